Context: an optimization exercise on an open-source flow, tuned for small area, a short achievable clock period and few clock cycles. The choices shown serve that exercise and are no tape-out recipe. RTL that was checked went through simulation tests only; none was proved equivalent to the original. Order is by start time. A run may have started before the one above it ended, and the first run may already hold edits. Some runs may be left out. An edit can pass the tests and still lose a function that they never use. No functional check of the RTL was part of runs 3 to 5, 7, 8, 10, 14, 15, 23, 31 and 32. Power is estimated from default activity; no workload was simulated.

### run.sh
#!/bin/bash
# synth_recipe.tcl (not shown) runs the flow's synth.tcl, then flattens the netlist and writes it again
# the make line also repeats each setting of config.mk as NAME=value (left out here)
make -C /OpenROAD-flow-scripts/flow DESIGN_CONFIG=/design/flow/config.mk WORK_HOME=/design/flow/orfs CLKGATE_MAP_FILE= SYNTH_SCRIPT=/design/flow/synth_recipe.tcl finish
### constraint.sdc
create_clock -name core_clock -period 12.0 [get_ports {clk}]
set_input_delay 2.4000 -clock core_clock [delete_from_list [all_inputs] [get_ports {clk}]]
set_output_delay 2.4000 -clock core_clock [all_outputs]
set_load 0.01 [all_outputs]
### config.mk
export PLATFORM = sky130hd
export DESIGN_NAME = task3
export DESIGN_NICKNAME = task3
export VERILOG_FILES = /design/flow/design.v
export SDC_FILE = /design/flow/constraint.sdc
export NUM_CORES = 4
export LEC_CHECK = 0
export CAP_MARGIN = 20
export CORE_MARGIN = 2
export CORE_UTILIZATION = 40
export SLEW_MARGIN = 20
### design.v
module new_top ( clk, rst, en, in0, in1, in2, done, out );
  input [3:0] in0;
  input [3:0] in1;
  input [3:0] in2;
  output reg [18:0] out;
  input clk, rst, en;
  output reg done;
  reg signed [18:0] result;
  reg [2:0] step;
    always @(posedge clk) begin
        if (!rst) begin
           out <= 0;
           done <= 0;
           result <= 0;
           step <= 0;
        end else begin
            case (step)
                0: begin
                    result <= 13;
                    step <= step + 1;
                    out <= result;
                end
                1: begin
                    result <= result + 5 * in0 * in0 + 8 * in0;
                    step <= step + 1;
                    out <= result;
                 end
                2: begin
                    result <= result - 4 * in1 * in1 + 3 * in1;
                    step <= step + 1;
                    out <= result;
                end
                3: begin
                    result <= result + 6 * in2 * in2 - 2 * in2;
                    step <= step + 1;
                    out <= result;
                end
                4: begin
                    done <= 1;
                    step <= 0;
                    out <= result;
                end
            endcase
         end
        end
endmodule
`timescale 1ns / 1ps
module task3(
    input [2:0] opcode,            
    output reg done,               
    output reg [23:0] out,         
    input [7:0] in2,               
    input [7:0] in1,               
    input [7:0] in0,               
    input clk,
    input rst
    );
    wire [3:0] in0_4bit;
    wire [3:0] in1_4bit;
    wire [3:0] in2_4bit;
    assign in0_4bit = in0[3:0];
    assign in1_4bit = in1[3:0];
    assign in2_4bit = in2[3:0];
    reg f_en;
    wire f_done;
    wire [18:0] f_out;
    new_top f_function (
        .clk(clk),
        .rst(rst),
        .en(f_en),
        .in0(in0_4bit),
        .in1(in1_4bit),
        .in2(in2_4bit),
        .done(f_done),
        .out(f_out)
    );
    always @(posedge clk) begin
        if (!rst) begin
            out <= 0;
            done <= 0;
            f_en <= 0;
        end
        else begin
            if (!done) begin
                case (opcode)
                    3'b000: begin  
                            out <= in0 + in1;
                            done <= 1;
                            end             
                    3'b001: begin  
                            out <= in0 - in1;              
                            done <= 1;
                            end
                    3'b010: begin  
                            out <= in0 * in1;
                            done <= 1;
                            end
                    3'b011: begin  
                            out <= in0 >> 1;
                            done <= 1;
                            end           
                    3'b100: begin  
                            out <= in0 * in0;
                            done <= 1;
                            end
                    3'b101: begin  
                            out <= in0 * in0 * in0;
                            done <= 1;
                            end      
                    3'b110: begin  
                            out <= in0 + in1 + in2;   
                            done <= 1;
                            end     
                    3'b111: begin
                            f_en <= 1;
                            if (!f_done) begin
                                f_en <= 1;
                                done <= 0;
                            end else begin
                                out <= {5'b0, f_out};
                                done <= 1;
                                f_en <= 0;
                            end
                            end
                endcase
           end
        end
     end
endmodule
==> results of run 1 <==
-- cells in the mapped netlist, types with 14 or more instances --
cell,count
a21o_1,29
a21oi_1,140
a221oi_1,14
a31oi_1,18
and2_1,99
clkbuf_1,53
dfxtp_1,67
fa_1,180
ha_1,246
inv_1,310
nand2_1,202
nand2b_1,18
nand3_1,29
nor2_1,126
nor3_1,28
o21a_1,15
o21ai_0,67
o21ai_1,23
xnor2_1,66
xor2_1,32
-- worst max-delay path: cells and delay by family --
kind,cells,cell delay (ns)
adders and majority gates,10,4.77
and+or+nand+nor,5,0.87
buffers and inverters,9,1.24
AOI/OAI and AO/OA,8,1.16
xor gates and xnor gates,2,0.86
-- cells by family (layout without fill, tap and decap cells) --
logic type	count (synthesis)	count (layout)
DFF	67	67
adders and majority gates	426	426
AOI/OAI and AO/OA	425	425
other	1	1
buffers and inverters	379	423
xor gates and xnor gates	99	99
muxes	9	9
and+or+nand+nor	549	549
-- registers in the layout, summed over array words and instances, names as in the netlist --
register	flops
out	24
f_function.out	19
f_function.result	19
f_function.step	3
done	1
f_function.done	1
-- area by class of cell --
cell class,count,share of cell area (%)
repair buffers,90,4.66
flip-flops and latches,67,7.73
clock inverters,1,0.173
clock buffers,15,1.60
multi-input cells,1509,75.2
inverters,317,6.86
well taps,518,3.74
-- layer usage --
metal / up-vias / share of wire [%]
met2: 396 / 47
met4: 0 / 2.3
met1: 6758 / 45
met5: - / 0
li1: 6561 / -
met3: 66 / 6.0
-- through the flow --
stage | hold WS, ns | worst slack (ns) | cells | util, % | area [um2]
final | 0.456 | 0.875 | 2517 | 44.7 | 17300
after floorplan | 0.428 | 1.72 | 1955 | - | 15800
after CTS | 0.457 | 0.898 | 2517 | 44.7 | 17300
after global placement | 0.443 | 0.799 | 2501 | 43.9 | 17000
after detailed placement | 0.449 | 0.578 | 2501 | 43.9 | 17000
after global routing | 0.472 | 0.247 | 2517 | 44.7 | 17300
-- path summary, 6_finish.rpt --
check | start | end | slack [ns]
worst max-delay path | in0[3] | out[20] | 0.88
worst min-delay path | f_function.out[10] | f_function.out[10] | 0.46
worst max register to register | f_function.result[4] | f_function.result[14] | 7.67
worst min register to register | f_function.out[10] | f_function.out[10] | 0.46
==> run summary, run 1 <==
I/O pins = 54
largest net degree at the start of global routing = 48
die width = 203 um
Clock Skews = 0.00784 ns
Reg clk slew, reported paths = 0.06 ns
Crit path required time = 12.21 ns
met2 Track Usage GR = 40.0%
vias in the first global route = 14356
yosys warns = 2
Final Cycle Share = 92.7%
Worst Path Arrival = 11.33 ns
1st-iter DRT viols = 1071
most common cell after layout, fill and taps aside = inv_1
Final Max Slew Viols = 0
DP HPWL = 38000 um
first-pass GRT wire length = 77200 um
simple-gate share of the synthesized area = 16.2%
Antenna Cells = 0
Die Y = 203 um
most used flip-flop cell after synthesis = dfxtp_1
Slowest-stage cell, CP = xnor2_1
Most Crowded Layer GR = met2
Bufs on Longest Clock Path = 2
proportion of layout cells with a drive suffix above 1 = 4.10%
final net count = 2449
vias per inst = 5.48
post-route ant nets = 0
GR Util met3 = 2.47%
sum of negative setup slack = 0 ns
Startpoint Class = input port
Clock H-tree levels = 3
Seq cells post-synth = 67
DRC errors left = 0
Area contributors post-synth = fa_1 23%, ha_1 19%, dfxtp_1 8.5%, inv_1 7.4%, nand2_1 4.8%
die area = 0.0411 mm2
final routed wire length divided by cell count = 18.7 um
worst hold path depth = 2
Post-synth EDFFs = 0
Setup Crit Path Kind = input port to flop
clock root buffer = clkbuf_16
endpoints failing setup = 0
Synth cell types = 83
fraction of synthesized area in multiplexers = 0.823%
core area = 0.0388 mm2
post-synthesis adder-cell area fraction = 42.3%
Synth Instances = 1955
Slew Limit Headroom = 37.1%
Yosys top cell by area = fa_1
final hold vios = 0
fill count = 3918
MaxCap Viol Count = 0
met1 Resource Use GR = 32.4%
hold_buf cts = 0
min Tclk post-route = 11.12 ns
CTS tree = built
Synth top area share = 22.8%
post-CTS resize count = 0
GPL Wtd Cong = 0.903
First-pass DRT Iterations = 5
status = finished clean
total grt overflow = 0
postcts setup bufs = 0
Core Rows = 72
Max Clk Rate = 89.9 MHz
worst reg-to-reg path cell count = 15
worst slew pin tran = 0.937 ns
main combinational cell family by area after synthesis = adder cells
antenna violations before repair = 0
Register Area = 0.00134 mm2
FFs w/ async S/R, synth = 0%
Area Growth Syn to Fin = 9.70%
worst-path maximum fanout = 10
CP peak stage delay = 0.70 ns
most frequent cells in the layout = 310 x inv_1, 246 x ha_1, 202 x nand2_1
HP Class = flop to flop
Clock Sinks = 67
area of the multi-input gates = 0.0130 mm2
Compound-Gate Fraction of Synth Area = 17.6%
xor/xnor share of the synthesized area = 5.53%
syn_area_per_cell = 8.09 um2
TritonCTS Buffers = 9
crit end category = flop
overall routing resource usage = 23.7%
routed vias = 13781
Cell Area, Synth = 0.0158 mm2
Worst-Skew Late Latency = 0.35 ns
initial core utilization = 40.7%
Critical Path Most Common Cell = fa_1
sequential fraction of the synthesis area = 8.48%
I/O Buffers = 53
DRT Wirelength = 47000 um
unrepaired setup endpoints after global routing = no
Testbench counts, summed over its fixed seeds: cycles 20,800.
Power of run 1 is left out: the tool's default activity adds up to more than one toggle a clock period on the data nets, which glitch-free logic cannot reach.
==> inputs of run 2 (changes only) <==
==> design.v (replaced) <==
`timescale 1ns / 1ps
module task3(
    input [2:0] opcode,
    output reg done,
    output reg [23:0] out,
    input [7:0] in2,
    input [7:0] in1,
    input [7:0] in0,
    input clk,
    input rst
    );
    reg [1:0] ph;    
    function [10:0] fx; input [3:0] v;
        case (v)
            4'd0: fx = 11'd0;
            4'd1: fx = 11'd13;
            4'd2: fx = 11'd36;
            4'd3: fx = 11'd69;
            4'd4: fx = 11'd112;
            4'd5: fx = 11'd165;
            4'd6: fx = 11'd228;
            4'd7: fx = 11'd301;
            4'd8: fx = 11'd384;
            4'd9: fx = 11'd477;
            4'd10: fx = 11'd580;
            4'd11: fx = 11'd693;
            4'd12: fx = 11'd816;
            4'd13: fx = 11'd949;
            4'd14: fx = 11'd1092;
            4'd15: fx = 11'd1245;
        endcase
    endfunction
    function [9:0] gy; input [3:0] v;
        case (v)
            4'd0: gy = 10'd0;
            4'd1: gy = 10'd1;
            4'd2: gy = 10'd10;
            4'd3: gy = 10'd27;
            4'd4: gy = 10'd52;
            4'd5: gy = 10'd85;
            4'd6: gy = 10'd126;
            4'd7: gy = 10'd175;
            4'd8: gy = 10'd232;
            4'd9: gy = 10'd297;
            4'd10: gy = 10'd370;
            4'd11: gy = 10'd451;
            4'd12: gy = 10'd540;
            4'd13: gy = 10'd637;
            4'd14: gy = 10'd742;
            4'd15: gy = 10'd855;
        endcase
    endfunction
    function [10:0] fz; input [3:0] v;
        case (v)
            4'd0: fz = 11'd13;
            4'd1: fz = 11'd17;
            4'd2: fz = 11'd33;
            4'd3: fz = 11'd61;
            4'd4: fz = 11'd101;
            4'd5: fz = 11'd153;
            4'd6: fz = 11'd217;
            4'd7: fz = 11'd293;
            4'd8: fz = 11'd381;
            4'd9: fz = 11'd481;
            4'd10: fz = 11'd593;
            4'd11: fz = 11'd717;
            4'd12: fz = 11'd853;
            4'd13: fz = 11'd1001;
            4'd14: fz = 11'd1161;
            4'd15: fz = 11'd1333;
        endcase
    endfunction
    wire sub = (opcode == 3'd1);
    reg [7:0] mx;
    always @*
        case (ph)
            2'd1:    mx = out[7:0];
            2'd2:    mx = out[23:16];
            default: mx = (opcode == 3'd2) ? in1 : in0;
        endcase
    wire [7:0] mz = (ph == 2'd2) ? out[15:8] : 8'd0;
    wire [15:0] prod = mx * in0 + mz;
    wire [9:0] sum = {2'b0, in0} + (sub ? {2'b11, ~in1} : {2'b0, in1})
                   + ((opcode == 3'd6) ? {2'b0, in2} : 10'd0) + {9'd0, sub};
    wire [12:0] f = {2'b0, fx(in0[3:0])} + {2'b0, fz(in2[3:0])} - {3'b0, gy(in1[3:0])};
    reg [23:0] res;
    always @* begin
        case (opcode)
            3'd0, 3'd6: res = {14'd0, sum};
            3'd1:       res = {{14{sum[9]}}, sum};
            3'd3:       res = {17'd0, in0[7:1]};
            3'd7:       res = {5'd0, {6{f[12]}}, f};
            3'd5:       res = (ph == 2'd1) ? {out[15:8], prod}
                            : (ph == 2'd2) ? {prod, out[7:0]} : {8'd0, prod};
            default:    res = {8'd0, prod};
        endcase
    end
    always @(posedge clk) begin
        if (!rst) begin
            done <= 1'b0;
            ph <= 2'd0;
        end else if (!done) begin
            out <= res;
            if (opcode == 3'd5 && ph != 2'd2)
                ph <= ph + 2'd1;
            else
                done <= 1'b1;
        end
    end
endmodule
==> run summary, run 2 <==
final net count = 901 (was 2449)
worst hold path depth = 1 (was 2)
most frequent cells in the layout = 88 x inv_1, 87 x nand2_1, 79 x ha_1 (was 310 x inv_1, 246 x ha_1, 202 x nand2_1)
DP HPWL = 14400 um (was 38000 um)
worst reg-to-reg path cell count = 19 (was 15)
clock root buffer = clkbuf_16 (unchanged)
postcts setup bufs = 0 (unchanged)
Clock Skews = 0.00493 ns (was 0.00784 ns)
Core Rows = 44 (was 72)
Clock Sinks = 27 (was 67)
Post-synth EDFFs = 24 (was 0)
Final WS setup = 3.60 ns (was 0.875 ns)
post-route ant nets = 0 (unchanged)
Slew Limit Headroom = 28.9% (was 37.1%)
I/O Buffers = 53 (unchanged)
antenna violations before repair = 0 (unchanged)
worst ir drop on vdd = 0.0856 mV
most used flip-flop cell after synthesis = edfxtp_1 (was dfxtp_1)
critical-path cell list = clkdlybuf4s50_1, nand2b_1, or2_2, nand2_1, a31oi_1, nand2_1, fa_1, inv_1, fa_1, inv_1, fa_1, fa_1, inv_1, ha_1, a21o_1, a21oi_1, a21oi_1, o41ai_1, xor2_1, o22ai_1
worst slew pin tran = 1.06 ns (was 0.937 ns)
Yosys top cell by area = fa_1 (unchanged)
unrepaired setup endpoints after global routing = no (unchanged)
Crit. path cell count = 20 (was 34)
Critical Path Most Common Cell = fa_1 (unchanged)
final routed wire length divided by cell count = 19.2 um (was 18.7 um)
Final Max Slew Viols = 0 (unchanged)
Startpoint Class = input port (unchanged)
r2r startpoint = ph[0] (was f_function.result[4])
r2r setup slk = 5.64 ns (was 7.67 ns)
final hold vios = 0 (unchanged)
CP peak stage delay = 0.82 ns (was 0.70 ns)
Clock H-tree levels = 1 (was 3)
Antenna Cells = 0 (unchanged)
DRC errors left = 0 (unchanged)
proportion of layout cells with a drive suffix above 1 = 3.29% (was 4.10%)
GPL Wtd Cong = 0.944 (was 0.903)
vias in the first global route = 5101 (was 14356)
die width = 126 um (was 203 um)
initial core utilization = 40.8% (was 40.7%)
Cell Area, Synth = 0.00593 mm2 (was 0.0158 mm2)
cell with the most instances after synthesis = inv_1 (unchanged)
Slowest-stage cell, CP = a31oi_1 (was xnor2_1)
HP Class = flop to flop (unchanged)
sum of negative setup slack = 0 ns (unchanged)
sequential fraction of the synthesis area = 13.2% (was 8.48%)
Seq cells post-synth = 27 (was 67)
most common cell after layout, fill and taps aside = inv_1 (unchanged)
Area contributors post-synth = fa_1 21%, ha_1 17%, edfxtp_1 12%, inv_1 5.6%, nand2_1 5.5% (was fa_1 23%, ha_1 19%, dfxtp_1 8.5%, inv_1 7.4%, nand2_1 4.8%)
vias per inst = 5.53 (was 5.48)
worst-path maximum fanout = 12 (was 10)
Worst-Skew Late Latency = 0.27 ns (was 0.35 ns)
syn_area_per_cell = 8.53 um2 (was 8.09 um2)
P_leak = 3.05 nW
1st-iter DRT viols = 457 (was 1071)
Worst Path Buf+Inv = 4 (was 9)
yosys warns = 1 (was 2)
overall routing resource usage = 22.4% (was 23.7%)
min Tclk post-route = 8.40 ns (was 11.12 ns)
I/O pins = 54 (unchanged)
Crit path required time = 11.97 ns (was 12.21 ns)
endpoints failing setup = 0 (unchanged)
Top reg by flops = out (unchanged)
Reg clk slew, reported paths = 0.07 ns (was 0.06 ns)
die area = 0.0158 mm2 (was 0.0411 mm2)
biggest regs = out: 24 flops, ph: 2 flops, done: 1 flops (was out: 24 flops, f_function.out: 19 flops, f_function.result: 19 flops)
Synth cell types = 62 (was 83)
First-pass DRT Iterations = 6 (was 5)
final core occ = 46.1% (was 44.7%)
MaxCap Viol Count = 0 (unchanged)
Final Cycle Share = 70.0% (was 92.7%)
Crit. Startpoint = opcode[0] (was in0[3])
post-CTS resize count = 0 (unchanged)
core area = 0.0145 mm2 (was 0.0388 mm2)
PwrDens = 159 mW/mm2
hold_buf cts = 0 (unchanged)
routed vias = 5056 (was 13781)
Area Growth Syn to Fin = 13.1% (was 9.70%)
hold_sp = ph[1] (was f_function.out[10])
largest net degree at the start of global routing = 24 (was 48)
Die Y = 126 um (was 203 um)
total power = 0.00107 W
crit end category = flop (unchanged)
Worst Path Arrival = 8.37 ns (was 11.33 ns)
Max Clk Rate = 119 MHz (was 89.9 MHz)
Synth Instances = 695 (was 1955)
Setup Crit Path Kind = input port to flop (unchanged)
Top delay family on crit path = adder cells (unchanged)
Synth top area share = 20.9% (was 22.8%)
status = finished clean (unchanged)
first-pass GRT wire length = 28100 um (was 77200 um)
max FFs per register = 24 (unchanged)
top cells by count, synth = 88 x inv_1, 87 x nand2_1, 79 x ha_1, 62 x fa_1, 45 x and2_1 (was 310 x inv_1, 246 x ha_1, 202 x nand2_1, 180 x fa_1, 140 x a21oi_1)
CTS tree = built (unchanged)
total grt overflow = 0 (unchanged)
pre-CTS setup slack = 3.42 ns (was 0.578 ns)
FFs w/ async S/R, synth = 0% (unchanged)
DRT Wirelength = 17600 um (was 47000 um)
Bufs on Longest Clock Path = 2 (unchanged)
TritonCTS Buffers = 3 (was 9)
==> run 2: changes by cell type after synthesis, moves of 40 or more <==
cell | previous run | this run
o21ai_0 | 67 | 23
clkbuf_1 | 53 | 13
fa_1 | 180 | 62
a21oi_1 | 140 | 42
inv_1 | 310 | 88
and2_1 | 99 | 45
dfxtp_1 | 67 | 3
nor2_1 | 126 | 26
ha_1 | 246 | 79
nand2_1 | 202 | 87
xnor2_1 | 66 | 17
==> run 2: final cells by class <==
class                   count  area (um2)
clock buffers               3        75.1
flip-flops and latches     27         781
repair buffers             59         576
inverters                  90         338
fillers                  1461        7830
multi-input cells         550        4700
well taps                 184         230
clock inverters             1        5.00
==> run 2: path summary, 6_finish.rpt <==
path                  end
setup / recovery  out[14]
hold / removal      ph[1]
setup reg to reg  out[14]
hold reg to reg     ph[1]
==> run 2: through the flow <==
stage                     area [um2]  std cells  hold WS (ns)
after floorplan                 5930        695         0.497
after global placement          6620        910         0.516
after detailed placement        6620        910         0.528
after CTS                       6700        914         0.544
after global routing            6700        914         0.577
final                           6700        914         0.539
==> run 2: metal layers <==
| layer | vias up | track usage, % | wire [um] |
|---|---|---|---|
| met5 | - | 0 | 0 |
| met4 | 0 | 4.01 | 227 |
| li1 | 2449 | - | - |
| met2 | 154 | 40.6 | 8870 |
| met1 | 2432 | 30.1 | 7550 |
| met3 | 21 | 0.935 | 913 |
==> run 2: cells by family (layout without fill, tap and decap cells) <==
logic type,count (synthesis),count (layout),share of synthesized area [%]
flip-flops,27,27,13.2
AND/OR/NAND/NOR,207,207,16.8
multiplexers,8,8,1.58
buffers and inverters,118,153,7.64
XOR/XNOR,35,35,5.17
AO/OA/AOI/OAI,159,159,18.0
adder cells (fa/ha/maj),141,141,37.6
==> run 2: report_power, final <==
group          total [W]  internal [W]  switching, W
Combinational   0.000848      0.000347      0.000501
Clock          0.0000779     0.0000451     0.0000328
Sequential      0.000142      0.000128     0.0000134
Total            0.00107      0.000521      0.000547
Testbench counts for the RTL of run 2, summed over its fixed seeds: cycles 18,034.
==> inputs of run 3 (changes only) <==
--- a/design.v
+++ b/design.v
@@ -10,5 +10,5 @@
     input rst
     );
-    reg [1:0] ph;    
+    reg [2:0] st;    
     function [10:0] fx; input [3:0] v;
         case (v)
@@ -72,13 +72,10 @@
     endfunction
     wire sub = (opcode == 3'd1);
-    reg [7:0] mx;
-    always @*
-        case (ph)
-            2'd1:    mx = out[7:0];
-            2'd2:    mx = out[23:16];
-            default: mx = (opcode == 3'd2) ? in1 : in0;
-        endcase
-    wire [7:0] mz = (ph == 2'd2) ? out[15:8] : 8'd0;
-    wire [15:0] prod = mx * in0 + mz;
+    wire [7:0] mb = (opcode == 3'd2) ? in1 : in0;
+    wire lo = (st == 3'd0);
+    wire sq = (st[2:1] == 2'd0);         
+    wire [3:0] d = sq ? (lo ? mb[3:0] : mb[7:4]) : out[3:0];
+    wire [7:0] z = lo ? 8'd0 : (sq ? out[11:4] : out[23:16]);
+    wire [11:0] t = in0 * d + z;
     wire [9:0] sum = {2'b0, in0} + (sub ? {2'b11, ~in1} : {2'b0, in1})
                    + ((opcode == 3'd6) ? {2'b0, in2} : 10'd0) + {9'd0, sub};
@@ -91,18 +88,17 @@
             3'd3:       res = {17'd0, in0[7:1]};
             3'd7:       res = {5'd0, {6{f[12]}}, f};
-            3'd5:       res = (ph == 2'd1) ? {out[15:8], prod}
-                            : (ph == 2'd2) ? {prod, out[7:0]} : {8'd0, prod};
-            default:    res = {8'd0, prod};
+            default:    res = lo ? {12'd0, t} : sq ? {8'd0, t, out[3:0]} : {t, out[15:4]};
         endcase
     end
+    wire last = (opcode == 3'd5) ? (st == 3'd5)
+              : (opcode == 3'd2 || opcode == 3'd4) ? (st == 3'd1) : 1'b1;
     always @(posedge clk) begin
         if (!rst) begin
             done <= 1'b0;
-            ph <= 2'd0;
+            st <= 3'd0;
         end else if (!done) begin
             out <= res;
-            if (opcode == 3'd5 && ph != 2'd2)
-                ph <= ph + 2'd1;
-            else
+            st <= st + 3'd1;
+            if (last)
                 done <= 1'b1;
         end
--- a/config.mk
+++ b/config.mk
@@ -6,6 +6,8 @@
 export NUM_CORES = 4
 export LEC_CHECK = 0
+export ABC_CLOCK_PERIOD_IN_PS = 3000
 export CAP_MARGIN = 20
 export CORE_MARGIN = 2
 export CORE_UTILIZATION = 40
+export SETUP_SLACK_MARGIN = 5
 export SLEW_MARGIN = 20
==> run summary, run 3 <==
worst-path maximum fanout = 19 (was 12)
Final Max Slew Viols = 0 (unchanged)
1st-iter DRT viols = 356 (was 457)
TritonCTS Buffers = 3 (unchanged)
most used flip-flop cell after synthesis = edfxtp_1 (unchanged)
Worst Path Arrival = 6.90 ns (was 8.37 ns)
MaxCap Viol Count = 0 (unchanged)
vias per inst = 5.60 (was 5.53)
FFs w/ async S/R, synth = 0% (unchanged)
Reg clk slew, reported paths = 0.07 ns (about the same)
Setup Crit Path Kind = input port to flop (unchanged)
Post-synth EDFFs = 24 (unchanged)
I/O Buffers = 53 (unchanged)
final hold vios = 0 (unchanged)
Max Clk Rate = 145 MHz (was 119 MHz)
area of the multi-input gates = 0.00405 mm2 (was 0.00470 mm2)
DRC errors left = 0 (unchanged)
PwrDens = 173 mW/mm2 (was 159 mW/mm2)
Crit path required time = 12.00 ns (was 11.97 ns)
cell with the most instances after synthesis = ha_1 (was inv_1)
First-pass DRT Iterations = 5 (was 6)
final core occ = 48.9% (was 46.1%)
die width = 116 um (was 126 um)
most common cell after layout, fill and taps aside = ha_1 (was inv_1)
top cells by count, synth = 63 x ha_1, 54 x inv_1, 50 x nand2_1, 39 x nor2_1, 38 x o21ai_0 (was 88 x inv_1, 87 x nand2_1, 79 x ha_1, 62 x fa_1, 45 x and2_1)
DP HPWL = 12100 um (was 14400 um)
Startpoint Class = input port (unchanged)
routed vias = 4383 (was 5056)
Antenna Cells = 0 (unchanged)
fill count = 1158 (was 1461)
Yosys top cell by area = ha_1 (was fa_1)
worst hold path depth = 2 (was 1)
Clock Sinks = 28 (was 27)
crit end category = flop (unchanged)
Area contributors post-synth = ha_1 16%, fa_1 15%, edfxtp_1 14%, inv_1 4.0%, xnor2_1 4.0% (was fa_1 21%, ha_1 17%, edfxtp_1 12%, inv_1 5.6%, nand2_1 5.5%)
GPL Wtd Cong = 0.942 (was 0.944)
status = finished clean (unchanged)
Synth top area share = 15.7% (was 20.9%)
Synth cell types = 65 (was 62)
max FFs per register = 24 (unchanged)
endpoints failing setup = 0 (unchanged)
hold_sp = st[0] (was ph[1])
Hold Crit Endpoint = st[0] (was ph[1])
first-pass GRT wire length = 23100 um (was 28100 um)
total grt overflow = 0 (unchanged)
Cells after DPL = 773 (was 910)
final net count = 744 (was 901)
Core Rows = 40 (was 44)
Clock H-tree levels = 1 (unchanged)
r2r setup slk = 6.49 ns (was 5.64 ns)
most frequent cells in the layout = 59 x ha_1, 54 x inv_1, 50 x nand2_1 (was 88 x inv_1, 87 x nand2_1, 79 x ha_1)
hold slack = 0.616 ns (was 0.539 ns)
filler-free cell count of the finished design = 782 (was 914)
die area = 0.0135 mm2 (was 0.0158 mm2)
Seq cells post-synth = 28 (was 27)
Top reg by flops = out (unchanged)
DRT Wirelength = 14800 um (was 17600 um)
CTS tree = built (unchanged)
HP Class = flop to flop (unchanged)
Synth Instances = 566 (was 695)
Register Area = 801 um2 (was 781 um2)
Area Growth Syn to Fin = 18.3% (was 13.1%)
RR Endpoint = out[15] (was out[14])
Clock Skews = 0.00251 ns (was 0.00493 ns)
worst reg-to-reg path cell count = 18 (was 19)
antenna violations before repair = 0 (unchanged)
I/O pins = 54 (unchanged)
Die Y = 116 um (was 126 um)
hold_buf cts = 0 (unchanged)
Worst-Skew Late Latency = 0.27 ns (about the same)
proportion of layout cells with a drive suffix above 1 = 11.2% (was 3.29%)
clock root buffer = clkbuf_16 (unchanged)
post-route ant nets = 0 (unchanged)
sequential fraction of the synthesis area = 15.9% (was 13.2%)
core area = 0.0122 mm2 (was 0.0145 mm2)
sum of negative setup slack = 0 ns (unchanged)
r2r startpoint = st[1] (was ph[0])
largest net degree at the start of global routing = 23 (was 24)
worst slew pin tran = 0.651 ns (was 1.06 ns)
yosys warns = 1 (unchanged)
Final Cycle Share = 57.5% (was 70.0%)
overall routing resource usage = 22.2% (was 22.4%)
P_leak = 2.55 nW (was 3.05 nW)
vias in the first global route = 4393 (was 5101)
Bufs on Longest Clock Path = 2 (unchanged)
unrepaired setup endpoints after global routing = yes (was no)
biggest regs = out: 24 flops, st: 3 flops, done: 1 flops (was out: 24 flops, ph: 2 flops, done: 1 flops)
syn_area_per_cell = 8.88 um2 (was 8.53 um2)
Slew Limit Headroom = 56.6% (was 28.9%)
worst ir drop on vdd = 0.104 mV (was 0.0856 mV)
min Tclk post-route = 6.90 ns (was 8.40 ns)
Cell Area, Synth = 0.00503 mm2 (was 0.00593 mm2)
initial core utilization = 41.3% (was 40.8%)
final routed wire length divided by cell count = 19.0 um (was 19.2 um)
==> run 3: worst max-delay path, stage by stage <==
cell      delay [ns]
buf_6           0.14
nand2b_4        0.16
nor2_4          0.14
mux4_2          0.53
mux2i_4         0.28
nand2b_4        0.20
fa_1            0.45
fa_1            0.53
fa_1            0.55
inv_1           0.07
ha_4            0.24
a211oi_4        0.26
o21bai_2        0.09
a221o_1         0.31
a21oi_2         0.18
xor2_2          0.25
o211ai_1        0.12
==> run 3: kinds of logic after synthesis <==
group / synth area share [%]
XOR/XNOR: 6.77
multiplexers: 5.70
AO/OA/AOI/OAI: 18.7
flip-flops: 15.9
adder cells (fa/ha/maj): 30.4
buffers and inverters: 5.92
AND/OR/NAND/NOR: 16.5
==> run 3: per-stage QoR <==
step	instance area, um2	power [W]	setup WS [ns]
final	5950	0.00103	5.10
after global routing	5950	0.00111	4.96
after CTS	5870	0.000983	5.01
after detailed placement	5760	0.000880	3.86
after global placement	5760	0.000868	3.99
after floorplan	5070	0.000671	5.00
==> run 3: power by group <==
part	leakage, nW	internal [W]	switching, W
clock	0.0511	0.0000665	0.0000335
combinational	2.24	0.000335	0.000453
sequential	0.265	0.000127	0.0000150
==> run 3: worst max-delay path by stage <==
stage / from / to / slack (ns) / depth (start not counted)
final: opcode[2] / out[15] / 5.10 / 17
after global routing: opcode[2] / out[8] / 4.96 / 18
after CTS: in1[3] / out[15] / 5.01 / 17
after detailed placement: opcode[2] / out[15] / 3.86 / 17
after global placement: opcode[2] / out[15] / 3.99 / 17
after floorplan: opcode[2] / out[11] / 5.00 / 18
==> run 3: area by class of cell <==
type / count / area share [%]
clock buffers: 3 / 1.26
repair buffers: 63 / 9.76
flip-flops and latches: 28 / 13.5
inverters: 54 / 3.41
clock inverters: 1 / 0.505
multi-input cells: 465 / 68.1
well taps: 168 / 3.53
==> run 3: repair_timing <==
action | CTS | global route
gates cloned | 0 | 0
pin swaps | 2 | 10
gates resized for setup | 30 | 25
endpoints found under the setup margin | 21 | 12
buffers inserted | 2 | 3
==> run 3: routing by layer <==
metal  GRT usage, %  vias up  wire, um
met4           4.44        0       253
met5              0        -         0
met1           29.6     2150      6270
met2           39.5      130      7590
li1               -     2084         -
met3           2.23       19       713
==> inputs of run 4 (changes only) <==
--- a/config.mk
+++ b/config.mk
@@ -6,8 +6,6 @@
 export NUM_CORES = 4
 export LEC_CHECK = 0
-export ABC_CLOCK_PERIOD_IN_PS = 3000
 export CAP_MARGIN = 20
 export CORE_MARGIN = 2
 export CORE_UTILIZATION = 40
-export SETUP_SLACK_MARGIN = 5
 export SLEW_MARGIN = 20
==> run summary, run 4 <==
die area = 0.0135 mm2 (unchanged)
Top reg by flops = out (unchanged)
Reg clk slew, reported paths = 0.07 ns (about the same)
I/O pins = 54 (unchanged)
MaxCap Viol Count = 0 (unchanged)
most common cell after layout, fill and taps aside = ha_1 (unchanged)
Reg power frac = 15.2% (was 13.8%)
first-pass GRT wire length = 22800 um (was 23100 um)
status = finished clean (unchanged)
First-pass DRT Iterations = 5 (unchanged)
1st-iter DRT viols = 342 (was 356)
Bufs on Longest Clock Path = 2 (unchanged)
Startpoint Class = input port (unchanged)
crit end category = flop (unchanged)
GPL Wtd Cong = 0.944 (was 0.942)
Max Clk Rate = 124 MHz (was 145 MHz)
most frequent cells in the layout = 63 x ha_1, 54 x inv_1, 53 x clkdlybuf4s50_1 (was 59 x ha_1, 54 x inv_1, 50 x nand2_1)
sum of negative setup slack = 0 ns (unchanged)
hold slack = 0.625 ns (was 0.616 ns)
Synth Instances = 566 (unchanged)
TritonCTS Buffers = 3 (unchanged)
r2r setup slk = 6.22 ns (was 6.49 ns)
Clock Skews = 0.00616 ns (was 0.00251 ns)
DP HPWL = 11800 um (was 12100 um)
vias in the first global route = 4299 (was 4393)
Cells after DPL = 772 (was 773)
Final Cycle Share = 67.0% (was 57.5%)
antenna violations before repair = 0 (unchanged)
hold_buf cts = 0 (unchanged)
proportion of layout cells with a drive suffix above 1 = 6.41% (was 11.2%)
Area contributors post-synth = ha_1 16%, fa_1 15%, edfxtp_1 14%, inv_1 4.0%, xnor2_1 4.0% (unchanged)
sw frac = 49.6% (was 48.6%)
Logic pwr share = 75.9% (was 76.5%)
final net count = 738 (was 744)
Crit path required time = 12.00 ns (about the same)
Antenna Cells = 0 (unchanged)
final hold vios = 0 (unchanged)
HP Class = flop to flop (unchanged)
clock root buffer = clkbuf_16 (unchanged)
unrepaired setup endpoints after global routing = no (was yes)
worst slew pin tran = 1.03 ns (was 0.651 ns)
P_int = 0.000472 W (was 0.000529 W)
Synth cell types = 65 (unchanged)
postcts setup bufs = 0 (was 2)
RR Endpoint = out[11] (was out[15])
core area = 0.0122 mm2 (unchanged)
filler-free cell count of the finished design = 776 (was 782)
CTS tree = built (unchanged)
I/O Buffers = 53 (unchanged)
initial core utilization = 41.3% (unchanged)
Clock Sinks = 28 (unchanged)
Worst Path Arrival = 8.04 ns (was 6.90 ns)
Die Y = 116 um (unchanged)
worst hold path depth = 2 (unchanged)
largest net degree at the start of global routing = 23 (unchanged)
P_leak = 2.46 nW (was 2.55 nW)
top cells by count, synth = 63 x ha_1, 54 x inv_1, 50 x nand2_1, 39 x nor2_1, 38 x o21ai_0 (unchanged)
syn_area_per_cell = 8.88 um2 (unchanged)
Seq cells post-synth = 28 (unchanged)
Crit. Startpoint = opcode[2] (unchanged)
Worst Setup EP = out[11] (was out[15])
DRT Wirelength = 14300 um (was 14800 um)
Clock H-tree levels = 1 (unchanged)
Synth top area share = 15.7% (unchanged)
min Tclk post-route = 8.05 ns (was 6.90 ns)
final core occ = 47.7% (was 48.9%)
overall routing resource usage = 21.8% (was 22.2%)
Yosys top cell by area = ha_1 (unchanged)
yosys warns = 1 (unchanged)
die width = 116 um (unchanged)
post-CTS resize count = 0 (was 30)
Setup Crit Path Kind = input port to flop (unchanged)
final routed wire length divided by cell count = 18.5 um (was 19.0 um)
Switch Pwr = 0.000465 W (was 0.000501 W)
routed vias = 4363 (was 4383)
Worst-Skew Late Latency = 0.27 ns (about the same)
fill count = 1176 (was 1158)
post-route ant nets = 0 (unchanged)
Post-synth EDFFs = 24 (unchanged)
endpoints failing setup = 0 (unchanged)
Slew Limit Headroom = 30.7% (was 56.6%)
Area Growth Syn to Fin = 15.4% (was 18.3%)
total grt overflow = 0 (unchanged)
cell with the most instances after synthesis = ha_1 (unchanged)
worst ir drop on vdd = 0.0958 mV (was 0.104 mV)
Final Max Slew Viols = 0 (unchanged)
most used flip-flop cell after synthesis = edfxtp_1 (unchanged)
worst-path maximum fanout = 19 (unchanged)
Core Rows = 40 (unchanged)
r2r startpoint = st[1] (unchanged)
worst reg-to-reg path cell count = 18 (unchanged)
FFs w/ async S/R, synth = 0% (unchanged)
max FFs per register = 24 (unchanged)
Cell Area, Synth = 0.00503 mm2 (unchanged)
sequential fraction of the synthesis area = 15.9% (unchanged)
biggest regs = out: 24 flops, st: 3 flops, done: 1 flops (unchanged)
Clk network pwr share = 9.0% (was 9.7%)
vias per inst = 5.62 (was 5.60)
DRC errors left = 0 (unchanged)
PwrDens = 162 mW/mm2 (was 173 mW/mm2)
## run 4: stage by stage
step	cell area [um2]	worst slack, ns	total power, W
4_1_cts	5800	3.99	0.000936
6_report	5800	3.95	0.000938
5_1_grt	5800	3.65	0.00102
3_5_place_dp	5710	3.71	0.000846
2_1_floorplan	5030	4.89	0.000649
3_3_place_gp	5710	3.88	0.000839
## run 4: worst max-delay path, cell delays in order
cell             delay [ns]
clkdlybuf4s50_1        0.73
nand2b_2               0.38
nor2_4                 0.21
mux4_2                 0.56
mux2i_4                0.26
nand2b_1               0.18
fa_1                   0.46
fa_1                   0.53
fa_1                   0.56
inv_1                  0.05
ha_1                   0.35
a211oi_1               0.30
o21bai_1               0.15
a221o_1                0.35
a21oi_2                0.18
xor2_2                 0.25
o221ai_2               0.15
## run 4: cell families (layout without fill, tap and decap cells)
kind of cell    Yosys count  in the layout  share of synthesized area, %
xor+xnor                 38             38                          6.77
buf+inv                  73            115                          5.92
simple gates            166            166                          16.5
fa+ha+maj               100            100                          30.4
flops                    28             28                          15.9
mux                      17             17                          5.70
compound gates          144            144                          18.7
## run 4: layout make-up
class	instances	area (um2)	area share, %
clock buffer	4	88.8	1.53
inverter	54	203	3.50
multi-input combinational	465	3940	67.9
sequential	28	801	13.8
tap	168	210	3.63
timing repair buffer	57	561	9.67
## run 4: layer usage
| metal | vias to the layer above | routed length (um) | GRT usage [%] |
|---|---|---|---|
| li1 | 2077 | - | - |
| met1 | 2119 | 6110 | 29.9 |
| met2 | 140 | 7010 | 36.8 |
| met3 | 27 | 882 | 2.59 |
| met4 | 0 | 327 | 5.56 |
| met5 | - | 0 | 0 |
## run 4: worst min-delay path by stage
stage,slack [ns],to,startpoint
floorplan,0.57,st[0],st[0]
global placement,0.60,st[0],st[0]
detailed placement,0.61,st[0],st[0]
CTS,0.63,st[0],st[0]
global route,0.67,st[0],st[0]
finish,0.63,st[0],st[0]
## run 4: power groups by stage
| stage | sequential [W] | clock, W | combinational, W |
|---|---|---|---|
| final | 0.000142 | 0.0000840 | 0.000711 |
| after floorplan | 0.000143 | 0 | 0.000507 |
| after global placement | 0.000144 | 0 | 0.000695 |
| after global routing | 0.000144 | 0.0000879 | 0.000790 |
| after CTS | 0.000142 | 0.0000853 | 0.000708 |
| after detailed placement | 0.000144 | 0 | 0.000702 |
==> inputs of run 5 (changes only) <==
==> flow/run.sh (new file) <==
#!/bin/bash
set -euo pipefail
cd "$(dirname "$0")/.."
bash standard.sh finish \
  SETUP_SLACK_MARGIN=7 \
  "BUFFER_PORTS_ARGS=-buffer_cell sky130_fd_sc_hd__buf_1" \
  > run_standard.log 2>&1
==> standard.sh (new file) <==
#!/bin/bash
# synth_recipe.tcl (not shown) runs the flow's synth.tcl, then flattens the netlist and writes it again
# the make line also repeats each setting of config.mk as NAME=value (left out here)
make -C /OpenROAD-flow-scripts/flow DESIGN_CONFIG=/design/flow/config.mk WORK_HOME=/design/flow/orfs CLKGATE_MAP_FILE= SYNTH_SCRIPT=/design/flow/synth_recipe.tcl "${@:-finish}"
--- a/config.mk
+++ b/config.mk
@@ -6,4 +6,5 @@
 export NUM_CORES = 4
 export LEC_CHECK = 0
+export ABC_CLOCK_PERIOD_IN_PS = 3000
 export CAP_MARGIN = 20
 export CORE_MARGIN = 2
removed: run.sh
==> run summary, run 5 <==
biggest regs = out: 24 flops, st: 3 flops, done: 1 flops (unchanged)
unrepaired setup endpoints after global routing = yes (was no)
Synth cell types = 65 (unchanged)
Worst Path Arrival = 6.67 ns (was 8.04 ns)
DRC errors left = 0 (unchanged)
CP peak stage delay = 0.56 ns (was 0.73 ns)
most used flip-flop cell after synthesis = edfxtp_1 (unchanged)
Area Growth Syn to Fin = 23.5% (was 15.4%)
worst ir drop on vdd = 0.111 mV (was 0.0958 mV)
worst reg-to-reg path cell count = 18 (unchanged)
min Tclk post-route = 6.68 ns (was 8.05 ns)
proportion of layout cells with a drive suffix above 1 = 22.9% (was 6.41%)
Max Clk Rate = 150 MHz (was 124 MHz)
hold_sp = done (was st[0])
First-pass DRT Iterations = 5 (unchanged)
Yosys top cell by area = ha_1 (unchanged)
die area = 0.0135 mm2 (unchanged)
sum of negative setup slack = 0 ns (unchanged)
Slowest-stage cell, CP = fa_1 (was clkdlybuf4s50_1)
Clock H-tree levels = 1 (unchanged)
overall routing resource usage = 22.4% (was 21.8%)
worst hold path depth = 2 (unchanged)
Reg clk slew, reported paths = 0.07 ns (about the same)
Logic pwr share = 81.1% (was 75.9%)
Cell Area, Synth = 0.00503 mm2 (unchanged)
I/O pins = 54 (unchanged)
Final Max Slew Viols = 0 (unchanged)
Setup Crit Path Kind = input port to flop (unchanged)
max FFs per register = 24 (unchanged)
Top reg by flops = out (unchanged)
Clock Sinks = 28 (unchanged)
FFs w/ async S/R, synth = 0% (unchanged)
Switch Pwr = 0.000619 W (was 0.000465 W)
HP Class = flop to flop (unchanged)
routed vias = 4604 (was 4363)
MaxCap Viol Count = 0 (unchanged)
Crit. Startpoint = opcode[2] (unchanged)
post-route ant nets = 0 (unchanged)
CTS tree = built (unchanged)
Area contributors post-synth = ha_1 16%, fa_1 15%, edfxtp_1 14%, inv_1 4.0%, xnor2_1 4.0% (unchanged)
Register Area = 801 um2 (unchanged)
DP HPWL = 11900 um (was 11800 um)
Critical Path Most Common Cell = fa_1 (unchanged)
worst slew pin tran = 0.734 ns (was 1.03 ns)
core area = 0.0122 mm2 (unchanged)
Slew Limit Headroom = 51.0% (was 30.7%)
Worst-Skew Late Latency = 0.26 ns (was 0.27 ns)
status = finished clean (unchanged)
vias in the first global route = 4503 (was 4299)
Crit. path cell count = 18 (was 17)
1st-iter DRT viols = 348 (was 342)
top cells by count, synth = 63 x ha_1, 54 x inv_1, 50 x nand2_1, 39 x nor2_1, 38 x o21ai_0 (unchanged)
sw frac = 48.5% (was 49.6%)
Reg power frac = 11.1% (was 15.2%)
P_int = 0.000659 W (was 0.000472 W)
worst-path maximum fanout = 7 (was 19)
Die Y = 116 um (unchanged)
Startpoint Class = input port (unchanged)
endpoints failing setup = 0 (unchanged)
Crit path required time = 11.99 ns (was 12.00 ns)
I/O Buffers = 53 (unchanged)
Core Rows = 40 (unchanged)
DRT Wirelength = 15500 um (was 14300 um)
final net count = 763 (was 738)
crit end category = flop (unchanged)
Clock Skews = 0.00278 ns (was 0.00616 ns)
yosys warns = 1 (unchanged)
sequential fraction of the synthesis area = 15.9% (unchanged)
Synth top area share = 15.7% (unchanged)
Clk network pwr share = 7.8% (was 9.0%)
syn_area_per_cell = 8.88 um2 (unchanged)
Final Cycle Share = 55.7% (was 67.0%)
fill count = 1151 (was 1176)
total power = 0.00128 W (was 0.000938 W)
most frequent cells in the layout = 52 x ha_1, 50 x nand2_1, 44 x inv_1 (was 63 x ha_1, 54 x inv_1, 53 x clkdlybuf4s50_1)
clock root buffer = clkbuf_16 (unchanged)
r2r startpoint = st[1] (unchanged)
Seq cells post-synth = 28 (unchanged)
Worst Path Buf+Inv = 3 (was 2)
P_leak = 2.59 nW (was 2.46 nW)
antenna violations before repair = 1 (was 0)
initial core utilization = 41.3% (unchanged)
die width = 116 um (unchanged)
area of the multi-input gates = 0.00438 mm2 (was 0.00394 mm2)
vias per inst = 5.74 (was 5.62)
critical-path cell list = buf_12, nand2b_4, nor2_4, buf_6, mux4_2, mux2i_4, nand2b_4, fa_1, fa_1, fa_1, inv_2, ha_4, a211oi_4, o21bai_2, a221o_1, a21oi_2, xor2_2, o211ai_1 (was clkdlybuf4s50_1, nand2b_2, nor2_4, mux4_2, mux2i_4, nand2b_1, fa_1, fa_1, fa_1, inv_1, ha_1, a211oi_1, o21bai_1, a221o_1, a21oi_2, xor2_2, o221ai_2)
Top delay family on crit path = adder cells (unchanged)
Bufs on Longest Clock Path = 2 (unchanged)
TritonCTS Buffers = 3 (unchanged)
PwrDens = 206 mW/mm2 (was 162 mW/mm2)
final routed wire length divided by cell count = 19.3 um (was 18.5 um)
cell with the most instances after synthesis = ha_1 (unchanged)
most common cell after layout, fill and taps aside = ha_1 (unchanged)
largest net degree at the start of global routing = 19 (was 23)
first-pass GRT wire length = 23300 um (was 22800 um)
GPL Wtd Cong = 0.937 (was 0.944)
total grt overflow = 0 (unchanged)
final hold vios = 0 (unchanged)
Synth Instances = 566 (unchanged)
Post-synth EDFFs = 24 (unchanged)
[run 5: cell counts after synthesis]
No cell type changed its count.
[run 5: worst paths after layout]
kind / slack [ns] / end
setup / recovery: 5.32 / out[15]
hold / removal: 0.62 / done
setup reg to reg: 6.52 / out[15]
hold reg to reg: 0.62 / done
[run 5: layer usage]
layer / share of wire (%) / up-vias / GRT usage [%]
met1: 40 / 2252 / 28.6
li1: - / 2123 / -
met5: 0 / - / 0
met2: 50 / 185 / 38.7
met4: 3.1 / 0 / 6.59
met3: 6.9 / 44 / 4.41
[run 5: cells by family after synthesis]
kind of cell / after synthesis / synth area share (%)
buf+inv: 73 / 5.92
xor+xnor: 38 / 6.77
flops: 28 / 15.9
compound gates: 144 / 18.7
fa+ha+maj: 100 / 30.4
simple gates: 166 / 16.5
mux: 17 / 5.70
[run 5: stage by stage]
| step | hold slack (ns) | instance area, um2 | instances | utilization, % | setup WS [ns] |
|---|---|---|---|---|---|
| after floorplan | 0.568 | 5170 | 566 | - | 5.22 |
| after global placement | 0.593 | 5530 | 774 | 45.4 | 4.61 |
| after detailed placement | 0.599 | 5530 | 774 | 45.4 | 4.48 |
| after CTS | 0.625 | 5890 | 792 | 48.4 | 5.30 |
| after global routing | 0.670 | 6210 | 801 | 51.0 | 5.19 |
| final | 0.623 | 6210 | 802 | 51.0 | 5.32 |
[run 5: area by class of cell]
type / count / area share, %
clock inverter: 1 / 0.484
multi-input combinational: 465 / 70.6
inverter: 54 / 3.31
clock buffer: 3 / 1.21
sequential: 28 / 12.9
timing repair buffer: 82 / 8.08
antenna: 1 / 0.0403
tap: 168 / 3.39
[run 5: worst min-delay path: stages (launching register included)]
cell and delay, ns:
dfxtp_1 0.37, a21oi_1 0.12, a21boi_0 0.08
[run 5: repair_timing]
item / CTS / global route
buffers inserted: 13 / 9
gates cloned: 1 / 0
pin swaps: 29 / 31
endpoints found under the setup margin: 23 / 23
hold buffers: 0 / 0
resized for setup: 46 / 48
[run 5: power groups by stage]
stage	Sequential, W	Clock, W	Combinational, W
global placement	0.000143	0	0.000761
floorplan	0.000143	0	0.000586
detailed placement	0.000143	0	0.000778
global route	0.000143	0.000105	0.00111
CTS	0.000141	0.000101	0.000868
finish	0.000142	0.000100	0.00104
==> inputs of run 6 (changes only) <==
--- a/design.v
+++ b/design.v
@@ -10,5 +10,5 @@
     input rst
     );
-    reg [2:0] st;    
+    reg [1:0] ph;    
     function [10:0] fx; input [3:0] v;
         case (v)
@@ -72,10 +72,13 @@
     endfunction
     wire sub = (opcode == 3'd1);
-    wire [7:0] mb = (opcode == 3'd2) ? in1 : in0;
-    wire lo = (st == 3'd0);
-    wire sq = (st[2:1] == 2'd0);         
-    wire [3:0] d = sq ? (lo ? mb[3:0] : mb[7:4]) : out[3:0];
-    wire [7:0] z = lo ? 8'd0 : (sq ? out[11:4] : out[23:16]);
-    wire [11:0] t = in0 * d + z;
+    reg [7:0] mx;
+    always @*
+        case (ph)
+            2'd1:    mx = out[7:0];
+            2'd2:    mx = out[23:16];
+            default: mx = (opcode == 3'd2) ? in1 : in0;
+        endcase
+    wire [7:0] mz = (ph == 2'd2) ? out[15:8] : 8'd0;
+    wire [15:0] prod = mx * in0 + mz;
     wire [9:0] sum = {2'b0, in0} + (sub ? {2'b11, ~in1} : {2'b0, in1})
                    + ((opcode == 3'd6) ? {2'b0, in2} : 10'd0) + {9'd0, sub};
@@ -88,17 +91,18 @@
             3'd3:       res = {17'd0, in0[7:1]};
             3'd7:       res = {5'd0, {6{f[12]}}, f};
-            default:    res = lo ? {12'd0, t} : sq ? {8'd0, t, out[3:0]} : {t, out[15:4]};
+            3'd5:       res = (ph == 2'd1) ? {out[15:8], prod}
+                            : (ph == 2'd2) ? {prod, out[7:0]} : {8'd0, prod};
+            default:    res = {8'd0, prod};
         endcase
     end
-    wire last = (opcode == 3'd5) ? (st == 3'd5)
-              : (opcode == 3'd2 || opcode == 3'd4) ? (st == 3'd1) : 1'b1;
     always @(posedge clk) begin
         if (!rst) begin
             done <= 1'b0;
-            st <= 3'd0;
+            ph <= 2'd0;
         end else if (!done) begin
             out <= res;
-            st <= st + 3'd1;
-            if (last)
+            if (opcode == 3'd5 && ph != 2'd2)
+                ph <= ph + 2'd1;
+            else
                 done <= 1'b1;
         end
==> run summary, run 6 <==
status = finished clean (unchanged)
P_leak = 3.20 nW (was 2.59 nW)
final hold vios = 0 (unchanged)
Die Y = 126 um (was 116 um)
TritonCTS Buffers = 3 (unchanged)
Critical Path Most Common Cell = fa_1 (unchanged)
HP Class = flop to flop (unchanged)
clock root buffer = clkbuf_16 (unchanged)
Final Cycle Share = 58.4% (was 55.7%)
sequential fraction of the synthesis area = 13.2% (was 15.9%)
PwrDens = 176 mW/mm2 (was 206 mW/mm2)
min Tclk post-route = 7.01 ns (was 6.68 ns)
Synth cell types = 62 (was 65)
Area Growth Syn to Fin = 22.9% (was 23.5%)
DRT Wirelength = 17600 um (was 15500 um)
syn_area_per_cell = 8.53 um2 (was 8.88 um2)
max FFs per register = 24 (unchanged)
unrepaired setup endpoints after global routing = yes (unchanged)
1st-iter DRT viols = 385 (was 348)
Reg clk slew, reported paths = 0.07 ns (about the same)
worst slew pin tran = 0.979 ns (was 0.734 ns)
GPL Wtd Cong = 0.903 (was 0.937)
Worst-Skew Late Latency = 0.26 ns (about the same)
core area = 0.0145 mm2 (was 0.0122 mm2)
Setup Crit Path Kind = input port to flop (unchanged)
crit end category = flop (unchanged)
Area contributors post-synth = fa_1 21%, ha_1 17%, edfxtp_1 12%, inv_1 5.6%, nand2_1 5.5% (was ha_1 16%, fa_1 15%, edfxtp_1 14%, inv_1 4.0%, xnor2_1 4.0%)
Seq cells post-synth = 27 (was 28)
Yosys top cell by area = fa_1 (was ha_1)
Clock H-tree levels = 1 (unchanged)
Post-synth EDFFs = 24 (unchanged)
CP peak stage delay = 0.55 ns (was 0.56 ns)
FFs w/ async S/R, synth = 0% (unchanged)
top cells by count, synth = 88 x inv_1, 87 x nand2_1, 79 x ha_1, 62 x fa_1, 45 x and2_1 (was 63 x ha_1, 54 x inv_1, 50 x nand2_1, 39 x nor2_1, 38 x o21ai_0)
proportion of layout cells with a drive suffix above 1 = 20.9% (was 22.9%)
Antenna Cells = 0 (was 1)
Worst Path Arrival = 6.98 ns (was 6.67 ns)
most frequent cells in the layout = 78 x inv_1, 67 x ha_1, 66 x nand2_1 (was 52 x ha_1, 50 x nand2_1, 44 x inv_1)
post-route ant nets = 0 (unchanged)
DRC errors left = 0 (unchanged)
hold_buf cts = 0 (unchanged)
fill count = 1371 (was 1151)
initial core utilization = 40.8% (was 41.3%)
Synth Instances = 695 (was 566)
final net count = 935 (was 763)
die width = 126 um (was 116 um)
final routed wire length divided by cell count = 18.6 um (was 19.3 um)
total power = 0.00128 W (about the same)
First-pass DRT Iterations = 5 (unchanged)
yosys warns = 1 (unchanged)
endpoints failing setup = 0 (unchanged)
biggest regs = out: 24 flops, ph: 2 flops, done: 1 flops (was out: 24 flops, st: 3 flops, done: 1 flops)
vias in the first global route = 5481 (was 4503)
worst ir drop on vdd = 0.108 mV (was 0.111 mV)
antenna violations before repair = 0 (was 1)
total grt overflow = 0 (unchanged)
I/O pins = 54 (unchanged)
Clock Sinks = 27 (was 28)
Cell Area, Synth = 0.00593 mm2 (was 0.00503 mm2)
CTS tree = built (unchanged)
MaxCap Viol Count = 0 (unchanged)
vias per inst = 5.59 (was 5.74)
Final Max Slew Viols = 0 (unchanged)
Startpoint Class = input port (unchanged)
Max Clk Rate = 143 MHz (was 150 MHz)
DP HPWL = 13700 um (was 11900 um)
Synth top area share = 20.9% (was 15.7%)
largest net degree at the start of global routing = 24 (was 19)
routed vias = 5297 (was 4604)
critical-path cell list = buf_12, nand2b_4, or2_4, nand2_2, a31oi_4, buf_12, buf_4, and2_4, fa_2, fa_1, fa_1, inv_1, fa_1, inv_2, ha_4, or4_4, o21ai_4, o21ai_2, xnor2_2, o22ai_2 (was buf_12, nand2b_4, nor2_4, buf_6, mux4_2, mux2i_4, nand2b_4, fa_1, fa_1, fa_1, inv_2, ha_4, a211oi_4, o21bai_2, a221o_1, a21oi_2, xor2_2, o211ai_1)
sum of negative setup slack = 0 ns (unchanged)
Slowest-stage cell, CP = fa_1 (unchanged)
Crit path required time = 11.97 ns (was 11.99 ns)
Bufs on Longest Clock Path = 2 (unchanged)
cell with the most instances after synthesis = inv_1 (was ha_1)
worst-path maximum fanout = 7 (unchanged)
most used flip-flop cell after synthesis = edfxtp_1 (unchanged)
Slew Limit Headroom = 34.5% (was 51.0%)
die area = 0.0158 mm2 (was 0.0135 mm2)
I/O Buffers = 53 (unchanged)
first-pass GRT wire length = 28100 um (was 23300 um)
Core Rows = 44 (was 40)
filler-free cell count of the finished design = 948 (was 802)
hold slack = 0.564 ns (was 0.623 ns)
Cells after DPL = 910 (was 774)
worst reg-to-reg path cell count = 18 (unchanged)
Clock Skews = 0.00409 ns (was 0.00278 ns)
Top reg by flops = out (unchanged)
overall routing resource usage = 22.0% (was 22.4%)
worst hold path depth = 1 (was 2)
most common cell after layout, fill and taps aside = inv_1 (was ha_1)
## run 6: changes by cell type after synthesis, sizes merged, moves of 8 or more
cell    change
nand2b     -15
nor2       -15
a31oi       +8
and2       +34
o21ai      -10
inv        +35
nor2b      -13
o22ai       +9
nand2      +37
fa         +25
ha         +16
## run 6: logic make-up (layout without fill, tap and decap cells)
family,after synthesis,after routing,synth area share [%]
muxes,8,8,1.58
and+or+nand+nor,207,209,16.8
buffers and inverters,118,185,7.64
DFF,27,27,13.2
adders and majority gates,141,141,37.6
AOI/OAI and AO/OA,159,159,18.0
xor gates and xnor gates,35,35,5.17
## run 6: stage by stage
| stage | setup slack (ns) | util (%) | area [um2] |
|---|---|---|---|
| detailed placement | 4.01 | 45.0 | 6540 |
| global route | 4.86 | 50.1 | 7280 |
| CTS | 5.04 | 48.1 | 6990 |
| global placement | 4.13 | 45.0 | 6540 |
| finish | 4.99 | 50.1 | 7280 |
| floorplan | 5.18 | - | 6230 |
## run 6: worst paths after layout
check                               end  slack, ns       from
worst max register to register  out[23]       6.14      ph[0]
worst min register to register    ph[1]       0.56      ph[1]
worst min-delay path              ph[1]       0.56      ph[1]
worst max-delay path            out[23]       4.99  opcode[0]
## run 6: worst max-delay path: cells and delay by family
kind | cells | cell delay, ns
adder cells (fa/ha/maj) | 5 | 2.04
buffers and inverters | 5 | 0.52
AND/OR/NAND/NOR | 5 | 1.24
AO/OA/AOI/OAI | 4 | 0.55
XOR/XNOR | 1 | 0.22
## run 6: repair_timing
| item | 4_1_cts | 5_1_grt |
|---|---|---|
| cloned | 2 | 0 |
| resized for setup | 49 | 49 |
| pin swaps | 42 | 35 |
| setup buffers | 22 | 10 |
| setup endpoints to repair | 24 | 23 |
## run 6: per-layer routing
metal | GRT usage (%) | up-vias | part of all wire [%]
met5 | 0 | - | 0
met4 | 5.30 | 0 | 2.5
met3 | 1.57 | 33 | 4.3
met2 | 39.6 | 157 | 51
met1 | 29.0 | 2588 | 43
li1 | - | 2519 | -
## run 6: final cells by class
class / count / area (um2) / area share, %
clock buffer: 4 / 78.8 / 1.08
inverter: 90 / 350 / 4.81
multi-input combinational: 552 / 5280 / 72.4
sequential: 27 / 781 / 10.7
tap: 184 / 230 / 3.16
timing repair buffer: 91 / 567 / 7.78
## run 6: power breakdown
| part | internal, W | switching [W] |
|---|---|---|
| registers | 0.000128 | 0.0000138 |
| clock network | 0.0000455 | 0.0000313 |
| logic | 0.000475 | 0.000590 |
| total | 0.000649 | 0.000635 |
Testbench counts for the RTL of run 6, summed over its fixed seeds: cycles 18,034.
==> inputs of run 7 (changes only) <==
--- a/design.v
+++ b/design.v
@@ -10,5 +10,4 @@
     input rst
     );
-    reg [1:0] ph;    
     function [10:0] fx; input [3:0] v;
         case (v)
@@ -71,4 +70,6 @@
         endcase
     endfunction
+    reg [1:0] ph;    
+    wire op7 = (opcode == 3'd7);
     wire sub = (opcode == 3'd1);
     reg [7:0] mx;
@@ -81,14 +82,15 @@
     wire [7:0] mz = (ph == 2'd2) ? out[15:8] : 8'd0;
     wire [15:0] prod = mx * in0 + mz;
-    wire [9:0] sum = {2'b0, in0} + (sub ? {2'b11, ~in1} : {2'b0, in1})
-                   + ((opcode == 3'd6) ? {2'b0, in2} : 10'd0) + {9'd0, sub};
-    wire [12:0] f = {2'b0, fx(in0[3:0])} + {2'b0, fz(in2[3:0])} - {3'b0, gy(in1[3:0])};
+    wire [12:0] s0 = op7 ? {2'b0, fx(in0[3:0])} : {5'd0, in0};
+    wire [12:0] s1 = op7 ? ~{3'b0, gy(in1[3:0])} : sub ? {5'h1f, ~in1} : {5'd0, in1};
+    wire [12:0] s2 = op7 ? {2'b0, fz(in2[3:0])} : (opcode == 3'd6) ? {5'd0, in2} : 13'd0;
+    wire [12:0] sum = s0 + s1 + s2 + {12'd0, sub | op7};
     reg [23:0] res;
     always @* begin
         case (opcode)
-            3'd0, 3'd6: res = {14'd0, sum};
-            3'd1:       res = {{14{sum[9]}}, sum};
+            3'd0, 3'd6: res = {14'd0, sum[9:0]};
+            3'd1:       res = {{14{sum[9]}}, sum[9:0]};
             3'd3:       res = {17'd0, in0[7:1]};
-            3'd7:       res = {5'd0, {6{f[12]}}, f};
+            3'd7:       res = {5'd0, {6{sum[12]}}, sum};
             3'd5:       res = (ph == 2'd1) ? {out[15:8], prod}
                             : (ph == 2'd2) ? {prod, out[7:0]} : {8'd0, prod};
==> run.sh (new file) <==
#!/bin/bash
# synth_recipe.tcl (not shown) runs the flow's synth.tcl, then flattens the netlist and writes it again
# the make line also repeats each setting of config.mk as NAME=value (left out here)
make -C /OpenROAD-flow-scripts/flow DESIGN_CONFIG=/design/flow/config.mk WORK_HOME=/design/flow/orfs CLKGATE_MAP_FILE= SYNTH_SCRIPT=/design/flow/synth_recipe.tcl finish
--- a/config.mk
+++ b/config.mk
@@ -10,3 +10,4 @@
 export CORE_MARGIN = 2
 export CORE_UTILIZATION = 40
+export SETUP_SLACK_MARGIN = 5
 export SLEW_MARGIN = 20
removed: flow/run.sh
removed: standard.sh
==> run summary, run 7 <==
Cell Area, Synth = 0.00556 mm2 (was 0.00593 mm2)
placed instance area = 0.00635 mm2 (was 0.00654 mm2)
min Tclk post-route = 7.34 ns (was 7.01 ns)
Startpoint Class = input port (unchanged)
largest net degree at the start of global routing = 20 (was 24)
Final Cycle Share = 61.2% (was 58.4%)
Post-synth EDFFs = 24 (unchanged)
Core Rows = 43 (was 44)
I/O pins = 54 (unchanged)
Worst-Skew Late Latency = 0.26 ns (about the same)
post-route ant nets = 0 (unchanged)
Clock Sinks = 27 (unchanged)
HP Class = flop to flop (unchanged)
final hold vios = 0 (unchanged)
crit end category = flop (unchanged)
Clock H-tree levels = 1 (unchanged)
GPL Wtd Cong = 0.935 (was 0.903)
die area = 0.0149 mm2 (was 0.0158 mm2)
Crit path required time = 12.02 ns (was 11.97 ns)
1st-iter DRT viols = 405 (was 385)
P_leak = 3.22 nW (was 3.20 nW)
r2r setup slk = 5.71 ns (was 6.14 ns)
die width = 122 um (was 126 um)
first-pass GRT wire length = 27300 um (was 28100 um)
unrepaired setup endpoints after global routing = yes (unchanged)
most used flip-flop cell after synthesis = edfxtp_1 (unchanged)
final core occ = 52.4% (was 50.1%)
worst-path maximum fanout = 6 (was 7)
overall routing resource usage = 23.6% (was 22.0%)
DP HPWL = 13200 um (was 13700 um)
Synth Instances = 658 (was 695)
endpoints failing setup = 0 (unchanged)
DRC errors left = 0 (unchanged)
worst slew pin tran = 1.11 ns (was 0.979 ns)
Top reg by flops = out (unchanged)
clock root buffer = clkbuf_16 (unchanged)
yosys warns = 1 (unchanged)
Slew Limit Headroom = 26.3% (was 34.5%)
Yosys top cell by area = fa_1 (unchanged)
CTS tree = built (unchanged)
vias per inst = 5.63 (was 5.59)
proportion of layout cells with a drive suffix above 1 = 18.6% (was 20.9%)
TritonCTS Buffers = 3 (unchanged)
Synth top area share = 19.8% (was 20.9%)
antenna violations before repair = 0 (unchanged)
most common cell after layout, fill and taps aside = inv_1 (unchanged)
hold slack = 0.554 ns (was 0.564 ns)
hold_buf cts = 0 (unchanged)
Seq cells post-synth = 27 (unchanged)
biggest regs = out: 24 flops, ph: 2 flops, done: 1 flops (unchanged)
Clock Skews = 0.00257 ns (was 0.00409 ns)
PwrDens = 189 mW/mm2 (was 176 mW/mm2)
final instance area = 0.00718 mm2 (was 0.00728 mm2)
Bufs on Longest Clock Path = 2 (unchanged)
sequential fraction of the synthesis area = 14.0% (was 13.2%)
top cells by count, synth = 87 x inv_1, 87 x nand2_1, 71 x ha_1, 55 x fa_1, 45 x and2_1 (was 88 x inv_1, 87 x nand2_1, 79 x ha_1, 62 x fa_1, 45 x and2_1)
core area = 0.0137 mm2 (was 0.0145 mm2)
vias in the first global route = 5213 (was 5481)
initial core utilization = 40.5% (was 40.8%)
Area contributors post-synth = fa_1 20%, ha_1 16%, edfxtp_1 13%, inv_1 5.9%, nand2_1 5.9% (was fa_1 21%, ha_1 17%, edfxtp_1 12%, inv_1 5.6%, nand2_1 5.5%)
status = finished clean (unchanged)
Area Growth Syn to Fin = 29.2% (was 22.9%)
I/O Buffers = 53 (unchanged)
sum of negative setup slack = 0 ns (unchanged)
final routed wire length divided by cell count = 19.1 um (was 18.6 um)
Setup Crit Path Kind = input port to flop (unchanged)
Die Y = 122 um (was 126 um)
total grt overflow = 0 (unchanged)
MaxCap Viol Count = 0 (unchanged)
most frequent cells in the layout = 81 x inv_1, 68 x nand2_1, 65 x ha_1 (was 78 x inv_1, 67 x ha_1, 66 x nand2_1)
Reg clk slew, reported paths = 0.07 ns (about the same)
Synth cell types = 56 (was 62)
Worst Path Arrival = 7.36 ns (was 6.98 ns)
Antenna Cells = 0 (unchanged)
Max Clk Rate = 136 MHz (was 143 MHz)
syn_area_per_cell = 8.45 um2 (was 8.53 um2)
worst ir drop on vdd = 0.163 mV (was 0.108 mV)
DRT Wirelength = 17200 um (was 17600 um)
FFs w/ async S/R, synth = 0% (unchanged)
max FFs per register = 24 (unchanged)
First-pass DRT Iterations = 5 (unchanged)
Final Max Slew Viols = 0 (unchanged)
fill count = 1272 (was 1371)
routed vias = 5087 (was 5297)
final net count = 880 (was 935)
-- run 7: power by group --
part           internal (W)  switching, W
combinational      0.000532      0.000607
sequential         0.000130     0.0000125
clock             0.0000454     0.0000331
-- run 7: critical path: stages --
cell      delay (ns)
buf_8           0.10
buf_12          0.12
nor3b_4         0.21
buf_6           0.15
nand2_1         0.09
a31oi_4         0.40
nand2_2         0.11
fa_1            0.50
fa_1            0.50
inv_1           0.05
fa_1            0.47
inv_1           0.05
fa_1            0.49
inv_2           0.05
ha_4            0.23
a21o_1          0.21
a221oi_4        0.39
buf_4           0.18
o211ai_1        0.12
xnor2_2         0.20
a221o_2         0.34
-- run 7: path summary, 6_finish.rpt --
path | from | end | depth (start not counted)
setup / recovery | opcode[0] | out[23] | 21
hold / removal | ph[1] | ph[1] | 1
setup reg to reg | ph[0] | out[23] | 19
hold reg to reg | ph[1] | ph[1] | 1
-- run 7: repair_timing --
item,4_1_cts,5_1_grt
gates cloned,3,0
resized for setup,98,34
buffers inserted,30,5
setup endpoints to repair,20,17
pin swaps,51,19
-- run 7: layout make-up --
cell class | instances | area (um2) | share of cell area (%)
tap | 180 | 225 | 3.14
clock buffer | 3 | 75.1 | 1.05
timing repair buffer | 95 | 1030 | 14.3
sequential | 27 | 781 | 10.9
multi-input combinational | 511 | 4740 | 66.0
inverter | 87 | 327 | 4.55
clock inverter | 1 | 7.51 | 0.105
-- run 7: layer usage --
metal / global-route usage [%] / up-vias / wire length, um
met4: 6.47 / 0 / 465
met2: 40.7 / 219 / 8440
li1: - / 2380 / -
met3: 1.26 / 32 / 1160
met1: 32.2 / 2456 / 7180
met5: 0 / - / 0
-- run 7: kinds of logic (layout without fill, tap and decap cells) --
logic type,Yosys count,count (layout),synth area share (%)
compound gates,148,148,18.3
flops,27,27,14.0
buf+inv,120,186,8.24
mux,8,8,1.78
xor+xnor,25,25,3.94
simple gates,204,204,17.9
fa+ha+maj,126,126,35.8
-- run 7: through the flow --
step	power, W	std cells	worst slack [ns]
floorplan	0.000709	658	4.96
global placement	0.000933	862	3.70
detailed placement	0.000942	862	3.43
CTS	0.00122	899	4.78
global route	0.00145	904	4.52
finish	0.00136	904	4.66
==> inputs of run 8 (changes only) <==
--- a/design.v
+++ b/design.v
@@ -73,13 +73,205 @@
     wire op7 = (opcode == 3'd7);
     wire sub = (opcode == 3'd1);
-    reg [7:0] mx;
-    always @*
-        case (ph)
-            2'd1:    mx = out[7:0];
-            2'd2:    mx = out[23:16];
-            default: mx = (opcode == 3'd2) ? in1 : in0;
-        endcase
-    wire [7:0] mz = (ph == 2'd2) ? out[15:8] : 8'd0;
-    wire [15:0] prod = mx * in0 + mz;
+    wire [7:0] mx = (ph == 2'd0) ? (opcode[2] ? in0 : in1) : (ph[0] ? out[7:0] : out[23:16]);
+    wire [7:0] mz = ph[1] ? out[15:8] : 8'd0;
+    wire m_1;
+    wire m_2;
+    wire m_3;
+    wire m_4;
+    wire m_5;
+    wire m_6;
+    wire m_7;
+    wire m_8;
+    wire m_9;
+    wire m_10;
+    wire m_11;
+    wire m_12;
+    wire m_13;
+    wire m_14;
+    wire m_15;
+    wire m_16;
+    wire m_17;
+    wire m_18;
+    wire m_19;
+    wire m_20;
+    wire m_21;
+    wire m_22;
+    wire m_23;
+    wire m_24;
+    wire m_25;
+    wire m_26;
+    wire m_27;
+    wire m_28;
+    wire m_29;
+    wire m_30;
+    wire m_31;
+    wire m_32;
+    wire m_33;
+    wire m_34;
+    wire m_35;
+    wire m_36;
+    wire m_37;
+    wire m_38;
+    wire m_39;
+    wire m_40;
+    wire m_41;
+    wire m_42;
+    wire m_43;
+    wire m_44;
+    wire m_45;
+    wire m_46;
+    wire m_47;
+    wire m_48;
+    wire m_49;
+    wire m_50;
+    wire m_51;
+    wire m_52;
+    wire m_53;
+    wire m_54;
+    wire m_55;
+    wire m_56;
+    wire m_57;
+    wire m_58;
+    wire m_59;
+    wire m_60;
+    wire m_61;
+    wire m_62;
+    wire m_63;
+    wire m_64;
+    wire m_65;
+    wire m_66;
+    wire m_67;
+    wire m_68;
+    wire m_69;
+    wire m_70;
+    wire m_71;
+    wire m_72;
+    wire m_73;
+    wire m_74;
+    wire m_75;
+    wire m_76;
+    wire m_77;
+    wire m_78;
+    wire m_79;
+    wire m_80;
+    wire m_81;
+    wire m_82;
+    wire m_83;
+    wire m_84;
+    wire m_85;
+    wire m_86;
+    wire m_87;
+    wire m_88;
+    wire m_89;
+    wire m_90;
+    wire m_91;
+    wire m_92;
+    wire m_93;
+    wire m_94;
+    wire m_95;
+    wire m_96;
+    wire m_97;
+    wire m_98;
+    assign m_1 = (mx[0] & in0[5]) ^ (mx[1] & in0[4]);
+    assign m_2 = (mx[0] & in0[5]) & (mx[1] & in0[4]);
+    assign m_3 = (mx[0] & in0[6]) ^ (mx[1] & in0[5]) ^ (mx[2] & in0[4]);
+    assign m_4 = ((mx[0] & in0[6]) & (mx[1] & in0[5])) | ((mx[0] & in0[6]) & (mx[2] & in0[4])) | ((mx[1] & in0[5]) & (mx[2] & in0[4]));
+    assign m_5 = (mx[3] & in0[3]) ^ (mx[4] & in0[2]);
+    assign m_6 = (mx[3] & in0[3]) & (mx[4] & in0[2]);
+    assign m_7 = (mx[0] & in0[7]) ^ (mx[1] & in0[6]) ^ (mx[2] & in0[5]);
+    assign m_8 = ((mx[0] & in0[7]) & (mx[1] & in0[6])) | ((mx[0] & in0[7]) & (mx[2] & in0[5])) | ((mx[1] & in0[6]) & (mx[2] & in0[5]));
+    assign m_9 = (mx[3] & in0[4]) ^ (mx[4] & in0[3]) ^ (mx[5] & in0[2]);
+    assign m_10 = ((mx[3] & in0[4]) & (mx[4] & in0[3])) | ((mx[3] & in0[4]) & (mx[5] & in0[2])) | ((mx[4] & in0[3]) & (mx[5] & in0[2]));
+    assign m_11 = (mx[6] & in0[1]) ^ (mx[7] & in0[0]);
+    assign m_12 = (mx[6] & in0[1]) & (mx[7] & in0[0]);
+    assign m_13 = (mx[1] & in0[7]) ^ (mx[2] & in0[6]) ^ (mx[3] & in0[5]);
+    assign m_14 = ((mx[1] & in0[7]) & (mx[2] & in0[6])) | ((mx[1] & in0[7]) & (mx[3] & in0[5])) | ((mx[2] & in0[6]) & (mx[3] & in0[5]));
+    assign m_15 = (mx[4] & in0[4]) ^ (mx[5] & in0[3]) ^ (mx[6] & in0[2]);
+    assign m_16 = ((mx[4] & in0[4]) & (mx[5] & in0[3])) | ((mx[4] & in0[4]) & (mx[6] & in0[2])) | ((mx[5] & in0[3]) & (mx[6] & in0[2]));
+    assign m_17 = (mx[2] & in0[7]) ^ (mx[3] & in0[6]) ^ (mx[4] & in0[5]);
+    assign m_18 = ((mx[2] & in0[7]) & (mx[3] & in0[6])) | ((mx[2] & in0[7]) & (mx[4] & in0[5])) | ((mx[3] & in0[6]) & (mx[4] & in0[5]));
+    assign m_19 = (mx[0] & in0[3]) ^ (mx[1] & in0[2]);
+    assign m_20 = (mx[0] & in0[3]) & (mx[1] & in0[2]);
+    assign m_21 = (mx[0] & in0[4]) ^ (mx[1] & in0[3]) ^ (mx[2] & in0[2]);
+    assign m_22 = ((mx[0] & in0[4]) & (mx[1] & in0[3])) | ((mx[0] & in0[4]) & (mx[2] & in0[2])) | ((mx[1] & in0[3]) & (mx[2] & in0[2]));
+    assign m_23 = (mx[3] & in0[1]) ^ (mx[4] & in0[0]);
+    assign m_24 = (mx[3] & in0[1]) & (mx[4] & in0[0]);
+    assign m_25 = (mx[2] & in0[3]) ^ (mx[3] & in0[2]) ^ (mx[4] & in0[1]);
+    assign m_26 = ((mx[2] & in0[3]) & (mx[3] & in0[2])) | ((mx[2] & in0[3]) & (mx[4] & in0[1])) | ((mx[3] & in0[2]) & (mx[4] & in0[1]));
+    assign m_27 = (mx[5] & in0[0]) ^ mz[5] ^ m_1;
+    assign m_28 = ((mx[5] & in0[0]) & mz[5]) | ((mx[5] & in0[0]) & m_1) | (mz[5] & m_1);
+    assign m_29 = (mx[5] & in0[1]) ^ (mx[6] & in0[0]) ^ mz[6];
+    assign m_30 = ((mx[5] & in0[1]) & (mx[6] & in0[0])) | ((mx[5] & in0[1]) & mz[6]) | ((mx[6] & in0[0]) & mz[6]);
+    assign m_31 = m_2 ^ m_3 ^ m_5;
+    assign m_32 = (m_2 & m_3) | (m_2 & m_5) | (m_3 & m_5);
+    assign m_33 = mz[7] ^ m_4 ^ m_6;
+    assign m_34 = (mz[7] & m_4) | (mz[7] & m_6) | (m_4 & m_6);
+    assign m_35 = m_7 ^ m_9 ^ m_11;
+    assign m_36 = (m_7 & m_9) | (m_7 & m_11) | (m_9 & m_11);
+    assign m_37 = (mx[7] & in0[1]) ^ m_8 ^ m_10;
+    assign m_38 = ((mx[7] & in0[1]) & m_8) | ((mx[7] & in0[1]) & m_10) | (m_8 & m_10);
+    assign m_39 = m_12 ^ m_13 ^ m_15;
+    assign m_40 = (m_12 & m_13) | (m_12 & m_15) | (m_13 & m_15);
+    assign m_41 = (mx[5] & in0[4]) ^ (mx[6] & in0[3]) ^ (mx[7] & in0[2]);
+    assign m_42 = ((mx[5] & in0[4]) & (mx[6] & in0[3])) | ((mx[5] & in0[4]) & (mx[7] & in0[2])) | ((mx[6] & in0[3]) & (mx[7] & in0[2]));
+    assign m_43 = m_14 ^ m_16 ^ m_17;
+    assign m_44 = (m_14 & m_16) | (m_14 & m_17) | (m_16 & m_17);
+    assign m_45 = (mx[3] & in0[7]) ^ (mx[4] & in0[6]) ^ (mx[5] & in0[5]);
+    assign m_46 = ((mx[3] & in0[7]) & (mx[4] & in0[6])) | ((mx[3] & in0[7]) & (mx[5] & in0[5])) | ((mx[4] & in0[6]) & (mx[5] & in0[5]));
+    assign m_47 = (mx[6] & in0[4]) ^ (mx[7] & in0[3]) ^ m_18;
+    assign m_48 = ((mx[6] & in0[4]) & (mx[7] & in0[3])) | ((mx[6] & in0[4]) & m_18) | ((mx[7] & in0[3]) & m_18);
+    assign m_49 = (mx[4] & in0[7]) ^ (mx[5] & in0[6]) ^ (mx[6] & in0[5]);
+    assign m_50 = ((mx[4] & in0[7]) & (mx[5] & in0[6])) | ((mx[4] & in0[7]) & (mx[6] & in0[5])) | ((mx[5] & in0[6]) & (mx[6] & in0[5]));
+    assign m_51 = (mx[0] & in0[2]) ^ (mx[1] & in0[1]);
+    assign m_52 = (mx[0] & in0[2]) & (mx[1] & in0[1]);
+    assign m_53 = (mx[2] & in0[1]) ^ (mx[3] & in0[0]) ^ mz[3];
+    assign m_54 = ((mx[2] & in0[1]) & (mx[3] & in0[0])) | ((mx[2] & in0[1]) & mz[3]) | ((mx[3] & in0[0]) & mz[3]);
+    assign m_55 = mz[4] ^ m_20 ^ m_21;
+    assign m_56 = (mz[4] & m_20) | (mz[4] & m_21) | (m_20 & m_21);
+    assign m_57 = m_22 ^ m_24 ^ m_25;
+    assign m_58 = (m_22 & m_24) | (m_22 & m_25) | (m_24 & m_25);
+    assign m_59 = m_26 ^ m_28 ^ m_29;
+    assign m_60 = (m_26 & m_28) | (m_26 & m_29) | (m_28 & m_29);
+    assign m_61 = m_30 ^ m_32 ^ m_33;
+    assign m_62 = (m_30 & m_32) | (m_30 & m_33) | (m_32 & m_33);
+    assign m_63 = m_34 ^ m_36 ^ m_37;
+    assign m_64 = (m_34 & m_36) | (m_34 & m_37) | (m_36 & m_37);
+    assign m_65 = m_38 ^ m_40 ^ m_41;
+    assign m_66 = (m_38 & m_40) | (m_38 & m_41) | (m_40 & m_41);
+    assign m_67 = m_42 ^ m_44 ^ m_45;
+    assign m_68 = (m_42 & m_44) | (m_42 & m_45) | (m_44 & m_45);
+    assign m_69 = (mx[7] & in0[4]) ^ m_46 ^ m_48;
+    assign m_70 = ((mx[7] & in0[4]) & m_46) | ((mx[7] & in0[4]) & m_48) | (m_46 & m_48);
+    assign m_71 = (mx[5] & in0[7]) ^ (mx[6] & in0[6]) ^ (mx[7] & in0[5]);
+    assign m_72 = ((mx[5] & in0[7]) & (mx[6] & in0[6])) | ((mx[5] & in0[7]) & (mx[7] & in0[5])) | ((mx[6] & in0[6]) & (mx[7] & in0[5]));
+    assign m_73 = (mx[0] & in0[1]) ^ (mx[1] & in0[0]);
+    assign m_74 = (mx[0] & in0[1]) & (mx[1] & in0[0]);
+    assign m_75 = (mx[2] & in0[0]) ^ mz[2] ^ m_51;
+    assign m_76 = ((mx[2] & in0[0]) & mz[2]) | ((mx[2] & in0[0]) & m_51) | (mz[2] & m_51);
+    assign m_77 = m_19 ^ m_52 ^ m_53;
+    assign m_78 = (m_19 & m_52) | (m_19 & m_53) | (m_52 & m_53);
+    assign m_79 = m_23 ^ m_54 ^ m_55;
+    assign m_80 = (m_23 & m_54) | (m_23 & m_55) | (m_54 & m_55);
+    assign m_81 = m_27 ^ m_56 ^ m_57;
+    assign m_82 = (m_27 & m_56) | (m_27 & m_57) | (m_56 & m_57);
+    assign m_83 = m_31 ^ m_58 ^ m_59;
+    assign m_84 = (m_31 & m_58) | (m_31 & m_59) | (m_58 & m_59);
+    assign m_85 = m_35 ^ m_60 ^ m_61;
+    assign m_86 = (m_35 & m_60) | (m_35 & m_61) | (m_60 & m_61);
+    assign m_87 = m_39 ^ m_62 ^ m_63;
+    assign m_88 = (m_39 & m_62) | (m_39 & m_63) | (m_62 & m_63);
+    assign m_89 = m_43 ^ m_64 ^ m_65;
+    assign m_90 = (m_43 & m_64) | (m_43 & m_65) | (m_64 & m_65);
+    assign m_91 = m_47 ^ m_66 ^ m_67;
+    assign m_92 = (m_47 & m_66) | (m_47 & m_67) | (m_66 & m_67);
+    assign m_93 = m_49 ^ m_68 ^ m_69;
+    assign m_94 = (m_49 & m_68) | (m_49 & m_69) | (m_68 & m_69);
+    assign m_95 = m_50 ^ m_70 ^ m_71;
+    assign m_96 = (m_50 & m_70) | (m_50 & m_71) | (m_70 & m_71);
+    assign m_97 = (mx[6] & in0[7]) ^ (mx[7] & in0[6]) ^ m_72;
+    assign m_98 = ((mx[6] & in0[7]) & (mx[7] & in0[6])) | ((mx[6] & in0[7]) & m_72) | ((mx[7] & in0[6]) & m_72);
+    wire [15:0] pa = {1'b0, (mx[7] & in0[7]), m_96, m_94, m_92, m_90, m_88, m_86, m_84, m_82, m_80, m_78, m_76, m_74, mz[1], (mx[0] & in0[0])};
+    wire [15:0] pb = {1'b0, m_98, m_97, m_95, m_93, m_91, m_89, m_87, m_85, m_83, m_81, m_79, m_77, m_75, m_73, mz[0]};
+    wire [15:0] prod = pa + pb;
     wire [12:0] s0 = op7 ? {2'b0, fx(in0[3:0])} : {5'd0, in0};
     wire [12:0] s1 = op7 ? ~{3'b0, gy(in1[3:0])} : sub ? {5'h1f, ~in1} : {5'd0, in1};
==> run summary, run 8 <==
TritonCTS Buffers = 3 (unchanged)
Slowest-stage cell, CP = fa_1 (unchanged)
die width = 123 um (was 122 um)
worst reg-to-reg path cell count = 18 (was 19)
vias in the first global route = 5082 (was 5213)
r2r setup slk = 5.54 ns (was 5.71 ns)
Clock Skews = 0.00598 ns (was 0.00257 ns)
final routed wire length divided by cell count = 19.0 um (was 19.1 um)
Reg clk slew, reported paths = 0.07 ns (about the same)
unrepaired setup endpoints after global routing = no (was yes)
1st-iter DRT viols = 454 (was 405)
r2r startpoint = ph[0] (unchanged)
Yosys top cell by area = fa_1 (unchanged)
Final Max Slew Viols = 0 (unchanged)
Synth cell types = 63 (was 56)
I/O Buffers = 53 (unchanged)
most common cell after layout, fill and taps aside = nand2_1 (was inv_1)
Cell Area, Synth = 0.00569 mm2 (was 0.00556 mm2)
FFs w/ async S/R, synth = 0% (unchanged)
Register Area = 781 um2 (unchanged)
Worst Path Arrival = 6.97 ns (was 7.36 ns)
area of the multi-input gates = 0.00465 mm2 (was 0.00474 mm2)
Final Cycle Share = 57.2% (was 61.2%)
overall routing resource usage = 22.6% (was 23.6%)
Bufs on Longest Clock Path = 2 (unchanged)
PwrDens = 152 mW/mm2 (was 189 mW/mm2)
post-route ant nets = 0 (unchanged)
DRC errors left = 0 (unchanged)
GPL Wtd Cong = 0.892 (was 0.935)
I/O pins = 54 (unchanged)
worst ir drop on vdd = 0.0889 mV (was 0.163 mV)
min Tclk post-route = 6.87 ns (was 7.34 ns)
yosys warns = 1 (unchanged)
Worst-Skew Late Latency = 0.26 ns (about the same)
most used flip-flop cell after synthesis = edfxtp_1 (unchanged)
P_leak = 3.01 nW (was 3.22 nW)
Crit path required time = 12.11 ns (was 12.02 ns)
hold_buf cts = 0 (unchanged)
cell with the most instances after synthesis = nand2_1
die area = 0.0152 mm2 (was 0.0149 mm2)
most frequent cells in the layout = 81 x nand2_1, 77 x inv_1, 55 x ha_1 (was 81 x inv_1, 68 x nand2_1, 65 x ha_1)
crit end category = flop (unchanged)
Synth top area share = 18.6% (was 19.8%)
CP peak stage delay = 0.55 ns (was 0.50 ns)
endpoints failing setup = 0 (unchanged)
Clock Sinks = 27 (unchanged)
biggest regs = out: 24 flops, ph: 2 flops, done: 1 flops (unchanged)
Worst Setup EP = out[21] (was out[23])
Clock H-tree levels = 1 (unchanged)
Slew Limit Headroom = 34.5% (was 26.3%)
Startpoint Class = input port (unchanged)
hold slack = 0.654 ns (was 0.554 ns)
status = finished clean (unchanged)
Area contributors post-synth = fa_1 19%, ha_1 13%, edfxtp_1 13%, nand2_1 5.5%, inv_1 5.1% (was fa_1 20%, ha_1 16%, edfxtp_1 13%, inv_1 5.9%, nand2_1 5.9%)
RR Endpoint = out[21] (was out[23])
Post-synth EDFFs = 24 (unchanged)
final hold vios = 0 (unchanged)
total grt overflow = 0 (unchanged)
initial core utilization = 41.0% (was 40.5%)
worst slew pin tran = 0.983 ns (was 1.11 ns)
Area Growth Syn to Fin = 18.0% (was 29.2%)
proportion of layout cells with a drive suffix above 1 = 11.9% (was 18.6%)
largest net degree at the start of global routing = 24 (was 20)
fill count = 1347 (was 1272)
Max Clk Rate = 146 MHz (was 136 MHz)
Setup Crit Path Kind = input port to flop (unchanged)
worst hold path depth = 2 (was 1)
Top reg by flops = out (unchanged)
Critical Path Most Common Cell = fa_1 (unchanged)
max FFs per register = 24 (unchanged)
DRT Wirelength = 17100 um (was 17200 um)
top cells by count, synth = 84 x nand2_1, 78 x inv_1, 59 x ha_1, 53 x fa_1, 43 x and2_1 (was 87 x inv_1, 87 x nand2_1, 71 x ha_1, 55 x fa_1, 45 x and2_1)
syn_area_per_cell = 8.42 um2 (was 8.45 um2)
worst-path maximum fanout = 6 (unchanged)
antenna violations before repair = 0 (unchanged)
Core Rows = 43 (unchanged)
Crit. Startpoint = in1[6] (was opcode[0])
routed vias = 5159 (was 5087)
Synth Instances = 676 (was 658)
CTS tree = built (unchanged)
sequential fraction of the synthesis area = 13.7% (was 14.0%)
Seq cells post-synth = 27 (unchanged)
Die Y = 123 um (was 122 um)
clock root buffer = clkbuf_16 (unchanged)
core area = 0.0139 mm2 (was 0.0137 mm2)
first-pass GRT wire length = 26300 um (was 27300 um)
Antenna Cells = 0 (unchanged)
final net count = 862 (was 880)
DP HPWL = 13500 um (was 13200 um)
vias per inst = 5.73 (was 5.63)
critical-path cell list = dlygate4sd2_1, mux2i_2, a21oi_4, and2_4, fa_1, inv_1, fa_1, fa_1, fa_1, inv_1, ha_4, and4_1, and2_1, o21a_2, a211oi_4, mux2_4, o211ai_1 (was buf_8, buf_12, nor3b_4, buf_6, nand2_1, a31oi_4, nand2_2, fa_1, fa_1, inv_1, fa_1, inv_1, fa_1, inv_2, ha_4, a21o_1, a221oi_4, buf_4, o211ai_1, xnor2_2, a221o_2)
First-pass DRT Iterations = 5 (unchanged)
sum of negative setup slack = 0 ns (unchanged)
HP Class = flop to flop (unchanged)
MaxCap Viol Count = 0 (unchanged)
run 8: changes by cell type after synthesis, sizes merged, moves of 6 or more:
cell	change
a221oi	-9
o211ai	+12
o21ai	-10
a31oi	-10
nor2b	+13
o221ai	+6
mux2i	+14
a21oi	+15
nand3	-7
ha	-12
inv	-9
a211oi	+7
run 8: worst min-delay path by stage:
stage	start	to
finish	out[15]	out[23]
CTS	out[11]	out[19]
global route	out[11]	out[19]
detailed placement	out[12]	out[20]
global placement	out[12]	out[20]
floorplan	out[10]	out[18]
run 8: cell families (layout without fill, tap and decap cells):
family / count (synthesis) / in the layout / synth area share, %
adder cells (fa/ha/maj): 112 / 112 / 31.6
AO/OA/AOI/OAI: 160 / 160 / 19.8
XOR/XNOR: 28 / 28 / 4.44
flip-flops: 27 / 27 / 13.7
multiplexers: 22 / 22 / 3.93
buffers and inverters: 110 / 154 / 7.45
AND/OR/NAND/NOR: 217 / 217 / 19.1
run 8: layout make-up:
class	instances	share of cell area (%)
clock inverters	1	0.112
flip-flops and latches	27	11.6
repair buffers	72	10.3
inverters	78	4.36
clock buffers	3	1.12
multi-input cells	539	69.2
well taps	180	3.35
run 8: critical path: cells and delay by family:
| kind | cells | cell delay, ns |
|---|---|---|
| multiplexers | 2 | 0.56 |
| adder cells (fa/ha/maj) | 5 | 2.23 |
| buffers and inverters | 3 | 0.42 |
| AO/OA/AOI/OAI | 4 | 0.79 |
| AND/OR/NAND/NOR | 3 | 0.58 |
run 8: report_power, final:
| group | switching (W) | internal, W | total [W] | leakage (nW) |
|---|---|---|---|---|
| logic | 0.000456 | 0.000346 | 0.000802 | 2.72 |
| clock network | 0.0000326 | 0.0000453 | 0.0000779 | 0.0371 |
| registers | 0.0000131 | 0.000130 | 0.000144 | 0.254 |
run 8: what timing repair did:
item	in CTS	in global routing
resized for setup	67	39
setup endpoints to repair	19	16
endpoints found under the hold margin	0	0
cloned	1	0
pin swaps	10	19
buffers inserted	8	7
run 8: stage by stage:
step	worst slack [ns]	util [%]	total power, W	area [um2]	std cells
after floorplan	5.04	-	0.000646	5730	676
after CTS	5.00	47.4	0.000944	6590	893
after global placement	3.84	45.9	0.000848	6370	880
final	5.13	48.4	0.00102	6720	900
after global routing	4.96	48.4	0.00110	6720	900
after detailed placement	3.75	45.9	0.000853	6370	880
run 8: routing by layer:
| metal | routed length, um | part of all wire (%) | GRT usage, % | vias to the layer above |
|---|---|---|---|---|
| met1 | 7160 | 42 | 29.0 | 2590 |
| met3 | 669 | 3.9 | 1.38 | 28 |
| met2 | 8850 | 52 | 41.9 | 143 |
| met4 | 370 | 2.2 | 4.33 | 0 |
| met5 | 0 | 0 | 0 | - |
| li1 | - | - | - | 2398 |
==> inputs of run 9 (changes only) <==
==> design.v (replaced) <==
`timescale 1ns / 1ps
module task3(
    input [2:0] opcode,
    output reg done,
    output reg [23:0] out,
    input [7:0] in2,
    input [7:0] in1,
    input [7:0] in0,
    input clk,
    input rst
    );
    function [10:0] fx; input [3:0] v;
        case (v)
            4'd0: fx = 11'd0;
            4'd1: fx = 11'd13;
            4'd2: fx = 11'd36;
            4'd3: fx = 11'd69;
            4'd4: fx = 11'd112;
            4'd5: fx = 11'd165;
            4'd6: fx = 11'd228;
            4'd7: fx = 11'd301;
            4'd8: fx = 11'd384;
            4'd9: fx = 11'd477;
            4'd10: fx = 11'd580;
            4'd11: fx = 11'd693;
            4'd12: fx = 11'd816;
            4'd13: fx = 11'd949;
            4'd14: fx = 11'd1092;
            4'd15: fx = 11'd1245;
        endcase
    endfunction
    function [9:0] gy; input [3:0] v;
        case (v)
            4'd0: gy = 10'd0;
            4'd1: gy = 10'd1;
            4'd2: gy = 10'd10;
            4'd3: gy = 10'd27;
            4'd4: gy = 10'd52;
            4'd5: gy = 10'd85;
            4'd6: gy = 10'd126;
            4'd7: gy = 10'd175;
            4'd8: gy = 10'd232;
            4'd9: gy = 10'd297;
            4'd10: gy = 10'd370;
            4'd11: gy = 10'd451;
            4'd12: gy = 10'd540;
            4'd13: gy = 10'd637;
            4'd14: gy = 10'd742;
            4'd15: gy = 10'd855;
        endcase
    endfunction
    function [10:0] fz; input [3:0] v;
        case (v)
            4'd0: fz = 11'd13;
            4'd1: fz = 11'd17;
            4'd2: fz = 11'd33;
            4'd3: fz = 11'd61;
            4'd4: fz = 11'd101;
            4'd5: fz = 11'd153;
            4'd6: fz = 11'd217;
            4'd7: fz = 11'd293;
            4'd8: fz = 11'd381;
            4'd9: fz = 11'd481;
            4'd10: fz = 11'd593;
            4'd11: fz = 11'd717;
            4'd12: fz = 11'd853;
            4'd13: fz = 11'd1001;
            4'd14: fz = 11'd1161;
            4'd15: fz = 11'd1333;
        endcase
    endfunction
    reg [1:0] st;        
    reg [7:0] areg;      
    reg [7:0] breg;      
    wire op7 = (opcode == 3'd7);
    wire sub = (opcode == 3'd1);
    wire [7:0] mx = (st == 2'd1) ? breg : (st == 2'd2) ? out[7:0] : out[23:16];
    wire [7:0] mz = (st == 2'd3) ? out[15:8] : 8'd0;
    wire m_1;
    wire m_2;
    wire m_3;
    wire m_4;
    wire m_5;
    wire m_6;
    wire m_7;
    wire m_8;
    wire m_9;
    wire m_10;
    wire m_11;
    wire m_12;
    wire m_13;
    wire m_14;
    wire m_15;
    wire m_16;
    wire m_17;
    wire m_18;
    wire m_19;
    wire m_20;
    wire m_21;
    wire m_22;
    wire m_23;
    wire m_24;
    wire m_25;
    wire m_26;
    wire m_27;
    wire m_28;
    wire m_29;
    wire m_30;
    wire m_31;
    wire m_32;
    wire m_33;
    wire m_34;
    wire m_35;
    wire m_36;
    wire m_37;
    wire m_38;
    wire m_39;
    wire m_40;
    wire m_41;
    wire m_42;
    wire m_43;
    wire m_44;
    wire m_45;
    wire m_46;
    wire m_47;
    wire m_48;
    wire m_49;
    wire m_50;
    wire m_51;
    wire m_52;
    wire m_53;
    wire m_54;
    wire m_55;
    wire m_56;
    wire m_57;
    wire m_58;
    wire m_59;
    wire m_60;
    wire m_61;
    wire m_62;
    wire m_63;
    wire m_64;
    wire m_65;
    wire m_66;
    wire m_67;
    wire m_68;
    wire m_69;
    wire m_70;
    wire m_71;
    wire m_72;
    wire m_73;
    wire m_74;
    wire m_75;
    wire m_76;
    wire m_77;
    wire m_78;
    wire m_79;
    wire m_80;
    wire m_81;
    wire m_82;
    wire m_83;
    wire m_84;
    wire m_85;
    wire m_86;
    wire m_87;
    wire m_88;
    wire m_89;
    wire m_90;
    wire m_91;
    wire m_92;
    wire m_93;
    wire m_94;
    wire m_95;
    wire m_96;
    wire m_97;
    wire m_98;
    assign m_1 = (mx[0] & areg[5]) ^ (mx[1] & areg[4]);
    assign m_2 = (mx[0] & areg[5]) & (mx[1] & areg[4]);
    assign m_3 = (mx[0] & areg[6]) ^ (mx[1] & areg[5]) ^ (mx[2] & areg[4]);
    assign m_4 = ((mx[0] & areg[6]) & (mx[1] & areg[5])) | ((mx[0] & areg[6]) & (mx[2] & areg[4])) | ((mx[1] & areg[5]) & (mx[2] & areg[4]));
    assign m_5 = (mx[3] & areg[3]) ^ (mx[4] & areg[2]);
    assign m_6 = (mx[3] & areg[3]) & (mx[4] & areg[2]);
    assign m_7 = (mx[0] & areg[7]) ^ (mx[1] & areg[6]) ^ (mx[2] & areg[5]);
    assign m_8 = ((mx[0] & areg[7]) & (mx[1] & areg[6])) | ((mx[0] & areg[7]) & (mx[2] & areg[5])) | ((mx[1] & areg[6]) & (mx[2] & areg[5]));
    assign m_9 = (mx[3] & areg[4]) ^ (mx[4] & areg[3]) ^ (mx[5] & areg[2]);
    assign m_10 = ((mx[3] & areg[4]) & (mx[4] & areg[3])) | ((mx[3] & areg[4]) & (mx[5] & areg[2])) | ((mx[4] & areg[3]) & (mx[5] & areg[2]));
    assign m_11 = (mx[6] & areg[1]) ^ (mx[7] & areg[0]);
    assign m_12 = (mx[6] & areg[1]) & (mx[7] & areg[0]);
    assign m_13 = (mx[1] & areg[7]) ^ (mx[2] & areg[6]) ^ (mx[3] & areg[5]);
    assign m_14 = ((mx[1] & areg[7]) & (mx[2] & areg[6])) | ((mx[1] & areg[7]) & (mx[3] & areg[5])) | ((mx[2] & areg[6]) & (mx[3] & areg[5]));
    assign m_15 = (mx[4] & areg[4]) ^ (mx[5] & areg[3]) ^ (mx[6] & areg[2]);
    assign m_16 = ((mx[4] & areg[4]) & (mx[5] & areg[3])) | ((mx[4] & areg[4]) & (mx[6] & areg[2])) | ((mx[5] & areg[3]) & (mx[6] & areg[2]));
    assign m_17 = (mx[2] & areg[7]) ^ (mx[3] & areg[6]) ^ (mx[4] & areg[5]);
    assign m_18 = ((mx[2] & areg[7]) & (mx[3] & areg[6])) | ((mx[2] & areg[7]) & (mx[4] & areg[5])) | ((mx[3] & areg[6]) & (mx[4] & areg[5]));
    assign m_19 = (mx[0] & areg[3]) ^ (mx[1] & areg[2]);
    assign m_20 = (mx[0] & areg[3]) & (mx[1] & areg[2]);
    assign m_21 = (mx[0] & areg[4]) ^ (mx[1] & areg[3]) ^ (mx[2] & areg[2]);
    assign m_22 = ((mx[0] & areg[4]) & (mx[1] & areg[3])) | ((mx[0] & areg[4]) & (mx[2] & areg[2])) | ((mx[1] & areg[3]) & (mx[2] & areg[2]));
    assign m_23 = (mx[3] & areg[1]) ^ (mx[4] & areg[0]);
    assign m_24 = (mx[3] & areg[1]) & (mx[4] & areg[0]);
    assign m_25 = (mx[2] & areg[3]) ^ (mx[3] & areg[2]) ^ (mx[4] & areg[1]);
    assign m_26 = ((mx[2] & areg[3]) & (mx[3] & areg[2])) | ((mx[2] & areg[3]) & (mx[4] & areg[1])) | ((mx[3] & areg[2]) & (mx[4] & areg[1]));
    assign m_27 = (mx[5] & areg[0]) ^ mz[5] ^ m_1;
    assign m_28 = ((mx[5] & areg[0]) & mz[5]) | ((mx[5] & areg[0]) & m_1) | (mz[5] & m_1);
    assign m_29 = (mx[5] & areg[1]) ^ (mx[6] & areg[0]) ^ mz[6];
    assign m_30 = ((mx[5] & areg[1]) & (mx[6] & areg[0])) | ((mx[5] & areg[1]) & mz[6]) | ((mx[6] & areg[0]) & mz[6]);
    assign m_31 = m_2 ^ m_3 ^ m_5;
    assign m_32 = (m_2 & m_3) | (m_2 & m_5) | (m_3 & m_5);
    assign m_33 = mz[7] ^ m_4 ^ m_6;
    assign m_34 = (mz[7] & m_4) | (mz[7] & m_6) | (m_4 & m_6);
    assign m_35 = m_7 ^ m_9 ^ m_11;
    assign m_36 = (m_7 & m_9) | (m_7 & m_11) | (m_9 & m_11);
    assign m_37 = (mx[7] & areg[1]) ^ m_8 ^ m_10;
    assign m_38 = ((mx[7] & areg[1]) & m_8) | ((mx[7] & areg[1]) & m_10) | (m_8 & m_10);
    assign m_39 = m_12 ^ m_13 ^ m_15;
    assign m_40 = (m_12 & m_13) | (m_12 & m_15) | (m_13 & m_15);
    assign m_41 = (mx[5] & areg[4]) ^ (mx[6] & areg[3]) ^ (mx[7] & areg[2]);
    assign m_42 = ((mx[5] & areg[4]) & (mx[6] & areg[3])) | ((mx[5] & areg[4]) & (mx[7] & areg[2])) | ((mx[6] & areg[3]) & (mx[7] & areg[2]));
    assign m_43 = m_14 ^ m_16 ^ m_17;
    assign m_44 = (m_14 & m_16) | (m_14 & m_17) | (m_16 & m_17);
    assign m_45 = (mx[3] & areg[7]) ^ (mx[4] & areg[6]) ^ (mx[5] & areg[5]);
    assign m_46 = ((mx[3] & areg[7]) & (mx[4] & areg[6])) | ((mx[3] & areg[7]) & (mx[5] & areg[5])) | ((mx[4] & areg[6]) & (mx[5] & areg[5]));
    assign m_47 = (mx[6] & areg[4]) ^ (mx[7] & areg[3]) ^ m_18;
    assign m_48 = ((mx[6] & areg[4]) & (mx[7] & areg[3])) | ((mx[6] & areg[4]) & m_18) | ((mx[7] & areg[3]) & m_18);
    assign m_49 = (mx[4] & areg[7]) ^ (mx[5] & areg[6]) ^ (mx[6] & areg[5]);
    assign m_50 = ((mx[4] & areg[7]) & (mx[5] & areg[6])) | ((mx[4] & areg[7]) & (mx[6] & areg[5])) | ((mx[5] & areg[6]) & (mx[6] & areg[5]));
    assign m_51 = (mx[0] & areg[2]) ^ (mx[1] & areg[1]);
    assign m_52 = (mx[0] & areg[2]) & (mx[1] & areg[1]);
    assign m_53 = (mx[2] & areg[1]) ^ (mx[3] & areg[0]) ^ mz[3];
    assign m_54 = ((mx[2] & areg[1]) & (mx[3] & areg[0])) | ((mx[2] & areg[1]) & mz[3]) | ((mx[3] & areg[0]) & mz[3]);
    assign m_55 = mz[4] ^ m_20 ^ m_21;
    assign m_56 = (mz[4] & m_20) | (mz[4] & m_21) | (m_20 & m_21);
    assign m_57 = m_22 ^ m_24 ^ m_25;
    assign m_58 = (m_22 & m_24) | (m_22 & m_25) | (m_24 & m_25);
    assign m_59 = m_26 ^ m_28 ^ m_29;
    assign m_60 = (m_26 & m_28) | (m_26 & m_29) | (m_28 & m_29);
    assign m_61 = m_30 ^ m_32 ^ m_33;
    assign m_62 = (m_30 & m_32) | (m_30 & m_33) | (m_32 & m_33);
    assign m_63 = m_34 ^ m_36 ^ m_37;
    assign m_64 = (m_34 & m_36) | (m_34 & m_37) | (m_36 & m_37);
    assign m_65 = m_38 ^ m_40 ^ m_41;
    assign m_66 = (m_38 & m_40) | (m_38 & m_41) | (m_40 & m_41);
    assign m_67 = m_42 ^ m_44 ^ m_45;
    assign m_68 = (m_42 & m_44) | (m_42 & m_45) | (m_44 & m_45);
    assign m_69 = (mx[7] & areg[4]) ^ m_46 ^ m_48;
    assign m_70 = ((mx[7] & areg[4]) & m_46) | ((mx[7] & areg[4]) & m_48) | (m_46 & m_48);
    assign m_71 = (mx[5] & areg[7]) ^ (mx[6] & areg[6]) ^ (mx[7] & areg[5]);
    assign m_72 = ((mx[5] & areg[7]) & (mx[6] & areg[6])) | ((mx[5] & areg[7]) & (mx[7] & areg[5])) | ((mx[6] & areg[6]) & (mx[7] & areg[5]));
    assign m_73 = (mx[0] & areg[1]) ^ (mx[1] & areg[0]);
    assign m_74 = (mx[0] & areg[1]) & (mx[1] & areg[0]);
    assign m_75 = (mx[2] & areg[0]) ^ mz[2] ^ m_51;
    assign m_76 = ((mx[2] & areg[0]) & mz[2]) | ((mx[2] & areg[0]) & m_51) | (mz[2] & m_51);
    assign m_77 = m_19 ^ m_52 ^ m_53;
    assign m_78 = (m_19 & m_52) | (m_19 & m_53) | (m_52 & m_53);
    assign m_79 = m_23 ^ m_54 ^ m_55;
    assign m_80 = (m_23 & m_54) | (m_23 & m_55) | (m_54 & m_55);
    assign m_81 = m_27 ^ m_56 ^ m_57;
    assign m_82 = (m_27 & m_56) | (m_27 & m_57) | (m_56 & m_57);
    assign m_83 = m_31 ^ m_58 ^ m_59;
    assign m_84 = (m_31 & m_58) | (m_31 & m_59) | (m_58 & m_59);
    assign m_85 = m_35 ^ m_60 ^ m_61;
    assign m_86 = (m_35 & m_60) | (m_35 & m_61) | (m_60 & m_61);
    assign m_87 = m_39 ^ m_62 ^ m_63;
    assign m_88 = (m_39 & m_62) | (m_39 & m_63) | (m_62 & m_63);
    assign m_89 = m_43 ^ m_64 ^ m_65;
    assign m_90 = (m_43 & m_64) | (m_43 & m_65) | (m_64 & m_65);
    assign m_91 = m_47 ^ m_66 ^ m_67;
    assign m_92 = (m_47 & m_66) | (m_47 & m_67) | (m_66 & m_67);
    assign m_93 = m_49 ^ m_68 ^ m_69;
    assign m_94 = (m_49 & m_68) | (m_49 & m_69) | (m_68 & m_69);
    assign m_95 = m_50 ^ m_70 ^ m_71;
    assign m_96 = (m_50 & m_70) | (m_50 & m_71) | (m_70 & m_71);
    assign m_97 = (mx[6] & areg[7]) ^ (mx[7] & areg[6]) ^ m_72;
    assign m_98 = ((mx[6] & areg[7]) & (mx[7] & areg[6])) | ((mx[6] & areg[7]) & m_72) | ((mx[7] & areg[6]) & m_72);
    wire [15:0] pa = {1'b0, (mx[7] & areg[7]), m_96, m_94, m_92, m_90, m_88, m_86, m_84, m_82, m_80, m_78, m_76, m_74, mz[1], (mx[0] & areg[0])};
    wire [15:0] pb = {1'b0, m_98, m_97, m_95, m_93, m_91, m_89, m_87, m_85, m_83, m_81, m_79, m_77, m_75, m_73, mz[0]};
    wire [15:0] prod = pa + pb;
    wire [12:0] s0 = op7 ? {2'b0, fx(in0[3:0])} : {5'd0, in0};
    wire [12:0] s1 = op7 ? ~{3'b0, gy(in1[3:0])} : sub ? {5'h1f, ~in1} : {5'd0, in1};
    wire [12:0] s2 = op7 ? {2'b0, fz(in2[3:0])} : (opcode == 3'd6) ? {5'd0, in2} : 13'd0;
    wire [12:0] sum = s0 + s1 + s2 + {12'd0, sub | op7};
    reg [23:0] res;
    always @* begin
        case (opcode)
            3'd0, 3'd6: res = {14'd0, sum[9:0]};
            3'd1:       res = {{14{sum[9]}}, sum[9:0]};
            3'd3:       res = {17'd0, in0[7:1]};
            3'd7:       res = {5'd0, {6{sum[12]}}, sum};
            default:    res = (st == 2'd2) ? {out[15:8], prod}
                            : (st == 2'd3) ? {prod, out[7:0]} : {8'd0, prod};
        endcase
    end
    wire mul = (opcode == 3'd2) | (opcode == 3'd4) | (opcode == 3'd5);
    wire last = !mul | ((opcode == 3'd5) ? (st == 2'd3) : (st == 2'd1));
    always @(posedge clk) begin
        areg <= in0;
        breg <= opcode[2] ? in0 : in1;
        if (!rst) begin
            done <= 1'b0;
            st <= 2'd0;
        end else if (!done) begin
            out <= res;
            st <= st + 2'd1;
            if (last)
                done <= 1'b1;
        end
    end
endmodule
==> run summary, run 9 <==
status = finished clean (unchanged)
DRT Wirelength = 16400 um (was 17100 um)
sum of negative setup slack = 0 ns (unchanged)
proportion of layout cells with a drive suffix above 1 = 5.03% (was 11.9%)
Post-synth EDFFs = 24 (unchanged)
Worst Path Arrival = 6.59 ns (was 6.97 ns)
die area = 0.0156 mm2 (was 0.0152 mm2)
vias in the first global route = 5056 (was 5082)
Synth Instances = 672 (was 676)
Bufs on Longest Clock Path = 2 (unchanged)
Final Max Slew Viols = 0 (unchanged)
hold_sp = done (was out[15])
Worst-Skew Late Latency = 0.28 ns (was 0.26 ns)
antenna violations before repair = 0 (unchanged)
yosys warns = 1 (unchanged)
worst slew pin tran = 0.972 ns (was 0.983 ns)
min Tclk post-route = 6.57 ns (was 6.87 ns)
filler-free cell count of the finished design = 900 (unchanged)
final hold vios = 0 (unchanged)
Core Rows = 44 (was 43)
Max Clk Rate = 152 MHz (was 146 MHz)
Register Area = 0.00110 mm2 (was 781 um2)
final routed wire length divided by cell count = 18.2 um (was 19.0 um)
GPL Wtd Cong = 0.937 (was 0.892)
total grt overflow = 0 (unchanged)
Clock Skews = 0.00639 ns (was 0.00598 ns)
Crit. Startpoint = opcode[1] (was in1[6])
biggest regs = out: 24 flops, areg: 8 flops, breg: 8 flops (was out: 24 flops, ph: 2 flops, done: 1 flops)
I/O Buffers = 53 (unchanged)
top cells by count, synth = 82 x inv_1, 82 x nand2_1, 57 x ha_1, 53 x fa_1, 47 x and2_1 (was 84 x nand2_1, 78 x inv_1, 59 x ha_1, 53 x fa_1, 43 x and2_1)
most used flip-flop cell after synthesis = edfxtp_1 (unchanged)
Area contributors post-synth = fa_1 18%, edfxtp_1 12%, ha_1 12%, dfxtp_1 6.5%, inv_1 5.3% (was fa_1 19%, ha_1 13%, edfxtp_1 13%, nand2_1 5.5%, inv_1 5.1%)
I/O pins = 54 (unchanged)
r2r setup slk = 5.91 ns (was 5.54 ns)
Final Cycle Share = 54.7% (was 57.2%)
Synth top area share = 18.2% (was 18.6%)
Clock Sinks = 43 (was 27)
Synth cell types = 63 (unchanged)
1st-iter DRT viols = 355 (was 454)
postcts setup bufs = 0 (was 8)
Slew Limit Headroom = 34.8% (was 34.5%)
Seq cells post-synth = 43 (was 27)
hold slack = 0.602 ns (was 0.654 ns)
Crit path required time = 12.02 ns (was 12.11 ns)
MaxCap Viol Count = 0 (unchanged)
Area Growth Syn to Fin = 14.5% (was 18.0%)
Clock H-tree levels = 2 (was 1)
DP HPWL = 13500 um (about the same)
Yosys top cell by area = fa_1 (unchanged)
fill count = 1407 (was 1347)
core area = 0.0144 mm2 (was 0.0139 mm2)
Top reg by flops = out (unchanged)
largest net degree at the start of global routing = 22 (was 24)
met2 Track Usage GR = 35.0% (was 41.9%)
GR Util met3 = 2.28% (was 1.38%)
CTS tree = built (unchanged)
die width = 125 um (was 123 um)
first-pass GRT wire length = 26400 um (was 26300 um)
overall routing resource usage = 21.2% (was 22.6%)
area of the multi-input gates = 0.00432 mm2 (was 0.00465 mm2)
TritonCTS Buffers = 5 (was 3)
Cells after DPL = 892 (was 880)
r2r startpoint = st[1] (was ph[0])
initial core utilization = 40.6% (was 41.0%)
Reg clk slew, reported paths = 0.06 ns (was 0.07 ns)
HP Class = flop to flop (unchanged)
Startpoint Class = input port (unchanged)
Die Y = 125 um (was 123 um)
most frequent cells in the layout = 82 x inv_1, 82 x nand2_1, 57 x ha_1 (was 81 x nand2_1, 77 x inv_1, 55 x ha_1)
met1 Resource Use GR = 28.8% (was 29.0%)
post-route ant nets = 0 (unchanged)
DRC errors left = 0 (unchanged)
Cell Area, Synth = 0.00583 mm2 (was 0.00569 mm2)
First-pass DRT Iterations = 5 (unchanged)
clock root buffer = clkbuf_16 (unchanged)
routed vias = 5022 (was 5159)
Antenna Cells = 0 (unchanged)
PwrDens = 182 mW/mm2 (was 152 mW/mm2)
unrepaired setup endpoints after global routing = no (unchanged)
Setup Crit Path Kind = input port to flop (unchanged)
worst-path maximum fanout = 11 (was 6)
sequential fraction of the synthesis area = 18.9% (was 13.7%)
worst ir drop on vdd = 0.112 mV (was 0.0889 mV)
final net count = 854 (was 862)
crit end category = flop (unchanged)
P_leak = 2.99 nW (was 3.01 nW)
vias per inst = 5.58 (was 5.73)
syn_area_per_cell = 8.68 um2 (was 8.42 um2)
FFs w/ async S/R, synth = 0% (unchanged)
endpoints failing setup = 0 (unchanged)
Most Crowded Layer GR = met2 (unchanged)
max FFs per register = 24 (unchanged)
-- run 9: path summary, 6_finish.rpt --
kind | to | cells past startpoint
setup / recovery | out[14] | 16
hold / removal | done | 1
setup reg to reg | out[10] | 18
hold reg to reg | done | 1
-- run 9: cell type report --
cell class	count	share of cell area (%)
Clock buffer	7	2.14
Clock inverter	1	0.131
Inverter	83	4.67
Multi-Input combinational cell	526	64.8
Sequential cell	43	16.5
Tap cell	184	3.45
Timing Repair Buffer	56	8.36
-- run 9: power breakdown --
part | total, W | switching [W] | internal (W)
Clock | 0.000136 | 0.0000532 | 0.0000832
Sequential | 0.000211 | 0.0000210 | 0.000190
Combinational | 0.000870 | 0.000517 | 0.000353
-- run 9: logic make-up after synthesis --
| kind of cell | after synthesis | synth area share [%] |
|---|---|---|
| flip-flops | 43 | 18.9 |
| AND/OR/NAND/NOR | 199 | 16.3 |
| multiplexers | 25 | 4.53 |
| XOR/XNOR | 31 | 4.66 |
| AO/OA/AOI/OAI | 161 | 18.1 |
| buffers and inverters | 103 | 7.04 |
| adder cells (fa/ha/maj) | 110 | 30.4 |
-- run 9: metal layers --
layer	vias to the layer above	wire length, um
li1	2360	-
met1	2439	7310
met2	189	7720
met3	34	876
met4	0	522
met5	-	0
-- run 9: worst max-delay path, stage by stage --
cell and delay [ns]:
clkdlybuf4s50_1 0.73, nor2_1 0.16, and2_1 0.33, nor2_2 0.25, inv_1 0.15, xnor2_1 0.17, fa_1 0.52, inv_1 0.04
ha_1 0.37, o21ai_0 0.25, o21bai_1 0.11, a21oi_2 0.24, o21ai_1 0.13, a21oi_1 0.30, o31a_2 0.31, o211ai_1 0.12
-- run 9: per-stage QoR --
step	util [%]	area, um2	worst slack [ns]	power (W)
finish	46.4	6670	5.43	0.00122
global route	46.4	6670	5.12	0.00133
CTS	46.4	6670	5.13	0.00122
detailed placement	45.3	6520	4.87	0.00107
global placement	45.3	6520	5.02	0.00106
floorplan	-	5830	6.14	0.000834
-- run 9: timing repair --
action                     4_1_cts  5_1_grt
setup endpoints to repair        0       13
resized for setup                0        3
hold buffers                     0        0
Testbench counts for the RTL of run 9, summed over its fixed seeds: cycles 21,090.
==> inputs of run 10 (changes only) <==
==> design.v: back to that of run 8 <==
==> flow/run.sh (new file) <==
#!/bin/bash
set -euo pipefail
cd "$(dirname "$0")/.."
bash standard.sh finish \
  SETUP_SLACK_MARGIN=6.5 \
  "BUFFER_PORTS_ARGS=-buffer_cell sky130_fd_sc_hd__buf_1" \
  > run_standard.log 2>&1
==> standard.sh (new file) <==
#!/bin/bash
# synth_recipe.tcl (not shown) runs the flow's synth.tcl, then flattens the netlist and writes it again
# the make line also repeats each setting of config.mk as NAME=value (left out here)
make -C /OpenROAD-flow-scripts/flow DESIGN_CONFIG=/design/flow/config.mk WORK_HOME=/design/flow/orfs CLKGATE_MAP_FILE= SYNTH_SCRIPT=/design/flow/synth_recipe.tcl "${@:-finish}"
--- a/config.mk
+++ b/config.mk
@@ -10,4 +10,3 @@
 export CORE_MARGIN = 2
 export CORE_UTILIZATION = 40
-export SETUP_SLACK_MARGIN = 5
 export SLEW_MARGIN = 20
removed: run.sh
==> run summary, run 10 <==
status = finished clean (unchanged)
fill count = 1323 (was 1407)
hold slack = 0.627 ns (was 0.602 ns)
placed instance area = 0.00616 mm2 (was 0.00652 mm2)
die width = 123 um (was 125 um)
die area = 0.0152 mm2 (was 0.0156 mm2)
vias per inst = 5.67 (was 5.58)
Area Growth Syn to Fin = 25.5% (was 14.5%)
top cells by count, synth = 84 x nand2_1, 78 x inv_1, 59 x ha_1, 53 x fa_1, 43 x and2_1 (was 82 x inv_1, 82 x nand2_1, 57 x ha_1, 53 x fa_1, 47 x and2_1)
Final WS setup = 5.21 ns (was 5.43 ns)
critical-path cell list = buf_6, buf_12, buf_8, mux2i_4, a21oi_4, buf_6, nand2_4, fa_2, inv_2, fa_1, fa_1, inv_2, fa_1, inv_2, ha_4, a211oi_2, o21bai_2, o21a_4, a211oi_4, mux2_4, o211ai_1 (was clkdlybuf4s50_1, nor2_1, and2_1, nor2_2, inv_1, xnor2_1, fa_1, inv_1, ha_1, o21ai_0, o21bai_1, a21oi_2, o21ai_1, a21oi_1, o31a_2, o211ai_1)
final routed wire length divided by cell count = 19.2 um (was 18.2 um)
worst slew pin tran = 1.13 ns (was 0.972 ns)
routed vias = 5289 (was 5022)
most common cell after layout, fill and taps aside = nand2_1
HP Class = flop to flop (unchanged)
xor/xnor share of the synthesized area = 4.44% (was 4.66%)
Worst Path Arrival = 6.90 ns (was 6.59 ns)
most frequent cells in the layout = 75 x nand2_1, 69 x inv_1, 50 x ha_1 (was 82 x inv_1, 82 x nand2_1, 57 x ha_1)
Clock Skews = 0.0128 ns (was 0.00639 ns)
Worst-Skew Late Latency = 0.27 ns (was 0.28 ns)
fraction of synthesized area in multiplexers = 3.93% (was 4.53%)
Core Rows = 43 (was 44)
cell with the most instances after synthesis = nand2_1
first-pass GRT wire length = 28400 um (was 26400 um)
Yosys top cell by area = fa_1 (unchanged)
worst-path maximum fanout = 6 (was 11)
DRC errors left = 0 (unchanged)
Reg clk slew, reported paths = 0.06 ns (about the same)
pre-CTS setup slack = 4.42 ns (was 4.87 ns)
core area = 0.0139 mm2 (was 0.0144 mm2)
Final Cycle Share = 56.6% (was 54.7%)
Synth cell types = 63 (unchanged)
endpoints failing setup = 0 (unchanged)
TritonCTS Buffers = 3 (was 5)
Final Max Slew Viols = 0 (unchanged)
max FFs per register = 24 (unchanged)
I/O pins = 54 (unchanged)
I/O Buffers = 53 (unchanged)
Clock Sinks = 27 (was 43)
Post-synth EDFFs = 24 (unchanged)
total power = 0.00131 W (was 0.00122 W)
largest net degree at the start of global routing = 24 (was 22)
sequential fraction of the synthesis area = 13.7% (was 18.9%)
Compound-Gate Fraction of Synth Area = 19.8% (was 18.1%)
post-synthesis adder-cell area fraction = 31.6% (was 30.4%)
CP peak stage delay = 0.55 ns (was 0.73 ns)
1st-iter DRT viols = 349 (was 355)
biggest regs = out: 24 flops, ph: 2 flops, done: 1 flops (was out: 24 flops, areg: 8 flops, breg: 8 flops)
simple-gate share of the synthesized area = 19.1% (was 16.3%)
First-pass DRT Iterations = 4 (was 5)
overall routing resource usage = 24.3% (was 21.2%)
worst ir drop on vdd = 0.139 mV (was 0.112 mV)
Synth Instances = 676 (was 672)
min Tclk post-route = 6.79 ns (was 6.57 ns)
crit end category = flop (unchanged)
MaxCap Viol Count = 0 (unchanged)
CTS tree = built (unchanged)
Clock H-tree levels = 1 (was 2)
unrepaired setup endpoints after global routing = yes (was no)
Area contributors post-synth = fa_1 19%, ha_1 13%, edfxtp_1 13%, nand2_1 5.5%, inv_1 5.1% (was fa_1 18%, edfxtp_1 12%, ha_1 12%, dfxtp_1 6.5%, inv_1 5.3%)
DP HPWL = 13500 um (about the same)
Bufs on Longest Clock Path = 2 (unchanged)
Slew Limit Headroom = 24.5% (was 34.8%)
Slowest-stage cell, CP = fa_1 (was clkdlybuf4s50_1)
Antenna Cells = 0 (unchanged)
final net count = 894 (was 854)
Die Y = 123 um (was 125 um)
initial core utilization = 41.0% (was 40.6%)
P_leak = 3.07 nW (was 2.99 nW)
antenna violations before repair = 0 (unchanged)
Cell Area, Synth = 0.00569 mm2 (was 0.00583 mm2)
FFs w/ async S/R, synth = 0% (unchanged)
Setup Crit Path Kind = input port to flop (unchanged)
Max Clk Rate = 147 MHz (was 152 MHz)
vias in the first global route = 5417 (was 5056)
total grt overflow = 0 (unchanged)
most used flip-flop cell after synthesis = edfxtp_1 (unchanged)
Seq cells post-synth = 27 (was 43)
Startpoint Class = input port (unchanged)
post-route ant nets = 0 (unchanged)
main combinational cell family by area after synthesis = adder cells (unchanged)
DRT Wirelength = 17900 um (was 16400 um)
syn_area_per_cell = 8.42 um2 (was 8.68 um2)
yosys warns = 1 (unchanged)
Synth top area share = 18.6% (was 18.2%)
PwrDens = 183 mW/mm2 (was 182 mW/mm2)
sum of negative setup slack = 0 ns (unchanged)
clock root buffer = clkbuf_16 (unchanged)
Top reg by flops = out (unchanged)
final hold vios = 0 (unchanged)
proportion of layout cells with a drive suffix above 1 = 21.9% (was 5.03%)
final instance area = 0.00714 mm2 (was 0.00667 mm2)
GPL Wtd Cong = 0.910 (was 0.937)
Crit path required time = 12.11 ns (was 12.02 ns)
## run 10: cell count changes in the layout (fill, tap and decap cells not counted), sizes merged, moves of 5 or more
cell | previous run | this run
a211oi | 10 | 16
a21oi | 36 | 42
buf | 3 | 104
clkdlybuf4s50 | 51 | 0
dfxtp | 19 | 3
mux2 | 11 | 3
mux2i | 14 | 19
nor2 | 34 | 28
nor2b | 4 | 19
nor3 | 3 | 9
o211ai | 13 | 20
o21ai | 46 | 23
o221ai | 1 | 6
## run 10: final cells by class
cell class	count	area [um2]	area share (%)
Clock buffer	3	75.1	1.05
Clock inverter	1	8.76	0.123
Sequential cell	27	781	10.9
Multi-Input combinational cell	539	5090	71.3
Tap cell	180	225	3.15
Inverter	78	293	4.10
Timing Repair Buffer	104	669	9.37
## run 10: cell families after synthesis
group                      Yosys count
xor gates and xnor gates            28
DFF                                 27
adders and majority gates          112
muxes                               22
AOI/OAI and AO/OA                  160
buffers and inverters              110
and+or+nand+nor                    217
## run 10: through the flow
| stage | util (%) | cells |
|---|---|---|
| floorplan | - | 676 |
| global placement | 44.4 | 883 |
| detailed placement | 44.4 | 883 |
| CTS | 49.3 | 917 |
| global route | 51.5 | 932 |
| finish | 51.5 | 932 |
## run 10: where the power goes
part | internal, W | total, W | switching, W
combinational | 0.000503 | 0.00108 | 0.000579
sequential | 0.000131 | 0.000144 | 0.0000134
clock | 0.0000462 | 0.0000801 | 0.0000340
total | 0.000680 | 0.00131 | 0.000626
## run 10: worst paths after layout
path | start | end | slack (ns) | depth (start not counted)
worst max-delay path | opcode[2] | out[21] | 5.21 | 21
worst min-delay path | out[12] | out[20] | 0.63 | 2
worst max register to register | ph[0] | out[21] | 5.58 | 19
worst min register to register | out[12] | out[20] | 0.63 | 2
## run 10: what timing repair did
item / 4_1_cts / 5_1_grt
setup endpoints to repair: 23 / 21
hold buffers: 0 / 0
buffers inserted: 29 / 15
gates cloned: 1 / 0
resized for setup: 89 / 36
pin swaps: 51 / 34
## run 10: routing by layer
metal | vias up | wire length (um) | GRT usage (%)
met5 | - | 0 | 0
met4 | 0 | 738 | 9.16
met3 | 56 | 766 | 2.35
met2 | 170 | 9120 | 43.8
met1 | 2598 | 7280 | 29.8
li1 | 2465 | - | -
## run 10: critical path: cells and delay by family
family | cells | cell delay, ns
fa+ha+maj | 5 | 2.00
compound gates | 6 | 1.27
buf+inv | 7 | 0.66
mux | 2 | 0.52
simple gates | 1 | 0.05
==> inputs of run 11 (changes only) <==
==> design.v: back to that of run 9 <==
==> flow/run.sh (replaced) <==
#!/bin/bash
set -euo pipefail
cd "$(dirname "$0")/.."
bash standard.sh finish \
  SETUP_SLACK_MARGIN=7 \
  "BUFFER_PORTS_ARGS=-buffer_cell sky130_fd_sc_hd__buf_1" \
  > run_standard.log 2>&1
==> run summary, run 11 <==
PwrDens = 189 mW/mm2 (was 183 mW/mm2)
Top delay family on crit path = compound AO/OA/AOI/OAI gates (was adder cells)
Core Rows = 44 (was 43)
critical-path cell list = buf_6, buf_8, buf_6, or3_4, fa_1, inv_2, fa_2, a211oi_2, o21bai_2, o31a_1, a41oi_2, xnor2_1, a211o_1 (was buf_6, buf_12, buf_8, mux2i_4, a21oi_4, buf_6, nand2_4, fa_2, inv_2, fa_1, fa_1, inv_2, fa_1, inv_2, ha_4, a211oi_2, o21bai_2, o21a_4, a211oi_4, mux2_4, o211ai_1)
max FFs per register = 24 (unchanged)
Seq cells post-synth = 43 (was 27)
overall routing resource usage = 22.5% (was 24.3%)
Cell Area, Synth = 0.00583 mm2 (was 0.00569 mm2)
1st-iter DRT viols = 286 (was 349)
sum of negative setup slack = 0 ns (unchanged)
RR Endpoint = out[10] (was out[21])
clock root buffer = clkbuf_16 (unchanged)
most common cell after layout, fill and taps aside = nand2_1 (unchanged)
Cells after DPL = 892 (was 883)
DP HPWL = 13600 um (was 13500 um)
Synth cell types = 63 (unchanged)
Setup Crit Path Kind = input port to flop (unchanged)
initial core utilization = 40.6% (was 41.0%)
vias per inst = 5.51 (was 5.67)
Slowest-stage cell, CP = fa_1 (unchanged)
final routed wire length divided by cell count = 18.6 um (was 19.2 um)
HP Class = flop to flop (unchanged)
die width = 125 um (was 123 um)
MaxCap Viol Count = 0 (unchanged)
proportion of layout cells with a drive suffix above 1 = 25.7% (was 21.9%)
CP peak stage delay = 0.54 ns (was 0.55 ns)
Top reg by flops = out (unchanged)
final net count = 904 (was 894)
P_leak = 3.28 nW (was 3.07 nW)
Clock H-tree levels = 2 (was 1)
total grt overflow = 0 (unchanged)
Reg clk slew, reported paths = 0.06 ns (about the same)
top cells by count, synth = 82 x inv_1, 82 x nand2_1, 57 x ha_1, 53 x fa_1, 47 x and2_1 (was 84 x nand2_1, 78 x inv_1, 59 x ha_1, 53 x fa_1, 43 x and2_1)
most used flip-flop cell after synthesis = edfxtp_1 (unchanged)
min Tclk post-route = 5.31 ns (was 6.79 ns)
Final Cycle Share = 44.3% (was 56.6%)
Area Growth Syn to Fin = 30.3% (was 25.5%)
Max Clk Rate = 188 MHz (was 147 MHz)
DRC errors left = 0 (unchanged)
DRT Wirelength = 17700 um (was 17900 um)
Worst Path Buf+Inv = 4 (was 7)
Bufs on Longest Clock Path = 2 (unchanged)
core area = 0.0144 mm2 (was 0.0139 mm2)
Clock Skews = 0.00587 ns (was 0.0128 ns)
biggest regs = out: 24 flops, areg: 8 flops, breg: 8 flops (was out: 24 flops, ph: 2 flops, done: 1 flops)
worst slew pin tran = 0.594 ns (was 1.13 ns)
Critical Path Most Common Cell = buf_6
Antenna Cells = 0 (unchanged)
final core occ = 52.9% (was 51.5%)
worst hold path depth = 1 (was 2)
hold_buf cts = 0 (unchanged)
die area = 0.0156 mm2 (was 0.0152 mm2)
Synth Instances = 672 (was 676)
Slew Limit Headroom = 60.3% (was 24.5%)
worst reg-to-reg path cell count = 18 (was 19)
Crit path required time = 12.04 ns (was 12.11 ns)
Yosys top cell by area = fa_1 (unchanged)
syn_area_per_cell = 8.68 um2 (was 8.42 um2)
r2r setup slk = 6.83 ns (was 5.58 ns)
crit end category = flop (unchanged)
final hold vios = 0 (unchanged)
FFs w/ async S/R, synth = 0% (unchanged)
yosys warns = 1 (unchanged)
Die Y = 125 um (was 123 um)
filler-free cell count of the finished design = 950 (was 932)
Post-synth EDFFs = 24 (unchanged)
antenna violations before repair = 0 (unchanged)
worst-path maximum fanout = 6 (unchanged)
Clock Sinks = 43 (was 27)
hold_sp = done (was out[12])
vias in the first global route = 5333 (was 5417)
sequential fraction of the synthesis area = 18.9% (was 13.7%)
Synth top area share = 18.2% (was 18.6%)
First-pass DRT Iterations = 4 (unchanged)
most frequent cells in the layout = 74 x nand2_1, 71 x inv_1, 50 x fa_1 (was 75 x nand2_1, 69 x inv_1, 50 x ha_1)
status = finished clean (unchanged)
Worst-Skew Late Latency = 0.29 ns (was 0.27 ns)
I/O Buffers = 53 (unchanged)
Worst Path Arrival = 5.35 ns (was 6.90 ns)
worst ir drop on vdd = 0.108 mV (was 0.139 mV)
first-pass GRT wire length = 28100 um (was 28400 um)
Final Max Slew Viols = 0 (unchanged)
routed vias = 5234 (was 5289)
largest net degree at the start of global routing = 18 (was 24)
GPL Wtd Cong = 0.916 (was 0.910)
CTS tree = built (unchanged)
r2r startpoint = st[0] (was ph[0])
TritonCTS Buffers = 5 (was 3)
post-route ant nets = 0 (unchanged)
Area contributors post-synth = fa_1 18%, edfxtp_1 12%, ha_1 12%, dfxtp_1 6.5%, inv_1 5.3% (was fa_1 19%, ha_1 13%, edfxtp_1 13%, nand2_1 5.5%, inv_1 5.1%)
I/O pins = 54 (unchanged)
Hold Crit Endpoint = done (was out[20])
unrepaired setup endpoints after global routing = yes (unchanged)
endpoints failing setup = 0 (unchanged)
Startpoint Class = input port (unchanged)
## run 11: metal layers
| layer | share of wire [%] | vias up | global-route usage (%) |
|---|---|---|---|
| met4 | 3.6 | 0 | 7.87 |
| met1 | 44 | 2560 | 30.1 |
| li1 | - | 2470 | - |
| met3 | 4.2 | 44 | 2.15 |
| met5 | 0 | - | 0 |
| met2 | 48 | 160 | 38.0 |
## run 11: what timing repair did
item | in CTS | in global routing
gates cloned | 1 | 0
setup endpoints to repair | 23 | 20
buffers inserted | 35 | 14
resized for setup | 123 | 55
pin swaps | 42 | 38
## run 11: kinds of logic after synthesis
family | share of synthesized area [%]
AOI/OAI and AO/OA | 18.1
xor gates and xnor gates | 4.66
adders and majority gates | 30.4
buffers and inverters | 7.04
DFF | 18.9
muxes | 4.53
and+or+nand+nor | 16.3
## run 11: layout make-up
class,instances,area [um2]
Inverter,83,334
Tap cell,184,230
Clock buffer,8,179
Sequential cell,43,1110
Timing Repair Buffer,105,731
Multi-Input combinational cell,527,5020
Fill cell,1301,6770
## run 11: stage by stage
step                      power (W)  hold WS [ns]  worst slack [ns]  area, um2
after floorplan            0.000850         0.584              6.68       6030
after detailed placement    0.00106         0.590              5.49       6310
after CTS                   0.00135         0.602              6.72       7250
after global routing        0.00156         0.620              6.60       7600
after global placement      0.00106         0.567              5.62       6310
final                       0.00144         0.599              6.69       7600
## run 11: report_power, final
group | internal [W] | switching [W] | leakage, nW
sequential | 0.000190 | 0.0000236 | 0.393
clock | 0.000102 | 0.0000539 | 0.0874
combinational | 0.000466 | 0.000602 | 2.79
total | 0.000758 | 0.000679 | 3.28
## run 11: worst max-delay path by stage
stage | start | to | slack, ns | depth (start not counted)
CTS | opcode[0] | out[15] | 6.72 | 14
global route | st[0] | out[10] | 6.60 | 20
floorplan | opcode[2] | out[10] | 6.68 | 16
finish | opcode[0] | out[10] | 6.69 | 13
global placement | opcode[2] | out[15] | 5.62 | 15
detailed placement | opcode[2] | out[19] | 5.49 | 15
Testbench counts for the RTL of run 11, summed over its fixed seeds: cycles 21,090.
==> inputs of run 12 (changes only) <==
==> flow/run.sh (replaced) <==
#!/bin/bash
set -euo pipefail
cd "$(dirname "$0")/.."
bash standard.sh finish \
  SETUP_SLACK_MARGIN=6.5 \
  "BUFFER_PORTS_ARGS=-buffer_cell sky130_fd_sc_hd__buf_1" \
  > run_standard.log 2>&1
==> run summary, run 12 <==
die area = 0.0156 mm2 (unchanged)
Top reg by flops = out (unchanged)
die width = 125 um (unchanged)
Post-synth EDFFs = 24 (unchanged)
Register Area = 0.00110 mm2 (was 0.00111 mm2)
DRT Wirelength = 17100 um (was 17700 um)
Synth Instances = 672 (unchanged)
routed vias = 5092 (was 5234)
Crit. Startpoint = opcode[1] (was opcode[0])
GPL Wtd Cong = 0.912 (was 0.916)
worst-path maximum fanout = 11 (was 6)
Cell Area, Synth = 0.00583 mm2 (unchanged)
First-pass DRT Iterations = 5 (was 4)
I/O Buffers = 53 (unchanged)
biggest regs = out: 24 flops, areg: 8 flops, breg: 8 flops (unchanged)
hold slack = 0.584 ns (was 0.599 ns)
xor/xnor share of the synthesized area = 4.66% (unchanged)
initial core utilization = 40.6% (unchanged)
top cells by count, synth = 82 x inv_1, 82 x nand2_1, 57 x ha_1, 53 x fa_1, 47 x and2_1 (unchanged)
Synth top area share = 18.2% (unchanged)
Final WS setup = 6.60 ns (was 6.69 ns)
simple-gate share of the synthesized area = 16.3% (unchanged)
Final Cycle Share = 45.0% (was 44.3%)
vias in the first global route = 5106 (was 5333)
sum of negative setup slack = 0 ns (unchanged)
Yosys top cell by area = fa_1 (unchanged)
1st-iter DRT viols = 351 (was 286)
Area contributors post-synth = fa_1 18%, edfxtp_1 12%, ha_1 12%, dfxtp_1 6.5%, inv_1 5.3% (unchanged)
r2r startpoint = st[0] (unchanged)
metal2 WL = 8610 um (was 8440 um)
first-pass GRT wire length = 26700 um (was 28100 um)
Clock Sinks = 43 (unchanged)
placed instance area = 0.00623 mm2 (was 0.00631 mm2)
post-route ant nets = 0 (unchanged)
core area = 0.0144 mm2 (unchanged)
CTS tree = built (unchanged)
critical-path cell list = buf_4, nor2_4, and2_4, nor2_4, xnor2_1, fa_1, inv_1, fa_2, a211oi_2, o21bai_1, o31a_1, a41oi_2, xnor2_1, a211o_1 (was buf_6, buf_8, buf_6, or3_4, fa_1, inv_2, fa_2, a211oi_2, o21bai_2, o31a_1, a41oi_2, xnor2_1, a211o_1)
worst slew pin tran = 0.548 ns (was 0.594 ns)
main combinational cell family by area after synthesis = adder cells (unchanged)
worst hold path depth = 1 (unchanged)
most used flip-flop cell after synthesis = edfxtp_1 (unchanged)
Die Y = 125 um (unchanged)
endpoints failing setup = 0 (unchanged)
proportion of layout cells with a drive suffix above 1 = 15.8% (was 25.7%)
most common cell after layout, fill and taps aside = nand2_1 (unchanged)
pre-CTS setup slack = 5.26 ns (was 5.49 ns)
MaxCap Viol Count = 0 (unchanged)
DP HPWL = 13800 um (was 13600 um)
min Tclk post-route = 5.40 ns (was 5.31 ns)
total grt overflow = 0 (unchanged)
Reg clk slew, reported paths = 0.06 ns (about the same)
final core occ = 47.7% (was 52.9%)
Area Growth Syn to Fin = 17.6% (was 30.3%)
Clock Skews = 0.0109 ns (was 0.00587 ns)
final hold vios = 0 (unchanged)
vias per inst = 5.55 (was 5.51)
Compound-Gate Fraction of Synth Area = 18.1% (unchanged)
Seq cells post-synth = 43 (unchanged)
Worst-Skew Late Latency = 0.29 ns (about the same)
most frequent cells in the layout = 80 x nand2_1, 79 x inv_1, 52 x fa_1 (was 74 x nand2_1, 71 x inv_1, 50 x fa_1)
RR Endpoint = out[10] (unchanged)
DR top layer = met4 (unchanged)
Core Rows = 44 (unchanged)
Clock H-tree levels = 2 (unchanged)
overall routing resource usage = 21.8% (was 22.5%)
WL met1 = 7100 um (was 7840 um)
syn_area_per_cell = 8.68 um2 (unchanged)
Antenna Cells = 0 (unchanged)
Final Max Slew Viols = 0 (unchanged)
Slowest-stage cell, CP = fa_1 (unchanged)
Synth cell types = 63 (unchanged)
final instance area = 0.00686 mm2 (was 0.00760 mm2)
TritonCTS Buffers = 5 (unchanged)
I/O pins = 54 (unchanged)
Max Clk Rate = 185 MHz (was 188 MHz)
Slew Limit Headroom = 63.3% (was 60.3%)
status = finished clean (unchanged)
Crit path required time = 12.04 ns (about the same)
fill count = 1387 (was 1301)
area of the multi-input gates = 0.00467 mm2 (was 0.00502 mm2)
max FFs per register = 24 (unchanged)
Setup Crit Path Kind = input port to flop (unchanged)
wire length on met3 = 740 um (was 736 um)
yosys warns = 1 (unchanged)
Worst Setup EP = out[10] (unchanged)
HP Class = flop to flop (unchanged)
P_leak = 3.02 nW (was 3.28 nW)
post-synthesis adder-cell area fraction = 30.4% (unchanged)
DRC errors left = 0 (unchanged)
largest net degree at the start of global routing = 20 (was 18)
r2r setup slk = 6.63 ns (was 6.83 ns)
antenna violations before repair = 0 (unchanged)
final net count = 871 (was 904)
final routed wire length divided by cell count = 18.6 um (about the same)
worst ir drop on vdd = 0.115 mV (was 0.108 mV)
CP peak stage delay = 0.51 ns (was 0.54 ns)
crit end category = flop (unchanged)
worst reg-to-reg path cell count = 19 (was 18)
clock root buffer = clkbuf_16 (unchanged)
Worst Path Arrival = 5.44 ns (was 5.35 ns)
Bufs on Longest Clock Path = 2 (unchanged)
fraction of synthesized area in multiplexers = 4.53% (unchanged)
FFs w/ async S/R, synth = 0% (unchanged)
unrepaired setup endpoints after global routing = no (was yes)
Startpoint Class = input port (unchanged)
sequential fraction of the synthesis area = 18.9% (unchanged)
PwrDens = 190 mW/mm2 (was 189 mW/mm2)
## run 12: worst min path at each step
stage	endpoint	start	slack, ns
finish	done	done	0.58
global route	done	done	0.61
CTS	done	done	0.59
detailed placement	done	done	0.57
global placement	done	done	0.56
floorplan	st[0]	st[0]	0.58
## run 12: logic make-up after synthesis
family,Yosys count
AND/OR/NAND/NOR,199
AO/OA/AOI/OAI,161
adder cells (fa/ha/maj),110
buffers and inverters,103
flip-flops,43
XOR/XNOR,31
multiplexers,25
## run 12: power breakdown
group / internal, W / total (W) / switching [W] / leakage, nW
Clock: 0.0000981 / 0.000153 / 0.0000548 / 0.0818
Combinational: 0.000376 / 0.000936 / 0.000560 / 2.54
Sequential: 0.000190 / 0.000213 / 0.0000234 / 0.393
Total: 0.000664 / 0.00130 / 0.000638 / 3.02
## run 12: layout make-up
cell class	count	area share [%]
Multi-Input combinational cell	527	68.0
Clock buffer	5	1.82
Inverter	83	4.54
Clock inverter	3	0.620
Sequential cell	43	16.1
Tap cell	184	3.36
Timing Repair Buffer	72	5.56
## run 12: what timing repair did
| action | 4_1_cts | 5_1_grt |
|---|---|---|
| buffers inserted | 6 | 11 |
| pin swaps | 6 | 11 |
| setup endpoints to repair | 23 | 17 |
| gates resized for setup | 42 | 43 |
| cloned | 1 | 0 |
| hold buffers | 0 | 0 |
## run 12: routing by layer
layer,global-route usage [%],vias up
met5,0,-
met4,10.3,0
met3,1.37,38
met2,38.1,179
met1,27.4,2472
li1,-,2403
## run 12: worst max-delay path: cells and delay by family
kind / cells / cell delay, ns
compound gates: 5 / 1.22
xor+xnor: 2 / 0.25
buf+inv: 2 / 0.24
simple gates: 3 / 0.42
fa+ha+maj: 2 / 0.90
## run 12: stage by stage
stage	total power (W)	cells
floorplan	0.000839	672
global placement	0.00106	891
detailed placement	0.00107	891
CTS	0.00125	906
global route	0.00141	917
finish	0.00130	917
==> inputs of run 13 (changes only) <==
==> flow/run.sh (replaced) <==
#!/bin/bash
set -euo pipefail
cd "$(dirname "$0")/.."
bash standard.sh finish \
  SETUP_SLACK_MARGIN=6 \
  "BUFFER_PORTS_ARGS=-buffer_cell sky130_fd_sc_hd__buf_1" \
  > run_standard.log 2>&1
==> run summary, run 13 <==
status = finished clean (unchanged)
first-pass GRT wire length = 26100 um (was 26700 um)
crit end category = flop (unchanged)
Startpoint Class = input port (unchanged)
Crit path required time = 12.04 ns (about the same)
final net count = 855 (was 871)
RR Endpoint = out[10] (unchanged)
Antenna Cells = 0 (unchanged)
overall routing resource usage = 20.7% (was 21.8%)
Clock Skews = 0.00391 ns (was 0.0109 ns)
die area = 0.0156 mm2 (unchanged)
r2r setup slk = 6.26 ns (was 6.63 ns)
endpoints failing setup = 0 (unchanged)
Core Rows = 44 (unchanged)
I/O pins = 54 (unchanged)
unrepaired setup endpoints after global routing = yes (was no)
Hold Crit Endpoint = done (unchanged)
most common cell after layout, fill and taps aside = inv_1 (was nand2_1)
Max Clk Rate = 173 MHz (was 185 MHz)
final routed wire length divided by cell count = 18.1 um (was 18.6 um)
initial core utilization = 40.6% (unchanged)
Final Max Slew Viols = 0 (unchanged)
I/O Buffers = 53 (unchanged)
antenna violations before repair = 0 (unchanged)
sum of negative setup slack = 0 ns (unchanged)
largest net degree at the start of global routing = 22 (was 20)
Clock Sinks = 43 (unchanged)
post-route ant nets = 0 (unchanged)
filler-free cell count of the finished design = 901 (was 917)
vias per inst = 5.55 (about the same)
most used flip-flop cell after synthesis = edfxtp_1 (unchanged)
Synth top area share = 18.2% (unchanged)
die width = 125 um (unchanged)
FFs w/ async S/R, synth = 0% (unchanged)
TritonCTS Buffers = 5 (unchanged)
Top reg by flops = out (unchanged)
Setup Crit Path Kind = input port to flop (unchanged)
HP Class = flop to flop (unchanged)
Die Y = 125 um (unchanged)
min Tclk post-route = 5.78 ns (was 5.40 ns)
Cells after DPL = 892 (was 891)
max FFs per register = 24 (unchanged)
total grt overflow = 0 (unchanged)
proportion of layout cells with a drive suffix above 1 = 7.81% (was 15.8%)
vias in the first global route = 4932 (was 5106)
Worst Path Arrival = 5.82 ns (was 5.44 ns)
core area = 0.0144 mm2 (unchanged)
Synth cell types = 63 (unchanged)
worst ir drop on vdd = 0.110 mV (was 0.115 mV)
CTS tree = built (unchanged)
Final Cycle Share = 48.2% (was 45.0%)
Synth Instances = 672 (unchanged)
biggest regs = out: 24 flops, areg: 8 flops, breg: 8 flops (unchanged)
hold slack = 0.601 ns (was 0.584 ns)
most frequent cells in the layout = 82 x inv_1, 81 x nand2_1, 57 x ha_1 (was 80 x nand2_1, 79 x inv_1, 52 x fa_1)
total power = 0.00119 W (was 0.00130 W)
Post-synth EDFFs = 24 (unchanged)
sequential fraction of the synthesis area = 18.9% (unchanged)
Bufs on Longest Clock Path = 2 (unchanged)
Area Growth Syn to Fin = 9.91% (was 17.6%)
PwrDens = 186 mW/mm2 (was 190 mW/mm2)
routed vias = 5000 (was 5092)
final hold vios = 0 (unchanged)
worst slew pin tran = 0.791 ns (was 0.548 ns)
hold_sp = done (unchanged)
DP HPWL = 13400 um (was 13800 um)
Reg clk slew, reported paths = 0.06 ns (about the same)
DRT Wirelength = 16300 um (was 17100 um)
Worst-Skew Late Latency = 0.28 ns (was 0.29 ns)
Slew Limit Headroom = 47.2% (was 63.3%)
MaxCap Viol Count = 0 (unchanged)
Cell Area, Synth = 0.00583 mm2 (unchanged)
yosys warns = 1 (unchanged)
top cells by count, synth = 82 x inv_1, 82 x nand2_1, 57 x ha_1, 53 x fa_1, 47 x and2_1 (unchanged)
P_leak = 2.87 nW (was 3.02 nW)
DRC errors left = 0 (unchanged)
Area contributors post-synth = fa_1 18%, edfxtp_1 12%, ha_1 12%, dfxtp_1 6.5%, inv_1 5.3% (unchanged)
Yosys top cell by area = fa_1 (unchanged)
Seq cells post-synth = 43 (unchanged)
clock root buffer = clkbuf_16 (unchanged)
hold_buf cts = 0 (unchanged)
First-pass DRT Iterations = 5 (unchanged)
worst hold path depth = 1 (unchanged)
1st-iter DRT viols = 303 (was 351)
worst-path maximum fanout = 7 (was 11)
Clock H-tree levels = 2 (unchanged)
r2r startpoint = st[1] (was st[0])
GPL Wtd Cong = 0.986 (was 0.912)
syn_area_per_cell = 8.68 um2 (unchanged)
worst reg-to-reg path cell count = 18 (was 19)
==> run 13: area by class of cell <==
type	count	area, um2
clock buffers	6	129
repair buffers	57	248
flip-flops and latches	43	1100
multi-input cells	526	4380
clock inverters	2	12.5
inverters	83	312
fillers	1467	7960
well taps	184	230
==> run 13: worst max path at each step <==
stage / startpoint / endpoint / slack (ns) / depth (start not counted)
after floorplan: opcode[1] / out[10] / 6.14 / 14
after detailed placement: opcode[2] / out[14] / 5.02 / 16
after global placement: opcode[2] / out[15] / 5.34 / 16
after CTS: in0[0] / out[14] / 6.00 / 16
final: in2[1] / out[10] / 6.22 / 16
after global routing: st[1] / out[21] / 5.97 / 16
==> run 13: kinds of logic after synthesis <==
family	Yosys count	synth area share, %
and+or+nand+nor	199	16.3
AOI/OAI and AO/OA	161	18.1
adders and majority gates	110	30.4
buffers and inverters	103	7.04
DFF	43	18.9
xor gates and xnor gates	31	4.66
muxes	25	4.53
==> run 13: where the power goes <==
part	total [W]	internal [W]	switching, W
Sequential	0.000213	0.000190	0.0000230
Clock	0.000130	0.0000767	0.0000533
Combinational	0.000849	0.000332	0.000517
Total	0.00119	0.000598	0.000593
==> run 13: metrics by stage <==
| stage | worst slack [ns] | area, um2 | util, % |
|---|---|---|---|
| 3_3_place_gp | 5.34 | 6180 | 43.0 |
| 3_5_place_dp | 5.02 | 6180 | 43.0 |
| 2_1_floorplan | 6.14 | 5830 | - |
| 5_1_grt | 5.97 | 6410 | 44.6 |
| 4_1_cts | 6.00 | 6340 | 44.1 |
| 6_report | 6.22 | 6410 | 44.6 |
==> run 13: metal layers <==
metal	wire length [um]	share of wire (%)	track usage, %	vias up
met2	7540	46	33.7	174
met4	390	2.4	6.35	0
met1	7490	46	29.3	2416
met5	0	0	0	-
li1	-	-	-	2384
met3	846	5.2	1.93	26
==> run 13: what timing repair did <==
item	4_1_cts	5_1_grt
endpoints found under the setup margin	18	17
gates resized for setup	7	20
setup buffers	0	1
pin swaps	0	1
==> run 13: worst max-delay path, stage by stage <==
cell	delay [ns]
buf_1	0.24
inv_1	0.11
ha_1	0.37
nand2_1	0.11
o311ai_0	0.14
o21ai_0	0.12
mux2i_1	0.11
nor2_1	0.20
fa_1	0.47
ha_1	0.35
o21ai_0	0.13
o21bai_1	0.12
o31a_1	0.29
a41oi_1	0.27
xnor2_1	0.10
a211o_1	0.29
==> inputs of run 14 (changes only) <==
--- a/design.v
+++ b/design.v
@@ -72,8 +72,7 @@
     reg [1:0] st;        
     reg [7:0] areg;      
-    reg [7:0] breg;      
     wire op7 = (opcode == 3'd7);
     wire sub = (opcode == 3'd1);
-    wire [7:0] mx = (st == 2'd1) ? breg : (st == 2'd2) ? out[7:0] : out[23:16];
+    wire [7:0] mx = (st == 2'd3) ? out[23:16] : out[7:0];
     wire [7:0] mz = (st == 2'd3) ? out[15:8] : 8'd0;
     wire m_1;
@@ -287,5 +286,6 @@
             3'd3:       res = {17'd0, in0[7:1]};
             3'd7:       res = {5'd0, {6{sum[12]}}, sum};
-            default:    res = (st == 2'd2) ? {out[15:8], prod}
+            default:    res = (st == 2'd0) ? {16'd0, opcode[2] ? in0 : in1}
+                            : (st == 2'd2) ? {out[15:8], prod}
                             : (st == 2'd3) ? {prod, out[7:0]} : {8'd0, prod};
         endcase
@@ -295,5 +295,4 @@
     always @(posedge clk) begin
         areg <= in0;
-        breg <= opcode[2] ? in0 : in1;
         if (!rst) begin
             done <= 1'b0;
==> run summary, run 14 <==
status = finished clean (unchanged)
sum of negative setup slack = 0 ns (unchanged)
Post-synth EDFFs = 24 (unchanged)
Slowest-stage cell, CP = fa_1 (unchanged)
crit end category = flop (unchanged)
most used flip-flop cell after synthesis = edfxtp_1 (unchanged)
core area = 0.0146 mm2 (was 0.0144 mm2)
Max Clk Rate = 172 MHz (was 173 MHz)
unrepaired setup endpoints after global routing = no (was yes)
syn_area_per_cell = 8.51 um2 (was 8.68 um2)
area of the multi-input gates = 0.00472 mm2 (was 0.00438 mm2)
Synth cell types = 67 (was 63)
PwrDens = 173 mW/mm2 (was 186 mW/mm2)
I/O pins = 54 (unchanged)
First-pass DRT Iterations = 5 (unchanged)
fill count = 1442 (was 1467)
proportion of layout cells with a drive suffix above 1 = 10.3% (was 7.81%)
endpoints failing setup = 0 (unchanged)
min Tclk post-route = 5.82 ns (was 5.78 ns)
DRC errors left = 0 (unchanged)
most common cell after layout, fill and taps aside = inv_1 (unchanged)
Clock Skews = 0.00607 ns (was 0.00391 ns)
I/O Buffers = 53 (unchanged)
1st-iter DRT viols = 492 (was 303)
Top delay family on crit path = compound AO/OA/AOI/OAI gates (unchanged)
first-pass GRT wire length = 28200 um (was 26100 um)
Area Growth Syn to Fin = 11.4% (was 9.91%)
Setup Crit Path Kind = input port to flop (unchanged)
Die Y = 127 um (was 125 um)
cell with the most instances after synthesis = inv_1
CTS tree = built (unchanged)
Final Cycle Share = 48.5% (was 48.2%)
clock root buffer = clkbuf_16 (unchanged)
Crit path required time = 12.02 ns (was 12.04 ns)
final hold vios = 0 (unchanged)
Slew Limit Headroom = 33.5% (was 47.2%)
die area = 0.0161 mm2 (was 0.0156 mm2)
worst ir drop on vdd = 0.0909 mV (was 0.110 mV)
most frequent cells in the layout = 90 x inv_1, 78 x nand2_1, 54 x ha_1 (was 82 x inv_1, 81 x nand2_1, 57 x ha_1)
Startpoint Class = input port (unchanged)
Reg clk slew, reported paths = 0.05 ns (was 0.06 ns)
Worst-Skew Late Latency = 0.28 ns (about the same)
HP Class = flop to flop (unchanged)
Clock Sinks = 35 (was 43)
Synth top area share = 17.6% (was 18.2%)
P_leak = 3.07 nW (was 2.87 nW)
post-route ant nets = 0 (unchanged)
CP peak stage delay = 0.45 ns (was 0.47 ns)
Synth Instances = 710 (was 672)
top cells by count, synth = 92 x inv_1, 79 x nand2_1, 59 x ha_1, 53 x fa_1, 43 x a21oi_1 (was 82 x inv_1, 82 x nand2_1, 57 x ha_1, 53 x fa_1, 47 x and2_1)
max FFs per register = 24 (unchanged)
hold slack = 0.568 ns (was 0.601 ns)
final net count = 896 (was 855)
Final Max Slew Viols = 0 (unchanged)
Register Area = 941 um2 (was 0.00110 mm2)
Worst Path Buf+Inv = 2 (unchanged)
Area contributors post-synth = fa_1 18%, ha_1 12%, edfxtp_1 12%, inv_1 5.7%, nand2_1 4.9% (was fa_1 18%, edfxtp_1 12%, ha_1 12%, dfxtp_1 6.5%, inv_1 5.3%)
die width = 127 um (was 125 um)
Worst Path Arrival = 5.84 ns (was 5.82 ns)
DRT Wirelength = 17500 um (was 16300 um)
Yosys top cell by area = fa_1 (unchanged)
FFs w/ async S/R, synth = 0% (unchanged)
largest net degree at the start of global routing = 37 (was 22)
initial core utilization = 41.3% (was 40.6%)
vias per inst = 5.77 (was 5.55)
worst-path maximum fanout = 7 (unchanged)
critical-path cell list = buf_2, inv_1, ha_1, nand2b_1, a31oi_1, o22ai_1, a21oi_2, fa_1, ha_2, and3_1, a221o_1, o22ai_2, xor2_1, nor2_1, a2111o_1 (was buf_1, inv_1, ha_1, nand2_1, o311ai_0, o21ai_0, mux2i_1, nor2_1, fa_1, ha_1, o21ai_0, o21bai_1, o31a_1, a41oi_1, xnor2_1, a211o_1)
Antenna Cells = 0 (unchanged)
final routed wire length divided by cell count = 18.6 um (was 18.1 um)
GPL Wtd Cong = 0.938 (was 0.986)
overall routing resource usage = 22.2% (was 20.7%)
biggest regs = out: 24 flops, areg: 8 flops, st: 2 flops (was out: 24 flops, areg: 8 flops, breg: 8 flops)
Cell Area, Synth = 0.00604 mm2 (was 0.00583 mm2)
total grt overflow = 0 (unchanged)
antenna violations before repair = 1 (was 0)
Seq cells post-synth = 35 (was 43)
yosys warns = 1 (unchanged)
vias in the first global route = 5221 (was 4932)
routed vias = 5421 (was 5000)
MaxCap Viol Count = 0 (unchanged)
Top reg by flops = out (unchanged)
worst slew pin tran = 0.996 ns (was 0.791 ns)
Core Rows = 44 (unchanged)
Clock H-tree levels = 2 (unchanged)
sequential fraction of the synthesis area = 15.6% (was 18.9%)
Bufs on Longest Clock Path = 2 (unchanged)
DP HPWL = 14200 um (was 13400 um)
TritonCTS Buffers = 5 (unchanged)
-- run 14: logic make-up (layout without fill, tap and decap cells) --
kind of cell             count (synthesis)  after routing  share of synthesized area, %
adder cells (fa/ha/maj)                112            112                          29.8
AO/OA/AOI/OAI                          179            179                          21.1
flip-flops                              35             35                          15.6
multiplexers                            26             26                          4.55
XOR/XNOR                                26             26                          3.77
AND/OR/NAND/NOR                        207            207                          17.0
buffers and inverters                  125            171                          8.22
-- run 14: worst reg2reg max path, stage by stage, from the launching register on --
cell      delay (ns)
dfxtp_1         0.39
ha_1            0.17
buf_4           0.26
mux2_2          0.48
and2_1          0.21
fa_1            0.54
inv_1           0.06
fa_1            0.42
inv_1           0.09
fa_1            0.42
inv_1           0.09
fa_1            0.38
inv_1           0.06
ha_1            0.32
and3_1          0.22
nand3_1         0.09
o211ai_1        0.09
a21oi_1         0.38
o21ai_0         0.26
a221o_1         0.39
-- run 14: where the power goes --
part / switching (W) / total [W] / internal (W)
Sequential: 0.0000161 / 0.000167 / 0.000151
Combinational: 0.000538 / 0.000875 / 0.000337
Clock: 0.0000469 / 0.000123 / 0.0000765
-- run 14: repair_timing --
item / in CTS / in global routing
gates resized for setup: 15 / 25
pin swaps: 3 / 4
hold buffers: 0 / 0
setup endpoints to repair: 16 / 17
buffers inserted: 1 / 8
-- run 14: worst paths after layout --
check	start	to	slack [ns]	cells after the start
max	in1[0]	out[10]	6.18	15
min	st[1]	st[1]	0.57	2
min reg2reg	st[1]	st[1]	0.57	2
max reg2reg	st[0]	out[23]	6.43	19
-- run 14: final cells by class --
cell class              count  share of cell area (%)
clock inverters             2                   0.186
repair buffers             69                    5.07
multi-input cells         550                    70.1
clock buffers               6                    1.91
well taps                 184                    3.42
flip-flops and latches     35                    14.0
inverters                  94                    5.33
-- run 14: metal layers --
| metal | track usage (%) | routed length, um |
|---|---|---|
| met5 | 0 | 0 |
| met4 | 3.49 | 221 |
| met3 | 2.61 | 1100 |
| met2 | 36.1 | 8200 |
| met1 | 32.4 | 7970 |
-- run 14: stage by stage --
stage / total power, W / std cells / setup WS (ns) / utilization [%] / area, um2
floorplan: 0.000809 / 710 / 6.05 / - / 6040
global placement: 0.00100 / 923 / 5.38 / 43.6 / 6380
detailed placement: 0.00102 / 923 / 5.42 / 43.6 / 6380
CTS: 0.00115 / 932 / 6.01 / 45.0 / 6590
global route: 0.00128 / 940 / 6.00 / 46.0 / 6730
finish: 0.00117 / 940 / 6.18 / 46.0 / 6730
==> inputs of run 15 (changes only) <==
--- a/design.v
+++ b/design.v
@@ -70,10 +70,10 @@
         endcase
     endfunction
-    reg [1:0] st;        
+    reg k1, k2, k3;      
     reg [7:0] areg;      
     wire op7 = (opcode == 3'd7);
     wire sub = (opcode == 3'd1);
-    wire [7:0] mx = (st == 2'd3) ? out[23:16] : out[7:0];
-    wire [7:0] mz = (st == 2'd3) ? out[15:8] : 8'd0;
+    wire [7:0] mx = k3 ? out[23:16] : out[7:0];
+    wire [7:0] mz = out[15:8] & {8{k3}};
     wire m_1;
     wire m_2;
@@ -286,19 +286,22 @@
             3'd3:       res = {17'd0, in0[7:1]};
             3'd7:       res = {5'd0, {6{sum[12]}}, sum};
-            default:    res = (st == 2'd0) ? {16'd0, opcode[2] ? in0 : in1}
-                            : (st == 2'd2) ? {out[15:8], prod}
-                            : (st == 2'd3) ? {prod, out[7:0]} : {8'd0, prod};
+            default:    res = k1 ? {8'd0, prod} : k2 ? {out[15:8], prod}
+                            : k3 ? {prod, out[7:0]} : {16'd0, opcode[2] ? in0 : in1};
         endcase
     end
     wire mul = (opcode == 3'd2) | (opcode == 3'd4) | (opcode == 3'd5);
-    wire last = !mul | ((opcode == 3'd5) ? (st == 2'd3) : (st == 2'd1));
+    wire last = !mul | ((opcode == 3'd5) ? k3 : k1);
     always @(posedge clk) begin
         areg <= in0;
         if (!rst) begin
             done <= 1'b0;
-            st <= 2'd0;
+            k1 <= 1'b0;
+            k2 <= 1'b0;
+            k3 <= 1'b0;
         end else if (!done) begin
             out <= res;
-            st <= st + 2'd1;
+            k1 <= !(k1 | k2 | k3);
+            k2 <= k1;
+            k3 <= k2;
             if (last)
                 done <= 1'b1;
==> run summary, run 15 <==
status = finished clean (unchanged)
most common cell after layout, fill and taps aside = inv_1 (unchanged)
unrepaired setup endpoints after global routing = yes (was no)
worst slew pin tran = 0.891 ns (was 0.996 ns)
HP Class = flop to flop (unchanged)
Final Cycle Share = 48.8% (was 48.5%)
DRT Wirelength = 16000 um (was 17500 um)
Final Max Slew Viols = 0 (unchanged)
Cell Area, Synth = 0.00575 mm2 (was 0.00604 mm2)
DP HPWL = 13200 um (was 14200 um)
Crit path required time = 12.02 ns (about the same)
first-pass GRT wire length = 25500 um (was 28200 um)
critical-path cell list = buf_1, inv_2, ha_1, o311ai_1, o21ai_1, mux2_2, nand2_1, fa_1, inv_1, ha_4, a21o_1, a31o_1, nor3b_2, o31ai_2, xor2_2, a22o_4, or3_1 (was buf_2, inv_1, ha_1, nand2b_1, a31oi_1, o22ai_1, a21oi_2, fa_1, ha_2, and3_1, a221o_1, o22ai_2, xor2_1, nor2_1, a2111o_1)
total grt overflow = 0 (unchanged)
DRC errors left = 0 (unchanged)
Slew Limit Headroom = 38.9% (was 33.5%)
vias per inst = 5.55 (was 5.77)
largest net degree at the start of global routing = 24 (was 37)
final hold vios = 0 (unchanged)
Antenna Cells = 0 (unchanged)
sw frac = 49.4% (was 51.6%)
vias in the first global route = 4972 (was 5221)
core area = 0.0140 mm2 (was 0.0146 mm2)
Clock H-tree levels = 2 (unchanged)
worst ir drop on vdd = 0.0940 mV (was 0.0909 mV)
final core occ = 45.8% (was 46.0%)
final instance area = 0.00640 mm2 (was 0.00673 mm2)
Core Rows = 43 (was 44)
P_leak = 2.86 nW (was 3.07 nW)
biggest regs = out: 24 flops, areg: 8 flops (was out: 24 flops, areg: 8 flops, st: 2 flops)
Final WS setup = 6.15 ns (was 6.18 ns)
Clock Skews = 0.00650 ns (was 0.00607 ns)
Slowest-stage cell, CP = fa_1 (unchanged)
Worst Path Arrival = 5.88 ns (was 5.84 ns)
Synth top area share = 18.4% (was 17.6%)
GR Util met3 = 1.19% (was 2.61%)
Clk network pwr share = 12.7% (was 10.6%)
max FFs per register = 24 (unchanged)
Clock Sinks = 36 (was 35)
Area contributors post-synth = fa_1 18%, edfxtp_1 13%, ha_1 12%, inv_1 5.9%, nand2_1 4.5% (was fa_1 18%, ha_1 12%, edfxtp_1 12%, inv_1 5.7%, nand2_1 4.9%)
Area Growth Syn to Fin = 11.3% (was 11.4%)
Reg power frac = 16.6% (was 14.3%)
Reg clk slew, reported paths = 0.05 ns (about the same)
Die Y = 124 um (was 127 um)
I/O Buffers = 53 (unchanged)
Synth Instances = 679 (was 710)
worst reg-to-reg path cell count = 15 (was 19)
Seq cells post-synth = 36 (was 35)
Most Crowded Layer GR = met2 (unchanged)
most used flip-flop cell after synthesis = edfxtp_1 (unchanged)
Worst Path Buf+Inv = 3 (was 2)
Worst-Skew Late Latency = 0.28 ns (about the same)
Max Clk Rate = 171 MHz (was 172 MHz)
Synth cell types = 52 (was 67)
Startpoint Class = input port (unchanged)
yosys warns = 1 (unchanged)
routed vias = 5019 (was 5421)
initial core utilization = 41.1% (was 41.3%)
most frequent cells in the layout = 88 x inv_1, 68 x nand2_1, 53 x fa_1 (was 90 x inv_1, 78 x nand2_1, 54 x ha_1)
sequential fraction of the synthesis area = 16.7% (was 15.6%)
CP peak stage delay = 0.39 ns (was 0.45 ns)
FFs w/ async S/R, synth = 0% (unchanged)
Top reg by flops = out (unchanged)
Bufs on Longest Clock Path = 2 (unchanged)
crit end category = flop (unchanged)
die area = 0.0154 mm2 (was 0.0161 mm2)
P_int = 0.000512 W (was 0.000565 W)
antenna violations before repair = 0 (was 1)
pre-CTS setup slack = 4.85 ns (was 5.42 ns)
Switch Pwr = 0.000501 W (was 0.000601 W)
sum of negative setup slack = 0 ns (unchanged)
Yosys top cell by area = fa_1 (unchanged)
post-route ant nets = 0 (unchanged)
I/O pins = 54 (unchanged)
die width = 124 um (was 127 um)
PwrDens = 158 mW/mm2 (was 173 mW/mm2)
placed instance area = 0.00612 mm2 (was 0.00638 mm2)
clock root buffer = clkbuf_16 (unchanged)
met2 Track Usage GR = 38.0% (was 36.1%)
1st-iter DRT viols = 328 (was 492)
worst hold path depth = 2 (unchanged)
worst-path maximum fanout = 7 (unchanged)
cell with the most instances after synthesis = inv_1 (unchanged)
MaxCap Viol Count = 0 (unchanged)
Setup Crit Path Kind = input port to flop (unchanged)
Top delay family on crit path = compound AO/OA/AOI/OAI gates (unchanged)
First-pass DRT Iterations = 5 (unchanged)
overall routing resource usage = 21.5% (was 22.2%)
Logic pwr share = 70.7% (was 75.1%)
final routed wire length divided by cell count = 17.7 um (was 18.6 um)
proportion of layout cells with a drive suffix above 1 = 7.87% (was 10.3%)
TritonCTS Buffers = 5 (unchanged)
final net count = 860 (was 896)
endpoints failing setup = 0 (unchanged)
GPL Wtd Cong = 0.936 (was 0.938)
hold_buf cts = 0 (unchanged)
fill count = 1405 (was 1442)
Post-synth EDFFs = 24 (unchanged)
min Tclk post-route = 5.85 ns (was 5.82 ns)
top cells by count, synth = 91 x inv_1, 69 x nand2_1, 55 x ha_1, 53 x fa_1, 46 x o21ai_0 (was 92 x inv_1, 79 x nand2_1, 59 x ha_1, 53 x fa_1, 43 x a21oi_1)
syn_area_per_cell = 8.47 um2 (was 8.51 um2)
Crit. path cell count = 17 (was 15)
CTS tree = built (unchanged)
met1 Resource Use GR = 27.7% (was 32.4%)
run 15: changes by cell type after synthesis, sizes merged, moves of 6 or more:
cell   before  now
buf        10    2
nor2b       9   41
mux2i      14   22
nand2      79   69
and2       37   25
a31oi      10    4
o21ai      31   46
run 15: power by group through the flow:
| stage | combinational [W] | clock (W) | sequential, W |
|---|---|---|---|
| after floorplan | 0.000516 | 0 | 0.000167 |
| after global placement | 0.000691 | 0 | 0.000170 |
| after detailed placement | 0.000695 | 0 | 0.000171 |
| after CTS | 0.000703 | 0.000129 | 0.000168 |
| after global routing | 0.000804 | 0.000134 | 0.000170 |
| final | 0.000717 | 0.000129 | 0.000168 |
run 15: final timing paths:
kind / startpoint / to / slack, ns
setup / recovery: in2[0] / out[15] / 6.15
hold / removal: k2 / k3 / 0.59
setup reg to reg: k3 / out[21] / 6.49
hold reg to reg: k2 / k3 / 0.59
run 15: layout make-up:
type	count	area, um2	area share, %
Multi-Input combinational cell	530	4450	69.5
Tap cell	180	225	3.52
Sequential cell	36	962	15.0
Clock inverter	2	10.0	0.156
Clock buffer	6	139	2.17
Inverter	92	350	5.47
Timing Repair Buffer	58	264	4.13
run 15: logic make-up (layout without fill, tap and decap cells):
logic type | Yosys count | count (layout) | synth area share (%)
AO/OA/AOI/OAI | 157 | 157 | 17.7
AND/OR/NAND/NOR | 208 | 208 | 18.1
multiplexers | 30 | 30 | 5.59
buffers and inverters | 113 | 158 | 7.40
XOR/XNOR | 27 | 27 | 4.11
flip-flops | 36 | 36 | 16.7
adder cells (fa/ha/maj) | 108 | 108 | 30.4
run 15: repair_timing:
action                     4_1_cts  5_1_grt
buffers inserted                 1        2
gates cloned                     0        0
resized for setup               23       23
setup endpoints to repair       19       18
pin swaps                        0        3
run 15: per-stage QoR:
| stage | instances | total power (W) | hold slack, ns |
|---|---|---|---|
| final | 904 | 0.00101 | 0.592 |
| after detailed placement | 893 | 0.000866 | 0.590 |
| after global routing | 904 | 0.00111 | 0.633 |
| after floorplan | 679 | 0.000683 | 0.531 |
| after global placement | 893 | 0.000861 | 0.570 |
| after CTS | 902 | 0.00100 | 0.603 |
run 15: worst min-delay path, stage by stage (launching register included):
cell     delay, ns
dfxtp_1       0.35
mux2i_1       0.14
nor2b_1       0.06
run 15: metal layers:
layer  wire length (um)  vias up
met5                  0        -
met4                474        0
met3                576       31
met2               7920      164
met1               7070     2434
li1                   -     2390
==> inputs of run 16 (changes only) <==
--- a/design.v
+++ b/design.v
@@ -72,6 +72,4 @@
     reg k1, k2, k3;      
     reg [7:0] areg;      
-    wire op7 = (opcode == 3'd7);
-    wire sub = (opcode == 3'd1);
     wire [7:0] mx = k3 ? out[23:16] : out[7:0];
     wire [7:0] mz = out[15:8] & {8{k3}};
@@ -275,18 +273,19 @@
     wire [15:0] pb = {1'b0, m_98, m_97, m_95, m_93, m_91, m_89, m_87, m_85, m_83, m_81, m_79, m_77, m_75, m_73, mz[0]};
     wire [15:0] prod = pa + pb;
-    wire [12:0] s0 = op7 ? {2'b0, fx(in0[3:0])} : {5'd0, in0};
-    wire [12:0] s1 = op7 ? ~{3'b0, gy(in1[3:0])} : sub ? {5'h1f, ~in1} : {5'd0, in1};
-    wire [12:0] s2 = op7 ? {2'b0, fz(in2[3:0])} : (opcode == 3'd6) ? {5'd0, in2} : 13'd0;
-    wire [12:0] sum = s0 + s1 + s2 + {12'd0, sub | op7};
+    wire t7 = opcode[2] & opcode[0];         
+    wire [12:0] s0 = t7 ? {2'b0, fx(in0[3:0])} : {5'd0, in0};
+    wire [12:0] s1 = (t7 ? {3'b0, gy(in1[3:0])} : {5'd0, in1}) ^ {13{opcode[0]}};
+    wire [12:0] s2 = opcode[2] ? (opcode[0] ? {2'b0, fz(in2[3:0])} : {5'd0, in2}) : 13'd0;
+    wire [12:0] sum = s0 + s1 + s2 + {12'd0, opcode[0]};
+    wire [23:0] sres = {{5{sum[12] & ~opcode[2]}}, {6{sum[12]}}, sum};
     reg [23:0] res;
     always @* begin
-        case (opcode)
-            3'd0, 3'd6: res = {14'd0, sum[9:0]};
-            3'd1:       res = {{14{sum[9]}}, sum[9:0]};
-            3'd3:       res = {17'd0, in0[7:1]};
-            3'd7:       res = {5'd0, {6{sum[12]}}, sum};
-            default:    res = k1 ? {8'd0, prod} : k2 ? {out[15:8], prod}
-                            : k3 ? {prod, out[7:0]} : {16'd0, opcode[2] ? in0 : in1};
-        endcase
+        if (opcode[2] == opcode[1])          
+            res = sres;
+        else if (opcode == 3'd3)
+            res = {17'd0, in0[7:1]};
+        else                                 
+            res = k1 ? {8'd0, prod} : k2 ? {out[15:8], prod}
+                : k3 ? {prod, out[7:0]} : {16'd0, opcode[2] ? in0 : in1};
     end
     wire mul = (opcode == 3'd2) | (opcode == 3'd4) | (opcode == 3'd5);
==> run summary, run 16 <==
FFs w/ async S/R, synth = 0% (unchanged)
HP Class = flop to flop (unchanged)
clock root buffer = clkbuf_16 (unchanged)
Final WS setup = 6.13 ns (was 6.15 ns)
vias per inst = 5.57 (was 5.55)
die width = 125 um (was 124 um)
vias in the first global route = 4878 (was 4972)
crit end category = flop (unchanged)
most common cell after layout, fill and taps aside = nand2_1 (was inv_1)
PwrDens = 181 mW/mm2 (was 158 mW/mm2)
Antenna Cells = 0 (unchanged)
hold_buf cts = 0 (unchanged)
worst slew pin tran = 0.979 ns (was 0.891 ns)
Cell Area, Synth = 0.00581 mm2 (was 0.00575 mm2)
worst hold path depth = 2 (unchanged)
Synth top area share = 19.0% (was 18.4%)
fill count = 1422 (was 1405)
DRT Wirelength = 16100 um (was 16000 um)
endpoints failing setup = 0 (unchanged)
total grt overflow = 0 (unchanged)
overall routing resource usage = 20.4% (was 21.5%)
Setup Crit Path Kind = input port to flop (unchanged)
Core Rows = 44 (was 43)
Yosys top cell by area = fa_1 (unchanged)
largest net degree at the start of global routing = 34 (was 24)
final routed wire length divided by cell count = 17.9 um (was 17.7 um)
Synth Instances = 677 (was 679)
post-route ant nets = 0 (unchanged)
I/O Buffers = 53 (unchanged)
most frequent cells in the layout = 91 x nand2_1, 88 x inv_1, 55 x fa_1 (was 88 x inv_1, 68 x nand2_1, 53 x fa_1)
Max Clk Rate = 170 MHz (was 171 MHz)
final core occ = 44.0% (was 45.8%)
first-pass GRT wire length = 25700 um (was 25500 um)
First-pass DRT Iterations = 4 (was 5)
cell with the most instances after synthesis = nand2_1 (was inv_1)
Bufs on Longest Clock Path = 2 (unchanged)
Startpoint Class = input port (unchanged)
Area contributors post-synth = fa_1 19%, edfxtp_1 12%, ha_1 12%, nand2_1 5.9%, inv_1 5.7% (was fa_1 18%, edfxtp_1 13%, ha_1 12%, inv_1 5.9%, nand2_1 4.5%)
worst ir drop on vdd = 0.102 mV (was 0.0940 mV)
fraction of synthesized area in multiplexers = 6.27% (was 5.59%)
proportion of layout cells with a drive suffix above 1 = 6.46% (was 7.87%)
top cells by count, synth = 92 x nand2_1, 88 x inv_1, 55 x fa_1, 54 x ha_1, 40 x and2_1 (was 91 x inv_1, 69 x nand2_1, 55 x ha_1, 53 x fa_1, 46 x o21ai_0)
post-synthesis adder-cell area fraction = 30.6% (was 30.4%)
Clock Skews = 0.0104 ns (was 0.00650 ns)
Slew Limit Headroom = 34.6% (was 38.9%)
Top reg by flops = out (unchanged)
Final Cycle Share = 48.9% (was 48.8%)
P_leak = 2.86 nW (about the same)
pre-CTS setup slack = 5.77 ns (was 4.85 ns)
postcts setup bufs = 0 (was 1)
Compound-Gate Fraction of Synth Area = 18.0% (was 17.7%)
Clock H-tree levels = 2 (unchanged)
Area Growth Syn to Fin = 8.88% (was 11.3%)
die area = 0.0155 mm2 (was 0.0154 mm2)
r2r setup slk = 6.45 ns (was 6.49 ns)
Seq cells post-synth = 36 (unchanged)
RR Endpoint = out[20] (was out[21])
core area = 0.0144 mm2 (was 0.0140 mm2)
status = finished clean (unchanged)
Final Max Slew Viols = 0 (unchanged)
most used flip-flop cell after synthesis = edfxtp_1 (unchanged)
simple-gate share of the synthesized area = 16.3% (was 18.1%)
Crit path required time = 12.03 ns (was 12.02 ns)
routed vias = 4991 (was 5019)
initial core utilization = 40.4% (was 41.1%)
syn_area_per_cell = 8.58 um2 (was 8.47 um2)
1st-iter DRT viols = 465 (was 328)
CTS tree = built (unchanged)
unrepaired setup endpoints after global routing = no (was yes)
yosys warns = 1 (unchanged)
Post-synth EDFFs = 24 (unchanged)
worst-path maximum fanout = 11 (was 7)
final net count = 849 (was 860)
worst reg-to-reg path cell count = 15 (unchanged)
r2r startpoint = k3 (unchanged)
I/O pins = 54 (unchanged)
xor/xnor share of the synthesized area = 4.52% (was 4.11%)
Synth cell types = 58 (was 52)
Worst Path Arrival = 5.89 ns (was 5.88 ns)
hold slack = 0.603 ns (was 0.592 ns)
min Tclk post-route = 5.87 ns (was 5.85 ns)
MaxCap Viol Count = 0 (unchanged)
TritonCTS Buffers = 5 (unchanged)
DP HPWL = 13100 um (was 13200 um)
main combinational cell family by area after synthesis = adder cells (unchanged)
GPL Wtd Cong = 0.906 (was 0.936)
max FFs per register = 24 (unchanged)
Hold Crit Endpoint = k3 (unchanged)
Die Y = 125 um (was 124 um)
DRC errors left = 0 (unchanged)
final hold vios = 0 (unchanged)
sequential fraction of the synthesis area = 16.5% (was 16.7%)
antenna violations before repair = 0 (unchanged)
Clock Sinks = 36 (unchanged)
hold_sp = k2 (unchanged)
sum of negative setup slack = 0 ns (unchanged)
biggest regs = out: 24 flops, areg: 8 flops (unchanged)
Worst-Skew Late Latency = 0.28 ns (about the same)
Reg clk slew, reported paths = 0.06 ns (was 0.05 ns)
==> run 16: changes by cell type after synthesis, sizes merged, moves of 4 or more <==
cell / previous run / this run
o211ai: 10 / 15
o211a: 0 / 6
nor2: 37 / 20
xor2: 12 / 16
mux2i: 22 / 18
nand2: 69 / 92
and2: 25 / 40
o21ai: 46 / 42
nor2b: 41 / 7
buf: 2 / 7
mux2: 7 / 16
a21o: 10 / 4
nor3b: 5 / 1
==> run 16: cells by family after synthesis <==
kind of cell	Yosys count
multiplexers	34
flip-flops	36
AND/OR/NAND/NOR	199
AO/OA/AOI/OAI	151
adder cells (fa/ha/maj)	109
XOR/XNOR	30
buffers and inverters	118
==> run 16: layer usage <==
metal	track usage, %	wire [um]	vias up
met5	0	0	-
met4	3.77	142	0
met3	1.93	664	11
met2	34.3	7620	156
met1	28.7	7630	2458
li1	-	-	2366
==> run 16: worst max-delay path, cell delays in order <==
cell,delay [ns]
buf_1,0.43
mux2_2,0.40
nand2_1,0.06
o21ai_0,0.08
a221o_1,0.39
fa_1,0.46
ha_1,0.35
o21a_1,0.13
o31a_1,0.16
o211ai_2,0.19
o211a_4,0.23
mux2_4,0.33
a221o_1,0.27
==> run 16: what timing repair did <==
item                                   in CTS  in global routing
endpoints found under the hold margin       0                  0
setup endpoints to repair                   0                 15
resized for setup                           0                 10
==> run 16: area by class of cell <==
type	count	area, um2	area share [%]
tap	184	230	3.64
clock buffer	8	156	2.47
inverter	89	334	5.28
timing repair buffer	56	230	3.64
multi-input combinational	523	4410	69.8
sequential	36	961	15.2
==> run 16: per-stage QoR <==
stage,cell area [um2],total power (W),std cells
floorplan,5810,0.000787,677
global placement,6140,0.000989,888
detailed placement,6140,0.00100,888
CTS,6300,0.00114,896
global route,6320,0.00125,896
finish,6320,0.00114,896
==> run 16: worst max path at each step <==
stage / startpoint / end / slack, ns / cells after the start
4_1_cts: in0[1] / out[19] / 6.05 / 13
5_1_grt: in1[3] / out[11] / 6.02 / 13
3_3_place_gp: in2[1] / out[21] / 5.85 / 15
3_5_place_dp: in0[1] / out[23] / 5.77 / 13
6_report: in1[3] / out[19] / 6.13 / 13
2_1_floorplan: opcode[2] / out[19] / 6.04 / 14
==> run 16: power breakdown <==
group          switching (W)  internal, W  leakage [nW]
clock              0.0000480    0.0000883        0.0772
combinational       0.000517     0.000317          2.45
sequential         0.0000180     0.000155         0.332
Testbench counts for the RTL of run 16, summed over its fixed seeds: cycles 21,090.
==> inputs of run 17 (changes only) <==
--- a/config.mk
+++ b/config.mk
@@ -9,4 +9,5 @@
 export CAP_MARGIN = 20
 export CORE_MARGIN = 2
-export CORE_UTILIZATION = 40
+export CORE_UTILIZATION = 70
+export CTS_BUF_LIST = sky130_fd_sc_hd__clkbuf_4 sky130_fd_sc_hd__clkbuf_8
 export SLEW_MARGIN = 20
==> run summary, run 17 <==
Clk network pwr share = 7.9% (was 11.9%)
proportion of layout cells with a drive suffix above 1 = 6.32% (was 6.46%)
sequential fraction of the synthesis area = 16.5% (unchanged)
HP Class = flop to flop (unchanged)
Switch Pwr = 0.000597 W (was 0.000583 W)
final hold vios = 0 (unchanged)
Crit path required time = 12.04 ns (was 12.03 ns)
filler-free cell count of the finished design = 817 (was 896)
worst ir drop on vdd = 0.101 mV (was 0.102 mV)
P_leak = 2.83 nW (was 2.86 nW)
First-pass DRT Iterations = 5 (was 4)
Yosys top cell by area = fa_1 (unchanged)
Final Cycle Share = 48.6% (was 48.9%)
clock root buffer = clkbuf_8 (was clkbuf_16)
Bufs on Longest Clock Path = 2 (unchanged)
sum of negative setup slack = 0 ns (unchanged)
Post-synth EDFFs = 24 (unchanged)
Top reg by flops = out (unchanged)
Die Y = 95.1 um (was 125 um)
CTS tree = built (unchanged)
vias in the first global route = 4959 (was 4878)
worst slew pin tran = 1.01 ns (was 0.979 ns)
min Tclk post-route = 5.83 ns (was 5.87 ns)
Clock Sinks = 36 (unchanged)
PwrDens = 182 mW/mm2 (was 181 mW/mm2)
Reg power frac = 15.3% (was 15.1%)
Compound-Gate Fraction of Synth Area = 18.0% (unchanged)
first-pass GRT wire length = 24700 um (was 25700 um)
Synth top area share = 19.0% (unchanged)
xor/xnor share of the synthesized area = 4.52% (unchanged)
crit end category = flop (unchanged)
Area Growth Syn to Fin = 5.88% (was 8.88%)
unrepaired setup endpoints after global routing = no (unchanged)
sw frac = 53.4% (was 51.0%)
Synth Instances = 677 (unchanged)
r2r setup slk = 6.51 ns (was 6.45 ns)
DRC errors left = 0 (unchanged)
fraction of synthesized area in multiplexers = 6.27% (unchanged)
max FFs per register = 24 (unchanged)
Clock Skews = 0.00618 ns (was 0.0104 ns)
largest net degree at the start of global routing = 34 (unchanged)
Setup Crit Path Kind = input port to flop (unchanged)
vias per inst = 6.34 (was 5.57)
post-synthesis adder-cell area fraction = 30.6% (unchanged)
endpoints failing setup = 0 (unchanged)
MaxCap Viol Count = 0 (unchanged)
worst reg-to-reg path cell count = 15 (unchanged)
main combinational cell family by area after synthesis = adder cells (unchanged)
Worst-Skew Late Latency = 0.29 ns (was 0.28 ns)
top cells by count, synth = 92 x nand2_1, 88 x inv_1, 55 x fa_1, 54 x ha_1, 40 x and2_1 (unchanged)
Area contributors post-synth = fa_1 19%, edfxtp_1 12%, ha_1 12%, nand2_1 5.9%, inv_1 5.7% (unchanged)
biggest regs = out: 24 flops, areg: 8 flops (unchanged)
I/O Buffers = 53 (unchanged)
initial core utilization = 71.4% (was 40.4%)
Cell Area, Synth = 0.00581 mm2 (unchanged)
I/O pins = 54 (unchanged)
post-route ant nets = 0 (unchanged)
die width = 95.1 um (was 125 um)
most used flip-flop cell after synthesis = edfxtp_1 (unchanged)
hold_sp = k2 (unchanged)
postcts setup bufs = 0 (unchanged)
die area = 0.00904 mm2 (was 0.0155 mm2)
Reg clk slew, reported paths = 0.07 ns (was 0.06 ns)
Cells after DPL = 809 (was 888)
worst-path maximum fanout = 11 (unchanged)
routed vias = 5177 (was 4991)
1st-iter DRT viols = 425 (was 465)
Hold Crit Endpoint = k3 (unchanged)
overall routing resource usage = 36.0% (was 20.4%)
r2r startpoint = k3 (unchanged)
Core Rows = 33 (was 44)
most frequent cells in the layout = 92 x nand2_1, 88 x inv_1, 55 x fa_1 (was 91 x nand2_1, 88 x inv_1, 55 x fa_1)
TritonCTS Buffers = 5 (unchanged)
Worst Path Arrival = 5.87 ns (was 5.89 ns)
antenna violations before repair = 0 (unchanged)
Final Max Slew Viols = 0 (unchanged)
Logic pwr share = 76.8% (was 73.0%)
P_int = 0.000521 W (was 0.000561 W)
RR Endpoint = out[20] (unchanged)
Slew Limit Headroom = 32.7% (was 34.6%)
hold_buf cts = 0 (unchanged)
cell with the most instances after synthesis = nand2_1 (unchanged)
Clock H-tree levels = 2 (unchanged)
GPL Wtd Cong = 0.958 (was 0.906)
worst hold path depth = 2 (unchanged)
yosys warns = 1 (unchanged)
DRT Wirelength = 15800 um (was 16100 um)
Startpoint Class = input port (unchanged)
syn_area_per_cell = 8.58 um2 (unchanged)
final routed wire length divided by cell count = 19.4 um (was 17.9 um)
final net count = 849 (unchanged)
DP HPWL = 12800 um (was 13100 um)
Antenna Cells = 0 (unchanged)
Seq cells post-synth = 36 (unchanged)
Synth cell types = 58 (unchanged)
FFs w/ async S/R, synth = 0% (unchanged)
most common cell after layout, fill and taps aside = nand2_1 (unchanged)
Max Clk Rate = 172 MHz (was 170 MHz)
simple-gate share of the synthesized area = 16.3% (unchanged)
status = finished clean (unchanged)
total grt overflow = 0 (unchanged)
core area = 0.00813 mm2 (was 0.0144 mm2)
==> run 17: cell counts after synthesis <==
No cell type changed its count.
==> run 17: how the worst max path moves through the flow <==
stage	from	to	slack [ns]	cells past startpoint
3_3_place_gp	in1[1]	out[9]	5.76	16
2_1_floorplan	opcode[2]	out[19]	6.04	14
3_5_place_dp	in0[1]	out[9]	5.71	14
6_report	in1[3]	out[9]	6.17	13
5_1_grt	in1[3]	out[9]	6.00	13
4_1_cts	in0[1]	out[9]	6.01	14
==> run 17: layout make-up <==
type	instances	area (um2)
well taps	105	131
repair buffers	56	230
clock buffers	7	83.8
inverters	89	334
clock inverters	1	8.76
flip-flops and latches	36	961
fillers	598	1980
multi-input cells	523	4400
==> run 17: layer usage <==
metal / global-route usage [%] / vias up / part of all wire (%)
met4: 17.8 / 0 / 4.9
met3: 4.03 / 61 / 6.9
met2: 64.3 / 269 / 51
met5: 0 / - / 0
met1: 42.9 / 2486 / 38
li1: - / 2361 / -
==> run 17: logic make-up after synthesis <==
group	after synthesis
AO/OA/AOI/OAI	151
XOR/XNOR	30
adder cells (fa/ha/maj)	109
buffers and inverters	118
flip-flops	36
multiplexers	34
AND/OR/NAND/NOR	199
==> run 17: what timing repair did <==
| action | 4_1_cts | 5_1_grt |
|---|---|---|
| resized for setup | 0 | 8 |
| endpoints found under the hold margin | 0 | 0 |
| setup endpoints to repair | 0 | 15 |
==> run 17: critical path, stage by stage <==
cell       delay [ns]
buf_1            0.43
mux2_2           0.40
nand2_1          0.06
o21ai_0          0.10
a221o_1          0.38
fa_1             0.46
ha_1             0.27
a2111oi_2        0.39
o21ai_2          0.15
a31o_1           0.26
a21oi_2          0.14
xnor2_1          0.12
a221o_1          0.31
==> run 17: through the flow <==
step | setup slack (ns) | instance area [um2] | hold slack, ns | power [W] | utilization [%]
after floorplan | 6.04 | 5810 | 0.536 | 0.000787 | -
after detailed placement | 5.71 | 6050 | 0.585 | 0.00100 | 74.3
after global routing | 6.00 | 6150 | 0.635 | 0.00120 | 75.6
after CTS | 6.01 | 6140 | 0.596 | 0.00109 | 75.5
after global placement | 5.76 | 6050 | 0.572 | 0.000978 | 74.3
final | 6.17 | 6150 | 0.598 | 0.00112 | 75.6
==> run 17: power by group through the flow <==
stage          combinational, W  sequential, W  clock [W]
3_3_place_gp           0.000806       0.000172          0
5_1_grt                0.000941       0.000172  0.0000918
3_5_place_dp           0.000828       0.000173          0
4_1_cts                0.000835       0.000170  0.0000880
2_1_floorplan          0.000616       0.000171          0
6_report               0.000859       0.000171  0.0000880
==> inputs of run 18 (changes only) <==
==> flow/run.sh (replaced) <==
#!/bin/bash
set -euo pipefail
cd "$(dirname "$0")/.."
bash standard.sh finish \
  SETUP_SLACK_MARGIN=6.5 \
  "BUFFER_PORTS_ARGS=-buffer_cell sky130_fd_sc_hd__buf_1" \
  > run_standard.log 2>&1
==> run summary, run 18 <==
Clock Sinks = 36 (unchanged)
antenna violations before repair = 0 (unchanged)
worst reg-to-reg path cell count = 15 (unchanged)
filler-free cell count of the finished design = 829 (was 817)
FFs w/ async S/R, synth = 0% (unchanged)
Die Y = 95.1 um (unchanged)
CTS tree = built (unchanged)
yosys warns = 1 (unchanged)
Seq cells post-synth = 36 (unchanged)
crit end category = flop (unchanged)
PwrDens = 184 mW/mm2 (was 182 mW/mm2)
vias in the first global route = 5112 (was 4959)
syn_area_per_cell = 8.58 um2 (unchanged)
Worst Path Arrival = 5.62 ns (was 5.87 ns)
Clock H-tree levels = 2 (unchanged)
final net count = 861 (was 849)
final instance area = 0.00654 mm2 (was 0.00615 mm2)
r2r startpoint = k3 (unchanged)
Worst-Skew Late Latency = 0.30 ns (was 0.29 ns)
Cell Area, Synth = 0.00581 mm2 (unchanged)
die area = 0.00904 mm2 (unchanged)
cell with the most instances after synthesis = nand2_1 (unchanged)
Startpoint Class = input port (unchanged)
biggest regs = out: 24 flops, areg: 8 flops (unchanged)
worst ir drop on vdd = 0.130 mV (was 0.101 mV)
die width = 95.1 um (unchanged)
worst-path maximum fanout = 5 (was 11)
Clk network pwr share = 9.0% (was 7.9%)
Clock Skews = 0.0105 ns (was 0.00618 ns)
Final Max Slew Viols = 0 (unchanged)
RR Endpoint = out[20] (unchanged)
TritonCTS Buffers = 5 (unchanged)
Setup Crit Path Kind = input port to flop (unchanged)
I/O Buffers = 53 (unchanged)
endpoints failing setup = 0 (unchanged)
GPL Wtd Cong = 0.992 (was 0.958)
status = finished clean (unchanged)
unrepaired setup endpoints after global routing = yes (was no)
worst hold path depth = 2 (unchanged)
Top reg by flops = out (unchanged)
sum of negative setup slack = 0 ns (unchanged)
fill count = 575 (was 598)
final hold vios = 0 (unchanged)
MaxCap Viol Count = 0 (unchanged)
hold_buf cts = 0 (unchanged)
r2r setup slk = 6.85 ns (was 6.51 ns)
sequential fraction of the synthesis area = 16.5% (unchanged)
Logic pwr share = 76.7% (was 76.8%)
most common cell after layout, fill and taps aside = nand2_1 (unchanged)
Area Growth Syn to Fin = 12.6% (was 5.88%)
Yosys top cell by area = fa_1 (unchanged)
largest net degree at the start of global routing = 34 (unchanged)
Slew Limit Headroom = 30.9% (was 32.7%)
Post-synth EDFFs = 24 (unchanged)
proportion of layout cells with a drive suffix above 1 = 12.4% (was 6.32%)
Final Cycle Share = 46.4% (was 48.6%)
Area contributors post-synth = fa_1 19%, edfxtp_1 12%, ha_1 12%, nand2_1 5.9%, inv_1 5.7% (unchanged)
most frequent cells in the layout = 91 x nand2_1, 83 x inv_1, 53 x fa_1 (was 92 x nand2_1, 88 x inv_1, 55 x fa_1)
hold slack = 0.577 ns (was 0.598 ns)
Max Clk Rate = 180 MHz (was 172 MHz)
Synth top area share = 19.0% (unchanged)
clock root buffer = clkbuf_8 (unchanged)
P_leak = 2.96 nW (was 2.83 nW)
total power = 0.00120 W (was 0.00112 W)
HP Class = flop to flop (unchanged)
core area = 0.00813 mm2 (unchanged)
total grt overflow = 0 (unchanged)
P_int = 0.000570 W (was 0.000521 W)
sw frac = 52.6% (was 53.4%)
Bufs on Longest Clock Path = 2 (unchanged)
Cells after DPL = 809 (unchanged)
DRT Wirelength = 16200 um (was 15800 um)
Reg clk slew, reported paths = 0.08 ns (was 0.07 ns)
initial core utilization = 71.4% (unchanged)
overall routing resource usage = 36.1% (was 36.0%)
max FFs per register = 24 (unchanged)
most used flip-flop cell after synthesis = edfxtp_1 (unchanged)
top cells by count, synth = 92 x nand2_1, 88 x inv_1, 55 x fa_1, 54 x ha_1, 40 x and2_1 (unchanged)
vias per inst = 6.40 (was 6.34)
Synth cell types = 58 (unchanged)
Switch Pwr = 0.000634 W (was 0.000597 W)
Crit. Startpoint = in1[0] (was in1[3])
final routed wire length divided by cell count = 19.5 um (was 19.4 um)
Core Rows = 33 (unchanged)
min Tclk post-route = 5.57 ns (was 5.83 ns)
routed vias = 5309 (was 5177)
post-route ant nets = 0 (unchanged)
I/O pins = 54 (unchanged)
DRC errors left = 0 (unchanged)
Crit path required time = 12.06 ns (was 12.04 ns)
1st-iter DRT viols = 379 (was 425)
Reg power frac = 14.3% (was 15.3%)
worst slew pin tran = 1.03 ns (was 1.01 ns)
DP HPWL = 12400 um (was 12800 um)
first-pass GRT wire length = 25100 um (was 24700 um)
placed instance area = 0.00613 mm2 (was 0.00605 mm2)
Worst Setup EP = out[23] (was out[9])
Synth Instances = 677 (unchanged)
First-pass DRT Iterations = 5 (unchanged)
Antenna Cells = 0 (unchanged)
==> run 18: cell counts after synthesis <==
No cell type changed its count.
==> run 18: worst min path at each step <==
stage | end | startpoint | slack, ns
3_3_place_gp | k3 | k2 | 0.56
2_1_floorplan | k3 | k2 | 0.54
6_report | k3 | k2 | 0.58
4_1_cts | k3 | k2 | 0.59
5_1_grt | k3 | k2 | 0.63
3_5_place_dp | k3 | k2 | 0.58
==> run 18: cell type report <==
| type | count | area (um2) | share of cell area (%) |
|---|---|---|---|
| clock buffer | 5 | 68.8 | 1.05 |
| clock inverter | 3 | 42.5 | 0.650 |
| inverter | 89 | 344 | 5.26 |
| multi-input combinational | 523 | 4600 | 70.3 |
| sequential | 36 | 962 | 14.7 |
| tap | 105 | 131 | 2.01 |
| timing repair buffer | 68 | 393 | 6.00 |
==> run 18: what timing repair did <==
item,in CTS,in global routing
hold endpoints to repair,0,0
gates resized for setup,29,37
cloned,0,0
endpoints found under the setup margin,17,17
buffers inserted,6,6
pin swaps,10,13
==> run 18: critical path, stage by stage <==
cell,delay (ns)
buf_12,0.09
inv_6,0.04
ha_4,0.26
o211ai_1,0.08
o21ai_1,0.15
mux2i_1,0.12
mux2_4,0.28
fa_1,0.54
ha_4,0.33
buf_6,0.12
a21oi_4,0.07
o211a_1,0.26
o211a_4,0.28
mux2_4,0.33
a221o_1,0.27
==> run 18: through the flow <==
step	worst slack [ns]	util (%)
final	6.43	80.4
after global routing	6.34	80.4
after CTS	6.51	78.3
after detailed placement	5.84	75.4
after global placement	5.95	75.4
after floorplan	6.50	-
==> run 18: power groups by stage <==
stage	clock, W	combinational, W	sequential [W]
after detailed placement	0	0.000855	0.000174
after global placement	0	0.000834	0.000173
final	0.000108	0.000924	0.000172
after CTS	0.000106	0.000880	0.000171
after global routing	0.000114	0.00101	0.000172
after floorplan	0	0.000631	0.000171
==> run 18: kinds of logic (layout without fill, tap and decap cells) <==
kind of cell	Yosys count	after routing	share of synthesized area (%)
mux	34	34	6.27
buf+inv	118	165	7.73
simple gates	199	199	16.3
xor+xnor	30	30	4.52
compound gates	151	151	18.0
fa+ha+maj	109	109	30.6
flops	36	36	16.5
==> run 18: layer usage <==
metal | track usage, % | part of all wire [%] | vias to the layer above
met5 | 0 | 0 | -
met4 | 17.4 | 5.5 | 0
met3 | 4.11 | 7.2 | 79
met2 | 62.9 | 49 | 297
met1 | 44.5 | 38 | 2545
li1 | - | - | 2388
==> inputs of run 19 (changes only) <==
==> flow/run.sh (replaced) <==
#!/bin/bash
set -euo pipefail
cd "$(dirname "$0")/.."
bash standard.sh finish \
  SETUP_SLACK_MARGIN=6 \
  "BUFFER_PORTS_ARGS=-buffer_cell sky130_fd_sc_hd__buf_1" \
  > run_standard.log 2>&1
--- a/config.mk
+++ b/config.mk
@@ -6,5 +6,5 @@
 export NUM_CORES = 4
 export LEC_CHECK = 0
-export ABC_CLOCK_PERIOD_IN_PS = 3000
+export ABC_AREA = 1
 export CAP_MARGIN = 20
 export CORE_MARGIN = 2
==> run summary, run 19 <==
status = finished clean (unchanged)
crit end category = flop (unchanged)
largest net degree at the start of global routing = 21 (was 34)
final core occ = 77.6% (was 80.4%)
Slew Limit Headroom = 51.6% (was 30.9%)
MaxCap Viol Count = 0 (unchanged)
endpoints failing setup = 0 (unchanged)
final hold vios = 0 (unchanged)
routed vias = 6214 (was 5309)
unrepaired setup endpoints after global routing = no (was yes)
Clock Skews = 0.00995 ns (was 0.0105 ns)
RR Endpoint = out[13] (was out[20])
Worst-Skew Late Latency = 0.29 ns (was 0.30 ns)
clock root buffer = clkbuf_8 (unchanged)
Hold Crit Endpoint = k3 (unchanged)
worst slew pin tran = 0.726 ns (was 1.03 ns)
Top reg by flops = out (unchanged)
Seq cells post-synth = 36 (unchanged)
hold slack = 0.527 ns (was 0.577 ns)
Synth cell types = 44 (was 58)
die area = 0.00941 mm2 (was 0.00904 mm2)
Area contributors post-synth = fa_1 18%, nand2_1 17%, edfxtp_1 12%, ha_1 11%, inv_1 10% (was fa_1 19%, edfxtp_1 12%, ha_1 12%, nand2_1 5.9%, inv_1 5.7%)
most used flip-flop cell after synthesis = edfxtp_1 (unchanged)
most common cell after layout, fill and taps aside = nand2_1 (unchanged)
First-pass DRT Iterations = 5 (unchanged)
sum of negative setup slack = 0 ns (unchanged)
overall routing resource usage = 39.1% (was 36.1%)
DRC errors left = 0 (unchanged)
area of the multi-input gates = 0.00433 mm2 (was 0.00460 mm2)
DRT Wirelength = 18200 um (was 16200 um)
initial core utilization = 73.0% (was 71.4%)
Die Y = 97 um (was 95.1 um)
worst reg-to-reg path cell count = 24 (was 15)
post-route ant nets = 0 (unchanged)
Synth top area share = 18.2% (was 19.0%)
Clock H-tree levels = 2 (unchanged)
max FFs per register = 24 (unchanged)
core area = 0.00830 mm2 (was 0.00813 mm2)
top cells by count, synth = 269 x nand2_1, 167 x inv_1, 62 x nor2_1, 56 x nand3_1, 55 x fa_1 (was 92 x nand2_1, 88 x inv_1, 55 x fa_1, 54 x ha_1, 40 x and2_1)
Yosys top cell by area = fa_1 (unchanged)
final routed wire length divided by cell count = 17.3 um (was 19.5 um)
Reg clk slew, reported paths = 0.07 ns (was 0.08 ns)
Post-synth EDFFs = 24 (unchanged)
Final Max Slew Viols = 0 (unchanged)
Synth Instances = 898 (was 677)
hold_sp = done (was k2)
HP Class = flop to flop (unchanged)
total grt overflow = 0 (unchanged)
cell with the most instances after synthesis = nand2_1 (unchanged)
worst ir drop on vdd = 0.148 mV (was 0.130 mV)
r2r setup slk = 6.98 ns (was 6.85 ns)
vias in the first global route = 6133 (was 5112)
I/O pins = 54 (unchanged)
syn_area_per_cell = 6.74 um2 (was 8.58 um2)
placed instance area = 0.00634 mm2 (was 0.00613 mm2)
Startpoint Class = input port (unchanged)
Bufs on Longest Clock Path = 2 (unchanged)
I/O Buffers = 53 (unchanged)
Worst Path Arrival = 5.71 ns (was 5.62 ns)
Core Rows = 33 (unchanged)
total power = 0.00137 W (was 0.00120 W)
fill count = 616 (was 575)
Clock Sinks = 36 (unchanged)
CTS tree = built (unchanged)
Cell Area, Synth = 0.00605 mm2 (was 0.00581 mm2)
worst-path maximum fanout = 20 (was 5)
Final Cycle Share = 47.3% (was 46.4%)
worst hold path depth = 1 (was 2)
r2r startpoint = k3 (unchanged)
Antenna Cells = 0 (unchanged)
final net count = 1084 (was 861)
PwrDens = 213 mW/mm2 (was 184 mW/mm2)
min Tclk post-route = 5.67 ns (was 5.57 ns)
most frequent cells in the layout = 269 x nand2_1, 167 x inv_1, 62 x nor2_1 (was 91 x nand2_1, 83 x inv_1, 53 x fa_1)
P_leak = 3.43 nW (was 2.96 nW)
Max Clk Rate = 176 MHz (was 180 MHz)
Area Growth Syn to Fin = 6.30% (was 12.6%)
biggest regs = out: 24 flops, areg: 8 flops (unchanged)
antenna violations before repair = 0 (unchanged)
TritonCTS Buffers = 5 (unchanged)
proportion of layout cells with a drive suffix above 1 = 4.75% (was 12.4%)
GPL Wtd Cong = 1.18 (was 0.992)
die width = 97 um (was 95.1 um)
DP HPWL = 15100 um (was 12400 um)
Crit path required time = 12.04 ns (was 12.06 ns)
hold_buf cts = 0 (unchanged)
vias per inst = 5.91 (was 6.40)
sequential fraction of the synthesis area = 15.9% (was 16.5%)
final instance area = 0.00644 mm2 (was 0.00654 mm2)
yosys warns = 1 (unchanged)
FFs w/ async S/R, synth = 0% (unchanged)
Register Area = 961 um2 (was 962 um2)
first-pass GRT wire length = 29200 um (was 25100 um)
1st-iter DRT viols = 549 (was 379)
Setup Crit Path Kind = input port to flop (unchanged)
## run 19: routing by layer
| layer | GRT usage, % | up-vias | part of all wire (%) | routed length [um] |
|---|---|---|---|---|
| met2 | 68.0 | 402 | 48 | 8790 |
| met3 | 4.05 | 99 | 7.6 | 1370 |
| met5 | 0 | - | 0 | 0 |
| li1 | - | 2897 | - | - |
| met1 | 44.7 | 2816 | 36 | 6500 |
| met4 | 27.8 | 0 | 8.2 | 1490 |
## run 19: metrics by stage
step	worst slack (ns)	cells
final	6.33	1052
after global routing	6.02	1052
after CTS	6.24	1052
after detailed placement	5.93	1044
after global placement	6.04	1044
after floorplan	6.89	898
## run 19: worst max path at each step
stage                          from       to  slack, ns  cells after the start
after floorplan           opcode[0]  out[12]       6.89                     14
after global placement    opcode[2]  out[18]       6.04                     15
after detailed placement  opcode[2]  out[15]       5.93                     15
after CTS                 opcode[2]  out[15]       6.24                     15
after global routing      opcode[0]  out[12]       6.02                     16
final                     opcode[0]  out[15]       6.33                     16
## run 19: cells by family (layout without fill, tap and decap cells)
family,Yosys count,in the layout,share of synthesized area (%)
AOI/OAI and AO/OA,125,125,11.9
xor gates and xnor gates,8,8,1.16
adders and majority gates,109,109,29.3
buffers and inverters,200,249,12.6
DFF,36,36,15.9
and+or+nand+nor,420,420,29.1
## run 19: layout make-up
cell class                      count  area share [%]
Clock buffer                        5            1.07
Clock inverter                      3           0.292
Inverter                          184            10.8
Multi-Input combinational cell    662            67.3
Sequential cell                    36            14.9
Tap cell                          105            2.04
Timing Repair Buffer               57            3.58
## run 19: timing repair
| action | in CTS | in global routing |
|---|---|---|
| hold endpoints to repair | 0 | 0 |
| setup buffers | 0 | 0 |
| gates resized for setup | 0 | 2 |
| endpoints found under the setup margin | 0 | 12 |
## run 19: worst max-delay path, cell delays in order
cell	delay, ns
buf_1	0.07
buf_4	0.22
nand2_1	0.31
clkinvlp_4	0.40
nand2_1	0.18
o21ai_0	0.12
fa_1	0.53
inv_1	0.04
ha_1	0.38
inv_1	0.11
o21ai_0	0.27
a31oi_1	0.16
nand3_1	0.09
nand2_1	0.07
nand3_1	0.21
nand2_1	0.12
## run 19: where the power goes
part | switching [W] | leakage, nW | internal, W
logic | 0.000745 | 3.05 | 0.000368
clock network | 0.0000429 | 0.0479 | 0.0000404
registers | 0.0000173 | 0.332 | 0.000159
==> inputs of run 20 (changes only) <==
==> flow/run.sh (replaced) <==
#!/bin/bash
set -euo pipefail
cd "$(dirname "$0")/.."
bash standard.sh finish \
  SETUP_SLACK_MARGIN=6.5 \
  "BUFFER_PORTS_ARGS=-buffer_cell sky130_fd_sc_hd__buf_1" \
  > run_standard.log 2>&1
==> run summary, run 20 <==
overall routing resource usage = 39.1% (unchanged)
TritonCTS Buffers = 5 (unchanged)
Top delay family on crit path = compound AO/OA/AOI/OAI gates (was simple AND/OR/NAND/NOR gates)
CTS tree = built (unchanged)
vias in the first global route = 6132 (was 6133)
Die Y = 97 um (unchanged)
Worst Path Arrival = 5.37 ns (was 5.71 ns)
P_leak = 3.47 nW (was 3.43 nW)
die width = 97 um (unchanged)
total grt overflow = 0 (unchanged)
worst reg-to-reg path cell count = 24 (unchanged)
Seq cells post-synth = 36 (unchanged)
Synth cell types = 44 (unchanged)
antenna violations before repair = 0 (unchanged)
r2r setup slk = 7.01 ns (was 6.98 ns)
routed vias = 6215 (was 6214)
min Tclk post-route = 5.32 ns (was 5.67 ns)
most used flip-flop cell after synthesis = edfxtp_1 (unchanged)
Slew Limit Headroom = 61.3% (was 51.6%)
Clock H-tree levels = 2 (unchanged)
r2r startpoint = k3 (unchanged)
final routed wire length divided by cell count = 17.2 um (was 17.3 um)
1st-iter DRT viols = 491 (was 549)
sum of negative setup slack = 0 ns (unchanged)
Core Rows = 33 (unchanged)
Cell Area, Synth = 0.00605 mm2 (unchanged)
Area contributors post-synth = fa_1 18%, nand2_1 17%, edfxtp_1 12%, ha_1 11%, inv_1 10% (unchanged)
fill count = 612 (was 616)
Worst Path Buf+Inv = 2 (was 5)
HP Class = flop to flop (unchanged)
Post-synth EDFFs = 24 (unchanged)
proportion of layout cells with a drive suffix above 1 = 6.53% (was 4.75%)
clock root buffer = clkbuf_8 (unchanged)
GPL Wtd Cong = 1.18 (unchanged)
worst-path maximum fanout = 8 (was 20)
biggest regs = out: 24 flops, areg: 8 flops (unchanged)
Crit. path cell count = 13 (was 16)
Crit. Startpoint = in0[3] (was opcode[0])
MaxCap Viol Count = 0 (unchanged)
Crit path required time = 12.05 ns (was 12.04 ns)
Register Area = 961 um2 (unchanged)
Max Clk Rate = 188 MHz (was 176 MHz)
die area = 0.00941 mm2 (unchanged)
DP HPWL = 15100 um (unchanged)
Top reg by flops = out (unchanged)
Antenna Cells = 0 (unchanged)
placed instance area = 0.00634 mm2 (unchanged)
Final WS setup = 6.68 ns (was 6.33 ns)
area of the multi-input gates = 0.00436 mm2 (was 0.00433 mm2)
Yosys top cell by area = fa_1 (unchanged)
Clock Skews = 0.00977 ns (was 0.00995 ns)
Synth Instances = 898 (unchanged)
max FFs per register = 24 (unchanged)
vias per inst = 5.89 (was 5.91)
most frequent cells in the layout = 268 x nand2_1, 166 x inv_1, 62 x nor2_1 (was 269 x nand2_1, 167 x inv_1, 62 x nor2_1)
core area = 0.00830 mm2 (unchanged)
Synth top area share = 18.2% (unchanged)
largest net degree at the start of global routing = 21 (unchanged)
sequential fraction of the synthesis area = 15.9% (unchanged)
total power = 0.00138 W (was 0.00137 W)
worst slew pin tran = 0.579 ns (was 0.726 ns)
pre-CTS setup slack = 5.93 ns (unchanged)
I/O pins = 54 (unchanged)
RR Endpoint = out[13] (unchanged)
most common cell after layout, fill and taps aside = nand2_1 (unchanged)
Reg clk slew, reported paths = 0.07 ns (about the same)
FFs w/ async S/R, synth = 0% (unchanged)
PwrDens = 211 mW/mm2 (was 213 mW/mm2)
endpoints failing setup = 0 (unchanged)
initial core utilization = 73.0% (unchanged)
DRC errors left = 0 (unchanged)
Final Cycle Share = 44.3% (was 47.3%)
yosys warns = 1 (unchanged)
first-pass GRT wire length = 29200 um (unchanged)
top cells by count, synth = 269 x nand2_1, 167 x inv_1, 62 x nor2_1, 56 x nand3_1, 55 x fa_1 (unchanged)
First-pass DRT Iterations = 5 (unchanged)
DRT Wirelength = 18200 um (about the same)
Final Max Slew Viols = 0 (unchanged)
Clock Sinks = 36 (unchanged)
worst ir drop on vdd = 0.148 mV (about the same)
critical-path cell list = buf_1, inv_1, a21oi_1, o21ai_0, a31oi_1, fa_1, ha_1, a21oi_1, o21ai_0, a21o_1, or2_1, nand3_1, nand2_1 (was buf_1, buf_4, nand2_1, clkinvlp_4, nand2_1, o21ai_0, fa_1, inv_1, ha_1, inv_1, o21ai_0, a31oi_1, nand3_1, nand2_1, nand3_1, nand2_1)
Slowest-stage cell, CP = fa_1 (unchanged)
hold_buf cts = 0 (unchanged)
crit end category = flop (unchanged)
status = finished clean (unchanged)
final net count = 1087 (was 1084)
Worst-Skew Late Latency = 0.30 ns (was 0.29 ns)
unrepaired setup endpoints after global routing = no (unchanged)
post-route ant nets = 0 (unchanged)
Setup Crit Path Kind = input port to flop (unchanged)
Worst Setup EP = out[6] (was out[15])
I/O Buffers = 53 (unchanged)
final hold vios = 0 (unchanged)
Bufs on Longest Clock Path = 2 (unchanged)
cell with the most instances after synthesis = nand2_1 (unchanged)
final instance area = 0.00651 mm2 (was 0.00644 mm2)
Startpoint Class = input port (unchanged)
CP peak stage delay = 0.45 ns (was 0.53 ns)
syn_area_per_cell = 6.74 um2 (unchanged)
Area Growth Syn to Fin = 7.46% (was 6.30%)
==> run 20: cell counts after synthesis <==
Identical to the previous run, type by type.
==> run 20: layout make-up <==
type,count,share of cell area [%]
Tap cell,105,2.02
Clock buffer,5,1.06
Inverter,184,10.8
Clock inverter,3,0.288
Timing Repair Buffer,60,4.08
Sequential cell,36,14.8
Multi-Input combinational cell,662,67.0
==> run 20: stage by stage <==
step	instances	util (%)	hold slack, ns
6_report	1055	78.4	0.530
5_1_grt	1055	78.4	0.542
3_3_place_gp	1044	76.4	0.473
3_5_place_dp	1044	76.4	0.508
2_1_floorplan	898	-	0.504
4_1_cts	1052	77.6	0.526
==> run 20: worst min path at each step <==
stage | slack [ns] | to | start | cells past startpoint
2_1_floorplan | 0.50 | k3 | done | 1
3_3_place_gp | 0.47 | k3 | done | 1
3_5_place_dp | 0.51 | k3 | done | 1
4_1_cts | 0.53 | k3 | done | 1
5_1_grt | 0.54 | k3 | done | 1
6_report | 0.53 | k3 | done | 1
==> run 20: kinds of logic after synthesis <==
family / share of synthesized area, %
AOI/OAI and AO/OA: 11.9
and+or+nand+nor: 29.1
buffers and inverters: 12.6
DFF: 15.9
adders and majority gates: 29.3
xor gates and xnor gates: 1.16
==> run 20: where the power goes <==
part | switching, W | leakage (nW) | internal (W)
registers | 0.0000172 | 0.332 | 0.000159
logic | 0.000743 | 3.09 | 0.000373
clock network | 0.0000436 | 0.0479 | 0.0000404
==> run 20: per-layer routing <==
metal	part of all wire [%]	routed length, um	track usage (%)
met5	0	0	0
met4	8.4	1520	27.8
met3	7.7	1390	4.05
met2	49	8910	68.0
met1	35	6360	44.7
==> run 20: timing repair <==
item | in CTS | in global routing
buffers inserted | 0 | 3
hold endpoints to repair | 0 | 0
endpoints found under the setup margin | 18 | 19
resized for setup | 5 | 14
pin swaps | 0 | 1
==> inputs of run 21 (changes only) <==
==> flow/run.sh (replaced) <==
#!/bin/bash
set -euo pipefail
cd "$(dirname "$0")/.."
bash standard.sh finish \
  SETUP_SLACK_MARGIN=7 \
  "BUFFER_PORTS_ARGS=-buffer_cell sky130_fd_sc_hd__buf_1" \
  > run_standard.log 2>&1
==> run summary, run 21 <==
Reg clk slew, reported paths = 0.08 ns (was 0.07 ns)
Startpoint Class = input port (unchanged)
total grt overflow = 0 (unchanged)
initial core utilization = 73.0% (unchanged)
1st-iter DRT viols = 673 (was 491)
sequential fraction of the synthesis area = 15.9% (unchanged)
CP peak stage delay = 0.60 ns (was 0.45 ns)
yosys warns = 1 (unchanged)
Setup Crit Path Kind = input port to flop (unchanged)
P_leak = 3.68 nW (was 3.47 nW)
TritonCTS Buffers = 5 (unchanged)
most used flip-flop cell after synthesis = edfxtp_1 (unchanged)
Crit path required time = 12.03 ns (was 12.05 ns)
most common cell after layout, fill and taps aside = nand2_1 (unchanged)
die width = 97 um (unchanged)
status = finished clean (unchanged)
Worst-Skew Late Latency = 0.29 ns (was 0.30 ns)
unrepaired setup endpoints after global routing = yes (was no)
DRT Wirelength = 21100 um (was 18200 um)
Slowest-stage cell, CP = o21ai_0 (was fa_1)
Max Clk Rate = 188 MHz (about the same)
most frequent cells in the layout = 257 x nand2_1, 156 x inv_1, 59 x nor2_1 (was 268 x nand2_1, 166 x inv_1, 62 x nor2_1)
Core Rows = 33 (unchanged)
antenna violations before repair = 0 (unchanged)
worst-path maximum fanout = 10 (was 8)
proportion of layout cells with a drive suffix above 1 = 16.3% (was 6.53%)
FFs w/ async S/R, synth = 0% (unchanged)
Seq cells post-synth = 36 (unchanged)
routed vias = 6670 (was 6215)
biggest regs = out: 24 flops, areg: 8 flops (unchanged)
Worst Path Arrival = 5.35 ns (was 5.37 ns)
Yosys top cell by area = fa_1 (unchanged)
Final Cycle Share = 44.3% (about the same)
vias per inst = 6.16 (was 5.89)
post-route ant nets = 0 (unchanged)
Synth top area share = 18.2% (unchanged)
PwrDens = 204 mW/mm2 (was 211 mW/mm2)
Cells after DPL = 1042 (was 1044)
Synth cell types = 44 (unchanged)
Top delay family on crit path = compound AO/OA/AOI/OAI gates (unchanged)
final instance area = 0.00717 mm2 (was 0.00651 mm2)
vias in the first global route = 6187 (was 6132)
filler-free cell count of the finished design = 1083 (was 1055)
total power = 0.00147 W (was 0.00138 W)
clock root buffer = clkbuf_8 (unchanged)
min Tclk post-route = 5.32 ns (about the same)
GPL Wtd Cong = 1.09 (was 1.18)
syn_area_per_cell = 6.74 um2 (unchanged)
DRC errors left = 0 (unchanged)
core area = 0.00830 mm2 (unchanged)
First-pass DRT Iterations = 8 (was 5)
first-pass GRT wire length = 29700 um (was 29200 um)
cell with the most instances after synthesis = nand2_1 (unchanged)
Clock Sinks = 36 (unchanged)
Critical Path Most Common Cell = nand2_2
Clock H-tree levels = 2 (unchanged)
MaxCap Viol Count = 0 (unchanged)
Area Growth Syn to Fin = 18.5% (was 7.46%)
final net count = 1115 (was 1087)
worst slew pin tran = 0.705 ns (was 0.579 ns)
hold_buf cts = 0 (unchanged)
crit end category = flop (unchanged)
worst ir drop on vdd = 0.146 mV (was 0.148 mV)
overall routing resource usage = 39.4% (was 39.1%)
Cell Area, Synth = 0.00605 mm2 (unchanged)
placed instance area = 0.00635 mm2 (was 0.00634 mm2)
largest net degree at the start of global routing = 21 (unchanged)
HP Class = flop to flop (unchanged)
Top reg by flops = out (unchanged)
I/O pins = 54 (unchanged)
Worst Path Buf+Inv = 2 (unchanged)
Synth Instances = 898 (unchanged)
final routed wire length divided by cell count = 19.4 um (was 17.2 um)
Final Max Slew Viols = 0 (unchanged)
Post-synth EDFFs = 24 (unchanged)
I/O Buffers = 53 (unchanged)
Antenna Cells = 0 (unchanged)
sum of negative setup slack = 0 ns (unchanged)
critical-path cell list = clkbuf_2, inv_1, o21ai_0, a32o_1, fa_1, ha_4, nand2_2, o21bai_4, nand2_2, nand3_2, nand2_2, nand3b_1, nand2_1 (was buf_1, inv_1, a21oi_1, o21ai_0, a31oi_1, fa_1, ha_1, a21oi_1, o21ai_0, a21o_1, or2_1, nand3_1, nand2_1)
die area = 0.00941 mm2 (unchanged)
Area contributors post-synth = fa_1 18%, nand2_1 17%, edfxtp_1 12%, ha_1 11%, inv_1 10% (unchanged)
CTS tree = built (unchanged)
Clock Skews = 0.00510 ns (was 0.00977 ns)
final hold vios = 0 (unchanged)
DP HPWL = 15100 um (about the same)
Die Y = 97 um (unchanged)
endpoints failing setup = 0 (unchanged)
Bufs on Longest Clock Path = 2 (unchanged)
top cells by count, synth = 269 x nand2_1, 167 x inv_1, 62 x nor2_1, 56 x nand3_1, 55 x fa_1 (unchanged)
Slew Limit Headroom = 52.5% (was 61.3%)
max FFs per register = 24 (unchanged)
## run 21: repair_timing
item	4_1_cts	5_1_grt
endpoints found under the setup margin	22	19
hold endpoints to repair	0	0
resized for setup	50	100
pin swaps	10	33
setup buffers	6	27
## run 21: through the flow
step | worst slack (ns) | utilization [%] | hold WS [ns]
final | 6.68 | 86.4 | 0.512
after global routing | 6.61 | 86.4 | 0.547
after CTS | 7.00 | 80.0 | 0.512
after detailed placement | 5.89 | 76.6 | 0.501
after global placement | 6.02 | 76.6 | 0.478
after floorplan | 7.01 | - | 0.504
## run 21: per-layer routing
layer	routed length [um]	share of wire [%]	vias to the layer above	GRT usage, %
li1	-	-	2971	-
met1	7000	33	3011	44.2
met2	9990	47	522	68.1
met3	2130	10	166	5.35
met4	1950	9.3	0	28.7
met5	0	0	-	0
## run 21: cell type report
class / count / area (um2)
multi-input cells: 662 / 4690
well taps: 105 / 131
clock inverters: 3 / 18.8
repair buffers: 88 / 562
clock buffers: 5 / 68.8
fillers: 470 / 1120
inverters: 184 / 742
flip-flops and latches: 36 / 965
## run 21: cells by family (layout without fill, tap and decap cells)
kind of cell	after synthesis	count (layout)	synth area share (%)
adders and majority gates	109	109	29.3
DFF	36	36	15.9
xor gates and xnor gates	8	8	1.16
and+or+nand+nor	420	420	29.1
buffers and inverters	200	280	12.6
AOI/OAI and AO/OA	125	125	11.9
## run 21: final timing paths
path | from | end | slack (ns) | depth (start not counted)
hold / removal | done | k3 | 0.51 | 1
setup reg to reg | k3 | out[22] | 7.19 | 21
hold reg to reg | done | k3 | 0.51 | 1
setup / recovery | in2[2] | out[23] | 6.68 | 13
## run 21: power by group
group / total (W) / internal, W / switching [W]
clock: 0.0000858 / 0.0000404 / 0.0000453
sequential: 0.000179 / 0.000159 / 0.0000198
combinational: 0.00120 / 0.000421 / 0.000782
==> inputs of run 22 (changes only) <==
==> flow/run.sh (replaced) <==
#!/bin/bash
set -euo pipefail
cd "$(dirname "$0")/.."
bash standard.sh finish \
  SETUP_SLACK_MARGIN=6.8 \
  "BUFFER_PORTS_ARGS=-buffer_cell sky130_fd_sc_hd__buf_1" \
  > run_standard.log 2>&1
==> run summary, run 22 <==
endpoints failing setup = 0 (unchanged)
hold_buf cts = 0 (unchanged)
Slew Limit Headroom = 60.8% (was 52.5%)
die area = 0.00941 mm2 (unchanged)
core area = 0.00830 mm2 (unchanged)
final instance area = 0.00668 mm2 (was 0.00717 mm2)
Area contributors post-synth = fa_1 18%, nand2_1 17%, edfxtp_1 12%, ha_1 11%, inv_1 10% (unchanged)
largest net degree at the start of global routing = 21 (unchanged)
final routed wire length divided by cell count = 17.5 um (was 19.4 um)
main combinational cell family by area after synthesis = adder cells (unchanged)
Bufs on Longest Clock Path = 2 (unchanged)
hold slack = 0.531 ns (was 0.512 ns)
DRT Wirelength = 18500 um (was 21100 um)
Clock Sinks = 36 (unchanged)
routed vias = 6303 (was 6670)
Post-synth EDFFs = 24 (unchanged)
Core Rows = 33 (unchanged)
final net count = 1091 (was 1115)
biggest regs = out: 24 flops, areg: 8 flops (unchanged)
r2r startpoint = k3 (unchanged)
first-pass GRT wire length = 29200 um (was 29700 um)
Area Growth Syn to Fin = 10.4% (was 18.5%)
Final Cycle Share = 42.7% (was 44.3%)
Startpoint Class = input port (unchanged)
sequential fraction of the synthesis area = 15.9% (unchanged)
worst reg-to-reg path cell count = 24 (was 21)
crit end category = flop (unchanged)
total grt overflow = 0 (unchanged)
Crit path required time = 12.04 ns (was 12.03 ns)
r2r setup slk = 7.08 ns (was 7.19 ns)
Synth cell types = 44 (unchanged)
total power = 0.00140 W (was 0.00147 W)
Yosys top cell by area = fa_1 (unchanged)
die width = 97 um (unchanged)
vias per inst = 5.95 (was 6.16)
Hold Crit Endpoint = k3 (unchanged)
Synth Instances = 898 (unchanged)
worst ir drop on vdd = 0.147 mV (was 0.146 mV)
Final Max Slew Viols = 0 (unchanged)
fraction of synthesized area in multiplexers = 0% (unchanged)
critical-path cell list = clkbuf_4, inv_2, ha_4, nand2_1, inv_2, nor2_1, o21ai_0, o211ai_1, fa_1, inv_1, ha_4, a21oi_4, o21ai_0, a21o_1, or2_1, nand3_1, nand2_1 (was clkbuf_2, inv_1, o21ai_0, a32o_1, fa_1, ha_4, nand2_2, o21bai_4, nand2_2, nand3_2, nand2_2, nand3b_1, nand2_1)
DRC errors left = 0 (unchanged)
post-route ant nets = 0 (unchanged)
1st-iter DRT viols = 555 (was 673)
Worst-Skew Late Latency = 0.29 ns (about the same)
area of the multi-input gates = 0.00448 mm2 (was 0.00469 mm2)
Compound-Gate Fraction of Synth Area = 11.9% (unchanged)
final hold vios = 0 (unchanged)
hold_sp = done (unchanged)
max FFs per register = 24 (unchanged)
Synth top area share = 18.2% (unchanged)
RR Endpoint = out[13] (was out[22])
Cell Area, Synth = 0.00605 mm2 (unchanged)
Die Y = 97 um (unchanged)
clock root buffer = clkbuf_8 (unchanged)
Cells after DPL = 1044 (was 1042)
Reg clk slew, reported paths = 0.07 ns (was 0.08 ns)
top cells by count, synth = 269 x nand2_1, 167 x inv_1, 62 x nor2_1, 56 x nand3_1, 55 x fa_1 (unchanged)
overall routing resource usage = 38.9% (was 39.4%)
vias in the first global route = 6131 (was 6187)
initial core utilization = 73.0% (unchanged)
CTS tree = built (unchanged)
status = finished clean (unchanged)
I/O pins = 54 (unchanged)
cell with the most instances after synthesis = nand2_1 (unchanged)
FFs w/ async S/R, synth = 0% (unchanged)
HP Class = flop to flop (unchanged)
GPL Wtd Cong = 1.18 (was 1.09)
placed instance area = 0.00634 mm2 (was 0.00635 mm2)
most frequent cells in the layout = 267 x nand2_1, 161 x inv_1, 60 x nor2_1 (was 257 x nand2_1, 156 x inv_1, 59 x nor2_1)
Clock H-tree levels = 2 (unchanged)
simple-gate share of the synthesized area = 29.1% (unchanged)
P_leak = 3.51 nW (was 3.68 nW)
Worst Path Buf+Inv = 4 (was 2)
worst hold path depth = 1 (unchanged)
Top reg by flops = out (unchanged)
MaxCap Viol Count = 0 (unchanged)
Clock Skews = 0.00810 ns (was 0.00510 ns)
yosys warns = 1 (unchanged)
sum of negative setup slack = 0 ns (unchanged)
CP peak stage delay = 0.57 ns (was 0.60 ns)
worst-path maximum fanout = 7 (was 10)
Register Area = 961 um2 (was 965 um2)
Setup Crit Path Kind = input port to flop (unchanged)
min Tclk post-route = 5.13 ns (was 5.32 ns)
Antenna Cells = 0 (unchanged)
First-pass DRT Iterations = 6 (was 8)
syn_area_per_cell = 6.74 um2 (unchanged)
worst slew pin tran = 0.588 ns (was 0.705 ns)
unrepaired setup endpoints after global routing = yes (unchanged)
Worst Path Arrival = 5.17 ns (was 5.35 ns)
xor/xnor share of the synthesized area = 1.16% (unchanged)
PwrDens = 210 mW/mm2 (was 204 mW/mm2)
DP HPWL = 15100 um (about the same)
Max Clk Rate = 195 MHz (was 188 MHz)
I/O Buffers = 53 (unchanged)
Seq cells post-synth = 36 (unchanged)
proportion of layout cells with a drive suffix above 1 = 9.12% (was 16.3%)
filler-free cell count of the finished design = 1059 (was 1083)
post-synthesis adder-cell area fraction = 29.3% (unchanged)
fill count = 591 (was 470)
antenna violations before repair = 0 (unchanged)
most common cell after layout, fill and taps aside = nand2_1 (unchanged)
Top delay family on crit path = adder cells (was compound AO/OA/AOI/OAI gates)
Slowest-stage cell, CP = fa_1 (was o21ai_0)
most used flip-flop cell after synthesis = edfxtp_1 (unchanged)
TritonCTS Buffers = 5 (unchanged)
run 22: repair_timing:
item | CTS | global route
gates cloned | 0 | 0
endpoints found under the hold margin | 0 | 0
resized for setup | 17 | 47
setup buffers | 3 | 4
setup endpoints to repair | 20 | 19
pin swaps | 1 | 7
run 22: cell type report:
class	instances	area share, %
clock inverters	3	0.281
flip-flops and latches	36	14.4
well taps	105	1.97
inverters	184	10.6
multi-input cells	662	67.1
repair buffers	64	4.68
clock buffers	5	1.03
run 22: power breakdown:
group,internal [W],leakage (nW),switching (W)
combinational,0.000389,3.13,0.000755
clock,0.0000404,0.0479,0.0000430
sequential,0.000159,0.332,0.0000174
run 22: layer usage:
layer  track usage, %  vias to the layer above  wire length [um]
met5                0                        -                 0
met4             27.1                        0              1540
met3             2.31                      108              1400
met2             68.6                      404              9060
met1             45.1                     2877              6540
li1                 -                     2914                 -
run 22: cells by family (layout without fill, tap and decap cells):
group | count (synthesis) | count (layout)
compound gates | 125 | 125
simple gates | 420 | 420
flops | 36 | 36
xor+xnor | 8 | 8
fa+ha+maj | 109 | 109
buf+inv | 200 | 256
run 22: how the worst max path moves through the flow:
stage | slack, ns | cells after the start | end | start
3_5_place_dp | 5.93 | 15 | out[15] | opcode[2]
5_1_grt | 6.70 | 16 | out[22] | in0[0]
4_1_cts | 6.80 | 18 | out[22] | in2[0]
6_report | 6.87 | 17 | out[6] | in2[1]
3_3_place_gp | 6.04 | 15 | out[18] | opcode[2]
2_1_floorplan | 6.89 | 14 | out[12] | opcode[0]
run 22: worst reg2reg max path: cells and delay by family, from the launching register on:
family | cells | cell delay, ns
AND/OR/NAND/NOR | 10 | 0.90
buffers and inverters | 7 | 0.77
adder cells (fa/ha/maj) | 5 | 2.36
AO/OA/AOI/OAI | 2 | 0.33
flip-flops | 1 | 0.30
run 22: per-stage QoR:
stage          utilization (%)  setup slack (ns)
5_1_grt                   80.5              6.70
4_1_cts                   78.2              6.80
3_5_place_dp              76.4              5.93
2_1_floorplan                -              6.89
6_report                  80.5              6.87
3_3_place_gp              76.4              6.04
==> inputs of run 23 (changes only) <==
--- a/design.v
+++ b/design.v
@@ -72,4 +72,6 @@
     reg k1, k2, k3;      
     reg [7:0] areg;      
+    wire op7 = (opcode == 3'd7);
+    wire sub = (opcode == 3'd1);
     wire [7:0] mx = k3 ? out[23:16] : out[7:0];
     wire [7:0] mz = out[15:8] & {8{k3}};
@@ -273,19 +275,18 @@
     wire [15:0] pb = {1'b0, m_98, m_97, m_95, m_93, m_91, m_89, m_87, m_85, m_83, m_81, m_79, m_77, m_75, m_73, mz[0]};
     wire [15:0] prod = pa + pb;
-    wire t7 = opcode[2] & opcode[0];         
-    wire [12:0] s0 = t7 ? {2'b0, fx(in0[3:0])} : {5'd0, in0};
-    wire [12:0] s1 = (t7 ? {3'b0, gy(in1[3:0])} : {5'd0, in1}) ^ {13{opcode[0]}};
-    wire [12:0] s2 = opcode[2] ? (opcode[0] ? {2'b0, fz(in2[3:0])} : {5'd0, in2}) : 13'd0;
-    wire [12:0] sum = s0 + s1 + s2 + {12'd0, opcode[0]};
-    wire [23:0] sres = {{5{sum[12] & ~opcode[2]}}, {6{sum[12]}}, sum};
+    wire [12:0] s0 = op7 ? {2'b0, fx(in0[3:0])} : {5'd0, in0};
+    wire [12:0] s1 = op7 ? ~{3'b0, gy(in1[3:0])} : sub ? {5'h1f, ~in1} : {5'd0, in1};
+    wire [12:0] s2 = op7 ? {2'b0, fz(in2[3:0])} : (opcode == 3'd6) ? {5'd0, in2} : 13'd0;
+    wire [12:0] sum = s0 + s1 + s2 + {12'd0, sub | op7};
     reg [23:0] res;
     always @* begin
-        if (opcode[2] == opcode[1])          
-            res = sres;
-        else if (opcode == 3'd3)
-            res = {17'd0, in0[7:1]};
-        else                                 
-            res = k1 ? {8'd0, prod} : k2 ? {out[15:8], prod}
-                : k3 ? {prod, out[7:0]} : {16'd0, opcode[2] ? in0 : in1};
+        case (opcode)
+            3'd0, 3'd6: res = {14'd0, sum[9:0]};
+            3'd1:       res = {{14{sum[9]}}, sum[9:0]};
+            3'd3:       res = {17'd0, in0[7:1]};
+            3'd7:       res = {5'd0, {6{sum[12]}}, sum};
+            default:    res = k1 ? {8'd0, prod} : k2 ? {out[15:8], prod}
+                            : k3 ? {prod, out[7:0]} : {16'd0, opcode[2] ? in0 : in1};
+        endcase
     end
     wire mul = (opcode == 3'd2) | (opcode == 3'd4) | (opcode == 3'd5);
==> run summary, run 23 <==
yosys warns = 1 (unchanged)
Core Rows = 33 (unchanged)
Synth cell types = 46 (was 44)
Top reg by flops = out (unchanged)
DRC errors left = 0 (unchanged)
First-pass DRT Iterations = 6 (unchanged)
Worst-Skew Late Latency = 0.29 ns (about the same)
Final Max Slew Viols = 0 (unchanged)
die width = 96.9 um (was 97 um)
sum of negative setup slack = 0 ns (unchanged)
P_int = 0.000626 W (was 0.000588 W)
proportion of layout cells with a drive suffix above 1 = 12.8% (was 9.12%)
DRT Wirelength = 19800 um (was 18500 um)
total power = 0.00149 W (was 0.00140 W)
Seq cells post-synth = 36 (unchanged)
final hold vios = 0 (unchanged)
endpoints failing setup = 0 (unchanged)
DP HPWL = 15200 um (was 15100 um)
critical-path cell list = buf_2, inv_1, ha_1, nor3_2, a211oi_2, fa_1, ha_4, a21o_1, nor2_1, nand4_1, nand3_4, buf_4, nand3_1 (was clkbuf_4, inv_2, ha_4, nand2_1, inv_2, nor2_1, o21ai_0, o211ai_1, fa_1, inv_1, ha_4, a21oi_4, o21ai_0, a21o_1, or2_1, nand3_1, nand2_1)
Die Y = 96.9 um (was 97 um)
most frequent cells in the layout = 231 x nand2_1, 170 x inv_1, 75 x nor2_1 (was 267 x nand2_1, 161 x inv_1, 60 x nor2_1)
Cell Area, Synth = 0.00605 mm2 (about the same)
most used flip-flop cell after synthesis = edfxtp_1 (unchanged)
Slew Limit Headroom = 52.3% (was 60.8%)
Crit. path cell count = 13 (was 17)
worst ir drop on vdd = 0.127 mV (was 0.147 mV)
Slowest-stage cell, CP = fa_1 (unchanged)
min Tclk post-route = 5.23 ns (was 5.13 ns)
antenna violations before repair = 0 (unchanged)
routed vias = 6536 (was 6303)
1st-iter DRT viols = 703 (was 555)
Clk network pwr share = 7.2% (was 5.9%)
status = finished clean (unchanged)
clock root buffer = clkbuf_8 (unchanged)
worst-path maximum fanout = 14 (was 7)
Yosys top cell by area = fa_1 (unchanged)
top cells by count, synth = 237 x nand2_1, 178 x inv_1, 76 x nor2_1, 59 x nand3_1, 55 x ha_1 (was 269 x nand2_1, 167 x inv_1, 62 x nor2_1, 56 x nand3_1, 55 x fa_1)
Final Cycle Share = 43.6% (was 42.7%)
most common cell after layout, fill and taps aside = nand2_1 (unchanged)
Reg clk slew, reported paths = 0.08 ns (was 0.07 ns)
Area Growth Syn to Fin = 13.7% (was 10.4%)
r2r setup slk = 7.14 ns (was 7.08 ns)
final routed wire length divided by cell count = 18.7 um (was 17.5 um)
CTS tree = built (unchanged)
Setup Crit Path Kind = input port to flop (unchanged)
Top delay family on crit path = adder cells (unchanged)
die area = 0.00940 mm2 (was 0.00941 mm2)
Worst Path Arrival = 5.25 ns (was 5.17 ns)
max FFs per register = 24 (unchanged)
overall routing resource usage = 41.0% (was 38.9%)
worst hold path depth = 1 (unchanged)
I/O pins = 54 (unchanged)
CP peak stage delay = 0.68 ns (was 0.57 ns)
cell with the most instances after synthesis = nand2_1 (unchanged)
Max Clk Rate = 191 MHz (was 195 MHz)
Area contributors post-synth = fa_1 18%, nand2_1 15%, edfxtp_1 12%, ha_1 11%, inv_1 11% (was fa_1 18%, nand2_1 17%, edfxtp_1 12%, ha_1 11%, inv_1 10%)
TritonCTS Buffers = 5 (unchanged)
crit end category = flop (unchanged)
FFs w/ async S/R, synth = 0% (unchanged)
PwrDens = 217 mW/mm2 (was 210 mW/mm2)
Switch Pwr = 0.000865 W (was 0.000815 W)
worst reg-to-reg path cell count = 21 (was 24)
MaxCap Viol Count = 0 (unchanged)
Logic pwr share = 80.8% (was 81.5%)
vias per inst = 6.17 (was 5.95)
initial core utilization = 72.9% (was 73.0%)
GPL Wtd Cong = 1.02 (was 1.18)
Bufs on Longest Clock Path = 2 (unchanged)
Synth top area share = 17.5% (was 18.2%)
core area = 0.00830 mm2 (unchanged)
syn_area_per_cell = 6.81 um2 (was 6.74 um2)
Clock H-tree levels = 2 (unchanged)
Clock Sinks = 36 (unchanged)
first-pass GRT wire length = 31100 um (was 29200 um)
Reg power frac = 12.0% (was 12.6%)
Synth Instances = 888 (was 898)
final net count = 1091 (unchanged)
sw frac = 58.0% (was 58.1%)
Clock Skews = 0.00267 ns (was 0.00810 ns)
HP Class = flop to flop (unchanged)
total grt overflow = 0 (unchanged)
unrepaired setup endpoints after global routing = no (was yes)
Startpoint Class = input port (unchanged)
P_leak = 3.62 nW (was 3.51 nW)
Post-synth EDFFs = 24 (unchanged)
biggest regs = out: 24 flops, areg: 8 flops (unchanged)
sequential fraction of the synthesis area = 15.9% (about the same)
Antenna Cells = 0 (unchanged)
largest net degree at the start of global routing = 19 (was 21)
Worst Path Buf+Inv = 3 (was 4)
vias in the first global route = 6505 (was 6131)
I/O Buffers = 53 (unchanged)
post-route ant nets = 0 (unchanged)
Crit path required time = 12.02 ns (was 12.04 ns)
worst slew pin tran = 0.702 ns (was 0.588 ns)
[run 23: changes by cell type in the layout (fill, tap and decap cells not counted), moves of 6 or more]
cell     before  now
or2_1         9    0
or2_2         2    9
inv_2        18   12
inv_1       161  170
o21ai_0      37   30
nor2_1       60   75
nand2_2       2    8
o21ai_1      16   10
buf_4        11   22
nand2_1     267  231
[run 23: cell families after synthesis]
logic type      count (synthesis)  synth area share [%]
fa+ha+maj                     108                  28.9
compound gates                123                  11.8
simple gates                  407                  28.8
buf+inv                       200                  12.5
xor+xnor                       11                  1.59
flops                          36                  15.9
mux                             3                 0.497
[run 23: worst paths after layout]
path / end / startpoint
worst max register to register: out[11] / k3
worst min-delay path: k3 / done
worst max-delay path: out[10] / in0[2]
worst min register to register: k3 / done
[run 23: layer usage]
layer	GRT usage, %	wire length (um)	up-vias
met4	25.4	1770	0
li1	-	-	2923
met2	73.6	9610	494
met1	46.1	6640	2951
met5	0	0	-
met3	4.77	1810	168
[run 23: repair_timing]
| item | 4_1_cts | 5_1_grt |
|---|---|---|
| cloned | 1 | 0 |
| pin swaps | 8 | 15 |
| setup endpoints to repair | 22 | 20 |
| buffers inserted | 5 | 12 |
| hold buffers | 0 | 0 |
| gates resized for setup | 32 | 60 |
[run 23: power by group through the flow]
stage	clock network, W	logic (W)	registers [W]
after detailed placement	0	0.00109	0.000180
final	0.000107	0.00120	0.000180
after global placement	0	0.00107	0.000179
after CTS	0.000105	0.00112	0.000177
after floorplan	0	0.000814	0.000178
after global routing	0.000112	0.00133	0.000180
[run 23: through the flow]
step / util, % / hold WS (ns) / setup slack, ns / std cells / cell area (um2)
6_report: 82.9 / 0.546 / 6.77 / 1060 / 6880
5_1_grt: 82.9 / 0.561 / 6.69 / 1060 / 6880
3_3_place_gp: 76.3 / 0.514 / 5.97 / 1034 / 6330
4_1_cts: 79.3 / 0.548 / 6.78 / 1048 / 6580
3_5_place_dp: 76.3 / 0.537 / 5.81 / 1034 / 6330
2_1_floorplan: - / 0.521 / 6.86 / 888 / 6050
[run 23: cell type report]
cell class              count  area, um2
clock buffers               5       68.8
clock inverters             3       42.5
fillers                   526       1420
inverters                 187        716
multi-input cells         653       4590
flip-flops and latches     36        965
well taps                 105        131
repair buffers             71        368
==> inputs of run 24 (changes only) <==
--- a/design.v
+++ b/design.v
@@ -3,5 +3,5 @@
     input [2:0] opcode,
     output reg done,
-    output reg [23:0] out,
+    output [23:0] out,
     input [7:0] in2,
     input [7:0] in1,
@@ -72,8 +72,11 @@
     reg k1, k2, k3;      
     reg [7:0] areg;      
-    wire op7 = (opcode == 3'd7);
-    wire sub = (opcode == 3'd1);
-    wire [7:0] mx = k3 ? out[23:16] : out[7:0];
-    wire [7:0] mz = out[15:8] & {8{k3}};
+    reg [23:0] oreg;     
+    reg [12:0] creg;     
+    reg e6, e5;          
+    wire [12:0] pre = oreg[12:0] + creg;
+    assign out = {oreg[23:19] | {5{pre[12] & e5}}, oreg[18:13] | {6{pre[12] & e6}}, pre};
+    wire [7:0] mx = oreg[7:0];
+    wire [7:0] mz = oreg[15:8] & {8{k3}};
     wire m_1;
     wire m_2;
@@ -275,18 +278,21 @@
     wire [15:0] pb = {1'b0, m_98, m_97, m_95, m_93, m_91, m_89, m_87, m_85, m_83, m_81, m_79, m_77, m_75, m_73, mz[0]};
     wire [15:0] prod = pa + pb;
-    wire [12:0] s0 = op7 ? {2'b0, fx(in0[3:0])} : {5'd0, in0};
-    wire [12:0] s1 = op7 ? ~{3'b0, gy(in1[3:0])} : sub ? {5'h1f, ~in1} : {5'd0, in1};
-    wire [12:0] s2 = op7 ? {2'b0, fz(in2[3:0])} : (opcode == 3'd6) ? {5'd0, in2} : 13'd0;
-    wire [12:0] sum = s0 + s1 + s2 + {12'd0, sub | op7};
+    wire t7 = opcode[2] & opcode[0];         
+    wire [12:0] s0 = t7 ? {2'b0, fx(in0[3:0])} : {5'd0, in0};
+    wire [12:0] s1 = (t7 ? {3'b0, gy(in1[3:0])} : {5'd0, in1}) ^ {13{opcode[0]}};
+    wire [12:0] s2 = opcode[2] ? (opcode[0] ? {2'b0, fz(in2[3:0])} : {5'd0, in2}) : 13'd0;
+    wire [12:0] cs_s = s0 ^ s1 ^ s2;
+    wire [12:0] cs_m = (s0 & s1) | (s0 & s2) | (s1 & s2);
+    wire [12:0] cs_c = {cs_m[11:0], opcode[0]};
+    wire sc = (opcode[2] == opcode[1]);      
     reg [23:0] res;
     always @* begin
-        case (opcode)
-            3'd0, 3'd6: res = {14'd0, sum[9:0]};
-            3'd1:       res = {{14{sum[9]}}, sum[9:0]};
-            3'd3:       res = {17'd0, in0[7:1]};
-            3'd7:       res = {5'd0, {6{sum[12]}}, sum};
-            default:    res = k1 ? {8'd0, prod} : k2 ? {out[15:8], prod}
-                            : k3 ? {prod, out[7:0]} : {16'd0, opcode[2] ? in0 : in1};
-        endcase
+        if (sc)
+            res = {11'd0, cs_s};
+        else if (opcode == 3'd3)
+            res = {17'd0, in0[7:1]};
+        else                                 
+            res = k1 ? {8'd0, prod} : k2 ? {prod[7:0], prod[15:8], oreg[15:8]}
+                : k3 ? {prod, oreg[23:16]} : {16'd0, opcode[2] ? in0 : in1};
     end
     wire mul = (opcode == 3'd2) | (opcode == 3'd4) | (opcode == 3'd5);
@@ -300,5 +306,8 @@
             k3 <= 1'b0;
         end else if (!done) begin
-            out <= res;
+            oreg <= res;
+            creg <= sc ? cs_c : 13'd0;
+            e6 <= sc;
+            e5 <= sc & ~opcode[2];
             k1 <= !(k1 | k2 | k3);
             k2 <= k1;
==> flow/run.sh (replaced) <==
#!/bin/bash
set -euo pipefail
cd "$(dirname "$0")/.."
bash standard.sh finish \
  SETUP_SLACK_MARGIN=7.4 \
  "BUFFER_PORTS_ARGS=-buffer_cell sky130_fd_sc_hd__buf_1" \
  > run_standard.log 2>&1
==> run summary, run 24 <==
Setup Crit Path Kind = flop to output port (was input port to flop)
Hold Crit Endpoint = k3 (unchanged)
Worst Path Arrival = 2.33 ns (was 5.25 ns)
cell with the most instances after synthesis = nand2_1 (unchanged)
r2r setup slk = 7.60 ns (was 7.14 ns)
PwrDens = 168 mW/mm2 (was 217 mW/mm2)
FFs w/ async S/R, synth = 0% (unchanged)
Seq cells post-synth = 50 (was 36)
total power = 0.00123 W (was 0.00149 W)
Bufs on Longest Clock Path = 2 (unchanged)
MaxCap Viol Count = 0 (unchanged)
unrepaired setup endpoints after global routing = yes (was no)
sequential fraction of the synthesis area = 20.7% (was 15.9%)
Clock Skews = 0.00936 ns (was 0.00267 ns)
DR top layer = met4 (unchanged)
worst reg-to-reg path cell count = 20 (was 21)
CTS tree = built (unchanged)
Area Growth Syn to Fin = 9.96% (was 13.7%)
initial core utilization = 72.1% (was 72.9%)
final hold vios = 0 (unchanged)
Slew Limit Headroom = 29.0% (was 52.3%)
die area = 0.0103 mm2 (was 0.00940 mm2)
Synth top area share = 17.1% (was 17.5%)
most common cell after layout, fill and taps aside = nand2_1 (unchanged)
routed vias = 6466 (was 6536)
crit end category = output port (was flop)
I/O pins = 54 (unchanged)
P_int = 0.000582 W (was 0.000626 W)
Antenna Cells = 0 (unchanged)
first-pass GRT wire length = 29100 um (was 31100 um)
Switch Pwr = 0.000650 W (was 0.000865 W)
post-route ant nets = 0 (unchanged)
biggest regs = oreg: 24 flops, creg: 12 flops, areg: 8 flops (was out: 24 flops, areg: 8 flops)
wire length on met3 = 2090 um (was 1810 um)
Crit path required time = 9.60 ns (was 12.02 ns)
Area contributors post-synth = edfxtp_1 17%, fa_1 17%, nand2_1 14%, ha_1 10%, inv_1 10% (was fa_1 18%, nand2_1 15%, edfxtp_1 12%, ha_1 11%, inv_1 11%)
min Tclk post-route = 4.73 ns (was 5.23 ns)
antenna violations before repair = 0 (unchanged)
Clk network pwr share = 9.3% (was 7.2%)
fill count = 672 (was 526)
DRT Wirelength = 18700 um (was 19800 um)
P_leak = 3.78 nW (was 3.62 nW)
worst-path maximum fanout = 5 (was 14)
DRC errors left = 0 (unchanged)
TritonCTS Buffers = 5 (unchanged)
r2r startpoint = oreg[2] (was k3)
proportion of layout cells with a drive suffix above 1 = 11.0% (was 12.8%)
1st-iter DRT viols = 809 (was 703)
sw frac = 52.8% (was 58.0%)
clock root buffer = clkbuf_8 (unchanged)
Synth cell types = 46 (unchanged)
Post-synth EDFFs = 38 (was 24)
Die Y = 102 um (was 96.9 um)
Core Rows = 35 (was 33)
metal2 WL = 8600 um (was 9610 um)
sum of negative setup slack = 0 ns (unchanged)
worst slew pin tran = 1.06 ns (was 0.702 ns)
Synth Instances = 934 (was 888)
Startpoint Class = flop (was input port)
Logic pwr share = 71.7% (was 80.8%)
Max Clk Rate = 211 MHz (was 191 MHz)
Final Cycle Share = 39.4% (was 43.6%)
top cells by count, synth = 257 x nand2_1, 183 x inv_1, 55 x fa_1, 55 x ha_1, 52 x nand3_1 (was 237 x nand2_1, 178 x inv_1, 76 x nor2_1, 59 x nand3_1, 55 x ha_1)
final routed wire length divided by cell count = 16.9 um (was 18.7 um)
Reg clk slew, reported paths = 0.12 ns (was 0.08 ns)
total grt overflow = 0 (unchanged)
I/O Buffers = 53 (unchanged)
final net count = 1119 (was 1091)
Cell Area, Synth = 0.00666 mm2 (was 0.00605 mm2)
vias per inst = 5.83 (was 6.17)
overall routing resource usage = 36.2% (was 41.0%)
DP HPWL = 14400 um (was 15200 um)
most used flip-flop cell after synthesis = edfxtp_1 (unchanged)
filler-free cell count of the finished design = 1110 (was 1060)
RR Endpoint = oreg[11] (was out[11])
most frequent cells in the layout = 253 x nand2_1, 180 x inv_1, 52 x fa_1 (was 231 x nand2_1, 170 x inv_1, 75 x nor2_1)
vias in the first global route = 5889 (was 6505)
syn_area_per_cell = 7.13 um2 (was 6.81 um2)
yosys warns = 1 (unchanged)
status = finished clean (unchanged)
Clock Sinks = 50 (was 36)
First-pass DRT Iterations = 7 (was 6)
core area = 0.00924 mm2 (was 0.00830 mm2)
Yosys top cell by area = edfxtp_1 (was fa_1)
Final Max Slew Viols = 0 (unchanged)
die width = 102 um (was 96.9 um)
Reg power frac = 18.9% (was 12.0%)
Top reg by flops = oreg (was out)
WL met1 = 7530 um (was 6640 um)
endpoints failing setup = 0 (unchanged)
Cells after DPL = 1081 (was 1034)
worst ir drop on vdd = 0.117 mV (was 0.127 mV)
hold_sp = done (unchanged)
Clock H-tree levels = 2 (unchanged)
max FFs per register = 24 (unchanged)
GPL Wtd Cong = 1.04 (was 1.02)
Worst-Skew Late Latency = 0.32 ns (was 0.29 ns)
largest net degree at the start of global routing = 39 (was 19)
worst hold path depth = 1 (unchanged)
HP Class = flop to flop (unchanged)
-- run 24: changes by cell type after synthesis, sizes merged, moves of 4 or more --
| cell | previous run | this run |
|---|---|---|
| nor2 | 83 | 53 |
| nand2 | 240 | 265 |
| edfxtp | 24 | 38 |
| clkbuf | 9 | 21 |
| buf | 4 | 15 |
| o21ai | 45 | 54 |
| a21oi | 43 | 51 |
| or2 | 10 | 3 |
| o211ai | 7 | 13 |
| nand3 | 60 | 55 |
| xnor2 | 4 | 9 |
| and2 | 0 | 4 |
| inv | 186 | 190 |
-- run 24: how the worst max path moves through the flow --
stage | startpoint | to | slack (ns)
after floorplan | rst | creg[0] | 7.50
after global placement | opcode[2] | oreg[7] | 7.04
after detailed placement | opcode[2] | oreg[7] | 6.86
after CTS | oreg[0] | out[10] | 7.40
after global routing | oreg[9] | out[13] | 7.20
final | oreg[9] | out[19] | 7.27
-- run 24: per-stage QoR --
stage	worst slack [ns]	utilization (%)	hold slack [ns]	cell area, um2
floorplan	7.50	-	0.548	6660
global placement	7.04	74.3	0.561	6870
detailed placement	6.86	74.3	0.576	6870
CTS	7.40	77.1	0.595	7120
global route	7.20	79.2	0.633	7320
finish	7.27	79.2	0.614	7320
-- run 24: layout make-up --
cell class / count / area (um2) / area share (%)
Clock buffer: 5 / 68.8 / 0.940
Inverter: 191 / 717 / 9.79
Timing Repair Buffer: 75 / 405 / 5.54
Tap cell: 129 / 161 / 2.20
Clock inverter: 3 / 28.8 / 0.393
Multi-Input combinational cell: 657 / 4560 / 62.3
Sequential cell: 50 / 1380 / 18.9
-- run 24: power groups by stage --
| stage | Clock [W] | Sequential [W] | Combinational, W |
|---|---|---|---|
| 6_report | 0.000115 | 0.000233 | 0.000884 |
| 5_1_grt | 0.000117 | 0.000234 | 0.000987 |
| 3_3_place_gp | 0 | 0.000243 | 0.000745 |
| 3_5_place_dp | 0 | 0.000243 | 0.000770 |
| 4_1_cts | 0.000110 | 0.000232 | 0.000798 |
| 2_1_floorplan | 0 | 0.000221 | 0.000591 |
-- run 24: cells by family (layout without fill, tap and decap cells) --
group	after synthesis	in the layout	synth area share, %
adder cells (fa/ha/maj)	110	110	26.9
AO/OA/AOI/OAI	137	137	11.6
AND/OR/NAND/NOR	393	393	25.3
flip-flops	50	50	20.7
XOR/XNOR	17	17	2.24
buffers and inverters	227	274	13.2
-- run 24: critical path, stage by stage (launching register included) --
cell and delay [ns]:
edfxtp_1 0.46, ha_1 0.42, nand2_1 0.14, nor2_1 0.24
nand2_1 0.13, nand3_2 0.08, nand2_1 0.05, and2_4 0.20
nand2_4 0.10, nand2_1 0.06, buf_2 0.13
-- run 24: metal layers --
layer / global-route usage (%) / vias to the layer above
met3: 4.49 / 56
met4: 8.73 / 0
li1: - / 3004
met5: 0 / -
met2: 58.0 / 460
met1: 52.5 / 2946
-- run 24: what timing repair did --
| action | CTS | global route |
|---|---|---|
| hold buffers | 0 | 0 |
| pin swaps | 5 | 11 |
| endpoints found under the setup margin | 33 | 28 |
| buffers inserted | 14 | 7 |
| gates resized for setup | 23 | 35 |
Testbench counts for the RTL of run 24, summed over its fixed seeds: cycles 21,090.
==> inputs of run 25 (changes only) <==
==> flow/run.sh (replaced) <==
#!/bin/bash
set -euo pipefail
cd "$(dirname "$0")/.."
bash standard.sh finish \
  SETUP_SLACK_MARGIN=7.2 \
  "BUFFER_PORTS_ARGS=-buffer_cell sky130_fd_sc_hd__buf_1" \
  > run_standard.log 2>&1
==> run summary, run 25 <==
Switch Pwr = 0.000624 W (was 0.000650 W)
antenna violations before repair = 0 (unchanged)
core area = 0.00924 mm2 (unchanged)
overall routing resource usage = 35.6% (was 36.2%)
sw frac = 53.9% (was 52.8%)
CP peak stage delay = 0.58 ns (was 0.46 ns)
DRT Wirelength = 18200 um (was 18700 um)
worst ir drop on vdd = 0.108 mV (was 0.117 mV)
Worst-Skew Late Latency = 0.32 ns (about the same)
pre-CTS setup slack = 6.86 ns (unchanged)
first-pass GRT wire length = 28600 um (was 29100 um)
proportion of layout cells with a drive suffix above 1 = 6.48% (was 11.0%)
final net count = 1110 (was 1119)
MaxCap Viol Count = 0 (unchanged)
Setup Crit Path Kind = flop to output port (unchanged)
Worst Path Arrival = 2.36 ns (was 2.33 ns)
yosys warns = 1 (unchanged)
P_leak = 3.69 nW (was 3.78 nW)
most common cell after layout, fill and taps aside = nand2_1 (unchanged)
final instance area = 0.00709 mm2 (was 0.00732 mm2)
Seq cells post-synth = 50 (unchanged)
status = finished clean (unchanged)
sequential fraction of the synthesis area = 20.7% (unchanged)
die area = 0.0103 mm2 (unchanged)
Synth top area share = 17.1% (unchanged)
Cell Area, Synth = 0.00666 mm2 (unchanged)
hold_buf cts = 0 (unchanged)
top cells by count, synth = 257 x nand2_1, 183 x inv_1, 55 x fa_1, 55 x ha_1, 52 x nand3_1 (unchanged)
Most Crowded Layer GR = met2 (unchanged)
Core Rows = 35 (unchanged)
total grt overflow = 0 (unchanged)
Clock Skews = 0.0103 ns (was 0.00936 ns)
Crit path required time = 9.60 ns (about the same)
TritonCTS Buffers = 5 (unchanged)
PwrDens = 163 mW/mm2 (was 168 mW/mm2)
cell with the most instances after synthesis = nand2_1 (unchanged)
final routed wire length divided by cell count = 16.5 um (was 16.9 um)
final hold vios = 0 (unchanged)
worst-path maximum fanout = 8 (was 5)
Bufs on Longest Clock Path = 2 (unchanged)
I/O pins = 54 (unchanged)
min Tclk post-route = 4.76 ns (was 4.73 ns)
Synth cell types = 46 (unchanged)
most used flip-flop cell after synthesis = edfxtp_1 (unchanged)
1st-iter DRT viols = 697 (was 809)
Die Y = 102 um (unchanged)
Area contributors post-synth = edfxtp_1 17%, fa_1 17%, nand2_1 14%, ha_1 10%, inv_1 10% (unchanged)
sum of negative setup slack = 0 ns (unchanged)
final core occ = 76.8% (was 79.2%)
I/O Buffers = 53 (unchanged)
P_int = 0.000535 W (was 0.000582 W)
Top delay family on crit path = flip-flops (was simple AND/OR/NAND/NOR gates)
HP Class = flop to flop (unchanged)
initial core utilization = 72.1% (unchanged)
Reg clk slew, reported paths = 0.11 ns (was 0.12 ns)
First-pass DRT Iterations = 6 (was 7)
crit end category = output port (unchanged)
most frequent cells in the layout = 256 x nand2_1, 182 x inv_1, 54 x fa_1 (was 253 x nand2_1, 180 x inv_1, 52 x fa_1)
Clock H-tree levels = 2 (unchanged)
Logic pwr share = 70.2% (was 71.7%)
Clock Sinks = 50 (unchanged)
Final WS setup = 7.24 ns (was 7.27 ns)
Top reg by flops = oreg (unchanged)
hold slack = 0.606 ns (was 0.614 ns)
Reg power frac = 20.1% (was 18.9%)
Area Growth Syn to Fin = 6.56% (was 9.96%)
Slowest-stage cell, CP = edfxtp_1 (unchanged)
vias in the first global route = 5841 (was 5889)
Startpoint Class = flop (unchanged)
die width = 102 um (unchanged)
met1 Resource Use GR = 51.5% (was 52.5%)
clock root buffer = clkbuf_8 (unchanged)
vias per inst = 5.82 (was 5.83)
GPL Wtd Cong = 1.04 (unchanged)
Antenna Cells = 0 (unchanged)
CTS tree = built (unchanged)
Yosys top cell by area = edfxtp_1 (unchanged)
Synth Instances = 934 (unchanged)
Final Cycle Share = 39.6% (was 39.4%)
max FFs per register = 24 (unchanged)
Slew Limit Headroom = 27.7% (was 29.0%)
post-route ant nets = 0 (unchanged)
worst slew pin tran = 1.08 ns (was 1.06 ns)
FFs w/ async S/R, synth = 0% (unchanged)
unrepaired setup endpoints after global routing = yes (unchanged)
DRC errors left = 0 (unchanged)
syn_area_per_cell = 7.13 um2 (unchanged)
critical-path cell list = ha_1, a21oi_1, o21ai_2, a21oi_1, nor2_1, nor2_1, xnor2_1, buf_1 (was ha_1, nand2_1, nor2_1, nand2_1, nand3_2, nand2_1, and2_4, nand2_4, nand2_1, buf_2)
biggest regs = oreg: 24 flops, creg: 12 flops, areg: 8 flops (unchanged)
DP HPWL = 14400 um (unchanged)
met2 Track Usage GR = 57.0% (was 58.0%)
Final Max Slew Viols = 0 (unchanged)
routed vias = 6410 (was 6466)
Post-synth EDFFs = 38 (unchanged)
endpoints failing setup = 0 (unchanged)
Worst Path Buf+Inv = 1 (unchanged)
Max Clk Rate = 210 MHz (was 211 MHz)
placed instance area = 0.00687 mm2 (unchanged)
Clk network pwr share = 9.7% (was 9.3%)
GR Util met3 = 4.28% (was 4.49%)
largest net degree at the start of global routing = 39 (unchanged)
-- run 25: cell count changes in the layout (fill, tap and decap cells not counted), moves of 3 or more --
cell	before	now
buf_1	38	52
ha_1	46	52
ha_4	6	1
buf_6	4	0
buf_2	10	0
nand2_1	253	256
a21oi_1	45	49
buf_4	21	13
a21oi_2	6	2
nand2_2	10	7
-- run 25: layout make-up --
cell class / count / area [um2]
clock buffers: 5 / 68.8
clock inverters: 3 / 28.8
fillers: 746 / 2150
inverters: 191 / 717
multi-input cells: 657 / 4440
flip-flops and latches: 50 / 1380
well taps: 129 / 161
repair buffers: 66 / 298
-- run 25: final timing paths --
kind | start | end | slack [ns] | depth (start not counted)
worst max-delay path | oreg[2] | out[9] | 7.24 | 8
worst min-delay path | done | k3 | 0.61 | 1
worst max register to register | oreg[2] | oreg[12] | 7.47 | 19
worst min register to register | done | k3 | 0.61 | 1
-- run 25: repair_timing --
action	CTS	global route
setup buffers	4	8
setup endpoints to repair	16	24
resized for setup	1	9
pin swaps	0	3
-- run 25: power by group through the flow --
stage / clock network (W) / logic [W] / registers (W)
finish: 0.000112 / 0.000815 / 0.000233
global route: 0.000117 / 0.000915 / 0.000234
CTS: 0.000110 / 0.000784 / 0.000235
detailed placement: 0 / 0.000770 / 0.000243
global placement: 0 / 0.000745 / 0.000243
floorplan: 0 / 0.000591 / 0.000221
-- run 25: per-stage QoR --
step	total power (W)	std cells
after floorplan	0.000813	934
after global placement	0.000988	1081
after detailed placement	0.00101	1081
after CTS	0.00113	1093
after global routing	0.00127	1101
final	0.00116	1101
-- run 25: worst reg2reg max path, delay by kind of cell, from the launching register on --
kind	cells	cell delay, ns
fa+ha+maj	5	2.49
buf+inv	3	0.30
flops	1	0.60
simple gates	11	0.89
-- run 25: cell families after synthesis --
logic type               share of synthesized area, %
flip-flops                                       20.7
AO/OA/AOI/OAI                                    11.6
AND/OR/NAND/NOR                                  25.3
adder cells (fa/ha/maj)                          26.9
XOR/XNOR                                         2.24
buffers and inverters                            13.2
-- run 25: metal layers --
metal | wire, um | share of wire, %
met5 | 0 | 0
met4 | 524 | 2.9
met3 | 1830 | 10
met2 | 8350 | 46
met1 | 7500 | 41
==> inputs of run 26 (changes only) <==
--- a/config.mk
+++ b/config.mk
@@ -6,5 +6,4 @@
 export NUM_CORES = 4
 export LEC_CHECK = 0
-export ABC_AREA = 1
 export CAP_MARGIN = 20
 export CORE_MARGIN = 2
==> run summary, run 26 <==
status = finished clean (unchanged)
GPL Wtd Cong = 0.987 (was 1.04)
CP peak stage delay = 0.52 ns (was 0.58 ns)
core area = 0.00881 mm2 (was 0.00924 mm2)
Crit path required time = 9.60 ns (about the same)
I/O Buffers = 53 (unchanged)
Reg clk slew, reported paths = 0.10 ns (was 0.11 ns)
total grt overflow = 0 (unchanged)
Bufs on Longest Clock Path = 2 (unchanged)
Startpoint Class = flop (unchanged)
biggest regs = oreg: 24 flops, creg: 12 flops, areg: 8 flops (unchanged)
1st-iter DRT viols = 570 (was 697)
critical-path cell list = ha_4, nand2_1, o21ai_1, o211ai_2, o21a_4, mux2i_4, or2_1, buf_2 (was ha_1, a21oi_1, o21ai_2, a21oi_1, nor2_1, nor2_1, xnor2_1, buf_1)
first-pass GRT wire length = 28400 um (was 28600 um)
CTS tree = built (unchanged)
most common cell after layout, fill and taps aside = nand2_1 (unchanged)
Cell Area, Synth = 0.00641 mm2 (was 0.00666 mm2)
largest net degree at the start of global routing = 39 (unchanged)
most used flip-flop cell after synthesis = edfxtp_1 (unchanged)
die width = 99.7 um (was 102 um)
filler-free cell count of the finished design = 897 (was 1101)
routed vias = 5727 (was 6410)
Top delay family on crit path = compound AO/OA/AOI/OAI gates (was flip-flops)
Synth top area share = 17.8% (was 17.1%)
Top reg by flops = oreg (unchanged)
I/O pins = 54 (unchanged)
Setup Crit Path Kind = flop to output port (unchanged)
most frequent cells in the layout = 90 x nand2_1, 72 x inv_1, 54 x fa_1 (was 256 x nand2_1, 182 x inv_1, 54 x fa_1)
Area Growth Syn to Fin = 11.3% (was 6.56%)
Yosys top cell by area = edfxtp_1 (unchanged)
sum of negative setup slack = 0 ns (unchanged)
P_leak = 3.07 nW (was 3.69 nW)
Post-synth EDFFs = 38 (unchanged)
MaxCap Viol Count = 0 (unchanged)
HP Class = flop to flop (unchanged)
Seq cells post-synth = 50 (unchanged)
vias per inst = 6.38 (was 5.82)
Slowest-stage cell, CP = edfxtp_1 (unchanged)
top cells by count, synth = 90 x nand2_1, 73 x inv_1, 55 x fa_1, 55 x ha_1, 50 x o21ai_0 (was 257 x nand2_1, 183 x inv_1, 55 x fa_1, 55 x ha_1, 52 x nand3_1)
DRC errors left = 0 (unchanged)
post-route ant nets = 0 (unchanged)
yosys warns = 1 (unchanged)
Clock Skews = 0.0128 ns (was 0.0103 ns)
Max Clk Rate = 198 MHz (was 210 MHz)
Final Max Slew Viols = 0 (unchanged)
worst slew pin tran = 1.06 ns (was 1.08 ns)
cell with the most instances after synthesis = nand2_1 (unchanged)
Worst Path Arrival = 2.64 ns (was 2.36 ns)
clock root buffer = clkbuf_8 (unchanged)
Synth Instances = 740 (was 934)
PwrDens = 169 mW/mm2 (was 163 mW/mm2)
DRT Wirelength = 17600 um (was 18200 um)
antenna violations before repair = 0 (unchanged)
Cells after DPL = 870 (was 1081)
TritonCTS Buffers = 5 (unchanged)
DP HPWL = 13500 um (was 14400 um)
Slew Limit Headroom = 29.0% (was 27.7%)
hold slack = 0.660 ns (was 0.606 ns)
Antenna Cells = 0 (unchanged)
Clock Sinks = 50 (unchanged)
die area = 0.00994 mm2 (was 0.0103 mm2)
endpoints failing setup = 0 (unchanged)
proportion of layout cells with a drive suffix above 1 = 12.4% (was 6.48%)
Core Rows = 34 (was 35)
crit end category = output port (unchanged)
r2r startpoint = oreg[2] (unchanged)
max FFs per register = 24 (unchanged)
Area contributors post-synth = edfxtp_1 18%, fa_1 17%, ha_1 11%, nand2_1 5.3%, inv_1 4.3% (was edfxtp_1 17%, fa_1 17%, nand2_1 14%, ha_1 10%, inv_1 10%)
final routed wire length divided by cell count = 19.6 um (was 16.5 um)
Die Y = 99.7 um (was 102 um)
overall routing resource usage = 36.7% (was 35.6%)
FFs w/ async S/R, synth = 0% (unchanged)
sequential fraction of the synthesis area = 21.6% (was 20.7%)
vias in the first global route = 5540 (was 5841)
worst ir drop on vdd = 0.257 mV (was 0.108 mV)
Worst-Skew Late Latency = 0.30 ns (was 0.32 ns)
Worst Path Buf+Inv = 1 (unchanged)
syn_area_per_cell = 8.66 um2 (was 7.13 um2)
final hold vios = 0 (unchanged)
First-pass DRT Iterations = 8 (was 6)
final net count = 927 (was 1110)
min Tclk post-route = 5.04 ns (was 4.76 ns)
Final Cycle Share = 42.0% (was 39.6%)
Synth cell types = 64 (was 46)
initial core utilization = 72.8% (was 72.1%)
hold_sp = done (unchanged)
worst-path maximum fanout = 6 (was 8)
Clock H-tree levels = 2 (unchanged)
Crit. Startpoint = oreg[7] (was oreg[2])
unrepaired setup endpoints after global routing = yes (unchanged)
[run 26: power by group]
| part | internal (W) | leakage (nW) | total, W | switching, W |
|---|---|---|---|---|
| sequential | 0.000209 | 0.468 | 0.000231 | 0.0000227 |
| clock | 0.0000400 | 0.0416 | 0.0000954 | 0.0000553 |
| combinational | 0.000353 | 2.56 | 0.000877 | 0.000524 |
| total | 0.000601 | 3.07 | 0.00120 | 0.000602 |
[run 26: final timing paths]
kind / cells after the start / slack, ns / end
setup / recovery: 8 / 6.96 / out[16]
hold / removal: 1 / 0.66 / done
setup reg to reg: 16 / 7.34 / oreg[13]
hold reg to reg: 1 / 0.66 / done
[run 26: routing by layer]
| layer | GRT usage [%] | vias up | part of all wire (%) |
|---|---|---|---|
| met2 | 58.0 | 367 | 46 |
| li1 | - | 2603 | - |
| met4 | 9.80 | 0 | 2.2 |
| met5 | 0 | - | 0 |
| met3 | 5.69 | 45 | 10 |
| met1 | 53.2 | 2712 | 41 |
[run 26: per-stage QoR]
stage / util (%) / cell area [um2] / total power (W) / worst slack [ns]
6_report: 81.0 / 7140 / 0.00120 / 6.96
2_1_floorplan: - / 6410 / 0.000802 / 7.46
3_3_place_gp: 75.3 / 6630 / 0.000982 / 6.97
3_5_place_dp: 75.3 / 6630 / 0.00101 / 6.85
5_1_grt: 81.0 / 7140 / 0.00129 / 6.92
4_1_cts: 78.9 / 6950 / 0.00113 / 7.02
[run 26: repair_timing]
item / in CTS / in global routing
setup buffers: 14 / 5
setup endpoints to repair: 19 / 33
gates resized for setup: 33 / 33
hold buffers: 0 / 0
pin swaps: 13 / 17
[run 26: kinds of logic (layout without fill, tap and decap cells)]
group	Yosys count	after routing	share of synthesized area (%)
AOI/OAI and AO/OA	158	158	15.6
xor gates and xnor gates	25	25	3.53
adders and majority gates	110	110	27.9
buffers and inverters	109	158	6.66
DFF	50	50	21.6
muxes	29	29	4.67
and+or+nand+nor	259	259	20.0
[run 26: final cells by class]
| type | count | area, um2 |
|---|---|---|
| Clock buffer | 5 | 68.8 |
| Clock inverter | 3 | 16.3 |
| Fill cell | 601 | 1670 |
| Inverter | 75 | 282 |
| Multi-Input combinational cell | 581 | 4860 |
| Sequential cell | 50 | 1380 |
| Tap cell | 108 | 135 |
| Timing Repair Buffer | 75 | 389 |
==> inputs of run 27 (changes only) <==
--- a/design.v
+++ b/design.v
@@ -75,5 +75,77 @@
     reg [12:0] creg;     
     reg e6, e5;          
-    wire [12:0] pre = oreg[12:0] + creg;
+    wire [12:0] pre_gi = oreg[12:0] & creg;
+    wire [12:0] pre_pi = oreg[12:0] ^ creg;
+    wire pre_g0_0 = pre_gi[0];
+    wire pre_p0_0 = pre_pi[0];
+    wire pre_g0_1 = pre_gi[1];
+    wire pre_p0_1 = pre_pi[1];
+    wire pre_g0_2 = pre_gi[2];
+    wire pre_p0_2 = pre_pi[2];
+    wire pre_g0_3 = pre_gi[3];
+    wire pre_p0_3 = pre_pi[3];
+    wire pre_g0_4 = pre_gi[4];
+    wire pre_p0_4 = pre_pi[4];
+    wire pre_g0_5 = pre_gi[5];
+    wire pre_p0_5 = pre_pi[5];
+    wire pre_g0_6 = pre_gi[6];
+    wire pre_p0_6 = pre_pi[6];
+    wire pre_g0_7 = pre_gi[7];
+    wire pre_p0_7 = pre_pi[7];
+    wire pre_g0_8 = pre_gi[8];
+    wire pre_p0_8 = pre_pi[8];
+    wire pre_g0_9 = pre_gi[9];
+    wire pre_p0_9 = pre_pi[9];
+    wire pre_g0_10 = pre_gi[10];
+    wire pre_p0_10 = pre_pi[10];
+    wire pre_g0_11 = pre_gi[11];
+    wire pre_p0_11 = pre_pi[11];
+    wire pre_g0_12 = pre_gi[12];
+    wire pre_p0_12 = pre_pi[12];
+    wire pre_g1_1 = pre_g0_1 | (pre_p0_1 & pre_g0_0);
+    wire pre_p1_1 = pre_p0_1 & pre_p0_0;
+    wire pre_g1_3 = pre_g0_3 | (pre_p0_3 & pre_g0_2);
+    wire pre_p1_3 = pre_p0_3 & pre_p0_2;
+    wire pre_g1_5 = pre_g0_5 | (pre_p0_5 & pre_g0_4);
+    wire pre_p1_5 = pre_p0_5 & pre_p0_4;
+    wire pre_g1_7 = pre_g0_7 | (pre_p0_7 & pre_g0_6);
+    wire pre_p1_7 = pre_p0_7 & pre_p0_6;
+    wire pre_g1_9 = pre_g0_9 | (pre_p0_9 & pre_g0_8);
+    wire pre_p1_9 = pre_p0_9 & pre_p0_8;
+    wire pre_g1_11 = pre_g0_11 | (pre_p0_11 & pre_g0_10);
+    wire pre_p1_11 = pre_p0_11 & pre_p0_10;
+    wire pre_g2_2 = pre_g0_2 | (pre_p0_2 & pre_g1_1);
+    wire pre_p2_2 = pre_p0_2 & pre_p1_1;
+    wire pre_g2_3 = pre_g1_3 | (pre_p1_3 & pre_g1_1);
+    wire pre_p2_3 = pre_p1_3 & pre_p1_1;
+    wire pre_g2_6 = pre_g0_6 | (pre_p0_6 & pre_g1_5);
+    wire pre_p2_6 = pre_p0_6 & pre_p1_5;
+    wire pre_g2_7 = pre_g1_7 | (pre_p1_7 & pre_g1_5);
+    wire pre_p2_7 = pre_p1_7 & pre_p1_5;
+    wire pre_g2_10 = pre_g0_10 | (pre_p0_10 & pre_g1_9);
+    wire pre_p2_10 = pre_p0_10 & pre_p1_9;
+    wire pre_g2_11 = pre_g1_11 | (pre_p1_11 & pre_g1_9);
+    wire pre_p2_11 = pre_p1_11 & pre_p1_9;
+    wire pre_g3_4 = pre_g0_4 | (pre_p0_4 & pre_g2_3);
+    wire pre_p3_4 = pre_p0_4 & pre_p2_3;
+    wire pre_g3_5 = pre_g1_5 | (pre_p1_5 & pre_g2_3);
+    wire pre_p3_5 = pre_p1_5 & pre_p2_3;
+    wire pre_g3_6 = pre_g2_6 | (pre_p2_6 & pre_g2_3);
+    wire pre_p3_6 = pre_p2_6 & pre_p2_3;
+    wire pre_g3_7 = pre_g2_7 | (pre_p2_7 & pre_g2_3);
+    wire pre_p3_7 = pre_p2_7 & pre_p2_3;
+    wire pre_g3_12 = pre_g0_12 | (pre_p0_12 & pre_g2_11);
+    wire pre_p3_12 = pre_p0_12 & pre_p2_11;
+    wire pre_g4_8 = pre_g0_8 | (pre_p0_8 & pre_g3_7);
+    wire pre_p4_8 = pre_p0_8 & pre_p3_7;
+    wire pre_g4_9 = pre_g1_9 | (pre_p1_9 & pre_g3_7);
+    wire pre_p4_9 = pre_p1_9 & pre_p3_7;
+    wire pre_g4_10 = pre_g2_10 | (pre_p2_10 & pre_g3_7);
+    wire pre_p4_10 = pre_p2_10 & pre_p3_7;
+    wire pre_g4_11 = pre_g2_11 | (pre_p2_11 & pre_g3_7);
+    wire pre_p4_11 = pre_p2_11 & pre_p3_7;
+    wire pre_g4_12 = pre_g3_12 | (pre_p3_12 & pre_g3_7);
+    wire pre_p4_12 = pre_p3_12 & pre_p3_7;
+    wire [12:0] pre = {(pre_pi[12] ^ pre_g4_11), (pre_pi[11] ^ pre_g4_10), (pre_pi[10] ^ pre_g4_9), (pre_pi[9] ^ pre_g4_8), (pre_pi[8] ^ pre_g3_7), (pre_pi[7] ^ pre_g3_6), (pre_pi[6] ^ pre_g3_5), (pre_pi[5] ^ pre_g3_4), (pre_pi[4] ^ pre_g2_3), (pre_pi[3] ^ pre_g2_2), (pre_pi[2] ^ pre_g1_1), (pre_pi[1] ^ pre_g0_0), (pre_pi[0])};
     assign out = {oreg[23:19] | {5{pre[12] & e5}}, oreg[18:13] | {6{pre[12] & e6}}, pre};
     wire [7:0] mx = oreg[7:0];
@@ -277,5 +349,103 @@
     wire [15:0] pa = {1'b0, (mx[7] & areg[7]), m_96, m_94, m_92, m_90, m_88, m_86, m_84, m_82, m_80, m_78, m_76, m_74, mz[1], (mx[0] & areg[0])};
     wire [15:0] pb = {1'b0, m_98, m_97, m_95, m_93, m_91, m_89, m_87, m_85, m_83, m_81, m_79, m_77, m_75, m_73, mz[0]};
-    wire [15:0] prod = pa + pb;
+    wire [15:0] prod_gi = pa & pb;
+    wire [15:0] prod_pi = pa ^ pb;
+    wire prod_g0_0 = prod_gi[0];
+    wire prod_p0_0 = prod_pi[0];
+    wire prod_g0_1 = prod_gi[1];
+    wire prod_p0_1 = prod_pi[1];
+    wire prod_g0_2 = prod_gi[2];
+    wire prod_p0_2 = prod_pi[2];
+    wire prod_g0_3 = prod_gi[3];
+    wire prod_p0_3 = prod_pi[3];
+    wire prod_g0_4 = prod_gi[4];
+    wire prod_p0_4 = prod_pi[4];
+    wire prod_g0_5 = prod_gi[5];
+    wire prod_p0_5 = prod_pi[5];
+    wire prod_g0_6 = prod_gi[6];
+    wire prod_p0_6 = prod_pi[6];
+    wire prod_g0_7 = prod_gi[7];
+    wire prod_p0_7 = prod_pi[7];
+    wire prod_g0_8 = prod_gi[8];
+    wire prod_p0_8 = prod_pi[8];
+    wire prod_g0_9 = prod_gi[9];
+    wire prod_p0_9 = prod_pi[9];
+    wire prod_g0_10 = prod_gi[10];
+    wire prod_p0_10 = prod_pi[10];
+    wire prod_g0_11 = prod_gi[11];
+    wire prod_p0_11 = prod_pi[11];
+    wire prod_g0_12 = prod_gi[12];
+    wire prod_p0_12 = prod_pi[12];
+    wire prod_g0_13 = prod_gi[13];
+    wire prod_p0_13 = prod_pi[13];
+    wire prod_g0_14 = prod_gi[14];
+    wire prod_p0_14 = prod_pi[14];
+    wire prod_g0_15 = prod_gi[15];
+    wire prod_p0_15 = prod_pi[15];
+    wire prod_g1_1 = prod_g0_1 | (prod_p0_1 & prod_g0_0);
+    wire prod_p1_1 = prod_p0_1 & prod_p0_0;
+    wire prod_g1_3 = prod_g0_3 | (prod_p0_3 & prod_g0_2);
+    wire prod_p1_3 = prod_p0_3 & prod_p0_2;
+    wire prod_g1_5 = prod_g0_5 | (prod_p0_5 & prod_g0_4);
+    wire prod_p1_5 = prod_p0_5 & prod_p0_4;
+    wire prod_g1_7 = prod_g0_7 | (prod_p0_7 & prod_g0_6);
+    wire prod_p1_7 = prod_p0_7 & prod_p0_6;
+    wire prod_g1_9 = prod_g0_9 | (prod_p0_9 & prod_g0_8);
+    wire prod_p1_9 = prod_p0_9 & prod_p0_8;
+    wire prod_g1_11 = prod_g0_11 | (prod_p0_11 & prod_g0_10);
+    wire prod_p1_11 = prod_p0_11 & prod_p0_10;
+    wire prod_g1_13 = prod_g0_13 | (prod_p0_13 & prod_g0_12);
+    wire prod_p1_13 = prod_p0_13 & prod_p0_12;
+    wire prod_g1_15 = prod_g0_15 | (prod_p0_15 & prod_g0_14);
+    wire prod_p1_15 = prod_p0_15 & prod_p0_14;
+    wire prod_g2_2 = prod_g0_2 | (prod_p0_2 & prod_g1_1);
+    wire prod_p2_2 = prod_p0_2 & prod_p1_1;
+    wire prod_g2_3 = prod_g1_3 | (prod_p1_3 & prod_g1_1);
+    wire prod_p2_3 = prod_p1_3 & prod_p1_1;
+    wire prod_g2_6 = prod_g0_6 | (prod_p0_6 & prod_g1_5);
+    wire prod_p2_6 = prod_p0_6 & prod_p1_5;
+    wire prod_g2_7 = prod_g1_7 | (prod_p1_7 & prod_g1_5);
+    wire prod_p2_7 = prod_p1_7 & prod_p1_5;
+    wire prod_g2_10 = prod_g0_10 | (prod_p0_10 & prod_g1_9);
+    wire prod_p2_10 = prod_p0_10 & prod_p1_9;
+    wire prod_g2_11 = prod_g1_11 | (prod_p1_11 & prod_g1_9);
+    wire prod_p2_11 = prod_p1_11 & prod_p1_9;
+    wire prod_g2_14 = prod_g0_14 | (prod_p0_14 & prod_g1_13);
+    wire prod_p2_14 = prod_p0_14 & prod_p1_13;
+    wire prod_g2_15 = prod_g1_15 | (prod_p1_15 & prod_g1_13);
+    wire prod_p2_15 = prod_p1_15 & prod_p1_13;
+    wire prod_g3_4 = prod_g0_4 | (prod_p0_4 & prod_g2_3);
+    wire prod_p3_4 = prod_p0_4 & prod_p2_3;
+    wire prod_g3_5 = prod_g1_5 | (prod_p1_5 & prod_g2_3);
+    wire prod_p3_5 = prod_p1_5 & prod_p2_3;
+    wire prod_g3_6 = prod_g2_6 | (prod_p2_6 & prod_g2_3);
+    wire prod_p3_6 = prod_p2_6 & prod_p2_3;
+    wire prod_g3_7 = prod_g2_7 | (prod_p2_7 & prod_g2_3);
+    wire prod_p3_7 = prod_p2_7 & prod_p2_3;
+    wire prod_g3_12 = prod_g0_12 | (prod_p0_12 & prod_g2_11);
+    wire prod_p3_12 = prod_p0_12 & prod_p2_11;
+    wire prod_g3_13 = prod_g1_13 | (prod_p1_13 & prod_g2_11);
+    wire prod_p3_13 = prod_p1_13 & prod_p2_11;
+    wire prod_g3_14 = prod_g2_14 | (prod_p2_14 & prod_g2_11);
+    wire prod_p3_14 = prod_p2_14 & prod_p2_11;
+    wire prod_g3_15 = prod_g2_15 | (prod_p2_15 & prod_g2_11);
+    wire prod_p3_15 = prod_p2_15 & prod_p2_11;
+    wire prod_g4_8 = prod_g0_8 | (prod_p0_8 & prod_g3_7);
+    wire prod_p4_8 = prod_p0_8 & prod_p3_7;
+    wire prod_g4_9 = prod_g1_9 | (prod_p1_9 & prod_g3_7);
+    wire prod_p4_9 = prod_p1_9 & prod_p3_7;
+    wire prod_g4_10 = prod_g2_10 | (prod_p2_10 & prod_g3_7);
+    wire prod_p4_10 = prod_p2_10 & prod_p3_7;
+    wire prod_g4_11 = prod_g2_11 | (prod_p2_11 & prod_g3_7);
+    wire prod_p4_11 = prod_p2_11 & prod_p3_7;
+    wire prod_g4_12 = prod_g3_12 | (prod_p3_12 & prod_g3_7);
+    wire prod_p4_12 = prod_p3_12 & prod_p3_7;
+    wire prod_g4_13 = prod_g3_13 | (prod_p3_13 & prod_g3_7);
+    wire prod_p4_13 = prod_p3_13 & prod_p3_7;
+    wire prod_g4_14 = prod_g3_14 | (prod_p3_14 & prod_g3_7);
+    wire prod_p4_14 = prod_p3_14 & prod_p3_7;
+    wire prod_g4_15 = prod_g3_15 | (prod_p3_15 & prod_g3_7);
+    wire prod_p4_15 = prod_p3_15 & prod_p3_7;
+    wire [15:0] prod = {(prod_pi[15] ^ prod_g4_14), (prod_pi[14] ^ prod_g4_13), (prod_pi[13] ^ prod_g4_12), (prod_pi[12] ^ prod_g4_11), (prod_pi[11] ^ prod_g4_10), (prod_pi[10] ^ prod_g4_9), (prod_pi[9] ^ prod_g4_8), (prod_pi[8] ^ prod_g3_7), (prod_pi[7] ^ prod_g3_6), (prod_pi[6] ^ prod_g3_5), (prod_pi[5] ^ prod_g3_4), (prod_pi[4] ^ prod_g2_3), (prod_pi[3] ^ prod_g2_2), (prod_pi[2] ^ prod_g1_1), (prod_pi[1] ^ prod_g0_0), (prod_pi[0])};
     wire t7 = opcode[2] & opcode[0];         
     wire [12:0] s0 = t7 ? {2'b0, fx(in0[3:0])} : {5'd0, in0};
==> flow/run.sh (replaced) <==
#!/bin/bash
set -euo pipefail
cd "$(dirname "$0")/.."
bash standard.sh finish \
  SETUP_SLACK_MARGIN=7.0 \
  "BUFFER_PORTS_ARGS=-buffer_cell sky130_fd_sc_hd__buf_1" \
  > run_standard.log 2>&1
--- a/config.mk
+++ b/config.mk
@@ -6,4 +6,5 @@
 export NUM_CORES = 4
 export LEC_CHECK = 0
+export ABC_AREA = 1
 export CAP_MARGIN = 20
 export CORE_MARGIN = 2
==> run summary, run 27 <==
Seq cells post-synth = 50 (unchanged)
P_leak = 3.43 nW (was 3.07 nW)
Final Max Slew Viols = 0 (unchanged)
vias per inst = 5.88 (was 6.38)
Synth cell types = 43 (was 64)
Final Cycle Share = 40.8% (was 42.0%)
fill count = 641 (was 601)
Reg clk slew, reported paths = 0.10 ns (about the same)
worst hold path depth = 1 (unchanged)
hold_buf cts = 0 (unchanged)
most frequent cells in the layout = 208 x nand2_1, 165 x inv_1, 61 x fa_1 (was 90 x nand2_1, 72 x inv_1, 54 x fa_1)
Clock H-tree levels = 2 (unchanged)
final net count = 988 (was 927)
Area contributors post-synth = fa_1 20%, edfxtp_1 19%, nand2_1 13%, ha_1 11%, inv_1 10% (was edfxtp_1 18%, fa_1 17%, ha_1 11%, nand2_1 5.3%, inv_1 4.3%)
Crit path required time = 9.60 ns (about the same)
final routed wire length divided by cell count = 18.0 um (was 19.6 um)
sum of negative setup slack = 0 ns (unchanged)
vias in the first global route = 5721 (was 5540)
Top reg by flops = oreg (unchanged)
antenna violations before repair = 0 (unchanged)
syn_area_per_cell = 7.60 um2 (was 8.66 um2)
Max Clk Rate = 204 MHz (was 198 MHz)
Slew Limit Headroom = 27.9% (was 29.0%)
sequential fraction of the synthesis area = 22.4% (was 21.6%)
largest net degree at the start of global routing = 39 (unchanged)
Hold Crit Endpoint = k2 (was done)
Setup Crit Path Kind = flop to output port (unchanged)
Worst Path Arrival = 2.50 ns (was 2.64 ns)
Core Rows = 34 (unchanged)
Clock Skews = 0.0150 ns (was 0.0128 ns)
cell with the most instances after synthesis = nand2_1 (unchanged)
r2r setup slk = 7.27 ns (was 7.34 ns)
max FFs per register = 24 (unchanged)
GR Util met3 = 4.72% (was 5.69%)
Startpoint Class = flop (unchanged)
biggest regs = oreg: 24 flops, creg: 12 flops, areg: 8 flops (unchanged)
Most Crowded Layer GR = met2 (unchanged)
Cell Area, Synth = 0.00616 mm2 (was 0.00641 mm2)
HP Class = flop to flop (unchanged)
die area = 0.00956 mm2 (was 0.00994 mm2)
first-pass GRT wire length = 28100 um (was 28400 um)
RR Endpoint = oreg[9] (was oreg[13])
I/O pins = 54 (unchanged)
yosys warns = 1 (unchanged)
DRC errors left = 0 (unchanged)
met2 Track Usage GR = 63.3% (was 58.0%)
initial core utilization = 71.3% (was 72.8%)
CTS tree = built (unchanged)
worst slew pin tran = 1.08 ns (was 1.06 ns)
TritonCTS Buffers = 5 (unchanged)
endpoints failing setup = 0 (unchanged)
proportion of layout cells with a drive suffix above 1 = 4.84% (was 12.4%)
I/O Buffers = 53 (unchanged)
worst-path maximum fanout = 9 (was 6)
post-route ant nets = 0 (unchanged)
die width = 97.8 um (was 99.7 um)
Post-synth EDFFs = 38 (unchanged)
core area = 0.00864 mm2 (was 0.00881 mm2)
most used flip-flop cell after synthesis = edfxtp_1 (unchanged)
Antenna Cells = 0 (unchanged)
top cells by count, synth = 210 x nand2_1, 165 x inv_1, 61 x fa_1, 52 x ha_1, 45 x a21oi_1 (was 90 x nand2_1, 73 x inv_1, 55 x fa_1, 55 x ha_1, 50 x o21ai_0)
DRT Wirelength = 17200 um (was 17600 um)
clock root buffer = clkbuf_8 (unchanged)
worst ir drop on vdd = 0.0794 mV (was 0.257 mV)
met1 Resource Use GR = 47.3% (was 53.2%)
r2r startpoint = oreg[1] (was oreg[2])
hold_sp = done (unchanged)
Clock Sinks = 50 (unchanged)
crit end category = output port (unchanged)
overall routing resource usage = 37.3% (was 36.7%)
Synth top area share = 19.8% (was 17.8%)
1st-iter DRT viols = 471 (was 570)
MaxCap Viol Count = 0 (unchanged)
most common cell after layout, fill and taps aside = nand2_1 (unchanged)
Yosys top cell by area = fa_1 (was edfxtp_1)
routed vias = 5616 (was 5727)
Die Y = 97.8 um (was 99.7 um)
final hold vios = 0 (unchanged)
DP HPWL = 13800 um (was 13500 um)
FFs w/ async S/R, synth = 0% (unchanged)
Bufs on Longest Clock Path = 2 (unchanged)
total grt overflow = 0 (unchanged)
worst reg-to-reg path cell count = 18 (was 16)
GPL Wtd Cong = 1.01 (was 0.987)
PwrDens = 156 mW/mm2 (was 169 mW/mm2)
min Tclk post-route = 4.90 ns (was 5.04 ns)
First-pass DRT Iterations = 6 (was 8)
status = finished clean (unchanged)
Worst-Skew Late Latency = 0.31 ns (was 0.30 ns)
Synth Instances = 810 (was 740)
total power = 0.00103 W (was 0.00120 W)
Area Growth Syn to Fin = 6.89% (was 11.3%)
unrepaired setup endpoints after global routing = no (was yes)
[run 27: cell count changes after synthesis, sizes merged, moves of 8 or more]
cell | before | now
a211oi | 10 | 2
a21oi | 37 | 45
and2 | 44 | 2
inv | 73 | 169
mux2i | 22 | 0
nand2 | 90 | 212
nand2b | 9 | 0
nand3 | 8 | 42
nor2b | 21 | 0
o21a | 9 | 1
o21ai | 56 | 41
or2 | 12 | 0
xnor2 | 18 | 5
[run 27: power breakdown]
group / internal, W / leakage [nW] / total (W) / switching [W]
Combinational: 0.000238 / 2.90 / 0.000668 / 0.000430
Clock: 0.0000646 / 0.0548 / 0.000123 / 0.0000583
Sequential: 0.000210 / 0.470 / 0.000234 / 0.0000240
Total: 0.000513 / 3.43 / 0.00103 / 0.000512
[run 27: critical path: stages (launching register included)]
cell      delay (ns)
edfxtp_1        0.60
ha_1            0.41
a21oi_1         0.25
nand3_4         0.16
fa_1            0.41
xor2_1          0.18
buf_1           0.17
[run 27: cells by family after synthesis]
kind of cell	count (synthesis)	synth area share, %
fa+ha+maj	113	30.4
compound gates	126	12.0
buf+inv	203	12.8
xor+xnor	15	2.13
flops	50	22.4
simple gates	303	20.3
[run 27: per-layer routing]
metal	vias up	routed length [um]
met4	0	723
li1	2607	-
met5	-	0
met1	2625	6510
met3	59	1390
met2	325	8590
[run 27: final cells by class]
cell class                      count  area (um2)  share of cell area (%)
Clock buffer                        6        76.3                    1.16
Clock inverter                      2        37.5                   0.570
Inverter                          169         637                    9.67
Multi-Input combinational cell    557        4040                    61.3
Sequential cell                    50        1390                    21.0
Tap cell                          108         135                    2.05
Timing Repair Buffer               63         275                    4.18
[run 27: how the worst max path moves through the flow]
stage	slack, ns	start	end	cells past startpoint
after floorplan	7.51	rst	creg[0]	2
after global placement	6.65	opcode[2]	oreg[7]	9
after detailed placement	6.51	opcode[2]	oreg[7]	9
after CTS	7.01	oreg[6]	out[9]	8
after global routing	6.97	oreg[0]	out[14]	13
final	7.10	oreg[7]	out[9]	6
[run 27: through the flow]
step	instances	hold WS (ns)	setup slack (ns)	cell area (um2)	util, %
floorplan	810	0.528	7.51	6160	-
global placement	939	0.545	6.65	6370	73.7
detailed placement	939	0.569	6.51	6370	73.7
CTS	955	0.589	7.01	6550	75.8
global route	955	0.642	6.97	6580	76.2
finish	955	0.589	7.10	6580	76.2
[run 27: what timing repair did]
action	4_1_cts	5_1_grt
setup buffers	8	0
gates cloned	0	0
endpoints found under the setup margin	30	29
resized for setup	2	11
Testbench counts for the RTL of run 27, summed over its fixed seeds: cycles 21,090.
==> inputs of run 28 (changes only) <==
==> flow/run.sh (replaced) <==
#!/bin/bash
set -euo pipefail
cd "$(dirname "$0")/.."
bash standard.sh finish \
  SETUP_SLACK_MARGIN=7.4 \
  "BUFFER_PORTS_ARGS=-buffer_cell sky130_fd_sc_hd__buf_1" \
  > run_standard.log 2>&1
==> run summary, run 28 <==
Clock Skews = 0.0176 ns (was 0.0150 ns)
vias per inst = 6.09 (was 5.88)
initial core utilization = 71.3% (unchanged)
FFs w/ async S/R, synth = 0% (unchanged)
biggest regs = oreg: 24 flops, creg: 12 flops, areg: 8 flops (unchanged)
wire length on met3 = 1710 um (was 1390 um)
Clk network pwr share = 11.1% (was 12.0%)
clock root buffer = clkbuf_8 (unchanged)
Max Clk Rate = 209 MHz (was 204 MHz)
MaxCap Viol Count = 0 (unchanged)
vias in the first global route = 5827 (was 5721)
first-pass GRT wire length = 29000 um (was 28100 um)
post-synthesis adder-cell area fraction = 30.4% (unchanged)
WL met1 = 6540 um (was 6510 um)
hold slack = 0.597 ns (was 0.589 ns)
Area contributors post-synth = fa_1 20%, edfxtp_1 19%, nand2_1 13%, ha_1 11%, inv_1 10% (unchanged)
sum of negative setup slack = 0 ns (unchanged)
post-route ant nets = 0 (unchanged)
Reg power frac = 21.0% (was 22.9%)
yosys warns = 1 (unchanged)
total grt overflow = 0 (unchanged)
fraction of synthesized area in multiplexers = 0% (unchanged)
Logic pwr share = 67.9% (was 65.2%)
PwrDens = 161 mW/mm2 (was 156 mW/mm2)
worst slew pin tran = 1.08 ns (about the same)
GPL Wtd Cong = 1.01 (unchanged)
Worst-Skew Late Latency = 0.31 ns (about the same)
cell with the most instances after synthesis = nand2_1 (unchanged)
r2r setup slk = 7.50 ns (was 7.27 ns)
crit end category = output port (unchanged)
First-pass DRT Iterations = 5 (was 6)
overall routing resource usage = 38.6% (was 37.3%)
final hold vios = 0 (unchanged)
DR top layer = met4 (unchanged)
worst-path maximum fanout = 6 (was 9)
Core Rows = 34 (unchanged)
proportion of layout cells with a drive suffix above 1 = 12.0% (was 4.84%)
most frequent cells in the layout = 203 x nand2_1, 161 x inv_1, 54 x fa_1 (was 208 x nand2_1, 165 x inv_1, 61 x fa_1)
Bufs on Longest Clock Path = 2 (unchanged)
Compound-Gate Fraction of Synth Area = 12.0% (unchanged)
DP HPWL = 13800 um (unchanged)
die area = 0.00956 mm2 (unchanged)
Clock Sinks = 50 (unchanged)
HP Class = flop to flop (unchanged)
die width = 97.8 um (unchanged)
Synth cell types = 43 (unchanged)
Clock H-tree levels = 2 (unchanged)
worst reg-to-reg path cell count = 19 (was 18)
max FFs per register = 24 (unchanged)
unrepaired setup endpoints after global routing = yes (was no)
main combinational cell family by area after synthesis = adder cells (unchanged)
TritonCTS Buffers = 5 (unchanged)
syn_area_per_cell = 7.60 um2 (unchanged)
Worst Setup EP = out[16] (was out[9])
endpoints failing setup = 0 (unchanged)
core area = 0.00864 mm2 (unchanged)
Final Cycle Share = 39.9% (was 40.8%)
1st-iter DRT viols = 560 (was 471)
xor/xnor share of the synthesized area = 2.13% (unchanged)
metal2 WL = 9280 um (was 8590 um)
most used flip-flop cell after synthesis = edfxtp_1 (unchanged)
Antenna Cells = 0 (unchanged)
sequential fraction of the synthesis area = 22.4% (unchanged)
DRT Wirelength = 18600 um (was 17200 um)
Switch Pwr = 0.000550 W (was 0.000512 W)
Setup Crit Path Kind = flop to output port (unchanged)
antenna violations before repair = 0 (unchanged)
sw frac = 49.4% (was 49.9%)
P_int = 0.000564 W (was 0.000513 W)
final net count = 999 (was 988)
top cells by count, synth = 210 x nand2_1, 165 x inv_1, 61 x fa_1, 52 x ha_1, 45 x a21oi_1 (unchanged)
Die Y = 97.8 um (unchanged)
Startpoint Class = flop (unchanged)
Crit path required time = 9.60 ns (about the same)
r2r startpoint = oreg[1] (unchanged)
Yosys top cell by area = fa_1 (unchanged)
Area Growth Syn to Fin = 12.6% (was 6.89%)
CTS tree = built (unchanged)
Post-synth EDFFs = 38 (unchanged)
Final Max Slew Viols = 0 (unchanged)
Worst Path Arrival = 2.39 ns (was 2.50 ns)
Synth top area share = 19.8% (unchanged)
routed vias = 5879 (was 5616)
min Tclk post-route = 4.79 ns (was 4.90 ns)
largest net degree at the start of global routing = 39 (unchanged)
I/O pins = 54 (unchanged)
Top reg by flops = oreg (unchanged)
worst ir drop on vdd = 0.0886 mV (was 0.0794 mV)
Reg clk slew, reported paths = 0.10 ns (about the same)
DRC errors left = 0 (unchanged)
Synth Instances = 810 (unchanged)
Crit. Startpoint = oreg[9] (was oreg[7])
Slew Limit Headroom = 27.5% (was 27.9%)
simple-gate share of the synthesized area = 20.3% (unchanged)
final routed wire length divided by cell count = 19.2 um (was 18.0 um)
Cell Area, Synth = 0.00616 mm2 (unchanged)
I/O Buffers = 53 (unchanged)
Seq cells post-synth = 50 (unchanged)
RR Endpoint = oreg[9] (unchanged)
most common cell after layout, fill and taps aside = nand2_1 (unchanged)
status = finished clean (unchanged)
P_leak = 3.53 nW (was 3.43 nW)
-- run 28: worst max-delay path, cell delays in order, from the launching register on --
cell	delay, ns
edfxtp_1	0.46
ha_1	0.41
a21o_1	0.25
a31oi_1	0.39
nand2_2	0.14
nand2_4	0.11
nand3_4	0.10
nand2_1	0.07
buf_1	0.15
-- run 28: area by class of cell --
class	instances	area, um2
Timing Repair Buffer	74	399
Clock inverter	2	37.5
Tap cell	108	135
Clock buffer	6	76.3
Multi-Input combinational cell	557	4260
Sequential cell	50	1390
Fill cell	559	1700
Inverter	169	644
-- run 28: cells by family after synthesis --
family	count (synthesis)
and+or+nand+nor	303
buffers and inverters	203
AOI/OAI and AO/OA	126
adders and majority gates	113
DFF	50
xor gates and xnor gates	15
-- run 28: what timing repair did --
item / CTS / global route
hold buffers: 0 / 0
setup buffers: 13 / 6
endpoints found under the setup margin: 46 / 33
gates resized for setup: 32 / 54
pin swaps: 5 / 14
-- run 28: how the worst min path moves through the flow --
stage	from	endpoint	cells after the start
3_3_place_gp	done	k3	1
2_1_floorplan	done	k2	1
5_1_grt	done	k3	1
3_5_place_dp	done	k2	1
6_report	done	k2	1
4_1_cts	done	k2	1
-- run 28: through the flow --
step                cell area (um2)  cells  power [W]  utilization [%]  setup WS [ns]
CTS                            6730    960    0.00103             77.9           7.38
detailed placement             6370    939   0.000870             73.7           6.51
floorplan                      6160    810   0.000684                -           7.51
global route                   6940    966    0.00120             80.3           7.16
global placement               6370    939   0.000846             73.7           6.65
finish                         6940    966    0.00111             80.3           7.21
-- run 28: routing by layer --
layer | global-route usage, % | vias up
met5 | 0 | -
met4 | 17.3 | 0
met3 | 3.65 | 88
met2 | 68.1 | 391
met1 | 48.5 | 2767
li1 | - | 2633
-- run 28: power groups by stage --
| stage | Combinational, W | Sequential (W) | Clock (W) |
|---|---|---|---|
| 4_1_cts | 0.000680 | 0.000232 | 0.000123 |
| 3_5_place_dp | 0.000626 | 0.000243 | 0 |
| 5_1_grt | 0.000831 | 0.000235 | 0.000129 |
| 6_report | 0.000757 | 0.000234 | 0.000124 |
| 2_1_floorplan | 0.000463 | 0.000222 | 0 |
| 3_3_place_gp | 0.000602 | 0.000243 | 0 |
==> inputs of run 29 (changes only) <==
==> flow/run.sh (replaced) <==
#!/bin/bash
set -euo pipefail
cd "$(dirname "$0")/.."
bash standard.sh finish \
  SETUP_SLACK_MARGIN=7.6 \
  "BUFFER_PORTS_ARGS=-buffer_cell sky130_fd_sc_hd__buf_1" \
  > run_standard.log 2>&1
==> run summary, run 29 <==
sequential fraction of the synthesis area = 22.4% (unchanged)
vias in the first global route = 6018 (was 5827)
Synth top area share = 19.8% (unchanged)
worst reg-to-reg path cell count = 22 (was 19)
routed vias = 6280 (was 5879)
DP HPWL = 13900 um (was 13800 um)
die width = 97.8 um (unchanged)
Cell Area, Synth = 0.00616 mm2 (unchanged)
top cells by count, synth = 210 x nand2_1, 165 x inv_1, 61 x fa_1, 52 x ha_1, 45 x a21oi_1 (unchanged)
sw frac = 50.6% (was 49.4%)
sum of negative setup slack = 0 ns (unchanged)
Synth cell types = 43 (unchanged)
final hold vios = 0 (unchanged)
clock root buffer = clkbuf_8 (unchanged)
DRT Wirelength = 21000 um (was 18600 um)
worst-path maximum fanout = 4 (was 6)
worst hold path depth = 1 (unchanged)
Synth Instances = 810 (unchanged)
Area contributors post-synth = fa_1 20%, edfxtp_1 19%, nand2_1 13%, ha_1 11%, inv_1 10% (unchanged)
Area Growth Syn to Fin = 20.1% (was 12.6%)
Reg clk slew, reported paths = 0.10 ns (about the same)
Switch Pwr = 0.000644 W (was 0.000550 W)
Seq cells post-synth = 50 (unchanged)
PwrDens = 172 mW/mm2 (was 161 mW/mm2)
Clock Sinks = 50 (unchanged)
Post-synth EDFFs = 38 (unchanged)
die area = 0.00956 mm2 (unchanged)
proportion of layout cells with a drive suffix above 1 = 21.8% (was 12.0%)
Final Max Slew Viols = 0 (unchanged)
initial core utilization = 71.3% (unchanged)
Final Cycle Share = 39.1% (was 39.9%)
min Tclk post-route = 4.69 ns (was 4.79 ns)
Reg power frac = 18.6% (was 21.0%)
FFs w/ async S/R, synth = 0% (unchanged)
Worst-Skew Late Latency = 0.32 ns (was 0.31 ns)
RR Endpoint = oreg[9] (unchanged)
Worst Path Arrival = 2.29 ns (was 2.39 ns)
Clk network pwr share = 8.1% (was 11.1%)
unrepaired setup endpoints after global routing = yes (unchanged)
Core Rows = 34 (unchanged)
Startpoint Class = flop (unchanged)
status = finished clean (unchanged)
overall routing resource usage = 39.4% (was 38.6%)
Crit path required time = 9.60 ns (about the same)
Bufs on Longest Clock Path = 2 (unchanged)
post-route ant nets = 0 (unchanged)
endpoints failing setup = 0 (unchanged)
r2r setup slk = 7.41 ns (was 7.50 ns)
r2r startpoint = oreg[4] (was oreg[1])
HP Class = flop to flop (unchanged)
CTS tree = built (unchanged)
most frequent cells in the layout = 176 x nand2_1, 153 x inv_1, 47 x fa_1 (was 203 x nand2_1, 161 x inv_1, 54 x fa_1)
Slew Limit Headroom = 52.7% (was 27.5%)
final core occ = 85.7% (was 80.3%)
I/O Buffers = 53 (unchanged)
Clock H-tree levels = 2 (unchanged)
final routed wire length divided by cell count = 21.4 um (was 19.2 um)
max FFs per register = 24 (unchanged)
hold_sp = done (unchanged)
total grt overflow = 0 (unchanged)
cell with the most instances after synthesis = nand2_1 (unchanged)
biggest regs = oreg: 24 flops, creg: 12 flops, areg: 8 flops (unchanged)
TritonCTS Buffers = 5 (unchanged)
worst ir drop on vdd = 0.0890 mV (was 0.0886 mV)
first-pass GRT wire length = 29700 um (was 29000 um)
First-pass DRT Iterations = 8 (was 5)
DRC errors left = 0 (unchanged)
GPL Wtd Cong = 1.00 (was 1.01)
P_int = 0.000629 W (was 0.000564 W)
Setup Crit Path Kind = flop to output port (unchanged)
Clock Skews = 0.0176 ns (about the same)
P_leak = 3.71 nW (was 3.53 nW)
crit end category = output port (unchanged)
MaxCap Viol Count = 0 (unchanged)
most used flip-flop cell after synthesis = edfxtp_1 (unchanged)
antenna violations before repair = 0 (unchanged)
most common cell after layout, fill and taps aside = nand2_1 (unchanged)
worst slew pin tran = 0.710 ns (was 1.08 ns)
I/O pins = 54 (unchanged)
Yosys top cell by area = fa_1 (unchanged)
yosys warns = 1 (unchanged)
Die Y = 97.8 um (unchanged)
vias per inst = 6.39 (was 6.09)
final net count = 1016 (was 999)
core area = 0.00864 mm2 (unchanged)
1st-iter DRT viols = 707 (was 560)
Antenna Cells = 0 (unchanged)
syn_area_per_cell = 7.60 um2 (unchanged)
Hold Crit Endpoint = k2 (unchanged)
largest net degree at the start of global routing = 39 (unchanged)
Max Clk Rate = 213 MHz (was 209 MHz)
Top reg by flops = oreg (unchanged)
Logic pwr share = 73.4% (was 67.9%)
-- run 29: cell counts after synthesis --
Identical to the previous run, type by type.
-- run 29: logic make-up (layout without fill, tap and decap cells) --
group	after synthesis	count (layout)	share of synthesized area, %
AND/OR/NAND/NOR	303	303	20.3
flip-flops	50	50	22.4
buffers and inverters	203	268	12.8
adder cells (fa/ha/maj)	113	113	30.4
XOR/XNOR	15	15	2.13
AO/OA/AOI/OAI	126	126	12.0
-- run 29: stage by stage --
step / setup slack [ns] / cells / area, um2 / power [W] / hold slack, ns
6_report: 7.31 / 983 / 7400 / 0.00127 / 0.617
5_1_grt: 7.23 / 983 / 7400 / 0.00134 / 0.636
4_1_cts: 7.37 / 969 / 6880 / 0.00106 / 0.601
3_5_place_dp: 6.54 / 938 / 6360 / 0.000871 / 0.576
3_3_place_gp: 6.66 / 938 / 6360 / 0.000842 / 0.546
2_1_floorplan: 7.60 / 810 / 6160 / 0.000684 / 0.537
-- run 29: worst max-delay path: stages, from the launching register on --
cell	delay, ns
edfxtp_1	0.38
ha_2	0.18
inv_2	0.04
fa_2	0.33
inv_2	0.08
nand3_2	0.09
nand2_4	0.09
nand3_4	0.07
nand3_4	0.12
fa_2	0.47
buf_6	0.13
-- run 29: worst max path at each step --
stage / startpoint / endpoint / slack (ns) / cells after the start
final: oreg[0] / out[8] / 7.31 / 10
after global routing: oreg[0] / out[8] / 7.23 / 10
after CTS: oreg[0] / out[8] / 7.37 / 10
after detailed placement: opcode[2] / oreg[7] / 6.54 / 9
after global placement: opcode[2] / oreg[7] / 6.66 / 9
after floorplan: oreg[2] / oreg[17] / 7.60 / 17
-- run 29: cell type report --
class | instances | area (um2)
multi-input cells | 557 | 4520
flip-flops and latches | 50 | 1390
fillers | 456 | 1240
inverters | 169 | 647
repair buffers | 91 | 628
well taps | 108 | 135
clock buffers | 5 | 68.8
clock inverters | 3 | 16.3
-- run 29: repair_timing --
action                     in CTS  in global routing
hold buffers                    0                  0
pin swaps                       9                 49
gates resized for setup        64                118
cloned                          0                  0
buffers inserted               23                 13
setup endpoints to repair      53                 42
-- run 29: power by group through the flow --
stage / clock, W / sequential, W / combinational, W
2_1_floorplan: 0 / 0.000221 / 0.000463
3_3_place_gp: 0 / 0.000244 / 0.000599
3_5_place_dp: 0 / 0.000245 / 0.000627
4_1_cts: 0.0000989 / 0.000234 / 0.000722
5_1_grt: 0.000106 / 0.000237 / 0.000999
6_report: 0.000103 / 0.000236 / 0.000935
-- run 29: per-layer routing --
metal | GRT usage [%] | up-vias | part of all wire (%) | routed length, um
met5 | 0 | - | 0 | 0
met1 | 48.4 | 2897 | 33 | 6920
li1 | - | 2669 | - | -
met4 | 20.2 | 0 | 8.2 | 1730
met2 | 68.2 | 551 | 48 | 10000
met3 | 5.44 | 163 | 11 | 2350
==> inputs of run 30 (changes only) <==
==> flow/run.sh (replaced) <==
#!/bin/bash
set -euo pipefail
cd "$(dirname "$0")/.."
bash standard.sh finish \
  SETUP_SLACK_MARGIN=7.2 \
  "BUFFER_PORTS_ARGS=-buffer_cell sky130_fd_sc_hd__buf_1" \
  > run_standard.log 2>&1
==> run summary, run 30 <==
routed vias = 5671 (was 6280)
Antenna Cells = 0 (unchanged)
worst hold path depth = 1 (unchanged)
I/O pins = 54 (unchanged)
antenna violations before repair = 0 (unchanged)
P_leak = 3.45 nW (was 3.71 nW)
largest net degree at the start of global routing = 39 (unchanged)
die area = 0.00956 mm2 (unchanged)
Bufs on Longest Clock Path = 2 (unchanged)
clock root buffer = clkbuf_8 (unchanged)
total grt overflow = 0 (unchanged)
sequential fraction of the synthesis area = 22.4% (unchanged)
final net count = 991 (was 1016)
I/O Buffers = 53 (unchanged)
die width = 97.8 um (unchanged)
PwrDens = 157 mW/mm2 (was 172 mW/mm2)
RR Endpoint = oreg[9] (unchanged)
Area contributors post-synth = fa_1 20%, edfxtp_1 19%, nand2_1 13%, ha_1 11%, inv_1 10% (unchanged)
pre-CTS setup slack = 6.51 ns (was 6.54 ns)
Synth top area share = 19.8% (unchanged)
Startpoint Class = flop (unchanged)
final routed wire length divided by cell count = 18.0 um (was 21.4 um)
GPL Wtd Cong = 1.01 (was 1.00)
biggest regs = oreg: 24 flops, creg: 12 flops, areg: 8 flops (unchanged)
HP Class = flop to flop (unchanged)
worst reg-to-reg path cell count = 18 (was 22)
most frequent cells in the layout = 206 x nand2_1, 164 x inv_1, 60 x fa_1 (was 176 x nand2_1, 153 x inv_1, 47 x fa_1)
Final WS setup = 7.30 ns (was 7.31 ns)
r2r startpoint = oreg[1] (was oreg[4])
MaxCap Viol Count = 0 (unchanged)
Yosys top cell by area = fa_1 (unchanged)
final core occ = 77.3% (was 85.7%)
r2r setup slk = 7.40 ns (was 7.41 ns)
crit end category = output port (unchanged)
final instance area = 0.00668 mm2 (was 0.00740 mm2)
most used flip-flop cell after synthesis = edfxtp_1 (unchanged)
First-pass DRT Iterations = 5 (was 8)
final hold vios = 0 (unchanged)
vias per inst = 5.92 (was 6.39)
Synth Instances = 810 (unchanged)
Setup Crit Path Kind = flop to output port (unchanged)
TritonCTS Buffers = 5 (unchanged)
CTS tree = built (unchanged)
Die Y = 97.8 um (unchanged)
Worst-Skew Late Latency = 0.31 ns (was 0.32 ns)
sum of negative setup slack = 0 ns (unchanged)
FFs w/ async S/R, synth = 0% (unchanged)
most common cell after layout, fill and taps aside = nand2_1 (unchanged)
top cells by count, synth = 210 x nand2_1, 165 x inv_1, 61 x fa_1, 52 x ha_1, 45 x a21oi_1 (unchanged)
worst slew pin tran = 1.07 ns (was 0.710 ns)
max FFs per register = 24 (unchanged)
Max Clk Rate = 213 MHz (about the same)
first-pass GRT wire length = 28300 um (was 29700 um)
endpoints failing setup = 0 (unchanged)
worst ir drop on vdd = 0.0792 mV (was 0.0890 mV)
syn_area_per_cell = 7.60 um2 (unchanged)
DRC errors left = 0 (unchanged)
cell with the most instances after synthesis = nand2_1 (unchanged)
vias in the first global route = 5751 (was 6018)
Crit path required time = 9.60 ns (about the same)
proportion of layout cells with a drive suffix above 1 = 6.12% (was 21.8%)
unrepaired setup endpoints after global routing = yes (unchanged)
Cell Area, Synth = 0.00616 mm2 (unchanged)
yosys warns = 1 (unchanged)
1st-iter DRT viols = 512 (was 707)
total power = 0.00104 W (was 0.00127 W)
status = finished clean (unchanged)
placed instance area = 0.00637 mm2 (was 0.00636 mm2)
Area Growth Syn to Fin = 8.41% (was 20.1%)
Slew Limit Headroom = 28.3% (was 52.7%)
Clock Sinks = 50 (unchanged)
Hold Crit Endpoint = k2 (unchanged)
min Tclk post-route = 4.70 ns (was 4.69 ns)
Final Cycle Share = 39.2% (was 39.1%)
Clock H-tree levels = 2 (unchanged)
initial core utilization = 71.3% (unchanged)
hold_sp = done (unchanged)
Seq cells post-synth = 50 (unchanged)
DRT Wirelength = 17200 um (was 21000 um)
Top reg by flops = oreg (unchanged)
worst-path maximum fanout = 4 (unchanged)
Core Rows = 34 (unchanged)
core area = 0.00864 mm2 (unchanged)
Clock Skews = 0.0190 ns (was 0.0176 ns)
post-route ant nets = 0 (unchanged)
Final Max Slew Viols = 0 (unchanged)
Worst Path Arrival = 2.30 ns (was 2.29 ns)
overall routing resource usage = 37.7% (was 39.4%)
Synth cell types = 43 (unchanged)
DP HPWL = 13800 um (was 13900 um)
Reg clk slew, reported paths = 0.10 ns (about the same)
Post-synth EDFFs = 38 (unchanged)
## run 30: changes by cell type in the layout (fill, tap and decap cells not counted), sizes merged
cell and delta:
buf -17, clkbuf -8, clkinv -3, inv +2
bufinv +1, clkdlybuf4s15 +1, clkinvlp -1
## run 30: cell type report
class / count / area (um2)
clock buffers: 6 / 76.3
clock inverters: 2 / 37.5
fillers: 617 / 1960
inverters: 169 / 637
multi-input cells: 557 / 4100
flip-flops and latches: 50 / 1390
well taps: 108 / 135
repair buffers: 66 / 309
## run 30: repair_timing
item / CTS / global route
buffers inserted: 10 / 1
resized for setup: 9 / 18
hold buffers: 0 / 0
pin swaps: 0 / 3
endpoints found under the setup margin: 41 / 25
## run 30: where the power goes
part	total (W)	internal [W]	switching (W)
combinational	0.000688	0.000251	0.000437
sequential	0.000233	0.000210	0.0000224
clock	0.000124	0.0000646	0.0000594
total	0.00104	0.000526	0.000519
## run 30: cell families (layout without fill, tap and decap cells)
logic type               Yosys count  count (layout)  share of synthesized area [%]
adder cells (fa/ha/maj)          113             113                           30.4
AND/OR/NAND/NOR                  303             303                           20.3
flip-flops                        50              50                           22.4
buffers and inverters            203             243                           12.8
AO/OA/AOI/OAI                    126             126                           12.0
XOR/XNOR                          15              15                           2.13
## run 30: per-stage QoR
step	std cells	hold WS [ns]
after floorplan	810	0.528
after global placement	939	0.545
after detailed placement	939	0.569
after CTS	957	0.589
after global routing	958	0.642
final	958	0.593
## run 30: how the worst max path moves through the flow
stage	cells past startpoint	start	to
after floorplan	2	rst	creg[0]
after global placement	9	opcode[2]	oreg[7]
after detailed placement	9	opcode[2]	oreg[7]
after CTS	13	creg[0]	out[14]
after global routing	10	oreg[0]	out[8]
final	6	oreg[7]	out[9]
## run 30: per-layer routing
metal  wire length [um]  part of all wire [%]  track usage, %  vias up
li1                   -                     -               -     2618
met1               6420                    37            46.9     2666
met2               8360                    49            63.8      315
met3               1440                   8.4            5.44       72
met4                978                   5.7            20.3        0
met5                  0                     0               0        -
## run 30: worst max-delay path: stages (launching register included)
cell and delay (ns):
edfxtp_1 0.49, ha_1 0.37, a21oi_1 0.25, nand3_4 0.17, fa_2 0.37, xor2_1 0.18
clkbuf_2 0.16
==> inputs of run 31 (changes only) <==
--- a/design.v
+++ b/design.v
@@ -249,102 +249,53 @@
     wire m_97;
     wire m_98;
-    assign m_1 = (mx[0] & areg[5]) ^ (mx[1] & areg[4]);
-    assign m_2 = (mx[0] & areg[5]) & (mx[1] & areg[4]);
-    assign m_3 = (mx[0] & areg[6]) ^ (mx[1] & areg[5]) ^ (mx[2] & areg[4]);
-    assign m_4 = ((mx[0] & areg[6]) & (mx[1] & areg[5])) | ((mx[0] & areg[6]) & (mx[2] & areg[4])) | ((mx[1] & areg[5]) & (mx[2] & areg[4]));
-    assign m_5 = (mx[3] & areg[3]) ^ (mx[4] & areg[2]);
-    assign m_6 = (mx[3] & areg[3]) & (mx[4] & areg[2]);
-    assign m_7 = (mx[0] & areg[7]) ^ (mx[1] & areg[6]) ^ (mx[2] & areg[5]);
-    assign m_8 = ((mx[0] & areg[7]) & (mx[1] & areg[6])) | ((mx[0] & areg[7]) & (mx[2] & areg[5])) | ((mx[1] & areg[6]) & (mx[2] & areg[5]));
-    assign m_9 = (mx[3] & areg[4]) ^ (mx[4] & areg[3]) ^ (mx[5] & areg[2]);
-    assign m_10 = ((mx[3] & areg[4]) & (mx[4] & areg[3])) | ((mx[3] & areg[4]) & (mx[5] & areg[2])) | ((mx[4] & areg[3]) & (mx[5] & areg[2]));
-    assign m_11 = (mx[6] & areg[1]) ^ (mx[7] & areg[0]);
-    assign m_12 = (mx[6] & areg[1]) & (mx[7] & areg[0]);
-    assign m_13 = (mx[1] & areg[7]) ^ (mx[2] & areg[6]) ^ (mx[3] & areg[5]);
-    assign m_14 = ((mx[1] & areg[7]) & (mx[2] & areg[6])) | ((mx[1] & areg[7]) & (mx[3] & areg[5])) | ((mx[2] & areg[6]) & (mx[3] & areg[5]));
-    assign m_15 = (mx[4] & areg[4]) ^ (mx[5] & areg[3]) ^ (mx[6] & areg[2]);
-    assign m_16 = ((mx[4] & areg[4]) & (mx[5] & areg[3])) | ((mx[4] & areg[4]) & (mx[6] & areg[2])) | ((mx[5] & areg[3]) & (mx[6] & areg[2]));
-    assign m_17 = (mx[2] & areg[7]) ^ (mx[3] & areg[6]) ^ (mx[4] & areg[5]);
-    assign m_18 = ((mx[2] & areg[7]) & (mx[3] & areg[6])) | ((mx[2] & areg[7]) & (mx[4] & areg[5])) | ((mx[3] & areg[6]) & (mx[4] & areg[5]));
-    assign m_19 = (mx[0] & areg[3]) ^ (mx[1] & areg[2]);
-    assign m_20 = (mx[0] & areg[3]) & (mx[1] & areg[2]);
-    assign m_21 = (mx[0] & areg[4]) ^ (mx[1] & areg[3]) ^ (mx[2] & areg[2]);
-    assign m_22 = ((mx[0] & areg[4]) & (mx[1] & areg[3])) | ((mx[0] & areg[4]) & (mx[2] & areg[2])) | ((mx[1] & areg[3]) & (mx[2] & areg[2]));
-    assign m_23 = (mx[3] & areg[1]) ^ (mx[4] & areg[0]);
-    assign m_24 = (mx[3] & areg[1]) & (mx[4] & areg[0]);
-    assign m_25 = (mx[2] & areg[3]) ^ (mx[3] & areg[2]) ^ (mx[4] & areg[1]);
-    assign m_26 = ((mx[2] & areg[3]) & (mx[3] & areg[2])) | ((mx[2] & areg[3]) & (mx[4] & areg[1])) | ((mx[3] & areg[2]) & (mx[4] & areg[1]));
-    assign m_27 = (mx[5] & areg[0]) ^ mz[5] ^ m_1;
-    assign m_28 = ((mx[5] & areg[0]) & mz[5]) | ((mx[5] & areg[0]) & m_1) | (mz[5] & m_1);
-    assign m_29 = (mx[5] & areg[1]) ^ (mx[6] & areg[0]) ^ mz[6];
-    assign m_30 = ((mx[5] & areg[1]) & (mx[6] & areg[0])) | ((mx[5] & areg[1]) & mz[6]) | ((mx[6] & areg[0]) & mz[6]);
-    assign m_31 = m_2 ^ m_3 ^ m_5;
-    assign m_32 = (m_2 & m_3) | (m_2 & m_5) | (m_3 & m_5);
-    assign m_33 = mz[7] ^ m_4 ^ m_6;
-    assign m_34 = (mz[7] & m_4) | (mz[7] & m_6) | (m_4 & m_6);
-    assign m_35 = m_7 ^ m_9 ^ m_11;
-    assign m_36 = (m_7 & m_9) | (m_7 & m_11) | (m_9 & m_11);
-    assign m_37 = (mx[7] & areg[1]) ^ m_8 ^ m_10;
-    assign m_38 = ((mx[7] & areg[1]) & m_8) | ((mx[7] & areg[1]) & m_10) | (m_8 & m_10);
-    assign m_39 = m_12 ^ m_13 ^ m_15;
-    assign m_40 = (m_12 & m_13) | (m_12 & m_15) | (m_13 & m_15);
-    assign m_41 = (mx[5] & areg[4]) ^ (mx[6] & areg[3]) ^ (mx[7] & areg[2]);
-    assign m_42 = ((mx[5] & areg[4]) & (mx[6] & areg[3])) | ((mx[5] & areg[4]) & (mx[7] & areg[2])) | ((mx[6] & areg[3]) & (mx[7] & areg[2]));
-    assign m_43 = m_14 ^ m_16 ^ m_17;
-    assign m_44 = (m_14 & m_16) | (m_14 & m_17) | (m_16 & m_17);
-    assign m_45 = (mx[3] & areg[7]) ^ (mx[4] & areg[6]) ^ (mx[5] & areg[5]);
-    assign m_46 = ((mx[3] & areg[7]) & (mx[4] & areg[6])) | ((mx[3] & areg[7]) & (mx[5] & areg[5])) | ((mx[4] & areg[6]) & (mx[5] & areg[5]));
-    assign m_47 = (mx[6] & areg[4]) ^ (mx[7] & areg[3]) ^ m_18;
-    assign m_48 = ((mx[6] & areg[4]) & (mx[7] & areg[3])) | ((mx[6] & areg[4]) & m_18) | ((mx[7] & areg[3]) & m_18);
-    assign m_49 = (mx[4] & areg[7]) ^ (mx[5] & areg[6]) ^ (mx[6] & areg[5]);
-    assign m_50 = ((mx[4] & areg[7]) & (mx[5] & areg[6])) | ((mx[4] & areg[7]) & (mx[6] & areg[5])) | ((mx[5] & areg[6]) & (mx[6] & areg[5]));
-    assign m_51 = (mx[0] & areg[2]) ^ (mx[1] & areg[1]);
-    assign m_52 = (mx[0] & areg[2]) & (mx[1] & areg[1]);
-    assign m_53 = (mx[2] & areg[1]) ^ (mx[3] & areg[0]) ^ mz[3];
-    assign m_54 = ((mx[2] & areg[1]) & (mx[3] & areg[0])) | ((mx[2] & areg[1]) & mz[3]) | ((mx[3] & areg[0]) & mz[3]);
-    assign m_55 = mz[4] ^ m_20 ^ m_21;
-    assign m_56 = (mz[4] & m_20) | (mz[4] & m_21) | (m_20 & m_21);
-    assign m_57 = m_22 ^ m_24 ^ m_25;
-    assign m_58 = (m_22 & m_24) | (m_22 & m_25) | (m_24 & m_25);
-    assign m_59 = m_26 ^ m_28 ^ m_29;
-    assign m_60 = (m_26 & m_28) | (m_26 & m_29) | (m_28 & m_29);
-    assign m_61 = m_30 ^ m_32 ^ m_33;
-    assign m_62 = (m_30 & m_32) | (m_30 & m_33) | (m_32 & m_33);
-    assign m_63 = m_34 ^ m_36 ^ m_37;
-    assign m_64 = (m_34 & m_36) | (m_34 & m_37) | (m_36 & m_37);
-    assign m_65 = m_38 ^ m_40 ^ m_41;
-    assign m_66 = (m_38 & m_40) | (m_38 & m_41) | (m_40 & m_41);
-    assign m_67 = m_42 ^ m_44 ^ m_45;
-    assign m_68 = (m_42 & m_44) | (m_42 & m_45) | (m_44 & m_45);
-    assign m_69 = (mx[7] & areg[4]) ^ m_46 ^ m_48;
-    assign m_70 = ((mx[7] & areg[4]) & m_46) | ((mx[7] & areg[4]) & m_48) | (m_46 & m_48);
-    assign m_71 = (mx[5] & areg[7]) ^ (mx[6] & areg[6]) ^ (mx[7] & areg[5]);
-    assign m_72 = ((mx[5] & areg[7]) & (mx[6] & areg[6])) | ((mx[5] & areg[7]) & (mx[7] & areg[5])) | ((mx[6] & areg[6]) & (mx[7] & areg[5]));
-    assign m_73 = (mx[0] & areg[1]) ^ (mx[1] & areg[0]);
-    assign m_74 = (mx[0] & areg[1]) & (mx[1] & areg[0]);
-    assign m_75 = (mx[2] & areg[0]) ^ mz[2] ^ m_51;
-    assign m_76 = ((mx[2] & areg[0]) & mz[2]) | ((mx[2] & areg[0]) & m_51) | (mz[2] & m_51);
-    assign m_77 = m_19 ^ m_52 ^ m_53;
-    assign m_78 = (m_19 & m_52) | (m_19 & m_53) | (m_52 & m_53);
-    assign m_79 = m_23 ^ m_54 ^ m_55;
-    assign m_80 = (m_23 & m_54) | (m_23 & m_55) | (m_54 & m_55);
-    assign m_81 = m_27 ^ m_56 ^ m_57;
-    assign m_82 = (m_27 & m_56) | (m_27 & m_57) | (m_56 & m_57);
-    assign m_83 = m_31 ^ m_58 ^ m_59;
-    assign m_84 = (m_31 & m_58) | (m_31 & m_59) | (m_58 & m_59);
-    assign m_85 = m_35 ^ m_60 ^ m_61;
-    assign m_86 = (m_35 & m_60) | (m_35 & m_61) | (m_60 & m_61);
-    assign m_87 = m_39 ^ m_62 ^ m_63;
-    assign m_88 = (m_39 & m_62) | (m_39 & m_63) | (m_62 & m_63);
-    assign m_89 = m_43 ^ m_64 ^ m_65;
-    assign m_90 = (m_43 & m_64) | (m_43 & m_65) | (m_64 & m_65);
-    assign m_91 = m_47 ^ m_66 ^ m_67;
-    assign m_92 = (m_47 & m_66) | (m_47 & m_67) | (m_66 & m_67);
-    assign m_93 = m_49 ^ m_68 ^ m_69;
-    assign m_94 = (m_49 & m_68) | (m_49 & m_69) | (m_68 & m_69);
-    assign m_95 = m_50 ^ m_70 ^ m_71;
-    assign m_96 = (m_50 & m_70) | (m_50 & m_71) | (m_70 & m_71);
-    assign m_97 = (mx[6] & areg[7]) ^ (mx[7] & areg[6]) ^ m_72;
-    assign m_98 = ((mx[6] & areg[7]) & (mx[7] & areg[6])) | ((mx[6] & areg[7]) & m_72) | ((mx[7] & areg[6]) & m_72);
+    assign {m_2, m_1} = (mx[0] & areg[5]) + (mx[1] & areg[4]);
+    assign {m_4, m_3} = (mx[0] & areg[6]) + (mx[1] & areg[5]) + (mx[2] & areg[4]);
+    assign {m_6, m_5} = (mx[3] & areg[3]) + (mx[4] & areg[2]);
+    assign {m_8, m_7} = (mx[0] & areg[7]) + (mx[1] & areg[6]) + (mx[2] & areg[5]);
+    assign {m_10, m_9} = (mx[3] & areg[4]) + (mx[4] & areg[3]) + (mx[5] & areg[2]);
+    assign {m_12, m_11} = (mx[6] & areg[1]) + (mx[7] & areg[0]);
+    assign {m_14, m_13} = (mx[1] & areg[7]) + (mx[2] & areg[6]) + (mx[3] & areg[5]);
+    assign {m_16, m_15} = (mx[4] & areg[4]) + (mx[5] & areg[3]) + (mx[6] & areg[2]);
+    assign {m_18, m_17} = (mx[2] & areg[7]) + (mx[3] & areg[6]) + (mx[4] & areg[5]);
+    assign {m_20, m_19} = (mx[0] & areg[3]) + (mx[1] & areg[2]);
+    assign {m_22, m_21} = (mx[0] & areg[4]) + (mx[1] & areg[3]) + (mx[2] & areg[2]);
+    assign {m_24, m_23} = (mx[3] & areg[1]) + (mx[4] & areg[0]);
+    assign {m_26, m_25} = (mx[2] & areg[3]) + (mx[3] & areg[2]) + (mx[4] & areg[1]);
+    assign {m_28, m_27} = (mx[5] & areg[0]) + mz[5] + m_1;
+    assign {m_30, m_29} = (mx[5] & areg[1]) + (mx[6] & areg[0]) + mz[6];
+    assign {m_32, m_31} = m_2 + m_3 + m_5;
+    assign {m_34, m_33} = mz[7] + m_4 + m_6;
+    assign {m_36, m_35} = m_7 + m_9 + m_11;
+    assign {m_38, m_37} = (mx[7] & areg[1]) + m_8 + m_10;
+    assign {m_40, m_39} = m_12 + m_13 + m_15;
+    assign {m_42, m_41} = (mx[5] & areg[4]) + (mx[6] & areg[3]) + (mx[7] & areg[2]);
+    assign {m_44, m_43} = m_14 + m_16 + m_17;
+    assign {m_46, m_45} = (mx[3] & areg[7]) + (mx[4] & areg[6]) + (mx[5] & areg[5]);
+    assign {m_48, m_47} = (mx[6] & areg[4]) + (mx[7] & areg[3]) + m_18;
+    assign {m_50, m_49} = (mx[4] & areg[7]) + (mx[5] & areg[6]) + (mx[6] & areg[5]);
+    assign {m_52, m_51} = (mx[0] & areg[2]) + (mx[1] & areg[1]);
+    assign {m_54, m_53} = (mx[2] & areg[1]) + (mx[3] & areg[0]) + mz[3];
+    assign {m_56, m_55} = mz[4] + m_20 + m_21;
+    assign {m_58, m_57} = m_22 + m_24 + m_25;
+    assign {m_60, m_59} = m_26 + m_28 + m_29;
+    assign {m_62, m_61} = m_30 + m_32 + m_33;
+    assign {m_64, m_63} = m_34 + m_36 + m_37;
+    assign {m_66, m_65} = m_38 + m_40 + m_41;
+    assign {m_68, m_67} = m_42 + m_44 + m_45;
+    assign {m_70, m_69} = (mx[7] & areg[4]) + m_46 + m_48;
+    assign {m_72, m_71} = (mx[5] & areg[7]) + (mx[6] & areg[6]) + (mx[7] & areg[5]);
+    assign {m_74, m_73} = (mx[0] & areg[1]) + (mx[1] & areg[0]);
+    assign {m_76, m_75} = (mx[2] & areg[0]) + mz[2] + m_51;
+    assign {m_78, m_77} = m_19 + m_52 + m_53;
+    assign {m_80, m_79} = m_23 + m_54 + m_55;
+    assign {m_82, m_81} = m_27 + m_56 + m_57;
+    assign {m_84, m_83} = m_31 + m_58 + m_59;
+    assign {m_86, m_85} = m_35 + m_60 + m_61;
+    assign {m_88, m_87} = m_39 + m_62 + m_63;
+    assign {m_90, m_89} = m_43 + m_64 + m_65;
+    assign {m_92, m_91} = m_47 + m_66 + m_67;
+    assign {m_94, m_93} = m_49 + m_68 + m_69;
+    assign {m_96, m_95} = m_50 + m_70 + m_71;
+    assign {m_98, m_97} = (mx[6] & areg[7]) + (mx[7] & areg[6]) + m_72;
     wire [15:0] pa = {1'b0, (mx[7] & areg[7]), m_96, m_94, m_92, m_90, m_88, m_86, m_84, m_82, m_80, m_78, m_76, m_74, mz[1], (mx[0] & areg[0])};
     wire [15:0] pb = {1'b0, m_98, m_97, m_95, m_93, m_91, m_89, m_87, m_85, m_83, m_81, m_79, m_77, m_75, m_73, mz[0]};
@@ -452,6 +403,9 @@
     wire [12:0] s1 = (t7 ? {3'b0, gy(in1[3:0])} : {5'd0, in1}) ^ {13{opcode[0]}};
     wire [12:0] s2 = opcode[2] ? (opcode[0] ? {2'b0, fz(in2[3:0])} : {5'd0, in2}) : 13'd0;
-    wire [12:0] cs_s = s0 ^ s1 ^ s2;
-    wire [12:0] cs_m = (s0 & s1) | (s0 & s2) | (s1 & s2);
+    wire [12:0] cs_s, cs_m;
+    genvar gi;
+    generate for (gi = 0; gi < 13; gi = gi + 1) begin : csa
+        assign {cs_m[gi], cs_s[gi]} = s0[gi] + s1[gi] + s2[gi];
+    end endgenerate
     wire [12:0] cs_c = {cs_m[11:0], opcode[0]};
     wire sc = (opcode[2] == opcode[1]);      
==> run summary, run 31 <==
Slew Limit Headroom = 27.8% (was 28.3%)
most used flip-flop cell after synthesis = edfxtp_1 (unchanged)
total grt overflow = 0 (unchanged)
final hold vios = 0 (unchanged)
fill count = 660 (was 617)
Hold Crit Endpoint = k2 (unchanged)
most frequent cells in the layout = 208 x nand2_1, 170 x inv_1, 59 x fa_1 (was 206 x nand2_1, 164 x inv_1, 60 x fa_1)
Post-synth EDFFs = 38 (unchanged)
Reg power frac = 21.8% (was 22.3%)
status = finished clean (unchanged)
I/O pins = 54 (unchanged)
Final Max Slew Viols = 0 (unchanged)
routed vias = 5637 (was 5671)
Seq cells post-synth = 50 (unchanged)
crit end category = output port (unchanged)
Clock H-tree levels = 2 (unchanged)
Worst-Skew Late Latency = 0.30 ns (was 0.31 ns)
cell with the most instances after synthesis = nand2_1 (unchanged)
die area = 0.00962 mm2 (was 0.00956 mm2)
most common cell after layout, fill and taps aside = nand2_1 (unchanged)
1st-iter DRT viols = 511 (was 512)
Switch Pwr = 0.000565 W (was 0.000519 W)
Logic pwr share = 68.9% (was 65.8%)
worst reg-to-reg path cell count = 17 (was 18)
Area contributors post-synth = fa_1 20%, edfxtp_1 18%, nand2_1 13%, ha_1 11%, inv_1 10% (was fa_1 20%, edfxtp_1 19%, nand2_1 13%, ha_1 11%, inv_1 10%)
max FFs per register = 24 (unchanged)
Setup Crit Path Kind = flop to output port (unchanged)
RR Endpoint = oreg[17] (was oreg[9])
Die Y = 98.1 um (was 97.8 um)
Synth Instances = 819 (was 810)
Final Cycle Share = 39.7% (was 39.2%)
worst hold path depth = 2 (was 1)
vias in the first global route = 5595 (was 5751)
worst-path maximum fanout = 3 (was 4)
CTS tree = built (unchanged)
Synth cell types = 48 (was 43)
hold_buf cts = 0 (unchanged)
Top reg by flops = oreg (unchanged)
proportion of layout cells with a drive suffix above 1 = 8.27% (was 6.12%)
Startpoint Class = flop (unchanged)
Yosys top cell by area = fa_1 (unchanged)
vias per inst = 5.83 (was 5.92)
sw frac = 51.9% (was 49.7%)
r2r startpoint = oreg[0] (was oreg[1])
r2r setup slk = 7.28 ns (was 7.40 ns)
DRT Wirelength = 17100 um (was 17200 um)
sum of negative setup slack = 0 ns (unchanged)
yosys warns = 1 (unchanged)
hold_sp = done (unchanged)
sequential fraction of the synthesis area = 22.3% (was 22.4%)
worst slew pin tran = 1.08 ns (was 1.07 ns)
Max Clk Rate = 210 MHz (was 213 MHz)
P_leak = 3.42 nW (was 3.45 nW)
Area Growth Syn to Fin = 8.24% (was 8.41%)
biggest regs = oreg: 24 flops, creg: 12 flops, areg: 8 flops (unchanged)
endpoints failing setup = 0 (unchanged)
die width = 98.1 um (was 97.8 um)
Clock Skews = 0.00816 ns (was 0.0190 ns)
GPL Wtd Cong = 1.02 (was 1.01)
P_int = 0.000525 W (was 0.000526 W)
Clock Sinks = 50 (unchanged)
final net count = 1000 (was 991)
Reg clk slew, reported paths = 0.10 ns (about the same)
Crit path required time = 9.60 ns (about the same)
largest net degree at the start of global routing = 39 (unchanged)
core area = 0.00864 mm2 (unchanged)
FFs w/ async S/R, synth = 0% (unchanged)
antenna violations before repair = 0 (unchanged)
post-route ant nets = 0 (unchanged)
PwrDens = 163 mW/mm2 (was 157 mW/mm2)
initial core utilization = 71.7% (was 71.3%)
min Tclk post-route = 4.76 ns (was 4.70 ns)
worst ir drop on vdd = 0.0983 mV (was 0.0792 mV)
First-pass DRT Iterations = 5 (unchanged)
TritonCTS Buffers = 5 (unchanged)
Synth top area share = 19.7% (was 19.8%)
Bufs on Longest Clock Path = 2 (unchanged)
I/O Buffers = 53 (unchanged)
overall routing resource usage = 35.9% (was 37.7%)
clock root buffer = clkbuf_8 (unchanged)
Cell Area, Synth = 0.00620 mm2 (was 0.00616 mm2)
MaxCap Viol Count = 0 (unchanged)
first-pass GRT wire length = 27000 um (was 28300 um)
Core Rows = 34 (unchanged)
unrepaired setup endpoints after global routing = yes (unchanged)
DRC errors left = 0 (unchanged)
Antenna Cells = 0 (unchanged)
DP HPWL = 13500 um (was 13800 um)
top cells by count, synth = 214 x nand2_1, 172 x inv_1, 61 x fa_1, 52 x ha_1, 41 x a21oi_1 (was 210 x nand2_1, 165 x inv_1, 61 x fa_1, 52 x ha_1, 45 x a21oi_1)
Clk network pwr share = 9.4% (was 11.9%)
final routed wire length divided by cell count = 17.7 um (was 18.0 um)
syn_area_per_cell = 7.57 um2 (was 7.60 um2)
total power = 0.00109 W (was 0.00104 W)
Worst Path Arrival = 2.36 ns (was 2.30 ns)
HP Class = flop to flop (unchanged)
[run 31: cells by family after synthesis]
kind of cell / after synthesis / synth area share, %
AO/OA/AOI/OAI: 121 / 11.7
XOR/XNOR: 13 / 1.84
adder cells (fa/ha/maj): 113 / 30.2
buffers and inverters: 214 / 13.5
flip-flops: 50 / 22.3
AND/OR/NAND/NOR: 308 / 20.4
[run 31: worst max path at each step]
stage                     startpoint  endpoint  slack, ns  depth (start not counted)
after detailed placement   opcode[2]  oreg[19]       6.67                          9
after global routing         oreg[0]   oreg[9]       7.13                         18
after global placement     opcode[2]  oreg[21]       6.89                          9
final                        oreg[0]    out[9]       7.24                         12
after floorplan                  rst   creg[0]       7.50                          2
after CTS                    oreg[0]   out[17]       7.19                         13
[run 31: layer usage]
metal,global-route usage [%],wire length (um)
met5,0,0
met2,61.7,8460
met1,45.6,6460
met4,14.6,688
met3,5.30,1500
[run 31: critical path: stages (launching register included)]
cell	delay, ns
edfxtp_1	0.43
buf_6	0.15
ha_4	0.15
inv_2	0.05
fa_2	0.20
inv_2	0.04
nand3_2	0.05
nand2_2	0.06
nand2_2	0.08
nand3_4	0.10
fa_2	0.37
xor2_1	0.20
buf_2	0.17
[run 31: repair_timing]
action                     4_1_cts  5_1_grt
hold endpoints to repair         0        0
buffers inserted                 5       10
resized for setup                6       36
pin swaps                        1        9
setup endpoints to repair       27       27
[run 31: through the flow]
| stage | setup slack (ns) | hold slack (ns) | cells | instance area (um2) | utilization, % |
|---|---|---|---|---|---|
| finish | 7.24 | 0.646 | 967 | 6710 | 77.7 |
| global placement | 6.89 | 0.621 | 944 | 6370 | 73.8 |
| global route | 7.13 | 0.679 | 967 | 6710 | 77.7 |
| floorplan | 7.50 | 0.512 | 819 | 6200 | - |
| detailed placement | 6.67 | 0.643 | 944 | 6370 | 73.8 |
| CTS | 7.19 | 0.658 | 957 | 6530 | 75.6 |
[run 31: layout make-up]
| type | count | area (um2) | share of cell area (%) |
|---|---|---|---|
| clock buffer | 5 | 68.8 | 1.03 |
| clock inverter | 3 | 25.0 | 0.373 |
| inverter | 178 | 674 | 10.1 |
| timing repair buffer | 68 | 332 | 4.94 |
| multi-input combinational | 555 | 4090 | 60.9 |
| tap | 108 | 135 | 2.01 |
| sequential | 50 | 1390 | 20.7 |
[run 31: power by group through the flow]
stage	Clock (W)	Combinational [W]	Sequential [W]
after floorplan	0	0.000503	0.000224
after global placement	0	0.000656	0.000246
after detailed placement	0	0.000680	0.000247
after CTS	0.000101	0.000695	0.000237
after global routing	0.000108	0.000828	0.000239
final	0.000102	0.000751	0.000237
==> inputs of run 32 (changes only) <==
--- a/design.v
+++ b/design.v
@@ -155,152 +155,159 @@
     wire m_3;
     wire m_4;
-    wire m_5;
     wire m_6;
     wire m_7;
     wire m_8;
     wire m_9;
-    wire m_10;
     wire m_11;
     wire m_12;
-    wire m_13;
     wire m_14;
     wire m_15;
     wire m_16;
     wire m_17;
-    wire m_18;
     wire m_19;
     wire m_20;
-    wire m_21;
     wire m_22;
     wire m_23;
-    wire m_24;
     wire m_25;
     wire m_26;
     wire m_27;
     wire m_28;
-    wire m_29;
     wire m_30;
     wire m_31;
     wire m_32;
     wire m_33;
-    wire m_34;
     wire m_35;
     wire m_36;
-    wire m_37;
     wire m_38;
     wire m_39;
-    wire m_40;
     wire m_41;
     wire m_42;
-    wire m_43;
     wire m_44;
     wire m_45;
-    wire m_46;
     wire m_47;
     wire m_48;
-    wire m_49;
     wire m_50;
     wire m_51;
-    wire m_52;
     wire m_53;
     wire m_54;
-    wire m_55;
     wire m_56;
     wire m_57;
-    wire m_58;
     wire m_59;
     wire m_60;
-    wire m_61;
     wire m_62;
     wire m_63;
-    wire m_64;
     wire m_65;
     wire m_66;
-    wire m_67;
     wire m_68;
     wire m_69;
-    wire m_70;
     wire m_71;
     wire m_72;
     wire m_73;
     wire m_74;
-    wire m_75;
     wire m_76;
     wire m_77;
-    wire m_78;
     wire m_79;
     wire m_80;
-    wire m_81;
     wire m_82;
     wire m_83;
-    wire m_84;
     wire m_85;
     wire m_86;
-    wire m_87;
     wire m_88;
     wire m_89;
-    wire m_90;
     wire m_91;
     wire m_92;
-    wire m_93;
     wire m_94;
     wire m_95;
-    wire m_96;
     wire m_97;
     wire m_98;
-    assign {m_2, m_1} = (mx[0] & areg[5]) + (mx[1] & areg[4]);
-    assign {m_4, m_3} = (mx[0] & areg[6]) + (mx[1] & areg[5]) + (mx[2] & areg[4]);
-    assign {m_6, m_5} = (mx[3] & areg[3]) + (mx[4] & areg[2]);
-    assign {m_8, m_7} = (mx[0] & areg[7]) + (mx[1] & areg[6]) + (mx[2] & areg[5]);
-    assign {m_10, m_9} = (mx[3] & areg[4]) + (mx[4] & areg[3]) + (mx[5] & areg[2]);
-    assign {m_12, m_11} = (mx[6] & areg[1]) + (mx[7] & areg[0]);
-    assign {m_14, m_13} = (mx[1] & areg[7]) + (mx[2] & areg[6]) + (mx[3] & areg[5]);
-    assign {m_16, m_15} = (mx[4] & areg[4]) + (mx[5] & areg[3]) + (mx[6] & areg[2]);
-    assign {m_18, m_17} = (mx[2] & areg[7]) + (mx[3] & areg[6]) + (mx[4] & areg[5]);
-    assign {m_20, m_19} = (mx[0] & areg[3]) + (mx[1] & areg[2]);
-    assign {m_22, m_21} = (mx[0] & areg[4]) + (mx[1] & areg[3]) + (mx[2] & areg[2]);
-    assign {m_24, m_23} = (mx[3] & areg[1]) + (mx[4] & areg[0]);
-    assign {m_26, m_25} = (mx[2] & areg[3]) + (mx[3] & areg[2]) + (mx[4] & areg[1]);
-    assign {m_28, m_27} = (mx[5] & areg[0]) + mz[5] + m_1;
-    assign {m_30, m_29} = (mx[5] & areg[1]) + (mx[6] & areg[0]) + mz[6];
-    assign {m_32, m_31} = m_2 + m_3 + m_5;
-    assign {m_34, m_33} = mz[7] + m_4 + m_6;
-    assign {m_36, m_35} = m_7 + m_9 + m_11;
-    assign {m_38, m_37} = (mx[7] & areg[1]) + m_8 + m_10;
-    assign {m_40, m_39} = m_12 + m_13 + m_15;
-    assign {m_42, m_41} = (mx[5] & areg[4]) + (mx[6] & areg[3]) + (mx[7] & areg[2]);
-    assign {m_44, m_43} = m_14 + m_16 + m_17;
-    assign {m_46, m_45} = (mx[3] & areg[7]) + (mx[4] & areg[6]) + (mx[5] & areg[5]);
-    assign {m_48, m_47} = (mx[6] & areg[4]) + (mx[7] & areg[3]) + m_18;
-    assign {m_50, m_49} = (mx[4] & areg[7]) + (mx[5] & areg[6]) + (mx[6] & areg[5]);
-    assign {m_52, m_51} = (mx[0] & areg[2]) + (mx[1] & areg[1]);
-    assign {m_54, m_53} = (mx[2] & areg[1]) + (mx[3] & areg[0]) + mz[3];
-    assign {m_56, m_55} = mz[4] + m_20 + m_21;
-    assign {m_58, m_57} = m_22 + m_24 + m_25;
-    assign {m_60, m_59} = m_26 + m_28 + m_29;
-    assign {m_62, m_61} = m_30 + m_32 + m_33;
-    assign {m_64, m_63} = m_34 + m_36 + m_37;
-    assign {m_66, m_65} = m_38 + m_40 + m_41;
-    assign {m_68, m_67} = m_42 + m_44 + m_45;
-    assign {m_70, m_69} = (mx[7] & areg[4]) + m_46 + m_48;
-    assign {m_72, m_71} = (mx[5] & areg[7]) + (mx[6] & areg[6]) + (mx[7] & areg[5]);
-    assign {m_74, m_73} = (mx[0] & areg[1]) + (mx[1] & areg[0]);
-    assign {m_76, m_75} = (mx[2] & areg[0]) + mz[2] + m_51;
-    assign {m_78, m_77} = m_19 + m_52 + m_53;
-    assign {m_80, m_79} = m_23 + m_54 + m_55;
-    assign {m_82, m_81} = m_27 + m_56 + m_57;
-    assign {m_84, m_83} = m_31 + m_58 + m_59;
-    assign {m_86, m_85} = m_35 + m_60 + m_61;
-    assign {m_88, m_87} = m_39 + m_62 + m_63;
-    assign {m_90, m_89} = m_43 + m_64 + m_65;
-    assign {m_92, m_91} = m_47 + m_66 + m_67;
-    assign {m_94, m_93} = m_49 + m_68 + m_69;
-    assign {m_96, m_95} = m_50 + m_70 + m_71;
-    assign {m_98, m_97} = (mx[6] & areg[7]) + (mx[7] & areg[6]) + m_72;
-    wire [15:0] pa = {1'b0, (mx[7] & areg[7]), m_96, m_94, m_92, m_90, m_88, m_86, m_84, m_82, m_80, m_78, m_76, m_74, mz[1], (mx[0] & areg[0])};
-    wire [15:0] pb = {1'b0, m_98, m_97, m_95, m_93, m_91, m_89, m_87, m_85, m_83, m_81, m_79, m_77, m_75, m_73, mz[0]};
+    wire m_100;
+    wire m_101;
+    wire m_103;
+    wire m_104;
+    wire m_105;
+    wire m_106;
+    wire m_108;
+    wire m_109;
+    wire m_111;
+    wire m_112;
+    wire m_114;
+    wire m_115;
+    wire m_117;
+    wire m_118;
+    wire m_120;
+    wire m_121;
+    wire m_123;
+    wire m_124;
+    wire m_126;
+    wire m_127;
+    wire m_129;
+    wire m_130;
+    wire m_132;
+    wire m_133;
+    wire m_135;
+    wire m_136;
+    wire m_138;
+    wire m_139;
+    assign m_1 = ~(~(mx[0] & areg[5]) ^ ~(mx[1] & areg[4]));
+    assign m_2 = ~(mx[0] & areg[5]) | ~(mx[1] & areg[4]);
+    fa_cell m_i5 (.a(~(mx[0] & areg[6])), .b(~(mx[1] & areg[5])), .c(~(mx[2] & areg[4])), .s(m_3), .co(m_4));
+    assign m_6 = ~(~(mx[3] & areg[3]) ^ ~(mx[4] & areg[2]));
+    assign m_7 = ~(mx[3] & areg[3]) | ~(mx[4] & areg[2]);
+    fa_cell m_i10 (.a(~(mx[0] & areg[7])), .b(~(mx[1] & areg[6])), .c(~(mx[2] & areg[5])), .s(m_8), .co(m_9));
+    fa_cell m_i13 (.a(~(mx[3] & areg[4])), .b(~(mx[4] & areg[3])), .c(~(mx[5] & areg[2])), .s(m_11), .co(m_12));
+    assign m_14 = ~(~(mx[6] & areg[1]) ^ ~(mx[7] & areg[0]));
+    assign m_15 = ~(mx[6] & areg[1]) | ~(mx[7] & areg[0]);
+    fa_cell m_i18 (.a(~(mx[1] & areg[7])), .b(~(mx[2] & areg[6])), .c(~(mx[3] & areg[5])), .s(m_16), .co(m_17));
+    fa_cell m_i21 (.a(~(mx[4] & areg[4])), .b(~(mx[5] & areg[3])), .c(~(mx[6] & areg[2])), .s(m_19), .co(m_20));
+    fa_cell m_i24 (.a(~(mx[2] & areg[7])), .b(~(mx[3] & areg[6])), .c(~(mx[4] & areg[5])), .s(m_22), .co(m_23));
+    assign m_25 = ~(~(mx[0] & areg[3]) ^ ~(mx[1] & areg[2]));
+    assign m_26 = ~(mx[0] & areg[3]) | ~(mx[1] & areg[2]);
+    fa_cell m_i29 (.a(~(mx[0] & areg[4])), .b(~(mx[1] & areg[3])), .c(~(mx[2] & areg[2])), .s(m_27), .co(m_28));
+    assign m_30 = ~(~(mx[3] & areg[1]) ^ ~(mx[4] & areg[0]));
+    assign m_31 = ~(mx[3] & areg[1]) | ~(mx[4] & areg[0]);
+    fa_cell m_i34 (.a(~(mx[2] & areg[3])), .b(~(mx[3] & areg[2])), .c(~(mx[4] & areg[1])), .s(m_32), .co(m_33));
+    fa_cell m_i37 (.a(~(mx[5] & areg[0])), .b(~mz[5]), .c(m_1), .s(m_35), .co(m_36));
+    fa_cell m_i40 (.a(~(mx[5] & areg[1])), .b(~(mx[6] & areg[0])), .c(~mz[6]), .s(m_38), .co(m_39));
+    fa_cell m_i43 (.a(m_2), .b(m_3), .c(m_6), .s(m_41), .co(m_42));
+    fa_cell m_i46 (.a(~mz[7]), .b(m_4), .c(m_7), .s(m_44), .co(m_45));
+    fa_cell m_i49 (.a(m_8), .b(m_11), .c(m_14), .s(m_47), .co(m_48));
+    fa_cell m_i52 (.a(~(mx[7] & areg[1])), .b(m_9), .c(m_12), .s(m_50), .co(m_51));
+    fa_cell m_i55 (.a(m_15), .b(m_16), .c(m_19), .s(m_53), .co(m_54));
+    fa_cell m_i58 (.a(~(mx[5] & areg[4])), .b(~(mx[6] & areg[3])), .c(~(mx[7] & areg[2])), .s(m_56), .co(m_57));
+    fa_cell m_i61 (.a(m_17), .b(m_20), .c(m_22), .s(m_59), .co(m_60));
+    fa_cell m_i64 (.a(~(mx[3] & areg[7])), .b(~(mx[4] & areg[6])), .c(~(mx[5] & areg[5])), .s(m_62), .co(m_63));
+    fa_cell m_i67 (.a(~(mx[6] & areg[4])), .b(~(mx[7] & areg[3])), .c(m_23), .s(m_65), .co(m_66));
+    fa_cell m_i70 (.a(~(mx[4] & areg[7])), .b(~(mx[5] & areg[6])), .c(~(mx[6] & areg[5])), .s(m_68), .co(m_69));
+    assign m_71 = ~(~(mx[0] & areg[2]) ^ ~(mx[1] & areg[1]));
+    assign m_72 = ~(mx[0] & areg[2]) | ~(mx[1] & areg[1]);
+    fa_cell m_i75 (.a(~(mx[2] & areg[1])), .b(~(mx[3] & areg[0])), .c(~mz[3]), .s(m_73), .co(m_74));
+    fa_cell m_i78 (.a(~mz[4]), .b(m_26), .c(m_27), .s(m_76), .co(m_77));
+    fa_cell m_i81 (.a(m_28), .b(m_31), .c(m_32), .s(m_79), .co(m_80));
+    fa_cell m_i84 (.a(m_33), .b(m_36), .c(m_38), .s(m_82), .co(m_83));
+    fa_cell m_i87 (.a(m_39), .b(m_42), .c(m_44), .s(m_85), .co(m_86));
+    fa_cell m_i90 (.a(m_45), .b(m_48), .c(m_50), .s(m_88), .co(m_89));
+    fa_cell m_i93 (.a(m_51), .b(m_54), .c(m_56), .s(m_91), .co(m_92));
+    fa_cell m_i96 (.a(m_57), .b(m_60), .c(m_62), .s(m_94), .co(m_95));
+    fa_cell m_i99 (.a(~(mx[7] & areg[4])), .b(m_63), .c(m_66), .s(m_97), .co(m_98));
+    fa_cell m_i102 (.a(~(mx[5] & areg[7])), .b(~(mx[6] & areg[6])), .c(~(mx[7] & areg[5])), .s(m_100), .co(m_101));
+    assign m_103 = ~(~(mx[0] & areg[1]) ^ ~(mx[1] & areg[0]));
+    assign m_104 = ~(mx[0] & areg[1]) | ~(mx[1] & areg[0]);
+    fa_cell m_i107 (.a(~(mx[2] & areg[0])), .b(~mz[2]), .c(m_71), .s(m_105), .co(m_106));
+    fa_cell m_i110 (.a(m_25), .b(m_72), .c(m_73), .s(m_108), .co(m_109));
+    fa_cell m_i113 (.a(m_30), .b(m_74), .c(m_76), .s(m_111), .co(m_112));
+    fa_cell m_i116 (.a(m_35), .b(m_77), .c(m_79), .s(m_114), .co(m_115));
+    fa_cell m_i119 (.a(m_41), .b(m_80), .c(m_82), .s(m_117), .co(m_118));
+    fa_cell m_i122 (.a(m_47), .b(m_83), .c(m_85), .s(m_120), .co(m_121));
+    fa_cell m_i125 (.a(m_53), .b(m_86), .c(m_88), .s(m_123), .co(m_124));
+    fa_cell m_i128 (.a(m_59), .b(m_89), .c(m_91), .s(m_126), .co(m_127));
+    fa_cell m_i131 (.a(m_65), .b(m_92), .c(m_94), .s(m_129), .co(m_130));
+    fa_cell m_i134 (.a(m_68), .b(m_95), .c(m_97), .s(m_132), .co(m_133));
+    fa_cell m_i137 (.a(m_69), .b(m_98), .c(m_100), .s(m_135), .co(m_136));
+    fa_cell m_i140 (.a(~(mx[6] & areg[7])), .b(~(mx[7] & areg[6])), .c(m_101), .s(m_138), .co(m_139));
+    wire [15:0] pa = {1'b1, ~(mx[7] & areg[7]), m_136, m_133, m_130, m_127, m_124, m_121, m_118, m_115, m_112, m_109, m_106, m_104, ~mz[1], ~(mx[0] & areg[0])};
+    wire [15:0] pb = {1'b1, m_139, m_138, m_135, m_132, m_129, m_126, m_123, m_120, m_117, m_114, m_111, m_108, m_105, m_103, ~mz[0]};
     wire [15:0] prod_gi = pa & pb;
     wire [15:0] prod_pi = pa ^ pb;
-    wire prod_g0_0 = prod_gi[0];
+    wire prod_g0_0 = prod_gi[0] | prod_pi[0];
     wire prod_p0_0 = prod_pi[0];
     wire prod_g0_1 = prod_gi[1];
@@ -398,5 +405,5 @@
     wire prod_g4_15 = prod_g3_15 | (prod_p3_15 & prod_g3_7);
     wire prod_p4_15 = prod_p3_15 & prod_p3_7;
-    wire [15:0] prod = {(prod_pi[15] ^ prod_g4_14), (prod_pi[14] ^ prod_g4_13), (prod_pi[13] ^ prod_g4_12), (prod_pi[12] ^ prod_g4_11), (prod_pi[11] ^ prod_g4_10), (prod_pi[10] ^ prod_g4_9), (prod_pi[9] ^ prod_g4_8), (prod_pi[8] ^ prod_g3_7), (prod_pi[7] ^ prod_g3_6), (prod_pi[6] ^ prod_g3_5), (prod_pi[5] ^ prod_g3_4), (prod_pi[4] ^ prod_g2_3), (prod_pi[3] ^ prod_g2_2), (prod_pi[2] ^ prod_g1_1), (prod_pi[1] ^ prod_g0_0), (prod_pi[0])};
+    wire [15:0] prod = {(~(prod_pi[15] ^ prod_g4_14)), (~(prod_pi[14] ^ prod_g4_13)), (~(prod_pi[13] ^ prod_g4_12)), (~(prod_pi[12] ^ prod_g4_11)), (~(prod_pi[11] ^ prod_g4_10)), (~(prod_pi[10] ^ prod_g4_9)), (~(prod_pi[9] ^ prod_g4_8)), (~(prod_pi[8] ^ prod_g3_7)), (~(prod_pi[7] ^ prod_g3_6)), (~(prod_pi[6] ^ prod_g3_5)), (~(prod_pi[5] ^ prod_g3_4)), (~(prod_pi[4] ^ prod_g2_3)), (~(prod_pi[3] ^ prod_g2_2)), (~(prod_pi[2] ^ prod_g1_1)), (~(prod_pi[1] ^ prod_g0_0)), (prod_pi[0])};
     wire t7 = opcode[2] & opcode[0];         
     wire [12:0] s0 = t7 ? {2'b0, fx(in0[3:0])} : {5'd0, in0};
@@ -406,5 +413,5 @@
     genvar gi;
     generate for (gi = 0; gi < 13; gi = gi + 1) begin : csa
-        assign {cs_m[gi], cs_s[gi]} = s0[gi] + s1[gi] + s2[gi];
+        fa_cell f (.a(s0[gi]), .b(s1[gi]), .c(s2[gi]), .s(cs_s[gi]), .co(cs_m[gi]));
     end endgenerate
     wire [12:0] cs_c = {cs_m[11:0], opcode[0]};
@@ -442,2 +449,8 @@
     end
 endmodule
+module fa_cell(input a, input b, input c, output s, output co);
+    assign {co, s} = a + b + c;
+endmodule
+module ha_cell(input a, input b, output s, output co);
+    assign {co, s} = a + b;
+endmodule
--- a/config.mk
+++ b/config.mk
@@ -12,2 +12,3 @@
 export CTS_BUF_LIST = sky130_fd_sc_hd__clkbuf_4 sky130_fd_sc_hd__clkbuf_8
 export SLEW_MARGIN = 20
+export SYNTH_HIERARCHICAL = 1
==> run summary, run 32 <==
I/O Buffers = 53 (unchanged)
largest net degree at the start of global routing = 40 (was 39)
Setup Crit Path Kind = flop to output port (unchanged)
biggest regs = oreg: 24 flops, creg: 13 flops, areg: 8 flops (was oreg: 24 flops, creg: 12 flops, areg: 8 flops)
most common cell after layout, fill and taps aside = nand2_1 (unchanged)
First-pass DRT Iterations = 10 (was 5)
post-route ant nets = 0 (unchanged)
most used flip-flop cell after synthesis = edfxtp_1 (unchanged)
final routed wire length divided by cell count = 18.9 um (was 17.7 um)
r2r startpoint = oreg[0] (unchanged)
I/O pins = 54 (unchanged)
Crit. path cell count = 12 (unchanged)
Seq cells post-synth = 51 (was 50)
proportion of layout cells with a drive suffix above 1 = 9.47% (was 8.27%)
DRC errors left = 0 (unchanged)
GPL Wtd Cong = 0.981 (was 1.02)
Synth Instances = 772 (was 819)
sum of negative setup slack = 0 ns (unchanged)
CTS tree = built (unchanged)
Synth top area share = 20.3% (was 19.7%)
vias per inst = 6.07 (was 5.83)
Top reg by flops = oreg (unchanged)
PwrDens = 199 mW/mm2 (was 163 mW/mm2)
Clock Sinks = 51 (was 50)
Crit path required time = 9.60 ns (about the same)
hold_buf cts = 0 (unchanged)
Core Rows = 34 (unchanged)
Reg clk slew, reported paths = 0.09 ns (was 0.10 ns)
Slew Limit Headroom = 55.9% (was 27.8%)
Area Growth Syn to Fin = 8.05% (was 8.24%)
MaxCap Viol Count = 0 (unchanged)
DRT Wirelength = 17400 um (was 17100 um)
Top delay family on crit path = simple AND/OR/NAND/NOR gates (was adder cells)
endpoints failing setup = 0 (unchanged)
r2r setup slk = 7.41 ns (was 7.28 ns)
min Tclk post-route = 4.74 ns (was 4.76 ns)
sequential fraction of the synthesis area = 22.8% (was 22.3%)
routed vias = 5586 (was 5637)
Antenna Cells = 0 (unchanged)
overall routing resource usage = 36.7% (was 35.9%)
antenna violations before repair = 0 (unchanged)
Startpoint Class = flop (unchanged)
max FFs per register = 24 (unchanged)
most frequent cells in the layout = 212 x nand2_1, 104 x inv_1, 61 x fa_1 (was 208 x nand2_1, 170 x inv_1, 59 x fa_1)
CP peak stage delay = 0.44 ns (was 0.43 ns)
P_leak = 3.06 nW (was 3.42 nW)
worst slew pin tran = 0.661 ns (was 1.08 ns)
syn_area_per_cell = 8.03 um2 (was 7.57 um2)
final hold vios = 0 (unchanged)
first-pass GRT wire length = 27700 um (was 27000 um)
RR Endpoint = oreg[9] (was oreg[17])
Worst Setup EP = out[21] (was out[9])
final net count = 958 (was 1000)
Post-synth EDFFs = 39 (was 38)
unrepaired setup endpoints after global routing = no (was yes)
Final Max Slew Viols = 0 (unchanged)
worst ir drop on vdd = 0.154 mV (was 0.0983 mV)
clock root buffer = clkbuf_8 (unchanged)
Clock Skews = 0.0121 ns (was 0.00816 ns)
DP HPWL = 13600 um (was 13500 um)
vias in the first global route = 5361 (was 5595)
Worst Path Arrival = 2.34 ns (was 2.36 ns)
critical-path cell list = ha_2, fa_2, nand3_2, nand2_2, nand4_1, nand2_2, nand2_2, nand2_2, nand2_4, nand3_4, nand2_1, buf_1 (was buf_6, ha_4, inv_2, fa_2, inv_2, nand3_2, nand2_2, nand2_2, nand3_4, fa_2, xor2_1, buf_2)
Worst Path Buf+Inv = 1 (was 4)
1st-iter DRT viols = 626 (was 511)
cell with the most instances after synthesis = nand2_1 (unchanged)
Yosys top cell by area = fa_1 (unchanged)
crit end category = output port (unchanged)
HP Class = flop to flop (unchanged)
worst-path maximum fanout = 5 (was 3)
Synth cell types = 51 (was 48)
Slowest-stage cell, CP = edfxtp_1 (unchanged)
Die Y = 98.1 um (about the same)
yosys warns = 7 (was 1)
die width = 98.1 um (about the same)
TritonCTS Buffers = 5 (unchanged)
Max Clk Rate = 211 MHz (was 210 MHz)
total grt overflow = 0 (unchanged)
worst reg-to-reg path cell count = 15 (was 17)
Clock H-tree levels = 2 (unchanged)
final core occ = 77.6% (was 77.7%)
Final Cycle Share = 39.5% (was 39.7%)
Critical Path Most Common Cell = nand2_2
Area contributors post-synth = fa_1 20%, edfxtp_1 19%, nand2_1 13%, ha_1 11%, inv_1 6.3% (was fa_1 20%, edfxtp_1 18%, nand2_1 13%, ha_1 11%, inv_1 10%)
core area = 0.00864 mm2 (unchanged)
Bufs on Longest Clock Path = 2 (unchanged)
Crit. Startpoint = oreg[0] (unchanged)
FFs w/ async S/R, synth = 0% (unchanged)
status = finished clean (unchanged)
Worst-Skew Late Latency = 0.31 ns (was 0.30 ns)
die area = 0.00962 mm2 (about the same)
top cells by count, synth = 215 x nand2_1, 104 x inv_1, 63 x fa_1, 54 x ha_1, 41 x a21oi_1 (was 214 x nand2_1, 172 x inv_1, 61 x fa_1, 52 x ha_1, 41 x a21oi_1)
Cell Area, Synth = 0.00620 mm2 (about the same)
initial core utilization = 71.8% (was 71.7%)
-- run 32: worst register-to-register path, delay by kind of cell (launching register included) --
kind	cells	cell delay, ns
AO/OA/AOI/OAI	3	0.52
adder cells (fa/ha/maj)	6	2.63
flip-flops	1	0.40
XOR/XNOR	1	0.24
buffers and inverters	2	0.27
AND/OR/NAND/NOR	3	0.30
-- run 32: per-layer routing --
| layer | wire length, um | share of wire, % | track usage, % | up-vias |
|---|---|---|---|---|
| met5 | 0 | 0 | 0 | - |
| met4 | 534 | 3.1 | 11.5 | 0 |
| met3 | 1760 | 10 | 5.94 | 48 |
| met2 | 8220 | 47 | 57.5 | 353 |
| met1 | 6880 | 40 | 53.1 | 2631 |
| li1 | - | - | - | 2554 |
-- run 32: layout make-up --
cell class	instances	area (um2)
inverter	109	412
timing repair buffer	69	343
clock buffer	5	68.8
fill	632	1940
multi-input combinational	576	4280
sequential	51	1420
tap	108	135
clock inverter	3	42.5
-- run 32: logic make-up after synthesis --
group / count (synthesis) / synth area share, %
and+or+nand+nor: 312 / 21.6
buffers and inverters: 148 / 9.53
AOI/OAI and AO/OA: 128 / 12.6
adders and majority gates: 117 / 31.2
DFF: 51 / 22.8
xor gates and xnor gates: 15 / 2.12
other: 1 / 0.0605
-- run 32: modules after synthesis, one instance, submodules excluded --
module | flops+latches | area (um2)
task3 | 51 | 5100
fa_cell | 0 | 20.0
-- run 32: what timing repair did --
action                     CTS  global route
pin swaps                    1             3
setup buffers                9             4
hold endpoints to repair     0             0
setup endpoints to repair   17            16
resized for setup            5            20
-- run 32: worst min path at each step --
stage,start,to,slack [ns],cells after the start
after floorplan,done,k2,0.56,2
after global placement,done,k2,0.57,2
after detailed placement,done,k2,0.60,2
after CTS,done,k2,0.61,2
after global routing,done,k2,0.65,2
final,done,k2,0.61,2
-- run 32: per-stage QoR --
stage | std cells | hold WS [ns] | instance area [um2] | setup WS (ns) | power (W)
after floorplan | 775 | 0.555 | 6210 | 7.46 | 0.000882
after global placement | 899 | 0.568 | 6390 | 7.22 | 0.00108
after detailed placement | 899 | 0.596 | 6390 | 7.15 | 0.00113
after CTS | 916 | 0.611 | 6590 | 7.21 | 0.00126
after global routing | 921 | 0.649 | 6700 | 7.10 | 0.00144
final | 921 | 0.605 | 6700 | 7.26 | 0.00133
-- run 32: where the power goes --
group	internal [W]	switching (W)
Clock	0.0000623	0.0000589
Sequential	0.000221	0.0000291
Combinational	0.000347	0.000614
Total	0.000630	0.000702
==> inputs of run 33 (changes only) <==
==> design.v: back to that of run 27 <==
==> flow/run.sh (replaced) <==
#!/bin/bash
set -euo pipefail
cd "$(dirname "$0")/.."
bash standard.sh finish \
  SETUP_SLACK_MARGIN=7.1 \
  "BUFFER_PORTS_ARGS=-buffer_cell sky130_fd_sc_hd__buf_1" \
  > run_standard.log 2>&1
--- a/config.mk
+++ b/config.mk
@@ -12,3 +12,2 @@
 export CTS_BUF_LIST = sky130_fd_sc_hd__clkbuf_4 sky130_fd_sc_hd__clkbuf_8
 export SLEW_MARGIN = 20
-export SYNTH_HIERARCHICAL = 1
==> run summary, run 33 <==
status = finished clean (unchanged)
DRT Wirelength = 17200 um (was 17400 um)
PwrDens = 156 mW/mm2 (was 199 mW/mm2)
Die Y = 97.8 um (was 98.1 um)
die area = 0.00956 mm2 (was 0.00962 mm2)
most frequent cells in the layout = 207 x nand2_1, 165 x inv_1, 61 x fa_1 (was 212 x nand2_1, 104 x inv_1, 61 x fa_1)
metal2 WL = 8550 um (was 8220 um)
crit end category = output port (unchanged)
clock root buffer = clkbuf_8 (unchanged)
first-pass GRT wire length = 28200 um (was 27700 um)
Clock H-tree levels = 2 (unchanged)
Cell Area, Synth = 0.00616 mm2 (was 0.00620 mm2)
Clock Sinks = 50 (was 51)
GPL Wtd Cong = 1.01 (was 0.981)
sequential fraction of the synthesis area = 22.4% (was 22.8%)
post-route ant nets = 0 (unchanged)
Bufs on Longest Clock Path = 2 (unchanged)
r2r startpoint = oreg[1] (was oreg[0])
Area Growth Syn to Fin = 7.88% (was 8.05%)
P_leak = 3.44 nW (was 3.06 nW)
FFs w/ async S/R, synth = 0% (unchanged)
worst ir drop on vdd = 0.0794 mV (was 0.154 mV)
Synth Instances = 810 (was 772)
max FFs per register = 24 (unchanged)
Setup Crit Path Kind = flop to output port (unchanged)
total grt overflow = 0 (unchanged)
hold slack = 0.586 ns (was 0.605 ns)
largest net degree at the start of global routing = 39 (was 40)
Startpoint Class = flop (unchanged)
yosys warns = 1 (was 7)
Worst-Skew Late Latency = 0.31 ns (about the same)
Reg clk slew, reported paths = 0.09 ns (about the same)
wire length on met3 = 1280 um (was 1760 um)
Final Cycle Share = 39.5% (about the same)
initial core utilization = 71.3% (was 71.8%)
Yosys top cell by area = fa_1 (unchanged)
final core occ = 76.9% (was 77.6%)
core area = 0.00864 mm2 (unchanged)
vias in the first global route = 5734 (was 5361)
Clock Skews = 0.0178 ns (was 0.0121 ns)
TritonCTS Buffers = 5 (unchanged)
Top reg by flops = oreg (unchanged)
DR top layer = met4 (unchanged)
1st-iter DRT viols = 494 (was 626)
hold_buf cts = 0 (unchanged)
Area contributors post-synth = fa_1 20%, edfxtp_1 19%, nand2_1 13%, ha_1 11%, inv_1 10% (was fa_1 20%, edfxtp_1 19%, nand2_1 13%, ha_1 11%, inv_1 6.3%)
Synth cell types = 43 (was 51)
DRC errors left = 0 (unchanged)
proportion of layout cells with a drive suffix above 1 = 5.54% (was 9.47%)
DP HPWL = 13800 um (was 13600 um)
Seq cells post-synth = 50 (was 51)
hold_sp = done (unchanged)
Cells after DPL = 939 (was 899)
biggest regs = oreg: 24 flops, creg: 12 flops, areg: 8 flops (was oreg: 24 flops, creg: 13 flops, areg: 8 flops)
HP Class = flop to flop (unchanged)
syn_area_per_cell = 7.60 um2 (was 8.03 um2)
Max Clk Rate = 211 MHz (about the same)
Crit path required time = 9.60 ns (about the same)
top cells by count, synth = 210 x nand2_1, 165 x inv_1, 61 x fa_1, 52 x ha_1, 45 x a21oi_1 (was 215 x nand2_1, 104 x inv_1, 63 x fa_1, 54 x ha_1, 41 x a21oi_1)
most used flip-flop cell after synthesis = edfxtp_1 (unchanged)
worst slew pin tran = 1.08 ns (was 0.661 ns)
WL met1 = 6550 um (was 6880 um)
overall routing resource usage = 37.5% (was 36.7%)
Final Max Slew Viols = 0 (unchanged)
sum of negative setup slack = 0 ns (unchanged)
most common cell after layout, fill and taps aside = nand2_1 (unchanged)
min Tclk post-route = 4.75 ns (was 4.74 ns)
First-pass DRT Iterations = 5 (was 10)
CTS tree = built (unchanged)
I/O Buffers = 53 (unchanged)
unrepaired setup endpoints after global routing = yes (was no)
worst-path maximum fanout = 4 (was 5)
total power = 0.00104 W (was 0.00133 W)
vias per inst = 5.87 (was 6.07)
cell with the most instances after synthesis = nand2_1 (unchanged)
endpoints failing setup = 0 (unchanged)
Antenna Cells = 0 (unchanged)
routed vias = 5616 (was 5586)
Slew Limit Headroom = 27.9% (was 55.9%)
final routed wire length divided by cell count = 18.0 um (was 18.9 um)
Core Rows = 34 (unchanged)
Synth top area share = 19.8% (was 20.3%)
Post-synth EDFFs = 38 (was 39)
I/O pins = 54 (unchanged)
final net count = 990 (was 958)
Crit. Startpoint = creg[0] (was oreg[0])
final hold vios = 0 (unchanged)
filler-free cell count of the finished design = 957 (was 921)
MaxCap Viol Count = 0 (unchanged)
antenna violations before repair = 0 (unchanged)
Worst Path Arrival = 2.35 ns (was 2.34 ns)
die width = 97.8 um (was 98.1 um)
-- run 33: layout make-up --
cell class                 instances  area [um2]
clock buffer                       6        76.3
clock inverter                     2        37.5
fill                             622        1990
inverter                         169         637
multi-input combinational        557        4080
sequential                        50        1390
tap                              108         135
timing repair buffer              65         297
-- run 33: critical path, stage by stage (launching register included) --
cell and delay [ns]:
edfxtp_1 0.39, ha_1 0.22, inv_1 0.07, fa_1 0.16
inv_1 0.07, nand3_1 0.09, nand2_2 0.09, nand3_2 0.09
nand3_4 0.11, fa_1 0.40, xor2_1 0.18, buf_1 0.17
-- run 33: cell families (layout without fill, tap and decap cells) --
logic type,after synthesis,in the layout,share of synthesized area (%)
xor+xnor,15,15,2.13
buf+inv,203,242,12.8
compound gates,126,126,12.0
fa+ha+maj,113,113,30.4
simple gates,303,303,20.3
flops,50,50,22.4
-- run 33: what timing repair did --
item | 4_1_cts | 5_1_grt
pin swaps | 0 | 1
setup buffers | 10 | 0
gates resized for setup | 4 | 15
endpoints found under the setup margin | 35 | 17
-- run 33: power by group --
part / switching (W) / internal, W
sequential: 0.0000220 / 0.000210
clock: 0.0000584 / 0.0000646
combinational: 0.000436 / 0.000247
total: 0.000516 / 0.000522
-- run 33: path summary, 6_finish.rpt --
kind	endpoint	slack (ns)	depth (start not counted)
max	out[9]	7.25	11
min	k2	0.59	1
max reg2reg	oreg[9]	7.33	18
min reg2reg	k2	0.59	1
-- run 33: per-stage QoR --
stage / area [um2] / setup slack (ns)
floorplan: 6160 / 7.51
global placement: 6370 / 6.65
detailed placement: 6370 / 6.51
CTS: 6570 / 7.14
global route: 6640 / 7.11
finish: 6640 / 7.25
-- run 33: layer usage --
layer  global-route usage, %  vias up
met5                       0        -
met1                    46.8     2678
met2                    64.4      265
met3                    5.23       56
li1                        -     2617
met4                    18.9        0
Testbench counts for the RTL of run 33, summed over its fixed seeds: cycles 21,090.
==> inputs of run 34 (changes only) <==
==> flow/run.sh (replaced) <==
#!/bin/bash
set -euo pipefail
cd "$(dirname "$0")/.."
bash standard.sh finish \
  SETUP_SLACK_MARGIN=7.3 \
  "BUFFER_PORTS_ARGS=-buffer_cell sky130_fd_sc_hd__buf_1" \
  > run_standard.log 2>&1
==> run summary, run 34 <==
Area Growth Syn to Fin = 10.2% (was 7.88%)
Synth top area share = 19.8% (unchanged)
Setup Crit Path Kind = flop to output port (unchanged)
MaxCap Viol Count = 0 (unchanged)
final routed wire length divided by cell count = 18.1 um (was 18.0 um)
r2r setup slk = 7.47 ns (was 7.33 ns)
max FFs per register = 24 (unchanged)
die area = 0.00956 mm2 (unchanged)
crit end category = output port (unchanged)
final instance area = 0.00679 mm2 (was 0.00664 mm2)
proportion of layout cells with a drive suffix above 1 = 8.79% (was 5.54%)
top cells by count, synth = 210 x nand2_1, 165 x inv_1, 61 x fa_1, 52 x ha_1, 45 x a21oi_1 (unchanged)
antenna violations before repair = 0 (unchanged)
Die Y = 97.8 um (unchanged)
cell with the most instances after synthesis = nand2_1 (unchanged)
Crit path required time = 9.60 ns (about the same)
Clock H-tree levels = 2 (unchanged)
Reg clk slew, reported paths = 0.11 ns (was 0.09 ns)
P_leak = 3.50 nW (was 3.44 nW)
CP peak stage delay = 0.42 ns (was 0.40 ns)
endpoints failing setup = 0 (unchanged)
HP Class = flop to flop (unchanged)
overall routing resource usage = 37.8% (was 37.5%)
Yosys top cell by area = fa_1 (unchanged)
syn_area_per_cell = 7.60 um2 (unchanged)
Cell Area, Synth = 0.00616 mm2 (unchanged)
Worst Setup EP = out[9] (unchanged)
Antenna Cells = 0 (unchanged)
Worst Path Arrival = 2.28 ns (was 2.35 ns)
CTS tree = built (unchanged)
initial core utilization = 71.3% (unchanged)
r2r startpoint = oreg[2] (was oreg[1])
final hold vios = 0 (unchanged)
post-route ant nets = 0 (unchanged)
die width = 97.8 um (unchanged)
Crit. Startpoint = oreg[3] (was creg[0])
Synth cell types = 43 (unchanged)
Bufs on Longest Clock Path = 2 (unchanged)
TritonCTS Buffers = 5 (unchanged)
Area contributors post-synth = fa_1 20%, edfxtp_1 19%, nand2_1 13%, ha_1 11%, inv_1 10% (unchanged)
Final Max Slew Viols = 0 (unchanged)
routed vias = 5665 (was 5616)
DRC errors left = 0 (unchanged)
GPL Wtd Cong = 1.01 (unchanged)
most used flip-flop cell after synthesis = edfxtp_1 (unchanged)
Max Clk Rate = 214 MHz (was 211 MHz)
FFs w/ async S/R, synth = 0% (unchanged)
worst ir drop on vdd = 0.0817 mV (was 0.0794 mV)
vias per inst = 5.89 (was 5.87)
worst slew pin tran = 1.08 ns (about the same)
biggest regs = oreg: 24 flops, creg: 12 flops, areg: 8 flops (unchanged)
core area = 0.00864 mm2 (unchanged)
largest net degree at the start of global routing = 39 (unchanged)
unrepaired setup endpoints after global routing = yes (unchanged)
Core Rows = 34 (unchanged)
min Tclk post-route = 4.68 ns (was 4.75 ns)
critical-path cell list = ha_1, a21oi_2, nand2_2, nand3_2, nand3_4, fa_2, xor2_2, buf_2 (was ha_1, inv_1, fa_1, inv_1, nand3_1, nand2_2, nand3_2, nand3_4, fa_1, xor2_1, buf_1)
Seq cells post-synth = 50 (unchanged)
total grt overflow = 0 (unchanged)
final net count = 994 (was 990)
DP HPWL = 13800 um (unchanged)
I/O Buffers = 53 (unchanged)
sum of negative setup slack = 0 ns (unchanged)
Worst-Skew Late Latency = 0.31 ns (about the same)
First-pass DRT Iterations = 5 (unchanged)
Synth Instances = 810 (unchanged)
placed instance area = 0.00637 mm2 (unchanged)
Clock Sinks = 50 (unchanged)
Clock Skews = 0.0199 ns (was 0.0178 ns)
RR Endpoint = oreg[9] (unchanged)
most common cell after layout, fill and taps aside = nand2_1 (unchanged)
worst-path maximum fanout = 3 (was 4)
Slew Limit Headroom = 27.8% (was 27.9%)
Top reg by flops = oreg (unchanged)
PwrDens = 157 mW/mm2 (was 156 mW/mm2)
Final Cycle Share = 39.0% (was 39.5%)
yosys warns = 1 (unchanged)
I/O pins = 54 (unchanged)
clock root buffer = clkbuf_8 (unchanged)
first-pass GRT wire length = 28300 um (was 28200 um)
worst reg-to-reg path cell count = 17 (was 18)
status = finished clean (unchanged)
1st-iter DRT viols = 426 (was 494)
DRT Wirelength = 17400 um (was 17200 um)
Startpoint Class = flop (unchanged)
vias in the first global route = 5767 (was 5734)
hold_buf cts = 0 (unchanged)
most frequent cells in the layout = 205 x nand2_1, 164 x inv_1, 58 x fa_1 (was 207 x nand2_1, 165 x inv_1, 61 x fa_1)
sequential fraction of the synthesis area = 22.4% (unchanged)
Post-synth EDFFs = 38 (unchanged)
Slowest-stage cell, CP = edfxtp_1 (was fa_1)
run 34: cell counts after synthesis:
Identical to the previous run, type by type.
run 34: through the flow:
| stage | hold WS (ns) | util [%] | setup slack (ns) | cells | power [W] |
|---|---|---|---|---|---|
| 2_1_floorplan | 0.528 | - | 7.51 | 810 | 0.000684 |
| 3_3_place_gp | 0.545 | 73.7 | 6.65 | 939 | 0.000846 |
| 3_5_place_dp | 0.569 | 73.7 | 6.51 | 939 | 0.000870 |
| 4_1_cts | 0.589 | 76.7 | 7.27 | 958 | 0.00102 |
| 5_1_grt | 0.642 | 78.6 | 7.23 | 961 | 0.00115 |
| 6_report | 0.599 | 78.6 | 7.32 | 961 | 0.00106 |
run 34: repair_timing:
item,4_1_cts,5_1_grt
resized for setup,17,33
endpoints found under the setup margin,43,30
setup buffers,11,3
pin swaps,1,5
run 34: power breakdown:
group          switching [W]  total [W]  internal [W]  leakage (nW)
logic               0.000446   0.000706      0.000260          2.97
clock network      0.0000595   0.000124     0.0000646        0.0548
registers          0.0000231   0.000234      0.000211         0.470
run 34: cell type report:
| type | instances | area, um2 |
|---|---|---|
| Clock buffer | 6 | 76.3 |
| Clock inverter | 2 | 37.5 |
| Fill cell | 592 | 1850 |
| Inverter | 169 | 637 |
| Multi-Input combinational cell | 557 | 4170 |
| Sequential cell | 50 | 1390 |
| Tap cell | 108 | 135 |
| Timing Repair Buffer | 69 | 342 |
run 34: kinds of logic after synthesis:
family / after synthesis / share of synthesized area [%]
and+or+nand+nor: 303 / 20.3
xor gates and xnor gates: 15 / 2.13
AOI/OAI and AO/OA: 126 / 12.0
DFF: 50 / 22.4
buffers and inverters: 203 / 12.8
adders and majority gates: 113 / 30.4
run 34: how the worst min path moves through the flow:
stage	endpoint	start	depth (start not counted)	slack (ns)
global placement	k3	done	1	0.55
finish	k2	done	1	0.60
global route	k3	done	1	0.64
CTS	k2	done	1	0.59
detailed placement	k2	done	1	0.57
floorplan	k2	done	1	0.53
run 34: metal layers:
metal / GRT usage (%) / routed length, um / vias to the layer above
met5: 0 / 0 / -
met1: 47.5 / 6370 / 2646
li1: - / - / 2629
met3: 5.23 / 1480 / 75
met4: 20.8 / 935 / 0
met2: 63.7 / 8620 / 315
run 34: worst max-delay path: cells and delay by family (launching register included):
| kind | cells | cell delay (ns) |
|---|---|---|
| and+or+nand+nor | 3 | 0.27 |
| adders and majority gates | 2 | 0.75 |
| buffers and inverters | 1 | 0.16 |
| DFF | 1 | 0.42 |
| xor gates and xnor gates | 1 | 0.17 |
| AOI/OAI and AO/OA | 1 | 0.18 |
==> inputs of run 35 (changes only) <==
==> flow/run.sh (replaced) <==
#!/bin/bash
set -euo pipefail
cd "$(dirname "$0")/.."
bash standard.sh finish \
  SETUP_SLACK_MARGIN=7.2 \
  "BUFFER_PORTS_ARGS=-buffer_cell sky130_fd_sc_hd__buf_1" \
  > run_standard.log 2>&1
--- a/config.mk
+++ b/config.mk
@@ -11,3 +11,4 @@
 export CORE_UTILIZATION = 70
 export CTS_BUF_LIST = sky130_fd_sc_hd__clkbuf_4 sky130_fd_sc_hd__clkbuf_8
+export PLACE_DENSITY = 0.9
 export SLEW_MARGIN = 20
==> run summary, run 35 <==
status = finished clean (unchanged)
placed instance area = 0.00637 mm2 (unchanged)
most frequent cells in the layout = 208 x nand2_1, 165 x inv_1, 61 x fa_1 (was 205 x nand2_1, 164 x inv_1, 58 x fa_1)
final core occ = 77.2% (was 78.6%)
main combinational cell family by area after synthesis = adder cells (unchanged)
sequential fraction of the synthesis area = 22.4% (unchanged)
post-synthesis adder-cell area fraction = 30.4% (unchanged)
HP Class = flop to flop (unchanged)
vias per inst = 6.11 (was 5.89)
1st-iter DRT viols = 493 (was 426)
Top reg by flops = oreg (unchanged)
worst-path maximum fanout = 5 (was 3)
Cell Area, Synth = 0.00616 mm2 (unchanged)
post-route ant nets = 0 (unchanged)
Crit path required time = 9.60 ns (about the same)
PwrDens = 155 mW/mm2 (was 157 mW/mm2)
First-pass DRT Iterations = 5 (unchanged)
top cells by count, synth = 210 x nand2_1, 165 x inv_1, 61 x fa_1, 52 x ha_1, 45 x a21oi_1 (unchanged)
DRC errors left = 0 (unchanged)
Max Clk Rate = 208 MHz (was 214 MHz)
worst reg-to-reg path cell count = 18 (was 17)
Crit. Startpoint = oreg[0] (was oreg[3])
clock root buffer = clkbuf_8 (unchanged)
Setup Crit Path Kind = flop to output port (unchanged)
filler-free cell count of the finished design = 960 (was 961)
cell with the most instances after synthesis = nand2_1 (unchanged)
hold_buf cts = 0 (unchanged)
Clock H-tree levels = 2 (unchanged)
Synth cell types = 43 (unchanged)
Top delay family on crit path = simple AND/OR/NAND/NOR gates (was adder cells)
most common cell after layout, fill and taps aside = nand2_1 (unchanged)
unrepaired setup endpoints after global routing = no (was yes)
Synth top area share = 19.8% (unchanged)
Core Rows = 34 (unchanged)
crit end category = output port (unchanged)
Clock Sinks = 50 (unchanged)
final routed wire length divided by cell count = 19.2 um (was 18.1 um)
yosys warns = 1 (unchanged)
sum of negative setup slack = 0 ns (unchanged)
r2r startpoint = oreg[6] (was oreg[2])
final instance area = 0.00666 mm2 (was 0.00679 mm2)
biggest regs = oreg: 24 flops, creg: 12 flops, areg: 8 flops (unchanged)
GPL Wtd Cong = 1.02 (was 1.01)
core area = 0.00864 mm2 (unchanged)
Cells after DPL = 939 (unchanged)
routed vias = 5863 (was 5665)
Critical Path Most Common Cell = nand2_1
fraction of synthesized area in multiplexers = 0% (unchanged)
simple-gate share of the synthesized area = 20.3% (unchanged)
CP peak stage delay = 0.39 ns (was 0.42 ns)
I/O pins = 54 (unchanged)
Worst Setup EP = out[19] (was out[9])
Final Max Slew Viols = 0 (unchanged)
critical-path cell list = ha_1, inv_1, fa_1, inv_1, nand3_1, nand2_2, nand3_2, nand3_4, nand2_1, nand2_1, nand2_2, nand3_4, nand2_1, buf_1 (was ha_1, a21oi_2, nand2_2, nand3_2, nand3_4, fa_2, xor2_2, buf_2)
final hold vios = 0 (unchanged)
die width = 97.8 um (unchanged)
overall routing resource usage = 38.0% (was 37.8%)
Reg clk slew, reported paths = 0.10 ns (was 0.11 ns)
initial core utilization = 71.3% (unchanged)
final net count = 993 (was 994)
P_leak = 3.47 nW (was 3.50 nW)
total power = 0.00103 W (was 0.00106 W)
Antenna Cells = 0 (unchanged)
largest net degree at the start of global routing = 39 (unchanged)
Worst-Skew Late Latency = 0.31 ns (about the same)
Seq cells post-synth = 50 (unchanged)
Crit. path cell count = 14 (was 8)
TritonCTS Buffers = 5 (unchanged)
Post-synth EDFFs = 38 (unchanged)
Worst Path Buf+Inv = 3 (was 1)
CTS tree = built (unchanged)
total grt overflow = 0 (unchanged)
Clock Skews = 0.0140 ns (was 0.0199 ns)
r2r setup slk = 7.30 ns (was 7.47 ns)
xor/xnor share of the synthesized area = 2.13% (unchanged)
Synth Instances = 810 (unchanged)
proportion of layout cells with a drive suffix above 1 = 5.52% (was 8.79%)
Area contributors post-synth = fa_1 20%, edfxtp_1 19%, nand2_1 13%, ha_1 11%, inv_1 10% (unchanged)
Startpoint Class = flop (unchanged)
Yosys top cell by area = fa_1 (unchanged)
Compound-Gate Fraction of Synth Area = 12.0% (unchanged)
Bufs on Longest Clock Path = 2 (unchanged)
Die Y = 97.8 um (unchanged)
antenna violations before repair = 0 (unchanged)
Slowest-stage cell, CP = fa_1 (was edfxtp_1)
die area = 0.00956 mm2 (unchanged)
min Tclk post-route = 4.82 ns (was 4.68 ns)
first-pass GRT wire length = 28600 um (was 28300 um)
Worst Path Arrival = 2.42 ns (was 2.28 ns)
FFs w/ async S/R, synth = 0% (unchanged)
most used flip-flop cell after synthesis = edfxtp_1 (unchanged)
DP HPWL = 13800 um (about the same)
Area Growth Syn to Fin = 8.19% (was 10.2%)
endpoints failing setup = 0 (unchanged)
max FFs per register = 24 (unchanged)
DRT Wirelength = 18400 um (was 17400 um)
MaxCap Viol Count = 0 (unchanged)
vias in the first global route = 5667 (was 5767)
I/O Buffers = 53 (unchanged)
syn_area_per_cell = 7.60 um2 (unchanged)
Slew Limit Headroom = 48.9% (was 27.8%)
Final Cycle Share = 40.2% (was 39.0%)
worst ir drop on vdd = 0.0908 mV (was 0.0817 mV)
worst slew pin tran = 0.766 ns (was 1.08 ns)
RR Endpoint = oreg[23] (was oreg[9])
-- run 35: cell types whose count changed in the layout (fill, tap and decap cells not counted), sizes merged --
cell and change:
clkdlybuf4s15 -1, clkbuf -5, buf +4, clkinv +2, clkinvlp -1
-- run 35: cell families after synthesis --
kind of cell               Yosys count
AOI/OAI and AO/OA                  126
xor gates and xnor gates            15
adders and majority gates          113
buffers and inverters              203
DFF                                 50
and+or+nand+nor                    303
-- run 35: stage by stage --
| step | setup slack [ns] | hold WS [ns] |
|---|---|---|
| final | 7.18 | 0.600 |
| after global routing | 7.07 | 0.637 |
| after CTS | 7.17 | 0.590 |
| after detailed placement | 6.82 | 0.567 |
| after global placement | 6.84 | 0.556 |
| after floorplan | 7.51 | 0.528 |
-- run 35: how the worst min path moves through the flow --
stage / from / endpoint / slack [ns] / cells past startpoint
2_1_floorplan: done / k2 / 0.53 / 1
3_3_place_gp: done / k3 / 0.56 / 1
3_5_place_dp: done / k2 / 0.57 / 1
4_1_cts: done / k2 / 0.59 / 1
5_1_grt: done / k3 / 0.64 / 1
6_report: done / k2 / 0.60 / 1
-- run 35: area by class of cell --
cell class | instances | area [um2]
fill | 619 | 1970
inverter | 169 | 637
timing repair buffer | 68 | 334
clock buffer | 5 | 68.8
tap | 108 | 135
multi-input combinational | 557 | 4060
sequential | 50 | 1380
clock inverter | 3 | 40.0
-- run 35: power breakdown --
part	switching (W)	internal (W)
combinational	0.000438	0.000239
sequential	0.0000230	0.000210
clock	0.0000595	0.0000615
total	0.000520	0.000511
-- run 35: repair_timing --
item / 4_1_cts / 5_1_grt
setup buffers: 7 / 5
setup endpoints to repair: 18 / 20
pin swaps: 0 / 3
gates resized for setup: 5 / 11
-- run 35: per-layer routing --
layer	vias to the layer above	routed length, um	global-route usage (%)
met1	2721	6550	49.3
met2	413	8770	63.7
li1	2622	-	-
met5	-	0	0
met3	107	1860	3.51
met4	0	1250	20.2
==> inputs of run 36 (changes only) <==
--- a/config.mk
+++ b/config.mk
@@ -9,6 +9,5 @@
 export CAP_MARGIN = 20
 export CORE_MARGIN = 2
-export CORE_UTILIZATION = 70
+export CORE_UTILIZATION = 85
 export CTS_BUF_LIST = sky130_fd_sc_hd__clkbuf_4 sky130_fd_sc_hd__clkbuf_8
-export PLACE_DENSITY = 0.9
 export SLEW_MARGIN = 20
==> run summary, run 36 <==
status = stopped before the end (was finished clean)
Failed at = 5_1_grt
first error = [ERROR GRT-0232] Routing congestion too high. Check the congestion heatmap in the GUI.
Post-synth EDFFs = 38 (unchanged)
Clock Sinks = 50 (unchanged)
most used flip-flop cell after synthesis = edfxtp_1 (unchanged)
DP HPWL = 13300 um (was 13800 um)
overall routing resource usage = 79.5%
top cells by count, synth = 210 x nand2_1, 165 x inv_1, 61 x fa_1, 52 x ha_1, 45 x a21oi_1 (unchanged)
Synth top area share = 19.8% (unchanged)
Cell Area, Synth = 0.00616 mm2 (unchanged)
FFs w/ async S/R, synth = 0% (unchanged)
Area contributors post-synth = fa_1 20%, edfxtp_1 19%, nand2_1 13%, ha_1 11%, inv_1 10% (unchanged)
initial core utilization = 86.3% (was 71.3%)
Seq cells post-synth = 50 (unchanged)
syn_area_per_cell = 7.60 um2 (unchanged)
cell with the most instances after synthesis = nand2_1 (unchanged)
Die Y = 89.1 um (was 97.8 um)
clock root buffer = clkbuf_8 (unchanged)
GPL Wtd Cong = 1.03 (was 1.02)
Bufs on Longest Clock Path = 2 (unchanged)
I/O Buffers = 53 (unchanged)
yosys warns = 1 (unchanged)
Clock H-tree levels = 2 (unchanged)
Synth cell types = 43 (unchanged)
die width = 89.1 um (was 97.8 um)
Yosys top cell by area = fa_1 (unchanged)
Synth Instances = 810 (unchanged)
Core Rows = 31 (was 34)
I/O pins = 54 (unchanged)
largest net degree at the start of global routing = 39
Worst EP Category = register data pin
sequential fraction of the synthesis area = 22.4% (unchanged)
TritonCTS Buffers = 5 (unchanged)
total grt overflow = 41
Worst Endpoint after GRT Repair = oreg[9]$_DFFE_PP_/D
run 36: stage by stage:
stage               worst slack, ns  util [%]  instances  area (um2)  hold WS, ns
floorplan                      7.51         -        810        6160        0.528
global placement               6.72      88.9        929        6350        0.540
detailed placement             6.60      88.9        929        6350        0.573
CTS                            7.21      92.6        948        6610        0.600
run 36: kinds of logic after synthesis:
logic type                 after synthesis  share of synthesized area, %
AOI/OAI and AO/OA                      126                          12.0
xor gates and xnor gates                15                          2.13
adders and majority gates              113                          30.4
buffers and inverters                  203                          12.8
DFF                                     50                          22.4
and+or+nand+nor                        303                          20.3
run 36: timing repair:
item,4_1_cts
resized for setup,17
hold buffers,0
setup buffers,11
pin swaps,2
setup endpoints to repair,38
run 36: worst min-delay path by stage:
stage	endpoint	from	depth (start not counted)
after CTS	k3	done	1
after detailed placement	k3	done	1
after global placement	k2	done	1
after floorplan	k2	done	1
run 36: per-layer routing:
layer,overflow,GRT usage (%)
met4,17,79.6
met3,1,65.1
met2,21,95.5
met5,1,18.8
met1,1,80.3
==> inputs of run 37 (changes only) <==
--- a/config.mk
+++ b/config.mk
@@ -7,7 +7,7 @@
 export LEC_CHECK = 0
 export ABC_AREA = 1
-export CAP_MARGIN = 20
+export CAP_MARGIN = 0
 export CORE_MARGIN = 2
-export CORE_UTILIZATION = 85
+export CORE_UTILIZATION = 70
 export CTS_BUF_LIST = sky130_fd_sc_hd__clkbuf_4 sky130_fd_sc_hd__clkbuf_8
-export SLEW_MARGIN = 20
+export SLEW_MARGIN = 0
==> run summary, run 37 <==
status = finished clean (was stopped before the end)
DRT Wirelength = 17200 um
final routed wire length divided by cell count = 18.0 um
first-pass GRT wire length = 28300 um
Core Rows = 34 (was 31)
max FFs per register = 24
most frequent cells in the layout = 206 x nand2_1, 164 x inv_1, 60 x fa_1
r2r startpoint = oreg[1]
Top reg by flops = oreg
DP HPWL = 13800 um (was 13300 um)
die area = 0.00956 mm2
die width = 97.8 um (was 89.1 um)
Clk network pwr share = 11.9%
post-route ant nets = 0
Setup Crit Path Kind = flop to output port
Crit path required time = 9.60 ns
CTS tree = built
core area = 0.00864 mm2
endpoints failing setup = 0
sum of negative setup slack = 0 ns
P_leak = 3.45 nW
MaxCap Viol Count = 0
Area Growth Syn to Fin = 8.41%
Final Max Slew Viols = 0
Synth Instances = 810 (unchanged)
Seq cells post-synth = 50 (unchanged)
Final WS setup = 7.30 ns
syn_area_per_cell = 7.60 um2 (unchanged)
most used flip-flop cell after synthesis = edfxtp_1 (unchanged)
clock root buffer = clkbuf_8 (unchanged)
Synth cell types = 43 (unchanged)
final instance area = 0.00668 mm2
Logic pwr share = 65.8%
I/O pins = 54 (unchanged)
GPL Wtd Cong = 1.01 (was 1.03)
final hold vios = 0
Final Cycle Share = 39.2%
top cells by count, synth = 210 x nand2_1, 165 x inv_1, 61 x fa_1, 52 x ha_1, 45 x a21oi_1 (unchanged)
total grt overflow = 0
min Tclk post-route = 4.70 ns
overall routing resource usage = 37.7%
Clock Skews = 0.0190 ns
HP Class = flop to flop
P_int = 0.000526 W
Switch Pwr = 0.000519 W
vias per inst = 5.92
biggest regs = oreg: 24 flops, creg: 12 flops, areg: 8 flops
Slew Limit Headroom = 28.3%
crit end category = output port
Worst-Skew Late Latency = 0.31 ns
1st-iter DRT viols = 512
Post-synth EDFFs = 38 (unchanged)
unrepaired setup endpoints after global routing = yes
hold slack = 0.593 ns
Cell Area, Synth = 0.00616 mm2 (unchanged)
Reg clk slew, reported paths = 0.10 ns
Synth top area share = 19.8% (unchanged)
final net count = 991
sequential fraction of the synthesis area = 22.4% (unchanged)
pre-CTS setup slack = 6.51 ns (was 6.60 ns)
Cells after DPL = 939 (was 929)
Reg power frac = 22.3%
Worst Path Arrival = 2.30 ns
Crit. Startpoint = oreg[7]
antenna violations before repair = 0
cell with the most instances after synthesis = nand2_1 (unchanged)
FFs w/ async S/R, synth = 0% (unchanged)
filler-free cell count of the finished design = 958
proportion of layout cells with a drive suffix above 1 = 6.12%
I/O Buffers = 53 (unchanged)
sw frac = 49.7%
Clock H-tree levels = 2 (unchanged)
Bufs on Longest Clock Path = 2 (unchanged)
most common cell after layout, fill and taps aside = nand2_1
placed instance area = 0.00637 mm2 (was 0.00635 mm2)
yosys warns = 1 (unchanged)
Max Clk Rate = 213 MHz
TritonCTS Buffers = 5 (unchanged)
hold_sp = done
Die Y = 97.8 um (was 89.1 um)
routed vias = 5671
vias in the first global route = 5751
Startpoint Class = flop
Yosys top cell by area = fa_1 (unchanged)
DRC errors left = 0
initial core utilization = 71.3% (was 86.3%)
PwrDens = 157 mW/mm2
First-pass DRT Iterations = 5
largest net degree at the start of global routing = 39
hold_buf cts = 0 (unchanged)
Antenna Cells = 0
worst-path maximum fanout = 4
Area contributors post-synth = fa_1 20%, edfxtp_1 19%, nand2_1 13%, ha_1 11%, inv_1 10% (unchanged)
worst ir drop on vdd = 0.0792 mV
Clock Sinks = 50 (unchanged)
worst slew pin tran = 1.07 ns
[run 37: kinds of logic (layout without fill, tap and decap cells)]
| group | count (synthesis) | count (layout) | synth area share [%] |
|---|---|---|---|
| AO/OA/AOI/OAI | 126 | 126 | 12.0 |
| XOR/XNOR | 15 | 15 | 2.13 |
| flip-flops | 50 | 50 | 22.4 |
| buffers and inverters | 203 | 243 | 12.8 |
| AND/OR/NAND/NOR | 303 | 303 | 20.3 |
| adder cells (fa/ha/maj) | 113 | 113 | 30.4 |
[run 37: path summary, 6_finish.rpt]
check        endpoint  slack [ns]  cells past startpoint
max            out[9]        7.30                      6
max reg2reg   oreg[9]        7.40                     18
min reg2reg        k2        0.59                      1
min                k2        0.59                      1
[run 37: routing by layer]
metal | wire length, um | part of all wire, % | track usage [%]
met2 | 8360 | 49 | 63.8
met3 | 1440 | 8.4 | 5.44
met1 | 6420 | 37 | 46.9
met4 | 978 | 5.7 | 20.3
met5 | 0 | 0 | 0
[run 37: power by group through the flow]
stage                     Clock (W)  Sequential [W]  Combinational, W
final                      0.000124        0.000233          0.000688
after global routing       0.000129        0.000234          0.000767
after CTS                  0.000123        0.000231          0.000649
after detailed placement          0        0.000243          0.000626
after global placement            0        0.000243          0.000602
after floorplan                   0        0.000222          0.000463
[run 37: what timing repair did]
item / in CTS / in global routing
pin swaps: 0 / 3
gates resized for setup: 9 / 18
setup endpoints to repair: 41 / 25
buffers inserted: 10 / 1
[run 37: through the flow]
step / util, % / power [W]
floorplan: - / 0.000684
global placement: 73.7 / 0.000846
detailed placement: 73.7 / 0.000870
CTS: 76.3 / 0.00100
global route: 77.3 / 0.00113
finish: 77.3 / 0.00104
[run 37: final cells by class]
class / instances / area, um2
clock buffers: 6 / 76.3
clock inverters: 2 / 37.5
fillers: 617 / 1960
inverters: 169 / 637
multi-input cells: 557 / 4100
flip-flops and latches: 50 / 1390
well taps: 108 / 135
repair buffers: 66 / 309
[run 37: critical path, stage by stage, from the launching register on]
cell	delay, ns
edfxtp_1	0.49
ha_1	0.37
a21oi_1	0.25
nand3_4	0.17
fa_2	0.37
xor2_1	0.18
clkbuf_2	0.16
==> inputs of run 38 (changes only) <==
--- a/config.mk
+++ b/config.mk
@@ -7,7 +7,7 @@
 export LEC_CHECK = 0
 export ABC_AREA = 1
-export CAP_MARGIN = 0
+export CAP_MARGIN = 20
 export CORE_MARGIN = 2
-export CORE_UTILIZATION = 70
+export CORE_UTILIZATION = 60
 export CTS_BUF_LIST = sky130_fd_sc_hd__clkbuf_4 sky130_fd_sc_hd__clkbuf_8
-export SLEW_MARGIN = 0
+export SLEW_MARGIN = 20
==> run summary, run 38 <==
yosys warns = 1 (unchanged)
initial core utilization = 62.4% (was 71.3%)
die width = 105 um (was 97.8 um)
Worst-Skew Late Latency = 0.34 ns (was 0.31 ns)
sequential fraction of the synthesis area = 22.4% (unchanged)
Max Clk Rate = 210 MHz (was 213 MHz)
DP HPWL = 13600 um (was 13800 um)
Slowest-stage cell, CP = fa_2 (was edfxtp_1)
1st-iter DRT viols = 535 (was 512)
DRT Wirelength = 17600 um (was 17200 um)
most frequent cells in the layout = 204 x nand2_1, 163 x inv_1, 58 x fa_1 (was 206 x nand2_1, 164 x inv_1, 60 x fa_1)
GPL Wtd Cong = 0.968 (was 1.01)
core area = 0.00986 mm2 (was 0.00864 mm2)
FFs w/ async S/R, synth = 0% (unchanged)
CP peak stage delay = 0.47 ns (was 0.49 ns)
endpoints failing setup = 0 (unchanged)
hold_sp = done (unchanged)
Area Growth Syn to Fin = 11.3% (was 8.41%)
antenna violations before repair = 0 (unchanged)
MaxCap Viol Count = 0 (unchanged)
routed vias = 5648 (was 5671)
Bufs on Longest Clock Path = 2 (unchanged)
Seq cells post-synth = 50 (unchanged)
Clock Skews = 0.0158 ns (was 0.0190 ns)
final routed wire length divided by cell count = 17.7 um (was 18.0 um)
simple-gate share of the synthesized area = 20.3% (unchanged)
sum of negative setup slack = 0 ns (unchanged)
largest net degree at the start of global routing = 39 (unchanged)
Antenna Cells = 0 (unchanged)
Setup Crit Path Kind = flop to output port (unchanged)
first-pass GRT wire length = 27800 um (was 28300 um)
total grt overflow = 0 (unchanged)
die area = 0.0111 mm2 (was 0.00956 mm2)
worst slew pin tran = 0.790 ns (was 1.07 ns)
Area contributors post-synth = fa_1 20%, edfxtp_1 19%, nand2_1 13%, ha_1 11%, inv_1 10% (unchanged)
Core Rows = 36 (was 34)
final hold vios = 0 (unchanged)
Final Max Slew Viols = 0 (unchanged)
crit end category = output port (unchanged)
CTS tree = built (unchanged)
TritonCTS Buffers = 5 (unchanged)
Synth cell types = 43 (unchanged)
Startpoint Class = flop (unchanged)
unrepaired setup endpoints after global routing = yes (unchanged)
Final Cycle Share = 39.6% (was 39.2%)
Synth Instances = 810 (unchanged)
HP Class = flop to flop (unchanged)
pre-CTS setup slack = 6.54 ns (was 6.51 ns)
worst hold path depth = 1 (unchanged)
vias in the first global route = 5501 (was 5751)
Post-synth EDFFs = 38 (unchanged)
Worst Path Arrival = 2.35 ns (was 2.30 ns)
biggest regs = oreg: 24 flops, creg: 12 flops, areg: 8 flops (unchanged)
PwrDens = 153 mW/mm2 (was 157 mW/mm2)
Compound-Gate Fraction of Synth Area = 12.0% (unchanged)
DRC errors left = 0 (unchanged)
post-synthesis adder-cell area fraction = 30.4% (unchanged)
min Tclk post-route = 4.75 ns (was 4.70 ns)
r2r setup slk = 7.38 ns (was 7.40 ns)
I/O pins = 54 (unchanged)
worst reg-to-reg path cell count = 19 (was 18)
Hold Crit Endpoint = k3 (was k2)
First-pass DRT Iterations = 5 (unchanged)
xor/xnor share of the synthesized area = 2.13% (unchanged)
Clock Sinks = 50 (unchanged)
max FFs per register = 24 (unchanged)
I/O Buffers = 53 (unchanged)
Cell Area, Synth = 0.00616 mm2 (unchanged)
main combinational cell family by area after synthesis = adder cells (unchanged)
worst-path maximum fanout = 4 (unchanged)
fraction of synthesized area in multiplexers = 0% (unchanged)
Top reg by flops = oreg (unchanged)
top cells by count, synth = 210 x nand2_1, 165 x inv_1, 61 x fa_1, 52 x ha_1, 45 x a21oi_1 (unchanged)
Reg clk slew, reported paths = 0.10 ns (about the same)
RR Endpoint = oreg[9] (unchanged)
Clock H-tree levels = 2 (unchanged)
worst ir drop on vdd = 0.0794 mV (was 0.0792 mV)
most common cell after layout, fill and taps aside = nand2_1 (unchanged)
clock root buffer = clkbuf_8 (unchanged)
hold slack = 0.581 ns (was 0.593 ns)
P_leak = 3.54 nW (was 3.45 nW)
Die Y = 105 um (was 97.8 um)
hold_buf cts = 0 (unchanged)
critical-path cell list = ha_2, inv_2, fa_2, inv_2, nand3_2, nand2_2, nand3_2, nand3_4, fa_2, buf_6 (was ha_1, a21oi_1, nand3_4, fa_2, xor2_1, clkbuf_2)
cell with the most instances after synthesis = nand2_1 (unchanged)
Synth top area share = 19.8% (unchanged)
vias per inst = 5.69 (was 5.92)
Slew Limit Headroom = 47.4% (was 28.3%)
Yosys top cell by area = fa_1 (unchanged)
overall routing resource usage = 32.4% (was 37.7%)
post-route ant nets = 0 (unchanged)
syn_area_per_cell = 7.60 um2 (unchanged)
Final WS setup = 7.25 ns (was 7.30 ns)
proportion of layout cells with a drive suffix above 1 = 9.19% (was 6.12%)
final net count = 1001 (was 991)
r2r startpoint = oreg[0] (was oreg[1])
status = finished clean (unchanged)
most used flip-flop cell after synthesis = edfxtp_1 (unchanged)
Crit path required time = 9.60 ns (about the same)
## run 38: worst max-delay path by stage
stage                     startpoint      end  slack, ns  depth (start not counted)
after CTS                    oreg[0]  out[17]       7.19                         14
after global routing         oreg[0]   out[8]       7.16                         10
final                        oreg[0]   out[8]       7.25                         10
after floorplan                  rst  creg[0]       7.51                          2
after detailed placement   opcode[2]  oreg[7]       6.54                          9
after global placement     opcode[2]  oreg[7]       6.68                          9
## run 38: cells by family (layout without fill, tap and decap cells)
family	count (synthesis)	after routing
buffers and inverters	203	253
and+or+nand+nor	303	303
DFF	50	50
adders and majority gates	113	113
xor gates and xnor gates	15	15
AOI/OAI and AO/OA	126	126
## run 38: report_power, final
part,leakage [nW],internal (W),switching (W)
Clock,0.0506,0.0000438,0.0000675
Combinational,3.02,0.000263,0.000437
Sequential,0.470,0.000210,0.0000240
Total,3.54,0.000517,0.000529
## run 38: cell type report
cell class	count	area, um2
multi-input combinational	557	4150
fill	790	3010
sequential	50	1380
inverter	169	637
timing repair buffer	76	418
tap	133	166
clock buffer	5	68.8
clock inverter	3	28.8
## run 38: repair_timing
item | in CTS | in global routing
pin swaps | 0 | 7
gates resized for setup | 13 | 36
setup endpoints to repair | 39 | 21
setup buffers | 13 | 8
## run 38: metrics by stage
step	utilization, %	area [um2]	total power, W	std cells
after floorplan	-	6160	0.000684	810
after global placement	64.8	6390	0.000845	963
after detailed placement	64.8	6390	0.000862	963
after CTS	67.1	6620	0.000986	984
after global routing	69.5	6850	0.00114	993
final	69.5	6850	0.00105	993
## run 38: worst max-delay path: cells and delay by family, from the launching register on
kind	cells	cell delay, ns
buffers and inverters	3	0.24
adders and majority gates	3	0.98
DFF	1	0.40
and+or+nand+nor	4	0.40
## run 38: metal layers
metal  up-vias  GRT usage (%)  share of wire, %
met5         -              0                 0
met3        52           3.77               6.8
met1      2676           41.1                40
met4         0           14.5               3.9
li1       2639              -                 -
met2       281           55.4                49

## static timing again, ports no longer ideal
The results above use ideal ports. As a check the final layouts listed here were re-extracted and re-timed, cells and wires unchanged. Step 1 sets driving cells, clkbuf_16 on the clock port and buf_2 on the other inputs (assumed; they add their load-dependent delay and slew). Step 2 moves the port delays by t, midway between the first and last clock arrival at a register: inputs arrive t later, outputs are due t later. That takes back most of the time a late clock gives input paths. a / b / c = ideal / step 1 / step 2; a / b = the first two.
run | shift t [ns] | setup WS [ns] | worst hold slack (ns) | worst data-port slew with drivers (ns)
run 1 | 0.387 | 0.875 / 0.881 / 0.494 | 0.456 / 0.456 / 0.456 | 0.05
run 2 | 0.298 | 3.601 / 3.597 / 3.298 | 0.539 / 0.539 / 0.539 | 0.04
run 3 | 0.300 | 5.097 / 5.082 / 4.782 | 0.616 / 0.616 / 0.616 | 0.06
run 4 | 0.301 | 3.955 / 3.950 / 3.649 | 0.625 / 0.625 / 0.625 | 0.05
run 5 | 0.295 | 5.317 / 5.288 / 4.992 | 0.623 / 0.623 / 0.623 | 0.08
run 6 | 0.293 | 4.991 / 4.972 / 4.679 | 0.564 / 0.564 / 0.564 | 0.06
run 7 | 0.288 | 4.657 / 4.648 / 4.359 | 0.554 / 0.554 / 0.554 | 0.05
run 8 | 0.292 | 5.134 / 5.115 / 4.823 | 0.654 / 0.654 / 0.654 | 0.07
run 9 | 0.317 | 5.433 / 5.449 / 5.132 | 0.602 / 0.602 / 0.602 | 0.04
run 10 | 0.300 | 5.206 / 5.210 / 4.910 | 0.627 / 0.627 / 0.627 | 0.04
run 11 | 0.318 | 6.688 / 6.692 / 6.374 | 0.599 / 0.599 / 0.599 | 0.06
run 12 | 0.319 | 6.597 / 6.612 / 6.294 | 0.584 / 0.584 / 0.584 | 0.05
run 13 | 0.315 | 6.222 / 6.235 / 5.920 | 0.601 / 0.601 / 0.601 | 0.04
run 14 | 0.308 | 6.179 / 6.194 / 5.886 | 0.568 / 0.568 / 0.568 | 0.03
run 15 | 0.309 | 6.149 / 6.159 / 5.849 | 0.592 / 0.592 / 0.592 | 0.05
run 16 | 0.310 | 6.133 / 6.148 / 5.837 | 0.603 / 0.603 / 0.603 | 0.04
run 17 | 0.314 | 6.170 / 6.176 / 5.863 | 0.598 / 0.598 / 0.598 | 0.04
run 18 | 0.329 | 6.434 / 6.387 / 6.058 | 0.577 / 0.577 / 0.577 | 0.07
run 19 | 0.317 | 6.329 / 6.336 / 6.019 | 0.527 / 0.527 / 0.527 | 0.04
run 20 | 0.321 | 6.680 / 6.684 / 6.363 | 0.530 / 0.530 / 0.530 | 0.04
run 21 | 0.317 | 6.684 / 6.692 / 6.375 | 0.512 / 0.512 / 0.512 | 0.07
run 22 | 0.317 | 6.875 / 6.880 / 6.563 | 0.531 / 0.531 / 0.531 | 0.04
run 23 | 0.311 | 6.768 / 6.758 / 6.446 | 0.546 / 0.546 / 0.546 | 0.04
run 24 | 0.347 | 7.269 / 7.237 / 7.215 | 0.614 / 0.614 / 0.614 | 0.03
run 25 | 0.342 | 7.244 / 7.213 / 7.046 | 0.606 / 0.606 / 0.606 | 0.03
run 26 | 0.329 | 6.956 / 6.925 / 7.076 | 0.660 / 0.660 / 0.660 | 0.03
run 27 | 0.333 | 7.104 / 7.071 / 7.039 | 0.589 / 0.589 / 0.589 | 0.04
run 28 | 0.337 | 7.207 / 7.173 / 7.216 | 0.597 / 0.597 / 0.597 | 0.04
run 29 | 0.343 | 7.309 / 7.275 / 7.349 | 0.617 / 0.617 / 0.617 | 0.05
run 30 | 0.335 | 7.302 / 7.270 / 7.074 | 0.593 / 0.593 / 0.593 | 0.04
run 31 | 0.331 | 7.235 / 7.202 / 7.144 | 0.646 / 0.646 / 0.646 | 0.04
run 32 | 0.331 | 7.257 / 7.227 / 7.068 | 0.605 / 0.605 / 0.605 | 0.04
run 33 | 0.336 | 7.254 / 7.221 / 6.993 | 0.586 / 0.586 / 0.586 | 0.04
run 34 | 0.339 | 7.316 / 7.282 / 7.085 | 0.599 / 0.599 / 0.599 | 0.04
run 35 | 0.331 | 7.181 / 7.151 / 7.173 | 0.600 / 0.600 / 0.600 | 0.05
run 37 | 0.335 | 7.302 / 7.270 / 7.074 | 0.593 / 0.593 / 0.593 | 0.04
run 38 | 0.365 | 7.248 / 7.212 / 7.024 | 0.581 / 0.581 / 0.581 | 0.04
After both steps every run listed still meets setup and hold. The setup slack of run 1, which loses most, moves by +0.006 ns with the drivers and by -0.381 ns with both steps.
